This design comes from an exercise in tuning for small area, a short achievable clock period and few clock cycles per item on the open sky130 flow, not from production work. Where RTL was checked, it was by simulation tests only, not by an equivalence proof against the original. Order is by start time. A run may have started before the one above it ended, and the first run may already hold edits. Not every run is shown, and edits may drop behaviour that the tests do not exercise. The RTL of runs 2 to 9, 13 to 15, 19, 22, 26, 33 to 35 and 43 was laid out without a check of its function. Power figures rest on the tool's default switching activity, not on a simulated workload.

### flow/run.sh
#!/bin/bash
# synth_recipe.tcl (not shown) runs the flow's synth.tcl, then flattens the netlist and writes it again
# the make line also repeats each setting of config.mk as NAME=value (left out here)
make -C /OpenROAD-flow-scripts/flow DESIGN_CONFIG=/design/flow/config.mk WORK_HOME=/design/flow/orfs CLKGATE_MAP_FILE= SYNTH_SCRIPT=/design/flow/synth_recipe.tcl finish
### flow/config.mk
export PLATFORM = sky130hd
export DESIGN_NAME = brick_sort
export DESIGN_NICKNAME = brick_sort
export VERILOG_FILES = /design/flow/design.v
export SDC_FILE = /design/flow/constraint.sdc
export NUM_CORES = 4
export LEC_CHECK = 0
export CAP_MARGIN = 20
export CORE_MARGIN = 2
export CORE_UTILIZATION = 40
export SLEW_MARGIN = 20
### flow/constraint.sdc
create_clock -name core_clock -period 6.0 [get_ports {clk}]
set_input_delay 1.2000 -clock core_clock [delete_from_list [all_inputs] [get_ports {clk}]]
set_output_delay 1.2000 -clock core_clock [all_outputs]
set_load 0.01 [all_outputs]
### flow/design.v
module brick_sort
   (
    clk,
    rst,
    src_tvalid,
    src_tready,
    src_tdata_raw,
    dest_tvalid,
    dest_tready,
    dest_tdata_raw
    );
   parameter NUM_ELEMS = 16;
   parameter DATA_WIDTH = 8;
   input   clk;
   input   rst;
   input   src_tvalid;
   output  src_tready;
   input [DATA_WIDTH*NUM_ELEMS-1:0] src_tdata_raw;
   output                 dest_tvalid;
   input                  dest_tready;
   output [DATA_WIDTH*NUM_ELEMS-1:0] dest_tdata_raw;
   wire [DATA_WIDTH-1:0]   src_tdata [NUM_ELEMS-1:0];
   wire [DATA_WIDTH-1:0]   dest_tdata [NUM_ELEMS-1:0];
   reg [DATA_WIDTH-1:0]    data_arr [NUM_ELEMS-1:0];
   localparam SM_INIT = 0;
   localparam SM_SORT = 1;
   localparam SM_EJECT = 2;
   reg 	[1:0]		   sm;
   reg 			   sort_even;
   reg [$clog2(NUM_ELEMS*2+1):0] cnter;
   genvar k;
   for(k = 0; k < NUM_ELEMS; k = k+1) begin
      assign dest_tdata_raw[(k+1)*DATA_WIDTH-1: k*DATA_WIDTH] = dest_tdata[k];
   end
   genvar j;
   for(j = 0; j < NUM_ELEMS; j = j+1) begin
      assign src_tdata[j] = src_tdata_raw[(j+1)*DATA_WIDTH-1: j*DATA_WIDTH];
   end
   genvar L;
   for(L = 0; L < NUM_ELEMS; L = L+1) begin
      assign dest_tdata[L] = data_arr[L];
   end
   assign dest_tvalid = (sm == SM_EJECT)?!rst:1'b0;
   assign src_tready = (sm == SM_INIT)?!rst:1'b0;
   integer i;
   always @(posedge clk) begin
      if (src_tvalid && src_tready) begin
	 for (i = 0; i < NUM_ELEMS; i = i + 1) begin
	   data_arr[i] <= src_tdata[i];
	 end
      end
      case (sm) 
	SM_INIT: sm <= (src_tvalid && src_tready)?SM_SORT:SM_INIT;
	SM_SORT: sm <= (cnter >= NUM_ELEMS-1)?SM_EJECT : SM_SORT;
	SM_EJECT: sm <= (dest_tvalid && dest_tready)?SM_INIT:SM_EJECT;
      endcase
      case (sm)
	SM_INIT: sort_even <= 1'b0;
	SM_SORT: sort_even <= !sort_even;
	SM_EJECT: sort_even <= 1'b0;
      endcase
      case (sm)
	SM_INIT: cnter <= 0;
	SM_SORT: cnter <= cnter + 1;
	SM_EJECT: cnter <= 0;
      endcase
      if (sm == SM_SORT) begin
	 if (sort_even) begin
	    for(i = 0; i < NUM_ELEMS - 1; i = i + 2) begin
	       if (data_arr[i] > data_arr[i + 1]) begin
		  data_arr[i + 1] <= data_arr[i];
		  data_arr[i] <= data_arr[i + 1];
	       end
	    end
	 end else begin
	    for(i = 1; i < NUM_ELEMS - 1; i = i + 2) begin
	       if (data_arr[i] > data_arr[i + 1]) begin
		  data_arr[i + 1] <= data_arr[i];
		  data_arr[i] <= data_arr[i + 1];
	       end
	    end
	 end
      end
      if (rst) begin
	 sm <= SM_INIT;
	 sort_even <= 1'b0;
	 cnter <= 0;
      end
   end
endmodule
==> results.txt, run 1 <==
status=complete, no violations; CTS buffer count=17; most common cell after layout, fill and taps aside=clkdlybuf4s50_1; DIE AREA=around 0.031 mm²; largest net degree at the start of global routing=between 100 and 150; fmax=0.272 GHz; CP endpoint kind=output pin; Buffers on Ports=261; Hold EP=cnter[5]$_SDFFE_PP0P_; maxcap violations=0; Gate Count Post-Synth=1500; reg2reg path depth=7; worst skew pair latency=approximately 0.43 ns; reg-to-reg slack, setup=2.94 ns; first-pass GRT wire length=64200 µm; num ports=about 260; reg2reg end=data_arr[2][6]$_DFF_P_; Final Util=52.4%; Area growth syn-to-layout=29.0%; total length of routed wires=41100 µm; Total Power=7.92 mW; initial detailed-routing violation count=979; Worst slew margin=between 30% and 40%; routed len/inst=19.6 µm; CTS hold repair buffers=0; synthesized area per cell=around 7.8 µm²; Die X-Extent=175 µm; CP Launch Type=input pin; Worst Hold Depth=2; # setup viols final=0; clk buf depth=2; Layout fillers=2772; gpl congestion=0.887; Starting Density=40.7%; synth top area cells=dfxtp_1 24%, ha_1 13%, mux2i_1 5.9%, nor2_1 5.7%, nand2_1 5.5%; worst-margin pin slew=0.990 ns; Setup CP Type=input pin to output pin; row count=62; area of the multi-input gates=0.00804 mm²; Syn. warnings=2; worst hold start=cnter[5]$_SDFFE_PP0P_; Die Ht=around 180 µm; ratio of cells with drive above 1 in the final layout=8.82%; count of cell types in the netlist=61; core footprint=~0.029 mm²; Worst Slack Setup Final=2.33 ns; vias in the first global route=roughly 11000; # DRC=0; Tmin final=3.67 ns; antenna violations before repair=7; Overall Global Routing Usage=26.2%; routed vias=12000; crit-path max FO=7; Reg clk slew, reported paths=0.07 ns; syn nets=roughly 1800; Final nets=~2000; VDD IR max=roughly 0.34 mV; Lkg Pwr=6.30 nW; Area after DPL=approximately 0.014 mm²; H-tree lvl count=4; EDFF count, synth=0; setup bufs post-CTS=0; async set-reset flop share out of synthesis=0%; TNS Setup=0 ns; commonest cells after routing, fill and taps aside=261 x clkdlybuf4s50_1, 179 x nor2_1, 170 x nand2_1, 137 x dfxtp_1, 125 x inv_1; CTS tree=done; number of antenna-violating nets in the routed design=0; CTS sink count=138; Yosys reg bits=roughly 140; total gr overflow=0; Post-CTS Resized=0; Pre-Repair DR Iteration Count=5; FF-to-FF Start=sm[1]$_SDFFE_PP0P_; Via density=5.71; Worst Path Required=4.80 ns; CP arrival=2.47 ns; ys flop type=dfxtp_1; skew final=0.0201 ns; hold crit path type=flip-flop to flip-flop; ratio of final minimum period to clock period=61.2%; RSZ-0062 raised after global routing=no; Syn Std Cell Area=~0.012 mm²; top cell type by total area after synthesis=dfxtp_1; share of the yosys chip area belonging to registers=23.6%; register area=0.00277 mm²; dpl cells=2065; max-slew violations=0; top cell type's share of synthesized area=23.6%; Post-DP HPWL=30000 µm; Final Cell Area=0.0151 mm²; Layout Cells excl Fill=2102; clock root buffer=clkbuf_16; worst slack, placed=2.23 ns; power density of the placed cells=roughly 520 mW/mm²; final hold violations=0; Final Hold Slack=0.518 ns
[worst max-delay path by stage]
stage	end	slack [ns]	from	depth (start not counted)
6_report	src_tready	2.33	rst	3
5_1_grt	src_tready	2.30	rst	3
4_1_cts	src_tready	2.32	rst	3
3_5_place_dp	data_arr[6][6]$_DFF_P_	2.23	rst	8
3_3_place_gp	data_arr[8][1]$_DFF_P_	2.29	rst	8
2_1_floorplan	src_tready	3.39	rst	1
[area by class of cell]
type | instances | share of cell area, %
Clock inverter | 12 | 0.920
Timing Repair Buffer | 276 | 18.1
Multi-Input combinational cell | 1141 | 53.3
Antenna cell | 6 | 0.0995
Inverter | 126 | 3.13
Tap cell | 384 | 3.18
Sequential cell | 138 | 18.3
Clock buffer | 19 | 2.93
[cell usage after synthesis (32+ instances only)]
master    number
a211oi_2      34
ha_1         125
nor2_1       179
mux2i_1       69
mux2_2        45
clkbuf_1      49
inv_1        125
a21oi_1       86
dfxtp_1      138
nand2_1      171
o21ai_0       44
nor3_1        32
o21ai_1       42
[critical path, cell delays in order]
cell,delay (ns)
clkdlybuf4s50_1,0.52
nor2b_1,0.20
clkdlybuf4s50_1,0.56
[kinds of logic after synthesis]
| family | synth area share [%] |
|---|---|
| adder cells (fa/ha/maj) | 13.4 |
| AO/OA/AOI/OAI | 26.7 |
| buffers and inverters | 7.98 |
| XOR/XNOR | 0.374 |
| multiplexers | 10.5 |
| AND/OR/NAND/NOR | 17.4 |
| flip-flops | 23.6 |
[per-layer routing]
| layer | part of all wire, % | up-vias | global-route usage [%] |
|---|---|---|---|
| li1 | - | 5828 | - |
| met1 | 48 | 5707 | 38.3 |
| met2 | 45 | 421 | 40.0 |
| met3 | 6.0 | 43 | 3.57 |
| met4 | 1.7 | 2 | 7.64 |
| met5 | 0.029 | - | 0 |
[power by group]
part	internal, mW	leakage (nW)	switching [mW]	total [mW]
sequential	1.24	1.15	0.521	1.76
clock	0.628	0.273	0.469	1.10
combinational	2.43	4.88	2.64	5.07
total	4.29	6.30	3.63	7.92
[registers in the layout, summed over array words and instances, names as in the netlist]
name and flops:
cnter 7, sm 2, data_arr 128, sort_even 1
Testbench counts, summed over its fixed seeds: cycles 17,280, items 960.
==> inputs of run 2 (changes only) <==
==> flow/design.v (replaced) <==
module brick_sort
   (
    clk,
    rst,
    src_tvalid,
    src_tready,
    src_tdata_raw,
    dest_tvalid,
    dest_tready,
    dest_tdata_raw
    );
   parameter NUM_ELEMS = 16;
   parameter DATA_WIDTH = 8;
   input   clk;
   input   rst;
   input   src_tvalid;
   output  src_tready;
   input [DATA_WIDTH*NUM_ELEMS-1:0] src_tdata_raw;
   output                 dest_tvalid;
   input                  dest_tready;
   output [DATA_WIDTH*NUM_ELEMS-1:0] dest_tdata_raw;
   reg [127:0] r1, r2, r3;
   reg [127:0] ro;
   wire [127:0] s0_0;
   wire s0_0_c0 = src_tdata_raw[7:0] > src_tdata_raw[111:104];
   assign s0_0[7:0] = s0_0_c0 ? src_tdata_raw[111:104] : src_tdata_raw[7:0];
   assign s0_0[111:104] = s0_0_c0 ? src_tdata_raw[7:0] : src_tdata_raw[111:104];
   wire s0_0_c1 = src_tdata_raw[15:8] > src_tdata_raw[103:96];
   assign s0_0[15:8] = s0_0_c1 ? src_tdata_raw[103:96] : src_tdata_raw[15:8];
   assign s0_0[103:96] = s0_0_c1 ? src_tdata_raw[15:8] : src_tdata_raw[103:96];
   wire s0_0_c2 = src_tdata_raw[23:16] > src_tdata_raw[127:120];
   assign s0_0[23:16] = s0_0_c2 ? src_tdata_raw[127:120] : src_tdata_raw[23:16];
   assign s0_0[127:120] = s0_0_c2 ? src_tdata_raw[23:16] : src_tdata_raw[127:120];
   wire s0_0_c3 = src_tdata_raw[31:24] > src_tdata_raw[119:112];
   assign s0_0[31:24] = s0_0_c3 ? src_tdata_raw[119:112] : src_tdata_raw[31:24];
   assign s0_0[119:112] = s0_0_c3 ? src_tdata_raw[31:24] : src_tdata_raw[119:112];
   wire s0_0_c4 = src_tdata_raw[39:32] > src_tdata_raw[71:64];
   assign s0_0[39:32] = s0_0_c4 ? src_tdata_raw[71:64] : src_tdata_raw[39:32];
   assign s0_0[71:64] = s0_0_c4 ? src_tdata_raw[39:32] : src_tdata_raw[71:64];
   wire s0_0_c5 = src_tdata_raw[47:40] > src_tdata_raw[55:48];
   assign s0_0[47:40] = s0_0_c5 ? src_tdata_raw[55:48] : src_tdata_raw[47:40];
   assign s0_0[55:48] = s0_0_c5 ? src_tdata_raw[47:40] : src_tdata_raw[55:48];
   wire s0_0_c7 = src_tdata_raw[63:56] > src_tdata_raw[95:88];
   assign s0_0[63:56] = s0_0_c7 ? src_tdata_raw[95:88] : src_tdata_raw[63:56];
   assign s0_0[95:88] = s0_0_c7 ? src_tdata_raw[63:56] : src_tdata_raw[95:88];
   wire s0_0_c9 = src_tdata_raw[79:72] > src_tdata_raw[87:80];
   assign s0_0[79:72] = s0_0_c9 ? src_tdata_raw[87:80] : src_tdata_raw[79:72];
   assign s0_0[87:80] = s0_0_c9 ? src_tdata_raw[79:72] : src_tdata_raw[87:80];
   wire [127:0] s1_0;
   wire s1_0_c0 = r1[7:0] > r1[47:40];
   assign s1_0[7:0] = s1_0_c0 ? r1[47:40] : r1[7:0];
   assign s1_0[47:40] = s1_0_c0 ? r1[7:0] : r1[47:40];
   wire s1_0_c1 = r1[15:8] > r1[63:56];
   assign s1_0[15:8] = s1_0_c1 ? r1[63:56] : r1[15:8];
   assign s1_0[63:56] = s1_0_c1 ? r1[15:8] : r1[63:56];
   wire s1_0_c2 = r1[23:16] > r1[79:72];
   assign s1_0[23:16] = s1_0_c2 ? r1[79:72] : r1[23:16];
   assign s1_0[79:72] = s1_0_c2 ? r1[23:16] : r1[79:72];
   wire s1_0_c3 = r1[31:24] > r1[39:32];
   assign s1_0[31:24] = s1_0_c3 ? r1[39:32] : r1[31:24];
   assign s1_0[39:32] = s1_0_c3 ? r1[31:24] : r1[39:32];
   wire s1_0_c6 = r1[55:48] > r1[111:104];
   assign s1_0[55:48] = s1_0_c6 ? r1[111:104] : r1[55:48];
   assign s1_0[111:104] = s1_0_c6 ? r1[55:48] : r1[111:104];
   wire s1_0_c8 = r1[71:64] > r1[119:112];
   assign s1_0[71:64] = s1_0_c8 ? r1[119:112] : r1[71:64];
   assign s1_0[119:112] = s1_0_c8 ? r1[71:64] : r1[119:112];
   wire s1_0_c10 = r1[87:80] > r1[127:120];
   assign s1_0[87:80] = s1_0_c10 ? r1[127:120] : r1[87:80];
   assign s1_0[127:120] = s1_0_c10 ? r1[87:80] : r1[127:120];
   wire s1_0_c11 = r1[95:88] > r1[103:96];
   assign s1_0[95:88] = s1_0_c11 ? r1[103:96] : r1[95:88];
   assign s1_0[103:96] = s1_0_c11 ? r1[95:88] : r1[103:96];
   wire [127:0] s1_1;
   wire s1_1_c0 = s1_0[7:0] > s1_0[15:8];
   assign s1_1[7:0] = s1_1_c0 ? s1_0[15:8] : s1_0[7:0];
   assign s1_1[15:8] = s1_1_c0 ? s1_0[7:0] : s1_0[15:8];
   wire s1_1_c2 = s1_0[23:16] > s1_0[31:24];
   assign s1_1[23:16] = s1_1_c2 ? s1_0[31:24] : s1_0[23:16];
   assign s1_1[31:24] = s1_1_c2 ? s1_0[23:16] : s1_0[31:24];
   wire s1_1_c4 = s1_0[39:32] > s1_0[47:40];
   assign s1_1[39:32] = s1_1_c4 ? s1_0[47:40] : s1_0[39:32];
   assign s1_1[47:40] = s1_1_c4 ? s1_0[39:32] : s1_0[47:40];
   wire s1_1_c6 = s1_0[55:48] > s1_0[71:64];
   assign s1_1[55:48] = s1_1_c6 ? s1_0[71:64] : s1_0[55:48];
   assign s1_1[71:64] = s1_1_c6 ? s1_0[55:48] : s1_0[71:64];
   wire s1_1_c7 = s1_0[63:56] > s1_0[79:72];
   assign s1_1[63:56] = s1_1_c7 ? s1_0[79:72] : s1_0[63:56];
   assign s1_1[79:72] = s1_1_c7 ? s1_0[63:56] : s1_0[79:72];
   wire s1_1_c10 = s1_0[87:80] > s1_0[95:88];
   assign s1_1[87:80] = s1_1_c10 ? s1_0[95:88] : s1_0[87:80];
   assign s1_1[95:88] = s1_1_c10 ? s1_0[87:80] : s1_0[95:88];
   wire s1_1_c12 = s1_0[103:96] > s1_0[111:104];
   assign s1_1[103:96] = s1_1_c12 ? s1_0[111:104] : s1_0[103:96];
   assign s1_1[111:104] = s1_1_c12 ? s1_0[103:96] : s1_0[111:104];
   wire s1_1_c14 = s1_0[119:112] > s1_0[127:120];
   assign s1_1[119:112] = s1_1_c14 ? s1_0[127:120] : s1_0[119:112];
   assign s1_1[127:120] = s1_1_c14 ? s1_0[119:112] : s1_0[127:120];
   wire [127:0] s1_2;
   wire s1_2_c0 = s1_1[7:0] > s1_1[23:16];
   assign s1_2[7:0] = s1_2_c0 ? s1_1[23:16] : s1_1[7:0];
   assign s1_2[23:16] = s1_2_c0 ? s1_1[7:0] : s1_1[23:16];
   wire s1_2_c1 = s1_1[15:8] > s1_1[31:24];
   assign s1_2[15:8] = s1_2_c1 ? s1_1[31:24] : s1_1[15:8];
   assign s1_2[31:24] = s1_2_c1 ? s1_1[15:8] : s1_1[31:24];
   wire s1_2_c4 = s1_1[39:32] > s1_1[87:80];
   assign s1_2[39:32] = s1_2_c4 ? s1_1[87:80] : s1_1[39:32];
   assign s1_2[87:80] = s1_2_c4 ? s1_1[39:32] : s1_1[87:80];
   wire s1_2_c5 = s1_1[47:40] > s1_1[95:88];
   assign s1_2[47:40] = s1_2_c5 ? s1_1[95:88] : s1_1[47:40];
   assign s1_2[95:88] = s1_2_c5 ? s1_1[47:40] : s1_1[95:88];
   wire s1_2_c6 = s1_1[55:48] > s1_1[63:56];
   assign s1_2[55:48] = s1_2_c6 ? s1_1[63:56] : s1_1[55:48];
   assign s1_2[63:56] = s1_2_c6 ? s1_1[55:48] : s1_1[63:56];
   wire s1_2_c8 = s1_1[71:64] > s1_1[79:72];
   assign s1_2[71:64] = s1_2_c8 ? s1_1[79:72] : s1_1[71:64];
   assign s1_2[79:72] = s1_2_c8 ? s1_1[71:64] : s1_1[79:72];
   wire s1_2_c12 = s1_1[103:96] > s1_1[119:112];
   assign s1_2[103:96] = s1_2_c12 ? s1_1[119:112] : s1_1[103:96];
   assign s1_2[119:112] = s1_2_c12 ? s1_1[103:96] : s1_1[119:112];
   wire s1_2_c13 = s1_1[111:104] > s1_1[127:120];
   assign s1_2[111:104] = s1_2_c13 ? s1_1[127:120] : s1_1[111:104];
   assign s1_2[127:120] = s1_2_c13 ? s1_1[111:104] : s1_1[127:120];
   wire [127:0] s2_0;
   wire s2_0_c1 = r2[15:8] > r2[23:16];
   assign s2_0[15:8] = s2_0_c1 ? r2[23:16] : r2[15:8];
   assign s2_0[23:16] = s2_0_c1 ? r2[15:8] : r2[23:16];
   wire s2_0_c3 = r2[31:24] > r2[103:96];
   assign s2_0[31:24] = s2_0_c3 ? r2[103:96] : r2[31:24];
   assign s2_0[103:96] = s2_0_c3 ? r2[31:24] : r2[103:96];
   wire s2_0_c4 = r2[39:32] > r2[55:48];
   assign s2_0[39:32] = s2_0_c4 ? r2[55:48] : r2[39:32];
   assign s2_0[55:48] = s2_0_c4 ? r2[39:32] : r2[55:48];
   wire s2_0_c5 = r2[47:40] > r2[63:56];
   assign s2_0[47:40] = s2_0_c5 ? r2[63:56] : r2[47:40];
   assign s2_0[63:56] = s2_0_c5 ? r2[47:40] : r2[63:56];
   wire s2_0_c8 = r2[71:64] > r2[87:80];
   assign s2_0[71:64] = s2_0_c8 ? r2[87:80] : r2[71:64];
   assign s2_0[87:80] = s2_0_c8 ? r2[71:64] : r2[87:80];
   wire s2_0_c9 = r2[79:72] > r2[95:88];
   assign s2_0[79:72] = s2_0_c9 ? r2[95:88] : r2[79:72];
   assign s2_0[95:88] = s2_0_c9 ? r2[79:72] : r2[95:88];
   wire s2_0_c13 = r2[111:104] > r2[119:112];
   assign s2_0[111:104] = s2_0_c13 ? r2[119:112] : r2[111:104];
   assign s2_0[119:112] = s2_0_c13 ? r2[111:104] : r2[119:112];
   assign s2_0[7:0] = r2[7:0];
   assign s2_0[127:120] = r2[127:120];
   wire [127:0] s2_1;
   wire s2_1_c1 = s2_0[15:8] > s2_0[39:32];
   assign s2_1[15:8] = s2_1_c1 ? s2_0[39:32] : s2_0[15:8];
   assign s2_1[39:32] = s2_1_c1 ? s2_0[15:8] : s2_0[39:32];
   wire s2_1_c2 = s2_0[23:16] > s2_0[55:48];
   assign s2_1[23:16] = s2_1_c2 ? s2_0[55:48] : s2_0[23:16];
   assign s2_1[55:48] = s2_1_c2 ? s2_0[23:16] : s2_0[55:48];
   wire s2_1_c5 = s2_0[47:40] > s2_0[71:64];
   assign s2_1[47:40] = s2_1_c5 ? s2_0[71:64] : s2_0[47:40];
   assign s2_1[71:64] = s2_1_c5 ? s2_0[47:40] : s2_0[71:64];
   wire s2_1_c7 = s2_0[63:56] > s2_0[87:80];
   assign s2_1[63:56] = s2_1_c7 ? s2_0[87:80] : s2_0[63:56];
   assign s2_1[87:80] = s2_1_c7 ? s2_0[63:56] : s2_0[87:80];
   wire s2_1_c9 = s2_0[79:72] > s2_0[111:104];
   assign s2_1[79:72] = s2_1_c9 ? s2_0[111:104] : s2_0[79:72];
   assign s2_1[111:104] = s2_1_c9 ? s2_0[79:72] : s2_0[111:104];
   wire s2_1_c11 = s2_0[95:88] > s2_0[119:112];
   assign s2_1[95:88] = s2_1_c11 ? s2_0[119:112] : s2_0[95:88];
   assign s2_1[119:112] = s2_1_c11 ? s2_0[95:88] : s2_0[119:112];
   assign s2_1[7:0] = s2_0[7:0];
   assign s2_1[31:24] = s2_0[31:24];
   assign s2_1[103:96] = s2_0[103:96];
   assign s2_1[127:120] = s2_0[127:120];
   wire [127:0] s2_2;
   wire s2_2_c2 = s2_1[23:16] > s2_1[39:32];
   assign s2_2[23:16] = s2_2_c2 ? s2_1[39:32] : s2_1[23:16];
   assign s2_2[39:32] = s2_2_c2 ? s2_1[23:16] : s2_1[39:32];
   wire s2_2_c3 = s2_1[31:24] > s2_1[55:48];
   assign s2_2[31:24] = s2_2_c3 ? s2_1[55:48] : s2_1[31:24];
   assign s2_2[55:48] = s2_2_c3 ? s2_1[31:24] : s2_1[55:48];
   wire s2_2_c9 = s2_1[79:72] > s2_1[103:96];
   assign s2_2[79:72] = s2_2_c9 ? s2_1[103:96] : s2_1[79:72];
   assign s2_2[103:96] = s2_2_c9 ? s2_1[79:72] : s2_1[103:96];
   wire s2_2_c11 = s2_1[95:88] > s2_1[111:104];
   assign s2_2[95:88] = s2_2_c11 ? s2_1[111:104] : s2_1[95:88];
   assign s2_2[111:104] = s2_2_c11 ? s2_1[95:88] : s2_1[111:104];
   assign s2_2[7:0] = s2_1[7:0];
   assign s2_2[15:8] = s2_1[15:8];
   assign s2_2[47:40] = s2_1[47:40];
   assign s2_2[63:56] = s2_1[63:56];
   assign s2_2[71:64] = s2_1[71:64];
   assign s2_2[87:80] = s2_1[87:80];
   assign s2_2[119:112] = s2_1[119:112];
   assign s2_2[127:120] = s2_1[127:120];
   wire [127:0] s3_0;
   wire s3_0_c3 = r3[31:24] > r3[47:40];
   assign s3_0[31:24] = s3_0_c3 ? r3[47:40] : r3[31:24];
   assign s3_0[47:40] = s3_0_c3 ? r3[31:24] : r3[47:40];
   wire s3_0_c6 = r3[55:48] > r3[71:64];
   assign s3_0[55:48] = s3_0_c6 ? r3[71:64] : r3[55:48];
   assign s3_0[71:64] = s3_0_c6 ? r3[55:48] : r3[71:64];
   wire s3_0_c7 = r3[63:56] > r3[79:72];
   assign s3_0[63:56] = s3_0_c7 ? r3[79:72] : r3[63:56];
   assign s3_0[79:72] = s3_0_c7 ? r3[63:56] : r3[79:72];
   wire s3_0_c10 = r3[87:80] > r3[103:96];
   assign s3_0[87:80] = s3_0_c10 ? r3[103:96] : r3[87:80];
   assign s3_0[103:96] = s3_0_c10 ? r3[87:80] : r3[103:96];
   assign s3_0[7:0] = r3[7:0];
   assign s3_0[15:8] = r3[15:8];
   assign s3_0[23:16] = r3[23:16];
   assign s3_0[39:32] = r3[39:32];
   assign s3_0[95:88] = r3[95:88];
   assign s3_0[111:104] = r3[111:104];
   assign s3_0[119:112] = r3[119:112];
   assign s3_0[127:120] = r3[127:120];
   wire [127:0] s3_1;
   wire s3_1_c3 = s3_0[31:24] > s3_0[39:32];
   assign s3_1[31:24] = s3_1_c3 ? s3_0[39:32] : s3_0[31:24];
   assign s3_1[39:32] = s3_1_c3 ? s3_0[31:24] : s3_0[39:32];
   wire s3_1_c5 = s3_0[47:40] > s3_0[55:48];
   assign s3_1[47:40] = s3_1_c5 ? s3_0[55:48] : s3_0[47:40];
   assign s3_1[55:48] = s3_1_c5 ? s3_0[47:40] : s3_0[55:48];
   wire s3_1_c7 = s3_0[63:56] > s3_0[71:64];
   assign s3_1[63:56] = s3_1_c7 ? s3_0[71:64] : s3_0[63:56];
   assign s3_1[71:64] = s3_1_c7 ? s3_0[63:56] : s3_0[71:64];
   wire s3_1_c9 = s3_0[79:72] > s3_0[87:80];
   assign s3_1[79:72] = s3_1_c9 ? s3_0[87:80] : s3_0[79:72];
   assign s3_1[87:80] = s3_1_c9 ? s3_0[79:72] : s3_0[87:80];
   wire s3_1_c11 = s3_0[95:88] > s3_0[103:96];
   assign s3_1[95:88] = s3_1_c11 ? s3_0[103:96] : s3_0[95:88];
   assign s3_1[103:96] = s3_1_c11 ? s3_0[95:88] : s3_0[103:96];
   assign s3_1[7:0] = s3_0[7:0];
   assign s3_1[15:8] = s3_0[15:8];
   assign s3_1[23:16] = s3_0[23:16];
   assign s3_1[111:104] = s3_0[111:104];
   assign s3_1[119:112] = s3_0[119:112];
   assign s3_1[127:120] = s3_0[127:120];
   wire [127:0] s3_2;
   wire s3_2_c6 = s3_1[55:48] > s3_1[63:56];
   assign s3_2[55:48] = s3_2_c6 ? s3_1[63:56] : s3_1[55:48];
   assign s3_2[63:56] = s3_2_c6 ? s3_1[55:48] : s3_1[63:56];
   wire s3_2_c8 = s3_1[71:64] > s3_1[79:72];
   assign s3_2[71:64] = s3_2_c8 ? s3_1[79:72] : s3_1[71:64];
   assign s3_2[79:72] = s3_2_c8 ? s3_1[71:64] : s3_1[79:72];
   assign s3_2[7:0] = s3_1[7:0];
   assign s3_2[15:8] = s3_1[15:8];
   assign s3_2[23:16] = s3_1[23:16];
   assign s3_2[31:24] = s3_1[31:24];
   assign s3_2[39:32] = s3_1[39:32];
   assign s3_2[47:40] = s3_1[47:40];
   assign s3_2[87:80] = s3_1[87:80];
   assign s3_2[95:88] = s3_1[95:88];
   assign s3_2[103:96] = s3_1[103:96];
   assign s3_2[111:104] = s3_1[111:104];
   assign s3_2[119:112] = s3_1[119:112];
   assign s3_2[127:120] = s3_1[127:120];
   wire [127:0] sorted = s3_2;
   reg v1, v2, v3;
   reg t1, t2, t3;
   reg rot;         
   reg ro_valid;
   wire front_v = v3;
   wire front_t = t3;
   wire ro_free = !ro_valid || dest_tready;
   wire exit_ok = front_v && (!rot || front_t) && ro_free;
   wire wrap = front_v && !exit_ok;
   assign src_tready = !rst && !rot && !wrap;
   assign dest_tvalid = !rst && ro_valid;
   assign dest_tdata_raw = ro;
   wire take = src_tvalid && src_tready;
   always @(posedge clk) begin
      r1 <= wrap ? sorted : s0_0;
      r2 <= s1_2;
      r3 <= s2_2;
      if (ro_free) ro <= sorted;
      t1 <= wrap && (!rot || front_t);
      t2 <= t1;
      t3 <= t2;
      if (rst) begin
         v1 <= 1'b0;
         v2 <= 1'b0;
         v3 <= 1'b0;
         rot <= 1'b0;
         ro_valid <= 1'b0;
      end else begin
         v1 <= wrap || take;
         v2 <= v1;
         v3 <= v2;
         rot <= rot ? !exit_ok : wrap;
         if (ro_free) ro_valid <= exit_ok;
      end
   end
endmodule
==> run 2 against run 1 <==
Die area grew to 3.0 times the previous value. Cell count grew to 2.6 times the previous value. Synthesized area rose to 3.1 times the previous value. Hold slack worse by 0.20 ns. Cell area increased to 3.0 times the previous value. Clock-buffer cell count is 62 higher.
==> results.txt, run 2 <==
simple-gate area share of the yosys netlist=7.84% (-9.6 points); max-slew violations=0 (unchanged); Worst Slack Setup Final=0.244 ns (-2.08 ns); CP endpoint kind=flip-flop; commonest cells after routing, fill and taps aside=537 x mux2i_1, 488 x inv_1, 474 x ha_1, 382 x dfxtp_1, 261 x clkdlybuf4s50_1; total length of routed wires=121000 µm (+200%); Syn. warnings=1 (-1); status=complete, no violations; share of the yosys chip area belonging to registers=32.6% (+9.0 points); # DRC=0 (unchanged); number of antenna-violating nets in the routed design=0 (unchanged); top cell type's share of synthesized area=21.9% (-1.7 points); family with the most delay on the worst path=compound AO/OA/AOI/OAI gates; crit-path most repeated cell=ha_1; largest family of logic cells by synthesized area=multiplexers; CP arrival=6.14 ns (+3.67 ns); final hold violations=0 (unchanged); gpl congestion=0.969 (+9.3%); routed vias=28800 (+140%); CTS tree=done; post-synthesis mux area share=24.6% (+14 points); largest net degree at the start of global routing=90 (-20%); Pre-Repair DR Iteration Count=5 (unchanged); Worst slew margin=28.4% (-5.6 points); count of cell types in the netlist=65 (+6.6%); Syn Std Cell Area=0.0359 mm² (+210%); fmax=0.174 GHz (-36%); Worst Path Required=6.38 ns (+1.58 ns); Overall Global Routing Usage=25.6% (-0.61 points); CP max-delay cell=or3_4; ratio of final minimum period to clock period=95.9% (+35 points); GRT Max-Usage Layer=met2; vias in the first global route=27600 (+140%); row count=109 (+76%); Synth Area in Compound Gates=11.9% (-15 points); DIE AREA=0.0921 mm² (+200%); reg2reg path depth=23 (+16); FF-to-FF Start=r3[53]$_DFF_P_; clock root buffer=clkbuf_16; Buffers on Ports=261 (unchanged); ratio of cells with drive above 1 in the final layout=18.1% (+9.3 points); ys flop type=dfxtp_1; core footprint=0.0886 mm² (+210%); routed len/inst=22.4 µm (+15%); clk buf depth=3 (+1); worst slack, placed=-0.224 ns (-2.45 ns); Starting Density=40.5% (-0.20 points); Synth Area in XOR/XNOR=0.0454% (-0.33 points); initial detailed-routing violation count=1763 (+80%); adder-cell share of the synthesized area=16.6% (+3.2 points); hold crit path type=flip-flop to flip-flop; Die Ht=303 µm (+73%); RSZ-0062 raised after global routing=yes; syn nets=4330 (+150%); worst-margin pin slew=1.07 ns (+0.0836 ns); worst hold start=t2$_DFF_P_; CTS buffer count=59 (+42); first-pass GRT wire length=175000 µm (+170%); antenna violations before repair=4 (-3); synthesized area per cell=9.63 µm² (+23%); Hold EP=t3$_DFF_P_; Reg clk slew, reported paths=0.07 ns (about the same); top cell type by total area after synthesis=dfxtp_1; grt met2 use=43.3% (+3.2 points); skew final=0.0389 ns (+0.0188 ns); Worst Hold Depth=0 (-2); Post-DP HPWL=101000 µm (+240%); H-tree lvl count=2 (-2); Die X-Extent=303 µm (+73%); EDFF count, synth=128 (+128); reg2reg end=ro[67]$_DFFE_PN_; reg-to-reg slack, setup=0.24 ns (-2.70 ns); crit-path max FO=8 (+1); Setup CP Type=flip-flop to flip-flop; # setup viols final=0 (unchanged); M3 GR Usage=3.56% (-0.013 points); Area growth syn-to-layout=24.3%; Final nets=4799 (+150%); CP Launch Type=flip-flop; Tmin final=5.76 ns (+2.08 ns); Buf/Inv on CP=3 (+1); Layout fillers=8168 (+190%); CTS hold repair buffers=0 (unchanged); Gate Count Post-Synth=3723 (+150%); most frequent cell after synthesis=mux2i_1; async set-reset flop share out of synthesis=0% (unchanged); CP Cell Sequence=ha_1, a211oi_2, o21ai_1, or3_4, nand3_4, mux2_2, inv_1, ha_1, and4_1, a21oi_1, nand2_1, a31o_4, a31oi_4, o211a_4, buf_4, mux2_4, ha_1, nand3_2, a21oi_2, a211oi_2, a21oi_4, clkbuf_16, mux2_2; num ports=262 (unchanged); met1 Usage GRT=33.3% (-5.0 points); Yosys reg bits=520 (+280%); CTS sink count=520 (+280%); most instantiated cells after synthesis=604 x mux2i_1, 488 x inv_1, 475 x ha_1; total gr overflow=0 (unchanged); worst skew pair latency=0.67 ns (+0.24 ns); most common cell after layout, fill and taps aside=mux2i_1; maxcap violations=0 (unchanged); synth top area cells=dfxtp_1 22%, mux2i_1 17%, ha_1 17%, edfxtp_1 11%, mux2_2 7.5%; Via density=5.32 (-6.9%); crit-path max cell delay=0.43 ns (-0.13 ns)
[run 2: cell count changes after synthesis, moves of 168 or more]
cell / delta
inv_1: +363
ha_1: +350
mux2_2: +195
dfxtp_1: +254
o21ai_0: +168
mux2i_1: +535
[run 2: kinds of logic (layout without fill, tap and decap cells)]
group | after synthesis | after routing
AOI/OAI and AO/OA | 695 | 695
xor gates and xnor gates | 1 | 1
adders and majority gates | 475 | 475
buffers and inverters | 602 | 1121
DFF | 520 | 520
muxes | 849 | 849
other | 0 | 1
and+or+nand+nor | 581 | 582
[run 2: layout make-up]
cell class / count / area [µm²] / area share (%)
Sequential cell: 520 / 11700 / 26.3
Clock inverter: 31 / 342 / 0.766
Inverter: 488 / 1830 / 4.11
Antenna cell: 1 / 2.50 / 0.00561
Timing Repair Buffer: 521 / 4780 / 10.7
Multi-Input combinational cell: 2602 / 22700 / 50.9
Clock buffer: 81 / 1780 / 3.99
Tap cell: 1165 / 1460 / 3.27
[run 2: how the worst max path moves through the flow]
| stage | end | startpoint | cells after the start | slack, ns |
|---|---|---|---|---|
| final | ro[67]$_DFFE_PN_ | r3[53]$_DFF_P_ | 23 | 0.24 |
| after global routing | r2[14]$_DFF_P_ | r1[41]$_DFF_P_ | 32 | -0.07 |
| after CTS | ro[71]$_DFFE_PN_ | r3[73]$_DFF_P_ | 28 | 0.004 |
| after detailed placement | r1[57]$_DFF_P_ | r3[73]$_DFF_P_ | 28 | -0.22 |
| after global placement | r1[57]$_DFF_P_ | r3[73]$_DFF_P_ | 29 | -0.21 |
| after floorplan | r2[44]$_DFF_P_ | r1[121]$_DFF_P_ | 36 | 0.004 |
[run 2: through the flow]
| stage | std cells | hold WS, ns | cell area [µm²] | util [%] | setup TNS, ns |
|---|---|---|---|---|---|
| floorplan | 3723 | 0.310 | 36000 | - | 0 |
| global placement | 5257 | 0.310 | 41300 | 46.6 | -5.88 |
| detailed placement | 5257 | 0.312 | 41300 | 46.6 | -5.76 |
| CTS | 5369 | 0.321 | 43400 | 49.0 | 0 |
| global route | 5408 | 0.323 | 44600 | 50.3 | -2.36 |
| finish | 5409 | 0.318 | 44600 | 50.3 | 0 |
[run 2: what timing repair did]
action | in CTS | in global routing
endpoints found under the hold margin | 0 | 0
cloned | 0 | 3
endpoints found under the setup margin | 55 | 255
setup buffers | 0 | 35
resized for setup | 8 | 170
pin swaps | 0 | 15
[run 2: worst register-to-register path, delay by kind of cell (launching register included)]
family | cells | cell delay [ns]
compound gates | 9 | 1.70
fa+ha+maj | 3 | 0.88
buf+inv | 3 | 0.45
flops | 1 | 0.42
mux | 3 | 1.03
simple gates | 5 | 1.00
[run 2: layer usage]
layer / vias to the layer above / wire length [µm]
li1: 14200 / -
met1: 13700 / 54200
met2: 638 / 56100
met3: 180 / 5500
met4: 0 / 5610
met5: - / 0
Power of run 2 is not shown: default switching activity piles up to over one toggle a cycle in this logic, so the estimate is an artifact.
==> inputs of run 3 (changes only) <==
==> flow/design.v (replaced) <==
module brick_sort
   (
    clk,
    rst,
    src_tvalid,
    src_tready,
    src_tdata_raw,
    dest_tvalid,
    dest_tready,
    dest_tdata_raw
    );
   parameter NUM_ELEMS = 16;
   parameter DATA_WIDTH = 8;
   input   clk;
   input   rst;
   input   src_tvalid;
   output  src_tready;
   input [DATA_WIDTH*NUM_ELEMS-1:0] src_tdata_raw;
   output                 dest_tvalid;
   input                  dest_tready;
   output [DATA_WIDTH*NUM_ELEMS-1:0] dest_tdata_raw;
   reg [127:0] r1, r2, r3, r4, r5;
   reg [127:0] ro;
   wire [127:0] s0_0;
   wire s0_0_c0 = src_tdata_raw[7:0] > src_tdata_raw[111:104];
   assign s0_0[7:0] = s0_0_c0 ? src_tdata_raw[111:104] : src_tdata_raw[7:0];
   assign s0_0[111:104] = s0_0_c0 ? src_tdata_raw[7:0] : src_tdata_raw[111:104];
   wire s0_0_c1 = src_tdata_raw[15:8] > src_tdata_raw[103:96];
   assign s0_0[15:8] = s0_0_c1 ? src_tdata_raw[103:96] : src_tdata_raw[15:8];
   assign s0_0[103:96] = s0_0_c1 ? src_tdata_raw[15:8] : src_tdata_raw[103:96];
   wire s0_0_c2 = src_tdata_raw[23:16] > src_tdata_raw[127:120];
   assign s0_0[23:16] = s0_0_c2 ? src_tdata_raw[127:120] : src_tdata_raw[23:16];
   assign s0_0[127:120] = s0_0_c2 ? src_tdata_raw[23:16] : src_tdata_raw[127:120];
   wire s0_0_c3 = src_tdata_raw[31:24] > src_tdata_raw[119:112];
   assign s0_0[31:24] = s0_0_c3 ? src_tdata_raw[119:112] : src_tdata_raw[31:24];
   assign s0_0[119:112] = s0_0_c3 ? src_tdata_raw[31:24] : src_tdata_raw[119:112];
   wire s0_0_c4 = src_tdata_raw[39:32] > src_tdata_raw[71:64];
   assign s0_0[39:32] = s0_0_c4 ? src_tdata_raw[71:64] : src_tdata_raw[39:32];
   assign s0_0[71:64] = s0_0_c4 ? src_tdata_raw[39:32] : src_tdata_raw[71:64];
   wire s0_0_c5 = src_tdata_raw[47:40] > src_tdata_raw[55:48];
   assign s0_0[47:40] = s0_0_c5 ? src_tdata_raw[55:48] : src_tdata_raw[47:40];
   assign s0_0[55:48] = s0_0_c5 ? src_tdata_raw[47:40] : src_tdata_raw[55:48];
   wire s0_0_c7 = src_tdata_raw[63:56] > src_tdata_raw[95:88];
   assign s0_0[63:56] = s0_0_c7 ? src_tdata_raw[95:88] : src_tdata_raw[63:56];
   assign s0_0[95:88] = s0_0_c7 ? src_tdata_raw[63:56] : src_tdata_raw[95:88];
   wire s0_0_c9 = src_tdata_raw[79:72] > src_tdata_raw[87:80];
   assign s0_0[79:72] = s0_0_c9 ? src_tdata_raw[87:80] : src_tdata_raw[79:72];
   assign s0_0[87:80] = s0_0_c9 ? src_tdata_raw[79:72] : src_tdata_raw[87:80];
   wire [127:0] s1_0;
   wire s1_0_c0 = r1[7:0] > r1[47:40];
   assign s1_0[7:0] = s1_0_c0 ? r1[47:40] : r1[7:0];
   assign s1_0[47:40] = s1_0_c0 ? r1[7:0] : r1[47:40];
   wire s1_0_c1 = r1[15:8] > r1[63:56];
   assign s1_0[15:8] = s1_0_c1 ? r1[63:56] : r1[15:8];
   assign s1_0[63:56] = s1_0_c1 ? r1[15:8] : r1[63:56];
   wire s1_0_c2 = r1[23:16] > r1[79:72];
   assign s1_0[23:16] = s1_0_c2 ? r1[79:72] : r1[23:16];
   assign s1_0[79:72] = s1_0_c2 ? r1[23:16] : r1[79:72];
   wire s1_0_c3 = r1[31:24] > r1[39:32];
   assign s1_0[31:24] = s1_0_c3 ? r1[39:32] : r1[31:24];
   assign s1_0[39:32] = s1_0_c3 ? r1[31:24] : r1[39:32];
   wire s1_0_c6 = r1[55:48] > r1[111:104];
   assign s1_0[55:48] = s1_0_c6 ? r1[111:104] : r1[55:48];
   assign s1_0[111:104] = s1_0_c6 ? r1[55:48] : r1[111:104];
   wire s1_0_c8 = r1[71:64] > r1[119:112];
   assign s1_0[71:64] = s1_0_c8 ? r1[119:112] : r1[71:64];
   assign s1_0[119:112] = s1_0_c8 ? r1[71:64] : r1[119:112];
   wire s1_0_c10 = r1[87:80] > r1[127:120];
   assign s1_0[87:80] = s1_0_c10 ? r1[127:120] : r1[87:80];
   assign s1_0[127:120] = s1_0_c10 ? r1[87:80] : r1[127:120];
   wire s1_0_c11 = r1[95:88] > r1[103:96];
   assign s1_0[95:88] = s1_0_c11 ? r1[103:96] : r1[95:88];
   assign s1_0[103:96] = s1_0_c11 ? r1[95:88] : r1[103:96];
   wire [127:0] s1_1;
   wire s1_1_c0 = s1_0[7:0] > s1_0[15:8];
   assign s1_1[7:0] = s1_1_c0 ? s1_0[15:8] : s1_0[7:0];
   assign s1_1[15:8] = s1_1_c0 ? s1_0[7:0] : s1_0[15:8];
   wire s1_1_c2 = s1_0[23:16] > s1_0[31:24];
   assign s1_1[23:16] = s1_1_c2 ? s1_0[31:24] : s1_0[23:16];
   assign s1_1[31:24] = s1_1_c2 ? s1_0[23:16] : s1_0[31:24];
   wire s1_1_c4 = s1_0[39:32] > s1_0[47:40];
   assign s1_1[39:32] = s1_1_c4 ? s1_0[47:40] : s1_0[39:32];
   assign s1_1[47:40] = s1_1_c4 ? s1_0[39:32] : s1_0[47:40];
   wire s1_1_c6 = s1_0[55:48] > s1_0[71:64];
   assign s1_1[55:48] = s1_1_c6 ? s1_0[71:64] : s1_0[55:48];
   assign s1_1[71:64] = s1_1_c6 ? s1_0[55:48] : s1_0[71:64];
   wire s1_1_c7 = s1_0[63:56] > s1_0[79:72];
   assign s1_1[63:56] = s1_1_c7 ? s1_0[79:72] : s1_0[63:56];
   assign s1_1[79:72] = s1_1_c7 ? s1_0[63:56] : s1_0[79:72];
   wire s1_1_c10 = s1_0[87:80] > s1_0[95:88];
   assign s1_1[87:80] = s1_1_c10 ? s1_0[95:88] : s1_0[87:80];
   assign s1_1[95:88] = s1_1_c10 ? s1_0[87:80] : s1_0[95:88];
   wire s1_1_c12 = s1_0[103:96] > s1_0[111:104];
   assign s1_1[103:96] = s1_1_c12 ? s1_0[111:104] : s1_0[103:96];
   assign s1_1[111:104] = s1_1_c12 ? s1_0[103:96] : s1_0[111:104];
   wire s1_1_c14 = s1_0[119:112] > s1_0[127:120];
   assign s1_1[119:112] = s1_1_c14 ? s1_0[127:120] : s1_0[119:112];
   assign s1_1[127:120] = s1_1_c14 ? s1_0[119:112] : s1_0[127:120];
   wire [127:0] s2_0;
   wire s2_0_c0 = r2[7:0] > r2[23:16];
   assign s2_0[7:0] = s2_0_c0 ? r2[23:16] : r2[7:0];
   assign s2_0[23:16] = s2_0_c0 ? r2[7:0] : r2[23:16];
   wire s2_0_c1 = r2[15:8] > r2[31:24];
   assign s2_0[15:8] = s2_0_c1 ? r2[31:24] : r2[15:8];
   assign s2_0[31:24] = s2_0_c1 ? r2[15:8] : r2[31:24];
   wire s2_0_c4 = r2[39:32] > r2[87:80];
   assign s2_0[39:32] = s2_0_c4 ? r2[87:80] : r2[39:32];
   assign s2_0[87:80] = s2_0_c4 ? r2[39:32] : r2[87:80];
   wire s2_0_c5 = r2[47:40] > r2[95:88];
   assign s2_0[47:40] = s2_0_c5 ? r2[95:88] : r2[47:40];
   assign s2_0[95:88] = s2_0_c5 ? r2[47:40] : r2[95:88];
   wire s2_0_c6 = r2[55:48] > r2[63:56];
   assign s2_0[55:48] = s2_0_c6 ? r2[63:56] : r2[55:48];
   assign s2_0[63:56] = s2_0_c6 ? r2[55:48] : r2[63:56];
   wire s2_0_c8 = r2[71:64] > r2[79:72];
   assign s2_0[71:64] = s2_0_c8 ? r2[79:72] : r2[71:64];
   assign s2_0[79:72] = s2_0_c8 ? r2[71:64] : r2[79:72];
   wire s2_0_c12 = r2[103:96] > r2[119:112];
   assign s2_0[103:96] = s2_0_c12 ? r2[119:112] : r2[103:96];
   assign s2_0[119:112] = s2_0_c12 ? r2[103:96] : r2[119:112];
   wire s2_0_c13 = r2[111:104] > r2[127:120];
   assign s2_0[111:104] = s2_0_c13 ? r2[127:120] : r2[111:104];
   assign s2_0[127:120] = s2_0_c13 ? r2[111:104] : r2[127:120];
   wire [127:0] s2_1;
   wire s2_1_c1 = s2_0[15:8] > s2_0[23:16];
   assign s2_1[15:8] = s2_1_c1 ? s2_0[23:16] : s2_0[15:8];
   assign s2_1[23:16] = s2_1_c1 ? s2_0[15:8] : s2_0[23:16];
   wire s2_1_c3 = s2_0[31:24] > s2_0[103:96];
   assign s2_1[31:24] = s2_1_c3 ? s2_0[103:96] : s2_0[31:24];
   assign s2_1[103:96] = s2_1_c3 ? s2_0[31:24] : s2_0[103:96];
   wire s2_1_c4 = s2_0[39:32] > s2_0[55:48];
   assign s2_1[39:32] = s2_1_c4 ? s2_0[55:48] : s2_0[39:32];
   assign s2_1[55:48] = s2_1_c4 ? s2_0[39:32] : s2_0[55:48];
   wire s2_1_c5 = s2_0[47:40] > s2_0[63:56];
   assign s2_1[47:40] = s2_1_c5 ? s2_0[63:56] : s2_0[47:40];
   assign s2_1[63:56] = s2_1_c5 ? s2_0[47:40] : s2_0[63:56];
   wire s2_1_c8 = s2_0[71:64] > s2_0[87:80];
   assign s2_1[71:64] = s2_1_c8 ? s2_0[87:80] : s2_0[71:64];
   assign s2_1[87:80] = s2_1_c8 ? s2_0[71:64] : s2_0[87:80];
   wire s2_1_c9 = s2_0[79:72] > s2_0[95:88];
   assign s2_1[79:72] = s2_1_c9 ? s2_0[95:88] : s2_0[79:72];
   assign s2_1[95:88] = s2_1_c9 ? s2_0[79:72] : s2_0[95:88];
   wire s2_1_c13 = s2_0[111:104] > s2_0[119:112];
   assign s2_1[111:104] = s2_1_c13 ? s2_0[119:112] : s2_0[111:104];
   assign s2_1[119:112] = s2_1_c13 ? s2_0[111:104] : s2_0[119:112];
   assign s2_1[7:0] = s2_0[7:0];
   assign s2_1[127:120] = s2_0[127:120];
   wire [127:0] s3_0;
   wire s3_0_c1 = r3[15:8] > r3[39:32];
   assign s3_0[15:8] = s3_0_c1 ? r3[39:32] : r3[15:8];
   assign s3_0[39:32] = s3_0_c1 ? r3[15:8] : r3[39:32];
   wire s3_0_c2 = r3[23:16] > r3[55:48];
   assign s3_0[23:16] = s3_0_c2 ? r3[55:48] : r3[23:16];
   assign s3_0[55:48] = s3_0_c2 ? r3[23:16] : r3[55:48];
   wire s3_0_c5 = r3[47:40] > r3[71:64];
   assign s3_0[47:40] = s3_0_c5 ? r3[71:64] : r3[47:40];
   assign s3_0[71:64] = s3_0_c5 ? r3[47:40] : r3[71:64];
   wire s3_0_c7 = r3[63:56] > r3[87:80];
   assign s3_0[63:56] = s3_0_c7 ? r3[87:80] : r3[63:56];
   assign s3_0[87:80] = s3_0_c7 ? r3[63:56] : r3[87:80];
   wire s3_0_c9 = r3[79:72] > r3[111:104];
   assign s3_0[79:72] = s3_0_c9 ? r3[111:104] : r3[79:72];
   assign s3_0[111:104] = s3_0_c9 ? r3[79:72] : r3[111:104];
   wire s3_0_c11 = r3[95:88] > r3[119:112];
   assign s3_0[95:88] = s3_0_c11 ? r3[119:112] : r3[95:88];
   assign s3_0[119:112] = s3_0_c11 ? r3[95:88] : r3[119:112];
   assign s3_0[7:0] = r3[7:0];
   assign s3_0[31:24] = r3[31:24];
   assign s3_0[103:96] = r3[103:96];
   assign s3_0[127:120] = r3[127:120];
   wire [127:0] s3_1;
   wire s3_1_c2 = s3_0[23:16] > s3_0[39:32];
   assign s3_1[23:16] = s3_1_c2 ? s3_0[39:32] : s3_0[23:16];
   assign s3_1[39:32] = s3_1_c2 ? s3_0[23:16] : s3_0[39:32];
   wire s3_1_c3 = s3_0[31:24] > s3_0[55:48];
   assign s3_1[31:24] = s3_1_c3 ? s3_0[55:48] : s3_0[31:24];
   assign s3_1[55:48] = s3_1_c3 ? s3_0[31:24] : s3_0[55:48];
   wire s3_1_c9 = s3_0[79:72] > s3_0[103:96];
   assign s3_1[79:72] = s3_1_c9 ? s3_0[103:96] : s3_0[79:72];
   assign s3_1[103:96] = s3_1_c9 ? s3_0[79:72] : s3_0[103:96];
   wire s3_1_c11 = s3_0[95:88] > s3_0[111:104];
   assign s3_1[95:88] = s3_1_c11 ? s3_0[111:104] : s3_0[95:88];
   assign s3_1[111:104] = s3_1_c11 ? s3_0[95:88] : s3_0[111:104];
   assign s3_1[7:0] = s3_0[7:0];
   assign s3_1[15:8] = s3_0[15:8];
   assign s3_1[47:40] = s3_0[47:40];
   assign s3_1[63:56] = s3_0[63:56];
   assign s3_1[71:64] = s3_0[71:64];
   assign s3_1[87:80] = s3_0[87:80];
   assign s3_1[119:112] = s3_0[119:112];
   assign s3_1[127:120] = s3_0[127:120];
   wire [127:0] s4_0;
   wire s4_0_c3 = r4[31:24] > r4[47:40];
   assign s4_0[31:24] = s4_0_c3 ? r4[47:40] : r4[31:24];
   assign s4_0[47:40] = s4_0_c3 ? r4[31:24] : r4[47:40];
   wire s4_0_c6 = r4[55:48] > r4[71:64];
   assign s4_0[55:48] = s4_0_c6 ? r4[71:64] : r4[55:48];
   assign s4_0[71:64] = s4_0_c6 ? r4[55:48] : r4[71:64];
   wire s4_0_c7 = r4[63:56] > r4[79:72];
   assign s4_0[63:56] = s4_0_c7 ? r4[79:72] : r4[63:56];
   assign s4_0[79:72] = s4_0_c7 ? r4[63:56] : r4[79:72];
   wire s4_0_c10 = r4[87:80] > r4[103:96];
   assign s4_0[87:80] = s4_0_c10 ? r4[103:96] : r4[87:80];
   assign s4_0[103:96] = s4_0_c10 ? r4[87:80] : r4[103:96];
   assign s4_0[7:0] = r4[7:0];
   assign s4_0[15:8] = r4[15:8];
   assign s4_0[23:16] = r4[23:16];
   assign s4_0[39:32] = r4[39:32];
   assign s4_0[95:88] = r4[95:88];
   assign s4_0[111:104] = r4[111:104];
   assign s4_0[119:112] = r4[119:112];
   assign s4_0[127:120] = r4[127:120];
   wire [127:0] s4_1;
   wire s4_1_c3 = s4_0[31:24] > s4_0[39:32];
   assign s4_1[31:24] = s4_1_c3 ? s4_0[39:32] : s4_0[31:24];
   assign s4_1[39:32] = s4_1_c3 ? s4_0[31:24] : s4_0[39:32];
   wire s4_1_c5 = s4_0[47:40] > s4_0[55:48];
   assign s4_1[47:40] = s4_1_c5 ? s4_0[55:48] : s4_0[47:40];
   assign s4_1[55:48] = s4_1_c5 ? s4_0[47:40] : s4_0[55:48];
   wire s4_1_c7 = s4_0[63:56] > s4_0[71:64];
   assign s4_1[63:56] = s4_1_c7 ? s4_0[71:64] : s4_0[63:56];
   assign s4_1[71:64] = s4_1_c7 ? s4_0[63:56] : s4_0[71:64];
   wire s4_1_c9 = s4_0[79:72] > s4_0[87:80];
   assign s4_1[79:72] = s4_1_c9 ? s4_0[87:80] : s4_0[79:72];
   assign s4_1[87:80] = s4_1_c9 ? s4_0[79:72] : s4_0[87:80];
   wire s4_1_c11 = s4_0[95:88] > s4_0[103:96];
   assign s4_1[95:88] = s4_1_c11 ? s4_0[103:96] : s4_0[95:88];
   assign s4_1[103:96] = s4_1_c11 ? s4_0[95:88] : s4_0[103:96];
   assign s4_1[7:0] = s4_0[7:0];
   assign s4_1[15:8] = s4_0[15:8];
   assign s4_1[23:16] = s4_0[23:16];
   assign s4_1[111:104] = s4_0[111:104];
   assign s4_1[119:112] = s4_0[119:112];
   assign s4_1[127:120] = s4_0[127:120];
   wire [127:0] s5_0;
   wire s5_0_c6 = r5[55:48] > r5[63:56];
   assign s5_0[55:48] = s5_0_c6 ? r5[63:56] : r5[55:48];
   assign s5_0[63:56] = s5_0_c6 ? r5[55:48] : r5[63:56];
   wire s5_0_c8 = r5[71:64] > r5[79:72];
   assign s5_0[71:64] = s5_0_c8 ? r5[79:72] : r5[71:64];
   assign s5_0[79:72] = s5_0_c8 ? r5[71:64] : r5[79:72];
   assign s5_0[7:0] = r5[7:0];
   assign s5_0[15:8] = r5[15:8];
   assign s5_0[23:16] = r5[23:16];
   assign s5_0[31:24] = r5[31:24];
   assign s5_0[39:32] = r5[39:32];
   assign s5_0[47:40] = r5[47:40];
   assign s5_0[87:80] = r5[87:80];
   assign s5_0[95:88] = r5[95:88];
   assign s5_0[103:96] = r5[103:96];
   assign s5_0[111:104] = r5[111:104];
   assign s5_0[119:112] = r5[119:112];
   assign s5_0[127:120] = r5[127:120];
   wire [127:0] sorted = s5_0;
   reg v1, v2, v3, v4, v5;
   reg t1, t2, t3, t4, t5;
   reg rot;         
   reg ro_valid;
   wire front_v = v5;
   wire front_t = t5;
   wire ro_free = !ro_valid || dest_tready;
   wire exit_ok = front_v && (!rot || front_t) && ro_free;
   wire wrap = front_v && !exit_ok;
   assign src_tready = !rst && !rot && !wrap;
   assign dest_tvalid = !rst && ro_valid;
   assign dest_tdata_raw = ro;
   wire take = src_tvalid && src_tready;
   always @(posedge clk) begin
      r1 <= wrap ? sorted : s0_0;
      r2 <= s1_1;
      r3 <= s2_1;
      r4 <= s3_1;
      r5 <= s4_1;
      if (ro_free) ro <= sorted;
      t1 <= wrap && (!rot || front_t);
      t2 <= t1;
      t3 <= t2;
      t4 <= t3;
      t5 <= t4;
      if (rst) begin
         v1 <= 1'b0;
         v2 <= 1'b0;
         v3 <= 1'b0;
         v4 <= 1'b0;
         v5 <= 1'b0;
         rot <= 1'b0;
         ro_valid <= 1'b0;
      end else begin
         v1 <= wrap || take;
         v2 <= v1;
         v3 <= v2;
         v4 <= v3;
         v5 <= v4;
         rot <= rot ? !exit_ok : wrap;
         if (ro_free) ro_valid <= exit_ok;
      end
   end
endmodule
==> run 3 against run 2 <==
Die area rose by 18%. Sequential share of layout area rose by 8.3 points. Setup slack improved by 1.4 ns. Sequential cell count rose by 260. First-iteration DRC count fell by 0.28%. Non-clock buffer count fell by 253. Cell area rose by 9.8%. Global-route usage fell by 2.3 points. Synthesized area rose by 18%. Clock-buffer cell count rose by 32. Clock skew fell by 0.015 ns. Cell count rose by 2.0%. Critical endpoint is now r2[78]$_DFF_P_.
==> results.txt, run 3 <==
max-slew violations=0 (unchanged); antenna violations before repair=13 (+9); # setup viols final=0 (unchanged); Final nets=4666 (-2.8%); top cell type's share of synthesized area=30.9% (+9.0 points); CP endpoint kind=flip-flop; EDFF count, synth=128 (unchanged); Worst Hold Depth=0 (unchanged); final hold violations=0 (unchanged); Syn Std Cell Area=0.0422 mm² (+18%); most instantiated cells after synthesis=652 x dfxtp_1, 564 x mux2_2, 480 x ha_1; CTS hold repair buffers=0 (unchanged); total gr overflow=0 (unchanged); RSZ-0062 raised after global routing=no; Area growth syn-to-layout=15.9%; Hold EP=r4[126]$_DFF_P_; num ports=262 (unchanged); reg2reg end=r2[78]$_DFF_P_; total length of routed wires=129000 µm (+6.2%); CTS buffer count=86 (+46%); Buffers on Ports=261 (unchanged); clock root buffer=clkbuf_16; count of cell types in the netlist=39 (-40%); ys flop type=dfxtp_1; worst skew pair latency=0.65 ns (-0.02 ns); synth top area cells=dfxtp_1 31%, mux2_2 15%, ha_1 14%, edfxtp_1 9.1%, mux2_4 7.4%; Worst Path Required=6.53 ns (+0.15 ns); most common cell after layout, fill and taps aside=dfxtp_1; ratio of cells with drive above 1 in the final layout=24.5% (+6.3 points); skew final=0.0238 ns (-0.0151 ns); commonest cells after routing, fill and taps aside=652 x dfxtp_1, 564 x mux2_2, 480 x ha_1, 467 x inv_1, 277 x a21oi_1; Setup CP Type=flip-flop to flip-flop; status=complete, no violations; fmax=0.229 GHz (+32%); initial detailed-routing violation count=1758 (-0.28%); # DRC=0 (unchanged); Pre-Repair DR Iteration Count=5 (unchanged); Reg clk slew, reported paths=0.06 ns (about the same); Overall Global Routing Usage=23.4% (-2.3 points); Final Hold Slack=0.324 ns (+0.00636 ns); number of antenna-violating nets in the routed design=0 (unchanged); vias in the first global route=28300 (+2.7%); first-pass GRT wire length=185000 µm (+6.0%); Area after DPL=0.0461 mm² (+11%); TNS Setup=0 ns (unchanged); most frequent cell after synthesis=dfxtp_1; share of the yosys chip area belonging to registers=40.0% (+7.4 points); Post-DP HPWL=104000 µm (+2.9%); reg2reg path depth=12 (-48%); Starting Density=40.2% (-0.22 points); crit-path max FO=16 (+8); Worst slew margin=23.8% (-4.6 points); async set-reset flop share out of synthesis=0% (unchanged); setup bufs post-CTS=0 (unchanged); reg-to-reg slack, setup=1.63 ns (+1.39 ns); Yosys reg bits=780 (+50%); H-tree lvl count=3 (+1); CP Launch Type=flip-flop; Tmin final=4.37 ns (-1.39 ns); largest net degree at the start of global routing=131 (+46%); gpl congestion=0.950 (-2.0%); Layout fillers=9757 (+19%); hold crit path type=flip-flop to flip-flop; Syn. warnings=1 (unchanged); CP arrival=4.90 ns (-1.24 ns); DIE AREA=0.108 mm² (+18%); maxcap violations=0 (unchanged); Post-CTS Resized=0 (-8); Die Ht=329 µm (+8.4%); top cell type by total area after synthesis=dfxtp_1; Gate Count Post-Synth=3795 (+1.9%); Die X-Extent=329 µm (+8.4%); row count=119 (+9.2%); FF-to-FF Start=r1[56]$_DFF_P_; CTS tree=done; Final Cell Area=0.0489 mm² (+9.8%); routed vias=28700 (-0.33%); Via density=5.19 (-2.3%); CTS sink count=780 (+50%); worst-margin pin slew=1.14 ns (+0.0649 ns); syn nets=4407 (+1.8%); ratio of final minimum period to clock period=72.8% (-23 points); routed len/inst=23.4 µm (+4.1%); worst hold start=r3[126]$_DFF_P_; clk buf depth=3 (unchanged); core footprint=0.105 mm² (+18%); synthesized area per cell=11.1 µm² (+16%)
run 3: routing by layer:
metal / up-vias / track usage [%] / wire length, µm
met1: 13800 / 30.4 / 57700
met4: 6 / 9.27 / 4790
met3: 164 / 3.19 / 5740
met5: - / 0 / 36
li1: 14000 / - / -
met2: 614 / 39.0 / 60700
run 3: worst max-delay path, stage by stage (launching register included):
cell and delay [ns]:
dfxtp_1 0.64, ha_1 0.25, nor2b_1 0.04, o211ai_1 0.18
a21oi_2 0.08, o22ai_2 0.77, mux2_2 0.45, ha_1 0.32
nand2_1 0.06, o21ai_0 0.24, mux2i_1 0.13, nor2_2 0.62
mux2_2 0.43
run 3: layout make-up:
| type | instances | area [µm²] | share of cell area (%) |
|---|---|---|---|
| multi-input combinational | 2451 | 23000 | 46.9 |
| sequential | 780 | 16900 | 34.5 |
| timing repair buffer | 268 | 2700 | 5.52 |
| clock buffer | 113 | 2450 | 5.01 |
| inverter | 467 | 1750 | 3.58 |
| tap | 1391 | 1740 | 3.56 |
| clock inverter | 42 | 409 | 0.836 |
| antenna | 6 | 15.0 | 0.0307 |
run 3: per-stage QoR:
stage	std cells	util [%]	worst slack [ns]
after CTS	5512	46.6	1.67
after global placement	5357	43.9	1.67
after floorplan	3795	-	0.922
after global routing	5517	46.6	1.38
final	5518	46.6	1.63
after detailed placement	5357	43.9	1.71
run 3: worst max-delay path by stage:
stage | from | cells past startpoint | endpoint | slack (ns)
2_1_floorplan | dest_tready | 4 | src_tready | 0.92
3_3_place_gp | r2[113]$_DFF_P_ | 14 | r3[117]$_DFF_P_ | 1.67
3_5_place_dp | r4[97]$_DFF_P_ | 13 | r5[96]$_DFF_P_ | 1.71
4_1_cts | r1[89]$_DFF_P_ | 12 | r2[104]$_DFF_P_ | 1.67
5_1_grt | r1[109]$_DFF_P_ | 12 | r2[67]$_DFF_P_ | 1.38
6_report | r1[56]$_DFF_P_ | 12 | r2[78]$_DFF_P_ | 1.63
run 3: kinds of logic (layout without fill, tap and decap cells):
kind of cell / count (synthesis) / after routing / share of synthesized area, %
compound gates: 596 / 596 / 8.96
fa+ha+maj: 480 / 480 / 14.2
buf+inv: 564 / 890 / 5.65
flops: 780 / 780 / 40.0
mux: 896 / 896 / 25.4
other cells: 0 / 6 / 0
simple gates: 479 / 479 / 5.77
Power of run 3 is left out for the same reason.
## Run 4: large edit since run 3, in outline
flow/design.v: 298 -> 315 lines; modules unchanged: 0
  brick_sort: edited, 298 -> 315 lines, shown in part
==> module brick_sort, changes in run 4, first 36 of 292 lines <==
@@ -19,149 +19,166 @@
    output                 dest_tvalid;
    input                  dest_tready;
    output [DATA_WIDTH*NUM_ELEMS-1:0] dest_tdata_raw;
+   function gt8;
+      input [7:0] a;
+      input [7:0] b;
+      reg [7:0] g, p;
+      reg g10, p10, g32, p32, g54, p54, g76, p76, g30, p30, g74, p74;
+      begin
+         g = a & ~b;           
+         p = a | ~b;           
+         g10 = g[1] | (p[1] & g[0]); p10 = g[1] | (p[1] & p[0]);
+         g32 = g[3] | (p[3] & g[2]); p32 = g[3] | (p[3] & p[2]);
+         g54 = g[5] | (p[5] & g[4]); p54 = g[5] | (p[5] & p[4]);
+         g76 = g[7] | (p[7] & g[6]); p76 = g[7] | (p[7] & p[6]);
+         g30 = g32 | (p32 & g10);
+         g74 = g76 | (p76 & g54); p74 = g76 | (p76 & p54);
+         gt8 = g74 | (p74 & g30);
+      end
+   endfunction
    reg [127:0] r1, r2, r3, r4, r5;
    reg [127:0] ro;
    wire [127:0] s0_0;
-   wire s0_0_c0 = src_tdata_raw[7:0] > src_tdata_raw[111:104];
+   wire s0_0_c0 = gt8(src_tdata_raw[7:0], src_tdata_raw[111:104]);
    assign s0_0[7:0] = s0_0_c0 ? src_tdata_raw[111:104] : src_tdata_raw[7:0];
    assign s0_0[111:104] = s0_0_c0 ? src_tdata_raw[7:0] : src_tdata_raw[111:104];
-   wire s0_0_c1 = src_tdata_raw[15:8] > src_tdata_raw[103:96];
+   wire s0_0_c1 = gt8(src_tdata_raw[15:8], src_tdata_raw[103:96]);
    assign s0_0[15:8] = s0_0_c1 ? src_tdata_raw[103:96] : src_tdata_raw[15:8];
    assign s0_0[103:96] = s0_0_c1 ? src_tdata_raw[15:8] : src_tdata_raw[103:96];
-   wire s0_0_c2 = src_tdata_raw[23:16] > src_tdata_raw[127:120];
+   wire s0_0_c2 = gt8(src_tdata_raw[23:16], src_tdata_raw[127:120]);
    assign s0_0[23:16] = s0_0_c2 ? src_tdata_raw[127:120] : src_tdata_raw[23:16];
    assign s0_0[127:120] = s0_0_c2 ? src_tdata_raw[23:16] : src_tdata_raw[127:120];
--- a/flow/config.mk
+++ b/flow/config.mk
@@ -8,4 +8,5 @@
 export CAP_MARGIN = 20
 export CORE_MARGIN = 2
 export CORE_UTILIZATION = 40
+export SETUP_SLACK_MARGIN = 3.0
 export SLEW_MARGIN = 20
==> run 4 against run 3 <==
Die area down 9.7%. Utilization is 12 points higher. Wire length grew 14%. Still clean. Critical endpoint is now r3[54]$_DFF_P_. Register-to-register slack better by 0.68 ns. Setup slack better by 0.68 ns. Synthesized area fell by 9.8%.
==> results.txt, run 4 <==
M3 GR Usage=5.29% (+2.1 points); antenna violations before repair=12 (-1); most instantiated cells after synthesis=652 x dfxtp_1, 467 x mux2i_1, 372 x nand2_1; Area growth syn-to-layout=45.2%; EDFF count, synth=128 (unchanged); Gate Count Post-Synth=3999 (+5.4%); worst-margin pin slew=1.16 ns (+0.0261 ns); DIE AREA=0.0977 mm² (-9.7%); synth top area cells=dfxtp_1 34%, mux2i_1 12%, edfxtp_1 10%, mux2_2 4.6%, nand2_1 3.7%; worst slack, placed=1.03 ns (-0.674 ns); share of the yosys chip area belonging to registers=44.3% (+4.3 points); total length of routed wires=147000 µm (+14%); initial detailed-routing violation count=2969 (+69%); max-slew violations=0 (unchanged); Tmin final=3.69 ns (-0.679 ns); CP arrival=4.23 ns (-0.67 ns); H-tree lvl count=3 (unchanged); worst skew pair latency=0.67 ns (+0.02 ns); largest net degree at the start of global routing=141 (+7.6%); routed vias=34000 (+19%); num ports=262 (unchanged); synthesized area per cell=9.53 µm² (-14%); Area after DPL=0.0423 mm² (-8.2%); count of cell types in the netlist=99 (+150%); Pre-Repair DR Iteration Count=6 (+1); RSZ-0062 raised after global routing=yes; ratio of cells with drive above 1 in the final layout=40.3% (+16 points); total gr overflow=0 (unchanged); routed len/inst=24.1 µm (+3.4%); fmax=0.271 GHz (+18%); syn nets=4131 (-6.3%); hold crit path type=flip-flop to flip-flop; crit-path most repeated cell=maj3_2; Setup CP Type=flip-flop to flip-flop; Buf/Inv on CP=2 (+2); family with the most delay on the worst path=adder cells; CP Launch Type=flip-flop; most frequent cell after synthesis=dfxtp_1; Post-DP HPWL=105000 µm (+0.96%); Final Cell Area=0.0553 mm² (+13%); core footprint=0.0947 mm² (-9.8%); Die X-Extent=313 µm (-5.0%); Die Ht=313 µm (-5.0%); TNS Setup=0 ns (unchanged); Via density=5.57 (+7.3%); CTS buffer count=88 (+2.3%); CP Cell Sequence=inv_1, maj3_2, maj3_2, maj3_2, nor2_4, mux2_4, o31ai_4, a31oi_1, maj3_2, maj3_2, o21bai_4, buf_12, mux2_4; crit-path max FO=8 (-8); # DRC=0 (unchanged); CP endpoint kind=flip-flop; Syn Std Cell Area=0.0381 mm² (-9.8%); vias in the first global route=32200 (+14%); skew final=0.0363 ns (+0.0125 ns); number of antenna-violating nets in the routed design=0 (unchanged); Worst slew margin=21.5% (-2.3 points); Worst Path Required=6.54 ns (about the same); Starting Density=40.2% (about the same); CTS sink count=780 (unchanged); gpl congestion=0.960 (+1.1%); CP max-delay cell=mux2_4; GRT Max-Usage Layer=met2; most common cell after layout, fill and taps aside=dfxtp_1; maxcap violations=0 (unchanged); ys flop type=dfxtp_1; grt met2 use=44.0% (+5.0 points); # setup viols final=0 (unchanged); final hold violations=0 (unchanged); async set-reset flop share out of synthesis=0% (unchanged); top cell type's share of synthesized area=34.3% (+3.3 points); Syn. warnings=1 (unchanged); Worst Slack Setup Final=2.31 ns (+0.679 ns); row count=113 (-5.0%); first-pass GRT wire length=209000 µm (+13%); status=complete, no violations; Final nets=4881 (+4.6%); CTS hold repair buffers=0 (unchanged); Reg clk slew, reported paths=0.06 ns (about the same); commonest cells after routing, fill and taps aside=479 x dfxtp_1, 340 x nand2_1, 331 x buf_4, 282 x mux2i_1, 259 x inv_1; top cell type by total area after synthesis=dfxtp_1; met1 Usage GRT=38.6% (+8.1 points); crit-path max cell delay=0.35 ns (-0.42 ns); clk buf depth=3 (unchanged); ratio of final minimum period to clock period=61.5% (-11 points); Buffers on Ports=261 (unchanged); CTS tree=done; Overall Global Routing Usage=28.5% (+5.2 points); clock root buffer=clkbuf_16; Yosys reg bits=780 (unchanged)
## run 4: cell count changes in the layout (fill, tap and decap cells not counted), moves of 116 or more
cell,before,now
buf_4,4,331
inv_1,467,259
mux2i_1,122,282
dfxtp_1,652,479
ha_1,480,0
nand4_1,120,3
nand2_1,89,340
mux2_2,564,90
dfxtp_2,0,116
maj3_2,0,154
mux2i_4,0,131
## run 4: cell families (layout without fill, tap and decap cells)
family          after synthesis  after routing  synth area share [%]
fa+ha+maj                   186            208                  5.11
flops                       780            780                  44.3
compound gates              942            949                  15.4
simple gates               1034           1053                  12.5
other cells                   0             13                     0
buf+inv                     405           1180                  4.74
mux                         652            652                  17.9
## run 4: cell type report
cell class                      count  area, µm²
Timing Repair Buffer              733       6980
Tap cell                         1265       1580
Clock inverter                     41        500
Inverter                          284       1070
Clock buffer                      122       2590
Fill cell                        7813      39400
Multi-Input combinational cell   2862      25300
Antenna cell                       13       32.5
Sequential cell                   780      17300
## run 4: metrics by stage
stage | utilization [%] | instances | hold slack, ns
2_1_floorplan | - | 3999 | 0.310
3_3_place_gp | 44.6 | 5417 | 0.310
3_5_place_dp | 44.6 | 5417 | 0.312
4_1_cts | 55.6 | 5964 | 0.324
5_1_grt | 58.4 | 6088 | 0.330
6_report | 58.4 | 6100 | 0.324
## run 4: path summary, 6_finish.rpt
check | start | to | slack, ns | depth (start not counted)
worst max-delay path | r2[61]$_DFF_P_ | r3[54]$_DFF_P_ | 2.31 | 13
worst min-delay path | r4[110]$_DFF_P_ | r5[110]$_DFF_P_ | 0.32 | 0
worst max register to register | r2[61]$_DFF_P_ | r3[54]$_DFF_P_ | 2.31 | 13
worst min register to register | r4[110]$_DFF_P_ | r5[110]$_DFF_P_ | 0.32 | 0
## run 4: timing repair
action	in CTS	in global routing
pin swaps	283	234
setup endpoints to repair	502	493
setup buffers	331	121
gates cloned	53	2
resized for setup	1157	438
## run 4: routing by layer
metal	wire length [µm]	vias to the layer above
met2	64900	1407
met5	59	-
met4	8080	10
met3	11600	365
li1	-	15800
met1	62700	16400
Power of run 4 is not shown: the default activity estimate is doubtful for this run.
==> inputs of run 5 (changes only) <==
--- a/flow/config.mk
+++ b/flow/config.mk
@@ -8,5 +8,4 @@
 export CAP_MARGIN = 20
 export CORE_MARGIN = 2
 export CORE_UTILIZATION = 40
-export SETUP_SLACK_MARGIN = 3.0
 export SLEW_MARGIN = 20
==> run 5 against run 4 <==
Synthesized area stayed put. Hold slack worse by 0.012 ns. Wire length is 14% lower.
==> results.txt, run 5 <==
Yosys reg bits=780 (unchanged); core footprint=0.0947 mm² (unchanged); CP arrival=5.31 ns (+1.08 ns); EDFF count, synth=128 (unchanged); ratio of final minimum period to clock period=79.5% (+18 points); crit-path max FO=20 (+12); register area=0.0169 mm² (-2.1%); antenna violations before repair=9 (-3); CTS buffer count=87 (-1.1%); Overall Global Routing Usage=25.2% (-3.3 points); CP endpoint kind=flip-flop; setup bufs post-CTS=0 (-100%); synthesized area per cell=9.53 µm² (unchanged); CTS tree=done; Post-CTS Resized=0 (-100%); Worst slew margin=23.3% (+1.7 points); DIE AREA=0.0977 mm² (unchanged); count of cell types in the netlist=99 (unchanged); CTS sink count=780 (unchanged); initial detailed-routing violation count=2829 (-4.7%); Buffers on Ports=261 (unchanged); reg2reg path depth=12 (-1); maxcap violations=0 (unchanged); area of the multi-input gates=0.0194 mm² (-23%); synth top area cells=dfxtp_1 34%, mux2i_1 12%, edfxtp_1 10%, mux2_2 4.6%, nand2_1 3.7%; worst-margin pin slew=1.14 ns (-0.0257 ns); share of the yosys chip area belonging to registers=44.3% (unchanged); H-tree lvl count=3 (unchanged); Layout fillers=9044 (+16%); syn nets=4131 (unchanged); routed vias=30300 (-11%); ratio of cells with drive above 1 in the final layout=11.0% (-29 points); total length of routed wires=127000 µm (-14%); Post-DP HPWL=102000 µm (-2.6%); Worst Hold Depth=0 (unchanged); gpl congestion=0.966 (+0.65%); async set-reset flop share out of synthesis=0% (unchanged); clk buf depth=3 (unchanged); CP Launch Type=flip-flop; Syn. warnings=1 (unchanged); commonest cells after routing, fill and taps aside=652 x dfxtp_1, 467 x mux2i_1, 372 x nand2_1, 306 x nor2_1, 284 x inv_1; Final Util=47.2% (-11 points); first-pass GRT wire length=183000 µm (-12%); row count=113 (unchanged); CTS hold repair buffers=0 (unchanged); Pre-Repair DR Iteration Count=6 (unchanged); Reg clk slew, reported paths=0.06 ns (about the same); Final nets=4376 (-10%); worst skew pair latency=0.66 ns (about the same); TNS Setup=0 ns (unchanged); Area growth syn-to-layout=17.2%; Worst Path Required=6.54 ns (about the same); fmax=0.210 GHz (-23%); # setup viols final=0 (unchanged); status=complete, no violations; top cell type's share of synthesized area=34.3% (unchanged); Syn Std Cell Area=0.0381 mm² (unchanged); vias in the first global route=27900 (-13%); total gr overflow=0 (unchanged); most common cell after layout, fill and taps aside=dfxtp_1; top cell type by total area after synthesis=dfxtp_1; most frequent cell after synthesis=dfxtp_1; Starting Density=40.2% (unchanged); Via density=5.43 (-2.5%); RSZ-0062 raised after global routing=no; hold crit path type=flip-flop to flip-flop; Die Ht=313 µm (unchanged); clock root buffer=clkbuf_16; final hold violations=0 (unchanged); Gate Count Post-Synth=3999 (unchanged); max-slew violations=0 (unchanged); Die X-Extent=313 µm (unchanged); ys flop type=dfxtp_1; number of antenna-violating nets in the routed design=0 (unchanged); largest net degree at the start of global routing=170 (+21%); most instantiated cells after synthesis=652 x dfxtp_1, 467 x mux2i_1, 372 x nand2_1; skew final=0.0306 ns (-0.00567 ns); # DRC=0 (unchanged); routed len/inst=22.8 µm (-5.6%); Tmin final=4.77 ns (+1.08 ns); num ports=262 (unchanged); Setup CP Type=flip-flop to flip-flop
## run 5: worst max-delay path, cell delays in order (launching register included)
cell	delay, ns
dfxtp_1	0.32
nor2b_1	0.13
maj3_2	0.31
maj3_1	0.36
maj3_2	0.32
nor2_2	0.71
mux2_2	0.42
o31ai_1	0.25
a31oi_1	0.12
maj3_1	0.39
maj3_2	0.33
o21bai_2	0.59
mux2_2	0.42
## run 5: cell type report
class	instances	area share, %
Tap cell	1265	3.54
Inverter	284	2.39
Sequential cell	780	37.8
Antenna cell	3	0.0168
Multi-Input combinational cell	2814	43.5
Clock buffer	121	5.65
Clock inverter	42	0.885
Timing Repair Buffer	277	6.15
## run 5: path summary, 6_finish.rpt
check	startpoint	to	slack, ns
min	r4[113]$_DFF_P_	r5[113]$_DFF_P_	0.31
min reg2reg	r4[113]$_DFF_P_	r5[113]$_DFF_P_	0.31
max reg2reg	r2[52]$_DFF_P_	r3[38]$_DFF_P_	1.23
max	r2[52]$_DFF_P_	r3[38]$_DFF_P_	1.23
## run 5: through the flow
step | setup slack (ns) | hold WS (ns) | cells | cell area [µm²]
after global routing | 0.973 | 0.309 | 5583 | 44700
after detailed placement | 1.18 | 0.312 | 5419 | 41700
after CTS | 1.29 | 0.303 | 5582 | 44600
after global placement | 1.20 | 0.310 | 5418 | 41700
after floorplan | 0.595 | 0.310 | 3999 | 38100
final | 1.23 | 0.312 | 5586 | 44700
## run 5: cells by family (layout without fill, tap and decap cells)
logic type               after synthesis  after routing  share of synthesized area (%)
other                                  0              3                              0
AND/OR/NAND/NOR                     1034           1034                           12.5
flip-flops                           780            780                           44.3
AO/OA/AOI/OAI                        942            942                           15.4
buffers and inverters                405            724                           4.74
adder cells (fa/ha/maj)              186            186                           5.11
multiplexers                         652            652                           17.9
## run 5: per-layer routing
layer | vias up | wire length (µm) | GRT usage (%)
met5 | - | 25 | 0
met4 | 4 | 4780 | 9.08
met3 | 196 | 8080 | 3.67
met1 | 14500 | 58000 | 35.1
li1 | 14700 | - | -
met2 | 948 | 56400 | 39.8
Power of run 5 is not shown: the default activity estimate is doubtful for this run.
==> inputs of run 6 (changes only) <==
==> flow/design.v: back to that of run 3 <==
--- a/flow/config.mk
+++ b/flow/config.mk
@@ -8,4 +8,5 @@
 export CAP_MARGIN = 20
 export CORE_MARGIN = 2
 export CORE_UTILIZATION = 40
+export SETUP_SLACK_MARGIN = 3.0
 export SLEW_MARGIN = 20
==> run 6 against run 5 <==
Wire length increased by 14%. Critical path type unchanged. Cell area rose by 37%. First-iteration DRC count fell by 27%. Critical path depth grew 6. Cell count increased by 8.7%. Via count is 5.7% higher. Synthesized cell count shrank 5.1%. Non-clock buffer count rose by 538. Clock skew decreased by 0.0055 ns. Clock-buffer cell count down 13. Synthesized area is 11% higher. Still clean.
==> results.txt, run 6 <==
status=complete, no violations; TNS Setup=0 ns (unchanged); share of the yosys chip area belonging to registers=40.0% (-4.3 points); max-slew violations=0 (unchanged); Layout Cells excl Fill=6074 (+8.7%); Via density=5.28 (-2.8%); RSZ-0062 raised after global routing=yes; Synth Area in XOR/XNOR=0% (unchanged); row count=119 (+5.3%); routed len/inst=23.8 µm (+4.4%); routed vias=32100 (+5.7%); gpl congestion=0.913 (-5.5%); most common cell after layout, fill and taps aside=mux2_4; DIE AREA=0.108 mm² (+11%); ratio of cells with drive above 1 in the final layout=51.7% (+41 points); top cell type's share of synthesized area=30.9% (-3.3 points); Overall Global Routing Usage=25.1% (-0.051 points); CTS sink count=780 (unchanged); clock root buffer=clkbuf_16; H-tree lvl count=3 (unchanged); Met3 Wirelength=7050 µm (-13%); antenna violations before repair=20 (+11); crit-path max FO=7 (-65%); simple-gate area share of the yosys netlist=5.77% (-6.7 points); M1 wire length=60300 µm (+4.0%); hold crit path type=flip-flop to flip-flop; synth top area cells=dfxtp_1 31%, mux2_2 15%, ha_1 14%, edfxtp_1 9.1%, mux2_4 7.4%; Worst slew margin=42.7% (+19 points); Final nets=5221 (+19%); total length of routed wires=145000 µm (+14%); most instantiated cells after synthesis=652 x dfxtp_1, 564 x mux2_2, 480 x ha_1; largest net degree at the start of global routing=110 (-35%); DR top layer=met4; top cell type by total area after synthesis=dfxtp_1; first-pass GRT wire length=201000 µm (+9.8%); fmax=0.289 GHz (+38%); ratio of final minimum period to clock period=57.7% (-22 points); # setup viols final=0 (unchanged); largest family of logic cells by synthesized area=multiplexers; count of cell types in the netlist=39 (-61%); vias in the first global route=31700 (+13%); dpl cells=5356 (-1.2%); ys flop type=dfxtp_1; CTS buffer count=85 (-2.3%); # DRC=0 (unchanged); Die X-Extent=329 µm (+5.2%); Reg clk slew, reported paths=0.06 ns (about the same); Syn. warnings=1 (unchanged); Synth Area in Compound Gates=8.96% (-6.5 points); CTS hold repair buffers=0 (unchanged); syn nets=4407 (+6.7%); worst-margin pin slew=0.851 ns (-0.288 ns); Buffers on Ports=261 (unchanged); clk buf depth=3 (unchanged); Pre-Repair DR Iteration Count=5 (-1); number of antenna-violating nets in the routed design=0 (unchanged); Die Ht=329 µm (+5.2%); final hold violations=0 (unchanged); Setup CP Type=flip-flop to flip-flop; post-synthesis mux area share=25.4% (+7.5 points); Post-DP HPWL=104000 µm (+1.6%); Starting Density=40.2% (about the same); CP Launch Type=flip-flop; Area growth syn-to-layout=44.8%; core footprint=0.105 mm² (+11%); Worst Path Required=6.57 ns (+0.03 ns); total gr overflow=0 (unchanged); maxcap violations=0 (unchanged); initial detailed-routing violation count=2056 (-27%); Worst Hold Depth=0 (unchanged); Tmin final=3.46 ns (-1.31 ns); Yosys reg bits=780 (unchanged); synthesized area per cell=11.1 µm² (+17%); commonest cells after routing, fill and taps aside=520 x mux2_4, 445 x dfxtp_1, 349 x inv_1, 327 x buf_4, 267 x ha_1; most frequent cell after synthesis=dfxtp_1; async set-reset flop share out of synthesis=0% (unchanged); CP endpoint kind=flip-flop; CTS tree=done; num ports=262 (unchanged); Routed met2 length=68300 µm (+21%); Gate Count Post-Synth=3795 (-5.1%); worst skew pair latency=0.65 ns (about the same); reg2reg path depth=18 (+6); Syn Std Cell Area=0.0422 mm² (+11%); CP arrival=4.03 ns (-1.28 ns); adder-cell share of the synthesized area=14.2% (+9.1 points); EDFF count, synth=128 (unchanged); skew final=0.0251 ns (-0.00552 ns)
[run 6: changes by cell type in the layout (fill, tap and decap cells not counted), moves of 117 or more]
cell     before  now
mux2_4       10  520
mux2i_1     467   57
buf_4        14  327
nand2_1     372   76
ha_1          0  267
ha_4          0  208
dfxtp_1     652  445
o21ai_0     260   60
nor2_1      306  111
dfxtp_2       0  162
buf_6         1  157
maj3_1      117    0
nand4_1       3  120
[run 6: logic make-up after synthesis]
logic type,after synthesis
AO/OA/AOI/OAI,596
adder cells (fa/ha/maj),480
buffers and inverters,564
flip-flops,780
multiplexers,896
AND/OR/NAND/NOR,479
[run 6: repair_timing]
item                                    4_1_cts  5_1_grt
pin swaps                                   257      229
gates resized for setup                     850      561
cloned                                       27        1
buffers inserted                            425      104
endpoints found under the setup margin      445      418
[run 6: final cells by class]
cell class | count | area, µm²
clock buffer | 108 | 2360
tap | 1391 | 1740
inverter | 467 | 1790
clock inverter | 48 | 667
sequential | 780 | 17300
multi-input combinational | 2460 | 29000
timing repair buffer | 815 | 8320
antenna | 5 | 12.5
fill | 8167 | 43800
[run 6: worst max-delay path, stage by stage (launching register included)]
cell and delay, ns:
dfxtp_2 0.34, inv_2 0.04, ha_4 0.21, nor2b_4 0.12, o211ai_1 0.27, a21oi_2 0.12, o22ai_4 0.19, buf_6 0.17
buf_6 0.11, mux2i_4 0.25, ha_4 0.23, nor2b_4 0.12, o21a_1 0.19, o21a_4 0.22, o31ai_4 0.30, buf_6 0.20
buf_12 0.15, nor2_4 0.04, a21oi_2 0.12
[run 6: through the flow]
step	area, µm²	hold WS [ns]	worst slack [ns]	utilization [%]
6_report	61100	0.322	2.54	58.3
3_3_place_gp	47100	0.311	1.88	44.9
2_1_floorplan	43500	0.310	2.11	-
3_5_place_dp	47100	0.312	1.84	44.9
4_1_cts	57700	0.322	2.63	55.0
5_1_grt	61100	0.328	2.46	58.2
[run 6: worst paths after layout]
| path | start | end | slack, ns |
|---|---|---|---|
| setup reg to reg | r3[49]$_DFF_P_ | r4[50]$_DFF_P_ | 2.54 |
| hold reg to reg | r4[126]$_DFF_P_ | r5[126]$_DFF_P_ | 0.32 |
| hold / removal | r4[126]$_DFF_P_ | r5[126]$_DFF_P_ | 0.32 |
| setup / recovery | r3[49]$_DFF_P_ | r4[50]$_DFF_P_ | 2.54 |
[run 6: per-layer routing]
| layer | global-route usage [%] | vias up |
|---|---|---|
| li1 | - | 15200 |
| met5 | 0 | - |
| met3 | 3.43 | 290 |
| met2 | 41.8 | 795 |
| met1 | 31.5 | 15800 |
| met4 | 13.8 | 0 |
Power of run 6 is not shown: default switching activity piles up to over one toggle a cycle in this logic, so the estimate is an artifact.
==> inputs of run 7 (changes only) <==
--- a/flow/config.mk
+++ b/flow/config.mk
@@ -5,6 +5,7 @@
 export SDC_FILE = /design/flow/constraint.sdc
 export NUM_CORES = 4
 export LEC_CHECK = 0
+export ABC_AREA = 1
 export CAP_MARGIN = 20
 export CORE_MARGIN = 2
 export CORE_UTILIZATION = 40
==> run 7 against run 6 <==
Wire length is 48% higher. Utilization is 0.33 points lower. Sequential share of layout area is 3.8 points lower. Die area is 15% higher. Critical path type unchanged.
==> results.txt, run 7 <==
status=complete, no violations; worst-margin pin slew=1.03 ns (+0.178 ns); register area=0.0172 mm² (-0.60%); reg2reg end=r2[46]$_DFF_P_; hold crit path type=flip-flop to flip-flop; Via density=5.47 (+3.6%); Yosys reg bits=780 (unchanged); EDFF count, synth=128 (unchanged); Area after DPL=0.0521 mm² (+10%); reg2reg path depth=21 (+3); synthesized area per cell=7.63 µm² (-31%); CP Cell Sequence=inv_6, ha_4, nand2_4, nor2_4, buf_4, nand4_4, nand3_1, and2_4, ha_1, inv_1, nand2_2, nand2_1, nand2_1, nand2_1, nand2_2, nand2_2, o21ai_4, buf_6, buf_12, nand3_4, nand2_4; CTS tree=done; Layout fillers=10400 (+27%); initial detailed-routing violation count=5085 (+150%); largest net degree at the start of global routing=95 (-14%); fmax=0.312 GHz (+7.8%); CTS buffer count=87 (+2.4%); reg-to-reg slack, setup=2.79 ns (+0.25 ns); Tmin final=3.21 ns (-0.252 ns); TNS Setup=0 ns (unchanged); ys flop type=dfxtp_1; Gate Count Post-Synth=6393 (+68%); worst slack, placed=1.10 ns (-0.738 ns); synth top area cells=dfxtp_1 27%, nand3_1 14%, nand2_1 13%, ha_1 12%, edfxtp_1 7.9%; skew final=0.0382 ns (+0.0131 ns); Overall Global Routing Usage=31.1% (+5.9 points); top cell type by total area after synthesis=dfxtp_1; num ports=262 (unchanged); number of antenna-violating nets in the routed design=0 (unchanged); CP endpoint kind=flip-flop; max-slew violations=0 (unchanged); maxcap violations=0 (unchanged); Final Util=57.9% (-0.33 points); Post-DP HPWL=155000 µm (+49%); CP max-delay cell=dfxtp_4; Reg clk slew, reported paths=0.06 ns (about the same); CP arrival=3.79 ns (-0.24 ns); vias in the first global route=43300 (+37%); DIE AREA=0.125 mm² (+15%); RSZ-0062 raised after global routing=yes; worst skew pair latency=0.69 ns (+0.04 ns); ratio of final minimum period to clock period=53.5% (-4.2 points); crit-path max FO=8 (+1); syn nets=7005 (+59%); Worst Path Required=6.58 ns (about the same); most common cell after layout, fill and taps aside=nand2_1; # setup viols final=0 (unchanged); commonest cells after routing, fill and taps aside=1291 x nand2_1, 1016 x nand3_1, 601 x inv_1, 502 x dfxtp_1, 434 x nand2_2; Buf/Inv on CP=5 (unchanged); Buffers on Ports=261 (unchanged); worst hold start=r4[117]$_DFF_P_; family with the most delay on the worst path=simple AND/OR/NAND/NOR gates; FF-to-FF Start=r1[47]$_DFF_P_; area of the multi-input gates=0.0363 mm² (+25%); first-pass GRT wire length=286000 µm (+42%); Syn. warnings=1 (unchanged); total length of routed wires=214000 µm (+48%); Setup CP Type=flip-flop to flip-flop; share of the yosys chip area belonging to registers=34.6% (-5.4 points); Starting Density=40.2% (about the same); total gr overflow=0 (unchanged); gpl congestion=1.00 (+9.6%); most frequent cell after synthesis=nand2_1; clock root buffer=clkbuf_16; row count=128 (+7.6%); Die X-Extent=353 µm (+7.4%); antenna violations before repair=29 (+45%); crit-path max cell delay=0.40 ns (+0.06 ns); CTS sink count=780 (unchanged); Worst slew margin=31.4% (-11 points); Die Ht=353 µm (+7.4%); # DRC=0 (unchanged); Worst Slack Setup Final=2.79 ns (+0.252 ns); clk buf depth=3 (unchanged); Worst Hold Depth=0 (unchanged); Syn Std Cell Area=0.0488 mm² (+16%); final hold violations=0 (unchanged); Hold EP=r5[117]$_DFF_P_; Pre-Repair DR Iteration Count=8 (+3); top cell type's share of synthesized area=26.7% (-4.2 points); CP Launch Type=flip-flop; routed len/inst=24.2 µm (+1.5%); ratio of cells with drive above 1 in the final layout=38.1% (-14 points); core footprint=0.121 mm² (+16%); most instantiated cells after synthesis=1735 x nand2_1, 1396 x nand3_1, 760 x inv_1; Final Cell Area=0.0703 mm² (+15%); async set-reset flop share out of synthesis=0% (unchanged); routed vias=48600 (+51%); Area growth syn-to-layout=44.1%; H-tree lvl count=3 (unchanged); count of cell types in the netlist=31 (-21%); Final nets=7786 (+49%)
[run 7: cell types whose count changed after synthesis, moves of 147 or more]
cell | before | now
nand2_1 | 90 | 1735
nand3_1 | 0 | 1396
mux2_2 | 564 | 0
inv_1 | 467 | 760
mux2_4 | 209 | 0
and2_1 | 16 | 208
nand2_4 | 0 | 167
a21oi_1 | 278 | 131
[run 7: final cells by class]
cell class | count | share of cell area (%)
multi-input cells | 4685 | 51.7
inverters | 799 | 4.61
well taps | 1625 | 2.89
repair inverters | 5 | 0.0623
diodes | 5 | 0.0178
clock buffers | 106 | 3.34
clock inverters | 57 | 0.865
repair buffers | 816 | 12.1
flip-flops and latches | 780 | 24.4
[run 7: logic make-up (layout without fill, tap and decap cells)]
family	after synthesis	after routing	synth area share, %
buffers and inverters	978	1783	9.13
adder cells (fa/ha/maj)	480	480	12.3
flip-flops	780	780	34.6
other	0	5	0
AND/OR/NAND/NOR	3877	3924	40.0
AO/OA/AOI/OAI	278	281	3.91
[run 7: timing repair]
action,in CTS,in global routing
setup endpoints to repair,481,416
pin swaps,237,582
buffers inserted,322,201
hold buffers,0,0
gates cloned,44,40
resized for setup,745,1430
[run 7: layer usage]
layer	wire length (µm)	GRT usage (%)	part of all wire, %
met1	89000	42.9	42
met2	91600	46.3	43
met3	18600	4.35	8.7
met4	15200	17.8	7.1
met5	58	0	0.027
[run 7: worst max path at each step]
stage	from	end	slack (ns)	cells past startpoint
final	r1[47]$_DFF_P_	r2[46]$_DFF_P_	2.79	21
after CTS	dest_tready	src_tready	2.85	8
after floorplan	dest_tready	src_tready	2.73	7
after detailed placement	dest_tready	src_tready	1.10	8
after global placement	dest_tready	src_tready	1.15	8
after global routing	r1[47]$_DFF_P_	r2[46]$_DFF_P_	2.74	21
[run 7: per-stage QoR]
step                hold slack, ns  std cells
floorplan                    0.310       6393
global placement             0.310       8103
detailed placement           0.312       8103
CTS                          0.314       8632
global route                 0.314       8873
finish                       0.311       8878
Power of run 7 is left out for the same reason.
--- run 8: outline of the changes from run 7 ---
flow/design.v: 298 -> 335 lines; modules unchanged: 0
  brick_sort: edited, 298 -> 335 lines, shown in part
==> module brick_sort, changes in run 8, first 36 of 548 lines <==
@@ -19,245 +19,262 @@
    output                 dest_tvalid;
    input                  dest_tready;
    output [DATA_WIDTH*NUM_ELEMS-1:0] dest_tdata_raw;
-   reg [127:0] r1, r2, r3, r4, r5;
+   function gt8;
+      input [7:0] a;
+      input [7:0] b;
+      reg [7:0] g, p;
+      reg g10, p10, g32, p32, g54, p54, g76, p76, g30, p30, g74, p74;
+      begin
+         g = a & ~b;           
+         p = a | ~b;           
+         g10 = g[1] | (p[1] & g[0]); p10 = g[1] | (p[1] & p[0]);
+         g32 = g[3] | (p[3] & g[2]); p32 = g[3] | (p[3] & p[2]);
+         g54 = g[5] | (p[5] & g[4]); p54 = g[5] | (p[5] & p[4]);
+         g76 = g[7] | (p[7] & g[6]); p76 = g[7] | (p[7] & p[6]);
+         g30 = g32 | (p32 & g10);
+         g74 = g76 | (p76 & g54); p74 = g76 | (p76 & p54);
+         gt8 = g74 | (p74 & g30);
+      end
+   endfunction
+   reg [127:0] r1, r2, r3, r4, r5, r6, r7, r8, r9, r10;
    reg [127:0] ro;
-   wire [127:0] s0_0;
-   wire s0_0_c0 = src_tdata_raw[7:0] > src_tdata_raw[111:104];
-   assign s0_0[7:0] = s0_0_c0 ? src_tdata_raw[111:104] : src_tdata_raw[7:0];
-   assign s0_0[111:104] = s0_0_c0 ? src_tdata_raw[7:0] : src_tdata_raw[111:104];
-   wire s0_0_c1 = src_tdata_raw[15:8] > src_tdata_raw[103:96];
-   assign s0_0[15:8] = s0_0_c1 ? src_tdata_raw[103:96] : src_tdata_raw[15:8];
-   assign s0_0[103:96] = s0_0_c1 ? src_tdata_raw[15:8] : src_tdata_raw[103:96];
-   wire s0_0_c2 = src_tdata_raw[23:16] > src_tdata_raw[127:120];
-   assign s0_0[23:16] = s0_0_c2 ? src_tdata_raw[127:120] : src_tdata_raw[23:16];
-   assign s0_0[127:120] = s0_0_c2 ? src_tdata_raw[23:16] : src_tdata_raw[127:120];
-   wire s0_0_c3 = src_tdata_raw[31:24] > src_tdata_raw[119:112];
-   assign s0_0[31:24] = s0_0_c3 ? src_tdata_raw[119:112] : src_tdata_raw[31:24];
--- a/flow/config.mk
+++ b/flow/config.mk
@@ -5,9 +5,8 @@
 export SDC_FILE = /design/flow/constraint.sdc
 export NUM_CORES = 4
 export LEC_CHECK = 0
-export ABC_AREA = 1
 export CAP_MARGIN = 20
 export CORE_MARGIN = 2
 export CORE_UTILIZATION = 40
-export SETUP_SLACK_MARGIN = 3.0
+export SETUP_SLACK_MARGIN = 3.4
 export SLEW_MARGIN = 20
==> run 8 against run 7 <==
Still clean on timing, DRC and antenna. Synthesized cell count is 31% lower. Utilization fell by 11 points. Non-clock buffer count down 516. Register-to-register slack better by 0.70 ns. Cell count decreased by 26%. Largest cell class is now registers.
==> results.txt, run 8 <==
worst slack, placed=1.87 ns (+0.769 ns); first-pass GRT wire length=205000 µm (-28%); most common cell after layout, fill and taps aside=dfxtp_1; Buffers on Ports=261 (unchanged); Area growth syn-to-layout=17.7%; skew final=0.0221 ns (-0.0161 ns); routed vias=32600 (-33%); antenna violations before repair=14 (-52%); max-slew violations=0 (unchanged); # setup viols final=0 (unchanged); Buf/Inv on CP=2 (-3); Lkg Pwr=approximately 26 nW; VDD IR max=0.297 mV; number of antenna-violating nets in the routed design=0 (unchanged); Gate Count Post-Synth=4426 (-31%); Die Ht=362 µm (+2.5%); crit-path max cell delay=0.15 ns (-0.25 ns); power density of the placed cells=598 mW/mm²; Syn Std Cell Area=0.0513 mm² (+5.1%); RSZ-0062 raised after global routing=yes; Syn. warnings=1 (unchanged); area of the multi-input gates=0.0193 mm² (-47%); CP Launch Type=input pin; most instantiated cells after synthesis=1302 x dfxtp_1, 578 x mux2_1, 462 x inv_1; synthesized area per cell=11.6 µm² (+52%); hold crit path type=flip-flop to flip-flop; Worst Slack Setup Final=3.01 ns (+0.222 ns); largest net degree at the start of global routing=76 (-20%); CP Cell Sequence=buf_8, nand2b_4, a21oi_4, nor3_4, buf_2; Starting Density=40.3% (+0.086 points); CP endpoint kind=output pin; vias in the first global route=31400 (-27%); worst skew pair latency=0.77 ns (+0.08 ns); Worst Path Required=4.80 ns (-1.78 ns); ys flop type=dfxtp_1; Via density=4.94 (-9.8%); CTS sink count=1430 (+83%); clk buf depth=3 (unchanged); async set-reset flop share out of synthesis=0% (unchanged); CTS buffer count=142 (+63%); final hold violations=0 (unchanged); Die X-Extent=362 µm (+2.5%); CTS tree=done; Final Util=47.4% (-11 points); fmax=0.335 GHz (+7.4%); Overall Global Routing Usage=21.2% (-9.8 points); reg-to-reg slack, setup=3.49 ns (+0.70 ns); total length of routed wires=142000 µm (-34%); count of cell types in the netlist=55 (+77%); top cell type by total area after synthesis=dfxtp_1; ratio of final minimum period to clock period=49.8% (-3.7 points); family with the most delay on the worst path=buffers and inverters; syn nets=4558 (-35%); ratio of cells with drive above 1 in the final layout=11.9% (-26 points); maxcap violations=0 (unchanged); Reg clk slew, reported paths=0.06 ns (about the same); commonest cells after routing, fill and taps aside=1300 x dfxtp_1, 578 x mux2_1, 462 x inv_1, 392 x nand2_1, 227 x maj3_1; Final Hold Slack=0.317 ns (+0.00595 ns); synth top area cells=dfxtp_1 51%, mux2_1 13%, edfxtp_1 7.5%, maj3_1 4.4%, inv_1 3.4%; CP max-delay cell=a21oi_4; total gr overflow=0 (unchanged); core footprint=0.127 mm² (+4.9%); gpl congestion=0.895 (-11%); register area=0.0299 mm² (+74%); CP arrival=1.79 ns (-2.00 ns); TNS Setup=0 ns (unchanged); Final nets=4939 (-37%); Worst slew margin=38.3% (+6.8 points); H-tree lvl count=4 (+1); num ports=262 (unchanged); EDFF count, synth=128 (unchanged); DIE AREA=0.131 mm² (+5.1%); Layout fillers=11400 (+9.4%); worst-margin pin slew=0.900 ns (-0.128 ns); CTS hold repair buffers=0 (unchanged); Layout Cells excl Fill=6593 (-26%); clock root buffer=clkbuf_16; share of the yosys chip area belonging to registers=58.3% (+24 points); status=complete, no violations; crit-path max FO=2 (-6); Tmin final=2.99 ns (-0.222 ns); Pre-Repair DR Iteration Count=7 (-1); initial detailed-routing violation count=2373 (-53%); Post-DP HPWL=110000 µm (-29%); dpl cells=6321 (-22%); Setup CP Type=input pin to output pin; # DRC=0 (unchanged); most frequent cell after synthesis=dfxtp_1; top cell type's share of synthesized area=50.8% (+24 points); routed len/inst=21.5 µm (-11%); row count=131 (+2.3%); Yosys reg bits=1430 (+83%)
[run 8: changes by cell type after synthesis, moves of 80 or more]
cell	previous run	this run
dfxtp_1	652	1302
mux2i_1	0	80
nand2b_1	0	107
inv_1	760	462
nand3_1	1396	34
nand2_1	1735	394
nor2b_1	0	135
maj3_1	0	227
ha_1	480	0
and2_1	208	37
nand2_2	146	0
nand2_4	167	0
mux2_1	0	578
[run 8: kinds of logic (layout without fill, tap and decap cells)]
kind of cell / after synthesis / count (layout) / share of synthesized area, %
compound gates: 596 / 596 / 8.22
fa+ha+maj: 236 / 236 / 4.63
buf+inv: 530 / 1029 / 4.28
flops: 1430 / 1430 / 58.3
mux: 734 / 734 / 16.1
other cells: 0 / 5 / 0
simple gates: 900 / 901 / 8.48
[run 8: cell type report]
class	instances	share of cell area (%)
Clock inverter	78	1.63
Clock buffer	185	6.56
Sequential cell	1430	49.5
Tap cell	1662	3.44
Multi-Input combinational cell	2467	32.0
Timing Repair Buffer	300	3.85
Inverter	466	2.97
Antenna cell	5	0.0207
[run 8: path summary, 6_finish.rpt]
| kind | from | end | depth (start not counted) |
|---|---|---|---|
| min reg2reg | r8[33]$_DFF_P_ | r9[33]$_DFF_P_ | 0 |
| max reg2reg | r2[32]$_DFF_P_ | r3[37]$_DFF_P_ | 7 |
| max | dest_tready | src_tready | 5 |
| min | r8[33]$_DFF_P_ | r9[33]$_DFF_P_ | 0 |
[run 8: metal layers]
layer	vias to the layer above	global-route usage (%)	routed length (µm)
li1	15900	-	-
met1	15700	28.7	65700
met2	764	34.7	65500
met3	176	3.26	6400
met4	2	6.77	4060
met5	-	0	12
[run 8: through the flow]
stage                     area [µm²]  total power [mW]
after floorplan                51400              22.8
after global placement         55900              27.2
after detailed placement       55900              27.1
after CTS                      60300              36.2
after global routing           60400              37.9
final                          60400              36.1
[run 8: timing repair]
item	4_1_cts	5_1_grt
endpoints found under the setup margin	253	81
buffers inserted	3	0
gates resized for setup	531	12
gates cloned	1	0
pin swaps	2	0
[run 8: power breakdown]
group | switching (mW) | total (mW) | internal (mW)
logic | 5.56 | 10.7 | 5.11
registers | 2.78 | 16.2 | 13.4
clock network | 3.81 | 9.27 | 5.46
total | 12.1 | 36.1 | 24.0
==> inputs of run 9 (changes only) <==
--- a/flow/config.mk
+++ b/flow/config.mk
@@ -8,5 +8,4 @@
 export CAP_MARGIN = 20
 export CORE_MARGIN = 2
 export CORE_UTILIZATION = 40
-export SETUP_SLACK_MARGIN = 3.4
 export SLEW_MARGIN = 20
==> run 9 against run 8 <==
Hold slack got worse by 0.0048 ns. Still clean on timing, DRC and antenna. Highest routed layer unchanged. Sequential power about the same. Clock-buffer cell count increased by 21. Clock power decreased by 0.6%. Critical path depth unchanged. Register-to-register slack got worse by 0.39 ns. First-iteration DRC count increased by 2.7%. Die area unchanged. Largest cell class unchanged.
==> results.txt, run 9 <==
fmax=0.252 GHz (-25%); Synth Area in Compound Gates=8.22% (unchanged); EDFF count, synth=128 (unchanged); VDD IR max=0.319 mV (+7.2%); Clock Power Share=25.3% (-0.4 points); hold crit path type=flip-flop to flip-flop; final hold violations=0 (unchanged); crit-path most repeated cell=clkdlybuf4s50_1; synth top area cells=dfxtp_1 51%, mux2_1 13%, edfxtp_1 7.5%, maj3_1 4.4%, inv_1 3.4%; Net Sw Frac=33.3% (-0.33 points); Synth Area in XOR/XNOR=0% (unchanged); Worst Slack Setup Final=2.02 ns (-0.989 ns); worst-margin pin slew=1.09 ns (+0.188 ns); num ports=262 (unchanged); routed len/inst=21.7 µm (+1.2%); maxcap violations=0 (unchanged); CP Cell Sequence=clkdlybuf4s50_1, nand2b_4, a21oi_4, nor3_1, clkdlybuf4s50_1; share of the yosys chip area belonging to registers=58.3% (unchanged); Buffers on Ports=261 (unchanged); largest net degree at the start of global routing=74 (-2.6%); Post-CTS Resized=0 (-100%); Final Cell Area=0.0608 mm² (+0.71%); top cell type's share of synthesized area=50.8% (unchanged); setup bufs post-CTS=0 (-3); Final Hold Slack=0.312 ns (-0.00476 ns); most instantiated cells after synthesis=1302 x dfxtp_1, 578 x mux2_1, 462 x inv_1; largest family of logic cells by synthesized area=multiplexers; synthesized area per cell=11.6 µm² (unchanged); Layout fillers=11300 (-0.44%); DIE AREA=0.131 mm² (unchanged); crit-path max cell delay=0.57 ns (+0.42 ns); RSZ-0062 raised after global routing=no; syn nets=4558 (unchanged); count of cell types in the netlist=55 (unchanged); M3 GR Usage=3.59% (+0.33 points); Worst Path Required=4.80 ns (about the same); Area after DPL=0.0559 mm² (about the same); met1 Usage GRT=28.7% (-0.083 points); Lkg Pwr=25.5 nW (-0.12%); ys flop type=dfxtp_1; Tmin final=3.98 ns (+0.989 ns); Starting Density=40.3% (unchanged); family with the most delay on the worst path=buffers and inverters; Die Ht=362 µm (unchanged); post-synthesis mux area share=16.1% (unchanged); Overall Global Routing Usage=21.4% (+0.20 points); simple-gate area share of the yosys netlist=8.48% (unchanged); H-tree lvl count=4 (unchanged); Buf/Inv on CP=2 (unchanged); Post-DP HPWL=111000 µm (+1.2%); Gate Count Post-Synth=4426 (unchanged); Worst slew margin=26.9% (-11 points); clock root buffer=clkbuf_16; Yosys reg bits=1430 (unchanged); skew final=0.0246 ns (+0.00249 ns); Setup CP Type=input pin to output pin; initial detailed-routing violation count=2438 (+2.7%); P_sw=12.1 mW (-0.18%); Comb power frac=30.1% (+0.5 points); core footprint=0.127 mm² (unchanged); Internal=24.3 mW (+1.3%); vias in the first global route=31800 (+1.2%); CTS sink count=1430 (unchanged); GRT Max-Usage Layer=met2; CTS buffer count=142 (unchanged); total gr overflow=0 (unchanged); CP max-delay cell=clkdlybuf4s50_1; CP endpoint kind=output pin; commonest cells after routing, fill and taps aside=1302 x dfxtp_1, 578 x mux2_1, 462 x inv_1, 393 x nand2_1, 261 x clkdlybuf4s50_1; Via density=4.93 (-0.25%); # setup viols final=0 (unchanged); worst skew pair latency=0.77 ns (about the same); first-pass GRT wire length=207000 µm (+0.93%); gpl congestion=0.897 (+0.19%); most frequent cell after synthesis=dfxtp_1; TNS Setup=0 ns (unchanged); routed vias=32400 (-0.41%); number of antenna-violating nets in the routed design=0 (unchanged); FF-to-FF Start=r10[48]$_DFF_P_; CP Launch Type=input pin; Die X-Extent=362 µm (unchanged); antenna violations before repair=10 (-4); Sequential Power Share=44.6% (-0.2 points); clk buf depth=3 (unchanged); CP arrival=2.78 ns (+0.99 ns); worst slack, placed=1.93 ns (+0.0592 ns); row count=131 (unchanged); Final nets=4934 (-0.10%); total length of routed wires=143000 µm (+1.0%); CTS hold repair buffers=0 (unchanged); status=complete, no violations; Total Power=36.4 mW (+0.80%); ratio of cells with drive above 1 in the final layout=8.97% (-3.0 points); Area growth syn-to-layout=18.5%; worst hold start=r8[7]$_DFF_P_; CTS tree=done; Syn. warnings=1 (unchanged); crit-path max FO=25 (+23); Syn Std Cell Area=0.0513 mm² (unchanged); power density of the placed cells=599 mW/mm² (about the same); most common cell after layout, fill and taps aside=dfxtp_1; Reg clk slew, reported paths=0.06 ns (about the same); adder-cell share of the synthesized area=4.63% (unchanged); Pre-Repair DR Iteration Count=8 (+1); top cell type by total area after synthesis=dfxtp_1; ratio of final minimum period to clock period=66.3% (+16 points); # DRC=0 (unchanged); max-slew violations=0 (unchanged); async set-reset flop share out of synthesis=0% (unchanged); grt met2 use=34.8% (+0.11 points); Worst Setup SP=dest_tready
## run 9: cell counts after synthesis
Identical to the previous run, type by type.
## run 9: layout make-up
class	instances	area [µm²]	share of cell area [%]
Sequential cell	1430	29900	49.2
Multi-Input combinational cell	2466	19200	31.6
Clock buffer	206	4250	6.99
Timing Repair Buffer	296	2890	4.75
Tap cell	1662	2080	3.42
Inverter	466	1790	2.94
Clock inverter	52	652	1.07
Antenna cell	4	10.0	0.0165
## run 9: logic make-up (layout without fill, tap and decap cells)
| group | after synthesis | in the layout |
|---|---|---|
| AND/OR/NAND/NOR | 900 | 900 |
| buffers and inverters | 530 | 1020 |
| other | 0 | 4 |
| AO/OA/AOI/OAI | 596 | 596 |
| adder cells (fa/ha/maj) | 236 | 236 |
| multiplexers | 734 | 734 |
| flip-flops | 1430 | 1430 |
## run 9: worst paths after layout
kind	cells past startpoint	slack, ns	to
worst max register to register	6	3.10	ro[49]$_DFFE_PN_
worst max-delay path	5	2.02	src_tready
worst min register to register	0	0.31	r9[7]$_DFF_P_
worst min-delay path	0	0.31	r9[7]$_DFF_P_
## run 9: metal layers
metal  share of wire, %  up-vias
li1                   -    15900
met1                 46    15600
met2                 46      787
met3                4.8      168
met4                3.2        2
met5             0.0091        -
## run 9: per-stage QoR
step                util [%]  std cells
global route            47.7       6578
global placement        43.9       6320
finish                  47.7       6582
CTS                     47.7       6578
detailed placement      43.9       6320
floorplan                  -       4426
## run 9: power by group through the flow
stage	Sequential [mW]	Combinational (mW)	Clock [mW]
CTS	16.2	11.0	9.37
global placement	16.4	10.8	0
floorplan	15.2	7.56	0
global route	16.6	11.8	9.73
detailed placement	16.4	10.8	0
finish	16.2	10.9	9.21
==> inputs of run 10 (changes only) <==
--- a/flow/design.v
+++ b/flow/design.v
@@ -278,7 +278,10 @@
    wire ro_free = !ro_valid || dest_tready;
    wire exit_ok = front_v && (!rot || front_t) && ro_free;
    wire wrap = front_v && !exit_ok;
-   assign src_tready = !rst && !rot && !wrap;
+   wire rot_n = rot ? !exit_ok : wrap;
+   wire ro_valid_n = ro_free ? exit_ok : ro_valid;
+   reg rdy_free, rdy_tr;
+   assign src_tready = !rst && (rdy_free || (rdy_tr && dest_tready));
    assign dest_tvalid = !rst && ro_valid;
    assign dest_tdata_raw = ro;
    wire take = src_tvalid && src_tready;
@@ -317,6 +320,8 @@
          v10 <= 1'b0;
          rot <= 1'b0;
          ro_valid <= 1'b0;
+         rdy_free <= 1'b1;
+         rdy_tr <= 1'b1;
       end else begin
          v1 <= wrap || take;
          v2 <= v1;
@@ -328,8 +333,10 @@
          v8 <= v7;
          v9 <= v8;
          v10 <= v9;
-         rot <= rot ? !exit_ok : wrap;
-         if (ro_free) ro_valid <= exit_ok;
+         rot <= rot_n;
+         ro_valid <= ro_valid_n;
+         rdy_free <= !rot_n && !(v9 && ro_valid_n);
+         rdy_tr <= !rot_n;
       end
    end
 endmodule
--- a/flow/config.mk
+++ b/flow/config.mk
@@ -5,7 +5,9 @@
 export SDC_FILE = /design/flow/constraint.sdc
 export NUM_CORES = 4
 export LEC_CHECK = 0
+export ABC_AREA = 1
 export CAP_MARGIN = 20
 export CORE_MARGIN = 2
 export CORE_UTILIZATION = 40
+export SETUP_SLACK_MARGIN = 3.3
 export SLEW_MARGIN = 20
==> run 10 against run 9 <==
Cell count up 38%. Still clean. Cell area grew 3.8%. Largest cell class unchanged. Via count rose by 36%. Highest routed layer unchanged. Critical path depth decreased by 1. Clock power is 2.6% higher. Fmax increased by 41%. Synthesized cell count increased by 58%. Combinational power up 24%.
==> results.txt, run 10 <==
CTS buffer count=149 (+4.9%); CP Launch Type=input pin; DIE AREA=0.139 mm² (+6.3%); Layout Cells excl Fill=9109 (+38%); Area growth syn-to-layout=15.7%; ratio of final minimum period to clock period=47.0% (-19 points); max-slew violations=0 (unchanged); Tmin final=2.82 ns (-1.15 ns); Pre-Repair DR Iteration Count=6 (-2); skew final=0.0328 ns (+0.00820 ns); most common cell after layout, fill and taps aside=nand2_1; routed len/inst=17.7 µm (-19%); final hold violations=0 (unchanged); Worst slew margin=48.4% (+22 points); maxcap violations=0 (unchanged); Syn Std Cell Area=0.0546 mm² (+6.3%); Final Cell Area=0.0631 mm² (+3.8%); RSZ-0062 raised after global routing=yes; row count=135 (+3.1%); Die X-Extent=373 µm (+3.1%); power density of the placed cells=618 mW/mm² (+3.2%); Final Hold Slack=0.296 ns (-0.0161 ns); worst-margin pin slew=0.773 ns (-0.316 ns); met1 Usage GRT=30.4% (+1.8 points); reg2reg path depth=7 (+1); top cell type's share of synthesized area=47.8% (-3.0 points); Post-DP HPWL=124000 µm (+11%); commonest cells after routing, fill and taps aside=2776 x nand2_1, 1304 x dfxtp_1, 944 x nand3_1, 593 x inv_1, 315 x nor2_1; TNS Setup=0 ns (unchanged); CP max-delay cell=buf_2; clk buf depth=3 (unchanged); synth top area cells=dfxtp_1 48%, nand2_1 19%, nand3_1 8.7%, edfxtp_1 7.0%, inv_1 4.1%; Die Ht=373 µm (+3.1%); ys flop type=dfxtp_1; core footprint=0.135 mm² (+6.4%); VDD IR max=0.278 mV (-13%); Worst Path Required=4.80 ns (about the same); CTS tree=done; Via density=4.84 (-1.7%); Worst Setup SP=dest_tready; EDFF count, synth=128 (unchanged); top cell type by total area after synthesis=dfxtp_1; most frequent cell after synthesis=nand2_1; ratio of cells with drive above 1 in the final layout=8.04% (-0.93 points); GRT Max-Usage Layer=met2; Overall Global Routing Usage=22.5% (+1.1 points); Syn. warnings=1 (unchanged); largest net degree at the start of global routing=131 (+77%); # setup viols final=0 (unchanged); synthesized area per cell=7.81 µm² (-33%); # DRC=0 (unchanged); H-tree lvl count=4 (unchanged); crit-path max FO=2 (-92%); most instantiated cells after synthesis=2777 x nand2_1, 1304 x dfxtp_1, 944 x nand3_1; fmax=0.354 GHz (+41%); crit path to=src_tready; reg2reg end=r2[116]$_DFF_P_; antenna violations before repair=9 (-1); Buffers on Ports=261 (unchanged); Setup CP Type=input pin to output pin; Worst path depth=4 (-1); Final nets=7328 (+49%); count of cell types in the netlist=26 (-53%); family with the most delay on the worst path=buffers and inverters; M3 GR Usage=3.88% (+0.29 points); status=complete, no violations; num ports=262 (unchanged); Yosys reg bits=1432 (+0.14%); initial detailed-routing violation count=3800 (+56%); routed vias=44100 (+36%); reg-to-reg slack, setup=3.68 ns (+0.58 ns); Buf/Inv on CP=2 (unchanged); worst skew pair latency=0.79 ns (+0.02 ns); syn nets=7117 (+56%); grt met2 use=35.5% (+0.68 points); CP Cell Sequence=buf_8, a21oi_2, nor2_1, buf_2; FF-to-FF Start=r1[118]$_DFF_P_; Reg clk slew, reported paths=0.06 ns (about the same); CP endpoint kind=output pin; number of antenna-violating nets in the routed design=0 (unchanged); first-pass GRT wire length=239000 µm (+16%); CTS sink count=1432 (+0.14%); Area after DPL=0.0581 mm² (+3.9%); clock root buffer=clkbuf_16; async set-reset flop share out of synthesis=0% (unchanged); crit-path max cell delay=0.14 ns (-0.43 ns); dpl cells=8823 (+40%); CP arrival=1.62 ns (-1.16 ns); Starting Density=40.3% (about the same); vias in the first global route=40200 (+26%); hold crit path type=flip-flop to flip-flop; gpl congestion=0.923 (+2.9%); Gate Count Post-Synth=6985 (+58%); Total Power=39.0 mW (+7.2%); share of the yosys chip area belonging to registers=54.9% (-3.4 points); total length of routed wires=161000 µm (+12%); Lkg Pwr=31.4 nW (+23%); total gr overflow=0 (unchanged)
==> run 10: changes by cell type after synthesis, sizes merged, moves of 150 or more <==
cell	delta
nand3	+910
mux2	-654
maj3	-236
buf	+171
inv	+150
nor2	+246
nand2	+2491
==> run 10: area by class of cell <==
cell class                 instances  area [µm²]
sequential                      1432       29900
inverter                         613        2310
clock buffer                     198        4200
multi-input combinational       4731       20900
clock inverter                    79         908
timing repair buffer             269        2630
tap                             1781        2230
fill                           13200       72300
antenna                            6        15.0
==> run 10: layer usage <==
| layer | share of wire, % | vias up |
|---|---|---|
| met5 | 0.025 | - |
| met4 | 4.2 | 6 |
| li1 | - | 22400 |
| met1 | 46 | 20300 |
| met2 | 45 | 1157 |
| met3 | 5.3 | 235 |
==> run 10: report_power, final <==
group | internal [mW] | switching, mW | total [mW]
sequential | 13.2 | 2.85 | 16.1
clock | 5.52 | 3.93 | 9.45
combinational | 4.24 | 9.27 | 13.5
==> run 10: through the flow <==
stage,worst slack [ns],utilization [%]
after floorplan,1.96,-
after global placement,2.19,42.9
after detailed placement,2.12,42.9
after CTS,3.12,46.6
after global routing,3.16,46.6
final,3.18,46.6
==> run 10: logic make-up (layout without fill, tap and decap cells) <==
kind of cell,count (synthesis),after routing,share of synthesized area (%)
buf+inv,822,1159,6.85
flops,1432,1432,54.9
other cells,0,6,0
simple gates,4258,4258,32.5
compound gates,473,473,5.78
==> run 10: how the worst min path moves through the flow <==
stage | slack (ns) | from | end | cells after the start
floorplan | 0.31 | r9[0]$_DFF_P_ | r10[0]$_DFF_P_ | 0
detailed placement | 0.31 | r9[123]$_DFF_P_ | r10[123]$_DFF_P_ | 0
global placement | 0.31 | r6[101]$_DFF_P_ | r7[101]$_DFF_P_ | 0
finish | 0.30 | r6[101]$_DFF_P_ | r7[101]$_DFF_P_ | 0
CTS | 0.30 | r6[101]$_DFF_P_ | r7[101]$_DFF_P_ | 0
global route | 0.31 | r6[101]$_DFF_P_ | r7[101]$_DFF_P_ | 0
==> run 10: timing repair <==
| action | in CTS | in global routing |
|---|---|---|
| pin swaps | 2 | 2 |
| setup buffers | 2 | 1 |
| hold buffers | 0 | 0 |
| setup endpoints to repair | 130 | 15 |
| gates cloned | 0 | 0 |
| hold endpoints to repair | 0 | 0 |
| gates resized for setup | 191 | 18 |
Testbench counts for the RTL of run 10, summed over its fixed seeds: cycles 1,048, items 960.
==> inputs of run 11 (changes only) <==
--- a/flow/config.mk
+++ b/flow/config.mk
@@ -5,7 +5,6 @@
 export SDC_FILE = /design/flow/constraint.sdc
 export NUM_CORES = 4
 export LEC_CHECK = 0
-export ABC_AREA = 1
 export CAP_MARGIN = 20
 export CORE_MARGIN = 2
 export CORE_UTILIZATION = 40
==> run 11 against run 10 <==
Still clean on timing, DRC and antenna. Cell count shrank 30%. Fmax grew 0.89%. Hold slack gained 0.017 ns. Register-to-register slack lost 0.32 ns. Largest cell class unchanged. Largest power group unchanged.
==> results.txt, run 11 <==
worst-margin pin slew=0.941 ns (+0.168 ns); most instantiated cells after synthesis=1304 x dfxtp_1, 492 x mux2_2, 441 x inv_1; family with the most delay on the worst path=buffers and inverters; most common cell after layout, fill and taps aside=dfxtp_1; clk buf depth=3 (unchanged); Buffers on Ports=261 (unchanged); Setup CP Type=input pin to output pin; CP arrival=1.60 ns (-0.02 ns); dpl cells=6124 (-31%); async set-reset flop share out of synthesis=0% (unchanged); Layout Cells excl Fill=6396 (-30%); Area growth syn-to-layout=17.4%; total length of routed wires=133000 µm (-17%); DIE AREA=0.135 mm² (-3.3%); top cell type by total area after synthesis=dfxtp_1; ratio of final minimum period to clock period=46.6% (-0.42 points); Layout fillers=11800 (-10%); hold crit path type=flip-flop to flip-flop; EDFF count, synth=128 (unchanged); crit-path most repeated cell=buf_6; Post-DP HPWL=104000 µm (-16%); synth top area cells=dfxtp_1 49%, mux2_2 11%, edfxtp_1 7.3%, mux2_4 6.5%, inv_1 3.1%; Die Ht=367 µm (-1.6%); Worst Path Required=4.80 ns (about the same); Yosys reg bits=1432 (unchanged); Pre-Repair DR Iteration Count=6 (unchanged); routed vias=30000 (-32%); TNS Setup=0 ns (unchanged); worst skew pair latency=0.76 ns (-0.03 ns); clock root buffer=clkbuf_16; commonest cells after routing, fill and taps aside=1304 x dfxtp_1, 492 x mux2_2, 440 x inv_1, 228 x mux2_4, 169 x nor2_1; synthesized area per cell=12.7 µm² (+62%); CP Cell Sequence=buf_6, a21oi_4, nor2_4, buf_6; CTS sink count=1432 (unchanged); register area=0.0299 mm² (unchanged); crit-path max FO=2 (unchanged); # DRC=0 (unchanged); top cell type's share of synthesized area=49.5% (+1.6 points); CP endpoint kind=output pin; ys flop type=dfxtp_1; Syn. warnings=1 (unchanged); most frequent cell after synthesis=dfxtp_1; Buf/Inv on CP=2 (unchanged); CTS tree=done; antenna violations before repair=12 (+3); total gr overflow=0 (unchanged); power density of the placed cells=618 mW/mm² (about the same); CTS hold repair buffers=0 (unchanged); count of cell types in the netlist=43 (+65%); vias in the first global route=30100 (-25%); first-pass GRT wire length=193000 µm (-19%); Reg clk slew, reported paths=0.06 ns (about the same); row count=133 (-1.5%); gpl congestion=0.882 (-4.4%); final hold violations=0 (unchanged); num ports=262 (unchanged); VDD IR max=0.269 mV (-3.5%); core footprint=0.131 mm² (-3.2%); Total Power=38.3 mW (-1.9%); Tmin final=2.80 ns (-0.0249 ns); status=complete, no violations; Gate Count Post-Synth=4160 (-40%); Worst slew margin=36.8% (-12 points); Starting Density=40.2% (about the same); share of the yosys chip area belonging to registers=56.8% (+1.9 points); skew final=0.0239 ns (-0.00882 ns); Via density=4.69 (-3.1%); largest net degree at the start of global routing=67 (-49%); Overall Global Routing Usage=19.4% (-3.1 points); CTS buffer count=144 (-3.4%); CP max-delay cell=a21oi_4; max-slew violations=0 (unchanged); maxcap violations=0 (unchanged); Lkg Pwr=26.0 nW (-17%); Syn Std Cell Area=0.0528 mm² (-3.3%); CP Launch Type=input pin; Final nets=4651 (-37%); crit-path max cell delay=0.14 ns (about the same); fmax=0.357 GHz (+0.89%); syn nets=4292 (-40%); number of antenna-violating nets in the routed design=0 (unchanged); area of the multi-input gates=0.0204 mm² (-2.5%); # setup viols final=0 (unchanged); H-tree lvl count=4 (unchanged); RSZ-0062 raised after global routing=yes; Die X-Extent=367 µm (-1.6%); initial detailed-routing violation count=1751 (-54%); routed len/inst=20.8 µm (+18%); ratio of cells with drive above 1 in the final layout=25.9% (+18 points); Final Util=47.2% (+0.64 points)
run 11: cell count changes in the layout (fill, tap and decap cells not counted), sizes merged, moves of 150 or more:
| cell | change |
|---|---|
| mux2i | +150 |
| inv | -187 |
| nor2 | -173 |
| maj3 | +272 |
| nand2 | -2806 |
| nand3 | -944 |
| mux2 | +726 |
run 11: final cells by class:
type | count | area share [%]
antenna | 4 | 0.0162
clock buffer | 205 | 7.02
clock inverter | 59 | 1.29
inverter | 441 | 2.68
multi-input combinational | 2230 | 32.9
sequential | 1432 | 48.3
tap | 1755 | 3.54
timing repair buffer | 270 | 4.22
run 11: per-stage QoR:
step	area [µm²]	hold slack, ns	worst slack [ns]
2_1_floorplan	52800	0.310	2.38
3_3_place_gp	56900	0.312	2.15
3_5_place_dp	56900	0.312	2.15
4_1_cts	61900	0.315	3.12
5_1_grt	61900	0.327	3.19
6_report	62000	0.313	3.20
run 11: worst paths after layout:
kind / start / endpoint / slack [ns] / cells past startpoint
min: t2$_DFF_P_ / t3$_DFF_P_ / 0.31 / 0
max: dest_tready / src_tready / 3.20 / 4
min reg2reg: t2$_DFF_P_ / t3$_DFF_P_ / 0.31 / 0
max reg2reg: r1[116]$_DFF_P_ / r2[28]$_DFF_P_ / 3.36 / 6
run 11: layer usage:
layer  global-route usage (%)  wire length [µm]  part of all wire (%)  vias to the layer above
met5                        0                 0                     0                        -
met4                     8.05              5160                   3.9                        0
met3                     2.85              4520                   3.4                      200
met2                     33.1             64200                    48                      531
met1                     24.5             59200                    44                    14300
li1                         -                 -                     -                    15000
run 11: timing repair:
item | CTS | global route
setup endpoints to repair | 130 | 9
gates resized for setup | 203 | 5
pin swaps | 1 | 1
setup buffers | 2 | 2
run 11: cell families (layout without fill, tap and decap cells):
kind of cell,Yosys count,after routing,share of synthesized area (%)
compound gates,504,504,7.48
fa+ha+maj,272,272,5.42
buf+inv,498,975,4.70
flops,1432,1432,56.8
mux,876,876,20.0
other cells,0,4,0
simple gates,578,578,5.67
run 11: where the power goes:
group / switching [mW] / internal [mW]
clock network: 3.74 / 5.83
registers: 2.73 / 13.5
logic: 5.89 / 6.62
total: 12.4 / 25.9
==> run 12: too many edits to list; what changed since run 11 <==
flow/design.v: 342 -> 338 lines; modules unchanged: 0
  brick_sort: edited, 342 -> 338 lines, shown in part
==> module brick_sort, changes in run 12, first 28 of 498 lines <==
@@ -36,245 +36,245 @@
          gt8 = g74 | (p74 & g30);
       end
    endfunction
-   reg [127:0] r1, r2, r3, r4, r5, r6, r7, r8, r9, r10;
+   reg [127:0] r1, r2, r3, r4, r5, r6, r7, r8, r9;
    reg [127:0] ro;
+   wire [127:0] s0_0;
+   wire s0_0_c0 = gt8(src_tdata_raw[7:0], src_tdata_raw[111:104]);
+   assign s0_0[7:0] = s0_0_c0 ? src_tdata_raw[111:104] : src_tdata_raw[7:0];
+   assign s0_0[111:104] = s0_0_c0 ? src_tdata_raw[7:0] : src_tdata_raw[111:104];
+   wire s0_0_c1 = gt8(src_tdata_raw[15:8], src_tdata_raw[103:96]);
+   assign s0_0[15:8] = s0_0_c1 ? src_tdata_raw[103:96] : src_tdata_raw[15:8];
+   assign s0_0[103:96] = s0_0_c1 ? src_tdata_raw[15:8] : src_tdata_raw[103:96];
+   wire s0_0_c2 = gt8(src_tdata_raw[23:16], src_tdata_raw[127:120]);
+   assign s0_0[23:16] = s0_0_c2 ? src_tdata_raw[127:120] : src_tdata_raw[23:16];
+   assign s0_0[127:120] = s0_0_c2 ? src_tdata_raw[23:16] : src_tdata_raw[127:120];
+   wire s0_0_c3 = gt8(src_tdata_raw[31:24], src_tdata_raw[119:112]);
+   assign s0_0[31:24] = s0_0_c3 ? src_tdata_raw[119:112] : src_tdata_raw[31:24];
+   assign s0_0[119:112] = s0_0_c3 ? src_tdata_raw[31:24] : src_tdata_raw[119:112];
+   wire s0_0_c4 = gt8(src_tdata_raw[39:32], src_tdata_raw[71:64]);
+   assign s0_0[39:32] = s0_0_c4 ? src_tdata_raw[71:64] : src_tdata_raw[39:32];
+   assign s0_0[71:64] = s0_0_c4 ? src_tdata_raw[39:32] : src_tdata_raw[71:64];
+   wire s0_0_c5 = gt8(src_tdata_raw[47:40], src_tdata_raw[55:48]);
+   assign s0_0[47:40] = s0_0_c5 ? src_tdata_raw[55:48] : src_tdata_raw[47:40];
+   assign s0_0[55:48] = s0_0_c5 ? src_tdata_raw[47:40] : src_tdata_raw[55:48];
+   wire s0_0_c7 = gt8(src_tdata_raw[63:56], src_tdata_raw[95:88]);
+   assign s0_0[63:56] = s0_0_c7 ? src_tdata_raw[95:88] : src_tdata_raw[63:56];
==> run 12 against run 11 <==
Still clean on timing, DRC and antenna. Non-clock buffer count is 28 higher. Setup slack worse by 0.0067 ns. Via count is 4.8% higher. Clock-buffer cell count is 29 lower. Hold slack worse by 0.013 ns. Combinational power is 14% lower. First-iteration DRC count is 34% higher. Clock skew is 0.0067 ns higher. Fmax is 0.24% lower. Critical path depth stayed put. Synthesized cell count is 0.46% lower. Critical endpoint unchanged. Largest power group unchanged.
==> results.txt, run 12 <==
skew final=0.0307 ns (+0.00672 ns); Post-DP HPWL=108000 µm (+4.1%); VDD IR max=0.240 mV (-11%); ratio of cells with drive above 1 in the final layout=24.1% (-1.7 points); Area growth syn-to-layout=20.5%; Gate Count Post-Synth=4141 (-0.46%); Synth Area in XOR/XNOR=0% (unchanged); Area after DPL=0.0523 mm² (-8.1%); ys flop type=dfxtp_1; fmax=0.357 GHz (-0.24%); dpl cells=5851 (-4.5%); CP endpoint kind=output pin; Yosys reg bits=1302 (-9.1%); CTS hold repair buffers=0 (unchanged); EDFF count, synth=128 (unchanged); Final Cell Area=0.0575 mm² (-7.2%); Layout fillers=10600 (-11%); row count=126 (-5.3%); largest family of logic cells by synthesized area=multiplexers; status=complete, no violations; Final Hold Slack=0.300 ns (-0.0130 ns); Overall Global Routing Usage=22.4% (+3.0 points); count of cell types in the netlist=49 (+14%); Final nets=4617 (-0.73%); commonest cells after routing, fill and taps aside=1168 x dfxtp_1, 565 x mux2_2, 415 x inv_1, 208 x o21ai_0, 200 x nand2_1; first-pass GRT wire length=200000 µm (+3.4%); total gr overflow=0 (unchanged); async set-reset flop share out of synthesis=0% (unchanged); Total Power=34.8 mW (-9.2%); CTS tree=done; # setup viols final=0 (unchanged); top cell type's share of synthesized area=49.3% (-0.21 points); vias in the first global route=30000 (-0.22%); post-synthesis mux area share=17.4% (-2.6 points); CTS sink count=1302 (-9.1%); largest net degree at the start of global routing=130 (+94%); CP Launch Type=input pin; Worst slew margin=20.1% (-17 points); Buffers on Ports=261 (unchanged); CP arrival=1.60 ns (about the same); most common cell after layout, fill and taps aside=dfxtp_1; syn nets=4273 (-0.44%); core footprint=0.118 mm² (-9.8%); antenna violations before repair=14 (+2); ratio of final minimum period to clock period=46.7% (+0.11 points); Layout Cells excl Fill=6139 (-4.0%); clock root buffer=clkbuf_16; num ports=262 (unchanged); clk buf depth=3 (unchanged); simple-gate area share of the yosys netlist=7.17% (+1.5 points); synth top area cells=dfxtp_1 49%, mux2_2 15%, edfxtp_1 8.1%, inv_1 3.3%, maj3_1 2.9%; DIE AREA=0.122 mm² (-9.5%); total length of routed wires=139000 µm (+4.8%); Via density=5.12 (+9.2%); Die X-Extent=349 µm (-4.9%); TNS Setup=0 ns (unchanged); share of the yosys chip area belonging to registers=57.3% (+0.56 points); Syn Std Cell Area=0.0477 mm² (-9.6%); worst-margin pin slew=1.19 ns (+0.245 ns); Lkg Pwr=23.8 nW (-8.4%); final hold violations=0 (unchanged); max-slew violations=0 (unchanged); synthesized area per cell=11.5 µm² (-9.2%); Setup CP Type=input pin to output pin; RSZ-0062 raised after global routing=yes; Pre-Repair DR Iteration Count=6 (unchanged); Worst Path Required=4.80 ns (about the same); hold crit path type=flip-flop to flip-flop; worst skew pair latency=0.75 ns (about the same); gpl congestion=0.910 (+3.1%); initial detailed-routing violation count=2351 (+34%); Die Ht=349 µm (-4.9%); number of antenna-violating nets in the routed design=0 (unchanged); Syn. warnings=1 (unchanged); CTS buffer count=134 (-6.9%); top cell type by total area after synthesis=dfxtp_1; # DRC=0 (unchanged); power density of the placed cells=605 mW/mm² (-2.1%); H-tree lvl count=4 (unchanged); most instantiated cells after synthesis=1174 x dfxtp_1, 627 x mux2_2, 416 x inv_1; Reg clk slew, reported paths=0.06 ns (about the same); routed vias=31400 (+4.8%); maxcap violations=0 (unchanged); most frequent cell after synthesis=dfxtp_1; routed len/inst=22.7 µm (+9.2%); Tmin final=2.80 ns (+0.00670 ns); Synth Area in Compound Gates=10.5% (+3.0 points); Starting Density=40.3% (+0.11 points); adder-cell share of the synthesized area=3.36% (-2.1 points); crit-path max FO=2 (unchanged)
## run 12: area by class of cell
cell class              count  area [µm²]  share of cell area [%]
repair buffers            298        2890                    5.03
clock buffers             176        3780                    6.57
multi-input cells        2333       19100                    33.1
flip-flops and latches   1302       27400                    47.6
clock inverters            72         910                    1.58
diodes                      6        15.0                  0.0261
inverters                 416        1570                    2.72
well taps                1536        1920                    3.34
## run 12: kinds of logic (layout without fill, tap and decap cells)
family / Yosys count / in the layout
AOI/OAI and AO/OA: 764 / 770
adders and majority gates: 158 / 158
buffers and inverters: 512 / 962
DFF: 1302 / 1302
muxes: 734 / 734
other: 0 / 6
and+or+nand+nor: 671 / 671
## run 12: worst max-delay path: stages
cell	delay (ns)
buf_8	0.10
a21oi_4	0.14
nor2_4	0.05
buf_6	0.11
## run 12: timing repair
item,in CTS,in global routing
gates resized for setup,182,88
hold endpoints to repair,0,0
cloned,1,6
setup endpoints to repair,316,453
setup buffers,21,6
pin swaps,9,10
## run 12: worst paths after layout
path	startpoint	end	slack, ns	cells past startpoint
max	dest_tready	src_tready	3.20	4
min	r8[11]$_DFF_P_	r9[11]$_DFF_P_	0.30	0
max reg2reg	r1[40]$_DFF_P_	r2[45]$_DFF_P_	3.30	7
min reg2reg	r8[11]$_DFF_P_	r9[11]$_DFF_P_	0.30	0
## run 12: metrics by stage
stage	util [%]	worst slack [ns]
floorplan	-	2.36
global placement	44.2	2.19
detailed placement	44.2	2.19
CTS	48.3	3.09
global route	48.6	3.17
finish	48.6	3.20
## run 12: per-layer routing
layer  routed length (µm)  GRT usage [%]  vias up
met5                   61              0        -
met4                 4120           7.25       10
met3                 7800           4.00      200
met2                60800           34.5      894
met1                66700           31.8    15100
li1                     -              -    15200
## run 12: where the power goes
group	internal, mW	leakage, nW	switching [mW]
logic	5.60	10.4	5.14
clock network	5.12	2.28	3.56
registers	12.4	11.2	2.93
total	23.1	23.8	11.6
Testbench counts for the RTL of run 12, summed over its fixed seeds: cycles 1,040, items 960.
==> inputs of run 13 (changes only) <==
--- a/flow/design.v
+++ b/flow/design.v
@@ -36,7 +36,7 @@
          gt8 = g74 | (p74 & g30);
       end
    endfunction
-   reg [127:0] r1, r2, r3, r4, r5, r6, r7, r8, r9;
+   reg [127:0] r1, r2, r3, r4, r5, r6, r7, r8;
    reg [127:0] ro;
    wire [127:0] s0_0;
    wire s0_0_c0 = gt8(src_tdata_raw[7:0], src_tdata_raw[111:104]);
@@ -249,32 +249,32 @@
    assign s8_0[111:104] = r8[111:104];
    assign s8_0[119:112] = r8[119:112];
    assign s8_0[127:120] = r8[127:120];
-   wire [127:0] s9_0;
-   wire s9_0_c6 = gt8(r9[55:48], r9[63:56]);
-   assign s9_0[55:48] = s9_0_c6 ? r9[63:56] : r9[55:48];
-   assign s9_0[63:56] = s9_0_c6 ? r9[55:48] : r9[63:56];
-   wire s9_0_c8 = gt8(r9[71:64], r9[79:72]);
-   assign s9_0[71:64] = s9_0_c8 ? r9[79:72] : r9[71:64];
-   assign s9_0[79:72] = s9_0_c8 ? r9[71:64] : r9[79:72];
-   assign s9_0[7:0] = r9[7:0];
-   assign s9_0[15:8] = r9[15:8];
-   assign s9_0[23:16] = r9[23:16];
-   assign s9_0[31:24] = r9[31:24];
-   assign s9_0[39:32] = r9[39:32];
-   assign s9_0[47:40] = r9[47:40];
-   assign s9_0[87:80] = r9[87:80];
-   assign s9_0[95:88] = r9[95:88];
-   assign s9_0[103:96] = r9[103:96];
-   assign s9_0[111:104] = r9[111:104];
-   assign s9_0[119:112] = r9[119:112];
-   assign s9_0[127:120] = r9[127:120];
-   wire [127:0] sorted = s9_0;
-   reg v1, v2, v3, v4, v5, v6, v7, v8, v9;
-   reg t1, t2, t3, t4, t5, t6, t7, t8, t9;
+   wire [127:0] s8_1;
+   wire s8_1_c6 = gt8(s8_0[55:48], s8_0[63:56]);
+   assign s8_1[55:48] = s8_1_c6 ? s8_0[63:56] : s8_0[55:48];
+   assign s8_1[63:56] = s8_1_c6 ? s8_0[55:48] : s8_0[63:56];
+   wire s8_1_c8 = gt8(s8_0[71:64], s8_0[79:72]);
+   assign s8_1[71:64] = s8_1_c8 ? s8_0[79:72] : s8_0[71:64];
+   assign s8_1[79:72] = s8_1_c8 ? s8_0[71:64] : s8_0[79:72];
+   assign s8_1[7:0] = s8_0[7:0];
+   assign s8_1[15:8] = s8_0[15:8];
+   assign s8_1[23:16] = s8_0[23:16];
+   assign s8_1[31:24] = s8_0[31:24];
+   assign s8_1[39:32] = s8_0[39:32];
+   assign s8_1[47:40] = s8_0[47:40];
+   assign s8_1[87:80] = s8_0[87:80];
+   assign s8_1[95:88] = s8_0[95:88];
+   assign s8_1[103:96] = s8_0[103:96];
+   assign s8_1[111:104] = s8_0[111:104];
+   assign s8_1[119:112] = s8_0[119:112];
+   assign s8_1[127:120] = s8_0[127:120];
+   wire [127:0] sorted = s8_1;
+   reg v1, v2, v3, v4, v5, v6, v7, v8;
+   reg t1, t2, t3, t4, t5, t6, t7, t8;
    reg rot;         
    reg ro_valid;
-   wire front_v = v9;
-   wire front_t = t9;
+   wire front_v = v8;
+   wire front_t = t8;
    wire ro_free = !ro_valid || dest_tready;
    wire exit_ok = front_v && (!rot || front_t) && ro_free;
    wire wrap = front_v && !exit_ok;
@@ -286,7 +286,7 @@
    assign dest_tdata_raw = ro;
    wire take = src_tvalid && src_tready;
    always @(posedge clk) begin
-      r1 <= wrap ? sorted : s0_0;
+      r1 <= wrap ? r8 : s0_0;
       r2 <= s1_0;
       r3 <= s2_0;
       r4 <= s3_0;
@@ -294,7 +294,6 @@
       r6 <= s5_0;
       r7 <= s6_0;
       r8 <= s7_0;
-      r9 <= s8_0;
       if (ro_free) ro <= sorted;
       t1 <= wrap && (!rot || front_t);
       t2 <= t1;
@@ -304,7 +303,6 @@
       t6 <= t5;
       t7 <= t6;
       t8 <= t7;
-      t9 <= t8;
       if (rst) begin
          v1 <= 1'b0;
          v2 <= 1'b0;
@@ -314,7 +312,6 @@
          v6 <= 1'b0;
          v7 <= 1'b0;
          v8 <= 1'b0;
-         v9 <= 1'b0;
          rot <= 1'b0;
          ro_valid <= 1'b0;
          rdy_free <= 1'b1;
@@ -328,10 +325,9 @@
          v6 <= v5;
          v7 <= v6;
          v8 <= v7;
-         v9 <= v8;
          rot <= rot_n;
          ro_valid <= ro_valid_n;
-         rdy_free <= !rot_n && !(v8 && ro_valid_n);
+         rdy_free <= !rot_n && !(v7 && ro_valid_n);
          rdy_tr <= !rot_n;
       end
    end
==> run 13 against run 12 <==
Cell area shrank 0.92%. Sequential cell count fell by 130. Synthesized area is 4.6% lower. Global-route usage is essentially flat. Register-to-register slack worse by 0.55 ns. Cell count down 4.0%. Clock-buffer cell count fell by 5. Largest cell class unchanged. Highest routed layer unchanged.
==> results.txt, run 13 <==
status=complete, no violations; Final Cell Area=0.0570 mm² (-0.92%); largest family of logic cells by synthesized area=multiplexers; # setup viols final=0 (unchanged); simple-gate area share of the yosys netlist=6.94% (-0.23 points); fmax=0.297 GHz (-17%); FF-to-FF Start=r8[40]$_DFF_P_; CTS tree=done; vias in the first global route=28600 (-4.5%); num ports=262 (unchanged); Yosys reg bits=1172 (-10%); share of the yosys chip area belonging to registers=54.4% (-3.0 points); gpl congestion=0.911 (+0.16%); skew final=0.0307 ns (+0.0000710 ns); maxcap violations=0 (unchanged); routed len/inst=22.6 µm (-0.41%); Synth Area in Compound Gates=5.60% (-4.9 points); hold crit path type=flip-flop to flip-flop; row count=123 (-2.4%); H-tree lvl count=3 (-1); synth top area cells=dfxtp_1 46%, mux2_4 15%, edfxtp_1 8.4%, maj3_2 7.2%, inv_1 2.9%; power density of the placed cells=610 mW/mm² (+0.90%); total gr overflow=0 (unchanged); most instantiated cells after synthesis=1044 x dfxtp_1, 450 x mux2_4, 353 x inv_1; Final nets=4414 (-4.4%); synthesized area per cell=12.0 µm² (+4.0%); TNS Setup=0 ns (unchanged); Area growth syn-to-layout=25.1%; dpl cells=5476 (-6.4%); top cell type by total area after synthesis=dfxtp_1; clk buf depth=3 (unchanged); CTS buffer count=119 (-11%); largest net degree at the start of global routing=60 (-54%); Gate Count Post-Synth=3799 (-8.3%); crit-path most repeated cell=maj3_2; Syn. warnings=1 (unchanged); Setup CP Type=input pin to flip-flop; Layout Cells excl Fill=5895 (-4.0%); register area=0.0249 mm² (-8.9%); Worst slew margin=41.5% (+21 points); CTS hold repair buffers=0 (unchanged); Lkg Pwr=24.8 nW (+4.2%); ratio of cells with drive above 1 in the final layout=38.3% (+14 points); worst skew pair latency=0.71 ns (-0.04 ns); ratio of final minimum period to clock period=56.2% (+9.4 points); Post-DP HPWL=99600 µm (-7.6%); clock root buffer=clkbuf_16; Layout fillers=9866 (-6.8%); crit-path max cell delay=0.38 ns (+0.24 ns); CP Cell Sequence=buf_6, nand2b_4, maj3_2, maj3_2, maj3_2, maj3_2, maj3_2, maj3_2, buf_6, maj3_2, nand3_2, nand3_2; DIE AREA=0.117 mm² (-4.5%); Die Ht=341 µm (-2.3%); CP Launch Type=input pin; VDD IR max=0.307 mV (+28%); family with the most delay on the worst path=adder cells; most common cell after layout, fill and taps aside=dfxtp_1; Worst Setup SP=src_tdata_raw[120]; total length of routed wires=133000 µm (-4.4%); Total Power=34.7 mW (about the same); top cell type's share of synthesized area=45.9% (-3.4 points); max-slew violations=0 (unchanged); area of the multi-input gates=0.0210 mm² (+10%); ys flop type=dfxtp_1; Worst Path Required=6.60 ns (+1.80 ns); syn nets=3931 (-8.0%); Buf/Inv on CP=2 (unchanged); Synth Area in XOR/XNOR=0% (unchanged); Overall Global Routing Usage=22.4% (about the same); crit-path max FO=5 (+3); Starting Density=40.4% (+0.060 points); post-synthesis mux area share=20.4% (+3.1 points); Area after DPL=0.0502 mm² (-4.0%); first-pass GRT wire length=191000 µm (-4.2%); core footprint=0.113 mm² (-4.7%); CP max-delay cell=maj3_2; CTS sink count=1172 (-10%); # DRC=0 (unchanged); RSZ-0062 raised after global routing=yes; Buffers on Ports=261 (unchanged); Via density=4.90 (-4.2%); Tmin final=3.37 ns (+0.566 ns); worst-margin pin slew=0.877 ns (-0.309 ns); CP arrival=3.97 ns (+2.37 ns); CP endpoint kind=flip-flop; EDFF count, synth=128 (unchanged); commonest cells after routing, fill and taps aside=942 x dfxtp_1, 471 x mux2_4, 350 x inv_1, 324 x nand2_1, 312 x maj3_2; reg-to-reg slack, setup=2.75 ns (-0.55 ns); count of cell types in the netlist=51 (+4.1%); reg2reg path depth=12 (+5); crit path to=r1[16]$_DFF_P_; routed vias=28900 (-8.0%); Syn Std Cell Area=0.0455 mm² (-4.6%); initial detailed-routing violation count=1789 (-24%); adder-cell share of the synthesized area=8.10% (+4.7 points); reg2reg end=ro[52]$_DFFE_PN_; Die X-Extent=341 µm (-2.3%); Reg clk slew, reported paths=0.06 ns (about the same); number of antenna-violating nets in the routed design=0 (unchanged); async set-reset flop share out of synthesis=0% (unchanged); Worst path depth=12 (+8); final hold violations=0 (unchanged); antenna violations before repair=12 (-2); most frequent cell after synthesis=dfxtp_1; Pre-Repair DR Iteration Count=7 (+1)
run 13: cell types whose count changed in the layout (fill, tap and decap cells not counted), sizes merged, moves of 36 or more:
cell and change:
maj3 +222, mux2i +49, buf +119, a2bb2oi -38, nand2b -103, dfxtp -130
o22ai -105, a221oi -77, o22a -44, nand2 +145, inv -70, mux2 -94
o21ai +62, clkdlybuf4s50 -36
run 13: where the power goes:
group	internal, mW	leakage [nW]	switching, mW
sequential	11.2	10.1	2.55
combinational	7.89	12.7	5.50
clock	4.49	2.01	3.15
run 13: metrics by stage:
stage,utilization [%],setup slack (ns),hold WS [ns]
2_1_floorplan,-,2.13,0.310
3_3_place_gp,44.6,1.39,0.310
3_5_place_dp,44.6,1.32,0.312
4_1_cts,50.0,2.70,0.319
5_1_grt,50.5,2.58,0.321
6_report,50.6,2.63,0.311
run 13: final cells by class:
type	count	area share (%)
Clock inverter	55	1.09
Multi-Input combinational cell	2233	36.9
Sequential cell	1172	43.8
Antenna cell	8	0.0351
Clock buffer	171	6.13
Timing Repair Buffer	403	6.47
Tap cell	1500	3.29
Inverter	353	2.33
run 13: worst min path at each step:
stage	from	endpoint	slack, ns	cells past startpoint
global route	r4[122]$_DFF_P_	r5[122]$_DFF_P_	0.32	0
detailed placement	r7[88]$_DFF_P_	r8[88]$_DFF_P_	0.31	0
floorplan	r5[24]$_DFF_P_	r6[24]$_DFF_P_	0.31	0
finish	r4[2]$_DFF_P_	r5[2]$_DFF_P_	0.31	0
global placement	r7[5]$_DFF_P_	r8[5]$_DFF_P_	0.31	0
CTS	r4[2]$_DFF_P_	r5[2]$_DFF_P_	0.32	0
run 13: layer usage:
| layer | global-route usage, % | vias up | share of wire, % |
|---|---|---|---|
| li1 | - | 14000 | - |
| met1 | 29.4 | 14100 | 45 |
| met2 | 37.2 | 631 | 47 |
| met3 | 3.46 | 178 | 4.5 |
| met4 | 8.61 | 8 | 3.8 |
| met5 | 0 | - | 0.038 |
run 13: logic make-up after synthesis:
logic type               Yosys count
AO/OA/AOI/OAI                    473
adder cells (fa/ha/maj)          332
buffers and inverters            448
flip-flops                      1172
multiplexers                     689
AND/OR/NAND/NOR                  685
run 13: what timing repair did:
item                                    CTS  global route
cloned                                   56             2
endpoints found under the hold margin     0             0
endpoints found under the setup margin  928           698
resized for setup                       480           132
setup buffers                            93            34
pin swaps                               159           120
==> inputs of run 14 (changes only) <==
==> flow/design.v (replaced) <==
module brick_sort
   (
    clk,
    rst,
    src_tvalid,
    src_tready,
    src_tdata_raw,
    dest_tvalid,
    dest_tready,
    dest_tdata_raw
    );
   parameter NUM_ELEMS = 16;
   parameter DATA_WIDTH = 8;
   input   clk;
   input   rst;
   input   src_tvalid;
   output  src_tready;
   input [DATA_WIDTH*NUM_ELEMS-1:0] src_tdata_raw;
   output                 dest_tvalid;
   input                  dest_tready;
   output [DATA_WIDTH*NUM_ELEMS-1:0] dest_tdata_raw;
   reg [127:0] r1, r2, r3, r4, r5, r6, r7, r8, r9;
   reg [127:0] ro;
   wire [127:0] s0_0;
   wire s0_0_c0 = src_tdata_raw[7:0] > src_tdata_raw[111:104];
   assign s0_0[7:0] = s0_0_c0 ? src_tdata_raw[111:104] : src_tdata_raw[7:0];
   assign s0_0[111:104] = s0_0_c0 ? src_tdata_raw[7:0] : src_tdata_raw[111:104];
   wire s0_0_c1 = src_tdata_raw[15:8] > src_tdata_raw[103:96];
   assign s0_0[15:8] = s0_0_c1 ? src_tdata_raw[103:96] : src_tdata_raw[15:8];
   assign s0_0[103:96] = s0_0_c1 ? src_tdata_raw[15:8] : src_tdata_raw[103:96];
   wire s0_0_c2 = src_tdata_raw[23:16] > src_tdata_raw[127:120];
   assign s0_0[23:16] = s0_0_c2 ? src_tdata_raw[127:120] : src_tdata_raw[23:16];
   assign s0_0[127:120] = s0_0_c2 ? src_tdata_raw[23:16] : src_tdata_raw[127:120];
   wire s0_0_c3 = src_tdata_raw[31:24] > src_tdata_raw[119:112];
   assign s0_0[31:24] = s0_0_c3 ? src_tdata_raw[119:112] : src_tdata_raw[31:24];
   assign s0_0[119:112] = s0_0_c3 ? src_tdata_raw[31:24] : src_tdata_raw[119:112];
   wire s0_0_c4 = src_tdata_raw[39:32] > src_tdata_raw[71:64];
   assign s0_0[39:32] = s0_0_c4 ? src_tdata_raw[71:64] : src_tdata_raw[39:32];
   assign s0_0[71:64] = s0_0_c4 ? src_tdata_raw[39:32] : src_tdata_raw[71:64];
   wire s0_0_c5 = src_tdata_raw[47:40] > src_tdata_raw[55:48];
   assign s0_0[47:40] = s0_0_c5 ? src_tdata_raw[55:48] : src_tdata_raw[47:40];
   assign s0_0[55:48] = s0_0_c5 ? src_tdata_raw[47:40] : src_tdata_raw[55:48];
   wire s0_0_c7 = src_tdata_raw[63:56] > src_tdata_raw[95:88];
   assign s0_0[63:56] = s0_0_c7 ? src_tdata_raw[95:88] : src_tdata_raw[63:56];
   assign s0_0[95:88] = s0_0_c7 ? src_tdata_raw[63:56] : src_tdata_raw[95:88];
   wire s0_0_c9 = src_tdata_raw[79:72] > src_tdata_raw[87:80];
   assign s0_0[79:72] = s0_0_c9 ? src_tdata_raw[87:80] : src_tdata_raw[79:72];
   assign s0_0[87:80] = s0_0_c9 ? src_tdata_raw[79:72] : src_tdata_raw[87:80];
   wire [127:0] s1_0;
   wire s1_0_c0 = r1[7:0] > r1[47:40];
   assign s1_0[7:0] = s1_0_c0 ? r1[47:40] : r1[7:0];
   assign s1_0[47:40] = s1_0_c0 ? r1[7:0] : r1[47:40];
   wire s1_0_c1 = r1[15:8] > r1[63:56];
   assign s1_0[15:8] = s1_0_c1 ? r1[63:56] : r1[15:8];
   assign s1_0[63:56] = s1_0_c1 ? r1[15:8] : r1[63:56];
   wire s1_0_c2 = r1[23:16] > r1[79:72];
   assign s1_0[23:16] = s1_0_c2 ? r1[79:72] : r1[23:16];
   assign s1_0[79:72] = s1_0_c2 ? r1[23:16] : r1[79:72];
   wire s1_0_c3 = r1[31:24] > r1[39:32];
   assign s1_0[31:24] = s1_0_c3 ? r1[39:32] : r1[31:24];
   assign s1_0[39:32] = s1_0_c3 ? r1[31:24] : r1[39:32];
   wire s1_0_c6 = r1[55:48] > r1[111:104];
   assign s1_0[55:48] = s1_0_c6 ? r1[111:104] : r1[55:48];
   assign s1_0[111:104] = s1_0_c6 ? r1[55:48] : r1[111:104];
   wire s1_0_c8 = r1[71:64] > r1[119:112];
   assign s1_0[71:64] = s1_0_c8 ? r1[119:112] : r1[71:64];
   assign s1_0[119:112] = s1_0_c8 ? r1[71:64] : r1[119:112];
   wire s1_0_c10 = r1[87:80] > r1[127:120];
   assign s1_0[87:80] = s1_0_c10 ? r1[127:120] : r1[87:80];
   assign s1_0[127:120] = s1_0_c10 ? r1[87:80] : r1[127:120];
   wire s1_0_c11 = r1[95:88] > r1[103:96];
   assign s1_0[95:88] = s1_0_c11 ? r1[103:96] : r1[95:88];
   assign s1_0[103:96] = s1_0_c11 ? r1[95:88] : r1[103:96];
   wire [127:0] s2_0;
   wire s2_0_c0 = r2[7:0] > r2[15:8];
   assign s2_0[7:0] = s2_0_c0 ? r2[15:8] : r2[7:0];
   assign s2_0[15:8] = s2_0_c0 ? r2[7:0] : r2[15:8];
   wire s2_0_c2 = r2[23:16] > r2[31:24];
   assign s2_0[23:16] = s2_0_c2 ? r2[31:24] : r2[23:16];
   assign s2_0[31:24] = s2_0_c2 ? r2[23:16] : r2[31:24];
   wire s2_0_c4 = r2[39:32] > r2[47:40];
   assign s2_0[39:32] = s2_0_c4 ? r2[47:40] : r2[39:32];
   assign s2_0[47:40] = s2_0_c4 ? r2[39:32] : r2[47:40];
   wire s2_0_c6 = r2[55:48] > r2[71:64];
   assign s2_0[55:48] = s2_0_c6 ? r2[71:64] : r2[55:48];
   assign s2_0[71:64] = s2_0_c6 ? r2[55:48] : r2[71:64];
   wire s2_0_c7 = r2[63:56] > r2[79:72];
   assign s2_0[63:56] = s2_0_c7 ? r2[79:72] : r2[63:56];
   assign s2_0[79:72] = s2_0_c7 ? r2[63:56] : r2[79:72];
   wire s2_0_c10 = r2[87:80] > r2[95:88];
   assign s2_0[87:80] = s2_0_c10 ? r2[95:88] : r2[87:80];
   assign s2_0[95:88] = s2_0_c10 ? r2[87:80] : r2[95:88];
   wire s2_0_c12 = r2[103:96] > r2[111:104];
   assign s2_0[103:96] = s2_0_c12 ? r2[111:104] : r2[103:96];
   assign s2_0[111:104] = s2_0_c12 ? r2[103:96] : r2[111:104];
   wire s2_0_c14 = r2[119:112] > r2[127:120];
   assign s2_0[119:112] = s2_0_c14 ? r2[127:120] : r2[119:112];
   assign s2_0[127:120] = s2_0_c14 ? r2[119:112] : r2[127:120];
   wire [127:0] s3_0;
   wire s3_0_c0 = r3[7:0] > r3[23:16];
   assign s3_0[7:0] = s3_0_c0 ? r3[23:16] : r3[7:0];
   assign s3_0[23:16] = s3_0_c0 ? r3[7:0] : r3[23:16];
   wire s3_0_c1 = r3[15:8] > r3[31:24];
   assign s3_0[15:8] = s3_0_c1 ? r3[31:24] : r3[15:8];
   assign s3_0[31:24] = s3_0_c1 ? r3[15:8] : r3[31:24];
   wire s3_0_c4 = r3[39:32] > r3[87:80];
   assign s3_0[39:32] = s3_0_c4 ? r3[87:80] : r3[39:32];
   assign s3_0[87:80] = s3_0_c4 ? r3[39:32] : r3[87:80];
   wire s3_0_c5 = r3[47:40] > r3[95:88];
   assign s3_0[47:40] = s3_0_c5 ? r3[95:88] : r3[47:40];
   assign s3_0[95:88] = s3_0_c5 ? r3[47:40] : r3[95:88];
   wire s3_0_c6 = r3[55:48] > r3[63:56];
   assign s3_0[55:48] = s3_0_c6 ? r3[63:56] : r3[55:48];
   assign s3_0[63:56] = s3_0_c6 ? r3[55:48] : r3[63:56];
   wire s3_0_c8 = r3[71:64] > r3[79:72];
   assign s3_0[71:64] = s3_0_c8 ? r3[79:72] : r3[71:64];
   assign s3_0[79:72] = s3_0_c8 ? r3[71:64] : r3[79:72];
   wire s3_0_c12 = r3[103:96] > r3[119:112];
   assign s3_0[103:96] = s3_0_c12 ? r3[119:112] : r3[103:96];
   assign s3_0[119:112] = s3_0_c12 ? r3[103:96] : r3[119:112];
   wire s3_0_c13 = r3[111:104] > r3[127:120];
   assign s3_0[111:104] = s3_0_c13 ? r3[127:120] : r3[111:104];
   assign s3_0[127:120] = s3_0_c13 ? r3[111:104] : r3[127:120];
   wire [127:0] s4_0;
   wire s4_0_c1 = r4[15:8] > r4[23:16];
   assign s4_0[15:8] = s4_0_c1 ? r4[23:16] : r4[15:8];
   assign s4_0[23:16] = s4_0_c1 ? r4[15:8] : r4[23:16];
   wire s4_0_c3 = r4[31:24] > r4[103:96];
   assign s4_0[31:24] = s4_0_c3 ? r4[103:96] : r4[31:24];
   assign s4_0[103:96] = s4_0_c3 ? r4[31:24] : r4[103:96];
   wire s4_0_c4 = r4[39:32] > r4[55:48];
   assign s4_0[39:32] = s4_0_c4 ? r4[55:48] : r4[39:32];
   assign s4_0[55:48] = s4_0_c4 ? r4[39:32] : r4[55:48];
   wire s4_0_c5 = r4[47:40] > r4[63:56];
   assign s4_0[47:40] = s4_0_c5 ? r4[63:56] : r4[47:40];
   assign s4_0[63:56] = s4_0_c5 ? r4[47:40] : r4[63:56];
   wire s4_0_c8 = r4[71:64] > r4[87:80];
   assign s4_0[71:64] = s4_0_c8 ? r4[87:80] : r4[71:64];
   assign s4_0[87:80] = s4_0_c8 ? r4[71:64] : r4[87:80];
   wire s4_0_c9 = r4[79:72] > r4[95:88];
   assign s4_0[79:72] = s4_0_c9 ? r4[95:88] : r4[79:72];
   assign s4_0[95:88] = s4_0_c9 ? r4[79:72] : r4[95:88];
   wire s4_0_c13 = r4[111:104] > r4[119:112];
   assign s4_0[111:104] = s4_0_c13 ? r4[119:112] : r4[111:104];
   assign s4_0[119:112] = s4_0_c13 ? r4[111:104] : r4[119:112];
   assign s4_0[7:0] = r4[7:0];
   assign s4_0[127:120] = r4[127:120];
   wire [127:0] s5_0;
   wire s5_0_c1 = r5[15:8] > r5[39:32];
   assign s5_0[15:8] = s5_0_c1 ? r5[39:32] : r5[15:8];
   assign s5_0[39:32] = s5_0_c1 ? r5[15:8] : r5[39:32];
   wire s5_0_c2 = r5[23:16] > r5[55:48];
   assign s5_0[23:16] = s5_0_c2 ? r5[55:48] : r5[23:16];
   assign s5_0[55:48] = s5_0_c2 ? r5[23:16] : r5[55:48];
   wire s5_0_c5 = r5[47:40] > r5[71:64];
   assign s5_0[47:40] = s5_0_c5 ? r5[71:64] : r5[47:40];
   assign s5_0[71:64] = s5_0_c5 ? r5[47:40] : r5[71:64];
   wire s5_0_c7 = r5[63:56] > r5[87:80];
   assign s5_0[63:56] = s5_0_c7 ? r5[87:80] : r5[63:56];
   assign s5_0[87:80] = s5_0_c7 ? r5[63:56] : r5[87:80];
   wire s5_0_c9 = r5[79:72] > r5[111:104];
   assign s5_0[79:72] = s5_0_c9 ? r5[111:104] : r5[79:72];
   assign s5_0[111:104] = s5_0_c9 ? r5[79:72] : r5[111:104];
   wire s5_0_c11 = r5[95:88] > r5[119:112];
   assign s5_0[95:88] = s5_0_c11 ? r5[119:112] : r5[95:88];
   assign s5_0[119:112] = s5_0_c11 ? r5[95:88] : r5[119:112];
   assign s5_0[7:0] = r5[7:0];
   assign s5_0[31:24] = r5[31:24];
   assign s5_0[103:96] = r5[103:96];
   assign s5_0[127:120] = r5[127:120];
   wire [127:0] s6_0;
   wire s6_0_c2 = r6[23:16] > r6[39:32];
   assign s6_0[23:16] = s6_0_c2 ? r6[39:32] : r6[23:16];
   assign s6_0[39:32] = s6_0_c2 ? r6[23:16] : r6[39:32];
   wire s6_0_c3 = r6[31:24] > r6[55:48];
   assign s6_0[31:24] = s6_0_c3 ? r6[55:48] : r6[31:24];
   assign s6_0[55:48] = s6_0_c3 ? r6[31:24] : r6[55:48];
   wire s6_0_c9 = r6[79:72] > r6[103:96];
   assign s6_0[79:72] = s6_0_c9 ? r6[103:96] : r6[79:72];
   assign s6_0[103:96] = s6_0_c9 ? r6[79:72] : r6[103:96];
   wire s6_0_c11 = r6[95:88] > r6[111:104];
   assign s6_0[95:88] = s6_0_c11 ? r6[111:104] : r6[95:88];
   assign s6_0[111:104] = s6_0_c11 ? r6[95:88] : r6[111:104];
   assign s6_0[7:0] = r6[7:0];
   assign s6_0[15:8] = r6[15:8];
   assign s6_0[47:40] = r6[47:40];
   assign s6_0[63:56] = r6[63:56];
   assign s6_0[71:64] = r6[71:64];
   assign s6_0[87:80] = r6[87:80];
   assign s6_0[119:112] = r6[119:112];
   assign s6_0[127:120] = r6[127:120];
   wire [127:0] s7_0;
   wire s7_0_c3 = r7[31:24] > r7[47:40];
   assign s7_0[31:24] = s7_0_c3 ? r7[47:40] : r7[31:24];
   assign s7_0[47:40] = s7_0_c3 ? r7[31:24] : r7[47:40];
   wire s7_0_c6 = r7[55:48] > r7[71:64];
   assign s7_0[55:48] = s7_0_c6 ? r7[71:64] : r7[55:48];
   assign s7_0[71:64] = s7_0_c6 ? r7[55:48] : r7[71:64];
   wire s7_0_c7 = r7[63:56] > r7[79:72];
   assign s7_0[63:56] = s7_0_c7 ? r7[79:72] : r7[63:56];
   assign s7_0[79:72] = s7_0_c7 ? r7[63:56] : r7[79:72];
   wire s7_0_c10 = r7[87:80] > r7[103:96];
   assign s7_0[87:80] = s7_0_c10 ? r7[103:96] : r7[87:80];
   assign s7_0[103:96] = s7_0_c10 ? r7[87:80] : r7[103:96];
   assign s7_0[7:0] = r7[7:0];
   assign s7_0[15:8] = r7[15:8];
   assign s7_0[23:16] = r7[23:16];
   assign s7_0[39:32] = r7[39:32];
   assign s7_0[95:88] = r7[95:88];
   assign s7_0[111:104] = r7[111:104];
   assign s7_0[119:112] = r7[119:112];
   assign s7_0[127:120] = r7[127:120];
   wire [127:0] s8_0;
   wire s8_0_c3 = r8[31:24] > r8[39:32];
   assign s8_0[31:24] = s8_0_c3 ? r8[39:32] : r8[31:24];
   assign s8_0[39:32] = s8_0_c3 ? r8[31:24] : r8[39:32];
   wire s8_0_c5 = r8[47:40] > r8[55:48];
   assign s8_0[47:40] = s8_0_c5 ? r8[55:48] : r8[47:40];
   assign s8_0[55:48] = s8_0_c5 ? r8[47:40] : r8[55:48];
   wire s8_0_c7 = r8[63:56] > r8[71:64];
   assign s8_0[63:56] = s8_0_c7 ? r8[71:64] : r8[63:56];
   assign s8_0[71:64] = s8_0_c7 ? r8[63:56] : r8[71:64];
   wire s8_0_c9 = r8[79:72] > r8[87:80];
   assign s8_0[79:72] = s8_0_c9 ? r8[87:80] : r8[79:72];
   assign s8_0[87:80] = s8_0_c9 ? r8[79:72] : r8[87:80];
   wire s8_0_c11 = r8[95:88] > r8[103:96];
   assign s8_0[95:88] = s8_0_c11 ? r8[103:96] : r8[95:88];
   assign s8_0[103:96] = s8_0_c11 ? r8[95:88] : r8[103:96];
   assign s8_0[7:0] = r8[7:0];
   assign s8_0[15:8] = r8[15:8];
   assign s8_0[23:16] = r8[23:16];
   assign s8_0[111:104] = r8[111:104];
   assign s8_0[119:112] = r8[119:112];
   assign s8_0[127:120] = r8[127:120];
   wire [127:0] s9_0;
   wire s9_0_c6 = r9[55:48] > r9[63:56];
   assign s9_0[55:48] = s9_0_c6 ? r9[63:56] : r9[55:48];
   assign s9_0[63:56] = s9_0_c6 ? r9[55:48] : r9[63:56];
   wire s9_0_c8 = r9[71:64] > r9[79:72];
   assign s9_0[71:64] = s9_0_c8 ? r9[79:72] : r9[71:64];
   assign s9_0[79:72] = s9_0_c8 ? r9[71:64] : r9[79:72];
   assign s9_0[7:0] = r9[7:0];
   assign s9_0[15:8] = r9[15:8];
   assign s9_0[23:16] = r9[23:16];
   assign s9_0[31:24] = r9[31:24];
   assign s9_0[39:32] = r9[39:32];
   assign s9_0[47:40] = r9[47:40];
   assign s9_0[87:80] = r9[87:80];
   assign s9_0[95:88] = r9[95:88];
   assign s9_0[103:96] = r9[103:96];
   assign s9_0[111:104] = r9[111:104];
   assign s9_0[119:112] = r9[119:112];
   assign s9_0[127:120] = r9[127:120];
   wire [127:0] sorted = s9_0;
   reg v1, v2, v3, v4, v5, v6, v7, v8, v9;
   reg t1, t2, t3, t4, t5, t6, t7, t8, t9;
   reg rot;         
   reg ro_valid;
   wire front_v = v9;
   wire front_t = t9;
   wire ro_free = !ro_valid || dest_tready;
   wire exit_ok = front_v && (!rot || front_t) && ro_free;
   wire wrap = front_v && !exit_ok;
   wire rot_n = rot ? !exit_ok : wrap;
   wire ro_valid_n = ro_free ? exit_ok : ro_valid;
   reg rdy_free, rdy_tr;
   assign src_tready = !rst && (rdy_free || (rdy_tr && dest_tready));
   assign dest_tvalid = !rst && ro_valid;
   assign dest_tdata_raw = ro;
   wire take = src_tvalid && src_tready;
   always @(posedge clk) begin
      r1 <= wrap ? sorted : s0_0;
      r2 <= s1_0;
      r3 <= s2_0;
      r4 <= s3_0;
      r5 <= s4_0;
      r6 <= s5_0;
      r7 <= s6_0;
      r8 <= s7_0;
      r9 <= s8_0;
      if (ro_free) ro <= sorted;
      t1 <= wrap && (!rot || front_t);
      t2 <= t1;
      t3 <= t2;
      t4 <= t3;
      t5 <= t4;
      t6 <= t5;
      t7 <= t6;
      t8 <= t7;
      t9 <= t8;
      if (rst) begin
         v1 <= 1'b0;
         v2 <= 1'b0;
         v3 <= 1'b0;
         v4 <= 1'b0;
         v5 <= 1'b0;
         v6 <= 1'b0;
         v7 <= 1'b0;
         v8 <= 1'b0;
         v9 <= 1'b0;
         rot <= 1'b0;
         ro_valid <= 1'b0;
         rdy_free <= 1'b1;
         rdy_tr <= 1'b1;
      end else begin
         v1 <= wrap || take;
         v2 <= v1;
         v3 <= v2;
         v4 <= v3;
         v5 <= v4;
         v6 <= v5;
         v7 <= v6;
         v8 <= v7;
         v9 <= v8;
         rot <= rot_n;
         ro_valid <= ro_valid_n;
         rdy_free <= !rot_n && !(v8 && ro_valid_n);
         rdy_tr <= !rot_n;
      end
   end
endmodule
==> run 14 against run 13 <==
Still clean. Cell area increased by 14%. Wire length increased by 23%. Global-route usage increased by 0.44 points. Via count increased by 27%. First-iteration DRC count increased by 69%. Utilization decreased by 2.7 points. Sequential share of layout area decreased by 1.7 points. Sequential cell count increased by 130. Synthesized area increased by 21%. Clock-buffer cell count increased by 22.
==> results.txt, run 14 <==
Buffers on Ports=261 (unchanged); ys flop type=dfxtp_1; total gr overflow=0 (unchanged); Overall Global Routing Usage=22.9% (+0.44 points); CTS sink count=1302 (+11%); top cell type's share of synthesized area=42.8% (-3.1 points); vias in the first global route=35800 (+25%); Setup CP Type=input pin to output pin; Layout fillers=12300 (+25%); clock root buffer=clkbuf_16; Die X-Extent=375 µm (+9.7%); Syn Std Cell Area=0.0549 mm² (+21%); H-tree lvl count=4 (+1); synthesized area per cell=11.6 µm² (-3.2%); skew final=0.0241 ns (-0.00661 ns); core footprint=0.136 mm² (+21%); routed len/inst=23.5 µm (+3.9%); Tmin final=2.80 ns (-0.567 ns); count of cell types in the netlist=49 (-3.9%); CP Launch Type=input pin; Area growth syn-to-layout=18.3%; antenna violations before repair=21 (+9); fmax=0.357 GHz (+20%); Via density=5.26 (+7.3%); CTS tree=done; # setup viols final=0 (unchanged); maxcap violations=0 (unchanged); Syn. warnings=1 (unchanged); Worst slew margin=31.9% (-9.6 points); CP arrival=1.60 ns (-2.37 ns); Gate Count Post-Synth=4735 (+25%); worst skew pair latency=0.77 ns (+0.06 ns); total length of routed wires=165000 µm (+23%); most common cell after layout, fill and taps aside=dfxtp_1; gpl congestion=0.934 (+2.5%); first-pass GRT wire length=236000 µm (+23%); top cell type by total area after synthesis=dfxtp_1; status=complete, no violations; CP max-delay cell=a21oi_4; crit-path max cell delay=0.15 ns (-0.23 ns); Yosys reg bits=1302 (+11%); final hold violations=0 (unchanged); crit-path max FO=2 (-3); EDFF count, synth=128 (unchanged); CP endpoint kind=output pin; syn nets=5347 (+36%); DIE AREA=0.140 mm² (+20%); Starting Density=40.5% (+0.046 points); routed vias=36800 (+27%); async set-reset flop share out of synthesis=0% (unchanged); Die Ht=375 µm (+9.7%); number of antenna-violating nets in the routed design=0 (unchanged); Reg clk slew, reported paths=0.06 ns (about the same); worst-margin pin slew=1.01 ns (+0.135 ns); initial detailed-routing violation count=3030 (+69%); most frequent cell after synthesis=dfxtp_1; Worst Path Required=4.80 ns (-1.80 ns); TNS Setup=0 ns (unchanged); largest net degree at the start of global routing=78 (+30%); Final nets=5709 (+29%); Pre-Repair DR Iteration Count=5 (-2); CTS buffer count=138 (+16%); num ports=262 (unchanged); ratio of cells with drive above 1 in the final layout=25.2% (-13 points); most instantiated cells after synthesis=1174 x dfxtp_1, 620 x mux2_2, 482 x inv_1; hold crit path type=flip-flop to flip-flop; synth top area cells=dfxtp_1 43%, mux2_2 13%, ha_1 11%, edfxtp_1 7.0%, mux2_4 4.5%; commonest cells after routing, fill and taps aside=1167 x dfxtp_1, 620 x mux2_2, 481 x inv_1, 477 x ha_1, 181 x nor2_1; CP Cell Sequence=buf_8, a21oi_4, nor2_4, buf_6; Post-DP HPWL=129000 µm (+30%); ratio of final minimum period to clock period=46.7% (-9.4 points); RSZ-0062 raised after global routing=yes; clk buf depth=3 (unchanged); max-slew violations=0 (unchanged); row count=135 (+9.8%); share of the yosys chip area belonging to registers=49.8% (-4.6 points); # DRC=0 (unchanged)
[run 14: critical path: cells and delay by family]
kind                   cells  cell delay, ns
buffers and inverters      2            0.21
AOI/OAI and AO/OA          1            0.15
and+or+nand+nor            1            0.04
[run 14: path summary, 6_finish.rpt]
check	slack [ns]	start	to	cells after the start
worst min-delay path	0.31	r7[93]$_DFF_P_	r8[93]$_DFF_P_	0
worst min register to register	0.31	r7[93]$_DFF_P_	r8[93]$_DFF_P_	0
worst max-delay path	3.20	dest_tready	src_tready	4
worst max register to register	3.32	r9[59]$_DFF_P_	r1[58]$_DFF_P_	8
[run 14: cell families after synthesis]
logic type	after synthesis	synth area share (%)
DFF	1302	49.8
muxes	818	17.8
AOI/OAI and AO/OA	786	9.45
and+or+nand+nor	732	7.10
buffers and inverters	617	4.92
adders and majority gates	480	10.9
[run 14: cell type report]
class | instances | area [µm²] | share of cell area [%]
diodes | 12 | 30.0 | 0.0462
flip-flops and latches | 1302 | 27400 | 42.1
repair buffers | 351 | 3350 | 5.16
inverters | 482 | 1810 | 2.79
well taps | 1781 | 2230 | 3.43
multi-input cells | 2822 | 25600 | 39.4
clock buffers | 193 | 4020 | 6.18
clock inverters | 56 | 594 | 0.914
[run 14: metal layers]
layer,vias to the layer above,part of all wire [%],GRT usage [%]
met1,17800,46,31.0
met5,-,0.0043,0
li1,17700,-,-
met4,2,4.5,10.0
met3,261,5.2,3.47
met2,1030,45,36.1
[run 14: repair_timing]
action,in CTS,in global routing
hold buffers,0,0
gates cloned,3,3
setup buffers,13,57
pin swaps,10,40
setup endpoints to repair,269,199
gates resized for setup,264,83
[run 14: stage by stage]
stage	setup WS, ns	instance area (µm²)	cells	hold slack, ns	utilization (%)
after floorplan	2.26	55000	4735	0.310	-
after global placement	2.13	59100	6662	0.310	43.5
after detailed placement	2.06	59100	6662	0.312	43.5
after CTS	3.08	64000	6927	0.316	47.1
after global routing	3.19	65000	6988	0.319	47.8
final	3.20	65000	6999	0.314	47.9
Power of run 14 is not shown: the default activity estimate is doubtful for this run.
==> run 15: too many edits to list; what changed since run 14 <==
flow/design.v: 321 -> 305 lines; modules unchanged: 0
  brick_sort: edited, 321 -> 305 lines, shown in part
==> module brick_sort, changes in run 15, first 35 of 434 lines <==
@@ -19,7 +19,7 @@
    output                 dest_tvalid;
    input                  dest_tready;
    output [DATA_WIDTH*NUM_ELEMS-1:0] dest_tdata_raw;
-   reg [127:0] r1, r2, r3, r4, r5, r6, r7, r8, r9;
+   reg [127:0] r1, r2, r3, r4, r5;
    reg [127:0] ro;
    wire [127:0] s0_0;
    wire s0_0_c0 = src_tdata_raw[7:0] > src_tdata_raw[111:104];
@@ -71,193 +71,193 @@
    wire s1_0_c11 = r1[95:88] > r1[103:96];
    assign s1_0[95:88] = s1_0_c11 ? r1[103:96] : r1[95:88];
    assign s1_0[103:96] = s1_0_c11 ? r1[95:88] : r1[103:96];
+   wire [127:0] s1_1;
+   wire s1_1_c0 = s1_0[7:0] > s1_0[15:8];
+   assign s1_1[7:0] = s1_1_c0 ? s1_0[15:8] : s1_0[7:0];
+   assign s1_1[15:8] = s1_1_c0 ? s1_0[7:0] : s1_0[15:8];
+   wire s1_1_c2 = s1_0[23:16] > s1_0[31:24];
+   assign s1_1[23:16] = s1_1_c2 ? s1_0[31:24] : s1_0[23:16];
+   assign s1_1[31:24] = s1_1_c2 ? s1_0[23:16] : s1_0[31:24];
+   wire s1_1_c4 = s1_0[39:32] > s1_0[47:40];
+   assign s1_1[39:32] = s1_1_c4 ? s1_0[47:40] : s1_0[39:32];
+   assign s1_1[47:40] = s1_1_c4 ? s1_0[39:32] : s1_0[47:40];
+   wire s1_1_c6 = s1_0[55:48] > s1_0[71:64];
+   assign s1_1[55:48] = s1_1_c6 ? s1_0[71:64] : s1_0[55:48];
+   assign s1_1[71:64] = s1_1_c6 ? s1_0[55:48] : s1_0[71:64];
+   wire s1_1_c7 = s1_0[63:56] > s1_0[79:72];
+   assign s1_1[63:56] = s1_1_c7 ? s1_0[79:72] : s1_0[63:56];
+   assign s1_1[79:72] = s1_1_c7 ? s1_0[63:56] : s1_0[79:72];
+   wire s1_1_c10 = s1_0[87:80] > s1_0[95:88];
+   assign s1_1[87:80] = s1_1_c10 ? s1_0[95:88] : s1_0[87:80];
+   assign s1_1[95:88] = s1_1_c10 ? s1_0[87:80] : s1_0[95:88];
+   wire s1_1_c12 = s1_0[103:96] > s1_0[111:104];
+   assign s1_1[103:96] = s1_1_c12 ? s1_0[111:104] : s1_0[103:96];
+   assign s1_1[111:104] = s1_1_c12 ? s1_0[103:96] : s1_0[111:104];
==> run 15 against run 14 <==
Still clean. Hold slack improved by 0.0094 ns. Wire length down 11%. Register-to-register slack worse by 0.83 ns. Fmax down 20%. Clock skew up 0.0047 ns. Die area fell by 23%. Clock-buffer cell count fell by 79. Synthesized cell count decreased by 20%. Global-route usage increased by 2.6 points. Critical path type is now flip-flop to flip-flop. Highest routed layer is now met4.
==> results.txt, run 15 <==
total length of routed wires=146000 µm (-11%); CP Cell Sequence=inv_4, ha_4, nor2b_4, o211ai_1, a21oi_2, o22ai_4, buf_12, buf_6, buf_4, mux2_4, inv_2, ha_4, a21oi_2, o21ai_2, a211oi_2, nor2_4, buf_6, mux2_4; synthesized area per cell=11.2 µm² (-3.6%); vias in the first global route=32100 (-10%); CTS hold repair buffers=0 (unchanged); Yosys reg bits=782 (-40%); DIE AREA=0.108 mm² (-23%); total gr overflow=0 (unchanged); top cell type's share of synthesized area=31.0% (-12 points); top cell type by total area after synthesis=dfxtp_1; row count=119 (-12%); worst-margin pin slew=0.825 ns (-0.187 ns); CTS buffer count=88 (-36%); final hold violations=0 (unchanged); worst skew pair latency=0.69 ns (-0.08 ns); status=complete, no violations; H-tree lvl count=3 (-1); max-slew violations=0 (unchanged); largest net degree at the start of global routing=100 (+28%); Post-DP HPWL=105000 µm (-19%); Syn Std Cell Area=0.0423 mm² (-23%); clk buf depth=3 (unchanged); Gate Count Post-Synth=3782 (-20%); CP max-delay cell=dfxtp_4; Syn. warnings=1 (unchanged); TNS Setup=0 ns (unchanged); fmax=0.285 GHz (-20%); Buffers on Ports=261 (unchanged); CTS sink count=782 (-40%); first-pass GRT wire length=205000 µm (-13%); Worst slew margin=44.8% (+13 points); syn nets=4394 (-18%); most frequent cell after synthesis=dfxtp_1; CP endpoint kind=flip-flop; Area growth syn-to-layout=45.9%; commonest cells after routing, fill and taps aside=480 x mux2_4, 435 x dfxtp_1, 340 x inv_1, 306 x buf_4, 289 x mux2_2; clock root buffer=clkbuf_16; Final nets=5181 (-9.2%); share of the yosys chip area belonging to registers=40.0% (-9.7 points); CP arrival=4.07 ns (+2.47 ns); # DRC=0 (unchanged); Via density=5.32 (+1.2%); routed len/inst=24.2 µm (+3.0%); RSZ-0062 raised after global routing=yes; crit-path max FO=5 (+3); async set-reset flop share out of synthesis=0% (unchanged); # setup viols final=0 (unchanged); initial detailed-routing violation count=1766 (-42%); num ports=262 (unchanged); Pre-Repair DR Iteration Count=7 (+2); Setup CP Type=flip-flop to flip-flop; crit-path max cell delay=0.39 ns (+0.24 ns); ratio of cells with drive above 1 in the final layout=53.3% (+28 points); skew final=0.0288 ns (+0.00465 ns); gpl congestion=0.936 (+0.21%); most instantiated cells after synthesis=654 x dfxtp_1, 555 x mux2_2, 480 x ha_1; CTS tree=done; hold crit path type=flip-flop to flip-flop; Worst Path Required=6.57 ns (+1.77 ns); Reg clk slew, reported paths=0.06 ns (about the same); most common cell after layout, fill and taps aside=mux2_4; maxcap violations=0 (unchanged); Tmin final=3.51 ns (+0.702 ns); Die Ht=329 µm (-12%); core footprint=0.105 mm² (-23%); EDFF count, synth=128 (unchanged); ratio of final minimum period to clock period=58.4% (+12 points); CP Launch Type=flip-flop; Overall Global Routing Usage=25.5% (+2.6 points); Die X-Extent=329 µm (-12%); Starting Density=40.2% (-0.22 points); ys flop type=dfxtp_1; count of cell types in the netlist=35 (-29%); synth top area cells=dfxtp_1 31%, mux2_2 15%, ha_1 14%, edfxtp_1 9.1%, mux2_4 7.6%; antenna violations before repair=6 (-71%); number of antenna-violating nets in the routed design=0 (unchanged); routed vias=32200 (-13%)
==> run 15: cell types whose count changed in the layout (fill, tap and decap cells not counted), moves of 103 or more <==
cell / before / now
ha_1: 477 / 247
inv_2: 0 / 103
ha_4: 3 / 222
buf_6: 2 / 129
dfxtp_2: 7 / 142
buf_4: 76 / 306
mux2_4: 164 / 480
mux2_2: 620 / 289
o21ai_0: 171 / 44
inv_1: 481 / 340
dfxtp_1: 1167 / 435
==> run 15: worst max-delay path: cells and delay by family, from the launching register on <==
kind            cells  cell delay (ns)
compound gates      6             1.06
buf+inv             6             0.66
fa+ha+maj           2             0.46
mux                 2             0.60
simple gates        2             0.23
flops               1             0.39
==> run 15: area by class of cell <==
class,count,area [µm²]
tap,1391,1740
fill,8322,43400
inverter,468,1820
clock inverter,52,609
antenna,4,10.0
sequential,782,17400
timing repair buffer,789,8320
multi-input combinational,2440,29300
clock buffer,114,2470
==> run 15: cells by family (layout without fill, tap and decap cells) <==
logic type               count (synthesis)  count (layout)  share of synthesized area, %
AO/OA/AOI/OAI                          550             555                          8.27
adder cells (fa/ha/maj)                480             480                          14.2
buffers and inverters                  566            1423                          5.66
flip-flops                             782             782                          40.0
multiplexers                           926             926                          26.1
other                                    0               4                             0
AND/OR/NAND/NOR                        478             479                          5.73
==> run 15: routing by layer <==
layer | track usage, % | share of wire [%]
met4 | 13.6 | 5.9
met3 | 3.45 | 5.2
met2 | 40.6 | 45
met5 | 0 | 0
met1 | 33.5 | 44
==> run 15: repair_timing <==
action                                  CTS  global route
resized for setup                       994           584
buffers inserted                        416            78
endpoints found under the setup margin  642           533
cloned                                   26             8
pin swaps                               263           245
==> run 15: through the flow <==
step / util [%] / setup WS (ns) / cell area [µm²] / instances / hold WS (ns)
2_1_floorplan: - / 2.38 / 44100 / 3782 / 0.310
3_3_place_gp: 45.4 / 1.52 / 47700 / 5342 / 0.310
6_report: 58.7 / 2.49 / 61700 / 6040 / 0.324
5_1_grt: 58.7 / 2.44 / 61700 / 6037 / 0.328
4_1_cts: 55.4 / 2.67 / 58200 / 5950 / 0.324
3_5_place_dp: 45.4 / 1.52 / 47700 / 5342 / 0.312
==> run 15: final timing paths <==
path | endpoint | start | slack [ns] | cells past startpoint
setup / recovery | r2[80]$_DFF_P_ | r1[97]$_DFF_P_ | 2.49 | 18
hold / removal | r4[2]$_DFF_P_ | r3[2]$_DFF_P_ | 0.32 | 0
setup reg to reg | r2[80]$_DFF_P_ | r1[97]$_DFF_P_ | 2.49 | 18
hold reg to reg | r4[2]$_DFF_P_ | r3[2]$_DFF_P_ | 0.32 | 0
Power of run 15 is not shown: default switching activity piles up to over one toggle a cycle in this logic, so the estimate is an artifact.
==> inputs of run 16 (changes only) <==
==> flow/design.v: back to that of run 12 <==
--- a/flow/config.mk
+++ b/flow/config.mk
@@ -7,6 +7,7 @@
 export LEC_CHECK = 0
 export CAP_MARGIN = 20
 export CORE_MARGIN = 2
-export CORE_UTILIZATION = 40
+export CORE_UTILIZATION = 60
+export PLACE_DENSITY = 0.72
 export SETUP_SLACK_MARGIN = 3.3
 export SLEW_MARGIN = 20
==> run 16 against run 15 <==
Synthesized area is 13% higher. Global-route usage increased by 5.8 points. Highest routed layer unchanged. Hold slack got worse by 0.014 ns. Utilization grew 13 points. Still clean. Wire length decreased by 10%. Setup slack improved by 0.69 ns. Critical path depth fell by 14. Cell area shrank 8.1%.
==> results.txt, run 16 <==
status=complete, no violations; vias in the first global route=30100 (-6.3%); CP endpoint kind=output pin; worst-margin pin slew=0.872 ns (+0.0466 ns); hold crit path type=flip-flop to flip-flop; ys flop type=dfxtp_1; core footprint=0.0789 mm² (-25%); Tmin final=2.82 ns (-0.687 ns); Final Util=71.9% (+13 points); async set-reset flop share out of synthesis=0% (unchanged); CTS tree=done; most common cell after layout, fill and taps aside=dfxtp_1; # setup viols final=0 (unchanged); Pre-Repair DR Iteration Count=6 (-1); Setup CP Type=input pin to output pin; synthesized area per cell=11.5 µm² (+3.0%); ratio of cells with drive above 1 in the final layout=24.0% (-29 points); Final nets=4614 (-11%); Gate Count Post-Synth=4141 (+9.5%); first-pass GRT wire length=190000 µm (-7.2%); reg-to-reg slack, setup=3.34 ns (+0.85 ns); CTS sink count=1302 (+66%); TNS Setup=0 ns (unchanged); max-slew violations=0 (unchanged); Syn Std Cell Area=0.0477 mm² (+13%); Area growth syn-to-layout=18.9%; routed vias=31900 (-0.70%); gpl congestion=0.966 (+3.3%); top cell type by total area after synthesis=dfxtp_1; CTS hold repair buffers=0 (unchanged); Overall Global Routing Usage=31.3% (+5.8 points); Layout fillers=5650 (-32%); Lkg Pwr=23.9 nW; Layout Cells excl Fill=5646 (-6.5%); num ports=262 (unchanged); Worst slew margin=41.9% (-2.9 points); reg2reg path depth=8 (-10); most instantiated cells after synthesis=1174 x dfxtp_1, 627 x mux2_2, 416 x inv_1; Buffers on Ports=261 (unchanged); DIE AREA=0.0818 mm² (-25%); number of antenna-violating nets in the routed design=0 (unchanged); Worst Path Required=4.80 ns (-1.77 ns); crit-path max FO=2 (-3); EDFF count, synth=128 (unchanged); Via density=5.66 (+6.2%); Die X-Extent=286 µm (-13%); # DRC=0 (unchanged); Syn. warnings=1 (unchanged); VDD IR max=0.296 mV; CP Launch Type=input pin; Die Ht=286 µm (-13%); synth top area cells=dfxtp_1 49%, mux2_2 15%, edfxtp_1 8.1%, inv_1 3.3%, maj3_1 2.9%; maxcap violations=0 (unchanged); crit path to=src_tready; Yosys reg bits=1302 (+66%); clock root buffer=clkbuf_16; RSZ-0062 raised after global routing=yes; Reg clk slew, reported paths=0.06 ns (about the same); syn nets=4273 (-2.8%); ratio of final minimum period to clock period=47.0% (-11 points); total length of routed wires=131000 µm (-10%); most frequent cell after synthesis=dfxtp_1; Worst Setup SP=dest_tready; Worst Hold Depth=0 (unchanged); largest net degree at the start of global routing=128 (+28%); commonest cells after routing, fill and taps aside=1170 x dfxtp_1, 571 x mux2_2, 414 x inv_1, 206 x o21ai_0, 200 x nand2_1; skew final=0.0289 ns (+0.000167 ns); final hold violations=0 (unchanged); reg2reg end=r2[64]$_DFF_P_; routed len/inst=23.3 µm (-3.8%); clk buf depth=3 (unchanged); share of the yosys chip area belonging to registers=57.3% (+17 points); row count=103 (-13%); initial detailed-routing violation count=2838 (+61%); dpl cells=5361 (+0.36%); fmax=0.355 GHz (+24%); Starting Density=60.5% (+20 points); H-tree lvl count=3 (unchanged); worst skew pair latency=0.71 ns (+0.02 ns); total gr overflow=0 (unchanged); CTS buffer count=120 (+36%); CP arrival=1.62 ns (-2.45 ns); power density of the placed cells=599 mW/mm²; antenna violations before repair=11 (+5); Post-DP HPWL=98200 µm (-6.2%); count of cell types in the netlist=49 (+40%); FF-to-FF Start=r1[64]$_DFF_P_; top cell type's share of synthesized area=49.3% (+18 points)
-- run 16: critical path, stage by stage --
cell	delay (ns)
buf_8	0.10
a21oi_4	0.15
nor2_4	0.05
buf_6	0.11
-- run 16: final cells by class --
| class | count | area, µm² | area share [%] |
|---|---|---|---|
| diodes | 7 | 17.5 | 0.0309 |
| repair buffers | 308 | 3090 | 5.45 |
| flip-flops and latches | 1302 | 27400 | 48.2 |
| clock inverters | 76 | 896 | 1.58 |
| inverters | 416 | 1570 | 2.76 |
| well taps | 1050 | 1310 | 2.32 |
| clock buffers | 153 | 3450 | 6.08 |
| multi-input cells | 2334 | 19000 | 33.6 |
-- run 16: worst min path at each step --
stage	start	to
5_1_grt	r6[87]$_DFF_P_	r7[87]$_DFF_P_
3_3_place_gp	r8[6]$_DFF_P_	r9[6]$_DFF_P_
6_report	r6[87]$_DFF_P_	r7[87]$_DFF_P_
2_1_floorplan	r4[0]$_DFF_P_	r5[0]$_DFF_P_
3_5_place_dp	r5[124]$_DFF_P_	r6[124]$_DFF_P_
4_1_cts	r6[87]$_DFF_P_	r7[87]$_DFF_P_
-- run 16: where the power goes --
part           switching (mW)  internal [mW]  leakage [nW]
sequential               2.85           12.4          11.2
clock                    3.41           4.72          2.14
combinational            5.01           5.62          10.5
total                    11.3           22.7          23.9
-- run 16: stage by stage --
stage | setup WS (ns) | instance area (µm²) | power (mW) | hold WS (ns)
floorplan | 2.36 | 48200 | 21.7 | 0.310
global placement | 2.16 | 51600 | 25.5 | 0.310
detailed placement | 2.15 | 51600 | 25.6 | 0.312
CTS | 3.11 | 56200 | 33.7 | 0.305
global route | 3.16 | 56700 | 35.4 | 0.313
finish | 3.18 | 56700 | 34.0 | 0.310
-- run 16: logic make-up (layout without fill, tap and decap cells) --
| family | Yosys count | after routing | share of synthesized area, % |
|---|---|---|---|
| AOI/OAI and AO/OA | 764 | 771 | 10.5 |
| adders and majority gates | 158 | 158 | 3.36 |
| buffers and inverters | 512 | 953 | 4.28 |
| DFF | 1302 | 1302 | 57.3 |
| muxes | 734 | 734 | 17.4 |
| other | 0 | 7 | 0 |
| and+or+nand+nor | 671 | 671 | 7.17 |
-- run 16: timing repair --
| action | CTS | global route |
|---|---|---|
| setup buffers | 24 | 15 |
| setup endpoints to repair | 337 | 450 |
| gates cloned | 3 | 7 |
| pin swaps | 10 | 16 |
| resized for setup | 185 | 84 |
-- run 16: per-layer routing --
layer / vias to the layer above / wire length, µm / global-route usage (%)
met5: - / 0 / 0
met4: 0 / 5650 / 12.6
met3: 218 / 8210 / 4.15
met2: 1117 / 57000 / 47.7
met1: 15400 / 60600 / 45.1
li1: 15200 / - / -
Testbench counts for the RTL of run 16, summed over its fixed seeds: cycles 1,040, items 960.
==> inputs of run 17 (changes only) <==
--- a/flow/config.mk
+++ b/flow/config.mk
@@ -7,7 +7,7 @@
 export LEC_CHECK = 0
 export CAP_MARGIN = 20
 export CORE_MARGIN = 2
-export CORE_UTILIZATION = 60
-export PLACE_DENSITY = 0.72
+export CORE_UTILIZATION = 40
+export CTS_BUF_LIST = sky130_fd_sc_hd__clkbuf_4
 export SETUP_SLACK_MARGIN = 3.3
 export SLEW_MARGIN = 20
==> run 17 against run 16 <==
Critical path depth unchanged. Sequential cell count unchanged. Sequential share of layout area increased by 0.47 points. Largest cell class unchanged. Critical endpoint unchanged. Cell area decreased by 0.94%. Power decreased by 1.6%. Die area increased by 49%. Largest power group unchanged. Synthesized cell count unchanged. Register-to-register slack got worse by 0.02 ns.
==> results.txt, run 17 <==
Gate Count Post-Synth=4141 (unchanged); Syn. warnings=1 (unchanged); adder-cell share of the synthesized area=3.36% (unchanged); top cell type's share of synthesized area=49.3% (unchanged); routed len/inst=21.9 µm (-6.0%); Buf/Inv on CP=2 (unchanged); worst hold start=r6[3]$_DFF_P_; EDFF count, synth=128 (unchanged); largest family of logic cells by synthesized area=multiplexers; Area after DPL=0.0523 mm² (+1.2%); total gr overflow=0 (unchanged); core footprint=0.118 mm² (+50%); number of antenna-violating nets in the routed design=0 (unchanged); H-tree lvl count=5 (+2); total length of routed wires=141000 µm (+7.4%); # DRC=0 (unchanged); gpl congestion=0.910 (-5.8%); vias in the first global route=31800 (+5.6%); synthesized area per cell=11.5 µm² (unchanged); crit-path max cell delay=0.29 ns (+0.14 ns); ratio of cells with drive above 1 in the final layout=30.4% (+6.3 points); Hold EP=r7[3]$_DFF_P_; fmax=0.328 GHz (-7.5%); Buffers on Ports=261 (unchanged); Setup CP Type=input pin to output pin; Layout fillers=10900 (+94%); most common cell after layout, fill and taps aside=dfxtp_1; Synth Area in Compound Gates=10.5% (unchanged); family with the most delay on the worst path=buffers and inverters; Via density=5.02 (-11%); Yosys reg bits=1302 (unchanged); Post-DP HPWL=108000 µm (+9.7%); FF-to-FF Start=r9[55]$_DFF_P_; final hold violations=0 (unchanged); reg2reg end=r1[59]$_DFF_P_; simple-gate area share of the yosys netlist=7.17% (unchanged); commonest cells after routing, fill and taps aside=1166 x dfxtp_1, 565 x mux2_2, 486 x clkbuf_4, 415 x inv_1, 208 x o21ai_0; CP arrival=1.85 ns (+0.23 ns); routed vias=32400 (+1.4%); worst skew pair latency=1.22 ns (+0.51 ns); Lkg Pwr=23.7 nW (-0.76%); Overall Global Routing Usage=22.7% (-8.6 points); Pre-Repair DR Iteration Count=6 (unchanged); post-synthesis mux area share=17.4% (unchanged); CTS tree=done; ratio of final minimum period to clock period=50.8% (+3.8 points); synth top area cells=dfxtp_1 49%, mux2_2 15%, edfxtp_1 8.1%, inv_1 3.3%, maj3_1 2.9%; Die Ht=349 µm (+22%); max-slew violations=0 (unchanged); Starting Density=40.3% (-20 points); largest net degree at the start of global routing=130 (+1.6%); initial detailed-routing violation count=2260 (-20%); Die X-Extent=349 µm (+22%); hold crit path type=flip-flop to flip-flop; num ports=262 (unchanged); first-pass GRT wire length=202000 µm (+6.5%); count of cell types in the netlist=49 (unchanged); async set-reset flop share out of synthesis=0% (unchanged); Final nets=4810 (+4.2%); Final Cell Area=0.0562 mm² (-0.94%); CP Cell Sequence=dlygate4sd2_1, a21oi_4, nor2_4, buf_6; syn nets=4273 (unchanged); status=complete, no violations; Syn Std Cell Area=0.0477 mm² (unchanged); CTS hold repair buffers=0 (unchanged); CP endpoint kind=output pin; skew final=0.0870 ns (+0.0581 ns); CTS buffer count=344 (+190%); clk buf depth=4 (+1); DIE AREA=0.122 mm² (+49%); CP max-delay cell=dlygate4sd2_1; top cell type by total area after synthesis=dfxtp_1; maxcap violations=0 (unchanged); CP Launch Type=input pin; clock root buffer=clkbuf_4; most instantiated cells after synthesis=1174 x dfxtp_1, 627 x mux2_2, 416 x inv_1; reg2reg path depth=9 (+1); VDD IR max=0.222 mV (-25%); crit-path max FO=2 (unchanged); Synth Area in XOR/XNOR=0% (unchanged); Area growth syn-to-layout=17.8%; reg-to-reg slack, setup=3.32 ns (-0.02 ns); Worst Slack Setup Final=2.95 ns (-0.228 ns); row count=126 (+22%); share of the yosys chip area belonging to registers=57.3% (unchanged); Reg clk slew, reported paths=0.07 ns (about the same); power density of the placed cells=595 mW/mm² (-0.69%); # setup viols final=0 (unchanged); Worst Hold Depth=0 (unchanged); Worst slew margin=27.4% (-14 points); Tmin final=3.05 ns (+0.228 ns); CTS sink count=1302 (unchanged); most frequent cell after synthesis=dfxtp_1; RSZ-0062 raised after global routing=yes; TNS Setup=0 ns (unchanged); ys flop type=dfxtp_1; worst-margin pin slew=1.08 ns (+0.206 ns); worst slack, placed=2.19 ns (+0.0354 ns); antenna violations before repair=16 (+5); Worst Path Required=4.80 ns (about the same)
[run 17: cell types whose count changed in the layout (fill, tap and decap cells not counted), moves of 12 or more]
cell and change:
buf_2 +124, clkinv_2 -20, clkdlybuf4s50_1 +36, dlygate4sd2_1 -143, clkbuf_4 +486, buf_4 -12
dlymetal6s2s_1 -19, clkinv_1 +65, clkbuf_16 -131
[run 17: worst max path at each step]
stage | start | to | slack [ns] | depth (start not counted)
after floorplan | dest_tready | ro[0]$_DFFE_PN_ | 2.36 | 2
after global placement | rst | dest_tvalid | 2.19 | 3
after detailed placement | src_tdata_raw[40] | r1[49]$_DFF_P_ | 2.19 | 8
after CTS | rdy_tr$_SDFF_PP1_ | src_tready | 2.82 | 3
after global routing | rdy_tr$_SDFF_PP1_ | src_tready | 2.87 | 3
final | dest_tready | src_tready | 2.95 | 4
[run 17: repair_timing]
action,in CTS,in global routing
endpoints found under the setup margin,256,541
resized for setup,544,55
gates cloned,0,4
setup buffers,3,10
pin swaps,3,6
[run 17: logic make-up after synthesis]
group | count (synthesis)
compound gates | 764
simple gates | 671
mux | 734
fa+ha+maj | 158
buf+inv | 512
flops | 1302
[run 17: metal layers]
| layer | global-route usage, % | part of all wire [%] | vias to the layer above |
|---|---|---|---|
| li1 | - | - | 15800 |
| met1 | 31.1 | 47 | 15400 |
| met2 | 34.6 | 44 | 1029 |
| met3 | 5.67 | 6.3 | 207 |
| met4 | 8.11 | 2.6 | 10 |
| met5 | 0 | 0.048 | - |
[run 17: through the flow]
stage / util, % / hold slack (ns) / instances / power (mW)
6_report: 47.5 / 0.276 / 6450 / 33.4
5_1_grt: 47.5 / 0.237 / 6447 / 35.2
4_1_cts: 47.3 / 0.259 / 6431 / 33.4
3_5_place_dp: 44.2 / 0.312 / 5851 / 26.0
3_3_place_gp: 44.2 / 0.310 / 5851 / 26.0
2_1_floorplan: - / 0.310 / 4141 / 21.7
[run 17: cell type report]
type | count | area [µm²] | area share, %
flip-flops and latches | 1302 | 27400 | 48.7
diodes | 5 | 12.5 | 0.0223
well taps | 1536 | 1920 | 3.42
multi-input cells | 2330 | 18900 | 33.7
clock buffers | 486 | 3650 | 6.49
inverters | 416 | 1570 | 2.79
clock inverters | 91 | 520 | 0.927
repair buffers | 284 | 2240 | 3.98
[run 17: power breakdown]
group | switching, mW | total (mW) | internal, mW
Combinational | 5.15 | 10.6 | 5.50
Clock | 3.49 | 7.46 | 3.97
Sequential | 2.95 | 15.3 | 12.4
==> inputs of run 18 (changes only) <==
--- a/flow/config.mk
+++ b/flow/config.mk
@@ -8,6 +8,6 @@
 export CAP_MARGIN = 20
 export CORE_MARGIN = 2
 export CORE_UTILIZATION = 40
-export CTS_BUF_LIST = sky130_fd_sc_hd__clkbuf_4
+export CTS_BUF_LIST = sky130_fd_sc_hd__clkbuf_8
 export SETUP_SLACK_MARGIN = 3.3
 export SLEW_MARGIN = 20
==> run 18 against run 17 <==
Still clean. Cell area grew 0.46%. Cell count shrank 3.0%. Wire length shrank 0.28%. Utilization grew 0.22 points. Critical path depth is the same. Global-route usage shrank 0.14 points. Sequential cell count is the same. Critical path type unchanged. Critical endpoint unchanged. Largest cell class unchanged.
==> results.txt, run 18 <==
core footprint=0.118 mm² (unchanged); CTS tree=done; status=complete, no violations; EDFF count, synth=128 (unchanged); CP Cell Sequence=buf_6, a21oi_4, nor2_4, buf_6; Die Ht=349 µm (unchanged); share of the yosys chip area belonging to registers=57.3% (unchanged); # DRC=0 (unchanged); antenna violations before repair=15 (-1); num ports=262 (unchanged); CTS sink count=1302 (unchanged); synth top area cells=dfxtp_1 49%, mux2_2 15%, edfxtp_1 8.1%, inv_1 3.3%, maj3_1 2.9%; Buffers on Ports=261 (unchanged); syn nets=4273 (unchanged); Sequential Power Share=45.6% (-0.3 points); fmax=0.357 GHz (+8.9%); skew final=0.0340 ns (-0.0530 ns); number of antenna-violating nets in the routed design=0 (unchanged); reg2reg end=r3[72]$_DFF_P_; total gr overflow=0 (unchanged); CTS buffer count=200 (-42%); P_sw=11.6 mW (about the same); initial detailed-routing violation count=2437 (+7.8%); GRT Max-Usage Layer=met2; Final nets=4683 (-2.6%); routed vias=31700 (-2.1%); VDD IR max=0.235 mV (+5.5%); Clock Power Share=22.7% (+0.4 points); largest net degree at the start of global routing=130 (unchanged); Worst Path Required=4.80 ns (about the same); count of cell types in the netlist=49 (unchanged); crit-path most repeated cell=buf_6; most frequent cell after synthesis=dfxtp_1; met1 Usage GRT=31.4% (+0.34 points); Overall Global Routing Usage=22.5% (-0.14 points); CP Launch Type=input pin; DIE AREA=0.122 mm² (unchanged); Lkg Pwr=23.7 nW (about the same); Buf/Inv on CP=2 (unchanged); top cell type by total area after synthesis=dfxtp_1; Final Cell Area=0.0564 mm² (+0.46%); Yosys reg bits=1302 (unchanged); Via density=5.07 (+0.94%); ratio of final minimum period to clock period=46.6% (-4.1 points); max-slew violations=0 (unchanged); power density of the placed cells=596 mW/mm² (+0.16%); total length of routed wires=141000 µm (-0.28%); ratio of cells with drive above 1 in the final layout=27.6% (-2.8 points); CTS hold repair buffers=0 (unchanged); async set-reset flop share out of synthesis=0% (unchanged); Worst slew margin=32.1% (+4.7 points); Syn. warnings=1 (unchanged); Area after DPL=0.0523 mm² (unchanged); first-pass GRT wire length=201000 µm (-0.66%); Hold EP=r9[11]$_DFF_P_; clock root buffer=clkbuf_8; hold crit path type=flip-flop to flip-flop; RSZ-0062 raised after global routing=yes; maxcap violations=0 (unchanged); # setup viols final=0 (unchanged); commonest cells after routing, fill and taps aside=1168 x dfxtp_1, 565 x mux2_2, 471 x inv_1, 250 x clkbuf_8, 208 x o21ai_0; worst hold start=r8[11]$_DFF_P_; Pre-Repair DR Iteration Count=5 (-1); vias in the first global route=30600 (-3.8%); most instantiated cells after synthesis=1174 x dfxtp_1, 627 x mux2_2, 416 x inv_1; Syn Std Cell Area=0.0477 mm² (unchanged); CP endpoint kind=output pin; reg-to-reg slack, setup=3.30 ns (-0.02 ns); Post-DP HPWL=108000 µm (unchanged); FF-to-FF Start=r2[72]$_DFF_P_; final hold violations=0 (unchanged); row count=126 (unchanged); Comb power frac=31.7% (about the same); clk buf depth=3 (-1); CP max-delay cell=a21oi_4; Setup CP Type=input pin to output pin; CP arrival=1.60 ns (-0.25 ns); most common cell after layout, fill and taps aside=dfxtp_1; Internal=22.1 mW (+1.0%); TNS Setup=0 ns (unchanged); gpl congestion=0.910 (unchanged); Gate Count Post-Synth=4141 (unchanged); Net Sw Frac=34.4% (-0.24 points); family with the most delay on the worst path=buffers and inverters; worst-margin pin slew=1.01 ns (-0.0702 ns); routed len/inst=22.5 µm (+2.8%); Die X-Extent=349 µm (unchanged); Reg clk slew, reported paths=0.06 ns (about the same); Tmin final=2.80 ns (-0.249 ns); M3 GR Usage=4.88% (-0.79 points); synthesized area per cell=11.5 µm² (unchanged); Worst Hold Depth=0 (unchanged); crit-path max cell delay=0.14 ns (-0.15 ns); Total Power=33.6 mW (+0.62%); worst skew pair latency=0.88 ns (-0.34 ns); Starting Density=40.3% (unchanged); Layout Cells excl Fill=6258 (-3.0%); ys flop type=dfxtp_1; top cell type's share of synthesized area=49.3% (unchanged); Area growth syn-to-layout=18.3%; dpl cells=5851 (unchanged); reg2reg path depth=7 (-2); grt met2 use=34.6% (-0.049 points); crit-path max FO=2 (unchanged); H-tree lvl count=4 (-1)
==> run 18: changes by cell type in the layout (fill, tap and decap cells not counted), sizes merged, moves of 3 or more <==
cell      delta
buf         +18
bufinv       +3
clkbuf     -236
clkinv      -46
clkinvlp     +8
inv         +61
==> run 18: layout make-up <==
class / instances / area [µm²]
diodes: 6 / 15.0
clock inverters: 117 / 807
multi-input cells: 2331 / 19000
flip-flops and latches: 1302 / 27400
inverters: 416 / 1570
well taps: 1536 / 1920
clock buffers: 250 / 3440
fillers: 10800 / 61800
repair buffers: 300 / 2380
==> run 18: repair_timing <==
item                                    4_1_cts  5_1_grt
gates resized for setup                     548       55
gates cloned                                  1        4
endpoints found under the setup margin      291      384
buffers inserted                             22        7
pin swaps                                     8        8
endpoints found under the hold margin         0        0
==> run 18: worst max path at each step <==
| stage | startpoint | endpoint | slack [ns] | cells past startpoint |
|---|---|---|---|---|
| 2_1_floorplan | dest_tready | ro[0]$_DFFE_PN_ | 2.36 | 2 |
| 3_3_place_gp | rst | dest_tvalid | 2.19 | 3 |
| 3_5_place_dp | src_tdata_raw[40] | r1[49]$_DFF_P_ | 2.19 | 8 |
| 4_1_cts | rst | dest_tvalid | 3.15 | 3 |
| 5_1_grt | dest_tready | src_tready | 3.19 | 4 |
| 6_report | dest_tready | src_tready | 3.20 | 4 |
==> run 18: metrics by stage <==
stage | hold slack [ns] | setup slack [ns] | utilization (%)
floorplan | 0.310 | 2.36 | -
CTS | 0.310 | 3.15 | 47.5
finish | 0.298 | 3.20 | 47.7
detailed placement | 0.312 | 2.19 | 44.2
global placement | 0.310 | 2.19 | 44.2
global route | 0.321 | 3.19 | 47.7
==> run 18: power groups by stage <==
stage | clock, mW | combinational, mW | sequential, mW
after CTS | 7.83 | 10.4 | 15.3
after detailed placement | 0 | 10.5 | 15.5
final | 7.64 | 10.7 | 15.3
after floorplan | 0 | 7.53 | 14.1
after global routing | 8.22 | 11.4 | 15.7
after global placement | 0 | 10.5 | 15.5
==> run 18: per-layer routing <==
layer	part of all wire (%)	wire, µm	up-vias
li1	-	-	15400
met1	48	66900	15200
met2	44	61700	929
met3	5.9	8250	210
met4	2.8	3890	12
met5	0.054	76	-
==> run 18: logic make-up after synthesis <==
| kind of cell | synth area share [%] |
|---|---|
| fa+ha+maj | 3.36 |
| compound gates | 10.5 |
| buf+inv | 4.28 |
| simple gates | 7.17 |
| flops | 57.3 |
| mux | 17.4 |
--- run 19: outline of the changes from run 18 ---
flow/design.v: 338 -> 322 lines; modules unchanged: 0
  brick_sort: edited, 338 -> 322 lines, not shown
removed: flow/run.sh
==> flow/flow/run.sh (new file) <==
#!/bin/bash
# Layout flow: the standard flow (standard.sh), except that the
# synthesis step maps the logic with the delay-driven ABC script in
# flow/abc_speed.script instead of ORFS's abc_speed.script.  Synthesis is
# otherwise ORFS's, run by standard.sh with the standard flow's synthesis script, so the
# registers (names, count, cell types) are those of the standard synthesis.
set -euo pipefail
here=$(pwd)
rm -rf "$here/scripts_abc"
cp -r "$FLOW_HOME/scripts" "$here/scripts_abc"
cp "$here/flow/abc_speed.script" "$here/scripts_abc/abc_speed.script"
bash standard.sh SCRIPTS_DIR="$here/scripts_abc" synth > "$here/synth.log" 2>&1
bash standard.sh > "$here/layout.log" 2>&1
==> flow/flow/abc_speed.script (new file) <==
strash
dch -f
map -D 1500
topo
buffer -p
upsize -D 1500
dnsize -D 1500
stime -p
==> flow/standard.sh (new file) <==
#!/bin/bash
# synth_recipe.tcl (not shown) runs the flow's synth.tcl, then flattens the netlist and writes it again
# the make line also repeats each setting of config.mk as NAME=value (left out here)
make -C /OpenROAD-flow-scripts/flow DESIGN_CONFIG=/design/flow/config.mk WORK_HOME=/design/flow/orfs CLKGATE_MAP_FILE= SYNTH_SCRIPT=/design/flow/synth_recipe.tcl "${@:-finish}"
==> run 19 against run 18 <==
Synthesized cell count is 23% higher. Hold slack better by 0.019 ns. Via count is 30% higher. Register-to-register slack worse by 0.22 ns. Clock-buffer cell count is 89 lower. Utilization is 15 points higher. Synthesized area is 23% lower. Cell count is 16% higher. Critical path type is now flip-flop to flip-flop. Highest routed layer unchanged.
==> results.txt, run 19 <==
row count=111 (-12%); top cell type by total area after synthesis=dfxtp_1; initial detailed-routing violation count=4147 (+70%); DIE AREA=0.0942 mm² (-23%); synthesized area per cell=7.20 µm² (-37%); Syn Std Cell Area=0.0367 mm² (-23%); Tmin final=2.92 ns (+0.121 ns); status=complete, no violations; Worst slew margin=38.5% (+6.4 points); fmax=0.343 GHz (-4.1%); CTS tree=done; GRT Max-Usage Layer=met2; ys flop type=dfxtp_1; dpl cells=6391 (+9.2%); async set-reset flop share out of synthesis=0% (unchanged); clk buf depth=3 (unchanged); CP arrival=3.62 ns (+2.02 ns); syn nets=5227 (+22%); H-tree lvl count=4 (unchanged); RSZ-0062 raised after global routing=yes; routed vias=41300 (+30%); Area growth syn-to-layout=56.5%; Overall Global Routing Usage=31.3% (+8.8 points); M3 GR Usage=6.08% (+1.2 points); Layout Cells excl Fill=7284 (+16%); grt met2 use=47.3% (+13 points); Yosys reg bits=782 (-40%); Setup CP Type=flip-flop to flip-flop; largest net degree at the start of global routing=129 (-0.77%); routed len/inst=23.0 µm (+2.1%); EDFF count, synth=128 (unchanged); total length of routed wires=167000 µm (+19%); final hold violations=0 (unchanged); ratio of cells with drive above 1 in the final layout=40.5% (+13 points); CP Launch Type=flip-flop; first-pass GRT wire length=219000 µm (+9.0%); hold crit path type=flip-flop to flip-flop; worst slack, placed=1.93 ns (-0.261 ns); Pre-Repair DR Iteration Count=7 (+2); vias in the first global route=34900 (+14%); Starting Density=40.2% (-0.13 points); Post-DP HPWL=111000 µm (+3.2%); most frequent cell after synthesis=nand2_1; synth top area cells=dfxtp_1 36%, nand2_1 13%, o21ai_0 13%, edfxtp_1 10%, inv_1 7.3%; clock root buffer=clkbuf_8; maxcap violations=0 (unchanged); gpl congestion=0.983 (+8.0%); skew final=0.0321 ns (-0.00194 ns); Via density=5.66 (+12%); core footprint=0.0912 mm² (-23%); CTS buffer count=135 (-33%); worst-margin pin slew=0.922 ns (-0.0851 ns); max-slew violations=0 (unchanged); commonest cells after routing, fill and taps aside=1004 x nand2_1, 547 x inv_1, 487 x dfxtp_1, 460 x o21ai_0, 378 x buf_4; Gate Count Post-Synth=5095 (+23%); met1 Usage GRT=42.8% (+11 points); crit-path max FO=8 (+6); # DRC=0 (unchanged); Syn. warnings=1 (unchanged); TNS Setup=0 ns (unchanged); # setup viols final=0 (unchanged); most common cell after layout, fill and taps aside=nand2_1; Reg clk slew, reported paths=0.06 ns (about the same); worst skew pair latency=0.82 ns (-0.06 ns); Worst Slack Setup Final=3.08 ns (-0.121 ns); Worst Path Required=6.71 ns (+1.91 ns); share of the yosys chip area belonging to registers=46.2% (-11 points); ratio of final minimum period to clock period=48.6% (+2.0 points); CTS sink count=782 (-40%); CP endpoint kind=flip-flop; num ports=262 (unchanged); count of cell types in the netlist=57 (+16%); most instantiated cells after synthesis=1319 x nand2_1, 978 x o21ai_0, 713 x inv_1; Die X-Extent=307 µm (-12%); Final nets=6114 (+31%); Die Ht=307 µm (-12%); number of antenna-violating nets in the routed design=0 (unchanged); Buffers on Ports=261 (unchanged); top cell type's share of synthesized area=35.7% (-14 points); total gr overflow=0 (unchanged); antenna violations before repair=15 (unchanged)
run 19: changes by cell type after synthesis, moves of 132 or more:
cell / before / now
nor2_1: 107 / 298
dfxtp_1: 1174 / 654
nand2b_1: 132 / 0
o21ai_0: 208 / 978
mux2_2: 627 / 0
inv_1: 416 / 713
nand2_1: 200 / 1319
maj3_1: 140 / 4
run 19: timing repair:
action | 4_1_cts | 5_1_grt
hold buffers | 0 | 0
hold endpoints to repair | 0 | 0
resized for setup | 1326 | 1869
endpoints found under the setup margin | 594 | 498
gates cloned | 63 | 46
pin swaps | 122 | 336
setup buffers | 234 | 297
run 19: logic make-up after synthesis:
kind of cell / Yosys count / share of synthesized area, %
buffers and inverters: 910 / 9.76
AO/OA/AOI/OAI: 1611 / 24.9
adder cells (fa/ha/maj): 4 / 0.109
flip-flops: 782 / 46.2
AND/OR/NAND/NOR: 1788 / 19.1
run 19: worst max-delay path, stage by stage (launching register included):
cell,delay (ns)
dfxtp_4,0.38
inv_2,0.04
o22ai_2,0.14
o21ai_2,0.07
o221ai_2,0.15
buf_6,0.17
a41oi_4,0.21
buf_6,0.19
o21ai_4,0.28
nand2_2,0.13
a31oi_4,0.22
nand2_2,0.09
o21ai_4,0.30
buf_8,0.21
nand2_2,0.09
o21ai_4,0.12
run 19: per-layer routing:
metal,wire length [µm],part of all wire [%],vias up
met5,69,0.041,-
met4,10400,6.2,10
met3,16200,9.7,507
met2,72600,43,2266
met1,68100,41,19600
li1,-,-,18900
run 19: path summary, 6_finish.rpt:
kind,startpoint,end,slack (ns),cells after the start
hold / removal,r4[23]$_DFF_P_,r5[23]$_DFF_P_,0.32,0
setup reg to reg,r1[81]$_DFF_P_,r2[94]$_DFF_P_,3.08,15
setup / recovery,r1[81]$_DFF_P_,r2[94]$_DFF_P_,3.08,15
hold reg to reg,r4[23]$_DFF_P_,r5[23]$_DFF_P_,0.32,0
run 19: stage by stage:
stage                     util, %  hold slack (ns)  area (µm²)
after floorplan                 -            0.310       36700
after global placement       44.2            0.310       40300
after CTS                    53.5            0.312       48900
after global routing         62.9            0.320       57400
final                        62.9            0.317       57400
after detailed placement     44.2            0.312       40300
run 19: cell type report:
class                   instances  area, µm²
diodes                          6       15.0
clock buffers                 161       2220
clock inverters                86        568
fillers                      7233      33800
inverters                     726       2840
multi-input cells            3456      24400
flip-flops and latches        782      17300
well taps                    1186       1480
repair buffers                879       8580
repair inverters                2       15.0
Power of run 19 is left out: the tool's default activity adds up to more than one toggle a clock period on the data nets, which glitch-free logic cannot reach.
==> inputs of run 20 (changes only) <==
==> flow/design.v: back to that of run 12 <==
==> flow/run.sh (new file) <==
#!/bin/bash
# synth_recipe.tcl (not shown) runs the flow's synth.tcl, then flattens the netlist and writes it again
# the make line also repeats each setting of config.mk as NAME=value (left out here)
make -C /OpenROAD-flow-scripts/flow DESIGN_CONFIG=/design/flow/config.mk WORK_HOME=/design/flow/orfs CLKGATE_MAP_FILE= SYNTH_SCRIPT=/design/flow/synth_recipe.tcl finish
--- a/flow/config.mk
+++ b/flow/config.mk
@@ -11,3 +11,4 @@
 export CTS_BUF_LIST = sky130_fd_sc_hd__clkbuf_8
 export SETUP_SLACK_MARGIN = 3.3
 export SLEW_MARGIN = 20
+export TNS_END_PERCENT = 5
removed: flow/flow/run.sh
removed: flow/flow/abc_speed.script
removed: flow/standard.sh
==> run 20 against run 19 <==
Via count decreased by 23%. Critical path type unchanged. Fmax fell by 0.52%. Synthesized cell count fell by 19%. Die area up 30%. Synthesized area increased by 30%. Still clean.
==> results.txt, run 20 <==
status=complete, no violations; top cell type by total area after synthesis=dfxtp_1; Gate Count Post-Synth=4141 (-19%); reg2reg path depth=7 (-8); Starting Density=40.3% (+0.13 points); Clock Power Share=23.7%; gpl congestion=0.912 (-7.2%); largest net degree at the start of global routing=130 (+0.78%); Die Ht=349 µm (+14%); H-tree lvl count=4 (unchanged); Worst path depth=7 (-8); EDFF count, synth=128 (unchanged); Layout Cells excl Fill=6251 (-14%); Net Sw Frac=about a third; worst-margin pin slew=0.843 ns (-0.0792 ns); initial detailed-routing violation count=2640 (-36%); DIE AREA=0.122 mm² (+30%); CTS sink count=1302 (+66%); # setup viols final=0 (unchanged); vias in the first global route=30700 (-12%); # DRC=0 (unchanged); total gr overflow=0 (unchanged); CP arrival=3.68 ns (+0.06 ns); Sequential Power Share=45.4%; routed vias=31700 (-23%); num ports=262 (unchanged); async set-reset flop share out of synthesis=0% (unchanged); family with the most delay on the worst path=adder cells; Buffers on Ports=261 (unchanged); Via density=5.07 (-11%); maxcap violations=0 (unchanged); fmax=0.341 GHz (-0.52%); Reg clk slew, reported paths=0.07 ns (about the same); dpl cells=5860 (-8.3%); crit-path max FO=12 (+4); TNS Setup=0 ns (unchanged); core footprint=0.118 mm² (+30%); Comb power frac=31.0%; synth top area cells=dfxtp_1 49%, mux2_2 15%, edfxtp_1 8.1%, inv_1 3.3%, maj3_1 2.9%; Die X-Extent=349 µm (+14%); Worst Hold Depth=0 (unchanged); P_sw=11.3 mW; Worst Path Required=6.75 ns (+0.04 ns); Final nets=4671 (-24%); Yosys reg bits=1302 (+66%); Worst slew margin=43.8% (+5.3 points); Internal=22.2 mW; Pre-Repair DR Iteration Count=6 (-1); first-pass GRT wire length=198000 µm (-9.5%); clock root buffer=clkbuf_8; total length of routed wires=138000 µm (-17%); routed len/inst=22.1 µm (-3.8%); CTS buffer count=206 (+53%); Setup CP Type=flip-flop to flip-flop; most frequent cell after synthesis=dfxtp_1; power density of the placed cells=about 590 mW/mm²; skew final=0.0445 ns (+0.0124 ns); Syn. warnings=1 (unchanged); VDD IR max=0.290 mV; Syn Std Cell Area=0.0477 mm² (+30%); crit-path most repeated cell=maj3_2; RSZ-0062 raised after global routing=yes; Post-DP HPWL=106000 µm (-5.1%); antenna violations before repair=9 (-6); CP endpoint kind=flip-flop; most common cell after layout, fill and taps aside=dfxtp_1; Tmin final=2.93 ns (+0.0154 ns); top cell type's share of synthesized area=49.3% (+14 points); CTS tree=done; crit-path max cell delay=0.54 ns (+0.16 ns); ratio of final minimum period to clock period=48.9% (+0.26 points); Final Util=47.7% (-15 points); CP Cell Sequence=nand2b_1, maj3_2, maj3_2, maj3_2, maj3_2, a21oi_4, mux2_2; count of cell types in the netlist=49 (-14%); Overall Global Routing Usage=22.1% (-9.2 points); most instantiated cells after synthesis=1174 x dfxtp_1, 627 x mux2_2, 416 x inv_1; commonest cells after routing, fill and taps aside=1174 x dfxtp_1, 627 x mux2_2, 472 x inv_1, 259 x clkbuf_8, 208 x o21ai_0; clk buf depth=3 (unchanged); CP Launch Type=flip-flop; Final Hold Slack=0.286 ns (-0.0308 ns); Area growth syn-to-layout=18.3%; synthesized area per cell=11.5 µm² (+60%); ys flop type=dfxtp_1; hold crit path type=flip-flop to flip-flop; share of the yosys chip area belonging to registers=57.3% (+11 points); number of antenna-violating nets in the routed design=0 (unchanged); Buf/Inv on CP=0 (-4); CP max-delay cell=dfxtp_1; Lkg Pwr=23.5 nW; max-slew violations=0 (unchanged); worst skew pair latency=0.88 ns (+0.06 ns); row count=126 (+14%); final hold violations=0 (unchanged); ratio of cells with drive above 1 in the final layout=23.4% (-17 points); syn nets=4273 (-18%)
run 20: changes by cell type after synthesis, sizes merged, moves of 102 or more:
cell | before | now
nand2b | 0 | 132
nand3 | 112 | 10
nor2 | 303 | 107
nand2 | 1320 | 200
dfxtp | 654 | 1174
inv | 724 | 416
mux2 | 0 | 664
maj3 | 4 | 158
o21ai | 1090 | 217
run 20: metrics by stage:
| stage | instance area (µm²) | setup slack [ns] | power, mW |
|---|---|---|---|
| 3_3_place_gp | 51900 | 1.85 | 25.8 |
| 2_1_floorplan | 47700 | 2.36 | 21.6 |
| 6_report | 56500 | 3.07 | 33.6 |
| 3_5_place_dp | 52000 | 1.94 | 25.8 |
| 5_1_grt | 56400 | 3.01 | 35.2 |
| 4_1_cts | 56300 | 3.01 | 33.7 |
run 20: timing repair:
action                     4_1_cts  5_1_grt
setup endpoints to repair      315      581
hold buffers                     0        0
pin swaps                        5        3
resized for setup              147       15
cloned                           0        1
buffers inserted                 5        1
run 20: logic make-up (layout without fill, tap and decap cells):
family,after synthesis,after routing,synth area share [%]
compound gates,764,765,10.5
flops,1302,1302,57.3
buf+inv,512,1080,4.28
other cells,0,5,0
mux,734,734,17.4
fa+ha+maj,158,158,3.36
simple gates,671,671,7.17
run 20: final cells by class:
cell class	instances	area, µm²
antenna	5	12.5
inverter	416	1570
fill	10800	61800
timing repair buffer	285	2690
multi-input combinational	2328	18400
sequential	1302	27300
tap	1536	1920
clock inverter	120	916
clock buffer	259	3560
run 20: power by group through the flow:
stage                     combinational [mW]  sequential, mW  clock (mW)
after CTS                               10.4            15.2        8.13
after global placement                  10.4            15.4           0
after detailed placement                10.4            15.4           0
final                                   10.4            15.2        7.95
after floorplan                         7.46            14.1           0
after global routing                    11.1            15.6        8.51
run 20: worst reg2reg max path, stage by stage, from the launching register on:
cell and delay [ns]:
dfxtp_1 0.54, nand2b_1 0.12, maj3_2 0.32, maj3_2 0.31
maj3_2 0.31, maj3_2 0.33, a21oi_4 0.46, mux2_2 0.42
run 20: worst paths after layout:
check	from	to	slack, ns
worst max-delay path	r1[64]$_DFF_P_	r2[65]$_DFF_P_	3.07
worst min-delay path	r7[105]$_DFF_P_	r8[105]$_DFF_P_	0.29
worst max register to register	r1[64]$_DFF_P_	r2[65]$_DFF_P_	3.07
worst min register to register	r7[105]$_DFF_P_	r8[105]$_DFF_P_	0.29
run 20: routing by layer:
layer,GRT usage (%),share of wire [%]
met2,34.6,44
met5,0,0.0094
met4,8.34,3.5
met3,3.88,5.7
met1,30.6,47
Testbench counts for the RTL of run 20, summed over its fixed seeds: cycles 1,040, items 960.
--- run 21: outline of the changes from run 20 ---
flow/design.v: 338 -> 321 lines; modules unchanged: 0
  brick_sort: edited, 338 -> 321 lines, shown in part
==> module brick_sort, changes in run 21, first 24 of 457 lines <==
@@ -22,21 +22,20 @@
    function gt8;
       input [7:0] a;
       input [7:0] b;
-      reg [7:0] g, p;
-      reg g10, p10, g32, p32, g54, p54, g76, p76, g30, p30, g74, p74;
+      reg [3:0] g, p;
+      reg g32, p32, g10, p10;
+      integer i;
       begin
-         g = a & ~b;           
-         p = a | ~b;           
-         g10 = g[1] | (p[1] & g[0]); p10 = g[1] | (p[1] & p[0]);
+         for (i = 0; i < 4; i = i + 1) begin
+            g[i] = (a[2*i+1] & ~b[2*i+1]) | ((((a[2*i+1] | ~b[2*i+1]) & a[2*i]) & ~b[2*i]));
+            p[i] = (a[2*i+1] & ~b[2*i+1]) | ((((a[2*i+1] | ~b[2*i+1]) & a[2*i]) | ((a[2*i+1] | ~b[2*i+1]) & ~b[2*i])));
+         end
+         g10 = g[1] | (p[1] & g[0]);
          g32 = g[3] | (p[3] & g[2]); p32 = g[3] | (p[3] & p[2]);
-         g54 = g[5] | (p[5] & g[4]); p54 = g[5] | (p[5] & p[4]);
-         g76 = g[7] | (p[7] & g[6]); p76 = g[7] | (p[7] & p[6]);
-         g30 = g32 | (p32 & g10);
-         g74 = g76 | (p76 & g54); p74 = g76 | (p76 & p54);
-         gt8 = g74 | (p74 & g30);
removed: flow/run.sh
==> flow/flow/run.sh (new file) <==
#!/bin/bash
# Layout flow: the standard flow (standard.sh), except that the
# synthesis step maps the logic with the delay-driven ABC script in
# flow/abc_speed.script instead of ORFS's abc_speed.script.  Synthesis is
# otherwise ORFS's, run by standard.sh with the standard flow's synthesis script, so the
# registers (names, count, cell types) are those of the standard synthesis.
set -euo pipefail
here=$(pwd)
rm -rf "$here/scripts_abc"
cp -r "$FLOW_HOME/scripts" "$here/scripts_abc"
cp "$here/flow/abc_speed.script" "$here/scripts_abc/abc_speed.script"
bash standard.sh SCRIPTS_DIR="$here/scripts_abc" synth > "$here/synth.log" 2>&1
bash standard.sh > "$here/layout.log" 2>&1
==> flow/flow/abc_speed.script (new file) <==
strash
dch -f
map -D 1500
topo
buffer -p
upsize -D 1500
dnsize -D 1500
stime -p
==> flow/standard.sh (new file) <==
#!/bin/bash
# synth_recipe.tcl (not shown) runs the flow's synth.tcl, then flattens the netlist and writes it again
# the make line also repeats each setting of config.mk as NAME=value (left out here)
make -C /OpenROAD-flow-scripts/flow DESIGN_CONFIG=/design/flow/config.mk WORK_HOME=/design/flow/orfs CLKGATE_MAP_FILE= SYNTH_SCRIPT=/design/flow/synth_recipe.tcl "${@:-finish}"
--- a/flow/config.mk
+++ b/flow/config.mk
@@ -9,6 +9,5 @@
 export CORE_MARGIN = 2
 export CORE_UTILIZATION = 40
 export CTS_BUF_LIST = sky130_fd_sc_hd__clkbuf_8
-export SETUP_SLACK_MARGIN = 3.3
+export SETUP_SLACK_MARGIN = 2.5
 export SLEW_MARGIN = 20
-export TNS_END_PERCENT = 5
==> run 21 against run 20 <==
Utilization is 0.071 points higher. Fmax is 14% lower. First-iteration DRC count is 22% higher. Clock skew is 0.012 ns lower. Die area is 24% lower. Critical path type is now input pin to output pin. Critical path depth is 3 lower. Hold slack better by 0.020 ns. Sequential share of layout area is 9.0 points lower. Synthesized area is 24% lower.
==> results.txt, run 21 <==
status=complete, no violations; share of the yosys chip area belonging to registers=46.8% (-10 points); TNS Setup=0 ns (unchanged); gpl congestion=0.979 (+7.4%); CTS hold repair buffers=0 (unchanged); DIE AREA=0.0928 mm² (-24%); RSZ-0062 raised after global routing=no; max-slew violations=0 (unchanged); Syn Std Cell Area=0.0362 mm² (-24%); reg-to-reg slack, setup=2.66 ns (-0.41 ns); num ports=262 (unchanged); CTS sink count=782 (-40%); Reg clk slew, reported paths=0.07 ns (about the same); Buf/Inv on CP=2 (+2); # DRC=0 (unchanged); core footprint=0.0897 mm² (-24%); largest net degree at the start of global routing=75 (-42%); CP Launch Type=input pin; FF-to-FF Start=r1[71]$_DFF_P_; commonest cells after routing, fill and taps aside=999 x nand2_1, 799 x o21ai_0, 652 x dfxtp_1, 613 x inv_1, 363 x nor2_1; ys flop type=dfxtp_1; routed vias=34200 (+7.9%); Syn. warnings=1 (unchanged); worst hold start=r4[122]$_DFF_P_; Overall Global Routing Usage=26.7% (+4.5 points); number of antenna-violating nets in the routed design=0 (unchanged); clock root buffer=clkbuf_8; family with the most delay on the worst path=buffers and inverters; first-pass GRT wire length=186000 µm (-6.2%); CTS buffer count=137 (-33%); Final nets=5212 (+12%); async set-reset flop share out of synthesis=0% (unchanged); clk buf depth=3 (unchanged); Via density=5.36 (+5.9%); row count=110 (-13%); most common cell after layout, fill and taps aside=nand2_1; vias in the first global route=30000 (-2.2%); Pre-Repair DR Iteration Count=6 (unchanged); worst-margin pin slew=1.09 ns (+0.248 ns); Buffers on Ports=261 (unchanged); total gr overflow=0 (unchanged); most instantiated cells after synthesis=1001 x nand2_1, 835 x o21ai_0, 654 x dfxtp_1; top cell type by total area after synthesis=dfxtp_1; Setup CP Type=input pin to output pin; Gate Count Post-Synth=4841 (+17%); initial detailed-routing violation count=3224 (+22%); syn nets=4973 (+16%); CP max-delay cell=clkdlybuf4s50_1; EDFF count, synth=128 (unchanged); Die Ht=305 µm (-13%); Worst Path Required=4.80 ns (-1.95 ns); count of cell types in the netlist=71 (+45%); final hold violations=0 (unchanged); synthesized area per cell=7.47 µm² (-35%); CP arrival=2.21 ns (-1.47 ns); synth top area cells=dfxtp_1 36%, o21ai_0 12%, edfxtp_1 11%, nand2_1 10%, inv_1 6.1%; reg2reg end=r2[51]$_DFF_P_; Yosys reg bits=782 (-40%); Tmin final=3.41 ns (+0.474 ns); crit-path max cell delay=0.53 ns (about the same); maxcap violations=0 (unchanged); worst skew pair latency=0.82 ns (-0.06 ns); ratio of cells with drive above 1 in the final layout=7.13% (-16 points); # setup viols final=0 (unchanged); ratio of final minimum period to clock period=56.8% (+7.9 points); CP Cell Sequence=clkdlybuf4s50_1, a21oi_1, nor2_1, clkdlybuf4s15_1; reg2reg path depth=11 (+4); top cell type's share of synthesized area=36.2% (-13 points); Area growth syn-to-layout=18.7%; most frequent cell after synthesis=nand2_1; Starting Density=40.3% (-0.051 points); Worst slew margin=26.5% (-17 points); Post-DP HPWL=101000 µm (-4.5%); hold crit path type=flip-flop to flip-flop; total length of routed wires=129000 µm (-6.8%); H-tree lvl count=4 (unchanged); Worst Hold Depth=0 (unchanged); skew final=0.0329 ns (-0.0116 ns); fmax=0.293 GHz (-14%); Hold EP=r5[122]$_DFF_P_; crit-path max FO=2 (-10); routed len/inst=20.2 µm (-8.6%); Die X-Extent=305 µm (-13%); antenna violations before repair=9 (unchanged); CP endpoint kind=output pin; CTS tree=done
[run 21: cell types whose count changed after synthesis, moves of 267 or more]
cell	change
o21ai_0	+627
nand2_1	+801
mux2_2	-627
nor2_1	+267
dfxtp_1	-520
[run 21: metrics by stage]
step | instance area (µm²) | instances | hold WS, ns | util [%] | setup slack [ns]
6_report | 42900 | 6371 | 0.306 | 47.8 | 2.59
5_1_grt | 42900 | 6369 | 0.323 | 47.8 | 2.49
4_1_cts | 42600 | 6348 | 0.310 | 47.5 | 2.50
3_5_place_dp | 39400 | 6096 | 0.312 | 43.9 | 1.78
3_3_place_gp | 39400 | 6096 | 0.310 | 43.9 | 1.68
2_1_floorplan | 36200 | 4841 | 0.310 | - | 2.41
[run 21: final cells by class]
type | count | area [µm²]
inverters | 594 | 2230
multi-input cells | 3271 | 16300
well taps | 1176 | 1470
flip-flops and latches | 782 | 16900
diodes | 4 | 10.0
fillers | 8952 | 46800
clock inverters | 86 | 797
clock buffers | 164 | 2260
repair buffers | 294 | 2900
[run 21: repair_timing]
action                                  CTS  global route
cloned                                    2             5
endpoints found under the setup margin  197           286
gates resized for setup                  32            68
pin swaps                                 1            10
setup buffers                             0            14
hold endpoints to repair                  0             0
[run 21: worst max path at each step]
stage | end | start | depth (start not counted)
floorplan | ro[0]$_DFFE_PN_ | dest_tready | 2
global placement | r1[45]$_DFF_P_ | dest_tready | 8
detailed placement | r3[38]$_DFF_P_ | r2[87]$_DFF_P_ | 12
CTS | r3[89]$_DFF_P_ | r2[71]$_DFF_P_ | 12
global route | r5[52]$_DFF_P_ | r4[51]$_DFF_P_ | 12
finish | src_tready | dest_tready | 4
[run 21: cell families after synthesis]
| family | share of synthesized area, % |
|---|---|
| flops | 46.8 |
| simple gates | 18.0 |
| buf+inv | 9.05 |
| compound gates | 26.2 |
[run 21: worst register-to-register path, cell delays in order, from the launching register on]
cell and delay [ns]:
dfxtp_1 0.66, nand2_1 0.14, a31oi_1 0.23, o2111ai_1 0.15, o211a_2 0.45, o21ai_1 0.31, inv_1 0.15, a31oi_1 0.23
o2111ai_1 0.20, nor2_4 0.30, nor2_4 0.13, o21ai_1 0.27
[run 21: metal layers]
metal	GRT usage [%]	part of all wire (%)
met5	0	0.018
met1	35.3	43
met3	4.62	7.1
met2	41.6	44
met4	14.2	5.4
Testbench counts for the RTL of run 21, summed over its fixed seeds: cycles 1,008, items 960.
Power of run 21 is not shown: default switching activity piles up to over one toggle a cycle in this logic, so the estimate is an artifact.
--- run 22: outline of the changes from run 21 ---
flow/design.v: 321 -> 317 lines; modules unchanged: 0
  brick_sort: edited, 321 -> 317 lines, shown in part
==> module brick_sort, changes in run 22, first 35 of 447 lines <==
@@ -35,7 +35,7 @@
          gt8 = g32 | (p32 & g10);
       end
    endfunction
-   reg [127:0] r1, r2, r3, r4, r5;
+   reg [127:0] r1, r2, r3, r4;
    reg [127:0] ro;
    wire [127:0] s0_0;
    wire s0_0_c0 = gt8(src_tdata_raw[7:0], src_tdata_raw[111:104]);
@@ -62,218 +62,218 @@
    wire s0_0_c9 = gt8(src_tdata_raw[79:72], src_tdata_raw[87:80]);
    assign s0_0[79:72] = s0_0_c9 ? src_tdata_raw[87:80] : src_tdata_raw[79:72];
    assign s0_0[87:80] = s0_0_c9 ? src_tdata_raw[79:72] : src_tdata_raw[87:80];
+   wire [127:0] s0_1;
+   wire s0_1_c0 = gt8(s0_0[7:0], s0_0[47:40]);
+   assign s0_1[7:0] = s0_1_c0 ? s0_0[47:40] : s0_0[7:0];
+   assign s0_1[47:40] = s0_1_c0 ? s0_0[7:0] : s0_0[47:40];
+   wire s0_1_c1 = gt8(s0_0[15:8], s0_0[63:56]);
+   assign s0_1[15:8] = s0_1_c1 ? s0_0[63:56] : s0_0[15:8];
+   assign s0_1[63:56] = s0_1_c1 ? s0_0[15:8] : s0_0[63:56];
+   wire s0_1_c2 = gt8(s0_0[23:16], s0_0[79:72]);
+   assign s0_1[23:16] = s0_1_c2 ? s0_0[79:72] : s0_0[23:16];
+   assign s0_1[79:72] = s0_1_c2 ? s0_0[23:16] : s0_0[79:72];
+   wire s0_1_c3 = gt8(s0_0[31:24], s0_0[39:32]);
+   assign s0_1[31:24] = s0_1_c3 ? s0_0[39:32] : s0_0[31:24];
+   assign s0_1[39:32] = s0_1_c3 ? s0_0[31:24] : s0_0[39:32];
+   wire s0_1_c6 = gt8(s0_0[55:48], s0_0[111:104]);
+   assign s0_1[55:48] = s0_1_c6 ? s0_0[111:104] : s0_0[55:48];
+   assign s0_1[111:104] = s0_1_c6 ? s0_0[55:48] : s0_0[111:104];
+   wire s0_1_c8 = gt8(s0_0[71:64], s0_0[119:112]);
+   assign s0_1[71:64] = s0_1_c8 ? s0_0[119:112] : s0_0[71:64];
+   assign s0_1[119:112] = s0_1_c8 ? s0_0[71:64] : s0_0[119:112];
+   wire s0_1_c10 = gt8(s0_0[87:80], s0_0[127:120]);
+   assign s0_1[87:80] = s0_1_c10 ? s0_0[127:120] : s0_0[87:80];
+   assign s0_1[127:120] = s0_1_c10 ? s0_0[87:80] : s0_0[127:120];
--- a/flow/config.mk
+++ b/flow/config.mk
@@ -9,5 +9,5 @@
 export CORE_MARGIN = 2
 export CORE_UTILIZATION = 40
 export CTS_BUF_LIST = sky130_fd_sc_hd__clkbuf_8
-export SETUP_SLACK_MARGIN = 2.5
+export SETUP_SLACK_MARGIN = 2.9
 export SLEW_MARGIN = 20
==> run 22 against run 21 <==
Still clean. Non-clock buffer count grew 321. Hold slack improved by 0.013 ns. Sequential share of layout area down 10 points. Largest cell class is now multi-input combinational cells.
==> results.txt, run 22 <==
status=complete, no violations; Post-DP HPWL=100000 µm (-0.66%); Syn Std Cell Area=0.0353 mm² (-2.3%); total length of routed wires=146000 µm (+14%); Area after DPL=0.0385 mm² (-2.3%); final hold violations=0 (unchanged); antenna violations before repair=20 (+11); Overall Global Routing Usage=29.1% (+2.4 points); worst skew pair latency=0.78 ns (-0.04 ns); gpl congestion=0.983 (+0.42%); Starting Density=40.5% (+0.22 points); Synth Area in Compound Gates=28.5% (+2.3 points); worst-margin pin slew=0.917 ns (-0.174 ns); DIE AREA=0.0907 mm² (-2.3%); adder-cell share of the synthesized area=0% (unchanged); CP endpoint kind=flip-flop; skew final=0.0493 ns (+0.0163 ns); Die Ht=301 µm (-1.2%); async set-reset flop share out of synthesis=0% (unchanged); Final Cell Area=0.0487 mm² (+13%); FF-to-FF Start=r1[11]$_DFF_P_; CTS hold repair buffers=0 (unchanged); H-tree lvl count=3 (-1); crit-path max FO=7 (+5); Final nets=5671 (+8.8%); family with the most delay on the worst path=compound AO/OA/AOI/OAI gates; Pre-Repair DR Iteration Count=6 (unchanged); CTS sink count=652 (-17%); maxcap violations=0 (unchanged); worst hold start=r3[123]$_DFF_P_; most frequent cell after synthesis=nand2_1; top cell type by total area after synthesis=dfxtp_1; fmax=0.283 GHz (-3.6%); Synth Area in XOR/XNOR=0% (unchanged); clock root buffer=clkbuf_8; clk buf depth=3 (unchanged); # setup viols final=0 (unchanged); # DRC=0 (unchanged); ratio of cells with drive above 1 in the final layout=24.1% (+17 points); Layout fillers=7951 (-11%); largest family of logic cells by synthesized area=compound AO/OA/AOI/OAI gates; reg2reg path depth=15 (+4); EDFF count, synth=128 (unchanged); total gr overflow=0 (unchanged); largest net degree at the start of global routing=115 (+53%); Final Util=55.8% (+8.0 points); Syn. warnings=1 (unchanged); Setup CP Type=input pin to flip-flop; share of the yosys chip area belonging to registers=40.6% (-6.2 points); num ports=262 (unchanged); Yosys reg bits=652 (-17%); Area growth syn-to-layout=37.8%; vias in the first global route=33400 (+11%); initial detailed-routing violation count=4406 (+37%); post-synthesis mux area share=0% (unchanged); Worst Path Required=6.67 ns (+1.87 ns); row count=108 (-1.8%); CTS buffer count=111 (-19%); most common cell after layout, fill and taps aside=nand2_1; max-slew violations=0 (unchanged); Gate Count Post-Synth=4925 (+1.7%); routed vias=38900 (+14%); most instantiated cells after synthesis=1035 x nand2_1, 786 x o21ai_0, 728 x inv_1; crit-path most repeated cell=buf_6; Worst Hold Depth=0 (unchanged); CTS tree=done; count of cell types in the netlist=69 (-2.8%); CP Launch Type=input pin; CP max-delay cell=a21oi_1; top cell type's share of synthesized area=29.7% (-6.5 points); Die X-Extent=301 µm (-1.2%); Buffers on Ports=261 (unchanged); syn nets=5057 (+1.7%); ys flop type=dfxtp_1; Worst slew margin=38.8% (+12 points); Reg clk slew, reported paths=0.07 ns (about the same); CP Cell Sequence=clkdlybuf4s15_1, nand2_1, a21oi_1, a41o_4, a21oi_4, buf_6, o21ai_4, nor2_4, o21ai_4, nand4_4, buf_6, nor2_4, buf_6, o21bai_1, nand3_1, nand2_1; number of antenna-violating nets in the routed design=0 (unchanged); core footprint=0.0872 mm² (-2.9%); first-pass GRT wire length=202000 µm (+8.9%); synth top area cells=dfxtp_1 30%, o21ai_0 11%, nand2_1 11%, edfxtp_1 11%, inv_1 7.7%; Buf/Inv on CP=4 (+2); CP arrival=4.21 ns (+2.00 ns); Hold EP=r4[123]$_DFF_P_; simple-gate area share of the yosys netlist=20.1% (+2.1 points); reg2reg end=r2[31]$_DFF_P_; synthesized area per cell=7.17 µm² (-4.0%); TNS Setup=0 ns (unchanged); ratio of final minimum period to clock period=58.9% (+2.1 points); reg-to-reg slack, setup=2.89 ns (+0.23 ns); hold crit path type=flip-flop to flip-flop; Via density=5.72 (+6.7%); routed len/inst=21.5 µm (+6.4%); RSZ-0062 raised after global routing=yes; commonest cells after routing, fill and taps aside=954 x nand2_1, 690 x inv_1, 519 x o21ai_0, 512 x dfxtp_1, 308 x nand3_1; Tmin final=3.54 ns (+0.128 ns); crit-path max cell delay=0.53 ns (about the same)
-- run 22: final cells by class --
cell class	count	area (µm²)	area share [%]
multi-input combinational	3417	21900	44.9
sequential	652	14300	29.5
timing repair buffer	615	5470	11.2
inverter	735	2830	5.80
clock buffer	138	1900	3.90
tap	1155	1450	2.97
clock inverter	70	742	1.52
timing repair inverter	7	50.0	0.103
antenna	9	22.5	0.0463
-- run 22: worst max-delay path by stage --
| stage | startpoint | end | slack [ns] | depth (start not counted) |
|---|---|---|---|---|
| floorplan | dest_tready | r1[80]$_DFF_P_ | 1.80 | 10 |
| global placement | src_tdata_raw[87] | r1[76]$_DFF_P_ | 0.90 | 12 |
| detailed placement | src_tdata_raw[87] | r1[76]$_DFF_P_ | 0.82 | 12 |
| CTS | src_tdata_raw[58] | r1[60]$_DFF_P_ | 2.85 | 16 |
| global route | src_tdata_raw[22] | r1[127]$_DFF_P_ | 2.41 | 16 |
| finish | src_tdata_raw[22] | r1[127]$_DFF_P_ | 2.46 | 16 |
-- run 22: routing by layer --
metal	GRT usage (%)	wire length, µm
met1	38.6	59300
met2	45.5	64800
met3	5.32	12900
met4	14.4	9120
met5	0	49
-- run 22: kinds of logic (layout without fill, tap and decap cells) --
kind of cell | after synthesis | in the layout
other | 0 | 9
DFF | 652 | 652
buffers and inverters | 930 | 1565
and+or+nand+nor | 1661 | 1668
AOI/OAI and AO/OA | 1682 | 1749
-- run 22: stage by stage --
step	setup WS, ns	instances	hold slack [ns]
floorplan	1.80	4925	0.310
global placement	0.899	6163	0.310
detailed placement	0.818	6163	0.312
CTS	2.85	6603	0.319
global route	2.41	6794	0.318
finish	2.46	6798	0.320
-- run 22: repair_timing --
item / 4_1_cts / 5_1_grt
resized for setup: 752 / 696
pin swaps: 137 / 190
setup endpoints to repair: 444 / 445
cloned: 54 / 32
setup buffers: 178 / 154
Power of run 22 is left out for the same reason.
==> inputs of run 23 (changes only) <==
==> flow/design.v: back to that of run 21 <==
==> run 23 against run 22 <==
Fmax rose by 15%. First-iteration DRC count down 24%. Critical path type is now flip-flop to flip-flop. Cell area is 9.7% lower. Register-to-register slack improved by 0.03 ns. Via count is 11% lower.
==> results.txt, run 23 <==
Via density=5.41 (-5.5%); status=complete, no violations; CTS tree=done; CP endpoint kind=flip-flop; num ports=262 (unchanged); fmax=0.325 GHz (+15%); CP arrival=3.76 ns (-0.45 ns); Syn Std Cell Area=0.0362 mm² (+2.4%); crit-path max cell delay=0.44 ns (-0.09 ns); Buf/Inv on CP=2 (-2); row count=110 (+1.9%); crit-path max FO=8 (+1); Starting Density=40.3% (-0.22 points); initial detailed-routing violation count=3355 (-24%); CTS sink count=782 (+20%); most common cell after layout, fill and taps aside=nand2_1; reg2reg path depth=14 (-1); Tmin final=3.08 ns (-0.456 ns); Die Ht=305 µm (+1.2%); maxcap violations=0 (unchanged); # setup viols final=0 (unchanged); reg-to-reg slack, setup=2.92 ns (+0.03 ns); Gate Count Post-Synth=4841 (-1.7%); hold crit path type=flip-flop to flip-flop; skew final=0.0330 ns (-0.0163 ns); CTS buffer count=137 (+23%); max-slew violations=0 (unchanged); FF-to-FF Start=r1[69]$_DFF_P_; largest net degree at the start of global routing=75 (-35%); Pre-Repair DR Iteration Count=6 (unchanged); clock root buffer=clkbuf_8; core footprint=0.0897 mm² (+3.0%); number of antenna-violating nets in the routed design=0 (unchanged); Overall Global Routing Usage=26.9% (-2.2 points); total gr overflow=0 (unchanged); Worst Path Required=6.68 ns (about the same); synthesized area per cell=7.47 µm² (+4.2%); Yosys reg bits=782 (+20%); Setup CP Type=flip-flop to flip-flop; routed len/inst=20.5 µm (-4.8%); ratio of cells with drive above 1 in the final layout=9.80% (-14 points); Buffers on Ports=261 (unchanged); synth top area cells=dfxtp_1 36%, o21ai_0 12%, edfxtp_1 11%, nand2_1 10%, inv_1 6.1%; TNS Setup=0 ns (unchanged); # DRC=0 (unchanged); Final Cell Area=0.0440 mm² (-9.7%); CP Cell Sequence=inv_1, or2_1, nand3_1, o2111ai_2, o211a_4, nand2_1, o21a_1, nand2_1, a31oi_2, o2111ai_2, nor2_4, buf_12, o21ai_0, o31ai_1; Worst Slack Setup Final=2.92 ns (+0.456 ns); reg2reg end=r2[49]$_DFF_P_; Worst slew margin=37.0% (-1.8 points); gpl congestion=0.979 (-0.42%); worst skew pair latency=0.82 ns (+0.04 ns); RSZ-0062 raised after global routing=yes; antenna violations before repair=9 (-55%); syn nets=4973 (-1.7%); ratio of final minimum period to clock period=51.3% (-7.6 points); total length of routed wires=131000 µm (-10%); worst slack, placed=1.78 ns (+0.964 ns); vias in the first global route=30400 (-8.9%); final hold violations=0 (unchanged); Syn. warnings=1 (unchanged); count of cell types in the netlist=71 (+2.9%); Area after DPL=0.0394 mm² (+2.4%); most frequent cell after synthesis=nand2_1; crit path to=r2[49]$_DFF_P_; ys flop type=dfxtp_1; Worst path depth=14 (-2); most instantiated cells after synthesis=1001 x nand2_1, 835 x o21ai_0, 654 x dfxtp_1; routed vias=34700 (-11%); async set-reset flop share out of synthesis=0% (unchanged); Die X-Extent=305 µm (+1.2%); top cell type by total area after synthesis=dfxtp_1; top cell type's share of synthesized area=36.2% (+6.5 points); Final nets=5257 (-7.3%); CP max-delay cell=dfxtp_2; worst-margin pin slew=0.935 ns (+0.0178 ns); H-tree lvl count=4 (+1); DIE AREA=0.0928 mm² (+2.4%); Worst Setup SP=r1[69]$_DFF_P_; CP Launch Type=flip-flop; share of the yosys chip area belonging to registers=46.8% (+6.2 points); Area growth syn-to-layout=21.6%; commonest cells after routing, fill and taps aside=993 x nand2_1, 697 x o21ai_0, 645 x dfxtp_1, 610 x inv_1, 356 x nor2_1; first-pass GRT wire length=188000 µm (-7.2%); Reg clk slew, reported paths=0.07 ns (about the same); Post-DP HPWL=101000 µm (+0.66%); family with the most delay on the worst path=compound AO/OA/AOI/OAI gates; clk buf depth=3 (unchanged); EDFF count, synth=128 (unchanged)
## run 23: cell count changes after synthesis, moves of 52 or more
cell	before	now
nand3_1	342	161
dfxtp_1	524	654
a21oi_1	132	194
o21a_1	98	31
o21ai_1	229	177
o22ai_1	79	139
nor2_1	158	374
o211ai_1	90	14
inv_1	728	584
## run 23: per-stage QoR
step | std cells | util, % | hold slack, ns
floorplan | 4841 | - | 0.310
global placement | 6096 | 43.9 | 0.310
detailed placement | 6096 | 43.9 | 0.312
CTS | 6372 | 47.9 | 0.310
global route | 6414 | 49.0 | 0.323
finish | 6417 | 49.0 | 0.306
## run 23: area by class of cell
cell class,instances,area [µm²]
diodes,5,12.5
clock buffers,164,2260
clock inverters,86,797
fillers,8887,45800
inverters,594,2250
multi-input cells,3293,17100
flip-flops and latches,782,17000
well taps,1176,1470
repair buffers,317,3140
## run 23: worst min path at each step
stage | to | start | cells after the start | slack (ns)
6_report | r5[122]$_DFF_P_ | r4[122]$_DFF_P_ | 0 | 0.31
5_1_grt | r5[118]$_DFF_P_ | r4[118]$_DFF_P_ | 0 | 0.32
4_1_cts | r5[122]$_DFF_P_ | r4[122]$_DFF_P_ | 0 | 0.31
3_5_place_dp | r5[14]$_DFF_P_ | r4[14]$_DFF_P_ | 0 | 0.31
3_3_place_gp | r4[124]$_DFF_P_ | r3[124]$_DFF_P_ | 0 | 0.31
2_1_floorplan | r4[0]$_DFF_P_ | r3[0]$_DFF_P_ | 0 | 0.31
## run 23: timing repair
| item | in CTS | in global routing |
|---|---|---|
| resized for setup | 135 | 218 |
| cloned | 12 | 17 |
| hold buffers | 0 | 0 |
| setup buffers | 14 | 23 |
| setup endpoints to repair | 356 | 392 |
| pin swaps | 15 | 15 |
## run 23: layer usage
| metal | vias to the layer above | GRT usage (%) | wire, µm |
|---|---|---|---|
| met5 | - | 0 | 11 |
| met4 | 2 | 14.3 | 7110 |
| met3 | 256 | 4.36 | 9820 |
| met2 | 1377 | 42.0 | 58100 |
| met1 | 16000 | 35.9 | 56200 |
| li1 | 17100 | - | - |
## run 23: cells by family (layout without fill, tap and decap cells)
family / count (synthesis) / count (layout) / synth area share [%]
and+or+nand+nor: 1611 / 1625 / 18.0
AOI/OAI and AO/OA: 1653 / 1668 / 26.2
other: 0 / 5 / 0
buffers and inverters: 795 / 1161 / 9.05
DFF: 782 / 782 / 46.8
Testbench counts for the RTL of run 23, summed over its fixed seeds: cycles 1,008, items 960.
Power of run 23 is left out for the same reason.
==> inputs of run 24 (changes only) <==
--- a/flow/config.mk
+++ b/flow/config.mk
@@ -9,5 +9,5 @@
 export CORE_MARGIN = 2
 export CORE_UTILIZATION = 40
 export CTS_BUF_LIST = sky130_fd_sc_hd__clkbuf_8
-export SETUP_SLACK_MARGIN = 2.9
+export SETUP_SLACK_MARGIN = 3.2
 export SLEW_MARGIN = 20
==> run 24 against run 23 <==
Sequential share of layout area down 3.6 points. Synthesized cell count stayed put. Utilization up 5.4 points. First-iteration DRC count increased by 6.5%. Via count grew 7.4%. Hold slack improved by 0.014 ns. Clock-buffer cell count down 2. Critical path type unchanged. Critical endpoint unchanged.
==> results.txt, run 24 <==
crit-path max FO=8 (unchanged); worst-margin pin slew=0.807 ns (-0.128 ns); count of cell types in the netlist=71 (unchanged); Reg clk slew, reported paths=0.06 ns (about the same); largest net degree at the start of global routing=135 (+80%); Setup CP Type=flip-flop to flip-flop; CP Cell Sequence=o21ai_2, a31oi_2, o211ai_1, o21a_4, o21ai_4, nand2_4, a31oi_4, o2111ai_4, nor2_4, buf_12, buf_6, o31ai_4; syn nets=4973 (unchanged); total length of routed wires=142000 µm (+8.4%); number of antenna-violating nets in the routed design=0 (unchanged); EDFF count, synth=128 (unchanged); CP endpoint kind=flip-flop; routed len/inst=21.4 µm (+4.4%); most instantiated cells after synthesis=1001 x nand2_1, 835 x o21ai_0, 654 x dfxtp_1; CTS hold repair buffers=0 (unchanged); Worst Hold Depth=0 (unchanged); Syn. warnings=1 (unchanged); hold crit path type=flip-flop to flip-flop; Overall Global Routing Usage=27.7% (+0.73 points); Starting Density=40.3% (unchanged); H-tree lvl count=4 (unchanged); # DRC=0 (unchanged); row count=110 (unchanged); reg2reg path depth=12 (-2); top cell type by total area after synthesis=dfxtp_1; Worst slew margin=46.2% (+9.2 points); Worst Path Required=6.68 ns (about the same); Yosys reg bits=782 (unchanged); ratio of cells with drive above 1 in the final layout=22.7% (+13 points); Buffers on Ports=261 (unchanged); synthesized area per cell=7.47 µm² (unchanged); gpl congestion=0.967 (-1.3%); antenna violations before repair=9 (unchanged); DIE AREA=0.0928 mm² (unchanged); top cell type's share of synthesized area=36.2% (unchanged); ys flop type=dfxtp_1; RSZ-0062 raised after global routing=yes; num ports=262 (unchanged); most common cell after layout, fill and taps aside=nand2_1; Syn Std Cell Area=0.0362 mm² (unchanged); # setup viols final=0 (unchanged); clock root buffer=clkbuf_8; worst skew pair latency=0.84 ns (+0.02 ns); async set-reset flop share out of synthesis=0% (unchanged); reg-to-reg slack, setup=3.06 ns (+0.14 ns); CP arrival=3.62 ns (-0.14 ns); Die X-Extent=305 µm (unchanged); final hold violations=0 (unchanged); Final Util=54.4% (+5.4 points); crit-path max cell delay=0.53 ns (+0.09 ns); total gr overflow=0 (unchanged); Final nets=5500 (+4.6%); maxcap violations=0 (unchanged); share of the yosys chip area belonging to registers=46.8% (unchanged); Die Ht=305 µm (unchanged); skew final=0.0373 ns (+0.00435 ns); TNS Setup=0 ns (unchanged); max-slew violations=0 (unchanged); initial detailed-routing violation count=3572 (+6.5%); CTS sink count=782 (unchanged); CTS tree=done; CTS buffer count=139 (+1.5%); CP max-delay cell=dfxtp_2; synth top area cells=dfxtp_1 36%, o21ai_0 12%, edfxtp_1 11%, nand2_1 10%, inv_1 6.1%; Area growth syn-to-layout=34.9%; core footprint=0.0897 mm² (unchanged); fmax=0.340 GHz (+4.6%); vias in the first global route=31900 (+5.0%); Post-DP HPWL=100000 µm (-0.58%); most frequent cell after synthesis=nand2_1; Via density=5.60 (+3.5%); Pre-Repair DR Iteration Count=6 (unchanged); commonest cells after routing, fill and taps aside=941 x nand2_1, 580 x dfxtp_1, 574 x inv_1, 540 x o21ai_0, 332 x nor2_1; ratio of final minimum period to clock period=49.1% (-2.3 points); Tmin final=2.94 ns (-0.137 ns); routed vias=37300 (+7.4%); Final Hold Slack=0.320 ns (+0.0139 ns); CP Launch Type=flip-flop; status=complete, no violations; Gate Count Post-Synth=4841 (unchanged); clk buf depth=3 (unchanged); first-pass GRT wire length=194000 µm (+3.1%)
-- run 24: cell types whose count changed in the layout (fill, tap and decap cells not counted), moves of 44 or more --
cell / before / now
clkdlybuf4s50_1: 257 / 129
dfxtp_1: 645 / 580
o21ai_2: 55 / 178
nand2_1: 993 / 941
o21ai_0: 697 / 540
dlygate4sd2_1: 1 / 128
dfxtp_2: 6 / 62
nand2_2: 6 / 50
o21ai_4: 2 / 54
buf_4: 43 / 186
a21oi_1: 180 / 129
-- run 24: path summary, 6_finish.rpt --
| kind | to | from |
|---|---|---|
| worst max-delay path | r2[49]$_DFF_P_ | r1[53]$_DFF_P_ |
| worst min-delay path | r5[107]$_DFF_P_ | r4[107]$_DFF_P_ |
| worst max register to register | r2[49]$_DFF_P_ | r1[53]$_DFF_P_ |
| worst min register to register | r5[107]$_DFF_P_ | r4[107]$_DFF_P_ |
-- run 24: final cells by class --
type | count | area [µm²]
fill | 8290 | 40900
sequential | 782 | 17100
inverter | 594 | 2270
antenna | 5 | 12.5
timing repair buffer | 499 | 4650
multi-input combinational | 3352 | 20300
clock buffer | 162 | 2230
tap | 1176 | 1470
clock inverter | 92 | 795
-- run 24: metrics by stage --
| step | cells | instance area (µm²) | setup slack [ns] |
|---|---|---|---|
| floorplan | 4841 | 36200 | 2.41 |
| global route | 6659 | 48800 | 2.97 |
| CTS | 6427 | 44000 | 3.06 |
| detailed placement | 6094 | 39400 | 1.73 |
| finish | 6662 | 48800 | 3.06 |
| global placement | 6094 | 39400 | 1.77 |
-- run 24: worst max-delay path, delay by kind of cell, from the launching register on --
family                 cells  cell delay (ns)
AOI/OAI and AO/OA          8             1.57
and+or+nand+nor            2             0.37
buffers and inverters      2             0.30
DFF                        1             0.53
-- run 24: timing repair --
item	in CTS	in global routing
endpoints found under the setup margin	554	485
pin swaps	36	159
cloned	30	70
setup buffers	49	160
resized for setup	567	802
-- run 24: kinds of logic (layout without fill, tap and decap cells) --
group / count (synthesis) / count (layout) / share of synthesized area, %
AOI/OAI and AO/OA: 1653 / 1701 / 26.2
and+or+nand+nor: 1611 / 1651 / 18.0
buffers and inverters: 795 / 1347 / 9.05
DFF: 782 / 782 / 46.8
other: 0 / 5 / 0
-- run 24: routing by layer --
metal / part of all wire (%) / track usage (%) / vias to the layer above
met5: 0.037 / 0 / -
met4: 7.6 / 17.8 / 8
met3: 8.5 / 4.80 / 418
met2: 44 / 42.7 / 1742
met1: 40 / 35.8 / 17400
li1: - / - / 17700
Power of run 24 is left out for the same reason.
==> inputs of run 25 (changes only) <==
==> flow/flow/abc_speed.script (replaced) <==
strash
dch -f
map -D 1200
topo
buffer -p
upsize -D 1200
dnsize -D 1200
stime -p
--- a/flow/config.mk
+++ b/flow/config.mk
@@ -9,5 +9,5 @@
 export CORE_MARGIN = 2
 export CORE_UTILIZATION = 40
 export CTS_BUF_LIST = sky130_fd_sc_hd__clkbuf_8
-export SETUP_SLACK_MARGIN = 3.2
+export SETUP_SLACK_MARGIN = 2.9
 export SLEW_MARGIN = 20
==> run 25 against run 24 <==
Still clean on timing, DRC and antenna. Cell area up 16%. Via count grew 39%. Fmax down 6.1%. Clock-buffer cell count grew 7. Setup slack worse by 0.19 ns. Synthesized area up 25%. First-iteration DRC count rose by 100%. Non-clock buffer count is 54 higher. Wire length is 57% higher. Die area grew 25%. Sequential share of layout area decreased by 4.9 points. Hold slack got worse by 0.0051 ns. Critical path type unchanged. Critical endpoint is now r3[68]$_DFF_P_. Highest routed layer unchanged.
==> results.txt, run 25 <==
skew final=0.0564 ns (+0.0190 ns); maxcap violations=0 (unchanged); initial detailed-routing violation count=7207 (+100%); Reg clk slew, reported paths=0.06 ns (about the same); CP Launch Type=flip-flop; Overall Global Routing Usage=36.4% (+8.7 points); EDFF count, synth=128 (unchanged); worst slack, placed=1.62 ns (-0.108 ns); antenna violations before repair=27 (+18); Layout fillers=11300 (+36%); largest net degree at the start of global routing=139 (+3.0%); Routed met2 length=88700 µm (+42%); Yosys reg bits=782 (unchanged); most common cell after layout, fill and taps aside=nand2_1; # setup viols final=0 (unchanged); most frequent cell after synthesis=nand2_1; CTS buffer count=140 (+0.72%); worst skew pair latency=0.90 ns (+0.06 ns); RSZ-0062 raised after global routing=yes; area of the multi-input gates=0.0257 mm² (+26%); total gr overflow=0 (unchanged); vias in the first global route=45900 (+44%); Die X-Extent=341 µm (+12%); most instantiated cells after synthesis=1542 x nand2_1, 950 x inv_1, 691 x o21ai_0; clk buf depth=3 (unchanged); TNS Setup=0 ns (unchanged); top cell type's share of synthesized area=28.9% (-7.3 points); Final Hold Slack=0.315 ns (-0.00510 ns); number of antenna-violating nets in the routed design=0 (unchanged); gpl congestion=1.05 (+8.7%); top cell type by total area after synthesis=dfxtp_1; Worst Path Required=6.69 ns (about the same); count of cell types in the netlist=64 (-9.9%); Met3 Wirelength=26400 µm (+120%); fmax=0.319 GHz (-6.1%); final hold violations=0 (unchanged); core footprint=0.112 mm² (+25%); CP endpoint kind=flip-flop; ys flop type=dfxtp_1; M1 wire length=92900 µm (+62%); CTS sink count=782 (unchanged); share of the yosys chip area belonging to registers=37.4% (-9.5 points); Worst Slack Setup Final=2.87 ns (-0.190 ns); Area growth syn-to-layout=24.9%; hold crit path type=flip-flop to flip-flop; async set-reset flop share out of synthesis=0% (unchanged); ratio of cells with drive above 1 in the final layout=13.1% (-9.6 points); Final Util=50.3% (-4.0 points); Tmin final=3.13 ns (+0.190 ns); syn nets=6693 (+35%); Via density=6.00 (+7.2%); routed vias=51800 (+39%); num ports=262 (unchanged); CTS tree=done; status=complete, no violations; Post-DP HPWL=174000 µm (+73%); CTS hold repair buffers=0 (unchanged); Syn. warnings=1 (unchanged); synth top area cells=dfxtp_1 29%, nand2_1 13%, edfxtp_1 8.5%, inv_1 7.9%, o21ai_0 7.6%; CP arrival=3.82 ns (+0.20 ns); Worst slew margin=16.3% (-30 points); Pre-Repair DR Iteration Count=7 (+1); Syn Std Cell Area=0.0453 mm² (+25%); Buffers on Ports=261 (unchanged); synthesized area per cell=6.91 µm² (-7.5%); Final nets=7140 (+30%); DR top layer=met5; total length of routed wires=223000 µm (+57%); routed len/inst=25.9 µm (+21%); H-tree lvl count=4 (unchanged); max-slew violations=0 (unchanged); register area=0.0170 mm² (-0.26%); ratio of final minimum period to clock period=52.2% (+3.2 points); Die Ht=341 µm (+12%); # DRC=0 (unchanged); clock root buffer=clkbuf_8; worst-margin pin slew=1.24 ns (+0.436 ns); first-pass GRT wire length=311000 µm (+61%); commonest cells after routing, fill and taps aside=1491 x nand2_1, 968 x inv_1, 603 x o21ai_0, 598 x dfxtp_1, 569 x nand3_1; crit-path max FO=11 (+3); Gate Count Post-Synth=6561 (+36%); Starting Density=40.3% (about the same); row count=123 (+12%); DIE AREA=0.116 mm² (+25%); Setup CP Type=flip-flop to flip-flop
run 25: cell count changes after synthesis, sizes merged, moves of 50 or more:
cell / previous run / this run
a21oi: 198 / 137
a31oi: 21 / 77
a41oi: 10 / 70
buf: 107 / 157
inv: 594 / 963
nand2: 1001 / 1546
nand3: 164 / 605
nand4: 8 / 203
o2111ai: 21 / 79
o211ai: 14 / 123
o21ai: 1031 / 753
o221ai: 2 / 57
o22ai: 140 / 343
run 25: worst paths after layout:
path | from | end | slack [ns] | depth (start not counted)
worst max-delay path | r2[79]$_DFF_P_ | r3[68]$_DFF_P_ | 2.87 | 13
worst min-delay path | r4[15]$_DFF_P_ | r5[15]$_DFF_P_ | 0.31 | 0
worst max register to register | r2[79]$_DFF_P_ | r3[68]$_DFF_P_ | 2.87 | 13
worst min register to register | r4[15]$_DFF_P_ | r5[15]$_DFF_P_ | 0.31 | 0
run 25: what timing repair did:
action,4_1_cts,5_1_grt
cloned,5,11
setup endpoints to repair,380,384
pin swaps,41,61
buffers inserted,103,149
resized for setup,267,257
run 25: routing by layer:
layer | track usage, % | vias up
li1 | - | 23800
met2 | 50.2 | 3090
met1 | 50.6 | 24400
met5 | 0 | -
met4 | 22.1 | 24
met3 | 9.35 | 537
run 25: stage by stage:
stage,std cells,instance area (µm²)
6_report,8635,56600
5_1_grt,8627,56600
4_1_cts,8465,54200
3_5_place_dp,8098,48900
3_3_place_gp,8096,48900
2_1_floorplan,6561,45300
run 25: worst max-delay path, stage by stage (launching register included):
cell and delay, ns:
dfxtp_4 0.48, inv_1 0.12, nand2_1 0.20, nand3_2 0.15
nand4_1 0.19, nand3_4 0.18, o21ai_0 0.40, nand2_1 0.13
nand2_1 0.16, a21boi_0 0.37, a21oi_4 0.13, buf_12 0.16
o211ai_1 0.09, nand2_1 0.18
run 25: cell type report:
class	count	share of cell area (%)
Clock buffer	169	4.11
Antenna cell	10	0.0442
Inverter	963	6.42
Clock inverter	90	1.56
Tap cell	1500	3.31
Sequential cell	782	30.0
Multi-Input combinational cell	4568	45.3
Timing Repair Buffer	553	9.19
run 25: cells by family after synthesis:
kind of cell / count (synthesis) / share of synthesized area, %
AND/OR/NAND/NOR: 2736 / 26.0
AO/OA/AOI/OAI: 1814 / 25.9
flip-flops: 782 / 37.4
multiplexers: 2 / 0.0442
buffers and inverters: 1227 / 10.7
Power of run 25 is left out for the same reason.
==> inputs of run 26 (changes only) <==
--- a/flow/design.v
+++ b/flow/design.v
@@ -22,17 +22,18 @@
    function gt8;
       input [7:0] a;
       input [7:0] b;
-      reg [3:0] g, p;
-      reg g32, p32, g10, p10;
-      integer i;
+      reg [7:0] g, p;
+      reg g10, p10, g32, p32, g54, p54, g76, p76, g30, p30, g74, p74;
       begin
-         for (i = 0; i < 4; i = i + 1) begin
-            g[i] = (a[2*i+1] & ~b[2*i+1]) | ((((a[2*i+1] | ~b[2*i+1]) & a[2*i]) & ~b[2*i]));
-            p[i] = (a[2*i+1] & ~b[2*i+1]) | ((((a[2*i+1] | ~b[2*i+1]) & a[2*i]) | ((a[2*i+1] | ~b[2*i+1]) & ~b[2*i])));
-         end
-         g10 = g[1] | (p[1] & g[0]);
+         g = a & ~b;           
+         p = a | ~b;           
+         g10 = g[1] | (p[1] & g[0]); p10 = g[1] | (p[1] & p[0]);
          g32 = g[3] | (p[3] & g[2]); p32 = g[3] | (p[3] & p[2]);
-         gt8 = g32 | (p32 & g10);
+         g54 = g[5] | (p[5] & g[4]); p54 = g[5] | (p[5] & p[4]);
+         g76 = g[7] | (p[7] & g[6]); p76 = g[7] | (p[7] & p[6]);
+         g30 = g32 | (p32 & g10);
+         g74 = g76 | (p76 & g54); p74 = g76 | (p76 & p54);
+         gt8 = g74 | (p74 & g30);
       end
    endfunction
    reg [127:0] r1, r2, r3, r4, r5;
==> flow/flow/abc_speed.script (replaced) <==
strash
dch -f
map -D 1500
topo
buffer -p
upsize -D 1500
dnsize -D 1500
stime -p
==> run 26 against run 25 <==
First-iteration DRC count is 48% lower. Clock skew is 0.021 ns lower. Clock-buffer cell count is 10 lower. Synthesized area is 19% lower. Fmax hardly changed. Critical path depth is 2 higher. Via count is 29% lower. Sequential share of layout area is 6.1 points higher. Utilization is 1.1 points higher. Die area is 19% lower.
==> results.txt, run 26 <==
Worst slew margin=50.0% (+34 points); syn nets=5227 (-22%); CP max-delay cell=dfxtp_2; Die X-Extent=307 µm (-9.9%); Tmin final=3.14 ns (+0.00161 ns); status=complete, no violations; H-tree lvl count=4 (unchanged); worst-margin pin slew=0.749 ns (-0.493 ns); share of the yosys chip area belonging to registers=46.2% (+8.8 points); Die Ht=307 µm (-9.9%); Worst Path Required=6.71 ns (+0.02 ns); most common cell after layout, fill and taps aside=nand2_1; ratio of final minimum period to clock period=52.3% (about the same); gpl congestion=0.987 (-6.0%); Buf/Inv on CP=5 (+3); clock root buffer=clkbuf_8; skew final=0.0359 ns (-0.0205 ns); final hold violations=0 (unchanged); row count=111 (-9.8%); crit-path max cell delay=0.48 ns (about the same); commonest cells after routing, fill and taps aside=1305 x nand2_1, 805 x o21ai_0, 738 x inv_1, 633 x dfxtp_1, 292 x nor2_1; CTS tree=done; Via density=5.39 (-10%); async set-reset flop share out of synthesis=0% (unchanged); Post-DP HPWL=108000 µm (-38%); synthesized area per cell=7.20 µm² (+4.2%); total gr overflow=0 (unchanged); Final nets=5685 (-20%); maxcap violations=0 (unchanged); Gate Count Post-Synth=5095 (-22%); clk buf depth=3 (unchanged); Buffers on Ports=261 (unchanged); CTS buffer count=134 (-4.3%); CP endpoint kind=flip-flop; worst hold start=r4[6]$_DFF_P_; core footprint=0.0912 mm² (-19%); Syn. warnings=1 (unchanged); Final Hold Slack=0.322 ns (+0.00756 ns); fmax=0.319 GHz (about the same); max-slew violations=0 (unchanged); EDFF count, synth=128 (unchanged); top cell type's share of synthesized area=35.7% (+6.8 points); top cell type by total area after synthesis=dfxtp_1; crit-path max FO=16 (+5); # setup viols final=0 (unchanged); num ports=262 (unchanged); CTS hold repair buffers=0 (unchanged); RSZ-0062 raised after global routing=yes; FF-to-FF Start=r1[51]$_DFF_P_; # DRC=0 (unchanged); DIE AREA=0.0942 mm² (-19%); family with the most delay on the worst path=compound AO/OA/AOI/OAI gates; TNS Setup=0 ns (unchanged); Worst Setup SP=r1[51]$_DFF_P_; synth top area cells=dfxtp_1 36%, nand2_1 13%, o21ai_0 13%, edfxtp_1 10%, inv_1 7.3%; CP Launch Type=flip-flop; worst skew pair latency=0.82 ns (-0.08 ns); routed vias=36900 (-29%); Final Util=51.5% (+1.1 points); total length of routed wires=144000 µm (-35%); Pre-Repair DR Iteration Count=6 (-1); first-pass GRT wire length=200000 µm (-36%); largest net degree at the start of global routing=129 (-7.2%); number of antenna-violating nets in the routed design=0 (unchanged); count of cell types in the netlist=57 (-11%); most frequent cell after synthesis=nand2_1; initial detailed-routing violation count=3743 (-48%); Area growth syn-to-layout=28.0%; Starting Density=40.2% (-0.083 points); routed len/inst=21.1 µm (-19%); vias in the first global route=31500 (-31%); Yosys reg bits=782 (unchanged); antenna violations before repair=14 (-48%); hold crit path type=flip-flop to flip-flop; ratio of cells with drive above 1 in the final layout=13.4% (+0.24 points); CP Cell Sequence=inv_1, nand2_1, nand2_1, o221ai_2, buf_4, a41oi_2, o21ai_1, inv_1, o22ai_1, a311oi_2, o21ai_1, buf_4, buf_6, nand2_1, o21ai_1; dpl cells=6390 (-21%); ys flop type=dfxtp_1; Layout Cells excl Fill=6847 (-21%); Reg clk slew, reported paths=0.05 ns (about the same); most instantiated cells after synthesis=1319 x nand2_1, 978 x o21ai_0, 713 x inv_1; Setup CP Type=flip-flop to flip-flop; Overall Global Routing Usage=28.7% (-7.7 points); CTS sink count=782 (unchanged); Syn Std Cell Area=0.0367 mm² (-19%); CP arrival=3.84 ns (+0.02 ns)
==> run 26: cell count changes after synthesis, moves of 90 or more <==
cell	delta
inv_1	-237
o211ai_1	-90
nand4_1	-181
nand2_1	-223
o21ai_0	+287
o22ai_1	-256
nand3_1	-489
==> run 26: cells by family after synthesis <==
logic type / count (synthesis) / share of synthesized area (%)
and+or+nand+nor: 1788 / 19.1
AOI/OAI and AO/OA: 1611 / 24.9
buffers and inverters: 910 / 9.76
DFF: 782 / 46.2
adders and majority gates: 4 / 0.109
==> run 26: final timing paths <==
kind	endpoint	slack, ns	cells past startpoint
max	r2[110]$_DFF_P_	2.86	15
min	r5[6]$_DFF_P_	0.32	0
max reg2reg	r2[110]$_DFF_P_	2.86	15
min reg2reg	r5[6]$_DFF_P_	0.32	0
==> run 26: per-stage QoR <==
stage          area, µm²  worst slack [ns]
2_1_floorplan      36700              2.41
3_3_place_gp       40300              1.64
3_5_place_dp       40300              1.68
4_1_cts            44600              2.86
5_1_grt            47000              2.76
6_report           47000              2.86
==> run 26: timing repair <==
item,4_1_cts,5_1_grt
endpoints found under the hold margin,0,0
pin swaps,22,47
resized for setup,202,332
setup buffers,62,106
endpoints found under the setup margin,381,392
gates cloned,17,28
==> run 26: routing by layer <==
metal | share of wire [%] | up-vias | GRT usage [%]
li1 | - | 17900 | -
met1 | 44 | 17100 | 39.7
met2 | 43 | 1633 | 43.6
met3 | 9.1 | 249 | 6.01
met4 | 4.3 | 8 | 11.7
met5 | 0.040 | - | 0
==> run 26: area by class of cell <==
| cell class | instances | area, µm² |
|---|---|---|
| timing repair buffer | 466 | 4460 |
| multi-input combinational | 3443 | 18500 |
| tap | 1186 | 1480 |
| sequential | 782 | 17000 |
| clock inverter | 78 | 632 |
| inverter | 726 | 2750 |
| fill | 8678 | 44300 |
| clock buffer | 159 | 2190 |
| antenna | 7 | 17.5 |
Power of run 26 is left out for the same reason.
==> inputs of run 27 (changes only) <==
--- a/flow/design.v
+++ b/flow/design.v
@@ -22,18 +22,17 @@
    function gt8;
       input [7:0] a;
       input [7:0] b;
-      reg [7:0] g, p;
-      reg g10, p10, g32, p32, g54, p54, g76, p76, g30, p30, g74, p74;
+      reg [3:0] g, p;
+      reg g32, p32, g10, p10;
+      integer i;
       begin
-         g = a & ~b;           
-         p = a | ~b;           
-         g10 = g[1] | (p[1] & g[0]); p10 = g[1] | (p[1] & p[0]);
+         for (i = 0; i < 4; i = i + 1) begin
+            g[i] = (a[2*i+1] & ~b[2*i+1]) | ((((a[2*i+1] | ~b[2*i+1]) & a[2*i]) & ~b[2*i]));
+            p[i] = (a[2*i+1] & ~b[2*i+1]) | ((((a[2*i+1] | ~b[2*i+1]) & a[2*i]) | ((a[2*i+1] | ~b[2*i+1]) & ~b[2*i])));
+         end
+         g10 = g[1] | (p[1] & g[0]);
          g32 = g[3] | (p[3] & g[2]); p32 = g[3] | (p[3] & p[2]);
-         g54 = g[5] | (p[5] & g[4]); p54 = g[5] | (p[5] & p[4]);
-         g76 = g[7] | (p[7] & g[6]); p76 = g[7] | (p[7] & p[6]);
-         g30 = g32 | (p32 & g10);
-         g74 = g76 | (p76 & g54); p74 = g76 | (p76 & p54);
-         gt8 = g74 | (p74 & g30);
+         gt8 = g32 | (p32 & g10);
       end
    endfunction
    reg [127:0] r1, r2, r3, r4, r5;
==> flow/flow/run.sh (replaced) <==
#!/bin/bash
# Layout flow: the standard flow (standard.sh) with two changes:
#  - the synthesis step maps the logic with the delay-driven ABC script in
#    flow/abc_speed.script instead of ORFS's abc_speed.script; synthesis is
#    otherwise ORFS's, run by standard.sh with the standard flow's synthesis script, so
#    the registers (names, count, cell types) are those of the standard
#    synthesis;
#  - every input and output port still gets its own buffer, but a
#    buf_1 (BUFFER_PORTS_ARGS) instead of the cell buffer_ports picks.
# Each step's full output is in synth.log and layout.log here, and ORFS's
# per-step logs are under orfs/logs.
set -euo pipefail
here=$(pwd)
rm -rf "$here/scripts_abc"
cp -r "$FLOW_HOME/scripts" "$here/scripts_abc"
cp "$here/flow/abc_speed.script" "$here/scripts_abc/abc_speed.script"
bash standard.sh SCRIPTS_DIR="$here/scripts_abc" synth > "$here/synth.log" 2>&1
bash standard.sh BUFFER_PORTS_ARGS="-buffer_cell sky130_fd_sc_hd__buf_1" finish > "$here/layout.log" 2>&1
==> run 27 against run 26 <==
Sequential cell count is the same. Critical path depth down 5. Setup slack improved by 0.054 ns. Sequential share of layout area is 4.0 points higher. Die area is 1.4% lower. First-iteration DRC count down 4.2%. Global-route usage fell by 1.9 points.
==> results.txt, run 27 <==
register area=0.0169 mm² (-0.13%); Gate Count Post-Synth=4841 (-5.0%); total gr overflow=0 (unchanged); EDFF count, synth=128 (unchanged); clock root buffer=clkbuf_8; CTS buffer count=136 (+1.5%); crit-path max cell delay=0.60 ns (+0.12 ns); row count=110 (-0.90%); RSZ-0062 raised after global routing=yes; worst-margin pin slew=0.944 ns (+0.194 ns); commonest cells after routing, fill and taps aside=996 x nand2_1, 690 x o21ai_0, 647 x dfxtp_1, 614 x inv_1, 358 x nor2_1; top cell type by total area after synthesis=dfxtp_1; Starting Density=40.3% (+0.081 points); # DRC=0 (unchanged); Yosys reg bits=782 (unchanged); Syn Std Cell Area=0.0362 mm² (-1.5%); CP Launch Type=flip-flop; num ports=262 (unchanged); Buffers on Ports=261 (unchanged); Via density=5.42 (+0.60%); CP max-delay cell=o21ai_0; number of antenna-violating nets in the routed design=0 (unchanged); ys flop type=dfxtp_1; Setup CP Type=flip-flop to flip-flop; share of the yosys chip area belonging to registers=46.8% (+0.68 points); largest net degree at the start of global routing=101 (-22%); Buf/Inv on CP=1 (-4); Worst slew margin=37.1% (-13 points); Overall Global Routing Usage=26.9% (-1.9 points); async set-reset flop share out of synthesis=0% (unchanged); Pre-Repair DR Iteration Count=8 (+2); max-slew violations=0 (unchanged); worst skew pair latency=0.83 ns (about the same); Worst Path Required=6.70 ns (about the same); first-pass GRT wire length=187000 µm (-6.3%); hold crit path type=flip-flop to flip-flop; top cell type's share of synthesized area=36.2% (+0.53 points); Final nets=5272 (-7.3%); CTS hold repair buffers=0 (unchanged); Tmin final=3.08 ns (-0.0543 ns); synth top area cells=dfxtp_1 36%, o21ai_0 12%, edfxtp_1 11%, nand2_1 10%, inv_1 6.1%; clk buf depth=3 (unchanged); Worst Hold Depth=0 (unchanged); gpl congestion=1.01 (+2.0%); Syn. warnings=1 (unchanged); CP Cell Sequence=inv_1, a22oi_1, o31ai_4, a21o_2, o21ai_0, nand2_1, nand3_1, o2111ai_1, o211a_4, a21oi_1; Layout fillers=9039 (+4.2%); Die Ht=305 µm (-0.72%); Post-DP HPWL=100000 µm (-7.5%); H-tree lvl count=4 (unchanged); most instantiated cells after synthesis=1001 x nand2_1, 835 x o21ai_0, 654 x dfxtp_1; vias in the first global route=30400 (-3.7%); total length of routed wires=131000 µm (-9.1%); count of cell types in the netlist=71 (+25%); Worst path depth=10 (-5); skew final=0.0419 ns (+0.00602 ns); Reg clk slew, reported paths=0.06 ns (about the same); routed len/inst=20.4 µm (-3.3%); routed vias=34900 (-5.4%); maxcap violations=0 (unchanged); status=complete, no violations; fmax=0.325 GHz (+1.8%); core footprint=0.0897 mm² (-1.7%); final hold violations=0 (unchanged); # setup viols final=0 (unchanged); initial detailed-routing violation count=3584 (-4.2%); DIE AREA=0.0928 mm² (-1.4%); CTS tree=done; antenna violations before repair=11 (-3); most frequent cell after synthesis=nand2_1; ratio of cells with drive above 1 in the final layout=9.73% (-3.6 points); area of the multi-input gates=0.0171 mm² (-7.6%); Die X-Extent=305 µm (-0.72%); CTS sink count=782 (unchanged); reg2reg path depth=10 (-5); family with the most delay on the worst path=compound AO/OA/AOI/OAI gates; synthesized area per cell=7.47 µm² (+3.7%); TNS Setup=0 ns (unchanged); syn nets=4973 (-4.9%); CP endpoint kind=flip-flop; ratio of final minimum period to clock period=51.3% (-0.90 points); most common cell after layout, fill and taps aside=nand2_1; CP arrival=3.78 ns (-0.06 ns); Area growth syn-to-layout=16.7%; crit-path max FO=16 (unchanged)
## run 27: cell types whose count changed after synthesis, sizes merged, moves of 29 or more
| cell | delta |
|---|---|
| nand2 | -319 |
| o21ai | -59 |
| inv | -130 |
| nand3 | +52 |
| o31ai | +29 |
| nor2 | +79 |
| a21oi | +53 |
| o21a | -58 |
| o22ai | +53 |
| a22oi | +39 |
## run 27: logic make-up (layout without fill, tap and decap cells)
family                 after synthesis  in the layout  share of synthesized area (%)
AO/OA/AOI/OAI                     1653           1666                           26.2
buffers and inverters              795           1178                           9.05
flip-flops                         782            782                           46.8
other                                0              7                              0
AND/OR/NAND/NOR                   1611           1628                           18.0
## run 27: path summary, 6_finish.rpt
| kind | start | endpoint | slack, ns |
|---|---|---|---|
| max | r1[121]$_DFF_P_ | r2[112]$_DFF_P_ | 2.92 |
| min | r4[7]$_DFF_P_ | r5[7]$_DFF_P_ | 0.31 |
| max reg2reg | r1[121]$_DFF_P_ | r2[112]$_DFF_P_ | 2.92 |
| min reg2reg | r4[7]$_DFF_P_ | r5[7]$_DFF_P_ | 0.31 |
## run 27: routing by layer
layer,vias up,global-route usage (%),part of all wire (%)
met4,4,16.7,6.6
li1,17100,-,-
met5,-,0,0.016
met1,16000,35.4,43
met3,327,4.96,7.3
met2,1415,40.8,43
## run 27: final cells by class
cell class                 instances  area share, %
clock buffer                     165           5.38
inverter                         594           5.32
timing repair buffer             332           3.73
antenna                            7         0.0415
multi-input combinational       3294           40.4
sequential                       782           40.1
tap                             1176           3.49
clock inverter                    87           1.47
## run 27: repair_timing
item,in CTS,in global routing
setup endpoints to repair,379,384
gates cloned,11,19
setup buffers,17,34
resized for setup,122,220
pin swaps,13,20
## run 27: metrics by stage
stage	instances	hold WS, ns	setup WS, ns	cell area, µm²	util (%)
6_report	6437	0.313	2.92	42200	47.0
5_1_grt	6435	0.317	2.83	42200	47.0
4_1_cts	6377	0.306	2.86	41200	46.0
3_5_place_dp	6097	0.312	1.80	37800	42.1
3_3_place_gp	6096	0.310	1.86	37700	42.1
2_1_floorplan	4841	0.310	2.41	36200	-
Testbench counts for the RTL of run 27, summed over its fixed seeds: cycles 1,008, items 960.
Power of run 27 is left out for the same reason.
==> inputs of run 28 (changes only) <==
--- a/flow/flow/run.sh
+++ b/flow/flow/run.sh
@@ -6,7 +6,7 @@
 #    the registers (names, count, cell types) are those of the standard
 #    synthesis;
 #  - every input and output port still gets its own buffer, but a
-#    buf_1 (BUFFER_PORTS_ARGS) instead of the cell buffer_ports picks.
+#    buf_2 (BUFFER_PORTS_ARGS) instead of the cell buffer_ports picks.
 # Each step's full output is in synth.log and layout.log here, and ORFS's
 # per-step logs are under orfs/logs.
 set -euo pipefail
@@ -15,4 +15,4 @@
 cp -r "$FLOW_HOME/scripts" "$here/scripts_abc"
 cp "$here/flow/abc_speed.script" "$here/scripts_abc/abc_speed.script"
 bash standard.sh SCRIPTS_DIR="$here/scripts_abc" synth > "$here/synth.log" 2>&1
-bash standard.sh BUFFER_PORTS_ARGS="-buffer_cell sky130_fd_sc_hd__buf_1" finish > "$here/layout.log" 2>&1
+bash standard.sh BUFFER_PORTS_ARGS="-buffer_cell sky130_fd_sc_hd__buf_2" finish > "$here/layout.log" 2>&1
==> run 28 against run 27 <==
Hold slack improved by 0.0019 ns. Highest routed layer unchanged. Setup slack improved by 0.013 ns. Clock skew decreased by 0.011 ns. Die area unchanged. Via count decreased by 0.64%. Sequential cell count unchanged.
==> results.txt, run 28 <==
Syn. warnings=1 (unchanged); Area growth syn-to-layout=17.4%; crit-path most repeated cell=nand2_1; synthesized area per cell=7.47 µm² (unchanged); max-slew violations=0 (unchanged); worst-margin pin slew=0.989 ns (+0.0452 ns); routed len/inst=20.5 µm (+0.85%); Pre-Repair DR Iteration Count=9 (+1); top cell type's share of synthesized area=36.2% (unchanged); CP Launch Type=flip-flop; Final nets=5250 (-0.42%); RSZ-0062 raised after global routing=yes; first-pass GRT wire length=187000 µm (+0.14%); most frequent cell after synthesis=nand2_1; Syn Std Cell Area=0.0362 mm² (unchanged); maxcap violations=0 (unchanged); area of the multi-input gates=0.0170 mm² (-0.17%); Via density=5.41 (-0.23%); ratio of final minimum period to clock period=51.1% (-0.22 points); CP arrival=3.72 ns (-0.06 ns); # DRC=0 (unchanged); register area=0.0169 mm² (about the same); total gr overflow=0 (unchanged); worst skew pair latency=0.82 ns (about the same); Layout fillers=8995 (-0.49%); # setup viols final=0 (unchanged); crit-path max FO=16 (unchanged); initial detailed-routing violation count=3472 (-3.1%); Post-DP HPWL=101000 µm (+0.50%); reg-to-reg slack, setup=2.93 ns (about the same); Reg clk slew, reported paths=0.06 ns (about the same); vias in the first global route=30200 (-0.60%); Worst Path Required=6.65 ns (-0.05 ns); Final Util=47.3% (+0.28 points); Overall Global Routing Usage=27.0% (+0.12 points); gpl congestion=0.983 (-2.3%); Worst slew margin=34.1% (-3.0 points); hold crit path type=flip-flop to flip-flop; most instantiated cells after synthesis=1001 x nand2_1, 835 x o21ai_0, 654 x dfxtp_1; core footprint=0.0897 mm² (unchanged); final hold violations=0 (unchanged); H-tree lvl count=4 (unchanged); clk buf depth=3 (unchanged); commonest cells after routing, fill and taps aside=995 x nand2_1, 697 x o21ai_0, 650 x dfxtp_1, 615 x inv_1, 359 x nor2_1; crit-path max cell delay=0.53 ns (-0.07 ns); CTS buffer count=134 (-1.5%); most common cell after layout, fill and taps aside=nand2_1; Gate Count Post-Synth=4841 (unchanged); number of antenna-violating nets in the routed design=0 (unchanged); total length of routed wires=132000 µm (+0.44%); Setup CP Type=flip-flop to flip-flop; Buffers on Ports=261 (unchanged); row count=110 (unchanged); count of cell types in the netlist=71 (unchanged); CTS tree=done; TNS Setup=0 ns (unchanged); Tmin final=3.07 ns (-0.0133 ns); CP Cell Sequence=inv_1, nand2_1, o21ai_1, a31oi_1, o211ai_1, o21a_2, o21ai_0, a22oi_1, nand3_1, o211ai_1, nand2_1, o2111ai_4, nand2_1, o21ai_0; crit path to=r3[74]$_DFF_P_; fmax=0.326 GHz (+0.43%); async set-reset flop share out of synthesis=0% (unchanged); clock root buffer=clkbuf_8; Starting Density=40.3% (unchanged); Final Hold Slack=0.314 ns (+0.00194 ns); num ports=262 (unchanged); ratio of cells with drive above 1 in the final layout=14.3% (+4.6 points); Yosys reg bits=782 (unchanged); CTS sink count=782 (unchanged); Die Ht=305 µm (unchanged); FF-to-FF Start=r2[71]$_DFF_P_; syn nets=4973 (unchanged); largest net degree at the start of global routing=87 (-14%); routed vias=34700 (-0.64%); ys flop type=dfxtp_1; share of the yosys chip area belonging to registers=46.8% (unchanged); status=complete, no violations; CP endpoint kind=flip-flop; EDFF count, synth=128 (unchanged); reg2reg path depth=14 (+4); reg2reg end=r3[74]$_DFF_P_; synth top area cells=dfxtp_1 36%, o21ai_0 12%, edfxtp_1 11%, nand2_1 10%, inv_1 6.1%; skew final=0.0308 ns (-0.0111 ns); DIE AREA=0.0928 mm² (unchanged); top cell type by total area after synthesis=dfxtp_1; antenna violations before repair=12 (+1); CP max-delay cell=o21ai_0; Die X-Extent=305 µm (unchanged); Worst Setup SP=r2[71]$_DFF_P_
run 28: cell types whose count changed in the layout (fill, tap and decap cells not counted), moves of 4 or more:
cell	previous run	this run
nor2_2	15	9
buf_1	261	0
o21ai_0	690	697
buf_2	0	261
buf_4	62	46
o21ai_1	279	270
clkinvlp_4	10	2
clkinv_1	12	8
run 28: layout make-up:
type | count | area share (%)
Antenna cell | 6 | 0.0354
Clock buffer | 165 | 5.35
Clock inverter | 82 | 1.64
Timing Repair Buffer | 316 | 4.22
Inverter | 594 | 5.26
Sequential cell | 782 | 39.9
Tap cell | 1176 | 3.47
Multi-Input combinational cell | 3290 | 40.1
run 28: how the worst min path moves through the flow:
stage	start	to	slack, ns	cells past startpoint
6_report	r4[118]$_DFF_P_	r5[118]$_DFF_P_	0.31	0
5_1_grt	r4[1]$_DFF_P_	r5[1]$_DFF_P_	0.31	0
4_1_cts	r4[1]$_DFF_P_	r5[1]$_DFF_P_	0.31	0
3_5_place_dp	r4[14]$_DFF_P_	r5[14]$_DFF_P_	0.31	0
3_3_place_gp	t1$_DFF_P_	t2$_DFF_P_	0.31	0
2_1_floorplan	r3[0]$_DFF_P_	r4[0]$_DFF_P_	0.31	0
run 28: metal layers:
layer  track usage, %  vias to the layer above  share of wire (%)
li1                 -                    17000                  -
met1             36.0                    16000                 43
met2             41.6                     1390                 44
met3             4.32                      257                7.1
met4             15.3                        4                5.6
met5                0                        -              0.019
run 28: timing repair:
item | CTS | global route
gates cloned | 7 | 19
pin swaps | 7 | 23
setup buffers | 10 | 25
hold buffers | 0 | 0
endpoints found under the setup margin | 347 | 369
resized for setup | 112 | 221
run 28: critical path: cells and delay by family, from the launching register on:
family / cells / cell delay (ns)
flops: 1 / 0.35
compound gates: 9 / 1.98
simple gates: 4 / 0.52
buf+inv: 1 / 0.07
run 28: cells by family after synthesis:
group                  synth area share (%)
AO/OA/AOI/OAI                          26.2
AND/OR/NAND/NOR                        18.0
buffers and inverters                  9.05
flip-flops                             46.8
run 28: stage by stage:
| step | setup WS, ns | instance area, µm² | std cells |
|---|---|---|---|
| 2_1_floorplan | 2.41 | 36200 | 4841 |
| 3_3_place_gp | 2.14 | 38100 | 6097 |
| 3_5_place_dp | 2.04 | 38100 | 6097 |
| 4_1_cts | 2.86 | 41500 | 6361 |
| 5_1_grt | 2.84 | 42500 | 6408 |
| 6_report | 2.93 | 42500 | 6411 |
Power of run 28 is left out for the same reason.
==> inputs of run 29 (changes only) <==
--- a/flow/flow/run.sh
+++ b/flow/flow/run.sh
@@ -6,7 +6,7 @@
 #    the registers (names, count, cell types) are those of the standard
 #    synthesis;
 #  - every input and output port still gets its own buffer, but a
-#    buf_2 (BUFFER_PORTS_ARGS) instead of the cell buffer_ports picks.
+#    buf_1 (BUFFER_PORTS_ARGS) instead of the cell buffer_ports picks.
 # Each step's full output is in synth.log and layout.log here, and ORFS's
 # per-step logs are under orfs/logs.
 set -euo pipefail
@@ -15,4 +15,4 @@
 cp -r "$FLOW_HOME/scripts" "$here/scripts_abc"
 cp "$here/flow/abc_speed.script" "$here/scripts_abc/abc_speed.script"
 bash standard.sh SCRIPTS_DIR="$here/scripts_abc" synth > "$here/synth.log" 2>&1
-bash standard.sh BUFFER_PORTS_ARGS="-buffer_cell sky130_fd_sc_hd__buf_2" finish > "$here/layout.log" 2>&1
+bash standard.sh BUFFER_PORTS_ARGS="-buffer_cell sky130_fd_sc_hd__buf_1" finish > "$here/layout.log" 2>&1
--- a/flow/config.mk
+++ b/flow/config.mk
@@ -9,5 +9,5 @@
 export CORE_MARGIN = 2
 export CORE_UTILIZATION = 40
 export CTS_BUF_LIST = sky130_fd_sc_hd__clkbuf_8
-export SETUP_SLACK_MARGIN = 2.9
+export SETUP_SLACK_MARGIN = 3.0
 export SLEW_MARGIN = 20
==> run 29 against run 28 <==
Fmax is 3.5% higher. Global-route usage is 0.086 points lower. Cell count is 0.78% higher. Via count is 1.5% higher. Register-to-register slack better by 0.10 ns. Cell area is 0.77% higher. Clock-buffer cell count stayed put. First-iteration DRC count is 0.63% lower. Synthesized area stayed put. Critical path type unchanged. Largest cell class unchanged.
==> results.txt, run 29 <==
Pre-Repair DR Iteration Count=6 (-3); antenna violations before repair=13 (+1); Reg clk slew, reported paths=0.06 ns (about the same); vias in the first global route=30500 (+0.93%); CTS tree=done; share of the yosys chip area belonging to registers=46.8% (unchanged); total length of routed wires=132000 µm (+0.34%); maxcap violations=0 (unchanged); Area after DPL=0.0378 mm² (-0.85%); clock root buffer=clkbuf_8; Final nets=5294 (+0.84%); max-slew violations=0 (unchanged); final hold violations=0 (unchanged); EDFF count, synth=128 (unchanged); Overall Global Routing Usage=26.9% (-0.086 points); crit-path max FO=32 (+16); Final Cell Area=0.0428 mm² (+0.77%); Setup CP Type=flip-flop to flip-flop; Worst Path Required=6.67 ns (+0.02 ns); num ports=262 (unchanged); CP arrival=3.64 ns (-0.08 ns); DIE AREA=0.0928 mm² (unchanged); async set-reset flop share out of synthesis=0% (unchanged); count of cell types in the netlist=71 (unchanged); most common cell after layout, fill and taps aside=nand2_1; status=complete, no violations; worst skew pair latency=0.82 ns (about the same); ratio of final minimum period to clock period=49.4% (-1.7 points); CTS buffer count=136 (+1.5%); # setup viols final=0 (unchanged); RSZ-0062 raised after global routing=yes; synth top area cells=dfxtp_1 36%, o21ai_0 12%, edfxtp_1 11%, nand2_1 10%, inv_1 6.1%; clk buf depth=3 (unchanged); Syn. warnings=1 (unchanged); Gate Count Post-Synth=4841 (unchanged); routed vias=35200 (+1.5%); syn nets=4973 (unchanged); initial detailed-routing violation count=3450 (-0.63%); Die X-Extent=305 µm (unchanged); most instantiated cells after synthesis=1001 x nand2_1, 835 x o21ai_0, 654 x dfxtp_1; row count=110 (unchanged); # DRC=0 (unchanged); gpl congestion=1.01 (+2.4%); commonest cells after routing, fill and taps aside=992 x nand2_1, 657 x o21ai_0, 637 x dfxtp_1, 612 x inv_1, 357 x nor2_1; most frequent cell after synthesis=nand2_1; ratio of cells with drive above 1 in the final layout=11.4% (-2.9 points); top cell type's share of synthesized area=36.2% (unchanged); Starting Density=40.3% (unchanged); core footprint=0.0897 mm² (unchanged); worst-margin pin slew=0.953 ns (-0.0358 ns); Layout Cells excl Fill=6461 (+0.78%); dpl cells=6097 (unchanged); Post-DP HPWL=100000 µm (-0.50%); Worst slew margin=36.5% (+2.4 points); H-tree lvl count=4 (unchanged); top cell type by total area after synthesis=dfxtp_1; Syn Std Cell Area=0.0362 mm² (unchanged); Via density=5.44 (+0.70%); synthesized area per cell=7.47 µm² (unchanged); CTS hold repair buffers=0 (unchanged); hold crit path type=flip-flop to flip-flop; CP endpoint kind=flip-flop; Buffers on Ports=261 (unchanged); Die Ht=305 µm (unchanged); routed len/inst=20.4 µm (-0.44%); CTS sink count=782 (unchanged); largest net degree at the start of global routing=101 (+16%); first-pass GRT wire length=187000 µm (about the same); fmax=0.337 GHz (+3.5%); CP Launch Type=flip-flop; Area growth syn-to-layout=18.3%; ys flop type=dfxtp_1; skew final=0.0383 ns (+0.00751 ns); TNS Setup=0 ns (unchanged); Yosys reg bits=782 (unchanged); number of antenna-violating nets in the routed design=0 (unchanged); Tmin final=2.96 ns (-0.104 ns); total gr overflow=0 (unchanged)
[run 29: cell counts after synthesis]
Identical to the previous run, type by type.
[run 29: cell type report]
class	instances	area, µm²
clock inverters	87	621
diodes	9	22.5
inverters	594	2240
clock buffers	165	2270
well taps	1176	1470
multi-input cells	3302	17500
fillers	9007	47000
flip-flops and latches	782	17000
repair buffers	346	1730
[run 29: kinds of logic after synthesis]
logic type             after synthesis  synth area share (%)
DFF                                782                  46.8
buffers and inverters              795                  9.05
AOI/OAI and AO/OA                 1653                  26.2
and+or+nand+nor                   1611                  18.0
[run 29: path summary, 6_finish.rpt]
path	from	endpoint	slack, ns	cells after the start
max	r1[50]$_DFF_P_	r2[107]$_DFF_P_	3.04	13
min	r4[7]$_DFF_P_	r5[7]$_DFF_P_	0.32	0
max reg2reg	r1[50]$_DFF_P_	r2[107]$_DFF_P_	3.04	13
min reg2reg	r4[7]$_DFF_P_	r5[7]$_DFF_P_	0.32	0
[run 29: worst max-delay path, stage by stage (launching register included)]
cell and delay (ns):
dfxtp_1 0.54, inv_1 0.17, a22oi_1 0.19, a21oi_1 0.11
o21a_4 0.33, o21ai_1 0.39, nor2_1 0.10, o21ai_1 0.16
o2111ai_1 0.13, nor2_2 0.30, nor2_4 0.10, buf_4 0.15
nand2_1 0.04, o21ai_0 0.10
[run 29: per-layer routing]
layer / vias to the layer above / wire length [µm] / track usage (%)
met4: 4 / 8240 / 17.0
met3: 321 / 9730 / 5.06
met2: 1475 / 57700 / 40.8
met5: - / 21 / 0
met1: 16200 / 56400 / 35.3
li1: 17200 / - / -
[run 29: metrics by stage]
step | setup slack (ns) | hold WS [ns] | utilization (%)
after global routing | 2.89 | 0.317 | 47.7
after global placement | 1.86 | 0.310 | 42.1
final | 3.04 | 0.316 | 47.7
after floorplan | 2.41 | 0.310 | -
after detailed placement | 1.80 | 0.312 | 42.1
after CTS | 2.96 | 0.306 | 46.1
[run 29: what timing repair did]
item	CTS	global route
setup buffers	17	47
pin swaps	15	34
endpoints found under the setup margin	417	371
gates cloned	13	26
resized for setup	172	301
Power of run 29 is left out for the same reason.
==> run 30: too many edits to list; what changed since run 29 <==
flow/design.v: 321 -> 302 lines; modules unchanged: 0
  brick_sort: edited, 321 -> 302 lines, shown in part
==> module brick_sort as of run 30, first 49 of 302 lines <==
module brick_sort
   (
    clk,
    rst,
    src_tvalid,
    src_tready,
    src_tdata_raw,
    dest_tvalid,
    dest_tready,
    dest_tdata_raw
    );
   parameter NUM_ELEMS = 16;
   parameter DATA_WIDTH = 8;
   input   clk;
   input   rst;
   input   src_tvalid;
   output  src_tready;
   input [DATA_WIDTH*NUM_ELEMS-1:0] src_tdata_raw;
   output                 dest_tvalid;
   input                  dest_tready;
   output [DATA_WIDTH*NUM_ELEMS-1:0] dest_tdata_raw;
   function gt8;
      input [7:0] a;
      input [7:0] b;
      reg [3:0] g, p;
      reg g32, p32, g10, p10;
      integer i;
      begin
         for (i = 0; i < 4; i = i + 1) begin
            g[i] = (a[2*i+1] & ~b[2*i+1]) | ((((a[2*i+1] | ~b[2*i+1]) & a[2*i]) & ~b[2*i]));
            p[i] = (a[2*i+1] & ~b[2*i+1]) | ((((a[2*i+1] | ~b[2*i+1]) & a[2*i]) | ((a[2*i+1] | ~b[2*i+1]) & ~b[2*i])));
         end
         g10 = g[1] | (p[1] & g[0]);
         g32 = g[3] | (p[3] & g[2]); p32 = g[3] | (p[3] & p[2]);
         gt8 = g32 | (p32 & g10);
      end
   endfunction
   reg [127:0] r1, r2, r3, r4;
   reg [127:0] ro;
   wire [127:0] s0_0;
   wire s0_0_c0 = gt8(src_tdata_raw[7:0], src_tdata_raw[15:8]);
   assign s0_0[7:0] = s0_0_c0 ? src_tdata_raw[15:8] : src_tdata_raw[7:0];
   assign s0_0[15:8] = s0_0_c0 ? src_tdata_raw[7:0] : src_tdata_raw[15:8];
   wire s0_0_c2 = gt8(src_tdata_raw[23:16], src_tdata_raw[31:24]);
   assign s0_0[23:16] = s0_0_c2 ? src_tdata_raw[31:24] : src_tdata_raw[23:16];
   assign s0_0[31:24] = s0_0_c2 ? src_tdata_raw[23:16] : src_tdata_raw[31:24];
   wire s0_0_c4 = gt8(src_tdata_raw[39:32], src_tdata_raw[47:40]);
   assign s0_0[39:32] = s0_0_c4 ? src_tdata_raw[47:40] : src_tdata_raw[39:32];
   assign s0_0[47:40] = s0_0_c4 ? src_tdata_raw[39:32] : src_tdata_raw[47:40];
--- a/flow/config.mk
+++ b/flow/config.mk
@@ -9,5 +9,5 @@
 export CORE_MARGIN = 2
 export CORE_UTILIZATION = 40
 export CTS_BUF_LIST = sky130_fd_sc_hd__clkbuf_8
-export SETUP_SLACK_MARGIN = 3.0
+export SETUP_SLACK_MARGIN = 3.15
 export SLEW_MARGIN = 20
==> run 30 against run 29 <==
Still clean. Non-clock buffer count up 98. Setup slack better by 0.052 ns. Clock skew is 0.015 ns higher. Cell count is 0.54% lower. Critical endpoint is now r2[19]$_DFF_P_.
==> results.txt, run 30 <==
row count=106 (-3.6%); Pre-Repair DR Iteration Count=8 (+2); clk buf depth=3 (unchanged); most common cell after layout, fill and taps aside=nand2_1; Tmin final=2.91 ns (-0.0519 ns); number of antenna-violating nets in the routed design=0 (unchanged); grt met2 use=42.5% (+1.7 points); top cell type's share of synthesized area=31.0% (-5.2 points); ratio of final minimum period to clock period=48.5% (-0.87 points); num ports=262 (unchanged); CP arrival=3.55 ns (-0.09 ns); worst skew pair latency=0.77 ns (-0.05 ns); Final nets=5330 (+0.68%); Die Ht=295 µm (-3.2%); ratio of cells with drive above 1 in the final layout=19.8% (+8.5 points); worst-margin pin slew=0.787 ns (-0.165 ns); top cell type by total area after synthesis=dfxtp_1; count of cell types in the netlist=68 (-4.2%); first-pass GRT wire length=179000 µm (-4.5%); max-slew violations=0 (unchanged); Buffers on Ports=261 (unchanged); Die X-Extent=295 µm (-3.2%); CP endpoint kind=flip-flop; ys flop type=dfxtp_1; total gr overflow=0 (unchanged); maxcap violations=0 (unchanged); DIE AREA=0.0870 mm² (-6.3%); crit-path max FO=8 (-75%); hold crit path type=flip-flop to flip-flop; Worst slew margin=47.5% (+11 points); GRT Max-Usage Layer=met2; most instantiated cells after synthesis=1009 x nand2_1, 812 x o21ai_0, 595 x inv_1; CP Cell Sequence=inv_1, o22ai_1, nand2_1, nand3_1, o211a_2, o21a_1, nor2_4, nor3_1, nor3_1, nand2_2, o221ai_4, o21ai_0; skew final=0.0536 ns (+0.0153 ns); M3 GR Usage=4.98% (-0.085 points); clock root buffer=clkbuf_8; CP Launch Type=flip-flop; routed vias=36500 (+3.8%); syn nets=4875 (-2.0%); CTS buffer count=110 (-19%); Gate Count Post-Synth=4743 (-2.0%); status=complete, no violations; Syn. warnings=1 (unchanged); largest net degree at the start of global routing=85 (-16%); Post-DP HPWL=92000 µm (-8.2%); # DRC=0 (unchanged); Yosys reg bits=652 (-17%); met1 Usage GRT=37.0% (+1.7 points); CTS tree=done; CP max-delay cell=o211a_2; antenna violations before repair=7 (-6); routed len/inst=20.4 µm (-0.39%); most frequent cell after synthesis=nand2_1; total length of routed wires=131000 µm (-0.93%); Area growth syn-to-layout=28.0%; async set-reset flop share out of synthesis=0% (unchanged); gpl congestion=0.945 (-6.1%); initial detailed-routing violation count=3868 (+12%); # setup viols final=0 (unchanged); H-tree lvl count=3 (-1); fmax=0.343 GHz (+1.8%); Reg clk slew, reported paths=0.06 ns (about the same); vias in the first global route=30100 (-1.2%); commonest cells after routing, fill and taps aside=984 x nand2_1, 593 x inv_1, 521 x o21ai_0, 466 x dfxtp_1, 305 x nor2_1; synth top area cells=dfxtp_1 31%, o21ai_0 12%, edfxtp_1 11%, nand2_1 11%, inv_1 6.6%; Starting Density=40.5% (+0.16 points); RSZ-0062 raised after global routing=yes; Syn Std Cell Area=0.0339 mm² (-6.4%); crit-path max cell delay=0.47 ns (-0.07 ns); synthesized area per cell=7.14 µm² (-4.4%); CTS sink count=652 (-17%); Via density=5.68 (+4.3%); Setup CP Type=flip-flop to flip-flop; Layout fillers=7965 (-12%); crit-path most repeated cell=nor3_1; core footprint=0.0837 mm² (-6.7%); CTS hold repair buffers=0 (unchanged); share of the yosys chip area belonging to registers=42.3% (-4.5 points); EDFF count, synth=128 (unchanged); final hold violations=0 (unchanged); TNS Setup=0 ns (unchanged); Worst Path Required=6.63 ns (-0.04 ns); Overall Global Routing Usage=26.9% (about the same)
## run 30: cell types whose count changed after synthesis, moves of 20 or more
cell,delta
dfxtp_1,-130
o22ai_1,+52
nor2_1,-42
nand3_1,-26
o21ai_1,+26
o21ai_0,-23
a21oi_1,+20
## run 30: kinds of logic after synthesis
logic type	after synthesis	share of synthesized area [%]
flip-flops	652	42.3
buffers and inverters	815	9.98
AND/OR/NAND/NOR	1536	18.1
AO/OA/AOI/OAI	1740	29.5
## run 30: cell type report
class                      instances  area, µm²  share of cell area, %
timing repair buffer             444       2620                   6.05
multi-input combinational       3376      20200                   46.6
antenna                            2       5.00                 0.0115
sequential                       652      14400                   33.3
clock inverter                    69        483                   1.11
inverter                         614       2340                   5.40
clock buffer                     135       1860                   4.29
tap                             1134       1420                   3.27
## run 30: stage by stage
step	setup slack [ns]	area, µm²	hold slack [ns]	utilization [%]	cells
2_1_floorplan	2.41	33900	0.310	-	4743
3_3_place_gp	2.07	35300	0.310	42.2	5947
3_5_place_dp	2.03	35300	0.312	42.2	5947
4_1_cts	3.13	39200	0.324	46.8	6235
5_1_grt	3.03	43300	0.328	51.8	6426
6_report	3.09	43300	0.323	51.8	6426
## run 30: timing repair
item                                    in CTS  in global routing
gates cloned                                30                 72
gates resized for setup                    349                728
pin swaps                                   37                118
endpoints found under the setup margin     474                460
setup buffers                               54                117
## run 30: routing by layer
metal  up-vias  wire, µm  share of wire (%)
met1     17100     55700                 43
met2      1709     59300                 45
li1      17400         -                  -
met5         -        23              0.018
met3       274     11600                8.9
met4         4      4250                3.3
## run 30: worst max-delay path: cells and delay by family (launching register included)
kind	cells	cell delay, ns
compound gates	5	1.37
simple gates	6	0.87
buf+inv	1	0.12
flops	1	0.44
## run 30: final timing paths
kind | slack, ns | cells after the start | from | endpoint
setup / recovery | 3.09 | 12 | r1[55]$_DFF_P_ | r2[19]$_DFF_P_
hold reg to reg | 0.32 | 0 | r3[125]$_DFF_P_ | r4[125]$_DFF_P_
setup reg to reg | 3.09 | 12 | r1[55]$_DFF_P_ | r2[19]$_DFF_P_
hold / removal | 0.32 | 0 | r3[125]$_DFF_P_ | r4[125]$_DFF_P_
Testbench counts for the RTL of run 30, summed over its fixed seeds: cycles 1,000, items 960.
Power of run 30 is left out for the same reason.
==> inputs of run 31 (changes only) <==
--- a/flow/config.mk
+++ b/flow/config.mk
@@ -9,5 +9,5 @@
 export CORE_MARGIN = 2
 export CORE_UTILIZATION = 40
 export CTS_BUF_LIST = sky130_fd_sc_hd__clkbuf_8
-export SETUP_SLACK_MARGIN = 3.15
+export SETUP_SLACK_MARGIN = 3.0
 export SLEW_MARGIN = 20
==> run 31 against run 30 <==
Still clean on timing, DRC and antenna. Critical path depth stayed put. Sequential share of layout area is 1.5 points higher. Fmax is 1.8% lower. Critical path type unchanged. Critical endpoint is now r3[119]$_DFF_P_.
==> results.txt, run 31 <==
max-slew violations=0 (unchanged); ratio of final minimum period to clock period=49.4% (+0.90 points); worst skew pair latency=0.76 ns (about the same); top cell type by total area after synthesis=dfxtp_1; CP Cell Sequence=o22ai_1, nand2_1, o2111ai_1, o211a_4, o21ai_2, o21ai_0, a31oi_2, nand2_1, nand3_1, a31oi_4, buf_4, o21ai_0; Worst Path Required=6.60 ns (-0.03 ns); # setup viols final=0 (unchanged); number of antenna-violating nets in the routed design=0 (unchanged); commonest cells after routing, fill and taps aside=1002 x nand2_1, 601 x inv_1, 584 x o21ai_0, 506 x dfxtp_1, 312 x nor2_1; Starting Density=40.5% (unchanged); core footprint=0.0837 mm² (unchanged); synth top area cells=dfxtp_1 31%, o21ai_0 12%, edfxtp_1 11%, nand2_1 11%, inv_1 6.6%; most instantiated cells after synthesis=1009 x nand2_1, 812 x o21ai_0, 595 x inv_1; Area growth syn-to-layout=21.9%; CTS buffer count=112 (+1.8%); hold crit path type=flip-flop to flip-flop; largest net degree at the start of global routing=93 (+9.4%); top cell type's share of synthesized area=31.0% (unchanged); worst-margin pin slew=0.779 ns (-0.00876 ns); Gate Count Post-Synth=4743 (unchanged); ys flop type=dfxtp_1; initial detailed-routing violation count=3637 (-6.0%); TNS Setup=0 ns (unchanged); Final nets=5225 (-2.0%); total length of routed wires=126000 µm (-3.5%); gpl congestion=0.984 (+4.1%); CP Launch Type=flip-flop; CTS sink count=652 (unchanged); Setup CP Type=flip-flop to flip-flop; clock root buffer=clkbuf_8; fmax=0.337 GHz (-1.8%); CTS tree=done; DIE AREA=0.0870 mm² (unchanged); routed len/inst=20.0 µm (-2.0%); Overall Global Routing Usage=26.4% (-0.55 points); clk buf depth=3 (unchanged); first-pass GRT wire length=175000 µm (-2.4%); RSZ-0062 raised after global routing=yes; CP endpoint kind=flip-flop; routed vias=35300 (-3.3%); Via density=5.58 (-1.7%); Layout fillers=8227 (+3.3%); Die X-Extent=295 µm (unchanged); count of cell types in the netlist=68 (unchanged); # DRC=0 (unchanged); CP arrival=3.56 ns (about the same); syn nets=4875 (unchanged); status=complete, no violations; Worst slew margin=48.1% (+0.58 points); crit-path max cell delay=0.45 ns (-0.02 ns); synthesized area per cell=7.14 µm² (unchanged); crit-path max FO=8 (unchanged); Syn. warnings=1 (unchanged); ratio of cells with drive above 1 in the final layout=13.9% (-5.9 points); Yosys reg bits=652 (unchanged); async set-reset flop share out of synthesis=0% (unchanged); most frequent cell after synthesis=nand2_1; total gr overflow=0 (unchanged); maxcap violations=0 (unchanged); share of the yosys chip area belonging to registers=42.3% (unchanged); antenna violations before repair=2 (-5); register area=0.0144 mm² (-0.42%); CP max-delay cell=dfxtp_1; most common cell after layout, fill and taps aside=nand2_1; Buffers on Ports=261 (unchanged); Post-DP HPWL=92000 µm (about the same); Die Ht=295 µm (unchanged); Syn Std Cell Area=0.0339 mm² (unchanged); Reg clk slew, reported paths=0.07 ns (about the same); EDFF count, synth=128 (unchanged); final hold violations=0 (unchanged); num ports=262 (unchanged); Tmin final=2.97 ns (+0.0539 ns); skew final=0.0510 ns (-0.00265 ns); row count=106 (unchanged); vias in the first global route=29400 (-2.4%); H-tree lvl count=3 (unchanged); Pre-Repair DR Iteration Count=7 (-1); area of the multi-input gates=0.0186 mm² (-7.9%)
## run 31: layout make-up
type	instances	area share [%]
multi-input combinational	3347	45.1
sequential	652	34.8
inverter	614	5.63
clock buffer	146	4.87
timing repair buffer	364	4.60
tap	1134	3.44
clock inverter	64	1.54
timing repair inverter	2	0.0334
antenna	1	0.00607
## run 31: metal layers
layer  wire length, µm  part of all wire [%]  vias up  global-route usage [%]
met4              3720                   2.9        2                    9.18
met3             10300                   8.2      225                    3.93
met2             56900                    45     1586                    41.0
li1                  -                     -    17100                       -
met1             55300                    44    16400                    37.1
met5                14                 0.011        -                       0
## run 31: worst max-delay path, delay by kind of cell (launching register included)
kind | cells | cell delay [ns]
simple gates | 3 | 0.34
buf+inv | 1 | 0.17
compound gates | 8 | 1.84
flops | 1 | 0.45
## run 31: timing repair
item,4_1_cts,5_1_grt
hold buffers,0,0
setup buffers,6,85
gates resized for setup,215,442
pin swaps,10,62
setup endpoints to repair,409,433
gates cloned,10,64
## run 31: metrics by stage
stage | instance area, µm² | utilization (%) | hold WS (ns) | instances | setup WS, ns
final | 41300 | 49.3 | 0.316 | 6324 | 3.03
after CTS | 38500 | 46.1 | 0.319 | 6174 | 2.89
after global placement | 35300 | 42.2 | 0.311 | 5948 | 2.06
after detailed placement | 35300 | 42.2 | 0.314 | 5948 | 2.04
after global routing | 41300 | 49.3 | 0.317 | 6324 | 2.84
after floorplan | 33900 | - | 0.310 | 4743 | 2.41
## run 31: kinds of logic (layout without fill, tap and decap cells)
| logic type | Yosys count | after routing | share of synthesized area (%) |
|---|---|---|---|
| AO/OA/AOI/OAI | 1740 | 1785 | 29.5 |
| buffers and inverters | 815 | 1190 | 9.98 |
| flip-flops | 652 | 652 | 42.3 |
| other | 0 | 1 | 0 |
| AND/OR/NAND/NOR | 1536 | 1562 | 18.1 |
## run 31: worst paths after layout
check            startpoint  cells after the start  slack (ns)              end
min           r3[6]$_DFF_P_                      0        0.32    r4[6]$_DFF_P_
min reg2reg   r3[6]$_DFF_P_                      0        0.32    r4[6]$_DFF_P_
max          r2[54]$_DFF_P_                     12        3.03  r3[119]$_DFF_P_
max reg2reg  r2[54]$_DFF_P_                     12        3.03  r3[119]$_DFF_P_
Power of run 31 is left out for the same reason.
==> inputs of run 32 (changes only) <==
==> flow/flow/abc_speed.script (replaced) <==
strash
dch -f
map -D 1800
topo
buffer -p
upsize -D 1800
dnsize -D 1800
stime -p
==> run 32 against run 31 <==
Register-to-register slack lost 0.06 ns. Setup slack got worse by 0.056 ns. Die area decreased by 1.5%. Non-clock buffer count rose by 143. Clock skew down 0.015 ns. First-iteration DRC count rose by 2.3%. Clock-buffer cell count fell by 9. Highest routed layer unchanged. Via count grew 1.3%. Wire length up 0.96%. Cell count increased by 0.46%. Sequential share of layout area shrank 1.4 points.
==> results.txt, run 32 <==
status=complete, no violations; Post-DP HPWL=88900 µm (-3.4%); worst skew pair latency=0.75 ns (about the same); Starting Density=40.5% (+0.086 points); area of the multi-input gates=0.0192 mm² (+3.3%); CP arrival=3.48 ns (-0.08 ns); row count=105 (-0.94%); Syn. warnings=1 (unchanged); total gr overflow=0 (unchanged); clock root buffer=clkbuf_8; top cell type by total area after synthesis=dfxtp_1; ratio of cells with drive above 1 in the final layout=20.3% (+6.4 points); Buffers on Ports=261 (unchanged); CTS buffer count=110 (-1.8%); skew final=0.0360 ns (-0.0149 ns); fmax=0.331 GHz (-1.8%); count of cell types in the netlist=65 (-4.4%); share of the yosys chip area belonging to registers=43.0% (+0.65 points); hold crit path type=flip-flop to flip-flop; most instantiated cells after synthesis=969 x nand2_1, 713 x o21ai_0, 562 x inv_1; register area=0.0144 mm² (+0.45%); CP Launch Type=flip-flop; Pre-Repair DR Iteration Count=6 (-1); Final Cell Area=0.0432 mm² (+4.7%); initial detailed-routing violation count=3722 (+2.3%); syn nets=4825 (-1.0%); reg2reg end=ro[108]$_DFFE_PN_; RSZ-0062 raised after global routing=yes; largest net degree at the start of global routing=129 (+39%); Final nets=5320 (+1.8%); commonest cells after routing, fill and taps aside=941 x nand2_1, 541 x inv_1, 473 x o21ai_0, 472 x dfxtp_1, 427 x nor2_1; num ports=262 (unchanged); Overall Global Routing Usage=26.3% (-0.031 points); CTS hold repair buffers=0 (unchanged); reg2reg path depth=15 (+3); total length of routed wires=127000 µm (+0.96%); ratio of final minimum period to clock period=50.3% (+0.93 points); first-pass GRT wire length=173000 µm (-1.0%); core footprint=0.0822 mm² (-1.7%); Via density=5.63 (+0.87%); vias in the first global route=29300 (-0.13%); Die Ht=293 µm (-0.75%); # setup viols final=0 (unchanged); Layout fillers=7906 (-3.9%); synth top area cells=dfxtp_1 31%, edfxtp_1 12%, nand2_1 11%, o21ai_0 11%, inv_1 6.3%; number of antenna-violating nets in the routed design=0 (unchanged); Die X-Extent=293 µm (-0.75%); top cell type's share of synthesized area=31.5% (+0.48 points); crit path to=ro[108]$_DFFE_PN_; gpl congestion=0.922 (-6.3%); ys flop type=dfxtp_1; reg-to-reg slack, setup=2.98 ns (-0.06 ns); most frequent cell after synthesis=nand2_1; antenna violations before repair=6 (+4); CP endpoint kind=flip-flop; Area growth syn-to-layout=29.5%; Reg clk slew, reported paths=0.06 ns (about the same); Worst Path Required=6.45 ns (-0.15 ns); CTS tree=done; worst-margin pin slew=0.879 ns (+0.100 ns); CTS sink count=652 (unchanged); crit-path max FO=9 (+1); Tmin final=3.02 ns (+0.0555 ns); clk buf depth=3 (unchanged); maxcap violations=0 (unchanged); DIE AREA=0.0857 mm² (-1.5%); Yosys reg bits=652 (unchanged); routed vias=35800 (+1.3%); # DRC=0 (unchanged); Worst Setup SP=r4[119]$_DFF_P_; synthesized area per cell=7.10 µm² (-0.47%); max-slew violations=0 (unchanged); H-tree lvl count=3 (unchanged); EDFF count, synth=128 (unchanged); Setup CP Type=flip-flop to flip-flop; Area after DPL=0.0349 mm² (-1.1%); final hold violations=0 (unchanged); async set-reset flop share out of synthesis=0% (unchanged); FF-to-FF Start=r4[119]$_DFF_P_; Syn Std Cell Area=0.0333 mm² (-1.5%); Gate Count Post-Synth=4693 (-1.1%); TNS Setup=0 ns (unchanged); most common cell after layout, fill and taps aside=nand2_1; Worst slew margin=40.8% (-7.3 points); routed len/inst=20.1 µm (+0.50%)
-- run 32: critical path, stage by stage, from the launching register on --
cell       delay (ns)
dfxtp_2          0.33
inv_2            0.11
nand2_2          0.10
nand2_1          0.13
o2111ai_2        0.14
o2111a_2         0.34
buf_6            0.17
o21ai_1          0.27
inv_1            0.10
nand3_1          0.14
nand2_4          0.08
a21oi_1          0.23
o21ai_4          0.09
buf_4            0.15
o2111ai_4        0.15
o21ai_0          0.20
-- run 32: what timing repair did --
item	4_1_cts	5_1_grt
setup endpoints to repair	431	423
gates cloned	34	63
gates resized for setup	274	704
buffers inserted	34	171
pin swaps	26	109
-- run 32: layout make-up --
cell class	instances	share of cell area, %
antenna	2	0.0116
clock buffer	137	4.37
clock inverter	68	2.05
inverter	588	5.16
multi-input combinational	3329	44.5
sequential	652	33.4
tap	1070	3.10
timing repair buffer	507	7.43
-- run 32: metrics by stage --
step | hold WS, ns | cells | utilization, % | worst slack (ns)
6_report | 0.321 | 6353 | 52.5 | 2.98
3_5_place_dp | 0.312 | 5844 | 42.4 | 1.95
3_3_place_gp | 0.310 | 5844 | 42.4 | 2.00
5_1_grt | 0.327 | 6352 | 52.5 | 2.82
4_1_cts | 0.320 | 6117 | 47.4 | 2.89
2_1_floorplan | 0.310 | 4693 | - | 2.41
-- run 32: cell families after synthesis --
group | after synthesis | synth area share (%)
AOI/OAI and AO/OA | 1671 | 28.9
and+or+nand+nor | 1578 | 18.5
buffers and inverters | 792 | 9.68
DFF | 652 | 43.0
-- run 32: layer usage --
metal  share of wire, %  global-route usage, %
met4                3.3                   8.92
met5              0.018                      0
met2                 46                   42.0
met1                 43                   36.5
met3                8.1                   3.73
-- run 32: worst min-delay path by stage --
stage,startpoint,to,cells after the start
after floorplan,r3[0]$_DFF_P_,r4[0]$_DFF_P_,0
after global placement,t2$_DFF_P_,t3$_DFF_P_,0
after detailed placement,r3[113]$_DFF_P_,r4[113]$_DFF_P_,0
after CTS,r3[118]$_DFF_P_,r4[118]$_DFF_P_,0
after global routing,t3$_DFF_P_,t4$_DFF_P_,0
final,r3[118]$_DFF_P_,r4[118]$_DFF_P_,0
Power of run 32 is left out for the same reason.
==> inputs of run 33 (changes only) <==
--- a/flow/design.v
+++ b/flow/design.v
@@ -138,96 +138,96 @@
    assign s2_0[63:56] = s2_0_c7 ? r2[127:120] : r2[63:56];
    assign s2_0[127:120] = s2_0_c7 ? r2[63:56] : r2[127:120];
    wire [127:0] s2_1;
-   wire s2_1_c1 = gt8(s2_0[15:8], s2_0[39:32]);
-   assign s2_1[15:8] = s2_1_c1 ? s2_0[39:32] : s2_0[15:8];
-   assign s2_1[39:32] = s2_1_c1 ? s2_0[15:8] : s2_0[39:32];
-   wire s2_1_c2 = gt8(s2_0[23:16], s2_0[71:64]);
-   assign s2_1[23:16] = s2_1_c2 ? s2_0[71:64] : s2_0[23:16];
-   assign s2_1[71:64] = s2_1_c2 ? s2_0[23:16] : s2_0[71:64];
-   wire s2_1_c3 = gt8(s2_0[31:24], s2_0[55:48]);
-   assign s2_1[31:24] = s2_1_c3 ? s2_0[55:48] : s2_0[31:24];
-   assign s2_1[55:48] = s2_1_c3 ? s2_0[31:24] : s2_0[55:48];
-   wire s2_1_c5 = gt8(s2_0[47:40], s2_0[103:96]);
-   assign s2_1[47:40] = s2_1_c5 ? s2_0[103:96] : s2_0[47:40];
-   assign s2_1[103:96] = s2_1_c5 ? s2_0[47:40] : s2_0[103:96];
-   wire s2_1_c7 = gt8(s2_0[63:56], s2_0[95:88]);
-   assign s2_1[63:56] = s2_1_c7 ? s2_0[95:88] : s2_0[63:56];
-   assign s2_1[95:88] = s2_1_c7 ? s2_0[63:56] : s2_0[95:88];
-   wire s2_1_c9 = gt8(s2_0[79:72], s2_0[87:80]);
-   assign s2_1[79:72] = s2_1_c9 ? s2_0[87:80] : s2_0[79:72];
-   assign s2_1[87:80] = s2_1_c9 ? s2_0[79:72] : s2_0[87:80];
-   wire s2_1_c13 = gt8(s2_0[111:104], s2_0[119:112]);
-   assign s2_1[111:104] = s2_1_c13 ? s2_0[119:112] : s2_0[111:104];
-   assign s2_1[119:112] = s2_1_c13 ? s2_0[111:104] : s2_0[119:112];
+   wire s2_1_c1 = gt8(s2_0[15:8], s2_0[71:64]);
+   assign s2_1[15:8] = s2_1_c1 ? s2_0[71:64] : s2_0[15:8];
+   assign s2_1[71:64] = s2_1_c1 ? s2_0[15:8] : s2_0[71:64];
+   wire s2_1_c2 = gt8(s2_0[23:16], s2_0[39:32]);
+   assign s2_1[23:16] = s2_1_c2 ? s2_0[39:32] : s2_0[23:16];
+   assign s2_1[39:32] = s2_1_c2 ? s2_0[23:16] : s2_0[39:32];
+   wire s2_1_c3 = gt8(s2_0[31:24], s2_0[103:96]);
+   assign s2_1[31:24] = s2_1_c3 ? s2_0[103:96] : s2_0[31:24];
+   assign s2_1[103:96] = s2_1_c3 ? s2_0[31:24] : s2_0[103:96];
+   wire s2_1_c5 = gt8(s2_0[47:40], s2_0[87:80]);
+   assign s2_1[47:40] = s2_1_c5 ? s2_0[87:80] : s2_0[47:40];
+   assign s2_1[87:80] = s2_1_c5 ? s2_0[47:40] : s2_0[87:80];
+   wire s2_1_c6 = gt8(s2_0[55:48], s2_0[79:72]);
+   assign s2_1[55:48] = s2_1_c6 ? s2_0[79:72] : s2_0[55:48];
+   assign s2_1[79:72] = s2_1_c6 ? s2_0[55:48] : s2_0[79:72];
+   wire s2_1_c7 = gt8(s2_0[63:56], s2_0[119:112]);
+   assign s2_1[63:56] = s2_1_c7 ? s2_0[119:112] : s2_0[63:56];
+   assign s2_1[119:112] = s2_1_c7 ? s2_0[63:56] : s2_0[119:112];
+   wire s2_1_c11 = gt8(s2_0[95:88], s2_0[111:104]);
+   assign s2_1[95:88] = s2_1_c11 ? s2_0[111:104] : s2_0[95:88];
+   assign s2_1[111:104] = s2_1_c11 ? s2_0[95:88] : s2_0[111:104];
    assign s2_1[7:0] = s2_0[7:0];
    assign s2_1[127:120] = s2_0[127:120];
    wire [127:0] s3_0;
-   wire s3_0_c1 = gt8(r3[15:8], r3[23:16]);
-   assign s3_0[15:8] = s3_0_c1 ? r3[23:16] : r3[15:8];
-   assign s3_0[23:16] = s3_0_c1 ? r3[15:8] : r3[23:16];
-   wire s3_0_c3 = gt8(r3[31:24], r3[103:96]);
-   assign s3_0[31:24] = s3_0_c3 ? r3[103:96] : r3[31:24];
-   assign s3_0[103:96] = s3_0_c3 ? r3[31:24] : r3[103:96];
+   wire s3_0_c3 = gt8(r3[31:24], r3[87:80]);
+   assign s3_0[31:24] = s3_0_c3 ? r3[87:80] : r3[31:24];
+   assign s3_0[87:80] = s3_0_c3 ? r3[31:24] : r3[87:80];
    wire s3_0_c4 = gt8(r3[39:32], r3[71:64]);
    assign s3_0[39:32] = s3_0_c4 ? r3[71:64] : r3[39:32];
    assign s3_0[71:64] = s3_0_c4 ? r3[39:32] : r3[71:64];
-   wire s3_0_c5 = gt8(r3[47:40], r3[87:80]);
-   assign s3_0[47:40] = s3_0_c5 ? r3[87:80] : r3[47:40];
-   assign s3_0[87:80] = s3_0_c5 ? r3[47:40] : r3[87:80];
-   wire s3_0_c6 = gt8(r3[55:48], r3[79:72]);
-   assign s3_0[55:48] = s3_0_c6 ? r3[79:72] : r3[55:48];
-   assign s3_0[79:72] = s3_0_c6 ? r3[55:48] : r3[79:72];
-   wire s3_0_c7 = gt8(r3[63:56], r3[111:104]);
-   assign s3_0[63:56] = s3_0_c7 ? r3[111:104] : r3[63:56];
-   assign s3_0[111:104] = s3_0_c7 ? r3[63:56] : r3[111:104];
+   wire s3_0_c5 = gt8(r3[47:40], r3[79:72]);
+   assign s3_0[47:40] = s3_0_c5 ? r3[79:72] : r3[47:40];
+   assign s3_0[79:72] = s3_0_c5 ? r3[47:40] : r3[79:72];
+   wire s3_0_c6 = gt8(r3[55:48], r3[103:96]);
+   assign s3_0[55:48] = s3_0_c6 ? r3[103:96] : r3[55:48];
+   assign s3_0[103:96] = s3_0_c6 ? r3[55:48] : r3[103:96];
+   wire s3_0_c7 = gt8(r3[63:56], r3[95:88]);
+   assign s3_0[63:56] = s3_0_c7 ? r3[95:88] : r3[63:56];
+   assign s3_0[95:88] = s3_0_c7 ? r3[63:56] : r3[95:88];
+   wire s3_0_c13 = gt8(r3[111:104], r3[119:112]);
+   assign s3_0[111:104] = s3_0_c13 ? r3[119:112] : r3[111:104];
+   assign s3_0[119:112] = s3_0_c13 ? r3[111:104] : r3[119:112];
    assign s3_0[7:0] = r3[7:0];
-   assign s3_0[95:88] = r3[95:88];
-   assign s3_0[119:112] = r3[119:112];
+   assign s3_0[15:8] = r3[15:8];
+   assign s3_0[23:16] = r3[23:16];
    assign s3_0[127:120] = r3[127:120];
    wire [127:0] s3_1;
-   wire s3_1_c2 = gt8(s3_0[23:16], s3_0[39:32]);
-   assign s3_1[23:16] = s3_1_c2 ? s3_0[39:32] : s3_0[23:16];
-   assign s3_1[39:32] = s3_1_c2 ? s3_0[23:16] : s3_0[39:32];
+   wire s3_1_c1 = gt8(s3_0[15:8], s3_0[23:16]);
+   assign s3_1[15:8] = s3_1_c1 ? s3_0[23:16] : s3_0[15:8];
+   assign s3_1[23:16] = s3_1_c1 ? s3_0[15:8] : s3_0[23:16];
    wire s3_1_c3 = gt8(s3_0[31:24], s3_0[47:40]);
    assign s3_1[31:24] = s3_1_c3 ? s3_0[47:40] : s3_0[31:24];
    assign s3_1[47:40] = s3_1_c3 ? s3_0[31:24] : s3_0[47:40];
    wire s3_1_c6 = gt8(s3_0[55:48], s3_0[71:64]);
    assign s3_1[55:48] = s3_1_c6 ? s3_0[71:64] : s3_0[55:48];
    assign s3_1[71:64] = s3_1_c6 ? s3_0[55:48] : s3_0[71:64];
-   wire s3_1_c7 = gt8(s3_0[63:56], s3_0[87:80]);
-   assign s3_1[63:56] = s3_1_c7 ? s3_0[87:80] : s3_0[63:56];
-   assign s3_1[87:80] = s3_1_c7 ? s3_0[63:56] : s3_0[87:80];
-   wire s3_1_c9 = gt8(s3_0[79:72], s3_0[103:96]);
-   assign s3_1[79:72] = s3_1_c9 ? s3_0[103:96] : s3_0[79:72];
-   assign s3_1[103:96] = s3_1_c9 ? s3_0[79:72] : s3_0[103:96];
+   wire s3_1_c7 = gt8(s3_0[63:56], s3_0[79:72]);
+   assign s3_1[63:56] = s3_1_c7 ? s3_0[79:72] : s3_0[63:56];
+   assign s3_1[79:72] = s3_1_c7 ? s3_0[63:56] : s3_0[79:72];
+   wire s3_1_c10 = gt8(s3_0[87:80], s3_0[103:96]);
+   assign s3_1[87:80] = s3_1_c10 ? s3_0[103:96] : s3_0[87:80];
+   assign s3_1[103:96] = s3_1_c10 ? s3_0[87:80] : s3_0[103:96];
    wire s3_1_c11 = gt8(s3_0[95:88], s3_0[111:104]);
    assign s3_1[95:88] = s3_1_c11 ? s3_0[111:104] : s3_0[95:88];
    assign s3_1[111:104] = s3_1_c11 ? s3_0[95:88] : s3_0[111:104];
    assign s3_1[7:0] = s3_0[7:0];
-   assign s3_1[15:8] = s3_0[15:8];
+   assign s3_1[39:32] = s3_0[39:32];
    assign s3_1[119:112] = s3_0[119:112];
    assign s3_1[127:120] = s3_0[127:120];
    wire [127:0] s4_0;
+   wire s4_0_c2 = gt8(r4[23:16], r4[39:32]);
+   assign s4_0[23:16] = s4_0_c2 ? r4[39:32] : r4[23:16];
+   assign s4_0[39:32] = s4_0_c2 ? r4[23:16] : r4[39:32];
    wire s4_0_c3 = gt8(r4[31:24], r4[55:48]);
    assign s4_0[31:24] = s4_0_c3 ? r4[55:48] : r4[31:24];
    assign s4_0[55:48] = s4_0_c3 ? r4[31:24] : r4[55:48];
    wire s4_0_c5 = gt8(r4[47:40], r4[71:64]);
    assign s4_0[47:40] = s4_0_c5 ? r4[71:64] : r4[47:40];
    assign s4_0[71:64] = s4_0_c5 ? r4[47:40] : r4[71:64];
-   wire s4_0_c7 = gt8(r4[63:56], r4[79:72]);
-   assign s4_0[63:56] = s4_0_c7 ? r4[79:72] : r4[63:56];
-   assign s4_0[79:72] = s4_0_c7 ? r4[63:56] : r4[79:72];
-   wire s4_0_c10 = gt8(r4[87:80], r4[103:96]);
-   assign s4_0[87:80] = s4_0_c10 ? r4[103:96] : r4[87:80];
-   assign s4_0[103:96] = s4_0_c10 ? r4[87:80] : r4[103:96];
-   wire s4_0_c11 = gt8(r4[95:88], r4[119:112]);
-   assign s4_0[95:88] = s4_0_c11 ? r4[119:112] : r4[95:88];
-   assign s4_0[119:112] = s4_0_c11 ? r4[95:88] : r4[119:112];
+   wire s4_0_c7 = gt8(r4[63:56], r4[87:80]);
+   assign s4_0[63:56] = s4_0_c7 ? r4[87:80] : r4[63:56];
+   assign s4_0[87:80] = s4_0_c7 ? r4[63:56] : r4[87:80];
+   wire s4_0_c9 = gt8(r4[79:72], r4[103:96]);
+   assign s4_0[79:72] = s4_0_c9 ? r4[103:96] : r4[79:72];
+   assign s4_0[103:96] = s4_0_c9 ? r4[79:72] : r4[103:96];
    assign s4_0[7:0] = r4[7:0];
    assign s4_0[15:8] = r4[15:8];
-   assign s4_0[23:16] = r4[23:16];
-   assign s4_0[39:32] = r4[39:32];
+   assign s4_0[95:88] = r4[95:88];
    assign s4_0[111:104] = r4[111:104];
+   assign s4_0[119:112] = r4[119:112];
    assign s4_0[127:120] = r4[127:120];
    wire [127:0] s4_1;
    wire s4_1_c3 = gt8(s4_0[31:24], s4_0[39:32]);
@@ -245,12 +245,11 @@
    wire s4_1_c11 = gt8(s4_0[95:88], s4_0[103:96]);
    assign s4_1[95:88] = s4_1_c11 ? s4_0[103:96] : s4_0[95:88];
    assign s4_1[103:96] = s4_1_c11 ? s4_0[95:88] : s4_0[103:96];
-   wire s4_1_c13 = gt8(s4_0[111:104], s4_0[119:112]);
-   assign s4_1[111:104] = s4_1_c13 ? s4_0[119:112] : s4_0[111:104];
-   assign s4_1[119:112] = s4_1_c13 ? s4_0[111:104] : s4_0[119:112];
    assign s4_1[7:0] = s4_0[7:0];
    assign s4_1[15:8] = s4_0[15:8];
    assign s4_1[23:16] = s4_0[23:16];
+   assign s4_1[111:104] = s4_0[111:104];
+   assign s4_1[119:112] = s4_0[119:112];
    assign s4_1[127:120] = s4_0[127:120];
    wire [127:0] sorted = s4_1;
    reg v1, v2, v3, v4;
==> flow/flow/abc_speed.script (replaced) <==
strash
dch -f
map -D 1500
topo
buffer -p
upsize -D 1500
dnsize -D 1500
stime -p
==> run 33 against run 32 <==
Via count down 3.3%. Fmax up 0.17%. Critical path depth unchanged. Clock-buffer cell count up 2. First-iteration DRC count down 15%. Synthesized cell count down 0.62%. Hold slack better by 0.0026 ns. Global-route usage up 0.23 points. Sequential cell count unchanged. Cell area down 6.3%. Setup slack better by 0.0052 ns. Critical path type unchanged. Highest routed layer is now met4.
==> results.txt, run 33 <==
reg2reg path depth=15 (unchanged); vias in the first global route=29200 (-0.42%); Die Ht=294 µm (+0.32%); syn nets=4796 (-0.60%); Worst slew margin=46.6% (+5.8 points); # setup viols final=0 (unchanged); gpl congestion=0.970 (+5.2%); Syn. warnings=1 (unchanged); initial detailed-routing violation count=3168 (-15%); hold crit path type=flip-flop to flip-flop; clk buf depth=3 (unchanged); Die X-Extent=294 µm (+0.32%); Final nets=5151 (-3.2%); row count=106 (+0.95%); Overall Global Routing Usage=26.6% (+0.23 points); clock root buffer=clkbuf_8; reg-to-reg slack, setup=2.98 ns (about the same); most frequent cell after synthesis=nand2_1; crit-path max cell delay=0.39 ns (+0.05 ns); EDFF count, synth=128 (unchanged); top cell type by total area after synthesis=dfxtp_1; Pre-Repair DR Iteration Count=8 (+2); worst hold start=r3[2]$_DFF_P_; Starting Density=40.3% (-0.25 points); Yosys reg bits=652 (unchanged); FF-to-FF Start=r4[43]$_DFF_P_; max-slew violations=0 (unchanged); total gr overflow=0 (unchanged); commonest cells after routing, fill and taps aside=972 x nand2_1, 570 x inv_1, 509 x dfxtp_1, 477 x o21ai_0, 375 x o21ai_1; num ports=262 (unchanged); synthesized area per cell=7.19 µm² (+1.3%); worst-margin pin slew=0.792 ns (-0.0864 ns); CP endpoint kind=flip-flop; CTS buffer count=111 (+0.91%); ratio of cells with drive above 1 in the final layout=13.7% (-6.6 points); first-pass GRT wire length=176000 µm (+1.5%); DIE AREA=0.0862 mm² (+0.64%); CP Launch Type=flip-flop; Tmin final=3.02 ns (-0.00520 ns); async set-reset flop share out of synthesis=0% (unchanged); CTS tree=done; RSZ-0062 raised after global routing=yes; # DRC=0 (unchanged); skew final=0.0408 ns (+0.00473 ns); TNS Setup=0 ns (unchanged); Hold EP=r4[2]$_DFF_P_; Post-DP HPWL=91400 µm (+2.9%); H-tree lvl count=3 (unchanged); reg2reg end=ro[41]$_DFFE_PN_; most common cell after layout, fill and taps aside=nand2_1; Final Hold Slack=0.324 ns (+0.00257 ns); count of cell types in the netlist=70 (+7.7%); total length of routed wires=124000 µm (-2.3%); top cell type's share of synthesized area=31.3% (-0.20 points); Area growth syn-to-layout=20.6%; crit-path max FO=11 (+2); ratio of final minimum period to clock period=50.3% (-0.087 points); ys flop type=dfxtp_1; worst skew pair latency=0.73 ns (-0.02 ns); fmax=0.332 GHz (+0.17%); CP max-delay cell=o211ai_1; routed vias=34600 (-3.3%); core footprint=0.0833 mm² (+1.3%); Via density=5.58 (-0.83%); Worst Path Required=6.44 ns (about the same); CP Cell Sequence=inv_4, nand2_2, o21ai_1, o311ai_1, o211a_1, buf_6, nor2_4, buf_12, nand2_1, o21ai_4, o211ai_1, buf_4, nand3_4, o21ai_0, o31ai_1; antenna violations before repair=3 (-3); status=complete, no violations; Buffers on Ports=261 (unchanged); number of antenna-violating nets in the routed design=0 (unchanged); most instantiated cells after synthesis=982 x nand2_1, 632 x o21ai_0, 555 x inv_1; routed len/inst=20.1 µm (+0.20%); CP arrival=3.46 ns (-0.02 ns); Setup CP Type=flip-flop to flip-flop; largest net degree at the start of global routing=129 (unchanged); Syn Std Cell Area=0.0336 mm² (+0.65%); Gate Count Post-Synth=4664 (-0.62%); synth top area cells=dfxtp_1 31%, edfxtp_1 11%, nand2_1 11%, o21ai_0 9.4%, inv_1 6.2%; Reg clk slew, reported paths=0.06 ns (about the same); maxcap violations=0 (unchanged); share of the yosys chip area belonging to registers=42.7% (-0.28 points); final hold violations=0 (unchanged); Worst Hold Depth=0 (unchanged); CTS sink count=652 (unchanged)
run 33: how the worst max path moves through the flow:
stage,start,endpoint,slack (ns),depth (start not counted)
CTS,r1[93]$_DFF_P_,r2[73]$_DFF_P_,2.91,13
finish,r4[43]$_DFF_P_,ro[41]$_DFFE_PN_,2.98,15
global placement,r4[37]$_DFF_P_,ro[32]$_DFFE_PN_,1.90,13
global route,r4[73]$_DFF_P_,ro[97]$_DFFE_PN_,2.88,13
detailed placement,r4[70]$_DFF_P_,ro[71]$_DFFE_PN_,2.05,13
floorplan,dest_tready,ro[0]$_DFFE_PN_,2.41,2
run 33: metal layers:
layer | global-route usage (%) | share of wire [%]
met3 | 3.44 | 7.3
met4 | 10.5 | 4.0
met1 | 35.5 | 42
met2 | 43.5 | 46
met5 | 0 | 0
run 33: final cells by class:
type,instances,area [µm²]
Antenna cell,1,2.50
Clock buffer,139,1910
Clock inverter,69,576
Fill cell,8331,42800
Inverter,574,2180
Multi-Input combinational cell,3299,18100
Sequential cell,652,14400
Tap cell,1080,1350
Timing Repair Buffer,380,1980
Timing Repair inverter,1,7.51
run 33: what timing repair did:
item / CTS / global route
gates resized for setup: 180 / 360
pin swaps: 22 / 63
hold buffers: 0 / 0
buffers inserted: 13 / 91
endpoints found under the setup margin: 389 / 392
cloned: 16 / 43
run 33: worst max-delay path: cells and delay by family, from the launching register on:
family / cells / cell delay (ns)
AOI/OAI and AO/OA: 7 / 1.52
and+or+nand+nor: 4 / 0.33
buffers and inverters: 4 / 0.52
DFF: 1 / 0.36
run 33: per-stage QoR:
stage	util, %	std cells	setup slack [ns]	cell area, µm²
floorplan	-	4664	2.41	33600
global placement	41.9	5823	1.90	34900
global route	48.6	6195	2.88	40500
detailed placement	41.9	5823	2.05	34900
CTS	45.8	6060	2.91	38100
finish	48.6	6195	2.98	40500
run 33: cell families (layout without fill, tap and decap cells):
logic type	Yosys count	in the layout	share of synthesized area, %
simple gates	1543	1577	18.3
other cells	0	1	0
compound gates	1698	1722	29.3
buf+inv	771	1163	9.72
flops	652	652	42.7
Power of run 33 is left out for the same reason.
==> inputs of run 34 (changes only) <==
--- a/flow/config.mk
+++ b/flow/config.mk
@@ -7,7 +7,8 @@
 export LEC_CHECK = 0
 export CAP_MARGIN = 20
 export CORE_MARGIN = 2
-export CORE_UTILIZATION = 40
+export CORE_UTILIZATION = 65
 export CTS_BUF_LIST = sky130_fd_sc_hd__clkbuf_8
+export PLACE_DENSITY = 0.8
 export SETUP_SLACK_MARGIN = 3.0
 export SLEW_MARGIN = 20
==> run 34 against run 33 <==
Highest routed layer is now met5. Still clean on timing, DRC and antenna. First-iteration DRC count rose by 58%. Die area fell by 38%. Clock skew fell by 0.011 ns. Clock-buffer cell count fell by 17. Hold slack improved by 0.0027 ns. Via count rose by 3.1%.
==> results.txt, run 34 <==
most common cell after layout, fill and taps aside=nand2_1; Starting Density=65.5% (+25 points); most frequent cell after synthesis=nand2_1; antenna violations before repair=0 (-3); syn nets=4796 (unchanged); share of the yosys chip area belonging to registers=42.7% (unchanged); Syn. warnings=1 (unchanged); worst slack, placed=1.97 ns (-0.0788 ns); Worst slew margin=39.0% (-7.6 points); clock root buffer=clkbuf_8; RSZ-0062 raised after global routing=yes; routed vias=35700 (+3.1%); core footprint=0.0512 mm² (-39%); max-slew violations=0 (unchanged); Post-DP HPWL=84000 µm (-8.1%); total gr overflow=0 (unchanged); H-tree lvl count=3 (unchanged); reg2reg path depth=14 (-1); commonest cells after routing, fill and taps aside=974 x nand2_1, 563 x inv_1, 506 x dfxtp_1, 496 x o21ai_0, 369 x o21ai_1; Via density=6.22 (+11%); Syn Std Cell Area=0.0336 mm² (unchanged); first-pass GRT wire length=164000 µm (-6.6%); Setup CP Type=flip-flop to flip-flop; ANT cells=0 (-1); vias in the first global route=28900 (-0.96%); Die X-Extent=231 µm (-21%); gpl congestion=1.04 (+7.6%); num ports=262 (unchanged); hold crit path type=flip-flop to flip-flop; status=complete, no violations; CTS tree=done; Area growth syn-to-layout=16.8%; CTS buffer count=103 (-7.2%); # DRC=0 (unchanged); Final nets=5104 (-0.91%); routed len/inst=20.6 µm (+2.6%); reg2reg end=ro[65]$_DFFE_PN_; top cell type by total area after synthesis=dfxtp_1; CP arrival=3.71 ns (+0.25 ns); CP endpoint kind=flip-flop; reg-to-reg slack, setup=2.77 ns (-0.22 ns); Final Cell Area=0.0392 mm² (-3.2%); DIE AREA=0.0535 mm² (-38%); crit path to=ro[65]$_DFFE_PN_; worst-margin pin slew=0.915 ns (+0.122 ns); final hold violations=0 (unchanged); Layout fillers=3958 (-52%); number of antenna-violating nets in the routed design=0 (unchanged); fmax=0.309 GHz (-6.7%); async set-reset flop share out of synthesis=0% (unchanged); FF-to-FF Start=r4[45]$_DFF_P_; synth top area cells=dfxtp_1 31%, edfxtp_1 11%, nand2_1 11%, o21ai_0 9.4%, inv_1 6.2%; ys flop type=dfxtp_1; Buffers on Ports=261 (unchanged); clk buf depth=3 (unchanged); Worst Slack Setup Final=2.77 ns (-0.216 ns); crit-path max FO=8 (-3); Pre-Repair DR Iteration Count=7 (-1); # setup viols final=0 (unchanged); maxcap violations=0 (unchanged); largest net degree at the start of global routing=88 (-32%); top cell type's share of synthesized area=31.3% (unchanged); ratio of cells with drive above 1 in the final layout=12.4% (-1.3 points); Worst Setup SP=r4[45]$_DFF_P_; Reg clk slew, reported paths=0.06 ns (about the same); count of cell types in the netlist=70 (unchanged); Worst Hold Depth=0 (unchanged); total length of routed wires=118000 µm (-5.0%); Overall Global Routing Usage=40.0% (+13 points); initial detailed-routing violation count=4997 (+58%); Die Ht=231 µm (-21%); EDFF count, synth=128 (unchanged); synthesized area per cell=7.19 µm² (unchanged); Yosys reg bits=652 (unchanged); Gate Count Post-Synth=4664 (unchanged); Worst Path Required=6.48 ns (+0.04 ns); Area after DPL=0.0344 mm² (-1.5%); worst skew pair latency=0.74 ns (about the same); skew final=0.0299 ns (-0.0109 ns); row count=83 (-22%); CTS sink count=652 (unchanged); CP Launch Type=flip-flop; most instantiated cells after synthesis=982 x nand2_1, 632 x o21ai_0, 555 x inv_1; TNS Setup=0 ns (unchanged); ratio of final minimum period to clock period=53.9% (+3.6 points); Tmin final=3.23 ns (+0.216 ns)
==> run 34: cell counts after synthesis <==
No cell type changed its count.
==> run 34: worst min-delay path by stage <==
stage / slack [ns] / endpoint / start
after CTS: 0.33 / r4[127]$_DFF_P_ / r3[127]$_DFF_P_
after detailed placement: 0.31 / r4[1]$_DFF_P_ / r3[1]$_DFF_P_
after floorplan: 0.31 / r4[0]$_DFF_P_ / r3[0]$_DFF_P_
after global routing: 0.33 / r4[120]$_DFF_P_ / r3[120]$_DFF_P_
after global placement: 0.31 / t3$_DFF_P_ / t2$_DFF_P_
final: 0.33 / r4[123]$_DFF_P_ / r3[123]$_DFF_P_
==> run 34: cell type report <==
type                            instances  area (µm²)  area share [%]
Tap cell                              680         851            2.17
Clock buffer                          122        1680            4.29
Multi-Input combinational cell       3293       17900            45.6
Sequential cell                       652       14400            36.7
Timing Repair Buffer                  348        1690            4.31
Clock inverter                         66         533            1.36
Inverter                              574        2180            5.57
==> run 34: cell families after synthesis <==
| kind of cell | Yosys count | share of synthesized area, % |
|---|---|---|
| buf+inv | 771 | 9.72 |
| compound gates | 1698 | 29.3 |
| simple gates | 1543 | 18.3 |
| flops | 652 | 42.7 |
==> run 34: timing repair <==
item	in CTS	in global routing
endpoints found under the setup margin	378	433
resized for setup	153	341
pin swaps	12	71
setup buffers	8	64
cloned	11	42
hold buffers	0	0
==> run 34: through the flow <==
stage | std cells | hold WS (ns) | utilization (%)
after floorplan | 4664 | 0.310 | -
after global placement | 5422 | 0.310 | 67.2
after detailed placement | 5422 | 0.315 | 67.2
after CTS | 5629 | 0.330 | 72.6
after global routing | 5735 | 0.332 | 76.5
final | 5735 | 0.327 | 76.5
==> run 34: worst max-delay path: stages (launching register included) <==
cell and delay [ns]:
dfxtp_1 0.39, inv_2 0.08, a221oi_2 0.31, nand2_1 0.09, o211ai_1 0.26, buf_4 0.24, nor2_4 0.08, o21ai_2 0.24
nand2_1 0.18, a311oi_4 0.38, buf_4 0.21, nor2_4 0.06, buf_4 0.17, o22ai_1 0.19, nand2_1 0.11
==> run 34: routing by layer <==
layer  vias to the layer above  track usage (%)  share of wire (%)
met5                         -                0              0.040
met4                         2             14.5                4.8
met3                       415             7.58                 13
met2                      2421             61.2                 43
met1                     16200             56.4                 39
li1                      16700                -                  -
Power of run 34 is left out for the same reason.
==> inputs of run 35 (changes only) <==
--- a/flow/config.mk
+++ b/flow/config.mk
@@ -7,8 +7,8 @@
 export LEC_CHECK = 0
 export CAP_MARGIN = 20
 export CORE_MARGIN = 2
-export CORE_UTILIZATION = 65
+export CORE_UTILIZATION = 55
 export CTS_BUF_LIST = sky130_fd_sc_hd__clkbuf_8
-export PLACE_DENSITY = 0.8
+export PLACE_DENSITY = 0.7
 export SETUP_SLACK_MARGIN = 3.0
 export SLEW_MARGIN = 20
==> run 35 against run 34 <==
Still clean. Wire length grew 1.3%. Via count fell by 1.2%. Fmax is 4.4% higher. Die area up 18%. Register-to-register slack better by 0.14 ns. Utilization fell by 11 points. Synthesized cell count unchanged. Clock skew is 0.0024 ns higher. Setup slack improved by 0.14 ns. Cell area is 1.6% higher. Hold slack worse by 0.018 ns.
==> results.txt, run 35 <==
simple-gate area share of the yosys netlist=18.3% (unchanged); clk buf depth=3 (unchanged); max-slew violations=0 (unchanged); DIE AREA=0.0630 mm² (+18%); routed vias=35200 (-1.2%); Via density=6.00 (-3.6%); CP endpoint kind=flip-flop; Reg clk slew, reported paths=0.06 ns (about the same); Die X-Extent=251 µm (+8.6%); adder-cell share of the synthesized area=0% (unchanged); Gate Count Post-Synth=4664 (unchanged); Buffers on Ports=261 (unchanged); clock root buffer=clkbuf_8; post-synthesis mux area share=0% (unchanged); ratio of cells with drive above 1 in the final layout=13.3% (+0.91 points); CP Launch Type=flip-flop; Final nets=5136 (+0.63%); Worst Path Required=6.59 ns (+0.11 ns); most frequent cell after synthesis=nand2_1; number of antenna-violating nets in the routed design=0 (unchanged); Layout fillers=5347 (+35%); top cell type's share of synthesized area=31.3% (unchanged); async set-reset flop share out of synthesis=0% (unchanged); Post-DP HPWL=86400 µm (+2.8%); CTS tree=done; Worst slew margin=47.5% (+8.5 points); worst-margin pin slew=0.787 ns (-0.127 ns); row count=90 (+8.4%); gpl congestion=1.00 (-4.2%); total gr overflow=0 (unchanged); Synth Area in Compound Gates=29.3% (unchanged); maxcap violations=0 (unchanged); CP arrival=3.69 ns (-0.02 ns); Area growth syn-to-layout=18.6%; commonest cells after routing, fill and taps aside=968 x nand2_1, 573 x inv_1, 510 x dfxtp_1, 487 x o21ai_0, 373 x o21ai_1; Die Ht=251 µm (+8.6%); crit-path max FO=7 (-1); initial detailed-routing violation count=4195 (-16%); total length of routed wires=120000 µm (+1.3%); share of the yosys chip area belonging to registers=42.7% (unchanged); EDFF count, synth=128 (unchanged); # DRC=0 (unchanged); Syn. warnings=1 (unchanged); antenna violations before repair=4 (+4); TNS Setup=0 ns (unchanged); fmax=0.323 GHz (+4.4%); Starting Density=55.6% (-9.9 points); CTS buffer count=105 (+1.9%); Setup CP Type=flip-flop to flip-flop; H-tree lvl count=3 (unchanged); most common cell after layout, fill and taps aside=nand2_1; CTS sink count=652 (unchanged); num ports=262 (unchanged); CTS hold repair buffers=0 (unchanged); ys flop type=dfxtp_1; most instantiated cells after synthesis=982 x nand2_1, 632 x o21ai_0, 555 x inv_1; Final Util=65.9% (-11 points); routed len/inst=20.4 µm (-1.2%); synthesized area per cell=7.19 µm² (unchanged); syn nets=4796 (unchanged); first-pass GRT wire length=166000 µm (+1.4%); hold crit path type=flip-flop to flip-flop; top cell type by total area after synthesis=dfxtp_1; core footprint=0.0604 mm² (+18%); vias in the first global route=28600 (-0.98%); final hold violations=0 (unchanged); ratio of final minimum period to clock period=51.6% (-2.3 points); largest net degree at the start of global routing=129 (+47%); # setup viols final=0 (unchanged); count of cell types in the netlist=70 (unchanged); worst skew pair latency=0.74 ns (about the same); synth top area cells=dfxtp_1 31%, edfxtp_1 11%, nand2_1 11%, o21ai_0 9.4%, inv_1 6.2%; Overall Global Routing Usage=34.5% (-5.5 points); largest family of logic cells by synthesized area=compound AO/OA/AOI/OAI gates; Yosys reg bits=652 (unchanged); Synth Area in XOR/XNOR=0% (unchanged); Tmin final=3.10 ns (-0.136 ns); Syn Std Cell Area=0.0336 mm² (unchanged); RSZ-0062 raised after global routing=yes; status=complete, no violations; Pre-Repair DR Iteration Count=7 (unchanged); skew final=0.0323 ns (+0.00240 ns)
-- run 35: worst max-delay path, cell delays in order (launching register included) --
cell and delay (ns):
dfxtp_4 0.37, nor2_1 0.13, a221oi_2 0.06, nand2_1 0.08, o211ai_1 0.30, buf_4 0.27, nor2_4 0.28, nand2_2 0.13
o21ai_4 0.11, nand2_2 0.09, a311oi_4 0.39, buf_4 0.22, nand3b_1 0.19, buf_6 0.15, nand3_1 0.06, nand2_1 0.11
-- run 35: repair_timing --
| item | in CTS | in global routing |
|---|---|---|
| pin swaps | 11 | 74 |
| buffers inserted | 5 | 88 |
| gates cloned | 11 | 53 |
| resized for setup | 151 | 398 |
| setup endpoints to repair | 375 | 404 |
-- run 35: logic make-up after synthesis --
family	after synthesis
AOI/OAI and AO/OA	1698
buffers and inverters	771
DFF	652
and+or+nand+nor	1543
-- run 35: final timing paths --
kind                   from          endpoint  slack [ns]  cells past startpoint
min           r3[0]$_DFF_P_     r4[0]$_DFF_P_        0.31                      0
max reg2reg  r4[47]$_DFF_P_  ro[67]$_DFFE_PN_        2.90                     15
min reg2reg   r3[0]$_DFF_P_     r4[0]$_DFF_P_        0.31                      0
max          r4[47]$_DFF_P_  ro[67]$_DFFE_PN_        2.90                     15
-- run 35: routing by layer --
| metal | share of wire (%) | routed length, µm | GRT usage, % |
|---|---|---|---|
| met4 | 3.9 | 4710 | 13.3 |
| met2 | 44 | 52400 | 52.5 |
| met5 | 0 | 0 | 0 |
| met3 | 9.9 | 11900 | 5.43 |
| met1 | 42 | 50700 | 49.2 |
-- run 35: through the flow --
stage	hold WS (ns)	cell area (µm²)	setup WS (ns)	std cells
floorplan	0.310	33600	2.41	4664
global placement	0.310	34500	2.03	5522
detailed placement	0.313	34500	2.00	5522
CTS	0.300	37200	2.97	5732
global route	0.294	39800	2.82	5875
finish	0.308	39800	2.90	5876
-- run 35: area by class of cell --
type / count / area [µm²] / share of cell area [%]
Sequential cell: 652 / 14400 / 36.1
Timing Repair inverter: 1 / 7.51 / 0.0189
Multi-Input combinational cell: 3303 / 18200 / 45.7
Tap cell: 782 / 978 / 2.46
Inverter: 574 / 2190 / 5.51
Antenna cell: 3 / 7.51 / 0.0189
Timing Repair Buffer: 367 / 1920 / 4.81
Clock inverter: 72 / 465 / 1.17
Clock buffer: 122 / 1680 / 4.22
Power of run 35 is left out for the same reason.
==> inputs of run 36 (changes only) <==
==> flow/design.v: back to that of run 30 <==
==> run 36 against run 35 <==
Hold slack gained 0.012 ns. Wire length shrank 1.8%. Critical path depth shrank 3. Cell count grew 0.58%. Register-to-register slack gained 0.08 ns. First-iteration DRC count grew 3.3%. Clock-buffer cell count grew 5. Setup slack gained 0.085 ns. Die area grew 0.87%. Critical endpoint is now r2[68]$_DFF_P_. Highest routed layer is now met5.
==> results.txt, run 36 <==
Worst slew margin=42.7% (-4.8 points); routed len/inst=19.9 µm (-2.4%); Final nets=5169 (+0.64%); CP endpoint kind=flip-flop; synth top area cells=dfxtp_1 31%, o21ai_0 12%, edfxtp_1 11%, nand2_1 11%, inv_1 6.6%; Overall Global Routing Usage=34.1% (-0.38 points); hold crit path type=flip-flop to flip-flop; worst-margin pin slew=0.860 ns (+0.0725 ns); initial detailed-routing violation count=4333 (+3.3%); reg-to-reg slack, setup=2.99 ns (+0.08 ns); clock root buffer=clkbuf_8; crit path to=r2[68]$_DFF_P_; Syn Std Cell Area=0.0339 mm² (+0.89%); TNS Setup=0 ns (unchanged); RSZ-0062 raised after global routing=yes; Gate Count Post-Synth=4743 (+1.7%); Area growth syn-to-layout=16.9%; routed vias=34900 (-1.0%); num ports=262 (unchanged); top cell type's share of synthesized area=31.0% (-0.28 points); worst skew pair latency=0.73 ns (about the same); CTS buffer count=106 (+0.95%); # setup viols final=0 (unchanged); Pre-Repair DR Iteration Count=6 (-1); CP Launch Type=flip-flop; CP arrival=3.56 ns (-0.13 ns); total gr overflow=0 (unchanged); antenna violations before repair=7 (+3); row count=90 (unchanged); crit-path max FO=32 (+25); Die Ht=252 µm (+0.44%); FF-to-FF Start=r1[87]$_DFF_P_; count of cell types in the netlist=68 (-2.9%); CP Cell Sequence=inv_1, nand2_1, nand3_1, o2111ai_1, o22a_4, o21ai_1, nand2_1, nand3_1, o211a_1, nand2_1, o21bai_2, o21ai_0; Yosys reg bits=652 (unchanged); vias in the first global route=28700 (+0.36%); number of antenna-violating nets in the routed design=0 (unchanged); async set-reset flop share out of synthesis=0% (unchanged); most common cell after layout, fill and taps aside=nand2_1; top cell type by total area after synthesis=dfxtp_1; Post-DP HPWL=86700 µm (+0.38%); largest net degree at the start of global routing=129 (unchanged); CP max-delay cell=o21ai_1; status=complete, no violations; max-slew violations=0 (unchanged); reg2reg path depth=12 (-3); Reg clk slew, reported paths=0.06 ns (about the same); Starting Density=55.9% (+0.29 points); final hold violations=0 (unchanged); # DRC=0 (unchanged); synthesized area per cell=7.14 µm² (-0.79%); core footprint=0.0606 mm² (+0.37%); Syn. warnings=1 (unchanged); DIE AREA=0.0636 mm² (+0.87%); EDFF count, synth=128 (unchanged); Buffers on Ports=261 (unchanged); Die X-Extent=252 µm (+0.44%); total length of routed wires=118000 µm (-1.8%); reg2reg end=r2[68]$_DFF_P_; Via density=5.90 (-1.6%); first-pass GRT wire length=166000 µm (-0.47%); ys flop type=dfxtp_1; Tmin final=3.01 ns (-0.0846 ns); ratio of final minimum period to clock period=50.2% (-1.4 points); clk buf depth=3 (unchanged); gpl congestion=0.971 (-2.9%); ratio of cells with drive above 1 in the final layout=10.9% (-2.4 points); maxcap violations=0 (unchanged); Setup CP Type=flip-flop to flip-flop; CTS hold repair buffers=0 (unchanged); most frequent cell after synthesis=nand2_1; skew final=0.0258 ns (-0.00648 ns); CTS tree=done; Worst Setup SP=r1[87]$_DFF_P_; syn nets=4875 (+1.6%); fmax=0.332 GHz (+2.8%); Worst Path Required=6.55 ns (-0.04 ns); crit-path most repeated cell=nand2_1; H-tree lvl count=3 (unchanged); crit-path max cell delay=0.62 ns (+0.23 ns); CTS sink count=652 (unchanged); share of the yosys chip area belonging to registers=42.3% (-0.38 points); commonest cells after routing, fill and taps aside=1002 x nand2_1, 627 x inv_1, 625 x o21ai_0, 521 x dfxtp_1, 319 x nor2_1; most instantiated cells after synthesis=1009 x nand2_1, 812 x o21ai_0, 595 x inv_1
run 36: cell families after synthesis:
kind of cell | share of synthesized area (%)
simple gates | 18.1
flops | 42.3
buf+inv | 9.98
compound gates | 29.5
run 36: how the worst min path moves through the flow:
stage,from,endpoint,slack [ns],cells past startpoint
after floorplan,r3[0]$_DFF_P_,r4[0]$_DFF_P_,0.31,0
after global placement,r3[127]$_DFF_P_,r4[127]$_DFF_P_,0.31,0
after detailed placement,r3[5]$_DFF_P_,r4[5]$_DFF_P_,0.31,0
after CTS,r3[5]$_DFF_P_,r4[5]$_DFF_P_,0.32,0
after global routing,r3[2]$_DFF_P_,r4[2]$_DFF_P_,0.33,0
final,r3[5]$_DFF_P_,r4[5]$_DFF_P_,0.32,0
run 36: layout make-up:
type                            instances  area, µm²
Multi-Input combinational cell       3328      18000
Sequential cell                       652      14300
Timing Repair inverter                  3       20.0
Fill cell                            5478      21000
Tap cell                              782        978
Clock inverter                         70        468
Clock buffer                          127       1750
Timing Repair Buffer                  332       1670
Antenna cell                            2       5.00
Inverter                              614       2330
run 36: critical path: cells and delay by family (launching register included):
kind                   cells  cell delay, ns
AO/OA/AOI/OAI              6            1.78
buffers and inverters      1            0.16
flip-flops                 1            0.30
AND/OR/NAND/NOR            5            0.59
run 36: timing repair:
action / 4_1_cts / 5_1_grt
pin swaps: 12 / 46
setup buffers: 7 / 51
cloned: 11 / 45
setup endpoints to repair: 398 / 433
gates resized for setup: 171 / 335
run 36: per-layer routing:
metal  vias up  share of wire (%)  global-route usage, %  wire, µm
met3       239                 11                   6.46     12400
met4         2                3.2                   11.1      3730
met1     16000                 43                   50.1     51100
met2      1713                 43                   50.2     50200
li1      16900                  -                      -         -
met5         -              0.011                      0        13
run 36: per-stage QoR:
stage	utilization, %	instance area [µm²]	worst slack, ns	instances	hold slack [ns]
6_report	65.3	39600	2.99	5910	0.320
5_1_grt	65.3	39600	2.79	5909	0.331
4_1_cts	62.1	37600	2.93	5812	0.323
3_5_place_dp	57.5	34900	2.03	5597	0.312
3_3_place_gp	57.5	34900	2.08	5597	0.311
2_1_floorplan	-	33900	2.41	4743	0.310
Testbench counts for the RTL of run 36, summed over its fixed seeds: cycles 1,000, items 960.
Power of run 36 is left out for the same reason.
==> inputs of run 37 (changes only) <==
--- a/flow/config.mk
+++ b/flow/config.mk
@@ -10,5 +10,5 @@
 export CORE_UTILIZATION = 55
 export CTS_BUF_LIST = sky130_fd_sc_hd__clkbuf_8
 export PLACE_DENSITY = 0.7
-export SETUP_SLACK_MARGIN = 3.0
+export SETUP_SLACK_MARGIN = 3.1
 export SLEW_MARGIN = 20
==> run 37 against run 36 <==
Synthesized area stayed put. Wire length is 2.6% higher. Setup slack better by 0.022 ns. Synthesized cell count stayed put. Still clean. Utilization is 2.0 points higher. Sequential share of layout area is 1.0 points lower. Hold slack better by 0.0011 ns. Global-route usage is 0.27 points higher. Clock-buffer cell count stayed put. Critical path depth stayed put.
==> results.txt, run 37 <==
status=complete, no violations; Yosys reg bits=652 (unchanged); share of the yosys chip area belonging to registers=42.3% (unchanged); EDFF count, synth=128 (unchanged); DIE AREA=0.0636 mm² (unchanged); skew final=0.0285 ns (+0.00273 ns); total length of routed wires=121000 µm (+2.6%); first-pass GRT wire length=167000 µm (+0.89%); Pre-Repair DR Iteration Count=6 (unchanged); worst hold start=r3[5]$_DFF_P_; clock root buffer=clkbuf_8; ratio of final minimum period to clock period=49.8% (-0.36 points); fmax=0.334 GHz (+0.73%); Worst slew margin=42.2% (-0.43 points); Gate Count Post-Synth=4743 (unchanged); reg2reg path depth=12 (unchanged); commonest cells after routing, fill and taps aside=998 x nand2_1, 615 x inv_1, 568 x o21ai_0, 503 x dfxtp_1, 316 x nor2_1; Syn Std Cell Area=0.0339 mm² (unchanged); Buffers on Ports=261 (unchanged); initial detailed-routing violation count=4590 (+5.9%); CTS sink count=652 (unchanged); async set-reset flop share out of synthesis=0% (unchanged); ys flop type=dfxtp_1; Worst Path Required=6.63 ns (+0.08 ns); Starting Density=55.9% (unchanged); synth top area cells=dfxtp_1 31%, o21ai_0 12%, edfxtp_1 11%, nand2_1 11%, inv_1 6.6%; Layout fillers=5339 (-2.5%); top cell type by total area after synthesis=dfxtp_1; row count=90 (unchanged); # setup viols final=0 (unchanged); reg2reg end=r2[43]$_DFF_P_; most frequent cell after synthesis=nand2_1; top cell type's share of synthesized area=31.0% (unchanged); most instantiated cells after synthesis=1009 x nand2_1, 812 x o21ai_0, 595 x inv_1; largest net degree at the start of global routing=129 (unchanged); Post-DP HPWL=86700 µm (unchanged); clk buf depth=3 (unchanged); num ports=262 (unchanged); CP Launch Type=flip-flop; Reg clk slew, reported paths=0.06 ns (about the same); Overall Global Routing Usage=34.3% (+0.27 points); Die Ht=252 µm (unchanged); core footprint=0.0606 mm² (unchanged); CP endpoint kind=flip-flop; number of antenna-violating nets in the routed design=0 (unchanged); final hold violations=0 (unchanged); Tmin final=2.99 ns (-0.0217 ns); routed vias=35800 (+2.7%); RSZ-0062 raised after global routing=yes; reg-to-reg slack, setup=3.01 ns (+0.02 ns); synthesized area per cell=7.14 µm² (unchanged); Hold EP=r4[5]$_DFF_P_; CTS tree=done; worst-margin pin slew=0.862 ns (+0.00239 ns); Final nets=5226 (+1.1%); crit-path max FO=8 (-75%); max-slew violations=0 (unchanged); Setup CP Type=flip-flop to flip-flop; count of cell types in the netlist=68 (unchanged); Worst Hold Depth=0 (unchanged); syn nets=4875 (unchanged); vias in the first global route=29100 (+1.2%); hold crit path type=flip-flop to flip-flop; Syn. warnings=1 (unchanged); FF-to-FF Start=r1[57]$_DFF_P_; H-tree lvl count=3 (unchanged); antenna violations before repair=10 (+3); TNS Setup=0 ns (unchanged); gpl congestion=0.971 (unchanged); ratio of cells with drive above 1 in the final layout=14.3% (+3.4 points); routed len/inst=20.2 µm (+1.6%); worst skew pair latency=0.73 ns (about the same); # DRC=0 (unchanged); CTS buffer count=106 (unchanged); CP arrival=3.62 ns (+0.06 ns); most common cell after layout, fill and taps aside=nand2_1; total gr overflow=0 (unchanged); Via density=6.00 (+1.7%); maxcap violations=0 (unchanged); Area growth syn-to-layout=20.4%; Die X-Extent=252 µm (unchanged)
==> run 37: cell counts after synthesis <==
No cell type changed its count.
==> run 37: cells by family (layout without fill, tap and decap cells) <==
family | count (synthesis) | after routing | share of synthesized area, %
flip-flops | 652 | 652 | 42.3
other | 0 | 4 | 0
AO/OA/AOI/OAI | 1740 | 1786 | 29.5
buffers and inverters | 815 | 1188 | 9.98
AND/OR/NAND/NOR | 1536 | 1557 | 18.1
==> run 37: routing by layer <==
metal / global-route usage [%] / wire length (µm) / vias to the layer above
met1: 50.2 / 51000 / 16400
li1: - / - / 17100
met5: 0 / 0 / -
met3: 6.90 / 13600 / 311
met2: 50.6 / 51900 / 1954
met4: 11.4 / 4110 / 0
==> run 37: worst max-delay path, stage by stage, from the launching register on <==
cell	delay (ns)
dfxtp_1	0.32
inv_1	0.13
a22oi_1	0.12
o31ai_2	0.30
nand2_2	0.18
nand2_8	0.14
clkinvlp_4	0.14
o21ai_1	0.51
o22ai_1	0.20
a31oi_1	0.40
o21a_2	0.28
nand2_1	0.08
o21ai_0	0.10
==> run 37: final cells by class <==
class                   count  area, µm²  area share (%)
multi-input cells        3343      18800            46.1
flip-flops and latches    652      14400            35.2
inverters                 614       2330            5.71
repair buffers            374       2050            5.02
clock buffers             127       1750            4.29
well taps                 782        978            2.40
clock inverters            70        468            1.15
repair inverters            3       20.0          0.0491
diodes                      4       10.0          0.0246
==> run 37: worst max-delay path by stage <==
stage	start	endpoint	slack, ns	cells after the start
2_1_floorplan	dest_tready	ro[0]$_DFFE_PN_	2.41	2
3_3_place_gp	src_tdata_raw[65]	r1[78]$_DFF_P_	2.08	12
3_5_place_dp	r1[63]$_DFF_P_	r2[62]$_DFF_P_	2.03	12
4_1_cts	r1[43]$_DFF_P_	r2[57]$_DFF_P_	3.02	15
5_1_grt	r1[57]$_DFF_P_	r2[43]$_DFF_P_	2.92	12
6_report	r1[57]$_DFF_P_	r2[43]$_DFF_P_	3.01	12
==> run 37: stage by stage <==
stage	instance area [µm²]	setup slack, ns	instances	utilization [%]	hold slack (ns)
finish	40800	3.01	5969	67.3	0.321
global route	40800	2.92	5966	67.3	0.331
CTS	38000	3.02	5829	62.7	0.323
detailed placement	34900	2.03	5597	57.5	0.312
global placement	34900	2.08	5597	57.5	0.311
floorplan	33900	2.41	4743	-	0.310
==> run 37: what timing repair did <==
item,4_1_cts,5_1_grt
hold buffers,0,0
pin swaps,15,73
buffers inserted,19,80
setup endpoints to repair,414,438
cloned,16,56
gates resized for setup,237,503
endpoints found under the hold margin,0,0
Power of run 37 is left out for the same reason.
==> inputs of run 38 (changes only) <==
==> flow/flow/abc_speed.script (replaced) <==
strash
dch -f
map -D 1650
topo
buffer -p
upsize -D 1650
dnsize -D 1650
stime -p
--- a/flow/config.mk
+++ b/flow/config.mk
@@ -10,5 +10,5 @@
 export CORE_UTILIZATION = 55
 export CTS_BUF_LIST = sky130_fd_sc_hd__clkbuf_8
 export PLACE_DENSITY = 0.7
-export SETUP_SLACK_MARGIN = 3.1
+export SETUP_SLACK_MARGIN = 3.0
 export SLEW_MARGIN = 20
==> run 38 against run 37 <==
Utilization grew 0.76 points. Cell count shrank 0.22%. Still clean on timing, DRC and antenna. Sequential share of layout area shrank 0.10 points. Hold slack gained 0.0017 ns. Sequential cell count is the same. Non-clock buffer count grew 57. Cell area grew 0.37%.
==> results.txt, run 38 <==
DIE AREA=0.0626 mm² (-1.5%); Setup CP Type=flip-flop to flip-flop; Yosys reg bits=652 (unchanged); Worst Slack Setup Final=3.02 ns (+0.00543 ns); CP endpoint kind=flip-flop; ratio of cells with drive above 1 in the final layout=15.8% (+1.4 points); antenna violations before repair=5 (-5); most frequent cell after synthesis=nand2_1; Tmin final=2.98 ns (-0.00543 ns); Post-DP HPWL=83700 µm (-3.4%); num ports=262 (unchanged); ratio of final minimum period to clock period=49.7% (-0.091 points); CTS sink count=652 (unchanged); Worst Hold Depth=0 (unchanged); worst skew pair latency=0.74 ns (about the same); crit-path max FO=22 (+14); synthesized area per cell=7.15 µm² (+0.14%); first-pass GRT wire length=166000 µm (-0.93%); reg2reg path depth=12 (unchanged); top cell type by total area after synthesis=dfxtp_1; Gate Count Post-Synth=4664 (-1.7%); # DRC=0 (unchanged); hold crit path type=flip-flop to flip-flop; commonest cells after routing, fill and taps aside=996 x nand2_1, 553 x inv_1, 502 x o21ai_0, 499 x dfxtp_1, 408 x nor2_1; most instantiated cells after synthesis=1006 x nand2_1, 714 x o21ai_0, 535 x inv_1; total length of routed wires=120000 µm (-0.14%); Pre-Repair DR Iteration Count=9 (+3); # setup viols final=0 (unchanged); Buffers on Ports=261 (unchanged); vias in the first global route=29000 (-0.27%); synth top area cells=dfxtp_1 31%, edfxtp_1 12%, nand2_1 11%, o21ai_0 11%, inv_1 6.0%; RSZ-0062 raised after global routing=yes; async set-reset flop share out of synthesis=0% (unchanged); Worst Setup SP=r2[35]$_DFF_P_; number of antenna-violating nets in the routed design=0 (unchanged); max-slew violations=0 (unchanged); Area growth syn-to-layout=22.7%; worst slack, placed=2.03 ns (+0.00467 ns); Overall Global Routing Usage=34.2% (-0.14 points); row count=90 (unchanged); final hold violations=0 (unchanged); routed vias=36000 (+0.60%); reg-to-reg slack, setup=3.02 ns (about the same); Starting Density=55.4% (-0.44 points); CP Launch Type=flip-flop; share of the yosys chip area belonging to registers=43.0% (+0.66 points); initial detailed-routing violation count=4337 (-5.5%); Syn Std Cell Area=0.0333 mm² (-1.5%); skew final=0.0312 ns (+0.00266 ns); CP arrival=3.58 ns (-0.04 ns); FF-to-FF Start=r2[35]$_DFF_P_; clk buf depth=3 (unchanged); routed len/inst=20.2 µm (about the same); Worst slew margin=34.2% (-8.1 points); count of cell types in the netlist=69 (+1.5%); reg2reg end=r3[96]$_DFF_P_; Worst Path Required=6.60 ns (-0.03 ns); total gr overflow=0 (unchanged); most common cell after layout, fill and taps aside=nand2_1; clock root buffer=clkbuf_8; worst-margin pin slew=0.983 ns (+0.121 ns); top cell type's share of synthesized area=31.5% (+0.48 points); gpl congestion=0.979 (+0.83%); largest net degree at the start of global routing=129 (unchanged); EDFF count, synth=128 (unchanged); H-tree lvl count=3 (unchanged); fmax=0.335 GHz (+0.18%); Final Hold Slack=0.323 ns (+0.00168 ns); Final Util=68.1% (+0.76 points); syn nets=4796 (-1.6%); ys flop type=dfxtp_1; Die X-Extent=250 µm (-0.75%); maxcap violations=0 (unchanged); core footprint=0.0601 mm² (-0.74%); Final nets=5214 (-0.23%); Die Ht=250 µm (-0.75%); TNS Setup=0 ns (unchanged); CTS tree=done; status=complete, no violations; crit path to=r3[96]$_DFF_P_; Reg clk slew, reported paths=0.06 ns (about the same); CTS buffer count=106 (unchanged); Via density=6.05 (+0.82%); Syn. warnings=1 (unchanged)
[run 38: cell count changes after synthesis, sizes merged, moves of 13 or more]
cell    delta
o21ai     -87
clkbuf    -16
o31ai     -49
inv       -66
o22ai     -22
nand3     -41
buf       +16
o211a     -14
o21a      -13
nor2      +90
o211ai    +16
a21oi     +99
[run 38: metrics by stage]
stage | std cells | instance area [µm²]
2_1_floorplan | 4664 | 33300
3_3_place_gp | 5527 | 34400
3_5_place_dp | 5527 | 34400
4_1_cts | 5781 | 37800
5_1_grt | 5955 | 40900
6_report | 5956 | 40900
[run 38: layout make-up]
class                      count  area (µm²)
inverter                     547        2060
sequential                   652       14400
clock buffer                 131        1800
clock inverter                66         536
fill                        5146       19200
tap                          782         978
antenna                        3        7.51
multi-input combinational   3344       18700
timing repair buffer         431        2470
[run 38: worst max-delay path, stage by stage (launching register included)]
cell and delay, ns:
dfxtp_1 0.37, inv_1 0.09, nand2_1 0.08, o21ai_0 0.08
o311a_1 0.31, nor2_1 0.17, nor2_4 0.08, buf_6 0.18
o21ai_0 0.44, o22ai_1 0.13, o221a_1 0.29, o21a_4 0.27
o21ai_1 0.37
[run 38: what timing repair did]
action / 4_1_cts / 5_1_grt
hold buffers: 0 / 0
setup buffers: 30 / 108
pin swaps: 24 / 85
endpoints found under the setup margin: 433 / 445
gates cloned: 27 / 64
resized for setup: 215 / 506
[run 38: cell families after synthesis]
kind of cell | Yosys count | synth area share (%)
DFF | 652 | 43.0
AOI/OAI and AO/OA | 1679 | 28.9
and+or+nand+nor | 1585 | 18.6
buffers and inverters | 748 | 9.48
[run 38: per-layer routing]
layer  routed length, µm  vias up  global-route usage (%)
li1                    -    17000                       -
met1               49800    16700                    48.2
met2               53200     2062                    52.9
met3               13500      283                    6.04
met4                3950        2                    11.9
met5                   7        -                       0
[run 38: worst min-delay path by stage]
| stage | from | end | slack [ns] |
|---|---|---|---|
| 3_3_place_gp | r3[127]$_DFF_P_ | r4[127]$_DFF_P_ | 0.31 |
| 5_1_grt | r3[125]$_DFF_P_ | r4[125]$_DFF_P_ | 0.33 |
| 3_5_place_dp | r3[115]$_DFF_P_ | r4[115]$_DFF_P_ | 0.31 |
| 4_1_cts | r3[115]$_DFF_P_ | r4[115]$_DFF_P_ | 0.33 |
| 6_report | r3[121]$_DFF_P_ | r4[121]$_DFF_P_ | 0.32 |
| 2_1_floorplan | r3[0]$_DFF_P_ | r4[0]$_DFF_P_ | 0.31 |
Power of run 38 is left out for the same reason.
==> inputs of run 39 (changes only) <==
==> flow/flow/abc_speed.script (replaced) <==
strash
dch -f
map -D 1500
topo
buffer -p
upsize -D 1500
dnsize -D 1500
stime -p
--- a/flow/config.mk
+++ b/flow/config.mk
@@ -5,10 +5,10 @@
 export SDC_FILE = /design/flow/constraint.sdc
 export NUM_CORES = 4
 export LEC_CHECK = 0
-export CAP_MARGIN = 20
+export CAP_MARGIN = 5
 export CORE_MARGIN = 2
 export CORE_UTILIZATION = 55
 export CTS_BUF_LIST = sky130_fd_sc_hd__clkbuf_8
 export PLACE_DENSITY = 0.7
 export SETUP_SLACK_MARGIN = 3.0
-export SLEW_MARGIN = 20
+export SLEW_MARGIN = 5
==> run 39 against run 38 <==
Highest routed layer unchanged. Via count decreased by 3.2%. Fmax decreased by 0.90%. Hold slack got worse by 0.0028 ns. Critical path depth unchanged. Register-to-register slack got worse by 0.03 ns. First-iteration DRC count about the same. Synthesized area increased by 1.6%. Global-route usage decreased by 0.13 points. Synthesized cell count increased by 1.7%. Critical path type unchanged. Clock skew decreased by 0.0054 ns. Wire length decreased by 2.4%.
==> results.txt, run 39 <==
Tmin final=3.01 ns (+0.0271 ns); gpl congestion=0.971 (-0.83%); skew final=0.0258 ns (-0.00539 ns); most frequent cell after synthesis=nand2_1; Via density=5.90 (-2.4%); most common cell after layout, fill and taps aside=nand2_1; num ports=262 (unchanged); crit-path most repeated cell=nand2_1; CP endpoint kind=flip-flop; most instantiated cells after synthesis=1009 x nand2_1, 812 x o21ai_0, 595 x inv_1; Die Ht=252 µm (+0.76%); TNS Setup=0 ns (unchanged); family with the most delay on the worst path=compound AO/OA/AOI/OAI gates; Setup CP Type=flip-flop to flip-flop; worst-margin pin slew=0.860 ns (-0.123 ns); core footprint=0.0606 mm² (+0.75%); routed len/inst=19.9 µm (-1.7%); Worst slew margin=42.7% (+8.5 points); async set-reset flop share out of synthesis=0% (unchanged); Worst Path Required=6.55 ns (-0.05 ns); crit-path max FO=32 (+45%); EDFF count, synth=128 (unchanged); Pre-Repair DR Iteration Count=6 (-3); CTS sink count=652 (unchanged); top cell type's share of synthesized area=31.0% (-0.48 points); H-tree lvl count=3 (unchanged); status=complete, no violations; ratio of cells with drive above 1 in the final layout=10.9% (-4.9 points); # DRC=0 (unchanged); Final nets=5169 (-0.86%); hold crit path type=flip-flop to flip-flop; syn nets=4875 (+1.6%); CP arrival=3.56 ns (-0.02 ns); row count=90 (unchanged); crit-path max cell delay=0.62 ns (+0.18 ns); Syn. warnings=1 (unchanged); Worst path depth=12 (unchanged); share of the yosys chip area belonging to registers=42.3% (-0.66 points); clk buf depth=3 (unchanged); Reg clk slew, reported paths=0.06 ns (about the same); top cell type by total area after synthesis=dfxtp_1; CP Launch Type=flip-flop; CP Cell Sequence=inv_1, nand2_1, nand3_1, o2111ai_1, o22a_4, o21ai_1, nand2_1, nand3_1, o211a_1, nand2_1, o21bai_2, o21ai_0; synth top area cells=dfxtp_1 31%, o21ai_0 12%, edfxtp_1 11%, nand2_1 11%, inv_1 6.6%; total length of routed wires=118000 µm (-2.4%); count of cell types in the netlist=68 (-1.4%); RSZ-0062 raised after global routing=yes; Overall Global Routing Usage=34.1% (-0.13 points); worst skew pair latency=0.73 ns (about the same); vias in the first global route=28700 (-0.92%); CTS buffer count=106 (unchanged); Die X-Extent=252 µm (+0.76%); CTS tree=done; antenna violations before repair=7 (+2); Syn Std Cell Area=0.0339 mm² (+1.6%); CP max-delay cell=o21ai_1; first-pass GRT wire length=166000 µm (about the same); routed vias=34900 (-3.2%); CTS hold repair buffers=0 (unchanged); number of antenna-violating nets in the routed design=0 (unchanged); final hold violations=0 (unchanged); maxcap violations=0 (unchanged); DIE AREA=0.0636 mm² (+1.5%); initial detailed-routing violation count=4333 (-0.092%); Starting Density=55.9% (+0.44 points); largest net degree at the start of global routing=129 (unchanged); Gate Count Post-Synth=4743 (+1.7%); reg2reg path depth=12 (unchanged); Worst Hold Depth=0 (unchanged); # setup viols final=0 (unchanged); commonest cells after routing, fill and taps aside=1002 x nand2_1, 627 x inv_1, 625 x o21ai_0, 521 x dfxtp_1, 319 x nor2_1; Area growth syn-to-layout=16.9%; max-slew violations=0 (unchanged); total gr overflow=0 (unchanged); fmax=0.332 GHz (-0.90%); synthesized area per cell=7.14 µm² (-0.14%); Buffers on Ports=261 (unchanged); reg-to-reg slack, setup=2.99 ns (-0.03 ns); Buf/Inv on CP=1 (-1); Final Util=65.3% (-2.8 points); clock root buffer=clkbuf_8; Yosys reg bits=652 (unchanged); ratio of final minimum period to clock period=50.2% (+0.45 points); Post-DP HPWL=86700 µm (+3.5%); ys flop type=dfxtp_1
## run 39: changes by cell type after synthesis, sizes merged, moves of 41 or more
| cell | delta |
|---|---|
| o21ai | +87 |
| nor2 | -90 |
| o31ai | +49 |
| a21oi | -99 |
| nand3 | +41 |
| inv | +66 |
## run 39: layout make-up
type | instances | area, µm²
Multi-Input combinational cell | 3328 | 18000
Antenna cell | 2 | 5.00
Sequential cell | 652 | 14300
Timing Repair Buffer | 332 | 1670
Timing Repair inverter | 3 | 20.0
Clock inverter | 70 | 468
Fill cell | 5478 | 21000
Tap cell | 782 | 978
Inverter | 614 | 2330
Clock buffer | 127 | 1750
## run 39: final timing paths
| path | start | end |
|---|---|---|
| min reg2reg | r3[5]$_DFF_P_ | r4[5]$_DFF_P_ |
| max reg2reg | r1[87]$_DFF_P_ | r2[68]$_DFF_P_ |
| min | r3[5]$_DFF_P_ | r4[5]$_DFF_P_ |
| max | r1[87]$_DFF_P_ | r2[68]$_DFF_P_ |
## run 39: logic make-up (layout without fill, tap and decap cells)
| kind of cell | after synthesis | in the layout | synth area share, % |
|---|---|---|---|
| AO/OA/AOI/OAI | 1740 | 1772 | 29.5 |
| AND/OR/NAND/NOR | 1536 | 1556 | 18.1 |
| buffers and inverters | 815 | 1146 | 9.98 |
| flip-flops | 652 | 652 | 42.3 |
| other | 0 | 2 | 0 |
## run 39: metrics by stage
| stage | cells | setup slack [ns] | hold slack (ns) | instance area [µm²] |
|---|---|---|---|---|
| final | 5910 | 2.99 | 0.320 | 39600 |
| after global placement | 5597 | 2.08 | 0.311 | 34900 |
| after CTS | 5812 | 2.93 | 0.323 | 37600 |
| after global routing | 5909 | 2.79 | 0.331 | 39600 |
| after floorplan | 4743 | 2.41 | 0.310 | 33900 |
| after detailed placement | 5597 | 2.04 | 0.312 | 34900 |
## run 39: repair_timing
action / in CTS / in global routing
gates cloned: 11 / 45
buffers inserted: 7 / 51
gates resized for setup: 173 / 335
setup endpoints to repair: 398 / 433
pin swaps: 12 / 46
hold endpoints to repair: 0 / 0
## run 39: routing by layer
metal	share of wire [%]	track usage, %
met5	0.011	0
met4	3.2	11.1
met3	11	6.46
met2	43	50.2
met1	43	50.1
Power of run 39 is left out for the same reason.
==> inputs of run 40 (changes only) <==
--- a/flow/config.mk
+++ b/flow/config.mk
@@ -5,10 +5,11 @@
 export SDC_FILE = /design/flow/constraint.sdc
 export NUM_CORES = 4
 export LEC_CHECK = 0
-export CAP_MARGIN = 5
+export CAP_MARGIN = 20
 export CORE_MARGIN = 2
 export CORE_UTILIZATION = 55
 export CTS_BUF_LIST = sky130_fd_sc_hd__clkbuf_8
+export GPL_TIMING_DRIVEN = 0
 export PLACE_DENSITY = 0.7
 export SETUP_SLACK_MARGIN = 3.0
-export SLEW_MARGIN = 5
+export SLEW_MARGIN = 20
==> run 40 against run 39 <==
Still clean. Global-route usage rose by 2.0 points. Cell area increased by 0.56%. Clock-buffer cell count rose by 7.
==> results.txt, run 40 <==
CTS buffer count=105 (-0.94%); hold crit path type=flip-flop to flip-flop; CTS hold repair buffers=0 (unchanged); Worst Slack Setup Final=2.98 ns (-0.00522 ns); DIE AREA=0.0636 mm² (unchanged); CP max-delay cell=clkbuf_2; most common cell after layout, fill and taps aside=nand2_1; CP Cell Sequence=buf_1, nor2_4, nor3_1, nor2_1, clkbuf_2, clkbuf_1, nand2_1, o21ai_1; routed vias=35000 (+0.43%); Die Ht=252 µm (unchanged); most instantiated cells after synthesis=1009 x nand2_1, 812 x o21ai_0, 595 x inv_1; Final nets=5262 (+1.8%); worst skew pair latency=0.75 ns (+0.02 ns); fmax=0.331 GHz (-0.17%); CTS tree=done; synth top area cells=dfxtp_1 31%, o21ai_0 12%, edfxtp_1 11%, nand2_1 11%, inv_1 6.6%; Post-DP HPWL=93700 µm (+8.1%); GRT Max-Usage Layer=met2; Starting Density=55.9% (unchanged); crit-path max FO=10 (-69%); # setup viols final=0 (unchanged); Worst Path Required=6.56 ns (about the same); share of the yosys chip area belonging to registers=42.3% (unchanged); register area=0.0144 mm² (+0.22%); first-pass GRT wire length=174000 µm (+5.3%); Pre-Repair DR Iteration Count=8 (+2); final hold violations=0 (unchanged); most frequent cell after synthesis=nand2_1; Worst slew margin=23.6% (-19 points); Die X-Extent=252 µm (unchanged); Buffers on Ports=261 (unchanged); worst-margin pin slew=1.15 ns (+0.286 ns); CP Launch Type=input pin; Via density=5.83 (-1.1%); clk buf depth=3 (unchanged); top cell type by total area after synthesis=dfxtp_1; vias in the first global route=30000 (+4.4%); skew final=0.0365 ns (+0.0108 ns); commonest cells after routing, fill and taps aside=1008 x nand2_1, 610 x inv_1, 589 x o21ai_0, 498 x dfxtp_1, 325 x nor2_1; Yosys reg bits=652 (unchanged); num ports=262 (unchanged); H-tree lvl count=3 (unchanged); ratio of cells with drive above 1 in the final layout=13.1% (+2.2 points); CP arrival=3.57 ns (about the same); count of cell types in the netlist=68 (unchanged); Syn Std Cell Area=0.0339 mm² (unchanged); row count=90 (unchanged); met1 Usage GRT=51.1% (+0.98 points); # DRC=0 (unchanged); antenna violations before repair=8 (+1); syn nets=4875 (unchanged); routed len/inst=20.0 µm (+0.75%); CP endpoint kind=flip-flop; maxcap violations=0 (unchanged); worst slack, placed=1.72 ns (-0.312 ns); ratio of final minimum period to clock period=50.3% (+0.087 points); crit-path max cell delay=0.59 ns (-0.03 ns); async set-reset flop share out of synthesis=0% (unchanged); Worst Setup SP=dest_tready; synthesized area per cell=7.14 µm² (unchanged); initial detailed-routing violation count=3722 (-14%); TNS Setup=0 ns (unchanged); Setup CP Type=input pin to flip-flop; number of antenna-violating nets in the routed design=0 (unchanged); FF-to-FF Start=r1[43]$_DFF_P_; Reg clk slew, reported paths=0.07 ns (about the same); grt met2 use=53.7% (+3.5 points); gpl congestion=1.01 (+4.0%); clock root buffer=clkbuf_8; max-slew violations=0 (unchanged); EDFF count, synth=128 (unchanged); Layout fillers=5449 (-0.53%); CTS sink count=652 (unchanged); total length of routed wires=120000 µm (+2.4%); area of the multi-input gates=0.0172 mm² (-4.6%); top cell type's share of synthesized area=31.0% (unchanged); Overall Global Routing Usage=36.1% (+2.0 points); worst hold start=r3[113]$_DFF_P_; ys flop type=dfxtp_1; largest net degree at the start of global routing=37 (-71%); Tmin final=3.02 ns (+0.00522 ns); Syn. warnings=1 (unchanged); M3 GR Usage=8.85% (+2.4 points); Area growth syn-to-layout=17.5%; core footprint=0.0606 mm² (unchanged); RSZ-0062 raised after global routing=yes; Gate Count Post-Synth=4743 (unchanged); total gr overflow=0 (unchanged); status=complete, no violations
run 40: cell counts after synthesis:
No cell type changed its count.
run 40: worst paths after layout:
check	to	slack, ns	cells after the start
max reg2reg	r2[59]$_DFF_P_	3.02	16
max	r1[25]$_DFF_P_	2.98	8
min	r4[113]$_DFF_P_	0.32	0
min reg2reg	r4[113]$_DFF_P_	0.32	0
run 40: final cells by class:
class | instances | share of cell area [%]
clock buffer | 134 | 4.64
multi-input combinational | 3276 | 43.2
timing repair buffer | 279 | 2.90
clock inverter | 62 | 1.72
sequential | 652 | 36.1
tap | 782 | 2.46
buffer | 201 | 3.15
timing repair inverter | 1 | 0.0126
antenna | 3 | 0.0189
inverter | 614 | 5.81
run 40: layer usage:
metal,wire [µm],vias up,share of wire [%]
li1,-,17000,-
met1,51900,16100,43
met2,50900,1643,42
met3,13300,254,11
met4,4160,0,3.5
met5,0,-,0
run 40: worst max-delay path: cells and delay by family:
| kind | cells | cell delay [ns] |
|---|---|---|
| AO/OA/AOI/OAI | 1 | 0.41 |
| AND/OR/NAND/NOR | 4 | 0.74 |
| buffers and inverters | 3 | 1.21 |
run 40: kinds of logic after synthesis:
group           synth area share [%]
compound gates                  29.5
buf+inv                         9.98
flops                           42.3
simple gates                    18.1
run 40: per-stage QoR:
stage               instance area, µm²  hold slack (ns)  cells  utilization, %
global route                     39800            0.327   6002            65.7
detailed placement               35900            0.312   5789            59.2
global placement                 35800            0.310   5786            59.1
CTS                              38500            0.320   5985            63.5
floorplan                        33900            0.310   4743               -
finish                           39800            0.318   6004            65.7
run 40: repair_timing:
item / CTS / global route
cloned: 0 / 1
gates resized for setup: 90 / 531
setup buffers: 0 / 15
setup endpoints to repair: 224 / 447
pin swaps: 0 / 15
Power of run 40 is left out for the same reason.
==> inputs of run 41 (changes only) <==
--- a/flow/config.mk
+++ b/flow/config.mk
@@ -9,7 +9,8 @@
 export CORE_MARGIN = 2
 export CORE_UTILIZATION = 55
 export CTS_BUF_LIST = sky130_fd_sc_hd__clkbuf_8
-export GPL_TIMING_DRIVEN = 0
+export CTS_CLUSTER_DIAMETER = 50
+export CTS_CLUSTER_SIZE = 16
 export PLACE_DENSITY = 0.7
 export SETUP_SLACK_MARGIN = 3.0
 export SLEW_MARGIN = 20
==> run 41 against run 40 <==
Still clean. Wire length is 1.9% lower. Global-route usage is 2.1 points lower. Die area stayed put. Synthesized area stayed put. First-iteration DRC count is 8.2% higher. Setup slack worse by 0.083 ns. Via count hardly changed. Utilization is 0.72 points lower. Register-to-register slack worse by 0.12 ns. Critical path type is now flip-flop to flip-flop. Critical endpoint is now r3[12]$_DFF_P_. Largest cell class unchanged.
==> results.txt, run 41 <==
status=complete, no violations; Gate Count Post-Synth=4743 (unchanged); reg-to-reg slack, setup=2.90 ns (-0.12 ns); maxcap violations=0 (unchanged); synthesized area per cell=7.14 µm² (unchanged); ratio of cells with drive above 1 in the final layout=11.3% (-1.8 points); final hold violations=0 (unchanged); synth top area cells=dfxtp_1 31%, o21ai_0 12%, edfxtp_1 11%, nand2_1 11%, inv_1 6.6%; RSZ-0062 raised after global routing=yes; Syn. warnings=1 (unchanged); async set-reset flop share out of synthesis=0% (unchanged); vias in the first global route=28400 (-5.2%); CTS buffer count=71 (-32%); Buffers on Ports=261 (unchanged); worst-margin pin slew=0.870 ns (-0.276 ns); num ports=262 (unchanged); Buf/Inv on CP=2 (-1); top cell type by total area after synthesis=dfxtp_1; ratio of final minimum period to clock period=51.7% (+1.4 points); total gr overflow=0 (unchanged); clk buf depth=3 (unchanged); routed len/inst=20.1 µm (+0.46%); # setup viols final=0 (unchanged); Final Hold Slack=0.332 ns (+0.0143 ns); most common cell after layout, fill and taps aside=nand2_1; worst skew pair latency=0.71 ns (-0.04 ns); Hold EP=r4[120]$_DFF_P_; clock root buffer=clkbuf_8; Starting Density=55.9% (unchanged); CTS tree=done; Area after DPL=0.0349 mm² (-2.9%); CP arrival=3.69 ns (+0.12 ns); first-pass GRT wire length=165000 µm (-5.6%); Overall Global Routing Usage=33.9% (-2.1 points); count of cell types in the netlist=68 (unchanged); syn nets=4875 (unchanged); Layout fillers=5543 (+1.7%); initial detailed-routing violation count=4027 (+8.2%); DIE AREA=0.0636 mm² (unchanged); Final nets=5154 (-2.1%); CP max-delay cell=a32oi_2; crit-path max FO=11 (+1); commonest cells after routing, fill and taps aside=1003 x nand2_1, 620 x o21ai_0, 590 x inv_1, 514 x dfxtp_1, 318 x nor2_1; EDFF count, synth=128 (unchanged); reg2reg path depth=16 (unchanged); fmax=0.323 GHz (-2.7%); worst hold start=r3[120]$_DFF_P_; reg2reg end=r3[12]$_DFF_P_; total length of routed wires=118000 µm (-1.9%); FF-to-FF Start=r2[35]$_DFF_P_; family with the most delay on the worst path=compound AO/OA/AOI/OAI gates; core footprint=0.0606 mm² (unchanged); max-slew violations=0 (unchanged); crit-path max cell delay=0.45 ns (-0.14 ns); CP Launch Type=flip-flop; Worst Hold Depth=0 (unchanged); CP endpoint kind=flip-flop; Post-DP HPWL=86700 µm (-7.5%); Pre-Repair DR Iteration Count=8 (unchanged); Worst Path Required=6.59 ns (+0.03 ns); largest net degree at the start of global routing=129 (+250%); share of the yosys chip area belonging to registers=42.3% (unchanged); Yosys reg bits=652 (unchanged); gpl congestion=0.971 (-3.9%); Via density=5.97 (+2.3%); Reg clk slew, reported paths=0.09 ns (+0.02 ns); skew final=0.0397 ns (+0.00318 ns); TNS Setup=0 ns (unchanged); Die X-Extent=252 µm (unchanged); ys flop type=dfxtp_1; # DRC=0 (unchanged); Tmin final=3.10 ns (+0.0827 ns); most frequent cell after synthesis=nand2_1; CTS sink count=652 (unchanged); routed vias=35000 (-0.037%); Setup CP Type=flip-flop to flip-flop; Die Ht=252 µm (unchanged); top cell type's share of synthesized area=31.0% (unchanged); antenna violations before repair=7 (-1); H-tree lvl count=3 (unchanged); Syn Std Cell Area=0.0339 mm² (unchanged); row count=90 (unchanged); Area growth syn-to-layout=16.2%; CP Cell Sequence=inv_1, nand2_1, o21ai_0, o31ai_2, buf_4, nand2_2, nand2_4, nand2_1, o21ai_4, nand2_1, o21ai_1, o21ai_0, a32oi_2, o21a_4, nor2_1, a21oi_1; CTS hold repair buffers=0 (unchanged); Final Cell Area=0.0393 mm² (-1.1%); most instantiated cells after synthesis=1009 x nand2_1, 812 x o21ai_0, 595 x inv_1; number of antenna-violating nets in the routed design=0 (unchanged); crit-path most repeated cell=nand2_1; Final Util=64.9% (-0.72 points); hold crit path type=flip-flop to flip-flop; Worst slew margin=42.0% (+18 points)
-- run 41: cell counts after synthesis --
No cell type changed its count.
-- run 41: final cells by class --
class | instances | area [µm²] | area share (%)
multi-input cells | 3335 | 18200 | 46.2
repair inverters | 2 | 11.3 | 0.0286
clock buffers | 77 | 1060 | 2.69
well taps | 782 | 978 | 2.49
diodes | 2 | 5.00 | 0.0127
flip-flops and latches | 652 | 14300 | 36.5
repair buffers | 346 | 1780 | 4.52
clock inverters | 54 | 648 | 1.65
inverters | 614 | 2330 | 5.91
-- run 41: routing by layer --
layer  up-vias  global-route usage [%]  share of wire, %
met3       264                    5.46                11
met4         0                    11.8               3.3
met1     16100                    50.3                43
met5         -                       0                 0
li1      16900                       -                 -
met2      1805                    49.9                43
-- run 41: how the worst max path moves through the flow --
stage | start | to | slack [ns] | cells past startpoint
floorplan | dest_tready | ro[0]$_DFFE_PN_ | 2.41 | 2
global placement | src_tdata_raw[65] | r1[78]$_DFF_P_ | 2.08 | 12
detailed placement | r1[63]$_DFF_P_ | r2[62]$_DFF_P_ | 2.03 | 12
CTS | r1[118]$_DFF_P_ | r2[87]$_DFF_P_ | 2.94 | 13
global route | r2[35]$_DFF_P_ | r3[12]$_DFF_P_ | 2.78 | 16
finish | r2[35]$_DFF_P_ | r3[12]$_DFF_P_ | 2.90 | 16
-- run 41: timing repair --
item / 4_1_cts / 5_1_grt
setup endpoints to repair: 400 / 436
pin swaps: 9 / 46
resized for setup: 173 / 378
gates cloned: 11 / 51
buffers inserted: 7 / 65
-- run 41: metrics by stage --
step	worst slack [ns]	cells
2_1_floorplan	2.41	4743
3_3_place_gp	2.08	5597
3_5_place_dp	2.03	5597
4_1_cts	2.94	5746
5_1_grt	2.78	5863
6_report	2.90	5864
-- run 41: worst register-to-register path: cells and delay by family (launching register included) --
family                 cells  cell delay, ns
AO/OA/AOI/OAI              8            1.74
buffers and inverters      2            0.27
flip-flops                 1            0.38
AND/OR/NAND/NOR            6            0.62
-- run 41: cells by family (layout without fill, tap and decap cells) --
| group | Yosys count | count (layout) | synth area share, % |
|---|---|---|---|
| AO/OA/AOI/OAI | 1740 | 1776 | 29.5 |
| AND/OR/NAND/NOR | 1536 | 1559 | 18.1 |
| other | 0 | 2 | 0 |
| buffers and inverters | 815 | 1093 | 9.98 |
| flip-flops | 652 | 652 | 42.3 |
Power of run 41 is left out for the same reason.
==> inputs of run 42 (changes only) <==
--- a/flow/config.mk
+++ b/flow/config.mk
@@ -9,8 +9,8 @@
 export CORE_MARGIN = 2
 export CORE_UTILIZATION = 55
 export CTS_BUF_LIST = sky130_fd_sc_hd__clkbuf_8
-export CTS_CLUSTER_DIAMETER = 50
-export CTS_CLUSTER_SIZE = 16
+export CTS_CLUSTER_DIAMETER = 45
+export CTS_CLUSTER_SIZE = 18
 export PLACE_DENSITY = 0.7
 export SETUP_SLACK_MARGIN = 3.0
 export SLEW_MARGIN = 20
==> run 42 against run 41 <==
Wire length fell by 1.2%. Clock skew is 0.0029 ns lower. Critical endpoint is now r4[68]$_DFF_P_. Register-to-register slack gained 0.15 ns. Sequential cell count is the same. Cell count about the same. First-iteration DRC count rose by 7.1%. Critical path depth shrank 3. Setup slack gained 0.15 ns. Die area unchanged. Hold slack got worse by 0.0091 ns.
==> results.txt, run 42 <==
CTS sink count=652 (unchanged); Die Ht=252 µm (unchanged); hold crit path type=flip-flop to flip-flop; worst-margin pin slew=0.846 ns (-0.0232 ns); skew final=0.0368 ns (-0.00293 ns); DIE AREA=0.0636 mm² (unchanged); Layout fillers=5558 (+0.27%); Overall Global Routing Usage=34.0% (about the same); top cell type's share of synthesized area=31.0% (unchanged); final hold violations=0 (unchanged); EDFF count, synth=128 (unchanged); RSZ-0062 raised after global routing=yes; synthesized area per cell=7.14 µm² (unchanged); reg2reg path depth=13 (-3); status=complete, no violations; ys flop type=dfxtp_1; reg2reg end=r4[68]$_DFF_P_; core footprint=0.0606 mm² (unchanged); row count=90 (unchanged); dpl cells=5597 (unchanged); routed vias=34800 (-0.48%); reg-to-reg slack, setup=3.05 ns (+0.15 ns); gpl congestion=0.971 (unchanged); CP Launch Type=flip-flop; # DRC=0 (unchanged); Worst Slack Setup Final=3.05 ns (+0.148 ns); Syn. warnings=1 (unchanged); Area growth syn-to-layout=15.4%; Worst Setup SP=r3[39]$_DFF_P_; maxcap violations=0 (unchanged); most instantiated cells after synthesis=1009 x nand2_1, 812 x o21ai_0, 595 x inv_1; max-slew violations=0 (unchanged); num ports=262 (unchanged); most common cell after layout, fill and taps aside=nand2_1; crit path to=r4[68]$_DFF_P_; clock root buffer=clkbuf_8; Reg clk slew, reported paths=0.09 ns (about the same); Post-DP HPWL=86700 µm (unchanged); commonest cells after routing, fill and taps aside=1004 x nand2_1, 633 x o21ai_0, 592 x inv_1, 517 x dfxtp_1, 317 x nor2_1; CP endpoint kind=flip-flop; fmax=0.339 GHz (+5.0%); routed len/inst=19.9 µm (-1.2%); top cell type by total area after synthesis=dfxtp_1; FF-to-FF Start=r3[39]$_DFF_P_; count of cell types in the netlist=68 (unchanged); worst slack, placed=2.03 ns (unchanged); crit-path max cell delay=0.48 ns (+0.03 ns); Via density=5.94 (-0.46%); register area=0.0143 mm² (about the same); vias in the first global route=28500 (+0.19%); Syn Std Cell Area=0.0339 mm² (unchanged); worst skew pair latency=0.71 ns (about the same); Buffers on Ports=261 (unchanged); CP arrival=3.56 ns (-0.13 ns); Worst Path Required=6.61 ns (+0.02 ns); largest net degree at the start of global routing=129 (unchanged); ratio of cells with drive above 1 in the final layout=10.8% (-0.57 points); initial detailed-routing violation count=4312 (+7.1%); Worst Hold Depth=0 (unchanged); total length of routed wires=117000 µm (-1.2%); CTS tree=done; synth top area cells=dfxtp_1 31%, o21ai_0 12%, edfxtp_1 11%, nand2_1 11%, inv_1 6.6%; Starting Density=55.9% (unchanged); Gate Count Post-Synth=4743 (unchanged); # setup viols final=0 (unchanged); number of antenna-violating nets in the routed design=0 (unchanged); antenna violations before repair=7 (unchanged); ratio of final minimum period to clock period=49.2% (-2.5 points); Pre-Repair DR Iteration Count=7 (-1); Final nets=5142 (-0.23%); syn nets=4875 (unchanged); total gr overflow=0 (unchanged); TNS Setup=0 ns (unchanged); most frequent cell after synthesis=nand2_1; worst hold start=r3[123]$_DFF_P_; Tmin final=2.95 ns (-0.148 ns); Worst slew margin=43.3% (+1.3 points); CP Cell Sequence=inv_2, nor2_1, nor3_1, nor2_1, o211ai_1, o211a_4, o21ai_1, inv_1, o2111ai_1, nor2_4, nor2_4, nand2_1, o21ai_0; Yosys reg bits=652 (unchanged); Layout Cells excl Fill=5863 (-0.017%); area of the multi-input gates=0.0179 mm² (-1.4%); Die X-Extent=252 µm (unchanged); crit-path max FO=32 (+21); H-tree lvl count=3 (unchanged); async set-reset flop share out of synthesis=0% (unchanged); share of the yosys chip area belonging to registers=42.3% (unchanged); clk buf depth=3 (unchanged); CP max-delay cell=o21ai_1; Setup CP Type=flip-flop to flip-flop; first-pass GRT wire length=165000 µm (+0.19%); CTS buffer count=81 (+14%)
## run 42: cell types whose count changed in the layout (fill, tap and decap cells not counted), moves of 8 or more
cell / previous run / this run
buf_4: 67 / 52
clkbuf_8: 77 / 85
o21ai_0: 620 / 633
o21ai_4: 23 / 14
## run 42: through the flow
stage	instance area, µm²	hold WS (ns)	utilization (%)
2_1_floorplan	33900	0.310	-
3_3_place_gp	34900	0.311	57.5
3_5_place_dp	34900	0.312	57.5
4_1_cts	37300	0.322	61.5
5_1_grt	39100	0.323	64.5
6_report	39100	0.323	64.5
## run 42: area by class of cell
cell class | instances | share of cell area [%]
clock buffer | 85 | 2.99
inverter | 614 | 5.95
multi-input combinational | 3331 | 45.9
timing repair buffer | 328 | 4.16
antenna | 3 | 0.0192
sequential | 652 | 36.7
tap | 782 | 2.50
timing repair inverter | 2 | 0.0320
clock inverter | 66 | 1.69
## run 42: timing repair
item / in CTS / in global routing
resized for setup: 178 / 314
gates cloned: 11 / 47
hold endpoints to repair: 0 / 0
buffers inserted: 6 / 48
endpoints found under the setup margin: 397 / 435
pin swaps: 10 / 43
hold buffers: 0 / 0
## run 42: kinds of logic (layout without fill, tap and decap cells)
family                 count (synthesis)  after routing  share of synthesized area, %
other                                  0              3                             0
AOI/OAI and AO/OA                   1740           1776                          29.5
DFF                                  652            652                          42.3
and+or+nand+nor                     1536           1555                          18.1
buffers and inverters                815           1095                          9.98
## run 42: layer usage
metal / part of all wire [%] / global-route usage (%)
met5: 0 / 0
met2: 43 / 50.0
met1: 44 / 50.5
met4: 2.9 / 11.2
met3: 11 / 5.43
## run 42: worst min-delay path by stage
stage | endpoint | slack [ns]
after floorplan | r4[0]$_DFF_P_ | 0.31
after global placement | r4[127]$_DFF_P_ | 0.31
after detailed placement | r4[5]$_DFF_P_ | 0.31
after CTS | r4[121]$_DFF_P_ | 0.32
after global routing | r4[121]$_DFF_P_ | 0.32
final | r4[123]$_DFF_P_ | 0.32
## run 42: worst max-delay path, delay by kind of cell, from the launching register on
family          cells  cell delay (ns)
compound gates      5             1.48
buf+inv             2             0.19
simple gates        6             0.77
flops               1             0.40
Power of run 42 is left out for the same reason.
==> inputs of run 43 (changes only) <==
==> flow/design.v: back to that of run 33 <==
==> run 43 against run 42 <==
Clock skew barely moved. First-iteration DRC count down 9.7%. Sequential cell count unchanged. Fmax decreased by 2.9%. Non-clock buffer count increased by 34. Via count is 0.10% lower. Cell count is 0.84% lower.
==> results.txt, run 43 <==
status=complete, no violations; routed vias=34800 (-0.10%); initial detailed-routing violation count=3892 (-9.7%); Pre-Repair DR Iteration Count=6 (-1); Final Util=64.9% (+0.43 points); Setup CP Type=flip-flop to flip-flop; final hold violations=0 (unchanged); Buffers on Ports=261 (unchanged); Die X-Extent=251 µm (-0.43%); CTS buffer count=79 (-2.5%); worst-margin pin slew=0.769 ns (-0.0777 ns); num ports=262 (unchanged); Layout Cells excl Fill=5814 (-0.84%); share of the yosys chip area belonging to registers=42.7% (+0.38 points); most common cell after layout, fill and taps aside=nand2_1; CP max-delay cell=o31ai_2; most frequent cell after synthesis=nand2_1; Syn. warnings=1 (unchanged); fmax=0.329 GHz (-2.9%); maxcap violations=0 (unchanged); total length of routed wires=118000 µm (+1.4%); CP endpoint kind=flip-flop; RSZ-0062 raised after global routing=yes; Syn Std Cell Area=0.0336 mm² (-0.88%); max-slew violations=0 (unchanged); gpl congestion=1.00 (+3.0%); Final Cell Area=0.0392 mm² (+0.29%); most instantiated cells after synthesis=982 x nand2_1, 632 x o21ai_0, 555 x inv_1; count of cell types in the netlist=70 (+2.9%); Worst Path Required=6.62 ns (about the same); CP Launch Type=flip-flop; ratio of cells with drive above 1 in the final layout=12.2% (+1.4 points); Post-DP HPWL=86400 µm (-0.38%); crit-path max cell delay=0.47 ns (about the same); CP Cell Sequence=inv_1, nand2_1, o21ai_0, o31ai_2, nand2_2, nand2_4, nor2_1, a21oi_2, inv_1, o211ai_1, o2111ai_2, o221a_4, o21ai_1; CTS tree=done; Area after DPL=0.0345 mm² (-0.95%); row count=90 (unchanged); number of antenna-violating nets in the routed design=0 (unchanged); largest net degree at the start of global routing=129 (unchanged); ys flop type=dfxtp_1; async set-reset flop share out of synthesis=0% (unchanged); dpl cells=5522 (-1.3%); # DRC=0 (unchanged); clock root buffer=clkbuf_8; Worst Setup SP=r1[43]$_DFF_P_; Starting Density=55.6% (-0.29 points); routed len/inst=20.3 µm (+2.3%); top cell type by total area after synthesis=dfxtp_1; CP arrival=3.66 ns (+0.10 ns); vias in the first global route=28500 (+0.032%); total gr overflow=0 (unchanged); first-pass GRT wire length=166000 µm (+0.84%); Via density=5.98 (+0.74%); clk buf depth=3 (unchanged); Gate Count Post-Synth=4664 (-1.7%); DIE AREA=0.0630 mm² (-0.87%); synthesized area per cell=7.19 µm² (+0.80%); hold crit path type=flip-flop to flip-flop; top cell type's share of synthesized area=31.3% (+0.28 points); EDFF count, synth=128 (unchanged); H-tree lvl count=3 (unchanged); ratio of final minimum period to clock period=50.7% (+1.5 points); CTS sink count=652 (unchanged); crit-path max FO=10 (-69%); skew final=0.0372 ns (+0.000375 ns); worst skew pair latency=0.74 ns (+0.03 ns); Worst slew margin=48.8% (+5.4 points); core footprint=0.0604 mm² (-0.37%); syn nets=4796 (-1.6%); worst hold start=r3[7]$_DFF_P_; FF-to-FF Start=r1[43]$_DFF_P_; Reg clk slew, reported paths=0.10 ns (about the same); family with the most delay on the worst path=compound AO/OA/AOI/OAI gates; Tmin final=3.04 ns (+0.0888 ns); Area growth syn-to-layout=16.8%; synth top area cells=dfxtp_1 31%, edfxtp_1 11%, nand2_1 11%, o21ai_0 9.4%, inv_1 6.2%; TNS Setup=0 ns (unchanged); Final nets=5095 (-0.91%); Yosys reg bits=652 (unchanged); CTS hold repair buffers=0 (unchanged); Die Ht=251 µm (-0.43%); # setup viols final=0 (unchanged); commonest cells after routing, fill and taps aside=972 x nand2_1, 554 x inv_1, 515 x dfxtp_1, 486 x o21ai_0, 372 x o21ai_1; Buf/Inv on CP=2 (unchanged); antenna violations before repair=3 (-4); crit-path most repeated cell=inv_1; Overall Global Routing Usage=34.4% (+0.42 points)
## run 43: cell type report
type                            count  area, µm²
Clock inverter                     64        717
Fill cell                        5446      21200
Antenna cell                        4       10.0
Inverter                          574       2180
Timing Repair Buffer              362       1860
Multi-Input combinational cell   3294      18000
Sequential cell                   652      14300
Tap cell                          782        978
Clock buffer                       82       1130
## run 43: timing repair
| item | in CTS | in global routing |
|---|---|---|
| hold endpoints to repair | 0 | 0 |
| endpoints found under the setup margin | 376 | 397 |
| gates resized for setup | 154 | 346 |
| pin swaps | 13 | 55 |
| setup buffers | 5 | 83 |
| cloned | 12 | 42 |
## run 43: cells by family after synthesis
group	share of synthesized area (%)
AO/OA/AOI/OAI	29.3
buffers and inverters	9.72
flip-flops	42.7
AND/OR/NAND/NOR	18.3
## run 43: path summary, 6_finish.rpt
kind | to | slack, ns | cells past startpoint
worst max register to register | r2[41]$_DFF_P_ | 2.96 | 13
worst min-delay path | r4[7]$_DFF_P_ | 0.30 | 0
worst min register to register | r4[7]$_DFF_P_ | 0.30 | 0
worst max-delay path | r2[41]$_DFF_P_ | 2.96 | 13
## run 43: through the flow
stage	hold WS [ns]	setup slack, ns
3_5_place_dp	0.313	2.00
6_report	0.302	2.96
2_1_floorplan	0.310	2.41
4_1_cts	0.322	2.94
3_3_place_gp	0.310	2.03
5_1_grt	0.327	2.84
## run 43: metal layers
metal	wire length (µm)	vias up	global-route usage, %	part of all wire, %
met5	0	-	0	0
met4	4580	0	11.2	3.9
met3	10500	283	5.02	8.9
met1	51000	16100	49.3	43
met2	52200	1731	53.3	44
li1	-	16600	-	-
Power of run 43 is left out for the same reason.
==> inputs of run 44 (changes only) <==
==> flow/design.v: back to that of run 30 <==
--- a/flow/config.mk
+++ b/flow/config.mk
@@ -12,5 +12,5 @@
 export CTS_CLUSTER_DIAMETER = 45
 export CTS_CLUSTER_SIZE = 18
 export PLACE_DENSITY = 0.7
-export SETUP_SLACK_MARGIN = 3.0
+export SETUP_SLACK_MARGIN = 3.05
 export SLEW_MARGIN = 20
==> run 44 against run 43 <==
Still clean. Via count rose by 1.8%. Clock skew up 0.0093 ns. Die area grew 0.87%. Synthesized area grew 0.89%. Utilization rose by 1.0 points. Non-clock buffer count decreased by 10. Global-route usage shrank 0.31 points. Critical path type unchanged.
==> results.txt, run 44 <==
status=complete, no violations; CP max-delay cell=o211a_2; fmax=0.338 GHz (+2.8%); Layout fillers=5424 (-0.40%); Via density=6.00 (+0.20%); ratio of final minimum period to clock period=49.3% (-1.4 points); Worst Path Required=6.59 ns (-0.03 ns); EDFF count, synth=128 (unchanged); skew final=0.0465 ns (+0.00932 ns); Setup CP Type=flip-flop to flip-flop; most common cell after layout, fill and taps aside=nand2_1; # setup viols final=0 (unchanged); Area growth syn-to-layout=18.0%; total length of routed wires=119000 µm (+0.95%); family with the most delay on the worst path=compound AO/OA/AOI/OAI gates; # DRC=0 (unchanged); gpl congestion=0.971 (-2.9%); first-pass GRT wire length=165000 µm (-0.51%); Syn. warnings=1 (unchanged); routed len/inst=20.2 µm (-0.67%); antenna violations before repair=7 (+4); Post-DP HPWL=86700 µm (+0.38%); synth top area cells=dfxtp_1 31%, o21ai_0 12%, edfxtp_1 11%, nand2_1 11%, inv_1 6.6%; largest net degree at the start of global routing=129 (unchanged); most frequent cell after synthesis=nand2_1; Buffers on Ports=261 (unchanged); Die X-Extent=252 µm (+0.44%); count of cell types in the netlist=68 (-2.9%); CP Cell Sequence=inv_1, o22ai_1, nand2_1, o2111ai_2, o211a_2, o21ai_4, inv_1, nand2_1, o211a_1, nand2_1, nor2_4, nor2_2, o21ai_1; crit-path max cell delay=0.42 ns (-0.05 ns); worst-margin pin slew=0.853 ns (+0.0847 ns); initial detailed-routing violation count=4295 (+10%); Die Ht=252 µm (+0.44%); number of antenna-violating nets in the routed design=0 (unchanged); hold crit path type=flip-flop to flip-flop; top cell type's share of synthesized area=31.0% (-0.28 points); routed vias=35400 (+1.8%); core footprint=0.0606 mm² (+0.37%); Overall Global Routing Usage=34.1% (-0.31 points); synthesized area per cell=7.14 µm² (-0.79%); syn nets=4875 (+1.6%); CTS buffer count=81 (+2.5%); Starting Density=55.9% (+0.29 points); Yosys reg bits=652 (unchanged); total gr overflow=0 (unchanged); CP Launch Type=flip-flop; DIE AREA=0.0636 mm² (+0.87%); Gate Count Post-Synth=4743 (+1.7%); CP endpoint kind=flip-flop; RSZ-0062 raised after global routing=yes; max-slew violations=0 (unchanged); Buf/Inv on CP=2 (unchanged); Tmin final=2.96 ns (-0.0834 ns); CP arrival=3.55 ns (-0.11 ns); clk buf depth=3 (unchanged); Worst slew margin=42.8% (-5.9 points); share of the yosys chip area belonging to registers=42.3% (-0.38 points); vias in the first global route=28600 (+0.28%); clock root buffer=clkbuf_8; async set-reset flop share out of synthesis=0% (unchanged); worst skew pair latency=0.72 ns (-0.02 ns); commonest cells after routing, fill and taps aside=999 x nand2_1, 591 x o21ai_0, 589 x inv_1, 515 x dfxtp_1, 316 x nor2_1; Pre-Repair DR Iteration Count=6 (unchanged); top cell type by total area after synthesis=dfxtp_1; TNS Setup=0 ns (unchanged); num ports=262 (unchanged); row count=90 (unchanged); Reg clk slew, reported paths=0.10 ns (about the same); crit-path max FO=5 (-5); CTS tree=done; H-tree lvl count=3 (unchanged); final hold violations=0 (unchanged); Syn Std Cell Area=0.0339 mm² (+0.89%); maxcap violations=0 (unchanged); area of the multi-input gates=0.0186 mm² (+3.6%); ratio of cells with drive above 1 in the final layout=12.9% (+0.69 points); crit-path most repeated cell=nand2_1; ys flop type=dfxtp_1; CTS sink count=652 (unchanged); Final nets=5188 (+1.8%); most instantiated cells after synthesis=1009 x nand2_1, 812 x o21ai_0, 595 x inv_1; register area=0.0143 mm² (unchanged)
-- run 44: per-stage QoR --
step	setup slack, ns	cells	instance area [µm²]	utilization (%)	hold WS [ns]
after global routing	2.88	5907	39900	65.9	0.323
after global placement	2.08	5597	34900	57.5	0.311
after CTS	2.99	5771	37400	61.7	0.322
after detailed placement	2.03	5597	34900	57.5	0.312
final	3.04	5909	39900	65.9	0.323
after floorplan	2.41	4743	33900	-	0.310
-- run 44: worst paths after layout --
path,startpoint,endpoint,slack (ns),cells after the start
setup / recovery,r1[55]$_DFF_P_,r2[39]$_DFF_P_,3.04,13
hold / removal,r3[123]$_DFF_P_,r4[123]$_DFF_P_,0.32,0
setup reg to reg,r1[55]$_DFF_P_,r2[39]$_DFF_P_,3.04,13
hold reg to reg,r3[123]$_DFF_P_,r4[123]$_DFF_P_,0.32,0
-- run 44: timing repair --
action	4_1_cts	5_1_grt
cloned	14	66
setup buffers	9	69
endpoints found under the setup margin	409	441
hold buffers	0	0
gates resized for setup	201	441
pin swaps	14	67
-- run 44: worst reg2reg max path, delay by kind of cell (launching register included) --
kind                   cells  cell delay [ns]
flip-flops                 1             0.39
AO/OA/AOI/OAI              6             1.48
AND/OR/NAND/NOR            5             0.69
buffers and inverters      2             0.25
-- run 44: cell type report --
class	instances	area share, %
Multi-Input combinational cell	3353	46.6
Sequential cell	652	35.9
Inverter	614	5.82
Timing Repair Buffer	352	4.56
Clock buffer	85	2.93
Tap cell	782	2.45
Clock inverter	66	1.66
Timing Repair inverter	2	0.0313
Antenna cell	3	0.0188
-- run 44: per-layer routing --
layer / vias to the layer above / share of wire, % / GRT usage [%]
met1: 16300 / 43 / 50.6
met3: 240 / 11 / 5.48
li1: 17000 / - / -
met2: 1859 / 43 / 50.3
met4: 0 / 3.0 / 11.2
met5: - / 0 / 0
-- run 44: kinds of logic after synthesis --
logic type	synth area share, %
and+or+nand+nor	18.1
buffers and inverters	9.98
DFF	42.3
AOI/OAI and AO/OA	29.5
Testbench counts for the RTL of run 44, summed over its fixed seeds: cycles 1,000, items 960.
Power of run 44 is left out for the same reason.
==> inputs of run 45 (changes only) <==
==> flow/flow/abc_speed.script (replaced) <==
strash
dch -f
map -D 1500
topo
buffer -p
upsize -D 1500
dnsize -D 1500
upsize -D 1500
dnsize -D 1500
stime -p
--- a/flow/config.mk
+++ b/flow/config.mk
@@ -12,5 +12,5 @@
 export CTS_CLUSTER_DIAMETER = 45
 export CTS_CLUSTER_SIZE = 18
 export PLACE_DENSITY = 0.7
-export SETUP_SLACK_MARGIN = 3.05
+export SETUP_SLACK_MARGIN = 3.0
 export SLEW_MARGIN = 20
==> run 45 against run 44 <==
Cell area down 0.72%. Clock-buffer cell count up 5. Synthesized cell count unchanged. Utilization down 0.48 points. Critical path depth up 2. Cell count down 0.32%. Register-to-register slack worse by 0.04 ns. First-iteration DRC count down 5.1%. Global-route usage down 0.11 points. Hold slack better by 0.0072 ns. Largest cell class unchanged. Sequential share of layout area up 0.26 points. Still clean.
==> results.txt, run 45 <==
async set-reset flop share out of synthesis=0% (unchanged); Yosys reg bits=652 (unchanged); top cell type's share of synthesized area=31.0% (about the same); ratio of final minimum period to clock period=49.9% (+0.60 points); CP Launch Type=flip-flop; core footprint=0.0606 mm² (unchanged); routed len/inst=20.2 µm (-0.21%); number of antenna-violating nets in the routed design=0 (unchanged); row count=90 (unchanged); Syn. warnings=1 (unchanged); Die X-Extent=252 µm (about the same); CP max-delay cell=o31ai_2; Syn Std Cell Area=0.0339 mm² (about the same); Setup CP Type=flip-flop to flip-flop; synthesized area per cell=7.14 µm² (about the same); worst skew pair latency=0.73 ns (about the same); CP endpoint kind=flip-flop; antenna violations before repair=6 (-1); Area growth syn-to-layout=17.0%; CTS buffer count=86 (+6.2%); Gate Count Post-Synth=4743 (unchanged); Reg clk slew, reported paths=0.10 ns (about the same); TNS Setup=0 ns (unchanged); final hold violations=0 (unchanged); Pre-Repair DR Iteration Count=7 (+1); fmax=0.334 GHz (-1.2%); family with the most delay on the worst path=compound AO/OA/AOI/OAI gates; hold crit path type=flip-flop to flip-flop; Tmin final=2.99 ns (+0.0360 ns); largest net degree at the start of global routing=90 (-30%); CTS sink count=652 (unchanged); Worst slew margin=44.1% (+1.3 points); CP arrival=3.62 ns (+0.07 ns); num ports=262 (unchanged); routed vias=35200 (-0.72%); # setup viols final=0 (unchanged); top cell type by total area after synthesis=dfxtp_1; EDFF count, synth=128 (unchanged); CP Cell Sequence=inv_1, nand2_1, o21ai_0, o31ai_2, nand2_2, nand2_4, nand2_1, o21ai_2, nand2_1, o21ai_1, o21ai_1, a32oi_2, o21a_4, nand2_1, o21ai_0; Starting Density=55.9% (about the same); Via density=5.97 (-0.40%); most frequent cell after synthesis=nand2_1; first-pass GRT wire length=165000 µm (-0.38%); Die Ht=252 µm (about the same); commonest cells after routing, fill and taps aside=1002 x nand2_1, 635 x o21ai_0, 587 x inv_1, 515 x dfxtp_1, 314 x nor2_1; max-slew violations=0 (unchanged); Post-DP HPWL=86500 µm (-0.22%); synth top area cells=dfxtp_1 31%, o21ai_0 12%, edfxtp_1 11%, nand2_1 11%, inv_1 6.6%; Buf/Inv on CP=1 (-1); RSZ-0062 raised after global routing=yes; Buffers on Ports=261 (unchanged); CTS tree=done; count of cell types in the netlist=66 (-2.9%); # DRC=0 (unchanged); status=complete, no violations; total gr overflow=0 (unchanged); share of the yosys chip area belonging to registers=42.3% (about the same); vias in the first global route=28300 (-0.87%); Overall Global Routing Usage=34.0% (-0.11 points); total length of routed wires=119000 µm (-0.53%); skew final=0.0368 ns (-0.00966 ns); Worst Path Required=6.62 ns (+0.03 ns); ratio of cells with drive above 1 in the final layout=11.7% (-1.1 points); crit-path max FO=8 (+3); clock root buffer=clkbuf_8; maxcap violations=0 (unchanged); CTS hold repair buffers=0 (unchanged); most instantiated cells after synthesis=1009 x nand2_1, 803 x o21ai_0, 595 x inv_1; worst-margin pin slew=0.838 ns (-0.0155 ns); initial detailed-routing violation count=4075 (-5.1%); H-tree lvl count=3 (unchanged); crit-path most repeated cell=nand2_1; syn nets=4875 (unchanged); crit-path max cell delay=0.50 ns (+0.08 ns); clk buf depth=3 (unchanged); ys flop type=dfxtp_1; Final nets=5165 (-0.44%); DIE AREA=0.0636 mm² (about the same); Layout fillers=5348 (-1.4%); gpl congestion=0.996 (+2.6%); most common cell after layout, fill and taps aside=nand2_1
-- run 45: metal layers --
layer	vias to the layer above	share of wire, %	track usage (%)
met5	-	0.011	0
li1	16900	-	-
met2	1775	44	51.0
met3	254	11	5.68
met1	16200	43	49.7
met4	2	3.1	10.8
-- run 45: cell families after synthesis --
| family | share of synthesized area [%] |
|---|---|
| compound gates | 29.5 |
| flops | 42.3 |
| buf+inv | 10.0 |
| simple gates | 18.1 |
-- run 45: cell type report --
type | instances | area, µm² | share of cell area, %
sequential | 652 | 14300 | 36.2
clock inverter | 72 | 813 | 2.05
timing repair inverter | 1 | 6.26 | 0.0158
tap | 782 | 978 | 2.47
inverter | 614 | 2320 | 5.85
clock buffer | 90 | 1240 | 3.12
antenna | 1 | 2.50 | 0.00631
multi-input combinational | 3336 | 18300 | 46.0
timing repair buffer | 342 | 1690 | 4.27
-- run 45: worst reg2reg max path: stages (launching register included) --
cell	delay (ns)
dfxtp_2	0.36
inv_1	0.07
nand2_1	0.08
o21ai_0	0.11
o31ai_2	0.50
nand2_2	0.20
nand2_4	0.14
nand2_1	0.07
o21ai_2	0.13
nand2_1	0.14
o21ai_1	0.09
o21ai_1	0.13
a32oi_2	0.39
o21a_4	0.25
nand2_1	0.07
o21ai_0	0.15
-- run 45: path summary, 6_finish.rpt --
check | slack, ns | startpoint | to | cells past startpoint
worst max-delay path | 3.01 | r2[35]$_DFF_P_ | r3[14]$_DFF_P_ | 15
worst min-delay path | 0.33 | r3[121]$_DFF_P_ | r4[121]$_DFF_P_ | 0
worst max register to register | 3.01 | r2[35]$_DFF_P_ | r3[14]$_DFF_P_ | 15
worst min register to register | 0.33 | r3[121]$_DFF_P_ | r4[121]$_DFF_P_ | 0
-- run 45: repair_timing --
action / CTS / global route
gates resized for setup: 182 / 347
hold endpoints to repair: 0 / 0
cloned: 7 / 55
pin swaps: 9 / 55
setup endpoints to repair: 419 / 436
setup buffers: 8 / 59
-- run 45: per-stage QoR --
step	hold slack, ns	util (%)	cell area [µm²]	worst slack, ns	std cells
final	0.330	65.4	39600	3.01	5890
after floorplan	0.310	-	33900	2.41	4743
after detailed placement	0.313	57.6	34900	2.08	5598
after global routing	0.331	65.4	39600	2.86	5890
after global placement	0.310	57.6	34900	2.12	5598
after CTS	0.334	61.9	37500	2.97	5775
Power of run 45 is left out for the same reason.

re-timing with driven ports:
Ports are ideal in the flow. The routed layouts listed here were re-timed in OpenROAD.
Step 1 assumes that a clkbuf_16 drives the clock port and a buf_2 every other input.
Step 2 times the ports against the registers' clock, not the clock port: input delays grow and output delays shrink by t, the midpoint of the rising clock arrivals with the driver on.
a / b / c = no drivers / after step 1 / after step 2; a / b = the first two.
run | t (ns) | setup WS [ns] | worst slew at a driven data input, ns
run 1 | 0.467 | 2.326 / 2.306 / 2.202 | 0.08
run 2 | 0.713 | 0.244 / 0.244 / 0.244 | 0.07
run 3 | 0.714 | 1.630 / 1.630 / 1.630 | 0.17
run 4 | 0.724 | 2.308 / 2.308 / 1.821 | 0.14
run 5 | 0.716 | 1.230 / 1.230 / 1.108 | 0.14
run 6 | 0.712 | 2.539 / 2.539 / 2.355 | 0.14
run 7 | 0.756 | 2.791 / 2.791 / 2.386 | 0.08
run 8 | 0.833 | 3.013 / 2.964 / 2.838 | 0.06
run 9 | 0.839 | 2.025 / 1.988 / 1.930 | 0.07
run 10 | 0.855 | 3.178 / 3.140 / 3.101 | 0.09
run 11 | 0.815 | 3.203 / 3.171 / 2.995 | 0.07
run 12 | 0.801 | 3.196 / 3.155 / 2.509 | 0.17
run 13 | 0.775 | 2.630 / 2.674 / 1.899 | 0.14
run 14 | 0.835 | 3.197 / 3.156 / 2.477 | 0.15
run 15 | 0.745 | 2.495 / 2.495 / 2.495 | 0.13
run 16 | 0.760 | 3.182 / 3.140 / 2.551 | 0.12
run 17 | 1.241 | 2.954 / 2.910 / 2.048 | 0.18
run 18 | 0.926 | 3.202 / 3.169 / 2.287 | 0.18
run 19 | 0.883 | 3.081 / 3.081 / 2.465 | 0.20
run 20 | 0.930 | 3.066 / 3.027 / 2.221 | 0.10
run 21 | 0.861 | 2.592 / 2.565 / 1.845 | 0.11
run 22 | 0.825 | 2.463 / 2.500 / 1.675 | 0.18
run 23 | 0.866 | 2.919 / 2.919 / 2.187 | 0.12
run 24 | 0.889 | 3.056 / 3.056 / 2.350 | 0.12
run 25 | 0.943 | 2.866 / 2.866 / 2.016 | 0.28
run 26 | 0.867 | 2.865 / 2.865 / 2.182 | 0.19
run 27 | 0.863 | 2.919 / 2.919 / 2.233 | 0.11
run 28 | 0.865 | 2.932 / 2.932 / 2.313 | 0.11
run 29 | 0.859 | 3.037 / 3.037 / 2.330 | 0.11
run 30 | 0.805 | 3.089 / 3.089 / 2.552 | 0.10
run 31 | 0.800 | 3.035 / 3.035 / 2.406 | 0.06
run 32 | 0.794 | 2.979 / 2.979 / 2.401 | 0.06
run 33 | 0.776 | 2.984 / 2.984 / 2.374 | 0.08
run 34 | 0.778 | 2.768 / 2.768 / 2.387 | 0.06
run 35 | 0.778 | 2.904 / 2.904 / 2.375 | 0.09
run 36 | 0.774 | 2.988 / 2.988 / 2.297 | 0.07
run 37 | 0.776 | 3.010 / 3.010 / 2.337 | 0.06
run 38 | 0.788 | 3.015 / 3.015 / 2.335 | 0.07
run 39 | 0.774 | 2.988 / 2.988 / 2.297 | 0.07
run 40 | 0.788 | 2.983 / 3.024 / 2.236 | 0.07
run 41 | 0.745 | 2.900 / 2.900 / 2.430 | 0.07
run 42 | 0.745 | 3.048 / 3.048 / 2.364 | 0.06
run 43 | 0.779 | 2.959 / 2.959 / 2.327 | 0.08
run 44 | 0.753 | 3.043 / 3.043 / 2.384 | 0.06
run 45 | 0.774 | 3.007 / 3.007 / 2.535 | 0.08
After both steps every run listed still meets setup and hold. For run 18, which loses most, drivers alone change the setup slack by -0.033 ns; drivers and shift together by -0.915 ns.
